This is an optimization exercise on Yosys and OpenROAD, whose aim is small area and a short achievable clock period, not a production implementation.
The RTL was checked by simulation tests, not by an equivalence proof against the original design.
The runs stand in the order in which they began. Some may have run side by side, so a run need not build on the results above it, and the first need not be the original design.
Some runs may be left out. An edit can pass the tests and still lose a function that they never use.
Power and IR drop assume default switching activity.

==> design/flow/design.v <==
module mux2_1 (out, i0, i1, s0); 
    input i0, i1; 
    input s0;
    output out;
    reg out;
    always @( s0 or i0 or i1 )
        case ({ s0}) 
        1'b0 : out = i0;
        1'b1 : out = i1;
    endcase
endmodule
module mux4_1 (result, i0, i1, i2, i3, s); 
    input i0, i1, i2, i3; 
    input [1:0] s;
    output result;
    reg result;
    always @( s[0] or s[1] or i0 or i1 or i2 or i3 )
        case ({s[1],s[0]}) 
            2'b00 : result = i0;
            2'b01 : result = i1;
            2'b10 : result = i2;
            2'b11 : result = i3;
    endcase
endmodule
module FAS(sum,carry_out,a,b,carry_in);
    input  a,b,carry_in;
    output sum, carry_out;
    assign sum = (~a & ~b & carry_in) | (~a & b & ~carry_in) | (a & ~b & ~carry_in) | (a & b & carry_in); 
    assign carry_out = (a & b) | (b & carry_in) | (carry_in & a); 
endmodule
module AND(and_out,input1,input2);
    input input1;
    input input2;
    output and_out;
    assign and_out = input1 & input2;
endmodule
module OR(or_out,input1,input2);
    input input1;
    input input2;
    output or_out;
    assign or_out = input1 | input2;
endmodule
module xor_behavioural(y,a,b);
    input a,b;
    output y;
	assign y = (~a & b) | (a & ~b);
endmodule
module ALU (alu_out,alu_carry_out,A,B,alu_carry_in,Operation);
    input A;
    input B;
    input alu_carry_in;
    input [3:0] Operation;
    output reg  alu_out;
    output wire  alu_carry_out;
    wire i0_1,i1_1;
    wire out1;
    assign i0_1 = A;
    assign i1_1 = ~A;
    mux2_1 m1(out1,i0_1,i1_1,Operation[3]);
    wire i0_2,i1_2;
    wire out2;
    assign i0_2 = B;
    assign i1_2 = ~B;
    mux2_1 m2(out2,i0_2,i1_2,Operation[2]);
    wire and1,carry_outt,summ,sum_,carry_out_;
    AND and_1(and1,out1,out2);
    wire or1;
    OR or_1(or1,out1,out2);
    wire sum, carry_out;
    FAS addsub1(sum,carry_out,out1,out2,alu_carry_in);
    assign alu_carry_out = carry_out;
    always @(*)
    begin
        case ({Operation[3], Operation[2],Operation[1],Operation[0]}) 
            4'b0000: alu_out = and1;  
            4'b0001: alu_out = or1;   
            4'b0010: alu_out = sum;   
            4'b0110: alu_out = sum;   
            4'b1101: alu_out = or1;   
            4'b1100: alu_out = and1;  
            4'b0111: alu_out = sum;   
            default: alu_out = 1'b0;
        endcase
    end
endmodule  
module ALU_params(Alu_out,Alu_carry_out,A,B,Alu_carry_in,Operation);
    parameter N = 64;
    input [N-1:0] A,B;
    input Alu_carry_in;
    input [3:0] Operation;
    output [N-1:0] Alu_out;
    output Alu_carry_out;
    genvar i;
    wire [N:0] w;
    assign w[0] = Alu_carry_in;
    assign Alu_carry_out = w[N];
    generate for( i = 0; i< N; i=i+1)
    begin: alu
        ALU alu(.alu_out(Alu_out[i]),.alu_carry_out(w[i+1]),.A(A[i]),.B(B[i]),.alu_carry_in(w[i]),.Operation(Operation));
    end
	 endgenerate
endmodule
module Zero_check(out,in);
    parameter N = 64; 
    input [N-1:0] in;
    output out; 
    assign out = in ? 0:1;
endmodule  
module SLT(out0,in0,coutt,overfg);
    input in0;
    input overfg;
    input coutt;
    wire w_1;
    output wire out0; 
    xor_behavioural xor_gate(w_1,in0,overfg);
    xor_behavioural xor_gate2(out0,w_1,coutt);
endmodule  
module Overflow(flag,a,b,bin,cin,cout,sumout);
    input a,b,bin,cout,cin,sumout;
    output flag;
    assign flag = (cin!=cout)?1:0;
endmodule  
module ALU_CU(operation,fun6,AluOp);
    input [5:0] fun6;
    input [1:0] AluOp;
    output [3:0] operation;
    wire w1,w2;
    OR or2(w1,fun6[3],fun6[0]);
    AND and2(operation[0],w1,AluOp[1]);
    OR or4(operation[1],~fun6[2],~AluOp[1]);
    AND and4(w2,fun6[1],AluOp[1]);
    OR or3(operation[2],w2,AluOp[0]);
    AND and5(operation[3],AluOp[0],~AluOp[0]);
endmodule  
module Control_Unit (instruction6_0,Branch,MemRead,ALUOp,MemToReg,MemWrite,ALUSrc,RegWrite);
    input [6:0] instruction6_0;
    output Branch;  
    output MemRead;
    output MemToReg;
    output [1:0] ALUOp;
    output MemWrite;
    output ALUSrc;
    output RegWrite;
    assign ALUSrc   = ~instruction6_0[6] & ~instruction6_0[5] | ~instruction6_0[6] & ~instruction6_0[4];
    assign RegWrite = ~instruction6_0[6] & ~instruction6_0[5] | ~instruction6_0[6] &  instruction6_0[4];
    assign MemWrite = ~instruction6_0[6] &  instruction6_0[5] | ~instruction6_0[6] &  instruction6_0[4];
    assign MemRead  = ~instruction6_0[6] & ~instruction6_0[5] & ~instruction6_0[4];
    assign Branch   =  instruction6_0[6] &  instruction6_0[5] & ~instruction6_0[4];
    assign ALUOp[1] = ~instruction6_0[6] &  instruction6_0[4];
    assign ALUOp[0] =  instruction6_0[6] &  instruction6_0[5] & ~instruction6_0[4];
    assign MemToReg = (~instruction6_0[6] & instruction6_0[4] | instruction6_0[6] & instruction6_0[5] & ~instruction6_0[4]);     
endmodule  
module mux_2to1_64bit(out, inA, inB, sel);
    output  [63:0] out;
    input   [63:0] inA;
    input   [63:0] inB;
    input          sel;
	reg [63:0]out;
	always@(inA,inB,sel) begin
        if (sel == 0) begin
        out <= inA;
        end
        else begin
        out <= inB;
        end
	end
endmodule  
module FA(sum,carry_out,a,b,carry_in);
    input  a,b,carry_in;
    output sum, carry_out;
    assign sum = (~a & ~b & carry_in) | (~a & b & ~carry_in) | (a & ~b & ~carry_in) | (a & b & carry_in); 
    assign carry_out = (a & b) | (b & carry_in) | (carry_in & a); 
endmodule  
module RCA_param(Sum, carry_out, A, B, carry_in);
    parameter N = 64;
    input  [N-1:0] A,B;
    input  carry_in;
    output  [N-1:0] Sum;
    output  carry_out;
    genvar i;
    wire [N:0] w;
    assign w[0] = carry_in;
    assign carry_out = w[N];
    generate for( i = 0; i< N; i=i+1)
    begin: fa0
        FA fa0(.sum(Sum[i]),.carry_out(w[i+1]),.a(A[i]),.b(B[i]),.carry_in(w[i]));
    end
	 endgenerate
endmodule  
module left_shift_1(out_shifted,inp);
    input [63:0] inp;
    output [63:0] out_shifted;
    assign out_shifted[63:1] = inp[62:0];
    assign out_shifted[0] = 0;
endmodule
module sign_extension(out, in,ExtendSign);
    input   [31:0] in;
	input ExtendSign;
	wire [51:0] ext;
    wire [6:0] Opc;
	assign Opc = in[6:0];
    output  [63:0] out;
	reg [63:0] out;
    always@(in or Opc or ExtendSign)
	 begin
		out = 64'h0000000000000000;
	 	if(Opc == 7'b0010011 || Opc == 7'b0000011 ) begin
			if (ExtendSign == 1) begin
				out = {52'hfffffffffffff , in[31:20]};
			end 
			else begin
				out = {52'h0000000000000 , in[31:20]};
			end
		end
	 	if(Opc == 7'b1100011) begin
			if (ExtendSign == 1) begin
				out = {52'hfffffffffffff , in[31],in[7],in[30:25],in[11:8]};
			end 
			else begin
				out = {52'h0000000000000 , in[31],in[7],in[30:25],in[11:8]};
			end
		end
	 	if(Opc == 7'b0100011) begin
			if (ExtendSign == 1) begin
				out = {52'hfffffffffffff , in[31:25],in[11:7]};
			end 
			else begin
				out = {52'h0000000000000 , in[31:25],in[11:7]};
			end
		end
	end
endmodule   
module getreg(inp,rs1,rs2,rd);
	input [31:0] inp;
	output reg [4:0] rs1,rs2,rd;
	wire [6:0] Opc;
	assign Opc = inp[6:0];
	always@(inp or Opc)
	begin
		rs1 = {inp[19:15]};
		rs2 = {inp[24:20]};
		rd  = {inp[11:7]};
	 	if(Opc == 7'b0110011 ) begin
			rs1 = {inp[19:15]};
			rs2 = {inp[24:20]};  
			rd  = {inp[11:7]}; 
		end
	 	if(Opc == 7'b0010011 || Opc == 7'b0000011 ) begin
			rs1 = {inp[19:15]};
			rs2 = {inp[24:20]};  
			rd  = {inp[11:7]}; 
		end
	 	if(Opc == 7'b1100011) begin
			rs1 = {inp[19:15]};
			rs2 = {inp[24:20]};
			rd  = {inp[19:15]};  
		end
	 	if(Opc == 7'b0100011) begin
			rs1 = {inp[19:15]};
			rs2 = {inp[24:20]};  
			rd  = {inp[11:7] }; 
		end
	end
endmodule  
module PCAdderr(PCResultT, PCAddResultT);
    input [63:0]  PCResultT;
    output reg [63:0]  PCAddResultT;
    always @(PCResultT)
    begin
    	PCAddResultT <= PCResultT + 64'h0000000000000004;
    end
endmodule  
module ProgramCounterr(PCNextt, PCResultt, Resett, Clkk,PCWritee);
	input [63:0] PCNextt;
	input Resett, Clkk,PCWritee;
	output reg [63:0]  PCResultt;
    always @(posedge Clkk)
    begin
    	if (Resett == 1)
    	begin
    		PCResultt <= 64'h0000000000000000;
    	end
    	else
    	begin
			if (PCWritee == 1) begin
				PCResultt <= PCNextt;
			end
    	end
    end
endmodule  
module RegisterFile(ReadRegister1, ReadRegister2, WriteRegister, WriteData, RegWrite, Clk, ReadData1, ReadData2);
	input [4:0] ReadRegister1,ReadRegister2,WriteRegister;
	input [63:0] WriteData;
	input RegWrite,Clk;
	output reg [63:0] ReadData1,ReadData2;
	reg [63:0] Registers [0:31];
	always @(posedge Clk)
	begin
		if (RegWrite == 1) 
		begin
			Registers[WriteRegister] <= WriteData;
		end
	end
	always @(negedge Clk)
	begin
		ReadData1 <= Registers[ReadRegister1];
		ReadData2 <= Registers[ReadRegister2];
	end
endmodule
module Fun6_OP(inst31,inst14_12,fun6);
	input inst31;
	input [2:0] inst14_12;
	output [5:0] fun6;
	reg [5:0] fun6;
	always @(inst31,inst14_12) 
	begin
		fun6 <= {2'b00,inst14_12[2:1],inst31,inst14_12[0]};
	end
endmodule  
module Datapath(Clk,Instruction,zero,PCNow,PCNext4,Reset,NewPC,Jump,PCWrite,writedataa,readdata1,readdata2,
	DMemAddress,DMemWrite,DMemRead,DMemReadData);
    input Clk;
	input Reset,Jump,PCWrite;
	input [63:0] NewPC;
    output [63:0] writedataa,readdata1,readdata2;
	output [63:0] PCNext4,PCNow;
	input wire [31:0] Instruction;
	output zero;
	output [63:0] DMemAddress;
	output DMemWrite,DMemRead;
	input [31:0] DMemReadData;
    wire [63:0] PCAdderOut,PCNext,PCOut;
    wire [63:0] new_pc_out;
    wire [1:0] ALU_Op;
    wire RegWrite, ALUSrc, MemWrite, MemRead, MemToReg;
    PCAdderr pcadder(PCOut,PCAdderOut);
	ProgramCounterr PCounterr(PCNext,PCOut,Reset,Clk,PCWrite);
	mux_2to1_64bit JumpOrPCNext4Mux(PCNext,new_pc_out,NewPC,Jump); 
	assign PCNow = PCOut;
	assign PCNext4 = PCAdderOut;
	wire branch;
	Control_Unit Main_CU(Instruction[6:0],branch,MemRead,ALU_Op,MemToReg,MemWrite,ALUSrc,RegWrite);
	wire [4:0] rss1, rss2, rdd;
	getreg GR(Instruction[31:0],rss1,rss2,rdd);
    RegisterFile RF(rss1,rss2,rdd,writedataa,RegWrite,Clk,readdata1,readdata2);
    wire [63:0] sign_extended;
    sign_extension SE(sign_extended, Instruction[31:0], Instruction[31]);
	wire [5:0] fun6_ALU_CU;
	Fun6_OP F6(Instruction[30],Instruction[14:12],fun6_ALU_CU);
    wire [3:0] Operation;
	ALU_CU alucu(Operation,fun6_ALU_CU,ALU_Op);
    wire [63:0] mux_out;
    mux_2to1_64bit mx21_64(mux_out,readdata2,sign_extended,ALUSrc);
	wire Alu_carry_out;
    wire [63:0] ALU_result;
    wire cin;
    assign cin = Operation[2];
    ALU_params AP(ALU_result,Alu_carry_out,readdata1,mux_out,cin,Operation);
	Zero_check ZC(zero,ALU_result);
    wire [63:0] readdata3;
    wire [1:0] bhw;
    assign bhw = 2;
    assign DMemAddress = ALU_result;
    assign DMemWrite = MemWrite;
    assign DMemRead = MemRead;
    assign readdata3 = MemRead ? {32'h00000000, DMemReadData} : 64'h0000000000000000;
    wire [63:0] mux_out_mr;
    mux_2to1_64bit MtoREg(mux_out_mr,readdata3,ALU_result,MemToReg);
    assign writedataa = mux_out_mr;
    wire [63:0] shifted_by_1;
    left_shift_1 LS1(shifted_by_1,sign_extended);
    wire [63:0] rca_out;
    wire carryin,carryout;
    assign carryin = 0;
    RCA_param ADDER_NPC(rca_out,carryout,PCOut,shifted_by_1,carryin);
	wire PCSrc;
	AND and_near_pcsrc(PCSrc,zero,branch);
    mux_2to1_64bit near_npc(new_pc_out,PCAdderOut,rca_out,PCSrc);
endmodule  
==> design/flow/run.sh <==
#!/bin/bash
# synth_recipe.tcl (not shown) runs the flow's synth.tcl, then flattens the netlist and writes it again
# the make line also repeats each setting of config.mk as NAME=value (left out here)
make -C /OpenROAD-flow-scripts/flow DESIGN_CONFIG=/design/flow/config.mk WORK_HOME=/design/flow/orfs CLKGATE_MAP_FILE= SYNTH_SCRIPT=/design/flow/synth_recipe.tcl finish
==> design/flow/config.mk <==
export PLATFORM = sky130hd
export DESIGN_NAME = Datapath
export DESIGN_NICKNAME = Datapath
export VERILOG_FILES = /design/flow/design.v
export SDC_FILE = /design/flow/constraint.sdc
export NUM_CORES = 4
export LEC_CHECK = 0
export CAP_MARGIN = 20
export CORE_MARGIN = 2
export CORE_UTILIZATION = 45
export SLEW_MARGIN = 20
==> design/flow/constraint.sdc <==
create_clock -name core_clock -period 90.0 [get_ports {Clk}]
set_input_delay 18.0000 -clock core_clock [delete_from_list [all_inputs] [get_ports {Clk}]]
set_output_delay 18.0000 -clock core_clock [all_outputs]
set_load 0.01 [all_outputs]
==> results of run 1 <==
==> registers in the layout (all words and copies together), names as in the netlist <==
signal / cells
RF.Registers: 2048
RF.ReadData1: 64
PCounterr.PCResultt: 64
RF.ReadData2: 64
==> worst register-to-register path: cells and delay by family (launching register included) <==
kind | cells | cell delay, ns
AND/OR/NAND/NOR | 6 | 0.94
flip-flops | 1 | 0.33
adder cells (fa/ha/maj) | 61 | 22.84
XOR/XNOR | 1 | 0.13
multiplexers | 2 | 0.82
buffers and inverters | 8 | 2.03
AO/OA/AOI/OAI | 3 | 0.54
==> layer usage <==
metal  vias to the layer above  track usage, %  share of wire [%]
li1                      24100               -                  -
met1                     34000            39.1                 36
met2                      3507            49.9                 49
met3                       747            5.58                8.5
met4                         0            17.0                6.8
met5                         -               0                  0
==> through the flow <==
stage	instance area [um^2]	instances	setup WS, ns
floorplan	108000	5461	0.0483
global placement	117000	8800	-1.83
detailed placement	117000	8806	-1.99
CTS	125000	9375	0.00300
global route	125000	9381	0.0156
finish	126000	9383	0.635
==> layout make-up <==
| class | count | area, um^2 |
|---|---|---|
| Fill cell | 18900 | 114000 |
| Sequential cell | 2240 | 65300 |
| Multi-Input combinational cell | 2571 | 40300 |
| Timing Repair Buffer | 775 | 7350 |
| Clock buffer | 291 | 6430 |
| Tap cell | 3185 | 3990 |
| Clock inverter | 278 | 1920 |
| Inverter | 40 | 151 |
| Antenna cell | 3 | 7.51 |
==> cell usage in the layout, fill, tap and decap left out, types with 19 or more instances in the layout <==
cell type,synthesis,final
clkbuf_16,0,245
clkinv_2,0,43
xor2_1,23,23
clkdlybuf4s50_1,0,501
xnor2_1,107,107
nand2_1,158,157
and2_1,29,24
nor2_4,0,37
maj3_1,25,25
nor2_1,112,66
dfxtp_1,192,191
fa_2,0,59
clkbuf_1,283,33
o21ai_0,48,38
a22oi_1,30,28
and3_1,19,19
mux2_2,133,132
inv_1,40,172
nand3_1,45,42
mux4_2,1280,1280
a22o_1,34,23
mux2i_1,56,56
a21oi_1,36,32
o22ai_1,47,47
buf_4,198,239
a211oi_1,44,44
fa_1,121,62
clkinv_1,0,42
edfxtp_1,2048,2048
a32o_1,28,28
==> synth_stat cells, types with 23 or more instances <==
cell / instances / area, um^2
a211oi_1: 44 / 330
a21oi_1: 36 / 180
a22o_1: 34 / 298
a22oi_1: 30 / 225
a32o_1: 28 / 280
and2_1: 29 / 181
buf_1: 109 / 409
buf_4: 198 / 1490
clkbuf_1: 283 / 1060
dfxtp_1: 192 / 3840
edfxtp_1: 2048 / 61500
fa_1: 121 / 2420
inv_1: 40 / 150
maj3_1: 25 / 250
mux2_2: 133 / 1500
mux2i_1: 56 / 561
mux4_2: 1280 / 28800
nand2_1: 158 / 593
nand3_1: 45 / 225
nor2_1: 112 / 420
o21ai_0: 48 / 240
o22ai_1: 47 / 294
xnor2_1: 107 / 937
xor2_1: 23 / 201
==> kinds of logic after synthesis <==
family / count (synthesis) / share of synthesized area (%)
compound gates: 359 / 2.42
fa+ha+maj: 153 / 2.55
simple gates: 459 / 2.03
flops: 2240 / 60.4
mux: 1469 / 28.5
xor+xnor: 131 / 1.07
buf+inv: 650 / 2.99
==> power groups by stage <==
| stage | clock network (uW) | logic [uW] | registers (uW) |
|---|---|---|---|
| finish | 1010 | 495 | 1230 |
| global route | 1070 | 511 | 1230 |
| CTS | 1020 | 489 | 1230 |
| detailed placement | 8.67 | 483 | 1250 |
| global placement | 8.67 | 477 | 1250 |
| floorplan | 8.67 | 256 | 1240 |
==> path summary, 6_finish.rpt <==
path / startpoint / endpoint / slack [ns] / depth (start not counted)
max: RF.ReadData2[0] / zero / 0.64 / 76
min reg2reg: PCounterr.PCResultt[0] / PCounterr.PCResultt[0] / 0.49 / 2
max reg2reg: RF.ReadData2[0] / PCounterr.PCResultt[31] / 17.35 / 81
min: PCounterr.PCResultt[0] / PCounterr.PCResultt[0] / 0.49 / 2
==> what timing repair did <==
| action | CTS | global route |
|---|---|---|
| setup buffers | 1 | 3 |
| hold endpoints to repair | 0 | 0 |
| resized for setup | 50 | 9 |
| pin swaps | 10 | 41 |
| setup endpoints to repair | 19 | 7 |
==> results.toml, run 1 <==
[worst_setup_path]
slowest_stage = "fa_2"
crit_type = "reg -> out"
end_kind = "output pin"
crit_path_start_kind = "register"
cp_num_buf_inv = 5
worstPathArrival_ns = 71.36
cp_max_fo = 3
cpMostUsedCell = "fa_2"
cp_top_family = "adder cells"
slowest_delay_ns = 0.44
required_ns = 72.00

[global_routing]
grt_pass1_vias = 63300
grt_max_degree = 140
grt.overflow.total = 0
antenna_found_initial = 8
grt_pass1_wl_mm = 517
gr-usage-all-layers_pct = 30.7

[power_and_ir_drop]
ir_worst_vdd_mv = 0.0174
power.switching_uw = 762
switching_share_pct = 27.8
p_int_uw = 1970
total_power_uw = 2740
p_per_area_nw_per_um2 = 21.8
p_clk_share_pct = 37.1
p_seq_share_pct = 44.8
pwr-share-comb_pct = 18.1
p_leak_uw = 0.0406

[final_layout]
syn_to_final_growth_pct = 16.0
final_util_pct = 52.3
fin_nets = 6243
drive_gt1_share_pct = 35.8

[cts]
cts-root-buf = "clkbuf_16"
cts_tree = "built"
ctsLongestPathBuffers = 3
htree_levels = 4
numCtsBuffers = 232
cts.clk_slew.worst_paths_ns = 0.06
cts_num_sinks = 2240
clk_latency_ns = 0.91
postCtsHoldBufs = 0

[placed_design]
port_buffers = 518
gp_congestion = 0.906
dp_hpwl_mm = 226

[floorplanning]
io_pins = 519
start_util_pct = 45.1
die-width_um = 494
row_count = 180
die_h_um = 494
die-area_um2 = 244000
core_um2 = 240000

[routing]
drtPass1Iterations = 5
viasPerCell = 6.65
routed_wl_mm = 375
vias = 62400
drt_iter0_markers = 7877
ant_nets = 0
drc = 0
wl_per_cell_um = 40.0

[synthesis]
synth_cells = 5461
synthesis.area_um2 = 108000
yosysSeqAreaShare_pct = 60.4
synth_edf_count = 2048
synth_area_per_cell_um2 = 19.8
ys.flop_type = "edfxtp_1"
ys_warn_count = 9
async_flop_share_pct = 0
synth_seq_cells = 2240
synth_cell_type_count = 78

[timing]
rsz0062_at_grt = "false"
drv_slew = 0
tightest_slew_ns = 1.30
whs_ns = 0.486
finalSetupViolations = 0
slew_headroom_pct = 13.7
hold_viol = 0
finClkSkew_ns = 0.0929
setup_tns_ns = 0

[worst_hold_path]
hold_path_class = "reg -> reg"

[run]
maxCapViolations = 0

[run_status]
outcome = "timing/DRC/antenna clean"
==> run 2, diff against run 1 <==
==> design/flow/design.v (replaced) <==
module c_aoi21(output y, input a1, a2, b1);
    assign y = ~((a1 & a2) | b1);
endmodule
module c_oai21(output y, input a1, a2, b1);
    assign y = ~((a1 | a2) & b1);
endmodule
module c_nand2(output y, input a, b);
    assign y = ~(a & b);
endmodule
module c_nor2(output y, input a, b);
    assign y = ~(a | b);
endmodule
module c_inv(output y, input a);
    assign y = ~a;
endmodule
module c_xor2(output y, input a, b);
    assign y = a ^ b;
endmodule
module c_xnor2(output y, input a, b);
    assign y = ~(a ^ b);
endmodule
module alu_front(output gn, pn, pp, k, input a, r, im, src, sub, ss, sa, so);
    wire bsel = src ? im : r;
    wire b    = bsel ^ sub;
    assign gn = ~(a & b & ss);
    assign pn = ~(a ^ b);
    wire lg   = (sa & a & bsel) | (so & (a | bsel));
    assign pp = ss ? (a ^ b) : lg;
    assign k  = ss & (a | b);
endmodule
module alu_front0(output gn, pp, k, input a, r, im, src, sub, ss, sa, so);
    wire bsel = src ? im : r;
    wire b    = bsel ^ sub;
    assign gn = ~(ss & ((a & b) | ((a ^ b) & sub)));
    wire lg   = (sa & a & bsel) | (so & (a | bsel));
    assign pp = ss ? (a ^ b) : lg;
    assign k  = ss & (a | b);
endmodule
module alu_and64(output y, input [63:0] z);
    assign y = &z;
endmodule
module ALU(result, zero, A, R, IMM, src, sub, ss, sa, so);
    input  [63:0] A, R, IMM;
    input         src, sub, ss, sa, so;
    output [63:0] result;
    output        zero;
    wire [63:0] pp, k, z;
    wire g0_0;
    wire g0_1;
    wire p0_1;
    wire g0_2;
    wire p0_2;
    wire g0_3;
    wire p0_3;
    wire g0_4;
    wire p0_4;
    wire g0_5;
    wire p0_5;
    wire g0_6;
    wire p0_6;
    wire g0_7;
    wire p0_7;
    wire g0_8;
    wire p0_8;
    wire g0_9;
    wire p0_9;
    wire g0_10;
    wire p0_10;
    wire g0_11;
    wire p0_11;
    wire g0_12;
    wire p0_12;
    wire g0_13;
    wire p0_13;
    wire g0_14;
    wire p0_14;
    wire g0_15;
    wire p0_15;
    wire g0_16;
    wire p0_16;
    wire g0_17;
    wire p0_17;
    wire g0_18;
    wire p0_18;
    wire g0_19;
    wire p0_19;
    wire g0_20;
    wire p0_20;
    wire g0_21;
    wire p0_21;
    wire g0_22;
    wire p0_22;
    wire g0_23;
    wire p0_23;
    wire g0_24;
    wire p0_24;
    wire g0_25;
    wire p0_25;
    wire g0_26;
    wire p0_26;
    wire g0_27;
    wire p0_27;
    wire g0_28;
    wire p0_28;
    wire g0_29;
    wire p0_29;
    wire g0_30;
    wire p0_30;
    wire g0_31;
    wire p0_31;
    wire g0_32;
    wire p0_32;
    wire g0_33;
    wire p0_33;
    wire g0_34;
    wire p0_34;
    wire g0_35;
    wire p0_35;
    wire g0_36;
    wire p0_36;
    wire g0_37;
    wire p0_37;
    wire g0_38;
    wire p0_38;
    wire g0_39;
    wire p0_39;
    wire g0_40;
    wire p0_40;
    wire g0_41;
    wire p0_41;
    wire g0_42;
    wire p0_42;
    wire g0_43;
    wire p0_43;
    wire g0_44;
    wire p0_44;
    wire g0_45;
    wire p0_45;
    wire g0_46;
    wire p0_46;
    wire g0_47;
    wire p0_47;
    wire g0_48;
    wire p0_48;
    wire g0_49;
    wire p0_49;
    wire g0_50;
    wire p0_50;
    wire g0_51;
    wire p0_51;
    wire g0_52;
    wire p0_52;
    wire g0_53;
    wire p0_53;
    wire g0_54;
    wire p0_54;
    wire g0_55;
    wire p0_55;
    wire g0_56;
    wire p0_56;
    wire g0_57;
    wire p0_57;
    wire g0_58;
    wire p0_58;
    wire g0_59;
    wire p0_59;
    wire g0_60;
    wire p0_60;
    wire g0_61;
    wire p0_61;
    wire g0_62;
    wire p0_62;
    wire g0_63;
    wire p0_63;
    wire g1_1;
    wire gdn_1;
    wire g1_2;
    wire p1_2;
    wire g1_3;
    wire p1_3;
    wire g1_4;
    wire p1_4;
    wire g1_5;
    wire p1_5;
    wire g1_6;
    wire p1_6;
    wire g1_7;
    wire p1_7;
    wire g1_8;
    wire p1_8;
    wire g1_9;
    wire p1_9;
    wire g1_10;
    wire p1_10;
    wire g1_11;
    wire p1_11;
    wire g1_12;
    wire p1_12;
    wire g1_13;
    wire p1_13;
    wire g1_14;
    wire p1_14;
    wire g1_15;
    wire p1_15;
    wire g1_16;
    wire p1_16;
    wire g1_17;
    wire p1_17;
    wire g1_18;
    wire p1_18;
    wire g1_19;
    wire p1_19;
    wire g1_20;
    wire p1_20;
    wire g1_21;
    wire p1_21;
    wire g1_22;
    wire p1_22;
    wire g1_23;
    wire p1_23;
    wire g1_24;
    wire p1_24;
    wire g1_25;
    wire p1_25;
    wire g1_26;
    wire p1_26;
    wire g1_27;
    wire p1_27;
    wire g1_28;
    wire p1_28;
    wire g1_29;
    wire p1_29;
    wire g1_30;
    wire p1_30;
    wire g1_31;
    wire p1_31;
    wire g1_32;
    wire p1_32;
    wire g1_33;
    wire p1_33;
    wire g1_34;
    wire p1_34;
    wire g1_35;
    wire p1_35;
    wire g1_36;
    wire p1_36;
    wire g1_37;
    wire p1_37;
    wire g1_38;
    wire p1_38;
    wire g1_39;
    wire p1_39;
    wire g1_40;
    wire p1_40;
    wire g1_41;
    wire p1_41;
    wire g1_42;
    wire p1_42;
    wire g1_43;
    wire p1_43;
    wire g1_44;
    wire p1_44;
    wire g1_45;
    wire p1_45;
    wire g1_46;
    wire p1_46;
    wire g1_47;
    wire p1_47;
    wire g1_48;
    wire p1_48;
    wire g1_49;
    wire p1_49;
    wire g1_50;
    wire p1_50;
    wire g1_51;
    wire p1_51;
    wire g1_52;
    wire p1_52;
    wire g1_53;
    wire p1_53;
    wire g1_54;
    wire p1_54;
    wire g1_55;
    wire p1_55;
    wire g1_56;
    wire p1_56;
    wire g1_57;
    wire p1_57;
    wire g1_58;
    wire p1_58;
    wire g1_59;
    wire p1_59;
    wire g1_60;
    wire p1_60;
    wire g1_61;
    wire p1_61;
    wire g1_62;
    wire p1_62;
    wire g1_63;
    wire p1_63;
    wire gdp_0;
    wire g2_2;
    wire g2_3;
    wire gdp_2;
    wire g2_4;
    wire p2_4;
    wire gdp_3;
    wire g2_5;
    wire p2_5;
    wire g2_6;
    wire p2_6;
    wire g2_7;
    wire p2_7;
    wire g2_8;
    wire p2_8;
    wire g2_9;
    wire p2_9;
    wire g2_10;
    wire p2_10;
    wire g2_11;
    wire p2_11;
    wire g2_12;
    wire p2_12;
    wire g2_13;
    wire p2_13;
    wire g2_14;
    wire p2_14;
    wire g2_15;
    wire p2_15;
    wire g2_16;
    wire p2_16;
    wire g2_17;
    wire p2_17;
    wire g2_18;
    wire p2_18;
    wire g2_19;
    wire p2_19;
    wire g2_20;
    wire p2_20;
    wire g2_21;
    wire p2_21;
    wire g2_22;
    wire p2_22;
    wire g2_23;
    wire p2_23;
    wire g2_24;
    wire p2_24;
    wire g2_25;
    wire p2_25;
    wire g2_26;
    wire p2_26;
    wire g2_27;
    wire p2_27;
    wire g2_28;
    wire p2_28;
    wire g2_29;
    wire p2_29;
    wire g2_30;
    wire p2_30;
    wire g2_31;
    wire p2_31;
    wire g2_32;
    wire p2_32;
    wire g2_33;
    wire p2_33;
    wire g2_34;
    wire p2_34;
    wire g2_35;
    wire p2_35;
    wire g2_36;
    wire p2_36;
    wire g2_37;
    wire p2_37;
    wire g2_38;
    wire p2_38;
    wire g2_39;
    wire p2_39;
    wire g2_40;
    wire p2_40;
    wire g2_41;
    wire p2_41;
    wire g2_42;
    wire p2_42;
    wire g2_43;
    wire p2_43;
    wire g2_44;
    wire p2_44;
    wire g2_45;
    wire p2_45;
    wire g2_46;
    wire p2_46;
    wire g2_47;
    wire p2_47;
    wire g2_48;
    wire p2_48;
    wire g2_49;
    wire p2_49;
    wire g2_50;
    wire p2_50;
    wire g2_51;
    wire p2_51;
    wire g2_52;
    wire p2_52;
    wire g2_53;
    wire p2_53;
    wire g2_54;
    wire p2_54;
    wire g2_55;
    wire p2_55;
    wire g2_56;
    wire p2_56;
    wire g2_57;
    wire p2_57;
    wire g2_58;
    wire p2_58;
    wire g2_59;
    wire p2_59;
    wire g2_60;
    wire p2_60;
    wire g2_61;
    wire p2_61;
    wire g2_62;
    wire p2_62;
    wire g2_63;
    wire p2_63;
    wire g3_4;
    wire g3_5;
    wire g3_6;
    wire g3_7;
    wire gdn_4;
    wire g3_8;
    wire p3_8;
    wire gdn_5;
    wire g3_9;
    wire p3_9;
    wire gdn_6;
    wire g3_10;
    wire p3_10;
    wire gdn_7;
    wire g3_11;
    wire p3_11;
    wire g3_12;
    wire p3_12;
    wire g3_13;
    wire p3_13;
    wire g3_14;
    wire p3_14;
    wire g3_15;
    wire p3_15;
    wire g3_16;
    wire p3_16;
    wire g3_17;
    wire p3_17;
    wire g3_18;
    wire p3_18;
    wire g3_19;
    wire p3_19;
    wire g3_20;
    wire p3_20;
    wire g3_21;
    wire p3_21;
    wire g3_22;
    wire p3_22;
    wire g3_23;
    wire p3_23;
    wire g3_24;
    wire p3_24;
    wire g3_25;
    wire p3_25;
    wire g3_26;
    wire p3_26;
    wire g3_27;
    wire p3_27;
    wire g3_28;
    wire p3_28;
    wire g3_29;
    wire p3_29;
    wire g3_30;
    wire p3_30;
    wire g3_31;
    wire p3_31;
    wire g3_32;
    wire p3_32;
    wire g3_33;
    wire p3_33;
    wire g3_34;
    wire p3_34;
    wire g3_35;
    wire p3_35;
    wire g3_36;
    wire p3_36;
    wire g3_37;
    wire p3_37;
    wire g3_38;
    wire p3_38;
    wire g3_39;
    wire p3_39;
    wire g3_40;
    wire p3_40;
    wire g3_41;
    wire p3_41;
    wire g3_42;
    wire p3_42;
    wire g3_43;
    wire p3_43;
    wire g3_44;
    wire p3_44;
    wire g3_45;
    wire p3_45;
    wire g3_46;
    wire p3_46;
    wire g3_47;
    wire p3_47;
    wire g3_48;
    wire p3_48;
    wire g3_49;
    wire p3_49;
    wire g3_50;
    wire p3_50;
    wire g3_51;
    wire p3_51;
    wire g3_52;
    wire p3_52;
    wire g3_53;
    wire p3_53;
    wire g3_54;
    wire p3_54;
    wire g3_55;
    wire p3_55;
    wire g3_56;
    wire p3_56;
    wire g3_57;
    wire p3_57;
    wire g3_58;
    wire p3_58;
    wire g3_59;
    wire p3_59;
    wire g3_60;
    wire p3_60;
    wire g3_61;
    wire p3_61;
    wire g3_62;
    wire p3_62;
    wire g3_63;
    wire p3_63;
    wire g4_8;
    wire g4_9;
    wire g4_10;
    wire g4_11;
    wire g4_12;
    wire g4_13;
    wire g4_14;
    wire g4_15;
    wire gdp_8;
    wire g4_16;
    wire p4_16;
    wire gdp_9;
    wire g4_17;
    wire p4_17;
    wire gdp_10;
    wire g4_18;
    wire p4_18;
    wire gdp_11;
    wire g4_19;
    wire p4_19;
    wire gdp_12;
    wire g4_20;
    wire p4_20;
    wire gdp_13;
    wire g4_21;
    wire p4_21;
    wire gdp_14;
    wire g4_22;
    wire p4_22;
    wire gdp_15;
    wire g4_23;
    wire p4_23;
    wire g4_24;
    wire p4_24;
    wire g4_25;
    wire p4_25;
    wire g4_26;
    wire p4_26;
    wire g4_27;
    wire p4_27;
    wire g4_28;
    wire p4_28;
    wire g4_29;
    wire p4_29;
    wire g4_30;
    wire p4_30;
    wire g4_31;
    wire p4_31;
    wire g4_32;
    wire p4_32;
    wire g4_33;
    wire p4_33;
    wire g4_34;
    wire p4_34;
    wire g4_35;
    wire p4_35;
    wire g4_36;
    wire p4_36;
    wire g4_37;
    wire p4_37;
    wire g4_38;
    wire p4_38;
    wire g4_39;
    wire p4_39;
    wire g4_40;
    wire p4_40;
    wire g4_41;
    wire p4_41;
    wire g4_42;
    wire p4_42;
    wire g4_43;
    wire p4_43;
    wire g4_44;
    wire p4_44;
    wire g4_45;
    wire p4_45;
    wire g4_46;
    wire p4_46;
    wire g4_47;
    wire p4_47;
    wire g4_48;
    wire p4_48;
    wire g4_49;
    wire p4_49;
    wire g4_50;
    wire p4_50;
    wire g4_51;
    wire p4_51;
    wire g4_52;
    wire p4_52;
    wire g4_53;
    wire p4_53;
    wire g4_54;
    wire p4_54;
    wire g4_55;
    wire p4_55;
    wire g4_56;
    wire p4_56;
    wire g4_57;
    wire p4_57;
    wire g4_58;
    wire p4_58;
    wire g4_59;
    wire p4_59;
    wire g4_60;
    wire p4_60;
    wire g4_61;
    wire p4_61;
    wire g4_62;
    wire p4_62;
    wire g4_63;
    wire p4_63;
    wire g5_16;
    wire g5_17;
    wire g5_18;
    wire g5_19;
    wire g5_20;
    wire g5_21;
    wire g5_22;
    wire g5_23;
    wire g5_24;
    wire g5_25;
    wire g5_26;
    wire g5_27;
    wire g5_28;
    wire g5_29;
    wire g5_30;
    wire g5_31;
    wire gdn_16;
    wire g5_32;
    wire p5_32;
    wire gdn_17;
    wire g5_33;
    wire p5_33;
    wire gdn_18;
    wire g5_34;
    wire p5_34;
    wire gdn_19;
    wire g5_35;
    wire p5_35;
    wire gdn_20;
    wire g5_36;
    wire p5_36;
    wire gdn_21;
    wire g5_37;
    wire p5_37;
    wire gdn_22;
    wire g5_38;
    wire p5_38;
    wire gdn_23;
    wire g5_39;
    wire p5_39;
    wire gdn_24;
    wire g5_40;
    wire p5_40;
    wire gdn_25;
    wire g5_41;
    wire p5_41;
    wire gdn_26;
    wire g5_42;
    wire p5_42;
    wire gdn_27;
    wire g5_43;
    wire p5_43;
    wire gdn_28;
    wire g5_44;
    wire p5_44;
    wire gdn_29;
    wire g5_45;
    wire p5_45;
    wire gdn_30;
    wire g5_46;
    wire p5_46;
    wire gdn_31;
    wire g5_47;
    wire p5_47;
    wire g5_48;
    wire p5_48;
    wire g5_49;
    wire p5_49;
    wire g5_50;
    wire p5_50;
    wire g5_51;
    wire p5_51;
    wire g5_52;
    wire p5_52;
    wire g5_53;
    wire p5_53;
    wire g5_54;
    wire p5_54;
    wire g5_55;
    wire p5_55;
    wire g5_56;
    wire p5_56;
    wire g5_57;
    wire p5_57;
    wire g5_58;
    wire p5_58;
    wire g5_59;
    wire p5_59;
    wire g5_60;
    wire p5_60;
    wire g5_61;
    wire p5_61;
    wire g5_62;
    wire p5_62;
    wire g5_63;
    wire p5_63;
    wire g6_32;
    wire g6_33;
    wire g6_34;
    wire g6_35;
    wire g6_36;
    wire g6_37;
    wire g6_38;
    wire g6_39;
    wire g6_40;
    wire g6_41;
    wire g6_42;
    wire g6_43;
    wire g6_44;
    wire g6_45;
    wire g6_46;
    wire g6_47;
    wire g6_48;
    wire g6_49;
    wire g6_50;
    wire g6_51;
    wire g6_52;
    wire g6_53;
    wire g6_54;
    wire g6_55;
    wire g6_56;
    wire g6_57;
    wire g6_58;
    wire g6_59;
    wire g6_60;
    wire g6_61;
    wire g6_62;
    wire g6_63;
    alu_front0 f0(.gn(g0_0), .pp(pp[0]), .k(k[0]), .a(A[0]), .r(R[0]), .im(IMM[0]), .src(src), .sub(sub), .ss(ss), .sa(sa), .so(so));
    alu_front f1(.gn(g0_1), .pn(p0_1), .pp(pp[1]), .k(k[1]), .a(A[1]), .r(R[1]), .im(IMM[1]), .src(src), .sub(sub), .ss(ss), .sa(sa), .so(so));
    alu_front f2(.gn(g0_2), .pn(p0_2), .pp(pp[2]), .k(k[2]), .a(A[2]), .r(R[2]), .im(IMM[2]), .src(src), .sub(sub), .ss(ss), .sa(sa), .so(so));
    alu_front f3(.gn(g0_3), .pn(p0_3), .pp(pp[3]), .k(k[3]), .a(A[3]), .r(R[3]), .im(IMM[3]), .src(src), .sub(sub), .ss(ss), .sa(sa), .so(so));
    alu_front f4(.gn(g0_4), .pn(p0_4), .pp(pp[4]), .k(k[4]), .a(A[4]), .r(R[4]), .im(IMM[4]), .src(src), .sub(sub), .ss(ss), .sa(sa), .so(so));
    alu_front f5(.gn(g0_5), .pn(p0_5), .pp(pp[5]), .k(k[5]), .a(A[5]), .r(R[5]), .im(IMM[5]), .src(src), .sub(sub), .ss(ss), .sa(sa), .so(so));
    alu_front f6(.gn(g0_6), .pn(p0_6), .pp(pp[6]), .k(k[6]), .a(A[6]), .r(R[6]), .im(IMM[6]), .src(src), .sub(sub), .ss(ss), .sa(sa), .so(so));
    alu_front f7(.gn(g0_7), .pn(p0_7), .pp(pp[7]), .k(k[7]), .a(A[7]), .r(R[7]), .im(IMM[7]), .src(src), .sub(sub), .ss(ss), .sa(sa), .so(so));
    alu_front f8(.gn(g0_8), .pn(p0_8), .pp(pp[8]), .k(k[8]), .a(A[8]), .r(R[8]), .im(IMM[8]), .src(src), .sub(sub), .ss(ss), .sa(sa), .so(so));
    alu_front f9(.gn(g0_9), .pn(p0_9), .pp(pp[9]), .k(k[9]), .a(A[9]), .r(R[9]), .im(IMM[9]), .src(src), .sub(sub), .ss(ss), .sa(sa), .so(so));
    alu_front f10(.gn(g0_10), .pn(p0_10), .pp(pp[10]), .k(k[10]), .a(A[10]), .r(R[10]), .im(IMM[10]), .src(src), .sub(sub), .ss(ss), .sa(sa), .so(so));
    alu_front f11(.gn(g0_11), .pn(p0_11), .pp(pp[11]), .k(k[11]), .a(A[11]), .r(R[11]), .im(IMM[11]), .src(src), .sub(sub), .ss(ss), .sa(sa), .so(so));
    alu_front f12(.gn(g0_12), .pn(p0_12), .pp(pp[12]), .k(k[12]), .a(A[12]), .r(R[12]), .im(IMM[12]), .src(src), .sub(sub), .ss(ss), .sa(sa), .so(so));
    alu_front f13(.gn(g0_13), .pn(p0_13), .pp(pp[13]), .k(k[13]), .a(A[13]), .r(R[13]), .im(IMM[13]), .src(src), .sub(sub), .ss(ss), .sa(sa), .so(so));
    alu_front f14(.gn(g0_14), .pn(p0_14), .pp(pp[14]), .k(k[14]), .a(A[14]), .r(R[14]), .im(IMM[14]), .src(src), .sub(sub), .ss(ss), .sa(sa), .so(so));
    alu_front f15(.gn(g0_15), .pn(p0_15), .pp(pp[15]), .k(k[15]), .a(A[15]), .r(R[15]), .im(IMM[15]), .src(src), .sub(sub), .ss(ss), .sa(sa), .so(so));
    alu_front f16(.gn(g0_16), .pn(p0_16), .pp(pp[16]), .k(k[16]), .a(A[16]), .r(R[16]), .im(IMM[16]), .src(src), .sub(sub), .ss(ss), .sa(sa), .so(so));
    alu_front f17(.gn(g0_17), .pn(p0_17), .pp(pp[17]), .k(k[17]), .a(A[17]), .r(R[17]), .im(IMM[17]), .src(src), .sub(sub), .ss(ss), .sa(sa), .so(so));
    alu_front f18(.gn(g0_18), .pn(p0_18), .pp(pp[18]), .k(k[18]), .a(A[18]), .r(R[18]), .im(IMM[18]), .src(src), .sub(sub), .ss(ss), .sa(sa), .so(so));
    alu_front f19(.gn(g0_19), .pn(p0_19), .pp(pp[19]), .k(k[19]), .a(A[19]), .r(R[19]), .im(IMM[19]), .src(src), .sub(sub), .ss(ss), .sa(sa), .so(so));
    alu_front f20(.gn(g0_20), .pn(p0_20), .pp(pp[20]), .k(k[20]), .a(A[20]), .r(R[20]), .im(IMM[20]), .src(src), .sub(sub), .ss(ss), .sa(sa), .so(so));
    alu_front f21(.gn(g0_21), .pn(p0_21), .pp(pp[21]), .k(k[21]), .a(A[21]), .r(R[21]), .im(IMM[21]), .src(src), .sub(sub), .ss(ss), .sa(sa), .so(so));
    alu_front f22(.gn(g0_22), .pn(p0_22), .pp(pp[22]), .k(k[22]), .a(A[22]), .r(R[22]), .im(IMM[22]), .src(src), .sub(sub), .ss(ss), .sa(sa), .so(so));
    alu_front f23(.gn(g0_23), .pn(p0_23), .pp(pp[23]), .k(k[23]), .a(A[23]), .r(R[23]), .im(IMM[23]), .src(src), .sub(sub), .ss(ss), .sa(sa), .so(so));
    alu_front f24(.gn(g0_24), .pn(p0_24), .pp(pp[24]), .k(k[24]), .a(A[24]), .r(R[24]), .im(IMM[24]), .src(src), .sub(sub), .ss(ss), .sa(sa), .so(so));
    alu_front f25(.gn(g0_25), .pn(p0_25), .pp(pp[25]), .k(k[25]), .a(A[25]), .r(R[25]), .im(IMM[25]), .src(src), .sub(sub), .ss(ss), .sa(sa), .so(so));
    alu_front f26(.gn(g0_26), .pn(p0_26), .pp(pp[26]), .k(k[26]), .a(A[26]), .r(R[26]), .im(IMM[26]), .src(src), .sub(sub), .ss(ss), .sa(sa), .so(so));
    alu_front f27(.gn(g0_27), .pn(p0_27), .pp(pp[27]), .k(k[27]), .a(A[27]), .r(R[27]), .im(IMM[27]), .src(src), .sub(sub), .ss(ss), .sa(sa), .so(so));
    alu_front f28(.gn(g0_28), .pn(p0_28), .pp(pp[28]), .k(k[28]), .a(A[28]), .r(R[28]), .im(IMM[28]), .src(src), .sub(sub), .ss(ss), .sa(sa), .so(so));
    alu_front f29(.gn(g0_29), .pn(p0_29), .pp(pp[29]), .k(k[29]), .a(A[29]), .r(R[29]), .im(IMM[29]), .src(src), .sub(sub), .ss(ss), .sa(sa), .so(so));
    alu_front f30(.gn(g0_30), .pn(p0_30), .pp(pp[30]), .k(k[30]), .a(A[30]), .r(R[30]), .im(IMM[30]), .src(src), .sub(sub), .ss(ss), .sa(sa), .so(so));
    alu_front f31(.gn(g0_31), .pn(p0_31), .pp(pp[31]), .k(k[31]), .a(A[31]), .r(R[31]), .im(IMM[31]), .src(src), .sub(sub), .ss(ss), .sa(sa), .so(so));
    alu_front f32(.gn(g0_32), .pn(p0_32), .pp(pp[32]), .k(k[32]), .a(A[32]), .r(R[32]), .im(IMM[32]), .src(src), .sub(sub), .ss(ss), .sa(sa), .so(so));
    alu_front f33(.gn(g0_33), .pn(p0_33), .pp(pp[33]), .k(k[33]), .a(A[33]), .r(R[33]), .im(IMM[33]), .src(src), .sub(sub), .ss(ss), .sa(sa), .so(so));
    alu_front f34(.gn(g0_34), .pn(p0_34), .pp(pp[34]), .k(k[34]), .a(A[34]), .r(R[34]), .im(IMM[34]), .src(src), .sub(sub), .ss(ss), .sa(sa), .so(so));
    alu_front f35(.gn(g0_35), .pn(p0_35), .pp(pp[35]), .k(k[35]), .a(A[35]), .r(R[35]), .im(IMM[35]), .src(src), .sub(sub), .ss(ss), .sa(sa), .so(so));
    alu_front f36(.gn(g0_36), .pn(p0_36), .pp(pp[36]), .k(k[36]), .a(A[36]), .r(R[36]), .im(IMM[36]), .src(src), .sub(sub), .ss(ss), .sa(sa), .so(so));
    alu_front f37(.gn(g0_37), .pn(p0_37), .pp(pp[37]), .k(k[37]), .a(A[37]), .r(R[37]), .im(IMM[37]), .src(src), .sub(sub), .ss(ss), .sa(sa), .so(so));
    alu_front f38(.gn(g0_38), .pn(p0_38), .pp(pp[38]), .k(k[38]), .a(A[38]), .r(R[38]), .im(IMM[38]), .src(src), .sub(sub), .ss(ss), .sa(sa), .so(so));
    alu_front f39(.gn(g0_39), .pn(p0_39), .pp(pp[39]), .k(k[39]), .a(A[39]), .r(R[39]), .im(IMM[39]), .src(src), .sub(sub), .ss(ss), .sa(sa), .so(so));
    alu_front f40(.gn(g0_40), .pn(p0_40), .pp(pp[40]), .k(k[40]), .a(A[40]), .r(R[40]), .im(IMM[40]), .src(src), .sub(sub), .ss(ss), .sa(sa), .so(so));
    alu_front f41(.gn(g0_41), .pn(p0_41), .pp(pp[41]), .k(k[41]), .a(A[41]), .r(R[41]), .im(IMM[41]), .src(src), .sub(sub), .ss(ss), .sa(sa), .so(so));
    alu_front f42(.gn(g0_42), .pn(p0_42), .pp(pp[42]), .k(k[42]), .a(A[42]), .r(R[42]), .im(IMM[42]), .src(src), .sub(sub), .ss(ss), .sa(sa), .so(so));
    alu_front f43(.gn(g0_43), .pn(p0_43), .pp(pp[43]), .k(k[43]), .a(A[43]), .r(R[43]), .im(IMM[43]), .src(src), .sub(sub), .ss(ss), .sa(sa), .so(so));
    alu_front f44(.gn(g0_44), .pn(p0_44), .pp(pp[44]), .k(k[44]), .a(A[44]), .r(R[44]), .im(IMM[44]), .src(src), .sub(sub), .ss(ss), .sa(sa), .so(so));
    alu_front f45(.gn(g0_45), .pn(p0_45), .pp(pp[45]), .k(k[45]), .a(A[45]), .r(R[45]), .im(IMM[45]), .src(src), .sub(sub), .ss(ss), .sa(sa), .so(so));
    alu_front f46(.gn(g0_46), .pn(p0_46), .pp(pp[46]), .k(k[46]), .a(A[46]), .r(R[46]), .im(IMM[46]), .src(src), .sub(sub), .ss(ss), .sa(sa), .so(so));
    alu_front f47(.gn(g0_47), .pn(p0_47), .pp(pp[47]), .k(k[47]), .a(A[47]), .r(R[47]), .im(IMM[47]), .src(src), .sub(sub), .ss(ss), .sa(sa), .so(so));
    alu_front f48(.gn(g0_48), .pn(p0_48), .pp(pp[48]), .k(k[48]), .a(A[48]), .r(R[48]), .im(IMM[48]), .src(src), .sub(sub), .ss(ss), .sa(sa), .so(so));
    alu_front f49(.gn(g0_49), .pn(p0_49), .pp(pp[49]), .k(k[49]), .a(A[49]), .r(R[49]), .im(IMM[49]), .src(src), .sub(sub), .ss(ss), .sa(sa), .so(so));
    alu_front f50(.gn(g0_50), .pn(p0_50), .pp(pp[50]), .k(k[50]), .a(A[50]), .r(R[50]), .im(IMM[50]), .src(src), .sub(sub), .ss(ss), .sa(sa), .so(so));
    alu_front f51(.gn(g0_51), .pn(p0_51), .pp(pp[51]), .k(k[51]), .a(A[51]), .r(R[51]), .im(IMM[51]), .src(src), .sub(sub), .ss(ss), .sa(sa), .so(so));
    alu_front f52(.gn(g0_52), .pn(p0_52), .pp(pp[52]), .k(k[52]), .a(A[52]), .r(R[52]), .im(IMM[52]), .src(src), .sub(sub), .ss(ss), .sa(sa), .so(so));
    alu_front f53(.gn(g0_53), .pn(p0_53), .pp(pp[53]), .k(k[53]), .a(A[53]), .r(R[53]), .im(IMM[53]), .src(src), .sub(sub), .ss(ss), .sa(sa), .so(so));
    alu_front f54(.gn(g0_54), .pn(p0_54), .pp(pp[54]), .k(k[54]), .a(A[54]), .r(R[54]), .im(IMM[54]), .src(src), .sub(sub), .ss(ss), .sa(sa), .so(so));
    alu_front f55(.gn(g0_55), .pn(p0_55), .pp(pp[55]), .k(k[55]), .a(A[55]), .r(R[55]), .im(IMM[55]), .src(src), .sub(sub), .ss(ss), .sa(sa), .so(so));
    alu_front f56(.gn(g0_56), .pn(p0_56), .pp(pp[56]), .k(k[56]), .a(A[56]), .r(R[56]), .im(IMM[56]), .src(src), .sub(sub), .ss(ss), .sa(sa), .so(so));
    alu_front f57(.gn(g0_57), .pn(p0_57), .pp(pp[57]), .k(k[57]), .a(A[57]), .r(R[57]), .im(IMM[57]), .src(src), .sub(sub), .ss(ss), .sa(sa), .so(so));
    alu_front f58(.gn(g0_58), .pn(p0_58), .pp(pp[58]), .k(k[58]), .a(A[58]), .r(R[58]), .im(IMM[58]), .src(src), .sub(sub), .ss(ss), .sa(sa), .so(so));
    alu_front f59(.gn(g0_59), .pn(p0_59), .pp(pp[59]), .k(k[59]), .a(A[59]), .r(R[59]), .im(IMM[59]), .src(src), .sub(sub), .ss(ss), .sa(sa), .so(so));
    alu_front f60(.gn(g0_60), .pn(p0_60), .pp(pp[60]), .k(k[60]), .a(A[60]), .r(R[60]), .im(IMM[60]), .src(src), .sub(sub), .ss(ss), .sa(sa), .so(so));
    alu_front f61(.gn(g0_61), .pn(p0_61), .pp(pp[61]), .k(k[61]), .a(A[61]), .r(R[61]), .im(IMM[61]), .src(src), .sub(sub), .ss(ss), .sa(sa), .so(so));
    alu_front f62(.gn(g0_62), .pn(p0_62), .pp(pp[62]), .k(k[62]), .a(A[62]), .r(R[62]), .im(IMM[62]), .src(src), .sub(sub), .ss(ss), .sa(sa), .so(so));
    alu_front f63(.gn(g0_63), .pn(p0_63), .pp(pp[63]), .k(k[63]), .a(A[63]), .r(R[63]), .im(IMM[63]), .src(src), .sub(sub), .ss(ss), .sa(sa), .so(so));
    c_oai21 u1(g1_1, p0_1, g0_0, g0_1);
    c_inv u2(gdn_1, g1_1);
    c_oai21 u3(g1_2, p0_2, gdn_1, g0_2);
    c_nor2 u4(p1_2, p0_2, p0_1);
    c_oai21 u5(g1_3, p0_3, g0_2, g0_3);
    c_nor2 u6(p1_3, p0_3, p0_2);
    c_oai21 u7(g1_4, p0_4, g0_3, g0_4);
    c_nor2 u8(p1_4, p0_4, p0_3);
    c_oai21 u9(g1_5, p0_5, g0_4, g0_5);
    c_nor2 u10(p1_5, p0_5, p0_4);
    c_oai21 u11(g1_6, p0_6, g0_5, g0_6);
    c_nor2 u12(p1_6, p0_6, p0_5);
    c_oai21 u13(g1_7, p0_7, g0_6, g0_7);
    c_nor2 u14(p1_7, p0_7, p0_6);
    c_oai21 u15(g1_8, p0_8, g0_7, g0_8);
    c_nor2 u16(p1_8, p0_8, p0_7);
    c_oai21 u17(g1_9, p0_9, g0_8, g0_9);
    c_nor2 u18(p1_9, p0_9, p0_8);
    c_oai21 u19(g1_10, p0_10, g0_9, g0_10);
    c_nor2 u20(p1_10, p0_10, p0_9);
    c_oai21 u21(g1_11, p0_11, g0_10, g0_11);
    c_nor2 u22(p1_11, p0_11, p0_10);
    c_oai21 u23(g1_12, p0_12, g0_11, g0_12);
    c_nor2 u24(p1_12, p0_12, p0_11);
    c_oai21 u25(g1_13, p0_13, g0_12, g0_13);
    c_nor2 u26(p1_13, p0_13, p0_12);
    c_oai21 u27(g1_14, p0_14, g0_13, g0_14);
    c_nor2 u28(p1_14, p0_14, p0_13);
    c_oai21 u29(g1_15, p0_15, g0_14, g0_15);
    c_nor2 u30(p1_15, p0_15, p0_14);
    c_oai21 u31(g1_16, p0_16, g0_15, g0_16);
    c_nor2 u32(p1_16, p0_16, p0_15);
    c_oai21 u33(g1_17, p0_17, g0_16, g0_17);
    c_nor2 u34(p1_17, p0_17, p0_16);
    c_oai21 u35(g1_18, p0_18, g0_17, g0_18);
    c_nor2 u36(p1_18, p0_18, p0_17);
    c_oai21 u37(g1_19, p0_19, g0_18, g0_19);
    c_nor2 u38(p1_19, p0_19, p0_18);
    c_oai21 u39(g1_20, p0_20, g0_19, g0_20);
    c_nor2 u40(p1_20, p0_20, p0_19);
    c_oai21 u41(g1_21, p0_21, g0_20, g0_21);
    c_nor2 u42(p1_21, p0_21, p0_20);
    c_oai21 u43(g1_22, p0_22, g0_21, g0_22);
    c_nor2 u44(p1_22, p0_22, p0_21);
    c_oai21 u45(g1_23, p0_23, g0_22, g0_23);
    c_nor2 u46(p1_23, p0_23, p0_22);
    c_oai21 u47(g1_24, p0_24, g0_23, g0_24);
    c_nor2 u48(p1_24, p0_24, p0_23);
    c_oai21 u49(g1_25, p0_25, g0_24, g0_25);
    c_nor2 u50(p1_25, p0_25, p0_24);
    c_oai21 u51(g1_26, p0_26, g0_25, g0_26);
    c_nor2 u52(p1_26, p0_26, p0_25);
    c_oai21 u53(g1_27, p0_27, g0_26, g0_27);
    c_nor2 u54(p1_27, p0_27, p0_26);
    c_oai21 u55(g1_28, p0_28, g0_27, g0_28);
    c_nor2 u56(p1_28, p0_28, p0_27);
    c_oai21 u57(g1_29, p0_29, g0_28, g0_29);
    c_nor2 u58(p1_29, p0_29, p0_28);
    c_oai21 u59(g1_30, p0_30, g0_29, g0_30);
    c_nor2 u60(p1_30, p0_30, p0_29);
    c_oai21 u61(g1_31, p0_31, g0_30, g0_31);
    c_nor2 u62(p1_31, p0_31, p0_30);
    c_oai21 u63(g1_32, p0_32, g0_31, g0_32);
    c_nor2 u64(p1_32, p0_32, p0_31);
    c_oai21 u65(g1_33, p0_33, g0_32, g0_33);
    c_nor2 u66(p1_33, p0_33, p0_32);
    c_oai21 u67(g1_34, p0_34, g0_33, g0_34);
    c_nor2 u68(p1_34, p0_34, p0_33);
    c_oai21 u69(g1_35, p0_35, g0_34, g0_35);
    c_nor2 u70(p1_35, p0_35, p0_34);
    c_oai21 u71(g1_36, p0_36, g0_35, g0_36);
    c_nor2 u72(p1_36, p0_36, p0_35);
    c_oai21 u73(g1_37, p0_37, g0_36, g0_37);
    c_nor2 u74(p1_37, p0_37, p0_36);
    c_oai21 u75(g1_38, p0_38, g0_37, g0_38);
    c_nor2 u76(p1_38, p0_38, p0_37);
    c_oai21 u77(g1_39, p0_39, g0_38, g0_39);
    c_nor2 u78(p1_39, p0_39, p0_38);
    c_oai21 u79(g1_40, p0_40, g0_39, g0_40);
    c_nor2 u80(p1_40, p0_40, p0_39);
    c_oai21 u81(g1_41, p0_41, g0_40, g0_41);
    c_nor2 u82(p1_41, p0_41, p0_40);
    c_oai21 u83(g1_42, p0_42, g0_41, g0_42);
    c_nor2 u84(p1_42, p0_42, p0_41);
    c_oai21 u85(g1_43, p0_43, g0_42, g0_43);
    c_nor2 u86(p1_43, p0_43, p0_42);
    c_oai21 u87(g1_44, p0_44, g0_43, g0_44);
    c_nor2 u88(p1_44, p0_44, p0_43);
    c_oai21 u89(g1_45, p0_45, g0_44, g0_45);
    c_nor2 u90(p1_45, p0_45, p0_44);
    c_oai21 u91(g1_46, p0_46, g0_45, g0_46);
    c_nor2 u92(p1_46, p0_46, p0_45);
    c_oai21 u93(g1_47, p0_47, g0_46, g0_47);
    c_nor2 u94(p1_47, p0_47, p0_46);
    c_oai21 u95(g1_48, p0_48, g0_47, g0_48);
    c_nor2 u96(p1_48, p0_48, p0_47);
    c_oai21 u97(g1_49, p0_49, g0_48, g0_49);
    c_nor2 u98(p1_49, p0_49, p0_48);
    c_oai21 u99(g1_50, p0_50, g0_49, g0_50);
    c_nor2 u100(p1_50, p0_50, p0_49);
    c_oai21 u101(g1_51, p0_51, g0_50, g0_51);
    c_nor2 u102(p1_51, p0_51, p0_50);
    c_oai21 u103(g1_52, p0_52, g0_51, g0_52);
    c_nor2 u104(p1_52, p0_52, p0_51);
    c_oai21 u105(g1_53, p0_53, g0_52, g0_53);
    c_nor2 u106(p1_53, p0_53, p0_52);
    c_oai21 u107(g1_54, p0_54, g0_53, g0_54);
    c_nor2 u108(p1_54, p0_54, p0_53);
    c_oai21 u109(g1_55, p0_55, g0_54, g0_55);
    c_nor2 u110(p1_55, p0_55, p0_54);
    c_oai21 u111(g1_56, p0_56, g0_55, g0_56);
    c_nor2 u112(p1_56, p0_56, p0_55);
    c_oai21 u113(g1_57, p0_57, g0_56, g0_57);
    c_nor2 u114(p1_57, p0_57, p0_56);
    c_oai21 u115(g1_58, p0_58, g0_57, g0_58);
    c_nor2 u116(p1_58, p0_58, p0_57);
    c_oai21 u117(g1_59, p0_59, g0_58, g0_59);
    c_nor2 u118(p1_59, p0_59, p0_58);
    c_oai21 u119(g1_60, p0_60, g0_59, g0_60);
    c_nor2 u120(p1_60, p0_60, p0_59);
    c_oai21 u121(g1_61, p0_61, g0_60, g0_61);
    c_nor2 u122(p1_61, p0_61, p0_60);
    c_oai21 u123(g1_62, p0_62, g0_61, g0_62);
    c_nor2 u124(p1_62, p0_62, p0_61);
    c_oai21 u125(g1_63, p0_63, g0_62, g0_63);
    c_nor2 u126(p1_63, p0_63, p0_62);
    c_inv u127(gdp_0, g0_0);
    c_aoi21 u128(g2_2, p1_2, gdp_0, g1_2);
    c_aoi21 u129(g2_3, p1_3, g1_1, g1_3);
    c_inv u130(gdp_2, g2_2);
    c_aoi21 u131(g2_4, p1_4, gdp_2, g1_4);
    c_nand2 u132(p2_4, p1_4, p1_2);
    c_inv u133(gdp_3, g2_3);
    c_aoi21 u134(g2_5, p1_5, gdp_3, g1_5);
    c_nand2 u135(p2_5, p1_5, p1_3);
    c_aoi21 u136(g2_6, p1_6, g1_4, g1_6);
    c_nand2 u137(p2_6, p1_6, p1_4);
    c_aoi21 u138(g2_7, p1_7, g1_5, g1_7);
    c_nand2 u139(p2_7, p1_7, p1_5);
    c_aoi21 u140(g2_8, p1_8, g1_6, g1_8);
    c_nand2 u141(p2_8, p1_8, p1_6);
    c_aoi21 u142(g2_9, p1_9, g1_7, g1_9);
    c_nand2 u143(p2_9, p1_9, p1_7);
    c_aoi21 u144(g2_10, p1_10, g1_8, g1_10);
    c_nand2 u145(p2_10, p1_10, p1_8);
    c_aoi21 u146(g2_11, p1_11, g1_9, g1_11);
    c_nand2 u147(p2_11, p1_11, p1_9);
    c_aoi21 u148(g2_12, p1_12, g1_10, g1_12);
    c_nand2 u149(p2_12, p1_12, p1_10);
    c_aoi21 u150(g2_13, p1_13, g1_11, g1_13);
    c_nand2 u151(p2_13, p1_13, p1_11);
    c_aoi21 u152(g2_14, p1_14, g1_12, g1_14);
    c_nand2 u153(p2_14, p1_14, p1_12);
    c_aoi21 u154(g2_15, p1_15, g1_13, g1_15);
    c_nand2 u155(p2_15, p1_15, p1_13);
    c_aoi21 u156(g2_16, p1_16, g1_14, g1_16);
    c_nand2 u157(p2_16, p1_16, p1_14);
    c_aoi21 u158(g2_17, p1_17, g1_15, g1_17);
    c_nand2 u159(p2_17, p1_17, p1_15);
    c_aoi21 u160(g2_18, p1_18, g1_16, g1_18);
    c_nand2 u161(p2_18, p1_18, p1_16);
    c_aoi21 u162(g2_19, p1_19, g1_17, g1_19);
    c_nand2 u163(p2_19, p1_19, p1_17);
    c_aoi21 u164(g2_20, p1_20, g1_18, g1_20);
    c_nand2 u165(p2_20, p1_20, p1_18);
    c_aoi21 u166(g2_21, p1_21, g1_19, g1_21);
    c_nand2 u167(p2_21, p1_21, p1_19);
    c_aoi21 u168(g2_22, p1_22, g1_20, g1_22);
    c_nand2 u169(p2_22, p1_22, p1_20);
    c_aoi21 u170(g2_23, p1_23, g1_21, g1_23);
    c_nand2 u171(p2_23, p1_23, p1_21);
    c_aoi21 u172(g2_24, p1_24, g1_22, g1_24);
    c_nand2 u173(p2_24, p1_24, p1_22);
    c_aoi21 u174(g2_25, p1_25, g1_23, g1_25);
    c_nand2 u175(p2_25, p1_25, p1_23);
    c_aoi21 u176(g2_26, p1_26, g1_24, g1_26);
    c_nand2 u177(p2_26, p1_26, p1_24);
    c_aoi21 u178(g2_27, p1_27, g1_25, g1_27);
    c_nand2 u179(p2_27, p1_27, p1_25);
    c_aoi21 u180(g2_28, p1_28, g1_26, g1_28);
    c_nand2 u181(p2_28, p1_28, p1_26);
    c_aoi21 u182(g2_29, p1_29, g1_27, g1_29);
    c_nand2 u183(p2_29, p1_29, p1_27);
    c_aoi21 u184(g2_30, p1_30, g1_28, g1_30);
    c_nand2 u185(p2_30, p1_30, p1_28);
    c_aoi21 u186(g2_31, p1_31, g1_29, g1_31);
    c_nand2 u187(p2_31, p1_31, p1_29);
    c_aoi21 u188(g2_32, p1_32, g1_30, g1_32);
    c_nand2 u189(p2_32, p1_32, p1_30);
    c_aoi21 u190(g2_33, p1_33, g1_31, g1_33);
    c_nand2 u191(p2_33, p1_33, p1_31);
    c_aoi21 u192(g2_34, p1_34, g1_32, g1_34);
    c_nand2 u193(p2_34, p1_34, p1_32);
    c_aoi21 u194(g2_35, p1_35, g1_33, g1_35);
    c_nand2 u195(p2_35, p1_35, p1_33);
    c_aoi21 u196(g2_36, p1_36, g1_34, g1_36);
    c_nand2 u197(p2_36, p1_36, p1_34);
    c_aoi21 u198(g2_37, p1_37, g1_35, g1_37);
    c_nand2 u199(p2_37, p1_37, p1_35);
    c_aoi21 u200(g2_38, p1_38, g1_36, g1_38);
    c_nand2 u201(p2_38, p1_38, p1_36);
    c_aoi21 u202(g2_39, p1_39, g1_37, g1_39);
    c_nand2 u203(p2_39, p1_39, p1_37);
    c_aoi21 u204(g2_40, p1_40, g1_38, g1_40);
    c_nand2 u205(p2_40, p1_40, p1_38);
    c_aoi21 u206(g2_41, p1_41, g1_39, g1_41);
    c_nand2 u207(p2_41, p1_41, p1_39);
    c_aoi21 u208(g2_42, p1_42, g1_40, g1_42);
    c_nand2 u209(p2_42, p1_42, p1_40);
    c_aoi21 u210(g2_43, p1_43, g1_41, g1_43);
    c_nand2 u211(p2_43, p1_43, p1_41);
    c_aoi21 u212(g2_44, p1_44, g1_42, g1_44);
    c_nand2 u213(p2_44, p1_44, p1_42);
    c_aoi21 u214(g2_45, p1_45, g1_43, g1_45);
    c_nand2 u215(p2_45, p1_45, p1_43);
    c_aoi21 u216(g2_46, p1_46, g1_44, g1_46);
    c_nand2 u217(p2_46, p1_46, p1_44);
    c_aoi21 u218(g2_47, p1_47, g1_45, g1_47);
    c_nand2 u219(p2_47, p1_47, p1_45);
    c_aoi21 u220(g2_48, p1_48, g1_46, g1_48);
    c_nand2 u221(p2_48, p1_48, p1_46);
    c_aoi21 u222(g2_49, p1_49, g1_47, g1_49);
    c_nand2 u223(p2_49, p1_49, p1_47);
    c_aoi21 u224(g2_50, p1_50, g1_48, g1_50);
    c_nand2 u225(p2_50, p1_50, p1_48);
    c_aoi21 u226(g2_51, p1_51, g1_49, g1_51);
    c_nand2 u227(p2_51, p1_51, p1_49);
    c_aoi21 u228(g2_52, p1_52, g1_50, g1_52);
    c_nand2 u229(p2_52, p1_52, p1_50);
    c_aoi21 u230(g2_53, p1_53, g1_51, g1_53);
    c_nand2 u231(p2_53, p1_53, p1_51);
    c_aoi21 u232(g2_54, p1_54, g1_52, g1_54);
    c_nand2 u233(p2_54, p1_54, p1_52);
    c_aoi21 u234(g2_55, p1_55, g1_53, g1_55);
    c_nand2 u235(p2_55, p1_55, p1_53);
    c_aoi21 u236(g2_56, p1_56, g1_54, g1_56);
    c_nand2 u237(p2_56, p1_56, p1_54);
    c_aoi21 u238(g2_57, p1_57, g1_55, g1_57);
    c_nand2 u239(p2_57, p1_57, p1_55);
    c_aoi21 u240(g2_58, p1_58, g1_56, g1_58);
    c_nand2 u241(p2_58, p1_58, p1_56);
    c_aoi21 u242(g2_59, p1_59, g1_57, g1_59);
    c_nand2 u243(p2_59, p1_59, p1_57);
    c_aoi21 u244(g2_60, p1_60, g1_58, g1_60);
    c_nand2 u245(p2_60, p1_60, p1_58);
    c_aoi21 u246(g2_61, p1_61, g1_59, g1_61);
    c_nand2 u247(p2_61, p1_61, p1_59);
    c_aoi21 u248(g2_62, p1_62, g1_60, g1_62);
    c_nand2 u249(p2_62, p1_62, p1_60);
    c_aoi21 u250(g2_63, p1_63, g1_61, g1_63);
    c_nand2 u251(p2_63, p1_63, p1_61);
    c_oai21 u252(g3_4, p2_4, g0_0, g2_4);
    c_oai21 u253(g3_5, p2_5, gdn_1, g2_5);
    c_oai21 u254(g3_6, p2_6, g2_2, g2_6);
    c_oai21 u255(g3_7, p2_7, g2_3, g2_7);
    c_inv u256(gdn_4, g3_4);
    c_oai21 u257(g3_8, p2_8, gdn_4, g2_8);
    c_nor2 u258(p3_8, p2_8, p2_4);
    c_inv u259(gdn_5, g3_5);
    c_oai21 u260(g3_9, p2_9, gdn_5, g2_9);
    c_nor2 u261(p3_9, p2_9, p2_5);
    c_inv u262(gdn_6, g3_6);
    c_oai21 u263(g3_10, p2_10, gdn_6, g2_10);
    c_nor2 u264(p3_10, p2_10, p2_6);
    c_inv u265(gdn_7, g3_7);
    c_oai21 u266(g3_11, p2_11, gdn_7, g2_11);
    c_nor2 u267(p3_11, p2_11, p2_7);
    c_oai21 u268(g3_12, p2_12, g2_8, g2_12);
    c_nor2 u269(p3_12, p2_12, p2_8);
    c_oai21 u270(g3_13, p2_13, g2_9, g2_13);
    c_nor2 u271(p3_13, p2_13, p2_9);
    c_oai21 u272(g3_14, p2_14, g2_10, g2_14);
    c_nor2 u273(p3_14, p2_14, p2_10);
    c_oai21 u274(g3_15, p2_15, g2_11, g2_15);
    c_nor2 u275(p3_15, p2_15, p2_11);
    c_oai21 u276(g3_16, p2_16, g2_12, g2_16);
    c_nor2 u277(p3_16, p2_16, p2_12);
    c_oai21 u278(g3_17, p2_17, g2_13, g2_17);
    c_nor2 u279(p3_17, p2_17, p2_13);
    c_oai21 u280(g3_18, p2_18, g2_14, g2_18);
    c_nor2 u281(p3_18, p2_18, p2_14);
    c_oai21 u282(g3_19, p2_19, g2_15, g2_19);
    c_nor2 u283(p3_19, p2_19, p2_15);
    c_oai21 u284(g3_20, p2_20, g2_16, g2_20);
    c_nor2 u285(p3_20, p2_20, p2_16);
    c_oai21 u286(g3_21, p2_21, g2_17, g2_21);
    c_nor2 u287(p3_21, p2_21, p2_17);
    c_oai21 u288(g3_22, p2_22, g2_18, g2_22);
    c_nor2 u289(p3_22, p2_22, p2_18);
    c_oai21 u290(g3_23, p2_23, g2_19, g2_23);
    c_nor2 u291(p3_23, p2_23, p2_19);
    c_oai21 u292(g3_24, p2_24, g2_20, g2_24);
    c_nor2 u293(p3_24, p2_24, p2_20);
    c_oai21 u294(g3_25, p2_25, g2_21, g2_25);
    c_nor2 u295(p3_25, p2_25, p2_21);
    c_oai21 u296(g3_26, p2_26, g2_22, g2_26);
    c_nor2 u297(p3_26, p2_26, p2_22);
    c_oai21 u298(g3_27, p2_27, g2_23, g2_27);
    c_nor2 u299(p3_27, p2_27, p2_23);
    c_oai21 u300(g3_28, p2_28, g2_24, g2_28);
    c_nor2 u301(p3_28, p2_28, p2_24);
    c_oai21 u302(g3_29, p2_29, g2_25, g2_29);
    c_nor2 u303(p3_29, p2_29, p2_25);
    c_oai21 u304(g3_30, p2_30, g2_26, g2_30);
    c_nor2 u305(p3_30, p2_30, p2_26);
    c_oai21 u306(g3_31, p2_31, g2_27, g2_31);
    c_nor2 u307(p3_31, p2_31, p2_27);
    c_oai21 u308(g3_32, p2_32, g2_28, g2_32);
    c_nor2 u309(p3_32, p2_32, p2_28);
    c_oai21 u310(g3_33, p2_33, g2_29, g2_33);
    c_nor2 u311(p3_33, p2_33, p2_29);
    c_oai21 u312(g3_34, p2_34, g2_30, g2_34);
    c_nor2 u313(p3_34, p2_34, p2_30);
    c_oai21 u314(g3_35, p2_35, g2_31, g2_35);
    c_nor2 u315(p3_35, p2_35, p2_31);
    c_oai21 u316(g3_36, p2_36, g2_32, g2_36);
    c_nor2 u317(p3_36, p2_36, p2_32);
    c_oai21 u318(g3_37, p2_37, g2_33, g2_37);
    c_nor2 u319(p3_37, p2_37, p2_33);
    c_oai21 u320(g3_38, p2_38, g2_34, g2_38);
    c_nor2 u321(p3_38, p2_38, p2_34);
    c_oai21 u322(g3_39, p2_39, g2_35, g2_39);
    c_nor2 u323(p3_39, p2_39, p2_35);
    c_oai21 u324(g3_40, p2_40, g2_36, g2_40);
    c_nor2 u325(p3_40, p2_40, p2_36);
    c_oai21 u326(g3_41, p2_41, g2_37, g2_41);
    c_nor2 u327(p3_41, p2_41, p2_37);
    c_oai21 u328(g3_42, p2_42, g2_38, g2_42);
    c_nor2 u329(p3_42, p2_42, p2_38);
    c_oai21 u330(g3_43, p2_43, g2_39, g2_43);
    c_nor2 u331(p3_43, p2_43, p2_39);
    c_oai21 u332(g3_44, p2_44, g2_40, g2_44);
    c_nor2 u333(p3_44, p2_44, p2_40);
    c_oai21 u334(g3_45, p2_45, g2_41, g2_45);
    c_nor2 u335(p3_45, p2_45, p2_41);
    c_oai21 u336(g3_46, p2_46, g2_42, g2_46);
    c_nor2 u337(p3_46, p2_46, p2_42);
    c_oai21 u338(g3_47, p2_47, g2_43, g2_47);
    c_nor2 u339(p3_47, p2_47, p2_43);
    c_oai21 u340(g3_48, p2_48, g2_44, g2_48);
    c_nor2 u341(p3_48, p2_48, p2_44);
    c_oai21 u342(g3_49, p2_49, g2_45, g2_49);
    c_nor2 u343(p3_49, p2_49, p2_45);
    c_oai21 u344(g3_50, p2_50, g2_46, g2_50);
    c_nor2 u345(p3_50, p2_50, p2_46);
    c_oai21 u346(g3_51, p2_51, g2_47, g2_51);
    c_nor2 u347(p3_51, p2_51, p2_47);
    c_oai21 u348(g3_52, p2_52, g2_48, g2_52);
    c_nor2 u349(p3_52, p2_52, p2_48);
    c_oai21 u350(g3_53, p2_53, g2_49, g2_53);
    c_nor2 u351(p3_53, p2_53, p2_49);
    c_oai21 u352(g3_54, p2_54, g2_50, g2_54);
    c_nor2 u353(p3_54, p2_54, p2_50);
    c_oai21 u354(g3_55, p2_55, g2_51, g2_55);
    c_nor2 u355(p3_55, p2_55, p2_51);
    c_oai21 u356(g3_56, p2_56, g2_52, g2_56);
    c_nor2 u357(p3_56, p2_56, p2_52);
    c_oai21 u358(g3_57, p2_57, g2_53, g2_57);
    c_nor2 u359(p3_57, p2_57, p2_53);
    c_oai21 u360(g3_58, p2_58, g2_54, g2_58);
    c_nor2 u361(p3_58, p2_58, p2_54);
    c_oai21 u362(g3_59, p2_59, g2_55, g2_59);
    c_nor2 u363(p3_59, p2_59, p2_55);
    c_oai21 u364(g3_60, p2_60, g2_56, g2_60);
    c_nor2 u365(p3_60, p2_60, p2_56);
    c_oai21 u366(g3_61, p2_61, g2_57, g2_61);
    c_nor2 u367(p3_61, p2_61, p2_57);
    c_oai21 u368(g3_62, p2_62, g2_58, g2_62);
    c_nor2 u369(p3_62, p2_62, p2_58);
    c_oai21 u370(g3_63, p2_63, g2_59, g2_63);
    c_nor2 u371(p3_63, p2_63, p2_59);
    c_aoi21 u372(g4_8, p3_8, gdp_0, g3_8);
    c_aoi21 u373(g4_9, p3_9, g1_1, g3_9);
    c_aoi21 u374(g4_10, p3_10, gdp_2, g3_10);
    c_aoi21 u375(g4_11, p3_11, gdp_3, g3_11);
    c_aoi21 u376(g4_12, p3_12, g3_4, g3_12);
    c_aoi21 u377(g4_13, p3_13, g3_5, g3_13);
    c_aoi21 u378(g4_14, p3_14, g3_6, g3_14);
    c_aoi21 u379(g4_15, p3_15, g3_7, g3_15);
    c_inv u380(gdp_8, g4_8);
    c_aoi21 u381(g4_16, p3_16, gdp_8, g3_16);
    c_nand2 u382(p4_16, p3_16, p3_8);
    c_inv u383(gdp_9, g4_9);
    c_aoi21 u384(g4_17, p3_17, gdp_9, g3_17);
    c_nand2 u385(p4_17, p3_17, p3_9);
    c_inv u386(gdp_10, g4_10);
    c_aoi21 u387(g4_18, p3_18, gdp_10, g3_18);
    c_nand2 u388(p4_18, p3_18, p3_10);
    c_inv u389(gdp_11, g4_11);
    c_aoi21 u390(g4_19, p3_19, gdp_11, g3_19);
    c_nand2 u391(p4_19, p3_19, p3_11);
    c_inv u392(gdp_12, g4_12);
    c_aoi21 u393(g4_20, p3_20, gdp_12, g3_20);
    c_nand2 u394(p4_20, p3_20, p3_12);
    c_inv u395(gdp_13, g4_13);
    c_aoi21 u396(g4_21, p3_21, gdp_13, g3_21);
    c_nand2 u397(p4_21, p3_21, p3_13);
    c_inv u398(gdp_14, g4_14);
    c_aoi21 u399(g4_22, p3_22, gdp_14, g3_22);
    c_nand2 u400(p4_22, p3_22, p3_14);
    c_inv u401(gdp_15, g4_15);
    c_aoi21 u402(g4_23, p3_23, gdp_15, g3_23);
    c_nand2 u403(p4_23, p3_23, p3_15);
    c_aoi21 u404(g4_24, p3_24, g3_16, g3_24);
    c_nand2 u405(p4_24, p3_24, p3_16);
    c_aoi21 u406(g4_25, p3_25, g3_17, g3_25);
    c_nand2 u407(p4_25, p3_25, p3_17);
    c_aoi21 u408(g4_26, p3_26, g3_18, g3_26);
    c_nand2 u409(p4_26, p3_26, p3_18);
    c_aoi21 u410(g4_27, p3_27, g3_19, g3_27);
    c_nand2 u411(p4_27, p3_27, p3_19);
    c_aoi21 u412(g4_28, p3_28, g3_20, g3_28);
    c_nand2 u413(p4_28, p3_28, p3_20);
    c_aoi21 u414(g4_29, p3_29, g3_21, g3_29);
    c_nand2 u415(p4_29, p3_29, p3_21);
    c_aoi21 u416(g4_30, p3_30, g3_22, g3_30);
    c_nand2 u417(p4_30, p3_30, p3_22);
    c_aoi21 u418(g4_31, p3_31, g3_23, g3_31);
    c_nand2 u419(p4_31, p3_31, p3_23);
    c_aoi21 u420(g4_32, p3_32, g3_24, g3_32);
    c_nand2 u421(p4_32, p3_32, p3_24);
    c_aoi21 u422(g4_33, p3_33, g3_25, g3_33);
    c_nand2 u423(p4_33, p3_33, p3_25);
    c_aoi21 u424(g4_34, p3_34, g3_26, g3_34);
    c_nand2 u425(p4_34, p3_34, p3_26);
    c_aoi21 u426(g4_35, p3_35, g3_27, g3_35);
    c_nand2 u427(p4_35, p3_35, p3_27);
    c_aoi21 u428(g4_36, p3_36, g3_28, g3_36);
    c_nand2 u429(p4_36, p3_36, p3_28);
    c_aoi21 u430(g4_37, p3_37, g3_29, g3_37);
    c_nand2 u431(p4_37, p3_37, p3_29);
    c_aoi21 u432(g4_38, p3_38, g3_30, g3_38);
    c_nand2 u433(p4_38, p3_38, p3_30);
    c_aoi21 u434(g4_39, p3_39, g3_31, g3_39);
    c_nand2 u435(p4_39, p3_39, p3_31);
    c_aoi21 u436(g4_40, p3_40, g3_32, g3_40);
    c_nand2 u437(p4_40, p3_40, p3_32);
    c_aoi21 u438(g4_41, p3_41, g3_33, g3_41);
    c_nand2 u439(p4_41, p3_41, p3_33);
    c_aoi21 u440(g4_42, p3_42, g3_34, g3_42);
    c_nand2 u441(p4_42, p3_42, p3_34);
    c_aoi21 u442(g4_43, p3_43, g3_35, g3_43);
    c_nand2 u443(p4_43, p3_43, p3_35);
    c_aoi21 u444(g4_44, p3_44, g3_36, g3_44);
    c_nand2 u445(p4_44, p3_44, p3_36);
    c_aoi21 u446(g4_45, p3_45, g3_37, g3_45);
    c_nand2 u447(p4_45, p3_45, p3_37);
    c_aoi21 u448(g4_46, p3_46, g3_38, g3_46);
    c_nand2 u449(p4_46, p3_46, p3_38);
    c_aoi21 u450(g4_47, p3_47, g3_39, g3_47);
    c_nand2 u451(p4_47, p3_47, p3_39);
    c_aoi21 u452(g4_48, p3_48, g3_40, g3_48);
    c_nand2 u453(p4_48, p3_48, p3_40);
    c_aoi21 u454(g4_49, p3_49, g3_41, g3_49);
    c_nand2 u455(p4_49, p3_49, p3_41);
    c_aoi21 u456(g4_50, p3_50, g3_42, g3_50);
    c_nand2 u457(p4_50, p3_50, p3_42);
    c_aoi21 u458(g4_51, p3_51, g3_43, g3_51);
    c_nand2 u459(p4_51, p3_51, p3_43);
    c_aoi21 u460(g4_52, p3_52, g3_44, g3_52);
    c_nand2 u461(p4_52, p3_52, p3_44);
    c_aoi21 u462(g4_53, p3_53, g3_45, g3_53);
    c_nand2 u463(p4_53, p3_53, p3_45);
    c_aoi21 u464(g4_54, p3_54, g3_46, g3_54);
    c_nand2 u465(p4_54, p3_54, p3_46);
    c_aoi21 u466(g4_55, p3_55, g3_47, g3_55);
    c_nand2 u467(p4_55, p3_55, p3_47);
    c_aoi21 u468(g4_56, p3_56, g3_48, g3_56);
    c_nand2 u469(p4_56, p3_56, p3_48);
    c_aoi21 u470(g4_57, p3_57, g3_49, g3_57);
    c_nand2 u471(p4_57, p3_57, p3_49);
    c_aoi21 u472(g4_58, p3_58, g3_50, g3_58);
    c_nand2 u473(p4_58, p3_58, p3_50);
    c_aoi21 u474(g4_59, p3_59, g3_51, g3_59);
    c_nand2 u475(p4_59, p3_59, p3_51);
    c_aoi21 u476(g4_60, p3_60, g3_52, g3_60);
    c_nand2 u477(p4_60, p3_60, p3_52);
    c_aoi21 u478(g4_61, p3_61, g3_53, g3_61);
    c_nand2 u479(p4_61, p3_61, p3_53);
    c_aoi21 u480(g4_62, p3_62, g3_54, g3_62);
    c_nand2 u481(p4_62, p3_62, p3_54);
    c_aoi21 u482(g4_63, p3_63, g3_55, g3_63);
    c_nand2 u483(p4_63, p3_63, p3_55);
    c_oai21 u484(g5_16, p4_16, g0_0, g4_16);
    c_oai21 u485(g5_17, p4_17, gdn_1, g4_17);
    c_oai21 u486(g5_18, p4_18, g2_2, g4_18);
    c_oai21 u487(g5_19, p4_19, g2_3, g4_19);
    c_oai21 u488(g5_20, p4_20, gdn_4, g4_20);
    c_oai21 u489(g5_21, p4_21, gdn_5, g4_21);
    c_oai21 u490(g5_22, p4_22, gdn_6, g4_22);
    c_oai21 u491(g5_23, p4_23, gdn_7, g4_23);
    c_oai21 u492(g5_24, p4_24, g4_8, g4_24);
    c_oai21 u493(g5_25, p4_25, g4_9, g4_25);
    c_oai21 u494(g5_26, p4_26, g4_10, g4_26);
    c_oai21 u495(g5_27, p4_27, g4_11, g4_27);
    c_oai21 u496(g5_28, p4_28, g4_12, g4_28);
    c_oai21 u497(g5_29, p4_29, g4_13, g4_29);
    c_oai21 u498(g5_30, p4_30, g4_14, g4_30);
    c_oai21 u499(g5_31, p4_31, g4_15, g4_31);
    c_inv u500(gdn_16, g5_16);
    c_oai21 u501(g5_32, p4_32, gdn_16, g4_32);
    c_nor2 u502(p5_32, p4_32, p4_16);
    c_inv u503(gdn_17, g5_17);
    c_oai21 u504(g5_33, p4_33, gdn_17, g4_33);
    c_nor2 u505(p5_33, p4_33, p4_17);
    c_inv u506(gdn_18, g5_18);
    c_oai21 u507(g5_34, p4_34, gdn_18, g4_34);
    c_nor2 u508(p5_34, p4_34, p4_18);
    c_inv u509(gdn_19, g5_19);
    c_oai21 u510(g5_35, p4_35, gdn_19, g4_35);
    c_nor2 u511(p5_35, p4_35, p4_19);
    c_inv u512(gdn_20, g5_20);
    c_oai21 u513(g5_36, p4_36, gdn_20, g4_36);
    c_nor2 u514(p5_36, p4_36, p4_20);
    c_inv u515(gdn_21, g5_21);
    c_oai21 u516(g5_37, p4_37, gdn_21, g4_37);
    c_nor2 u517(p5_37, p4_37, p4_21);
    c_inv u518(gdn_22, g5_22);
    c_oai21 u519(g5_38, p4_38, gdn_22, g4_38);
    c_nor2 u520(p5_38, p4_38, p4_22);
    c_inv u521(gdn_23, g5_23);
    c_oai21 u522(g5_39, p4_39, gdn_23, g4_39);
    c_nor2 u523(p5_39, p4_39, p4_23);
    c_inv u524(gdn_24, g5_24);
    c_oai21 u525(g5_40, p4_40, gdn_24, g4_40);
    c_nor2 u526(p5_40, p4_40, p4_24);
    c_inv u527(gdn_25, g5_25);
    c_oai21 u528(g5_41, p4_41, gdn_25, g4_41);
    c_nor2 u529(p5_41, p4_41, p4_25);
    c_inv u530(gdn_26, g5_26);
    c_oai21 u531(g5_42, p4_42, gdn_26, g4_42);
    c_nor2 u532(p5_42, p4_42, p4_26);
    c_inv u533(gdn_27, g5_27);
    c_oai21 u534(g5_43, p4_43, gdn_27, g4_43);
    c_nor2 u535(p5_43, p4_43, p4_27);
    c_inv u536(gdn_28, g5_28);
    c_oai21 u537(g5_44, p4_44, gdn_28, g4_44);
    c_nor2 u538(p5_44, p4_44, p4_28);
    c_inv u539(gdn_29, g5_29);
    c_oai21 u540(g5_45, p4_45, gdn_29, g4_45);
    c_nor2 u541(p5_45, p4_45, p4_29);
    c_inv u542(gdn_30, g5_30);
    c_oai21 u543(g5_46, p4_46, gdn_30, g4_46);
    c_nor2 u544(p5_46, p4_46, p4_30);
    c_inv u545(gdn_31, g5_31);
    c_oai21 u546(g5_47, p4_47, gdn_31, g4_47);
    c_nor2 u547(p5_47, p4_47, p4_31);
    c_oai21 u548(g5_48, p4_48, g4_32, g4_48);
    c_nor2 u549(p5_48, p4_48, p4_32);
    c_oai21 u550(g5_49, p4_49, g4_33, g4_49);
    c_nor2 u551(p5_49, p4_49, p4_33);
    c_oai21 u552(g5_50, p4_50, g4_34, g4_50);
    c_nor2 u553(p5_50, p4_50, p4_34);
    c_oai21 u554(g5_51, p4_51, g4_35, g4_51);
    c_nor2 u555(p5_51, p4_51, p4_35);
    c_oai21 u556(g5_52, p4_52, g4_36, g4_52);
    c_nor2 u557(p5_52, p4_52, p4_36);
    c_oai21 u558(g5_53, p4_53, g4_37, g4_53);
    c_nor2 u559(p5_53, p4_53, p4_37);
    c_oai21 u560(g5_54, p4_54, g4_38, g4_54);
    c_nor2 u561(p5_54, p4_54, p4_38);
    c_oai21 u562(g5_55, p4_55, g4_39, g4_55);
    c_nor2 u563(p5_55, p4_55, p4_39);
    c_oai21 u564(g5_56, p4_56, g4_40, g4_56);
    c_nor2 u565(p5_56, p4_56, p4_40);
    c_oai21 u566(g5_57, p4_57, g4_41, g4_57);
    c_nor2 u567(p5_57, p4_57, p4_41);
    c_oai21 u568(g5_58, p4_58, g4_42, g4_58);
    c_nor2 u569(p5_58, p4_58, p4_42);
    c_oai21 u570(g5_59, p4_59, g4_43, g4_59);
    c_nor2 u571(p5_59, p4_59, p4_43);
    c_oai21 u572(g5_60, p4_60, g4_44, g4_60);
    c_nor2 u573(p5_60, p4_60, p4_44);
    c_oai21 u574(g5_61, p4_61, g4_45, g4_61);
    c_nor2 u575(p5_61, p4_61, p4_45);
    c_oai21 u576(g5_62, p4_62, g4_46, g4_62);
    c_nor2 u577(p5_62, p4_62, p4_46);
    c_oai21 u578(g5_63, p4_63, g4_47, g4_63);
    c_nor2 u579(p5_63, p4_63, p4_47);
    c_aoi21 u580(g6_32, p5_32, gdp_0, g5_32);
    c_aoi21 u581(g6_33, p5_33, g1_1, g5_33);
    c_aoi21 u582(g6_34, p5_34, gdp_2, g5_34);
    c_aoi21 u583(g6_35, p5_35, gdp_3, g5_35);
    c_aoi21 u584(g6_36, p5_36, g3_4, g5_36);
    c_aoi21 u585(g6_37, p5_37, g3_5, g5_37);
    c_aoi21 u586(g6_38, p5_38, g3_6, g5_38);
    c_aoi21 u587(g6_39, p5_39, g3_7, g5_39);
    c_aoi21 u588(g6_40, p5_40, gdp_8, g5_40);
    c_aoi21 u589(g6_41, p5_41, gdp_9, g5_41);
    c_aoi21 u590(g6_42, p5_42, gdp_10, g5_42);
    c_aoi21 u591(g6_43, p5_43, gdp_11, g5_43);
    c_aoi21 u592(g6_44, p5_44, gdp_12, g5_44);
    c_aoi21 u593(g6_45, p5_45, gdp_13, g5_45);
    c_aoi21 u594(g6_46, p5_46, gdp_14, g5_46);
    c_aoi21 u595(g6_47, p5_47, gdp_15, g5_47);
    c_aoi21 u596(g6_48, p5_48, g5_16, g5_48);
    c_aoi21 u597(g6_49, p5_49, g5_17, g5_49);
    c_aoi21 u598(g6_50, p5_50, g5_18, g5_50);
    c_aoi21 u599(g6_51, p5_51, g5_19, g5_51);
    c_aoi21 u600(g6_52, p5_52, g5_20, g5_52);
    c_aoi21 u601(g6_53, p5_53, g5_21, g5_53);
    c_aoi21 u602(g6_54, p5_54, g5_22, g5_54);
    c_aoi21 u603(g6_55, p5_55, g5_23, g5_55);
    c_aoi21 u604(g6_56, p5_56, g5_24, g5_56);
    c_aoi21 u605(g6_57, p5_57, g5_25, g5_57);
    c_aoi21 u606(g6_58, p5_58, g5_26, g5_58);
    c_aoi21 u607(g6_59, p5_59, g5_27, g5_59);
    c_aoi21 u608(g6_60, p5_60, g5_28, g5_60);
    c_aoi21 u609(g6_61, p5_61, g5_29, g5_61);
    c_aoi21 u610(g6_62, p5_62, g5_30, g5_62);
    c_aoi21 u611(g6_63, p5_63, g5_31, g5_63);
    wire cin = sub & ss;
    assign result[0] = pp[0] ^ cin;
    c_xor2 u612(result[1], pp[1], gdp_0);
    c_xor2 u613(result[2], pp[2], g1_1);
    c_xor2 u614(result[3], pp[3], gdp_2);
    c_xor2 u615(result[4], pp[4], gdp_3);
    c_xor2 u616(result[5], pp[5], g3_4);
    c_xor2 u617(result[6], pp[6], g3_5);
    c_xor2 u618(result[7], pp[7], g3_6);
    c_xor2 u619(result[8], pp[8], g3_7);
    c_xor2 u620(result[9], pp[9], gdp_8);
    c_xor2 u621(result[10], pp[10], gdp_9);
    c_xor2 u622(result[11], pp[11], gdp_10);
    c_xor2 u623(result[12], pp[12], gdp_11);
    c_xor2 u624(result[13], pp[13], gdp_12);
    c_xor2 u625(result[14], pp[14], gdp_13);
    c_xor2 u626(result[15], pp[15], gdp_14);
    c_xor2 u627(result[16], pp[16], gdp_15);
    c_xor2 u628(result[17], pp[17], g5_16);
    c_xor2 u629(result[18], pp[18], g5_17);
    c_xor2 u630(result[19], pp[19], g5_18);
    c_xor2 u631(result[20], pp[20], g5_19);
    c_xor2 u632(result[21], pp[21], g5_20);
    c_xor2 u633(result[22], pp[22], g5_21);
    c_xor2 u634(result[23], pp[23], g5_22);
    c_xor2 u635(result[24], pp[24], g5_23);
    c_xor2 u636(result[25], pp[25], g5_24);
    c_xor2 u637(result[26], pp[26], g5_25);
    c_xor2 u638(result[27], pp[27], g5_26);
    c_xor2 u639(result[28], pp[28], g5_27);
    c_xor2 u640(result[29], pp[29], g5_28);
    c_xor2 u641(result[30], pp[30], g5_29);
    c_xor2 u642(result[31], pp[31], g5_30);
    c_xor2 u643(result[32], pp[32], g5_31);
    c_xnor2 u644(result[33], pp[33], g6_32);
    c_xnor2 u645(result[34], pp[34], g6_33);
    c_xnor2 u646(result[35], pp[35], g6_34);
    c_xnor2 u647(result[36], pp[36], g6_35);
    c_xnor2 u648(result[37], pp[37], g6_36);
    c_xnor2 u649(result[38], pp[38], g6_37);
    c_xnor2 u650(result[39], pp[39], g6_38);
    c_xnor2 u651(result[40], pp[40], g6_39);
    c_xnor2 u652(result[41], pp[41], g6_40);
    c_xnor2 u653(result[42], pp[42], g6_41);
    c_xnor2 u654(result[43], pp[43], g6_42);
    c_xnor2 u655(result[44], pp[44], g6_43);
    c_xnor2 u656(result[45], pp[45], g6_44);
    c_xnor2 u657(result[46], pp[46], g6_45);
    c_xnor2 u658(result[47], pp[47], g6_46);
    c_xnor2 u659(result[48], pp[48], g6_47);
    c_xnor2 u660(result[49], pp[49], g6_48);
    c_xnor2 u661(result[50], pp[50], g6_49);
    c_xnor2 u662(result[51], pp[51], g6_50);
    c_xnor2 u663(result[52], pp[52], g6_51);
    c_xnor2 u664(result[53], pp[53], g6_52);
    c_xnor2 u665(result[54], pp[54], g6_53);
    c_xnor2 u666(result[55], pp[55], g6_54);
    c_xnor2 u667(result[56], pp[56], g6_55);
    c_xnor2 u668(result[57], pp[57], g6_56);
    c_xnor2 u669(result[58], pp[58], g6_57);
    c_xnor2 u670(result[59], pp[59], g6_58);
    c_xnor2 u671(result[60], pp[60], g6_59);
    c_xnor2 u672(result[61], pp[61], g6_60);
    c_xnor2 u673(result[62], pp[62], g6_61);
    c_xnor2 u674(result[63], pp[63], g6_62);
    assign z[0] = ~(pp[0] ^ cin);
    c_xnor2 u675(z[1], pp[1], k[0]);
    c_xnor2 u676(z[2], pp[2], k[1]);
    c_xnor2 u677(z[3], pp[3], k[2]);
    c_xnor2 u678(z[4], pp[4], k[3]);
    c_xnor2 u679(z[5], pp[5], k[4]);
    c_xnor2 u680(z[6], pp[6], k[5]);
    c_xnor2 u681(z[7], pp[7], k[6]);
    c_xnor2 u682(z[8], pp[8], k[7]);
    c_xnor2 u683(z[9], pp[9], k[8]);
    c_xnor2 u684(z[10], pp[10], k[9]);
    c_xnor2 u685(z[11], pp[11], k[10]);
    c_xnor2 u686(z[12], pp[12], k[11]);
    c_xnor2 u687(z[13], pp[13], k[12]);
    c_xnor2 u688(z[14], pp[14], k[13]);
    c_xnor2 u689(z[15], pp[15], k[14]);
    c_xnor2 u690(z[16], pp[16], k[15]);
    c_xnor2 u691(z[17], pp[17], k[16]);
    c_xnor2 u692(z[18], pp[18], k[17]);
    c_xnor2 u693(z[19], pp[19], k[18]);
    c_xnor2 u694(z[20], pp[20], k[19]);
    c_xnor2 u695(z[21], pp[21], k[20]);
    c_xnor2 u696(z[22], pp[22], k[21]);
    c_xnor2 u697(z[23], pp[23], k[22]);
    c_xnor2 u698(z[24], pp[24], k[23]);
    c_xnor2 u699(z[25], pp[25], k[24]);
    c_xnor2 u700(z[26], pp[26], k[25]);
    c_xnor2 u701(z[27], pp[27], k[26]);
    c_xnor2 u702(z[28], pp[28], k[27]);
    c_xnor2 u703(z[29], pp[29], k[28]);
    c_xnor2 u704(z[30], pp[30], k[29]);
    c_xnor2 u705(z[31], pp[31], k[30]);
    c_xnor2 u706(z[32], pp[32], k[31]);
    c_xnor2 u707(z[33], pp[33], k[32]);
    c_xnor2 u708(z[34], pp[34], k[33]);
    c_xnor2 u709(z[35], pp[35], k[34]);
    c_xnor2 u710(z[36], pp[36], k[35]);
    c_xnor2 u711(z[37], pp[37], k[36]);
    c_xnor2 u712(z[38], pp[38], k[37]);
    c_xnor2 u713(z[39], pp[39], k[38]);
    c_xnor2 u714(z[40], pp[40], k[39]);
    c_xnor2 u715(z[41], pp[41], k[40]);
    c_xnor2 u716(z[42], pp[42], k[41]);
    c_xnor2 u717(z[43], pp[43], k[42]);
    c_xnor2 u718(z[44], pp[44], k[43]);
    c_xnor2 u719(z[45], pp[45], k[44]);
    c_xnor2 u720(z[46], pp[46], k[45]);
    c_xnor2 u721(z[47], pp[47], k[46]);
    c_xnor2 u722(z[48], pp[48], k[47]);
    c_xnor2 u723(z[49], pp[49], k[48]);
    c_xnor2 u724(z[50], pp[50], k[49]);
    c_xnor2 u725(z[51], pp[51], k[50]);
    c_xnor2 u726(z[52], pp[52], k[51]);
    c_xnor2 u727(z[53], pp[53], k[52]);
    c_xnor2 u728(z[54], pp[54], k[53]);
    c_xnor2 u729(z[55], pp[55], k[54]);
    c_xnor2 u730(z[56], pp[56], k[55]);
    c_xnor2 u731(z[57], pp[57], k[56]);
    c_xnor2 u732(z[58], pp[58], k[57]);
    c_xnor2 u733(z[59], pp[59], k[58]);
    c_xnor2 u734(z[60], pp[60], k[59]);
    c_xnor2 u735(z[61], pp[61], k[60]);
    c_xnor2 u736(z[62], pp[62], k[61]);
    c_xnor2 u737(z[63], pp[63], k[62]);
    alu_and64 zt(zero, z);
endmodule
module ALU_CU(operation, f3, b30, AluOp);
    input  [2:0] f3;
    input        b30;
    input  [1:0] AluOp;
    output [2:0] operation;
    assign operation[0] = (f3[2] | f3[0]) & AluOp[1];
    assign operation[1] = ~f3[1] | ~AluOp[1];
    assign operation[2] = (b30 & AluOp[1]) | AluOp[0];
endmodule
module Control_Unit (instruction6_0,Branch,MemRead,ALUOp,MemToReg,MemWrite,ALUSrc,RegWrite);
    input  [6:0] instruction6_0;
    output Branch, MemRead, MemToReg, MemWrite, ALUSrc, RegWrite;
    output [1:0] ALUOp;
    wire i6 = instruction6_0[6], i5 = instruction6_0[5], i4 = instruction6_0[4];
    assign ALUSrc   = ~i6 & ~i5 | ~i6 & ~i4;
    assign RegWrite = ~i6 & ~i5 | ~i6 &  i4;
    assign MemWrite = ~i6 &  i5 | ~i6 &  i4;
    assign MemRead  = ~i6 & ~i5 & ~i4;
    assign Branch   =  i6 &  i5 & ~i4;
    assign ALUOp[1] = ~i6 &  i4;
    assign ALUOp[0] =  i6 &  i5 & ~i4;
    assign MemToReg = ~i6 & i4 | i6 & i5 & ~i4;
endmodule
module c_aoi222(output y, input a1, a2, b1, b2, c1, c2);
    assign y = ~((a1 & a2) | (b1 & b2) | (c1 & c2));
endmodule
module c_aoi22(output y, input a1, a2, b1, b2);
    assign y = ~((a1 & a2) | (b1 & b2));
endmodule
module c_nand4(output y, input a, b, c, d);
    assign y = ~(a & b & c & d);
endmodule
module c_nand3(output y, input a, b, c);
    assign y = ~(a & b & c);
endmodule
module c_or3(output y, input a, b, c);
    assign y = a | b | c;
endmodule
module rdmux(output y, input [31:0] s, input [31:0] r);
    wire [10:0] g;
    genvar k;
    generate for (k = 0; k < 10; k = k + 1) begin : grp
        c_aoi222 u(g[k], s[3*k], r[3*k], s[3*k+1], r[3*k+1], s[3*k+2], r[3*k+2]);
    end endgenerate
    c_aoi22 u10(g[10], s[30], r[30], s[31], r[31]);
    wire h0, h1, h2;
    c_nand4 n0(h0, g[0], g[1], g[2], g[3]);
    c_nand4 n1(h1, g[4], g[5], g[6], g[7]);
    c_nand3 n2(h2, g[8], g[9], g[10]);
    c_or3 o(y, h0, h1, h2);
endmodule
module wdbit(output y, input res, m2r, mr, d);
    assign y = m2r ? res : (mr & d);
endmodule
module pc_add(output [63:0] pc4, output [63:0] pcbr, input [63:0] pc, input [11:0] imm12, input immsign);
    wire [64:2] ci;
    assign ci[2] = 1'b1;
    genvar i;
    generate for (i = 2; i < 64; i = i + 1) begin : inc
        assign pc4[i]  = pc[i] ^ ci[i];
        assign ci[i+1] = pc[i] & ci[i];
    end endgenerate
    assign pc4[1:0] = pc[1:0];
    wire [63:0] off = {{51{immsign}}, imm12, 1'b0};
    wire [64:1] cb;
    assign cb[1] = 1'b0;
    assign pcbr[0] = pc[0];
    generate for (i = 1; i < 64; i = i + 1) begin : badd
        assign pcbr[i]  = pc[i] ^ off[i] ^ cb[i];
        assign cb[i+1]  = (pc[i] & off[i]) | (cb[i] & (pc[i] ^ off[i]));
    end endgenerate
endmodule
module Datapath(Clk,Instruction,zero,PCNow,PCNext4,Reset,NewPC,Jump,PCWrite,writedataa,readdata1,readdata2,
	DMemAddress,DMemWrite,DMemRead,DMemReadData);
    input         Clk;
    input         Reset, Jump, PCWrite;
    input  [63:0] NewPC;
    output [63:0] writedataa, readdata1, readdata2;
    output [63:0] PCNext4, PCNow;
    input  [31:0] Instruction;
    output        zero;
    output [63:0] DMemAddress;
    output        DMemWrite, DMemRead;
    input  [31:0] DMemReadData;
    wire [6:0] opc = Instruction[6:0];
    wire [4:0] rs1 = Instruction[19:15];
    wire [4:0] rs2 = Instruction[24:20];
    wire [4:0] rd  = Instruction[11:7];
    wire Branch, MemRead, MemToReg, MemWrite, ALUSrc, RegWrite;
    wire [1:0] ALUOp;
    Control_Unit cu(opc, Branch, MemRead, ALUOp, MemToReg, MemWrite, ALUSrc, RegWrite);
    wire [2:0] Operation;
    ALU_CU alucu(Operation, Instruction[14:12], Instruction[30], ALUOp);
    wire sub     = Operation[2];
    wire sel_sum = Operation[1] & (Operation[2] | ~Operation[0]);
    wire sel_and = ~Operation[2] & ~Operation[1] & ~Operation[0];
    wire sel_or  = ~Operation[2] & ~Operation[1] &  Operation[0];
    wire isI = (opc == 7'b0010011) | (opc == 7'b0000011);
    wire isB = (opc == 7'b1100011);
    wire isS = (opc == 7'b0100011);
    wire [11:0] imm12 = isB ? {Instruction[31], Instruction[7], Instruction[30:25], Instruction[11:8]} :
                        isS ? {Instruction[31:25], Instruction[11:7]} :
                        isI ? Instruction[31:20] : 12'd0;
    wire immsign = (isI | isB | isS) & Instruction[31];
    wire [63:0] imm = {{52{immsign}}, imm12};
    wire [63:0] wd_rf;
    reg [63:0] rf [0:31];
    always @(posedge Clk)
        if (RegWrite) rf[rd] <= wd_rf;
    wire [31:0] s1, s2;
    genvar k, b;
    generate for (k = 0; k < 32; k = k + 1) begin : dec
        assign s1[k] = rs1 == k;
        assign s2[k] = rs2 == k;
    end endgenerate
    generate for (b = 0; b < 64; b = b + 1) begin : rbit
        wire [31:0] col;
        for (k = 0; k < 32; k = k + 1) begin : c
            assign col[k] = rf[k][b];
        end
        rdmux m1(readdata1[b], s1, col);
        rdmux m2(readdata2[b], s2, col);
    end endgenerate
    wire [63:0] alu_res;
    ALU alu(alu_res, zero, readdata1, readdata2, imm, ALUSrc, sub, sel_sum, sel_and, sel_or);
    assign DMemAddress = alu_res;
    assign DMemWrite   = MemWrite;
    assign DMemRead    = MemRead;
    wire [63:0] dm = {32'd0, DMemReadData};
    generate for (b = 0; b < 64; b = b + 1) begin : wdb
        wdbit wp(writedataa[b], alu_res[b], MemToReg, MemRead, dm[b]);
        wdbit wr(wd_rf[b],      alu_res[b], MemToReg, MemRead, dm[b]);
    end endgenerate
    reg  [63:0] pc;
    wire [63:0] pcbr;
    assign PCNow = pc;
    pc_add pca(PCNext4, pcbr, pc, imm[11:0], immsign);
    wire [63:0] pcn = Jump ? NewPC : ((zero & Branch) ? pcbr : PCNext4);
    always @(posedge Clk)
        if (Reset) pc <= 64'd0;
        else if (PCWrite) pc <= pcn;
endmodule
--- a/design/flow/config.mk
+++ b/design/flow/config.mk
@@ -9,3 +9,4 @@
 export CORE_MARGIN = 2
 export CORE_UTILIZATION = 45
 export SLEW_MARGIN = 20
+export SYNTH_HIERARCHICAL = 1
==> run 2 against run 1 <==
Critical path depth down 49. Worst hold slack better by 0.075 ns. Largest cell class unchanged. Power down 3.9%. Sequential power down 7%. Non-clock buffer count up 46. Critical endpoint is now DMemAddress[49]. Global-route usage up 9.2 points. Clock power down 11%. Register-to-register slack better by 47 ns. Die area down 8.9%. Utilization up 1.7 points. Still clean.
==> results.toml, run 2 <==
[cts]
cts-root-buf = "clkbuf_16"
htree_levels = 4
cts_tree = "built"
clk_latency_ns = 0.92
cts_num_sinks = 2112
ctsResizeCount = 0
cts.clk_slew.worst_paths_ns = 0.06
postCtsHoldBufs = 0
numCtsBuffers = 216
ctsLongestPathBuffers = 3
post_cts_buffers = 0

[routing]
drtPass1Iterations = 14
wl_per_cell_um = 42.6
ant_nets = 0
viasPerCell = 7.59
drc = 0
routed_wl_mm = 460
drt_iter0_markers = 22100
vias = 81900

[worst_setup_path]
crit_type = "in -> out"
slowest_stage = "clkdlybuf4s50_1"
cp_top_family = "buffers and inverters"
cp_max_fo = 35
rr_startpoint = "pc[1]"
cp_num_buf_inv = 8
slowest_delay_ns = 0.93
worstSetupEndpoint = "DMemAddress[49]"
path_depth = 27
end_kind = "output pin"
required_ns = 72.00
reg2reg_setup_slack_ns = 63.97
crit_path_start_kind = "input pin"
setup.worst_path.start = "Instruction[21]"
r2r-end = "pc[63]"
worstPathArrival_ns = 27.40
ff2ff_path_depth = 66

[floorplanning]
io_pins = 519
core_um2 = 217000
start_util_pct = 45.3
die-width_um = 472
die_h_um = 472
die-area_um2 = 223000
row_count = 171

[synthesis]
synth_area_per_cell_um2 = 14.7
synth_cells = 6714
synthesis.area_um2 = 98500
ys_warn_count = 7

[timing]
fin_crit_ns = 45.40
rsz0062_at_grt = "false"
hold_viol = 0
slew_headroom_pct = 11.2
drv_slew = 0
finalSetupViolations = 0
max_freq_ghz = 0.0220
setup_tns_ns = 0
min_period_over_period_pct = 50.4
finClkSkew_ns = 0.0632
tightest_slew_ns = 1.33

[placed_design]
dp_hpwl_mm = 296
gp_congestion = 1.04
port_buffers = 518

[final_layout]
mostFrequentLayoutCells = "edfxtp_1 (2,048), a222oi_1 (1,280), clkdlybuf4s50_1 (515), nand2_1 (443), buf_4 (297)"
fin_nets = 8120
largest_reg_flops = 2048
drive_gt1_share_pct = 15.3
regMostFlops = "rf"
syn_to_final_growth_pct = 19.2
biggestRegsByFlops = "rf: 2048 flops, pc: 64 flops"
mostFrequentLayoutCell = "edfxtp_1"

[power_and_ir_drop]
total_power_uw = 2630
p_leak_uw = 0.0383
p_per_area_nw_per_um2 = 22.4
ir_worst_vdd_mv = 0.0167

[run_status]
outcome = "timing/DRC/antenna clean"

[run]
maxCapViolations = 0

[worst_hold_path]
hold_path_class = "reg -> reg"

[global_routing]
grt_pass1_vias = 77400
antenna_found_initial = 39
gr-usage-all-layers_pct = 39.8
grt_pass1_wl_mm = 619
grt.overflow.total = 0
grt_max_degree = 159
-- run 2: worst min path at each step --
stage	from	end	slack [ns]	cells after the start
floorplan	pc[0]	pc[0]	0.53	2
global placement	pc[61]	pc[61]	0.55	2
detailed placement	pc[63]	pc[63]	0.55	2
CTS	pc[63]	pc[63]	0.55	2
global route	pc[63]	pc[63]	0.59	2
finish	pc[63]	pc[63]	0.56	2
-- run 2: area by class of cell --
type                    instances  area, um^2
diodes                         16        40.0
inverters                     225         845
flip-flops and latches       2112       62800
repair buffers                821        7540
clock buffers                 267        5640
clock inverters               138        1340
multi-input cells            4364       35700
fillers                     18000       99900
well taps                    2854        3570
-- run 2: report_power, final --
group	leakage (uW)	internal [uW]	switching (uW)	total, uW
Sequential	0.0193	1150	7.05	1150
Clock	0.00339	499	401	900
Combinational	0.0156	173	400	573
-- run 2: tightest hold or removal path, stage by stage, from the launching register on --
cell and delay (ns):
dfxtp_1 0.35, nand2b_1 0.08, o32ai_1 0.08
-- run 2: per-stage QoR --
stage          hold WS (ns)  instances  setup WS [ns]  cell area, um^2  utilization (%)
3_3_place_gp          0.547      10400          44.76           110000             50.8
4_1_cts               0.550      10800          44.97           117000             54.0
5_1_grt               0.586      10800          44.57           117000             54.0
2_1_floorplan         0.532       6777          31.77            98800                -
6_report              0.561      10800          44.60           117000             54.0
3_5_place_dp          0.547      10400          44.79           110000             50.8
-- run 2: routing by layer --
layer  up-vias  global-route usage [%]  wire length, um  part of all wire (%)
met3      1636                    13.3            71200                    15
met1     40500                    50.6           159000                    35
met4        26                    26.8            36100                   7.8
met2      7912                    57.9           194000                    42
li1      31800                       -                -                     -
met5         -                   0.151              191                 0.042
==> run 3, diff against run 2 <==
==> design/flow/design.v (replaced) <==
module c_aoi21(output y, input a1, a2, b1);
    assign y = ~((a1 & a2) | b1);
endmodule
module c_oai21(output y, input a1, a2, b1);
    assign y = ~((a1 | a2) & b1);
endmodule
module c_nand2(output y, input a, b);
    assign y = ~(a & b);
endmodule
module c_nor2(output y, input a, b);
    assign y = ~(a | b);
endmodule
module c_inv(output y, input a);
    assign y = ~a;
endmodule
module c_xor2(output y, input a, b);
    assign y = a ^ b;
endmodule
module c_xnor2(output y, input a, b);
    assign y = ~(a ^ b);
endmodule
module c_mux2i(output y, input a0, a1, s);
    assign y = ~(s ? a1 : a0);
endmodule
module c_nand3b(output y, input an, b, c);
    assign y = ~(~an & b & c);
endmodule
module c_nand2b(output y, input an, b);
    assign y = ~(~an & b);
endmodule
module c_o22ai(output y, input a1, a2, b1, b2);
    assign y = ~((a1 | a2) & (b1 | b2));
endmodule
module c_kbit(output y, input a, bn, ss);
    assign y = ss & (a | ~bn);
endmodule
module alu_front0(output gn, pp, k, input a, r, im, src, sub, ss, sa, so);
    wire bsel = src ? im : r;
    wire b    = bsel ^ sub;
    assign gn = ~(ss & ((a & b) | ((a ^ b) & sub)));
    wire lg   = (sa & a & bsel) | (so & (a | bsel));
    assign pp = ss ? (a ^ b) : lg;
    assign k  = ss & (a | b);
endmodule
module alu_and64(output y, input [63:0] z);
    assign y = &z;
endmodule
module ALU(result, zero, A, R, IMM12, isg, src, sub, ss, sa, so);
    input  [63:0] A, R;
    input  [11:0] IMM12;
    input         isg;
    wire   [63:0] IMM = {{52{isg}}, IMM12};
    input         src, sub, ss, sa, so;
    output [63:0] result;
    output        zero;
    wire [63:0] pp, k, z;
    wire c1n = ~(ss | so);
    wire c2n = ~(sa | so);
    wire [63:0] imx = IMM ^ {64{sub}};
    wire [63:0] b1 = src ? imx : {64{~sub}};
    wire [63:0] b0 = src ? imx : {64{sub}};
    wire g0_0;
    wire bn_1;
    wire p0_1;
    wire g0_1;
    wire un_1;
    wire bn_2;
    wire p0_2;
    wire g0_2;
    wire un_2;
    wire bn_3;
    wire p0_3;
    wire g0_3;
    wire un_3;
    wire bn_4;
    wire p0_4;
    wire g0_4;
    wire un_4;
    wire bn_5;
    wire p0_5;
    wire g0_5;
    wire un_5;
    wire bn_6;
    wire p0_6;
    wire g0_6;
    wire un_6;
    wire bn_7;
    wire p0_7;
    wire g0_7;
    wire un_7;
    wire bn_8;
    wire p0_8;
    wire g0_8;
    wire un_8;
    wire bn_9;
    wire p0_9;
    wire g0_9;
    wire un_9;
    wire bn_10;
    wire p0_10;
    wire g0_10;
    wire un_10;
    wire bn_11;
    wire p0_11;
    wire g0_11;
    wire un_11;
    wire bn_12;
    wire p0_12;
    wire g0_12;
    wire un_12;
    wire bn_13;
    wire p0_13;
    wire g0_13;
    wire un_13;
    wire bn_14;
    wire p0_14;
    wire g0_14;
    wire un_14;
    wire bn_15;
    wire p0_15;
    wire g0_15;
    wire un_15;
    wire bn_16;
    wire p0_16;
    wire g0_16;
    wire un_16;
    wire bn_17;
    wire p0_17;
    wire g0_17;
    wire un_17;
    wire bn_18;
    wire p0_18;
    wire g0_18;
    wire un_18;
    wire bn_19;
    wire p0_19;
    wire g0_19;
    wire un_19;
    wire bn_20;
    wire p0_20;
    wire g0_20;
    wire un_20;
    wire bn_21;
    wire p0_21;
    wire g0_21;
    wire un_21;
    wire bn_22;
    wire p0_22;
    wire g0_22;
    wire un_22;
    wire bn_23;
    wire p0_23;
    wire g0_23;
    wire un_23;
    wire bn_24;
    wire p0_24;
    wire g0_24;
    wire un_24;
    wire bn_25;
    wire p0_25;
    wire g0_25;
    wire un_25;
    wire bn_26;
    wire p0_26;
    wire g0_26;
    wire un_26;
    wire bn_27;
    wire p0_27;
    wire g0_27;
    wire un_27;
    wire bn_28;
    wire p0_28;
    wire g0_28;
    wire un_28;
    wire bn_29;
    wire p0_29;
    wire g0_29;
    wire un_29;
    wire bn_30;
    wire p0_30;
    wire g0_30;
    wire un_30;
    wire bn_31;
    wire p0_31;
    wire g0_31;
    wire un_31;
    wire bn_32;
    wire p0_32;
    wire g0_32;
    wire un_32;
    wire bn_33;
    wire p0_33;
    wire g0_33;
    wire un_33;
    wire bn_34;
    wire p0_34;
    wire g0_34;
    wire un_34;
    wire bn_35;
    wire p0_35;
    wire g0_35;
    wire un_35;
    wire bn_36;
    wire p0_36;
    wire g0_36;
    wire un_36;
    wire bn_37;
    wire p0_37;
    wire g0_37;
    wire un_37;
    wire bn_38;
    wire p0_38;
    wire g0_38;
    wire un_38;
    wire bn_39;
    wire p0_39;
    wire g0_39;
    wire un_39;
    wire bn_40;
    wire p0_40;
    wire g0_40;
    wire un_40;
    wire bn_41;
    wire p0_41;
    wire g0_41;
    wire un_41;
    wire bn_42;
    wire p0_42;
    wire g0_42;
    wire un_42;
    wire bn_43;
    wire p0_43;
    wire g0_43;
    wire un_43;
    wire bn_44;
    wire p0_44;
    wire g0_44;
    wire un_44;
    wire bn_45;
    wire p0_45;
    wire g0_45;
    wire un_45;
    wire bn_46;
    wire p0_46;
    wire g0_46;
    wire un_46;
    wire bn_47;
    wire p0_47;
    wire g0_47;
    wire un_47;
    wire bn_48;
    wire p0_48;
    wire g0_48;
    wire un_48;
    wire bn_49;
    wire p0_49;
    wire g0_49;
    wire un_49;
    wire bn_50;
    wire p0_50;
    wire g0_50;
    wire un_50;
    wire bn_51;
    wire p0_51;
    wire g0_51;
    wire un_51;
    wire bn_52;
    wire p0_52;
    wire g0_52;
    wire un_52;
    wire bn_53;
    wire p0_53;
    wire g0_53;
    wire un_53;
    wire bn_54;
    wire p0_54;
    wire g0_54;
    wire un_54;
    wire bn_55;
    wire p0_55;
    wire g0_55;
    wire un_55;
    wire bn_56;
    wire p0_56;
    wire g0_56;
    wire un_56;
    wire bn_57;
    wire p0_57;
    wire g0_57;
    wire un_57;
    wire bn_58;
    wire p0_58;
    wire g0_58;
    wire un_58;
    wire bn_59;
    wire p0_59;
    wire g0_59;
    wire un_59;
    wire bn_60;
    wire p0_60;
    wire g0_60;
    wire un_60;
    wire bn_61;
    wire p0_61;
    wire g0_61;
    wire un_61;
    wire bn_62;
    wire p0_62;
    wire g0_62;
    wire un_62;
    wire bn_63;
    wire p0_63;
    wire g0_63;
    wire un_63;
    wire g1_1;
    wire g1_3;
    wire p1_3;
    wire g1_5;
    wire p1_5;
    wire g1_7;
    wire p1_7;
    wire g1_9;
    wire p1_9;
    wire g1_11;
    wire p1_11;
    wire g1_13;
    wire p1_13;
    wire g1_15;
    wire p1_15;
    wire g1_17;
    wire p1_17;
    wire g1_19;
    wire p1_19;
    wire g1_21;
    wire p1_21;
    wire g1_23;
    wire p1_23;
    wire g1_25;
    wire p1_25;
    wire g1_27;
    wire p1_27;
    wire g1_29;
    wire p1_29;
    wire g1_31;
    wire p1_31;
    wire g1_33;
    wire p1_33;
    wire g1_35;
    wire p1_35;
    wire g1_37;
    wire p1_37;
    wire g1_39;
    wire p1_39;
    wire g1_41;
    wire p1_41;
    wire g1_43;
    wire p1_43;
    wire g1_45;
    wire p1_45;
    wire g1_47;
    wire p1_47;
    wire g1_49;
    wire p1_49;
    wire g1_51;
    wire p1_51;
    wire g1_53;
    wire p1_53;
    wire g1_55;
    wire p1_55;
    wire g1_57;
    wire p1_57;
    wire g1_59;
    wire p1_59;
    wire g1_61;
    wire p1_61;
    wire g1_63;
    wire p1_63;
    wire g2_3;
    wire g2_5;
    wire p2_5;
    wire g2_7;
    wire p2_7;
    wire g2_9;
    wire p2_9;
    wire g2_11;
    wire p2_11;
    wire g2_13;
    wire p2_13;
    wire g2_15;
    wire p2_15;
    wire g2_17;
    wire p2_17;
    wire g2_19;
    wire p2_19;
    wire g2_21;
    wire p2_21;
    wire g2_23;
    wire p2_23;
    wire g2_25;
    wire p2_25;
    wire g2_27;
    wire p2_27;
    wire g2_29;
    wire p2_29;
    wire g2_31;
    wire p2_31;
    wire g2_33;
    wire p2_33;
    wire g2_35;
    wire p2_35;
    wire g2_37;
    wire p2_37;
    wire g2_39;
    wire p2_39;
    wire g2_41;
    wire p2_41;
    wire g2_43;
    wire p2_43;
    wire g2_45;
    wire p2_45;
    wire g2_47;
    wire p2_47;
    wire g2_49;
    wire p2_49;
    wire g2_51;
    wire p2_51;
    wire g2_53;
    wire p2_53;
    wire g2_55;
    wire p2_55;
    wire g2_57;
    wire p2_57;
    wire g2_59;
    wire p2_59;
    wire g2_61;
    wire p2_61;
    wire g2_63;
    wire p2_63;
    wire gdn_1;
    wire g3_5;
    wire g3_7;
    wire g3_9;
    wire p3_9;
    wire g3_11;
    wire p3_11;
    wire g3_13;
    wire p3_13;
    wire g3_15;
    wire p3_15;
    wire g3_17;
    wire p3_17;
    wire g3_19;
    wire p3_19;
    wire g3_21;
    wire p3_21;
    wire g3_23;
    wire p3_23;
    wire g3_25;
    wire p3_25;
    wire g3_27;
    wire p3_27;
    wire g3_29;
    wire p3_29;
    wire g3_31;
    wire p3_31;
    wire g3_33;
    wire p3_33;
    wire g3_35;
    wire p3_35;
    wire g3_37;
    wire p3_37;
    wire g3_39;
    wire p3_39;
    wire g3_41;
    wire p3_41;
    wire g3_43;
    wire p3_43;
    wire g3_45;
    wire p3_45;
    wire g3_47;
    wire p3_47;
    wire g3_49;
    wire p3_49;
    wire g3_51;
    wire p3_51;
    wire g3_53;
    wire p3_53;
    wire g3_55;
    wire p3_55;
    wire g3_57;
    wire p3_57;
    wire g3_59;
    wire p3_59;
    wire g3_61;
    wire p3_61;
    wire g3_63;
    wire p3_63;
    wire g4_9;
    wire gdp_3;
    wire g4_11;
    wire g4_13;
    wire g4_15;
    wire g4_17;
    wire p4_17;
    wire g4_19;
    wire p4_19;
    wire g4_21;
    wire p4_21;
    wire g4_23;
    wire p4_23;
    wire g4_25;
    wire p4_25;
    wire g4_27;
    wire p4_27;
    wire g4_29;
    wire p4_29;
    wire g4_31;
    wire p4_31;
    wire g4_33;
    wire p4_33;
    wire g4_35;
    wire p4_35;
    wire g4_37;
    wire p4_37;
    wire g4_39;
    wire p4_39;
    wire g4_41;
    wire p4_41;
    wire g4_43;
    wire p4_43;
    wire g4_45;
    wire p4_45;
    wire g4_47;
    wire p4_47;
    wire g4_49;
    wire p4_49;
    wire g4_51;
    wire p4_51;
    wire g4_53;
    wire p4_53;
    wire g4_55;
    wire p4_55;
    wire g4_57;
    wire p4_57;
    wire g4_59;
    wire p4_59;
    wire g4_61;
    wire p4_61;
    wire g4_63;
    wire p4_63;
    wire g5_17;
    wire g5_19;
    wire gdn_5;
    wire g5_21;
    wire gdn_7;
    wire g5_23;
    wire g5_25;
    wire g5_27;
    wire g5_29;
    wire g5_31;
    wire g5_33;
    wire p5_33;
    wire g5_35;
    wire p5_35;
    wire g5_37;
    wire p5_37;
    wire g5_39;
    wire p5_39;
    wire g5_41;
    wire p5_41;
    wire g5_43;
    wire p5_43;
    wire g5_45;
    wire p5_45;
    wire g5_47;
    wire p5_47;
    wire g5_49;
    wire p5_49;
    wire g5_51;
    wire p5_51;
    wire g5_53;
    wire p5_53;
    wire g5_55;
    wire p5_55;
    wire g5_57;
    wire p5_57;
    wire g5_59;
    wire p5_59;
    wire g5_61;
    wire p5_61;
    wire g5_63;
    wire p5_63;
    wire g6_33;
    wire g6_35;
    wire g6_37;
    wire g6_39;
    wire gdp_9;
    wire g6_41;
    wire gdp_11;
    wire g6_43;
    wire gdp_13;
    wire g6_45;
    wire gdp_15;
    wire g6_47;
    wire g6_49;
    wire g6_51;
    wire g6_53;
    wire g6_55;
    wire g6_57;
    wire g6_59;
    wire g6_61;
    wire g6_63;
    wire g7_2;
    wire g7_4;
    wire g7_6;
    wire g7_8;
    wire g7_10;
    wire g7_12;
    wire g7_14;
    wire g7_16;
    wire gdn_17;
    wire g7_18;
    wire gdn_19;
    wire g7_20;
    wire gdn_21;
    wire g7_22;
    wire gdn_23;
    wire g7_24;
    wire gdn_25;
    wire g7_26;
    wire gdn_27;
    wire g7_28;
    wire gdn_29;
    wire g7_30;
    wire gdn_31;
    wire g7_32;
    wire g7_34;
    wire g7_36;
    wire g7_38;
    wire g7_40;
    wire g7_42;
    wire g7_44;
    wire g7_46;
    wire g7_48;
    wire g7_50;
    wire g7_52;
    wire g7_54;
    wire g7_56;
    wire g7_58;
    wire g7_60;
    wire g7_62;
    alu_front0 f0(.gn(g0_0), .pp(pp[0]), .k(k[0]), .a(A[0]), .r(R[0]), .im(IMM[0]), .src(src), .sub(sub), .ss(ss), .sa(sa), .so(so));
    c_mux2i u1(bn_1, b0[1], b1[1], R[1]);
    c_xor2 u2(p0_1, A[1], bn_1);
    c_nand3b u3(g0_1, bn_1, A[1], ss);
    c_nand2b u4(un_1, bn_1, A[1]);
    c_o22ai u5(pp[1], p0_1, c1n, un_1, c2n);
    c_kbit u6(k[1], A[1], bn_1, ss);
    c_mux2i u7(bn_2, b0[2], b1[2], R[2]);
    c_xor2 u8(p0_2, A[2], bn_2);
    c_nand3b u9(g0_2, bn_2, A[2], ss);
    c_nand2b u10(un_2, bn_2, A[2]);
    c_o22ai u11(pp[2], p0_2, c1n, un_2, c2n);
    c_kbit u12(k[2], A[2], bn_2, ss);
    c_mux2i u13(bn_3, b0[3], b1[3], R[3]);
    c_xor2 u14(p0_3, A[3], bn_3);
    c_nand3b u15(g0_3, bn_3, A[3], ss);
    c_nand2b u16(un_3, bn_3, A[3]);
    c_o22ai u17(pp[3], p0_3, c1n, un_3, c2n);
    c_kbit u18(k[3], A[3], bn_3, ss);
    c_mux2i u19(bn_4, b0[4], b1[4], R[4]);
    c_xor2 u20(p0_4, A[4], bn_4);
    c_nand3b u21(g0_4, bn_4, A[4], ss);
    c_nand2b u22(un_4, bn_4, A[4]);
    c_o22ai u23(pp[4], p0_4, c1n, un_4, c2n);
    c_kbit u24(k[4], A[4], bn_4, ss);
    c_mux2i u25(bn_5, b0[5], b1[5], R[5]);
    c_xor2 u26(p0_5, A[5], bn_5);
    c_nand3b u27(g0_5, bn_5, A[5], ss);
    c_nand2b u28(un_5, bn_5, A[5]);
    c_o22ai u29(pp[5], p0_5, c1n, un_5, c2n);
    c_kbit u30(k[5], A[5], bn_5, ss);
    c_mux2i u31(bn_6, b0[6], b1[6], R[6]);
    c_xor2 u32(p0_6, A[6], bn_6);
    c_nand3b u33(g0_6, bn_6, A[6], ss);
    c_nand2b u34(un_6, bn_6, A[6]);
    c_o22ai u35(pp[6], p0_6, c1n, un_6, c2n);
    c_kbit u36(k[6], A[6], bn_6, ss);
    c_mux2i u37(bn_7, b0[7], b1[7], R[7]);
    c_xor2 u38(p0_7, A[7], bn_7);
    c_nand3b u39(g0_7, bn_7, A[7], ss);
    c_nand2b u40(un_7, bn_7, A[7]);
    c_o22ai u41(pp[7], p0_7, c1n, un_7, c2n);
    c_kbit u42(k[7], A[7], bn_7, ss);
    c_mux2i u43(bn_8, b0[8], b1[8], R[8]);
    c_xor2 u44(p0_8, A[8], bn_8);
    c_nand3b u45(g0_8, bn_8, A[8], ss);
    c_nand2b u46(un_8, bn_8, A[8]);
    c_o22ai u47(pp[8], p0_8, c1n, un_8, c2n);
    c_kbit u48(k[8], A[8], bn_8, ss);
    c_mux2i u49(bn_9, b0[9], b1[9], R[9]);
    c_xor2 u50(p0_9, A[9], bn_9);
    c_nand3b u51(g0_9, bn_9, A[9], ss);
    c_nand2b u52(un_9, bn_9, A[9]);
    c_o22ai u53(pp[9], p0_9, c1n, un_9, c2n);
    c_kbit u54(k[9], A[9], bn_9, ss);
    c_mux2i u55(bn_10, b0[10], b1[10], R[10]);
    c_xor2 u56(p0_10, A[10], bn_10);
    c_nand3b u57(g0_10, bn_10, A[10], ss);
    c_nand2b u58(un_10, bn_10, A[10]);
    c_o22ai u59(pp[10], p0_10, c1n, un_10, c2n);
    c_kbit u60(k[10], A[10], bn_10, ss);
    c_mux2i u61(bn_11, b0[11], b1[11], R[11]);
    c_xor2 u62(p0_11, A[11], bn_11);
    c_nand3b u63(g0_11, bn_11, A[11], ss);
    c_nand2b u64(un_11, bn_11, A[11]);
    c_o22ai u65(pp[11], p0_11, c1n, un_11, c2n);
    c_kbit u66(k[11], A[11], bn_11, ss);
    c_mux2i u67(bn_12, b0[12], b1[12], R[12]);
    c_xor2 u68(p0_12, A[12], bn_12);
    c_nand3b u69(g0_12, bn_12, A[12], ss);
    c_nand2b u70(un_12, bn_12, A[12]);
    c_o22ai u71(pp[12], p0_12, c1n, un_12, c2n);
    c_kbit u72(k[12], A[12], bn_12, ss);
    c_mux2i u73(bn_13, b0[13], b1[13], R[13]);
    c_xor2 u74(p0_13, A[13], bn_13);
    c_nand3b u75(g0_13, bn_13, A[13], ss);
    c_nand2b u76(un_13, bn_13, A[13]);
    c_o22ai u77(pp[13], p0_13, c1n, un_13, c2n);
    c_kbit u78(k[13], A[13], bn_13, ss);
    c_mux2i u79(bn_14, b0[14], b1[14], R[14]);
    c_xor2 u80(p0_14, A[14], bn_14);
    c_nand3b u81(g0_14, bn_14, A[14], ss);
    c_nand2b u82(un_14, bn_14, A[14]);
    c_o22ai u83(pp[14], p0_14, c1n, un_14, c2n);
    c_kbit u84(k[14], A[14], bn_14, ss);
    c_mux2i u85(bn_15, b0[15], b1[15], R[15]);
    c_xor2 u86(p0_15, A[15], bn_15);
    c_nand3b u87(g0_15, bn_15, A[15], ss);
    c_nand2b u88(un_15, bn_15, A[15]);
    c_o22ai u89(pp[15], p0_15, c1n, un_15, c2n);
    c_kbit u90(k[15], A[15], bn_15, ss);
    c_mux2i u91(bn_16, b0[16], b1[16], R[16]);
    c_xor2 u92(p0_16, A[16], bn_16);
    c_nand3b u93(g0_16, bn_16, A[16], ss);
    c_nand2b u94(un_16, bn_16, A[16]);
    c_o22ai u95(pp[16], p0_16, c1n, un_16, c2n);
    c_kbit u96(k[16], A[16], bn_16, ss);
    c_mux2i u97(bn_17, b0[17], b1[17], R[17]);
    c_xor2 u98(p0_17, A[17], bn_17);
    c_nand3b u99(g0_17, bn_17, A[17], ss);
    c_nand2b u100(un_17, bn_17, A[17]);
    c_o22ai u101(pp[17], p0_17, c1n, un_17, c2n);
    c_kbit u102(k[17], A[17], bn_17, ss);
    c_mux2i u103(bn_18, b0[18], b1[18], R[18]);
    c_xor2 u104(p0_18, A[18], bn_18);
    c_nand3b u105(g0_18, bn_18, A[18], ss);
    c_nand2b u106(un_18, bn_18, A[18]);
    c_o22ai u107(pp[18], p0_18, c1n, un_18, c2n);
    c_kbit u108(k[18], A[18], bn_18, ss);
    c_mux2i u109(bn_19, b0[19], b1[19], R[19]);
    c_xor2 u110(p0_19, A[19], bn_19);
    c_nand3b u111(g0_19, bn_19, A[19], ss);
    c_nand2b u112(un_19, bn_19, A[19]);
    c_o22ai u113(pp[19], p0_19, c1n, un_19, c2n);
    c_kbit u114(k[19], A[19], bn_19, ss);
    c_mux2i u115(bn_20, b0[20], b1[20], R[20]);
    c_xor2 u116(p0_20, A[20], bn_20);
    c_nand3b u117(g0_20, bn_20, A[20], ss);
    c_nand2b u118(un_20, bn_20, A[20]);
    c_o22ai u119(pp[20], p0_20, c1n, un_20, c2n);
    c_kbit u120(k[20], A[20], bn_20, ss);
    c_mux2i u121(bn_21, b0[21], b1[21], R[21]);
    c_xor2 u122(p0_21, A[21], bn_21);
    c_nand3b u123(g0_21, bn_21, A[21], ss);
    c_nand2b u124(un_21, bn_21, A[21]);
    c_o22ai u125(pp[21], p0_21, c1n, un_21, c2n);
    c_kbit u126(k[21], A[21], bn_21, ss);
    c_mux2i u127(bn_22, b0[22], b1[22], R[22]);
    c_xor2 u128(p0_22, A[22], bn_22);
    c_nand3b u129(g0_22, bn_22, A[22], ss);
    c_nand2b u130(un_22, bn_22, A[22]);
    c_o22ai u131(pp[22], p0_22, c1n, un_22, c2n);
    c_kbit u132(k[22], A[22], bn_22, ss);
    c_mux2i u133(bn_23, b0[23], b1[23], R[23]);
    c_xor2 u134(p0_23, A[23], bn_23);
    c_nand3b u135(g0_23, bn_23, A[23], ss);
    c_nand2b u136(un_23, bn_23, A[23]);
    c_o22ai u137(pp[23], p0_23, c1n, un_23, c2n);
    c_kbit u138(k[23], A[23], bn_23, ss);
    c_mux2i u139(bn_24, b0[24], b1[24], R[24]);
    c_xor2 u140(p0_24, A[24], bn_24);
    c_nand3b u141(g0_24, bn_24, A[24], ss);
    c_nand2b u142(un_24, bn_24, A[24]);
    c_o22ai u143(pp[24], p0_24, c1n, un_24, c2n);
    c_kbit u144(k[24], A[24], bn_24, ss);
    c_mux2i u145(bn_25, b0[25], b1[25], R[25]);
    c_xor2 u146(p0_25, A[25], bn_25);
    c_nand3b u147(g0_25, bn_25, A[25], ss);
    c_nand2b u148(un_25, bn_25, A[25]);
    c_o22ai u149(pp[25], p0_25, c1n, un_25, c2n);
    c_kbit u150(k[25], A[25], bn_25, ss);
    c_mux2i u151(bn_26, b0[26], b1[26], R[26]);
    c_xor2 u152(p0_26, A[26], bn_26);
    c_nand3b u153(g0_26, bn_26, A[26], ss);
    c_nand2b u154(un_26, bn_26, A[26]);
    c_o22ai u155(pp[26], p0_26, c1n, un_26, c2n);
    c_kbit u156(k[26], A[26], bn_26, ss);
    c_mux2i u157(bn_27, b0[27], b1[27], R[27]);
    c_xor2 u158(p0_27, A[27], bn_27);
    c_nand3b u159(g0_27, bn_27, A[27], ss);
    c_nand2b u160(un_27, bn_27, A[27]);
    c_o22ai u161(pp[27], p0_27, c1n, un_27, c2n);
    c_kbit u162(k[27], A[27], bn_27, ss);
    c_mux2i u163(bn_28, b0[28], b1[28], R[28]);
    c_xor2 u164(p0_28, A[28], bn_28);
    c_nand3b u165(g0_28, bn_28, A[28], ss);
    c_nand2b u166(un_28, bn_28, A[28]);
    c_o22ai u167(pp[28], p0_28, c1n, un_28, c2n);
    c_kbit u168(k[28], A[28], bn_28, ss);
    c_mux2i u169(bn_29, b0[29], b1[29], R[29]);
    c_xor2 u170(p0_29, A[29], bn_29);
    c_nand3b u171(g0_29, bn_29, A[29], ss);
    c_nand2b u172(un_29, bn_29, A[29]);
    c_o22ai u173(pp[29], p0_29, c1n, un_29, c2n);
    c_kbit u174(k[29], A[29], bn_29, ss);
    c_mux2i u175(bn_30, b0[30], b1[30], R[30]);
    c_xor2 u176(p0_30, A[30], bn_30);
    c_nand3b u177(g0_30, bn_30, A[30], ss);
    c_nand2b u178(un_30, bn_30, A[30]);
    c_o22ai u179(pp[30], p0_30, c1n, un_30, c2n);
    c_kbit u180(k[30], A[30], bn_30, ss);
    c_mux2i u181(bn_31, b0[31], b1[31], R[31]);
    c_xor2 u182(p0_31, A[31], bn_31);
    c_nand3b u183(g0_31, bn_31, A[31], ss);
    c_nand2b u184(un_31, bn_31, A[31]);
    c_o22ai u185(pp[31], p0_31, c1n, un_31, c2n);
    c_kbit u186(k[31], A[31], bn_31, ss);
    c_mux2i u187(bn_32, b0[32], b1[32], R[32]);
    c_xor2 u188(p0_32, A[32], bn_32);
    c_nand3b u189(g0_32, bn_32, A[32], ss);
    c_nand2b u190(un_32, bn_32, A[32]);
    c_o22ai u191(pp[32], p0_32, c1n, un_32, c2n);
    c_kbit u192(k[32], A[32], bn_32, ss);
    c_mux2i u193(bn_33, b0[33], b1[33], R[33]);
    c_xor2 u194(p0_33, A[33], bn_33);
    c_nand3b u195(g0_33, bn_33, A[33], ss);
    c_nand2b u196(un_33, bn_33, A[33]);
    c_o22ai u197(pp[33], p0_33, c1n, un_33, c2n);
    c_kbit u198(k[33], A[33], bn_33, ss);
    c_mux2i u199(bn_34, b0[34], b1[34], R[34]);
    c_xor2 u200(p0_34, A[34], bn_34);
    c_nand3b u201(g0_34, bn_34, A[34], ss);
    c_nand2b u202(un_34, bn_34, A[34]);
    c_o22ai u203(pp[34], p0_34, c1n, un_34, c2n);
    c_kbit u204(k[34], A[34], bn_34, ss);
    c_mux2i u205(bn_35, b0[35], b1[35], R[35]);
    c_xor2 u206(p0_35, A[35], bn_35);
    c_nand3b u207(g0_35, bn_35, A[35], ss);
    c_nand2b u208(un_35, bn_35, A[35]);
    c_o22ai u209(pp[35], p0_35, c1n, un_35, c2n);
    c_kbit u210(k[35], A[35], bn_35, ss);
    c_mux2i u211(bn_36, b0[36], b1[36], R[36]);
    c_xor2 u212(p0_36, A[36], bn_36);
    c_nand3b u213(g0_36, bn_36, A[36], ss);
    c_nand2b u214(un_36, bn_36, A[36]);
    c_o22ai u215(pp[36], p0_36, c1n, un_36, c2n);
    c_kbit u216(k[36], A[36], bn_36, ss);
    c_mux2i u217(bn_37, b0[37], b1[37], R[37]);
    c_xor2 u218(p0_37, A[37], bn_37);
    c_nand3b u219(g0_37, bn_37, A[37], ss);
    c_nand2b u220(un_37, bn_37, A[37]);
    c_o22ai u221(pp[37], p0_37, c1n, un_37, c2n);
    c_kbit u222(k[37], A[37], bn_37, ss);
    c_mux2i u223(bn_38, b0[38], b1[38], R[38]);
    c_xor2 u224(p0_38, A[38], bn_38);
    c_nand3b u225(g0_38, bn_38, A[38], ss);
    c_nand2b u226(un_38, bn_38, A[38]);
    c_o22ai u227(pp[38], p0_38, c1n, un_38, c2n);
    c_kbit u228(k[38], A[38], bn_38, ss);
    c_mux2i u229(bn_39, b0[39], b1[39], R[39]);
    c_xor2 u230(p0_39, A[39], bn_39);
    c_nand3b u231(g0_39, bn_39, A[39], ss);
    c_nand2b u232(un_39, bn_39, A[39]);
    c_o22ai u233(pp[39], p0_39, c1n, un_39, c2n);
    c_kbit u234(k[39], A[39], bn_39, ss);
    c_mux2i u235(bn_40, b0[40], b1[40], R[40]);
    c_xor2 u236(p0_40, A[40], bn_40);
    c_nand3b u237(g0_40, bn_40, A[40], ss);
    c_nand2b u238(un_40, bn_40, A[40]);
    c_o22ai u239(pp[40], p0_40, c1n, un_40, c2n);
    c_kbit u240(k[40], A[40], bn_40, ss);
    c_mux2i u241(bn_41, b0[41], b1[41], R[41]);
    c_xor2 u242(p0_41, A[41], bn_41);
    c_nand3b u243(g0_41, bn_41, A[41], ss);
    c_nand2b u244(un_41, bn_41, A[41]);
    c_o22ai u245(pp[41], p0_41, c1n, un_41, c2n);
    c_kbit u246(k[41], A[41], bn_41, ss);
    c_mux2i u247(bn_42, b0[42], b1[42], R[42]);
    c_xor2 u248(p0_42, A[42], bn_42);
    c_nand3b u249(g0_42, bn_42, A[42], ss);
    c_nand2b u250(un_42, bn_42, A[42]);
    c_o22ai u251(pp[42], p0_42, c1n, un_42, c2n);
    c_kbit u252(k[42], A[42], bn_42, ss);
    c_mux2i u253(bn_43, b0[43], b1[43], R[43]);
    c_xor2 u254(p0_43, A[43], bn_43);
    c_nand3b u255(g0_43, bn_43, A[43], ss);
    c_nand2b u256(un_43, bn_43, A[43]);
    c_o22ai u257(pp[43], p0_43, c1n, un_43, c2n);
    c_kbit u258(k[43], A[43], bn_43, ss);
    c_mux2i u259(bn_44, b0[44], b1[44], R[44]);
    c_xor2 u260(p0_44, A[44], bn_44);
    c_nand3b u261(g0_44, bn_44, A[44], ss);
    c_nand2b u262(un_44, bn_44, A[44]);
    c_o22ai u263(pp[44], p0_44, c1n, un_44, c2n);
    c_kbit u264(k[44], A[44], bn_44, ss);
    c_mux2i u265(bn_45, b0[45], b1[45], R[45]);
    c_xor2 u266(p0_45, A[45], bn_45);
    c_nand3b u267(g0_45, bn_45, A[45], ss);
    c_nand2b u268(un_45, bn_45, A[45]);
    c_o22ai u269(pp[45], p0_45, c1n, un_45, c2n);
    c_kbit u270(k[45], A[45], bn_45, ss);
    c_mux2i u271(bn_46, b0[46], b1[46], R[46]);
    c_xor2 u272(p0_46, A[46], bn_46);
    c_nand3b u273(g0_46, bn_46, A[46], ss);
    c_nand2b u274(un_46, bn_46, A[46]);
    c_o22ai u275(pp[46], p0_46, c1n, un_46, c2n);
    c_kbit u276(k[46], A[46], bn_46, ss);
    c_mux2i u277(bn_47, b0[47], b1[47], R[47]);
    c_xor2 u278(p0_47, A[47], bn_47);
    c_nand3b u279(g0_47, bn_47, A[47], ss);
    c_nand2b u280(un_47, bn_47, A[47]);
    c_o22ai u281(pp[47], p0_47, c1n, un_47, c2n);
    c_kbit u282(k[47], A[47], bn_47, ss);
    c_mux2i u283(bn_48, b0[48], b1[48], R[48]);
    c_xor2 u284(p0_48, A[48], bn_48);
    c_nand3b u285(g0_48, bn_48, A[48], ss);
    c_nand2b u286(un_48, bn_48, A[48]);
    c_o22ai u287(pp[48], p0_48, c1n, un_48, c2n);
    c_kbit u288(k[48], A[48], bn_48, ss);
    c_mux2i u289(bn_49, b0[49], b1[49], R[49]);
    c_xor2 u290(p0_49, A[49], bn_49);
    c_nand3b u291(g0_49, bn_49, A[49], ss);
    c_nand2b u292(un_49, bn_49, A[49]);
    c_o22ai u293(pp[49], p0_49, c1n, un_49, c2n);
    c_kbit u294(k[49], A[49], bn_49, ss);
    c_mux2i u295(bn_50, b0[50], b1[50], R[50]);
    c_xor2 u296(p0_50, A[50], bn_50);
    c_nand3b u297(g0_50, bn_50, A[50], ss);
    c_nand2b u298(un_50, bn_50, A[50]);
    c_o22ai u299(pp[50], p0_50, c1n, un_50, c2n);
    c_kbit u300(k[50], A[50], bn_50, ss);
    c_mux2i u301(bn_51, b0[51], b1[51], R[51]);
    c_xor2 u302(p0_51, A[51], bn_51);
    c_nand3b u303(g0_51, bn_51, A[51], ss);
    c_nand2b u304(un_51, bn_51, A[51]);
    c_o22ai u305(pp[51], p0_51, c1n, un_51, c2n);
    c_kbit u306(k[51], A[51], bn_51, ss);
    c_mux2i u307(bn_52, b0[52], b1[52], R[52]);
    c_xor2 u308(p0_52, A[52], bn_52);
    c_nand3b u309(g0_52, bn_52, A[52], ss);
    c_nand2b u310(un_52, bn_52, A[52]);
    c_o22ai u311(pp[52], p0_52, c1n, un_52, c2n);
    c_kbit u312(k[52], A[52], bn_52, ss);
    c_mux2i u313(bn_53, b0[53], b1[53], R[53]);
    c_xor2 u314(p0_53, A[53], bn_53);
    c_nand3b u315(g0_53, bn_53, A[53], ss);
    c_nand2b u316(un_53, bn_53, A[53]);
    c_o22ai u317(pp[53], p0_53, c1n, un_53, c2n);
    c_kbit u318(k[53], A[53], bn_53, ss);
    c_mux2i u319(bn_54, b0[54], b1[54], R[54]);
    c_xor2 u320(p0_54, A[54], bn_54);
    c_nand3b u321(g0_54, bn_54, A[54], ss);
    c_nand2b u322(un_54, bn_54, A[54]);
    c_o22ai u323(pp[54], p0_54, c1n, un_54, c2n);
    c_kbit u324(k[54], A[54], bn_54, ss);
    c_mux2i u325(bn_55, b0[55], b1[55], R[55]);
    c_xor2 u326(p0_55, A[55], bn_55);
    c_nand3b u327(g0_55, bn_55, A[55], ss);
    c_nand2b u328(un_55, bn_55, A[55]);
    c_o22ai u329(pp[55], p0_55, c1n, un_55, c2n);
    c_kbit u330(k[55], A[55], bn_55, ss);
    c_mux2i u331(bn_56, b0[56], b1[56], R[56]);
    c_xor2 u332(p0_56, A[56], bn_56);
    c_nand3b u333(g0_56, bn_56, A[56], ss);
    c_nand2b u334(un_56, bn_56, A[56]);
    c_o22ai u335(pp[56], p0_56, c1n, un_56, c2n);
    c_kbit u336(k[56], A[56], bn_56, ss);
    c_mux2i u337(bn_57, b0[57], b1[57], R[57]);
    c_xor2 u338(p0_57, A[57], bn_57);
    c_nand3b u339(g0_57, bn_57, A[57], ss);
    c_nand2b u340(un_57, bn_57, A[57]);
    c_o22ai u341(pp[57], p0_57, c1n, un_57, c2n);
    c_kbit u342(k[57], A[57], bn_57, ss);
    c_mux2i u343(bn_58, b0[58], b1[58], R[58]);
    c_xor2 u344(p0_58, A[58], bn_58);
    c_nand3b u345(g0_58, bn_58, A[58], ss);
    c_nand2b u346(un_58, bn_58, A[58]);
    c_o22ai u347(pp[58], p0_58, c1n, un_58, c2n);
    c_kbit u348(k[58], A[58], bn_58, ss);
    c_mux2i u349(bn_59, b0[59], b1[59], R[59]);
    c_xor2 u350(p0_59, A[59], bn_59);
    c_nand3b u351(g0_59, bn_59, A[59], ss);
    c_nand2b u352(un_59, bn_59, A[59]);
    c_o22ai u353(pp[59], p0_59, c1n, un_59, c2n);
    c_kbit u354(k[59], A[59], bn_59, ss);
    c_mux2i u355(bn_60, b0[60], b1[60], R[60]);
    c_xor2 u356(p0_60, A[60], bn_60);
    c_nand3b u357(g0_60, bn_60, A[60], ss);
    c_nand2b u358(un_60, bn_60, A[60]);
    c_o22ai u359(pp[60], p0_60, c1n, un_60, c2n);
    c_kbit u360(k[60], A[60], bn_60, ss);
    c_mux2i u361(bn_61, b0[61], b1[61], R[61]);
    c_xor2 u362(p0_61, A[61], bn_61);
    c_nand3b u363(g0_61, bn_61, A[61], ss);
    c_nand2b u364(un_61, bn_61, A[61]);
    c_o22ai u365(pp[61], p0_61, c1n, un_61, c2n);
    c_kbit u366(k[61], A[61], bn_61, ss);
    c_mux2i u367(bn_62, b0[62], b1[62], R[62]);
    c_xor2 u368(p0_62, A[62], bn_62);
    c_nand3b u369(g0_62, bn_62, A[62], ss);
    c_nand2b u370(un_62, bn_62, A[62]);
    c_o22ai u371(pp[62], p0_62, c1n, un_62, c2n);
    c_kbit u372(k[62], A[62], bn_62, ss);
    c_mux2i u373(bn_63, b0[63], b1[63], R[63]);
    c_xor2 u374(p0_63, A[63], bn_63);
    c_nand3b u375(g0_63, bn_63, A[63], ss);
    c_nand2b u376(un_63, bn_63, A[63]);
    c_o22ai u377(pp[63], p0_63, c1n, un_63, c2n);
    c_kbit u378(k[63], A[63], bn_63, ss);
    c_oai21 u379(g1_1, p0_1, g0_0, g0_1);
    c_oai21 u380(g1_3, p0_3, g0_2, g0_3);
    c_nor2 u381(p1_3, p0_3, p0_2);
    c_oai21 u382(g1_5, p0_5, g0_4, g0_5);
    c_nor2 u383(p1_5, p0_5, p0_4);
    c_oai21 u384(g1_7, p0_7, g0_6, g0_7);
    c_nor2 u385(p1_7, p0_7, p0_6);
    c_oai21 u386(g1_9, p0_9, g0_8, g0_9);
    c_nor2 u387(p1_9, p0_9, p0_8);
    c_oai21 u388(g1_11, p0_11, g0_10, g0_11);
    c_nor2 u389(p1_11, p0_11, p0_10);
    c_oai21 u390(g1_13, p0_13, g0_12, g0_13);
    c_nor2 u391(p1_13, p0_13, p0_12);
    c_oai21 u392(g1_15, p0_15, g0_14, g0_15);
    c_nor2 u393(p1_15, p0_15, p0_14);
    c_oai21 u394(g1_17, p0_17, g0_16, g0_17);
    c_nor2 u395(p1_17, p0_17, p0_16);
    c_oai21 u396(g1_19, p0_19, g0_18, g0_19);
    c_nor2 u397(p1_19, p0_19, p0_18);
    c_oai21 u398(g1_21, p0_21, g0_20, g0_21);
    c_nor2 u399(p1_21, p0_21, p0_20);
    c_oai21 u400(g1_23, p0_23, g0_22, g0_23);
    c_nor2 u401(p1_23, p0_23, p0_22);
    c_oai21 u402(g1_25, p0_25, g0_24, g0_25);
    c_nor2 u403(p1_25, p0_25, p0_24);
    c_oai21 u404(g1_27, p0_27, g0_26, g0_27);
    c_nor2 u405(p1_27, p0_27, p0_26);
    c_oai21 u406(g1_29, p0_29, g0_28, g0_29);
    c_nor2 u407(p1_29, p0_29, p0_28);
    c_oai21 u408(g1_31, p0_31, g0_30, g0_31);
    c_nor2 u409(p1_31, p0_31, p0_30);
    c_oai21 u410(g1_33, p0_33, g0_32, g0_33);
    c_nor2 u411(p1_33, p0_33, p0_32);
    c_oai21 u412(g1_35, p0_35, g0_34, g0_35);
    c_nor2 u413(p1_35, p0_35, p0_34);
    c_oai21 u414(g1_37, p0_37, g0_36, g0_37);
    c_nor2 u415(p1_37, p0_37, p0_36);
    c_oai21 u416(g1_39, p0_39, g0_38, g0_39);
    c_nor2 u417(p1_39, p0_39, p0_38);
    c_oai21 u418(g1_41, p0_41, g0_40, g0_41);
    c_nor2 u419(p1_41, p0_41, p0_40);
    c_oai21 u420(g1_43, p0_43, g0_42, g0_43);
    c_nor2 u421(p1_43, p0_43, p0_42);
    c_oai21 u422(g1_45, p0_45, g0_44, g0_45);
    c_nor2 u423(p1_45, p0_45, p0_44);
    c_oai21 u424(g1_47, p0_47, g0_46, g0_47);
    c_nor2 u425(p1_47, p0_47, p0_46);
    c_oai21 u426(g1_49, p0_49, g0_48, g0_49);
    c_nor2 u427(p1_49, p0_49, p0_48);
    c_oai21 u428(g1_51, p0_51, g0_50, g0_51);
    c_nor2 u429(p1_51, p0_51, p0_50);
    c_oai21 u430(g1_53, p0_53, g0_52, g0_53);
    c_nor2 u431(p1_53, p0_53, p0_52);
    c_oai21 u432(g1_55, p0_55, g0_54, g0_55);
    c_nor2 u433(p1_55, p0_55, p0_54);
    c_oai21 u434(g1_57, p0_57, g0_56, g0_57);
    c_nor2 u435(p1_57, p0_57, p0_56);
    c_oai21 u436(g1_59, p0_59, g0_58, g0_59);
    c_nor2 u437(p1_59, p0_59, p0_58);
    c_oai21 u438(g1_61, p0_61, g0_60, g0_61);
    c_nor2 u439(p1_61, p0_61, p0_60);
    c_oai21 u440(g1_63, p0_63, g0_62, g0_63);
    c_nor2 u441(p1_63, p0_63, p0_62);
    c_aoi21 u442(g2_3, p1_3, g1_1, g1_3);
    c_aoi21 u443(g2_5, p1_5, g1_3, g1_5);
    c_nand2 u444(p2_5, p1_5, p1_3);
    c_aoi21 u445(g2_7, p1_7, g1_5, g1_7);
    c_nand2 u446(p2_7, p1_7, p1_5);
    c_aoi21 u447(g2_9, p1_9, g1_7, g1_9);
    c_nand2 u448(p2_9, p1_9, p1_7);
    c_aoi21 u449(g2_11, p1_11, g1_9, g1_11);
    c_nand2 u450(p2_11, p1_11, p1_9);
    c_aoi21 u451(g2_13, p1_13, g1_11, g1_13);
    c_nand2 u452(p2_13, p1_13, p1_11);
    c_aoi21 u453(g2_15, p1_15, g1_13, g1_15);
    c_nand2 u454(p2_15, p1_15, p1_13);
    c_aoi21 u455(g2_17, p1_17, g1_15, g1_17);
    c_nand2 u456(p2_17, p1_17, p1_15);
    c_aoi21 u457(g2_19, p1_19, g1_17, g1_19);
    c_nand2 u458(p2_19, p1_19, p1_17);
    c_aoi21 u459(g2_21, p1_21, g1_19, g1_21);
    c_nand2 u460(p2_21, p1_21, p1_19);
    c_aoi21 u461(g2_23, p1_23, g1_21, g1_23);
    c_nand2 u462(p2_23, p1_23, p1_21);
    c_aoi21 u463(g2_25, p1_25, g1_23, g1_25);
    c_nand2 u464(p2_25, p1_25, p1_23);
    c_aoi21 u465(g2_27, p1_27, g1_25, g1_27);
    c_nand2 u466(p2_27, p1_27, p1_25);
    c_aoi21 u467(g2_29, p1_29, g1_27, g1_29);
    c_nand2 u468(p2_29, p1_29, p1_27);
    c_aoi21 u469(g2_31, p1_31, g1_29, g1_31);
    c_nand2 u470(p2_31, p1_31, p1_29);
    c_aoi21 u471(g2_33, p1_33, g1_31, g1_33);
    c_nand2 u472(p2_33, p1_33, p1_31);
    c_aoi21 u473(g2_35, p1_35, g1_33, g1_35);
    c_nand2 u474(p2_35, p1_35, p1_33);
    c_aoi21 u475(g2_37, p1_37, g1_35, g1_37);
    c_nand2 u476(p2_37, p1_37, p1_35);
    c_aoi21 u477(g2_39, p1_39, g1_37, g1_39);
    c_nand2 u478(p2_39, p1_39, p1_37);
    c_aoi21 u479(g2_41, p1_41, g1_39, g1_41);
    c_nand2 u480(p2_41, p1_41, p1_39);
    c_aoi21 u481(g2_43, p1_43, g1_41, g1_43);
    c_nand2 u482(p2_43, p1_43, p1_41);
    c_aoi21 u483(g2_45, p1_45, g1_43, g1_45);
    c_nand2 u484(p2_45, p1_45, p1_43);
    c_aoi21 u485(g2_47, p1_47, g1_45, g1_47);
    c_nand2 u486(p2_47, p1_47, p1_45);
    c_aoi21 u487(g2_49, p1_49, g1_47, g1_49);
    c_nand2 u488(p2_49, p1_49, p1_47);
    c_aoi21 u489(g2_51, p1_51, g1_49, g1_51);
    c_nand2 u490(p2_51, p1_51, p1_49);
    c_aoi21 u491(g2_53, p1_53, g1_51, g1_53);
    c_nand2 u492(p2_53, p1_53, p1_51);
    c_aoi21 u493(g2_55, p1_55, g1_53, g1_55);
    c_nand2 u494(p2_55, p1_55, p1_53);
    c_aoi21 u495(g2_57, p1_57, g1_55, g1_57);
    c_nand2 u496(p2_57, p1_57, p1_55);
    c_aoi21 u497(g2_59, p1_59, g1_57, g1_59);
    c_nand2 u498(p2_59, p1_59, p1_57);
    c_aoi21 u499(g2_61, p1_61, g1_59, g1_61);
    c_nand2 u500(p2_61, p1_61, p1_59);
    c_aoi21 u501(g2_63, p1_63, g1_61, g1_63);
    c_nand2 u502(p2_63, p1_63, p1_61);
    c_inv u503(gdn_1, g1_1);
    c_oai21 u504(g3_5, p2_5, gdn_1, g2_5);
    c_oai21 u505(g3_7, p2_7, g2_3, g2_7);
    c_oai21 u506(g3_9, p2_9, g2_5, g2_9);
    c_nor2 u507(p3_9, p2_9, p2_5);
    c_oai21 u508(g3_11, p2_11, g2_7, g2_11);
    c_nor2 u509(p3_11, p2_11, p2_7);
    c_oai21 u510(g3_13, p2_13, g2_9, g2_13);
    c_nor2 u511(p3_13, p2_13, p2_9);
    c_oai21 u512(g3_15, p2_15, g2_11, g2_15);
    c_nor2 u513(p3_15, p2_15, p2_11);
    c_oai21 u514(g3_17, p2_17, g2_13, g2_17);
    c_nor2 u515(p3_17, p2_17, p2_13);
    c_oai21 u516(g3_19, p2_19, g2_15, g2_19);
    c_nor2 u517(p3_19, p2_19, p2_15);
    c_oai21 u518(g3_21, p2_21, g2_17, g2_21);
    c_nor2 u519(p3_21, p2_21, p2_17);
    c_oai21 u520(g3_23, p2_23, g2_19, g2_23);
    c_nor2 u521(p3_23, p2_23, p2_19);
    c_oai21 u522(g3_25, p2_25, g2_21, g2_25);
    c_nor2 u523(p3_25, p2_25, p2_21);
    c_oai21 u524(g3_27, p2_27, g2_23, g2_27);
    c_nor2 u525(p3_27, p2_27, p2_23);
    c_oai21 u526(g3_29, p2_29, g2_25, g2_29);
    c_nor2 u527(p3_29, p2_29, p2_25);
    c_oai21 u528(g3_31, p2_31, g2_27, g2_31);
    c_nor2 u529(p3_31, p2_31, p2_27);
    c_oai21 u530(g3_33, p2_33, g2_29, g2_33);
    c_nor2 u531(p3_33, p2_33, p2_29);
    c_oai21 u532(g3_35, p2_35, g2_31, g2_35);
    c_nor2 u533(p3_35, p2_35, p2_31);
    c_oai21 u534(g3_37, p2_37, g2_33, g2_37);
    c_nor2 u535(p3_37, p2_37, p2_33);
    c_oai21 u536(g3_39, p2_39, g2_35, g2_39);
    c_nor2 u537(p3_39, p2_39, p2_35);
    c_oai21 u538(g3_41, p2_41, g2_37, g2_41);
    c_nor2 u539(p3_41, p2_41, p2_37);
    c_oai21 u540(g3_43, p2_43, g2_39, g2_43);
    c_nor2 u541(p3_43, p2_43, p2_39);
    c_oai21 u542(g3_45, p2_45, g2_41, g2_45);
    c_nor2 u543(p3_45, p2_45, p2_41);
    c_oai21 u544(g3_47, p2_47, g2_43, g2_47);
    c_nor2 u545(p3_47, p2_47, p2_43);
    c_oai21 u546(g3_49, p2_49, g2_45, g2_49);
    c_nor2 u547(p3_49, p2_49, p2_45);
    c_oai21 u548(g3_51, p2_51, g2_47, g2_51);
    c_nor2 u549(p3_51, p2_51, p2_47);
    c_oai21 u550(g3_53, p2_53, g2_49, g2_53);
    c_nor2 u551(p3_53, p2_53, p2_49);
    c_oai21 u552(g3_55, p2_55, g2_51, g2_55);
    c_nor2 u553(p3_55, p2_55, p2_51);
    c_oai21 u554(g3_57, p2_57, g2_53, g2_57);
    c_nor2 u555(p3_57, p2_57, p2_53);
    c_oai21 u556(g3_59, p2_59, g2_55, g2_59);
    c_nor2 u557(p3_59, p2_59, p2_55);
    c_oai21 u558(g3_61, p2_61, g2_57, g2_61);
    c_nor2 u559(p3_61, p2_61, p2_57);
    c_oai21 u560(g3_63, p2_63, g2_59, g2_63);
    c_nor2 u561(p3_63, p2_63, p2_59);
    c_aoi21 u562(g4_9, p3_9, g1_1, g3_9);
    c_inv u563(gdp_3, g2_3);
    c_aoi21 u564(g4_11, p3_11, gdp_3, g3_11);
    c_aoi21 u565(g4_13, p3_13, g3_5, g3_13);
    c_aoi21 u566(g4_15, p3_15, g3_7, g3_15);
    c_aoi21 u567(g4_17, p3_17, g3_9, g3_17);
    c_nand2 u568(p4_17, p3_17, p3_9);
    c_aoi21 u569(g4_19, p3_19, g3_11, g3_19);
    c_nand2 u570(p4_19, p3_19, p3_11);
    c_aoi21 u571(g4_21, p3_21, g3_13, g3_21);
    c_nand2 u572(p4_21, p3_21, p3_13);
    c_aoi21 u573(g4_23, p3_23, g3_15, g3_23);
    c_nand2 u574(p4_23, p3_23, p3_15);
    c_aoi21 u575(g4_25, p3_25, g3_17, g3_25);
    c_nand2 u576(p4_25, p3_25, p3_17);
    c_aoi21 u577(g4_27, p3_27, g3_19, g3_27);
    c_nand2 u578(p4_27, p3_27, p3_19);
    c_aoi21 u579(g4_29, p3_29, g3_21, g3_29);
    c_nand2 u580(p4_29, p3_29, p3_21);
    c_aoi21 u581(g4_31, p3_31, g3_23, g3_31);
    c_nand2 u582(p4_31, p3_31, p3_23);
    c_aoi21 u583(g4_33, p3_33, g3_25, g3_33);
    c_nand2 u584(p4_33, p3_33, p3_25);
    c_aoi21 u585(g4_35, p3_35, g3_27, g3_35);
    c_nand2 u586(p4_35, p3_35, p3_27);
    c_aoi21 u587(g4_37, p3_37, g3_29, g3_37);
    c_nand2 u588(p4_37, p3_37, p3_29);
    c_aoi21 u589(g4_39, p3_39, g3_31, g3_39);
    c_nand2 u590(p4_39, p3_39, p3_31);
    c_aoi21 u591(g4_41, p3_41, g3_33, g3_41);
    c_nand2 u592(p4_41, p3_41, p3_33);
    c_aoi21 u593(g4_43, p3_43, g3_35, g3_43);
    c_nand2 u594(p4_43, p3_43, p3_35);
    c_aoi21 u595(g4_45, p3_45, g3_37, g3_45);
    c_nand2 u596(p4_45, p3_45, p3_37);
    c_aoi21 u597(g4_47, p3_47, g3_39, g3_47);
    c_nand2 u598(p4_47, p3_47, p3_39);
    c_aoi21 u599(g4_49, p3_49, g3_41, g3_49);
    c_nand2 u600(p4_49, p3_49, p3_41);
    c_aoi21 u601(g4_51, p3_51, g3_43, g3_51);
    c_nand2 u602(p4_51, p3_51, p3_43);
    c_aoi21 u603(g4_53, p3_53, g3_45, g3_53);
    c_nand2 u604(p4_53, p3_53, p3_45);
    c_aoi21 u605(g4_55, p3_55, g3_47, g3_55);
    c_nand2 u606(p4_55, p3_55, p3_47);
    c_aoi21 u607(g4_57, p3_57, g3_49, g3_57);
    c_nand2 u608(p4_57, p3_57, p3_49);
    c_aoi21 u609(g4_59, p3_59, g3_51, g3_59);
    c_nand2 u610(p4_59, p3_59, p3_51);
    c_aoi21 u611(g4_61, p3_61, g3_53, g3_61);
    c_nand2 u612(p4_61, p3_61, p3_53);
    c_aoi21 u613(g4_63, p3_63, g3_55, g3_63);
    c_nand2 u614(p4_63, p3_63, p3_55);
    c_oai21 u615(g5_17, p4_17, gdn_1, g4_17);
    c_oai21 u616(g5_19, p4_19, g2_3, g4_19);
    c_inv u617(gdn_5, g3_5);
    c_oai21 u618(g5_21, p4_21, gdn_5, g4_21);
    c_inv u619(gdn_7, g3_7);
    c_oai21 u620(g5_23, p4_23, gdn_7, g4_23);
    c_oai21 u621(g5_25, p4_25, g4_9, g4_25);
    c_oai21 u622(g5_27, p4_27, g4_11, g4_27);
    c_oai21 u623(g5_29, p4_29, g4_13, g4_29);
    c_oai21 u624(g5_31, p4_31, g4_15, g4_31);
    c_oai21 u625(g5_33, p4_33, g4_17, g4_33);
    c_nor2 u626(p5_33, p4_33, p4_17);
    c_oai21 u627(g5_35, p4_35, g4_19, g4_35);
    c_nor2 u628(p5_35, p4_35, p4_19);
    c_oai21 u629(g5_37, p4_37, g4_21, g4_37);
    c_nor2 u630(p5_37, p4_37, p4_21);
    c_oai21 u631(g5_39, p4_39, g4_23, g4_39);
    c_nor2 u632(p5_39, p4_39, p4_23);
    c_oai21 u633(g5_41, p4_41, g4_25, g4_41);
    c_nor2 u634(p5_41, p4_41, p4_25);
    c_oai21 u635(g5_43, p4_43, g4_27, g4_43);
    c_nor2 u636(p5_43, p4_43, p4_27);
    c_oai21 u637(g5_45, p4_45, g4_29, g4_45);
    c_nor2 u638(p5_45, p4_45, p4_29);
    c_oai21 u639(g5_47, p4_47, g4_31, g4_47);
    c_nor2 u640(p5_47, p4_47, p4_31);
    c_oai21 u641(g5_49, p4_49, g4_33, g4_49);
    c_nor2 u642(p5_49, p4_49, p4_33);
    c_oai21 u643(g5_51, p4_51, g4_35, g4_51);
    c_nor2 u644(p5_51, p4_51, p4_35);
    c_oai21 u645(g5_53, p4_53, g4_37, g4_53);
    c_nor2 u646(p5_53, p4_53, p4_37);
    c_oai21 u647(g5_55, p4_55, g4_39, g4_55);
    c_nor2 u648(p5_55, p4_55, p4_39);
    c_oai21 u649(g5_57, p4_57, g4_41, g4_57);
    c_nor2 u650(p5_57, p4_57, p4_41);
    c_oai21 u651(g5_59, p4_59, g4_43, g4_59);
    c_nor2 u652(p5_59, p4_59, p4_43);
    c_oai21 u653(g5_61, p4_61, g4_45, g4_61);
    c_nor2 u654(p5_61, p4_61, p4_45);
    c_oai21 u655(g5_63, p4_63, g4_47, g4_63);
    c_nor2 u656(p5_63, p4_63, p4_47);
    c_aoi21 u657(g6_33, p5_33, g1_1, g5_33);
    c_aoi21 u658(g6_35, p5_35, gdp_3, g5_35);
    c_aoi21 u659(g6_37, p5_37, g3_5, g5_37);
    c_aoi21 u660(g6_39, p5_39, g3_7, g5_39);
    c_inv u661(gdp_9, g4_9);
    c_aoi21 u662(g6_41, p5_41, gdp_9, g5_41);
    c_inv u663(gdp_11, g4_11);
    c_aoi21 u664(g6_43, p5_43, gdp_11, g5_43);
    c_inv u665(gdp_13, g4_13);
    c_aoi21 u666(g6_45, p5_45, gdp_13, g5_45);
    c_inv u667(gdp_15, g4_15);
    c_aoi21 u668(g6_47, p5_47, gdp_15, g5_47);
    c_aoi21 u669(g6_49, p5_49, g5_17, g5_49);
    c_aoi21 u670(g6_51, p5_51, g5_19, g5_51);
    c_aoi21 u671(g6_53, p5_53, g5_21, g5_53);
    c_aoi21 u672(g6_55, p5_55, g5_23, g5_55);
    c_aoi21 u673(g6_57, p5_57, g5_25, g5_57);
    c_aoi21 u674(g6_59, p5_59, g5_27, g5_59);
    c_aoi21 u675(g6_61, p5_61, g5_29, g5_61);
    c_aoi21 u676(g6_63, p5_63, g5_31, g5_63);
    c_oai21 u677(g7_2, p0_2, gdn_1, g0_2);
    c_oai21 u678(g7_4, p0_4, g2_3, g0_4);
    c_oai21 u679(g7_6, p0_6, gdn_5, g0_6);
    c_oai21 u680(g7_8, p0_8, gdn_7, g0_8);
    c_oai21 u681(g7_10, p0_10, g4_9, g0_10);
    c_oai21 u682(g7_12, p0_12, g4_11, g0_12);
    c_oai21 u683(g7_14, p0_14, g4_13, g0_14);
    c_oai21 u684(g7_16, p0_16, g4_15, g0_16);
    c_inv u685(gdn_17, g5_17);
    c_oai21 u686(g7_18, p0_18, gdn_17, g0_18);
    c_inv u687(gdn_19, g5_19);
    c_oai21 u688(g7_20, p0_20, gdn_19, g0_20);
    c_inv u689(gdn_21, g5_21);
    c_oai21 u690(g7_22, p0_22, gdn_21, g0_22);
    c_inv u691(gdn_23, g5_23);
    c_oai21 u692(g7_24, p0_24, gdn_23, g0_24);
    c_inv u693(gdn_25, g5_25);
    c_oai21 u694(g7_26, p0_26, gdn_25, g0_26);
    c_inv u695(gdn_27, g5_27);
    c_oai21 u696(g7_28, p0_28, gdn_27, g0_28);
    c_inv u697(gdn_29, g5_29);
    c_oai21 u698(g7_30, p0_30, gdn_29, g0_30);
    c_inv u699(gdn_31, g5_31);
    c_oai21 u700(g7_32, p0_32, gdn_31, g0_32);
    c_oai21 u701(g7_34, p0_34, g6_33, g0_34);
    c_oai21 u702(g7_36, p0_36, g6_35, g0_36);
    c_oai21 u703(g7_38, p0_38, g6_37, g0_38);
    c_oai21 u704(g7_40, p0_40, g6_39, g0_40);
    c_oai21 u705(g7_42, p0_42, g6_41, g0_42);
    c_oai21 u706(g7_44, p0_44, g6_43, g0_44);
    c_oai21 u707(g7_46, p0_46, g6_45, g0_46);
    c_oai21 u708(g7_48, p0_48, g6_47, g0_48);
    c_oai21 u709(g7_50, p0_50, g6_49, g0_50);
    c_oai21 u710(g7_52, p0_52, g6_51, g0_52);
    c_oai21 u711(g7_54, p0_54, g6_53, g0_54);
    c_oai21 u712(g7_56, p0_56, g6_55, g0_56);
    c_oai21 u713(g7_58, p0_58, g6_57, g0_58);
    c_oai21 u714(g7_60, p0_60, g6_59, g0_60);
    c_oai21 u715(g7_62, p0_62, g6_61, g0_62);
    wire cin = sub & ss;
    assign result[0] = pp[0] ^ cin;
    c_xnor2 u716(result[1], pp[1], g0_0);
    c_xor2 u717(result[2], pp[2], g1_1);
    c_xor2 u718(result[3], pp[3], g7_2);
    c_xor2 u719(result[4], pp[4], gdp_3);
    c_xor2 u720(result[5], pp[5], g7_4);
    c_xor2 u721(result[6], pp[6], g3_5);
    c_xor2 u722(result[7], pp[7], g7_6);
    c_xor2 u723(result[8], pp[8], g3_7);
    c_xor2 u724(result[9], pp[9], g7_8);
    c_xor2 u725(result[10], pp[10], gdp_9);
    c_xor2 u726(result[11], pp[11], g7_10);
    c_xor2 u727(result[12], pp[12], gdp_11);
    c_xor2 u728(result[13], pp[13], g7_12);
    c_xor2 u729(result[14], pp[14], gdp_13);
    c_xor2 u730(result[15], pp[15], g7_14);
    c_xor2 u731(result[16], pp[16], gdp_15);
    c_xor2 u732(result[17], pp[17], g7_16);
    c_xor2 u733(result[18], pp[18], g5_17);
    c_xor2 u734(result[19], pp[19], g7_18);
    c_xor2 u735(result[20], pp[20], g5_19);
    c_xor2 u736(result[21], pp[21], g7_20);
    c_xor2 u737(result[22], pp[22], g5_21);
    c_xor2 u738(result[23], pp[23], g7_22);
    c_xor2 u739(result[24], pp[24], g5_23);
    c_xor2 u740(result[25], pp[25], g7_24);
    c_xor2 u741(result[26], pp[26], g5_25);
    c_xor2 u742(result[27], pp[27], g7_26);
    c_xor2 u743(result[28], pp[28], g5_27);
    c_xor2 u744(result[29], pp[29], g7_28);
    c_xor2 u745(result[30], pp[30], g5_29);
    c_xor2 u746(result[31], pp[31], g7_30);
    c_xor2 u747(result[32], pp[32], g5_31);
    c_xor2 u748(result[33], pp[33], g7_32);
    c_xnor2 u749(result[34], pp[34], g6_33);
    c_xor2 u750(result[35], pp[35], g7_34);
    c_xnor2 u751(result[36], pp[36], g6_35);
    c_xor2 u752(result[37], pp[37], g7_36);
    c_xnor2 u753(result[38], pp[38], g6_37);
    c_xor2 u754(result[39], pp[39], g7_38);
    c_xnor2 u755(result[40], pp[40], g6_39);
    c_xor2 u756(result[41], pp[41], g7_40);
    c_xnor2 u757(result[42], pp[42], g6_41);
    c_xor2 u758(result[43], pp[43], g7_42);
    c_xnor2 u759(result[44], pp[44], g6_43);
    c_xor2 u760(result[45], pp[45], g7_44);
    c_xnor2 u761(result[46], pp[46], g6_45);
    c_xor2 u762(result[47], pp[47], g7_46);
    c_xnor2 u763(result[48], pp[48], g6_47);
    c_xor2 u764(result[49], pp[49], g7_48);
    c_xnor2 u765(result[50], pp[50], g6_49);
    c_xor2 u766(result[51], pp[51], g7_50);
    c_xnor2 u767(result[52], pp[52], g6_51);
    c_xor2 u768(result[53], pp[53], g7_52);
    c_xnor2 u769(result[54], pp[54], g6_53);
    c_xor2 u770(result[55], pp[55], g7_54);
    c_xnor2 u771(result[56], pp[56], g6_55);
    c_xor2 u772(result[57], pp[57], g7_56);
    c_xnor2 u773(result[58], pp[58], g6_57);
    c_xor2 u774(result[59], pp[59], g7_58);
    c_xnor2 u775(result[60], pp[60], g6_59);
    c_xor2 u776(result[61], pp[61], g7_60);
    c_xnor2 u777(result[62], pp[62], g6_61);
    c_xor2 u778(result[63], pp[63], g7_62);
    assign z[0] = ~(pp[0] ^ cin);
    c_xnor2 u779(z[1], pp[1], k[0]);
    c_xnor2 u780(z[2], pp[2], k[1]);
    c_xnor2 u781(z[3], pp[3], k[2]);
    c_xnor2 u782(z[4], pp[4], k[3]);
    c_xnor2 u783(z[5], pp[5], k[4]);
    c_xnor2 u784(z[6], pp[6], k[5]);
    c_xnor2 u785(z[7], pp[7], k[6]);
    c_xnor2 u786(z[8], pp[8], k[7]);
    c_xnor2 u787(z[9], pp[9], k[8]);
    c_xnor2 u788(z[10], pp[10], k[9]);
    c_xnor2 u789(z[11], pp[11], k[10]);
    c_xnor2 u790(z[12], pp[12], k[11]);
    c_xnor2 u791(z[13], pp[13], k[12]);
    c_xnor2 u792(z[14], pp[14], k[13]);
    c_xnor2 u793(z[15], pp[15], k[14]);
    c_xnor2 u794(z[16], pp[16], k[15]);
    c_xnor2 u795(z[17], pp[17], k[16]);
    c_xnor2 u796(z[18], pp[18], k[17]);
    c_xnor2 u797(z[19], pp[19], k[18]);
    c_xnor2 u798(z[20], pp[20], k[19]);
    c_xnor2 u799(z[21], pp[21], k[20]);
    c_xnor2 u800(z[22], pp[22], k[21]);
    c_xnor2 u801(z[23], pp[23], k[22]);
    c_xnor2 u802(z[24], pp[24], k[23]);
    c_xnor2 u803(z[25], pp[25], k[24]);
    c_xnor2 u804(z[26], pp[26], k[25]);
    c_xnor2 u805(z[27], pp[27], k[26]);
    c_xnor2 u806(z[28], pp[28], k[27]);
    c_xnor2 u807(z[29], pp[29], k[28]);
    c_xnor2 u808(z[30], pp[30], k[29]);
    c_xnor2 u809(z[31], pp[31], k[30]);
    c_xnor2 u810(z[32], pp[32], k[31]);
    c_xnor2 u811(z[33], pp[33], k[32]);
    c_xnor2 u812(z[34], pp[34], k[33]);
    c_xnor2 u813(z[35], pp[35], k[34]);
    c_xnor2 u814(z[36], pp[36], k[35]);
    c_xnor2 u815(z[37], pp[37], k[36]);
    c_xnor2 u816(z[38], pp[38], k[37]);
    c_xnor2 u817(z[39], pp[39], k[38]);
    c_xnor2 u818(z[40], pp[40], k[39]);
    c_xnor2 u819(z[41], pp[41], k[40]);
    c_xnor2 u820(z[42], pp[42], k[41]);
    c_xnor2 u821(z[43], pp[43], k[42]);
    c_xnor2 u822(z[44], pp[44], k[43]);
    c_xnor2 u823(z[45], pp[45], k[44]);
    c_xnor2 u824(z[46], pp[46], k[45]);
    c_xnor2 u825(z[47], pp[47], k[46]);
    c_xnor2 u826(z[48], pp[48], k[47]);
    c_xnor2 u827(z[49], pp[49], k[48]);
    c_xnor2 u828(z[50], pp[50], k[49]);
    c_xnor2 u829(z[51], pp[51], k[50]);
    c_xnor2 u830(z[52], pp[52], k[51]);
    c_xnor2 u831(z[53], pp[53], k[52]);
    c_xnor2 u832(z[54], pp[54], k[53]);
    c_xnor2 u833(z[55], pp[55], k[54]);
    c_xnor2 u834(z[56], pp[56], k[55]);
    c_xnor2 u835(z[57], pp[57], k[56]);
    c_xnor2 u836(z[58], pp[58], k[57]);
    c_xnor2 u837(z[59], pp[59], k[58]);
    c_xnor2 u838(z[60], pp[60], k[59]);
    c_xnor2 u839(z[61], pp[61], k[60]);
    c_xnor2 u840(z[62], pp[62], k[61]);
    c_xnor2 u841(z[63], pp[63], k[62]);
    alu_and64 zt(zero, z);
endmodule
module ALU_CU(operation, f3, b30, AluOp);
    input  [2:0] f3;
    input        b30;
    input  [1:0] AluOp;
    output [2:0] operation;
    assign operation[0] = (f3[2] | f3[0]) & AluOp[1];
    assign operation[1] = ~f3[1] | ~AluOp[1];
    assign operation[2] = (b30 & AluOp[1]) | AluOp[0];
endmodule
module Control_Unit (instruction6_0,Branch,MemRead,ALUOp,MemToReg,MemWrite,ALUSrc,RegWrite);
    input  [6:0] instruction6_0;
    output Branch, MemRead, MemToReg, MemWrite, ALUSrc, RegWrite;
    output [1:0] ALUOp;
    wire i6 = instruction6_0[6], i5 = instruction6_0[5], i4 = instruction6_0[4];
    assign ALUSrc   = ~i6 & ~i5 | ~i6 & ~i4;
    assign RegWrite = ~i6 & ~i5 | ~i6 &  i4;
    assign MemWrite = ~i6 &  i5 | ~i6 &  i4;
    assign MemRead  = ~i6 & ~i5 & ~i4;
    assign Branch   =  i6 &  i5 & ~i4;
    assign ALUOp[1] = ~i6 &  i4;
    assign ALUOp[0] =  i6 &  i5 & ~i4;
    assign MemToReg = ~i6 & i4 | i6 & i5 & ~i4;
endmodule
module c_aoi222(output y, input a1, a2, b1, b2, c1, c2);
    assign y = ~((a1 & a2) | (b1 & b2) | (c1 & c2));
endmodule
module c_aoi22(output y, input a1, a2, b1, b2);
    assign y = ~((a1 & a2) | (b1 & b2));
endmodule
module c_nand4(output y, input a, b, c, d);
    assign y = ~(a & b & c & d);
endmodule
module c_nand3(output y, input a, b, c);
    assign y = ~(a & b & c);
endmodule
module rd_tail(output y, input h0, h1, g8, g9, s30, r30, s31, r31);
    wire g10 = ~((s30 & r30) | (s31 & r31));
    assign y = h0 | h1 | ~(g8 & g9 & g10);
endmodule
module rdmux(output y, input [31:0] s, input [31:0] r);
    wire [10:0] g;
    genvar k;
    generate for (k = 0; k < 10; k = k + 1) begin : grp
        c_aoi222 u(g[k], s[3*k], r[3*k], s[3*k+1], r[3*k+1], s[3*k+2], r[3*k+2]);
    end endgenerate
    wire h0, h1;
    c_nand4 n0(h0, g[0], g[1], g[2], g[3]);
    c_nand4 n1(h1, g[4], g[5], g[6], g[7]);
    rd_tail t(y, h0, h1, g[8], g[9], s[30], r[30], s[31], r[31]);
endmodule
module wdbit(output y, input res, m2r, mr, d);
    assign y = m2r ? res : (mr & d);
endmodule
module wdbit_hi(output y, input res, m2r);
    assign y = m2r & res;
endmodule
module pcn_bit(output y, input q, pc4, pcbr, npc, take, jump, rst, we);
    assign y = rst ? 1'b0 : (we ? (jump ? npc : (take ? pcbr : pc4)) : q);
endmodule
module pc_add(output [63:0] pc4, output [63:0] pcbr, input [63:0] pc, input [11:0] imm12, input immsign);
    wire [64:2] ci;
    assign ci[2] = 1'b1;
    genvar i;
    generate for (i = 2; i < 64; i = i + 1) begin : inc
        assign pc4[i]  = pc[i] ^ ci[i];
        assign ci[i+1] = pc[i] & ci[i];
    end endgenerate
    assign pc4[1:0] = pc[1:0];
    wire [63:0] off = {{51{immsign}}, imm12, 1'b0};
    wire [64:1] cb;
    assign cb[1] = 1'b0;
    assign pcbr[0] = pc[0];
    generate for (i = 1; i < 64; i = i + 1) begin : badd
        assign pcbr[i]  = pc[i] ^ off[i] ^ cb[i];
        assign cb[i+1]  = (pc[i] & off[i]) | (cb[i] & (pc[i] ^ off[i]));
    end endgenerate
endmodule
module Datapath(Clk,Instruction,zero,PCNow,PCNext4,Reset,NewPC,Jump,PCWrite,writedataa,readdata1,readdata2,
	DMemAddress,DMemWrite,DMemRead,DMemReadData);
    input         Clk;
    input         Reset, Jump, PCWrite;
    input  [63:0] NewPC;
    output [63:0] writedataa, readdata1, readdata2;
    output [63:0] PCNext4, PCNow;
    input  [31:0] Instruction;
    output        zero;
    output [63:0] DMemAddress;
    output        DMemWrite, DMemRead;
    input  [31:0] DMemReadData;
    wire [6:0] opc = Instruction[6:0];
    wire [4:0] rs1 = Instruction[19:15];
    wire [4:0] rs2 = Instruction[24:20];
    wire [4:0] rd  = Instruction[11:7];
    wire Branch, MemRead, MemToReg, MemWrite, ALUSrc, RegWrite;
    wire [1:0] ALUOp;
    Control_Unit cu(opc, Branch, MemRead, ALUOp, MemToReg, MemWrite, ALUSrc, RegWrite);
    wire [2:0] Operation;
    ALU_CU alucu(Operation, Instruction[14:12], Instruction[30], ALUOp);
    wire sub     = Operation[2];
    wire sel_sum = Operation[1] & (Operation[2] | ~Operation[0]);
    wire sel_and = ~Operation[2] & ~Operation[1] & ~Operation[0];
    wire sel_or  = ~Operation[2] & ~Operation[1] &  Operation[0];
    wire isI = (opc == 7'b0010011) | (opc == 7'b0000011);
    wire isB = (opc == 7'b1100011);
    wire isS = (opc == 7'b0100011);
    wire [11:0] imm12 = isB ? {Instruction[31], Instruction[7], Instruction[30:25], Instruction[11:8]} :
                        isS ? {Instruction[31:25], Instruction[11:7]} :
                        isI ? Instruction[31:20] : 12'd0;
    wire immsign = (isI | isB | isS) & Instruction[31];
    wire [63:0] imm = {{52{immsign}}, imm12};
    wire [63:0] wd_rf;
    reg [63:0] rf [0:31];
    always @(posedge Clk)
        if (RegWrite) rf[rd] <= wd_rf;
    wire [31:0] s1, s2;
    genvar k, b;
    generate for (k = 0; k < 32; k = k + 1) begin : dec
        assign s1[k] = rs1 == k;
        assign s2[k] = rs2 == k;
    end endgenerate
    generate for (b = 0; b < 64; b = b + 1) begin : rbit
        wire [31:0] col;
        for (k = 0; k < 32; k = k + 1) begin : c
            assign col[k] = rf[k][b];
        end
        rdmux m1(readdata1[b], s1, col);
        rdmux m2(readdata2[b], s2, col);
    end endgenerate
    wire [63:0] alu_res;
    ALU alu(alu_res, zero, readdata1, readdata2, imm12, immsign, ALUSrc, sub, sel_sum, sel_and, sel_or);
    assign DMemAddress = alu_res;
    assign DMemWrite   = MemWrite;
    assign DMemRead    = MemRead;
    generate for (b = 0; b < 32; b = b + 1) begin : wdb
        wdbit wp(writedataa[b], alu_res[b], MemToReg, MemRead, DMemReadData[b]);
        wdbit wr(wd_rf[b],      alu_res[b], MemToReg, MemRead, DMemReadData[b]);
    end endgenerate
    generate for (b = 32; b < 64; b = b + 1) begin : wdbh
        wdbit_hi wp(writedataa[b], alu_res[b], MemToReg);
        wdbit_hi wr(wd_rf[b],      alu_res[b], MemToReg);
    end endgenerate
    reg  [63:0] pc;
    wire [63:0] pcbr;
    assign PCNow = pc;
    pc_add pca(PCNext4, pcbr, pc, imm[11:0], immsign);
    wire [63:0] pcn;
    wire take = zero & Branch;
    generate for (b = 0; b < 64; b = b + 1) begin : pcb
        pcn_bit u(pcn[b], pc[b], PCNext4[b], pcbr[b], NewPC[b], take, Jump, Reset, PCWrite);
    end endgenerate
    always @(posedge Clk)
        pc <= pcn;
endmodule
==> design/flow/flow/run.sh (new file) <==
#!/bin/bash
# The standard layout with two changes to how it is made (the clock,
# SDC and design are unchanged):
#  - ports are buffered with buf_1 instead of the delay buffer buffer_ports
#    picks by default (the resizer upsizes the ones that need it);
#  - repair_timing is asked for 48 ns of setup slack, so the input-to-output
#    paths get sized and buffered for speed instead of being left at 0 margin.
set -euo pipefail
bash standard.sh \
  "BUFFER_PORTS_ARGS=-buffer_cell sky130_fd_sc_hd__buf_1" \
  SETUP_SLACK_MARGIN=48 \
  finish > standard.log 2>&1
==> design/flow/standard.sh (new file) <==
#!/bin/bash
# synth_recipe.tcl (not shown) runs the flow's synth.tcl, then flattens the netlist and writes it again
# the make line also repeats each setting of config.mk as NAME=value (left out here)
make -C /OpenROAD-flow-scripts/flow DESIGN_CONFIG=/design/flow/config.mk WORK_HOME=/design/flow/orfs CLKGATE_MAP_FILE= SYNTH_SCRIPT=/design/flow/synth_recipe.tcl "${@:-finish}"
--- a/design/flow/config.mk
+++ b/design/flow/config.mk
@@ -8,5 +8,8 @@
 export CAP_MARGIN = 20
 export CORE_MARGIN = 2
 export CORE_UTILIZATION = 45
+export CTS_BUF_LIST = sky130_fd_sc_hd__clkbuf_16
+export CTS_CLUSTER_DIAMETER = 100
+export CTS_CLUSTER_SIZE = 25
 export SLEW_MARGIN = 20
 export SYNTH_HIERARCHICAL = 1
removed: design/flow/run.sh
==> run 3 against run 2 <==
Fmax increased by 7.8%. First-iteration DRC count decreased by 2.3%. Die area decreased by 5.5%. Largest cell class unchanged. Critical path type unchanged.
==> results.toml, run 3 <==
[run_status]
outcome = "timing/DRC/antenna clean"

[worst_setup_path]
reg2reg_setup_slack_ns = 65.98
slowest_stage = "xor2_2"
worstPathArrival_ns = 24.11
crit_path_start_kind = "input pin"
r2r-end = "pc[63]"
setup.worst_path.start = "Instruction[23]"
ff2ff_path_depth = 65
crit_type = "in -> out"
rr_startpoint = "pc[1]"
worstPathCellList = "buf_1 > buf_4 > or3b_4 > nor2_4 > buf_6 > buf_6 > a222oi_1 > nand4_1 > nor2_4 > nand4_1 > mux2i_1 > xor2_1 > nor2_2 > a21oi_2 > o21ai_1 > a21oi_2 > o21ai_1 > a21oi_2 > o21ai_1 > xor2_2 > and2_1 > buf_1"
required_ns = 72.00
slowest_delay_ns = 0.60
cp_max_fo = 35
worstSetupEndpoint = "writedataa[41]"
end_kind = "output pin"

[routing]
vias = 76100
drtPass1Iterations = 14
drt_iter0_markers = 21500
ant_nets = 0
routed_wl_mm = 425
drc = 0
wl_per_cell_um = 44.3
viasPerCell = 7.93

[synthesis]
synth_cells = 5934
yosys.area.top_type = "edfxtp_1"
synth_area_leaders = "edfxtp_1 (66%), a222oi_1 (14%), nand4_1 (2.7%)"
synth_cell_type_count = 51
synthesis.area_um2 = 93100
ys_warn_count = 7
synth_top_cells_by_count = "edfxtp_1 (2,048), a222oi_1 (1,280), nand4_1 (400), nor2_1 (311), nand2_1 (201)"
synth_edf_count = 2048
ys.flop_type = "edfxtp_1"
async_flop_share_pct = 0
synth_seq_cells = 2112
synth_top_area_share_pct = 66.1
yosysSeqAreaShare_pct = 67.4
synth_area_per_cell_um2 = 15.7
yosysMostFrequentCell = "edfxtp_1"

[timing]
slew_headroom_pct = 10.3
max_freq_ghz = 0.0237
rsz0062_at_grt = "true"
min_period_over_period_pct = 46.8
tightest_slew_ns = 1.34
fin_crit_ns = 42.11
setup_tns_ns = 0
whs_ns = 0.593
finClkSkew_ns = 0.0677
hold_viol = 0
finalSetupViolations = 0
drv_slew = 0

[floorplanning]
core_um2 = 205000
die_h_um = 459
start_util_pct = 45.4
io_pins = 519
die-area_um2 = 210000
row_count = 166
die-width_um = 459

[cts]
clk_latency_ns = 0.87
htree_levels = 3
numCtsBuffers = 100
cts-root-buf = "clkbuf_16"
cts_num_sinks = 2112
ctsLongestPathBuffers = 3
cts.clk_slew.worst_paths_ns = 0.09
cts_tree = "built"

[global_routing]
grt.overflow.total = 0
gr-usage-all-layers_pct = 38.6
grt_max_degree = 101
grt_pass1_vias = 70200
grt_pass1_wl_mm = 568
antenna_found_initial = 24

[final_layout]
instances_no_fill = 9599
largest_reg_flops = 2048
fin_nets = 7126
fillCellCount = 17200
regMostFlops = "rf"
drive_gt1_share_pct = 11.9
biggestRegsByFlops = "rf: 2048 flops, pc: 64 flops"
mostFrequentLayoutCell = "edfxtp_1"
syn_to_final_growth_pct = 13.4
mostFrequentLayoutCells = "edfxtp_1 (2,048), a222oi_1 (1,280), buf_1 (508), nand4_1 (400), buf_4 (290)"

[power_and_ir_drop]
p_leak_uw = 0.0320
ir_worst_vdd_mv = 0.0210
p_per_area_nw_per_um2 = 20.3

[placed_design]
placed_cells = 9352
port_buffers = 518
gp_congestion = 0.970
dp_hpwl_mm = 261

[worst_hold_path]
hp-start = "pc[40]"
hold_path_class = "reg -> reg"

[run]
maxCapViolations = 0
-- run 3: cell types whose count changed in the layout (fill, tap and decap cells not counted), moves of 130 or more --
cell,change
o21ai_1,-146
or3_1,-130
nand2_1,-244
buf_1,+508
inv_1,-140
clkdlybuf4s50_1,-515
-- run 3: cell families (layout without fill, tap and decap cells) --
logic type | count (synthesis) | after routing | share of synthesized area [%]
DFF | 2112 | 2112 | 67.4
muxes | 131 | 131 | 1.42
buffers and inverters | 109 | 1057 | 0.504
xor gates and xnor gates | 218 | 218 | 2.07
adders and majority gates | 123 | 123 | 2.15
other | 0 | 16 | 0
AOI/OAI and AO/OA | 1872 | 1872 | 18.1
and+or+nand+nor | 1369 | 1382 | 8.30
-- run 3: critical path: cells and delay by family --
kind	cells	cell delay [ns]
AOI/OAI and AO/OA	7	1.65
xor gates and xnor gates	2	1.10
buffers and inverters	5	1.03
muxes	1	0.40
and+or+nand+nor	7	1.87
-- run 3: what timing repair did --
action | in CTS | in global routing
gates resized for setup | 103 | 82
setup buffers | 29 | 60
hold buffers | 0 | 0
cloned | 9 | 4
pin swaps | 20 | 19
endpoints found under the setup margin | 128 | 107
-- run 3: area by class of cell --
class	instances	area (um^2)	share of cell area, %
Antenna cell	16	40.0	0.0379
Clock buffer	100	2500	2.37
Clock inverter	26	348	0.330
Inverter	82	308	0.292
Multi-Input combinational cell	3726	31500	29.8
Sequential cell	2112	62800	59.5
Tap cell	2688	3360	3.19
Timing Repair Buffer	849	4680	4.44
-- run 3: how the worst min path moves through the flow --
stage             end  cells past startpoint
2_1_floorplan   pc[0]                      2
3_3_place_gp    pc[0]                      2
3_5_place_dp    pc[0]                      2
4_1_cts        pc[40]                      2
5_1_grt        pc[32]                      2
6_report       pc[40]                      2
-- run 3: modules after synthesis, one instance, submodules excluded, excerpt --
| module | flops+latches | area [um^2] |
|---|---|---|
| Datapath | 2112 | 63800 |
| ALU | 0 | 418 |
| rd_tail | 0 | 17.5 |
| alu_and64 | 0 | 134 |
| c_nand2b | 0 | 6.26 |
| c_nor2 | 0 | 3.75 |
| c_aoi222 | 0 | 10.0 |
| c_oai21 | 0 | 5.00 |
| ALU_CU | 0 | 18.8 |
| c_kbit | 0 | 11.3 |
| c_nand2 | 0 | 3.75 |
| alu_front0 | 0 | 85.1 |
-- run 3: metrics by stage --
stage | setup WS, ns | cell area (um^2) | utilization (%) | total power, uW
finish | 47.89 | 106000 | 51.4 | 2150
global route | 47.94 | 105000 | 51.4 | 2190
CTS | 47.89 | 105000 | 51.0 | 2120
detailed placement | 46.09 | 101000 | 49.2 | 1600
global placement | 46.19 | 101000 | 49.2 | 1590
floorplan | 47.73 | 93100 | - | 1380
-- run 3: power by group --
| part | switching (uW) | internal [uW] | total (uW) |
|---|---|---|---|
| Combinational | 353 | 113 | 466 |
| Clock | 323 | 209 | 532 |
| Sequential | 5.78 | 1140 | 1150 |
-- run 3: metal layers --
layer | routed length, um | vias up | global-route usage, %
met1 | 143000 | 38100 | 48.5
met5 | 273 | - | 0.666
met3 | 71200 | 1445 | 15.2
met4 | 33400 | 18 | 24.4
li1 | - | 29200 | -
met2 | 178000 | 7398 | 55.7
==> run 4, diff against run 3 <==
--- a/design/flow/config.mk
+++ b/design/flow/config.mk
@@ -6,6 +6,8 @@
 export NUM_CORES = 4
 export LEC_CHECK = 0
 export CAP_MARGIN = 20
+export CELL_PAD_IN_SITES_DETAIL_PLACEMENT = 1
+export CELL_PAD_IN_SITES_GLOBAL_PLACEMENT = 1
 export CORE_MARGIN = 2
 export CORE_UTILIZATION = 45
 export CTS_BUF_LIST = sky130_fd_sc_hd__clkbuf_16
==> run 4 against run 3 <==
Still clean on timing, DRC and antenna. Register-to-register slack got worse by 0.02 ns. Power decreased by 0.22%. Synthesized cell count unchanged. Clock power increased by 2%. Worst hold slack got worse by 0.0050 ns. Clock skew decreased by 0.015 ns. Flip-flop and latch count unchanged. Non-clock buffer count decreased by 11. Critical endpoint is now writedataa[37]. Largest cell class unchanged. Highest routed layer unchanged.
==> results.toml, run 4 <==
[run_status]
outcome = "timing/DRC/antenna clean"

[global_routing]
grt_max_degree = 140
grt_pass1_wl_mm = 634
grt.overflow.total = 0
antenna_found_initial = 29
gr-usage-all-layers_pct = 43.9
grt_pass1_vias = 75500

[worst_setup_path]
cp_max_fo = 28
ff2ff_path_depth = 65
reg2reg_setup_slack_ns = 65.96
crit_type = "in -> out"
crit_path_start_kind = "input pin"
end_kind = "output pin"
required_ns = 72.00
worstPathArrival_ns = 24.22

[routing]
routed_wl_mm = 479
viasPerCell = 8.17
drt_iter0_markers = 20400
drtPass1Iterations = 15
wl_per_cell_um = 50.0
ant_nets = 0
drc = 0
vias = 78300

[power_and_ir_drop]
p_per_area_nw_per_um2 = 20.3
ir_worst_vdd_mv = 0.0215
p_leak_uw = 0.0320

[timing]
slew_headroom_pct = 11.9
rsz0062_at_grt = "true"
tightest_slew_ns = 1.32
max_freq_ghz = 0.0237
min_period_over_period_pct = 46.9
finClkSkew_ns = 0.0531
hold_viol = 0
setup_tns_ns = 0
drv_slew = 0
finalSetupViolations = 0
fin_crit_ns = 42.22

[synthesis]
synth_cells = 5934
synth_seq_cells = 2112
ys.flop_type = "edfxtp_1"
synth_top_area_share_pct = 66.1
async_flop_share_pct = 0
synth_edf_count = 2048
synth_cell_type_count = 51
synth_area_per_cell_um2 = 15.7
yosysMostFrequentCell = "edfxtp_1"
yosys.area.top_type = "edfxtp_1"
synth_area_leaders = "edfxtp_1 (66%), a222oi_1 (14%), nand4_1 (2.7%)"
yosysSeqAreaShare_pct = 67.4
ys_warn_count = 7
synthesis.area_um2 = 93100
synth_top_cells_by_count = "edfxtp_1 (2,048), a222oi_1 (1,280), nand4_1 (400), nor2_1 (311), nand2_1 (201)"

[final_layout]
syn_to_final_growth_pct = 13.4
fin_area_um2 = 106000
drive_gt1_share_pct = 11.6
mostFrequentLayoutCell = "edfxtp_1"
regMostFlops = "rf"
biggestRegsByFlops = "rf: 2048 flops, pc: 64 flops"
fin_nets = 7108
mostFrequentLayoutCells = "edfxtp_1 (2,048), a222oi_1 (1,280), buf_1 (507), nand4_1 (400), buf_4 (254)"
largest_reg_flops = 2048

[run]
maxCapViolations = 0

[placed_design]
gp_congestion = 0.942
port_buffers = 518
place_area_um2 = 101000
dp_hpwl_mm = 279

[cts]
cts_tree = "built"
numCtsBuffers = 99
cts-root-buf = "clkbuf_16"
clk_latency_ns = 0.85
cts.clk_slew.worst_paths_ns = 0.11
postCtsHoldBufs = 0
ctsLongestPathBuffers = 3
htree_levels = 3
cts_num_sinks = 2112

[floorplanning]
io_pins = 519
row_count = 166
start_util_pct = 45.4
core_um2 = 205000
die_h_um = 459
die-area_um2 = 210000
die-width_um = 459

[worst_hold_path]
min_path_cells = 2
hold_path_class = "reg -> reg"
-- run 4: kinds of logic after synthesis --
| group | after synthesis | share of synthesized area [%] |
|---|---|---|
| buffers and inverters | 109 | 0.504 |
| DFF | 2112 | 67.4 |
| xor gates and xnor gates | 218 | 2.07 |
| muxes | 131 | 1.42 |
| AOI/OAI and AO/OA | 1872 | 18.1 |
| adders and majority gates | 123 | 2.15 |
| and+or+nand+nor | 1369 | 8.30 |
-- run 4: worst max-delay path, stage by stage --
cell and delay [ns]:
buf_1 0.36, or3b_4 0.62, nor2_4 0.20, buf_4 0.61
buf_6 0.53, a222oi_1 0.19, nand4_1 0.19, nor2_1 0.08
nand4_1 0.24, xor2_1 0.31, o21ai_1 0.35, a21oi_2 0.27
o21ai_1 0.19, a21oi_2 0.29, o21ai_1 0.13, a21oi_2 0.44
o21ai_1 0.21, xor2_2 0.52, and2_1 0.20, buf_1 0.15
-- run 4: timing repair --
item,in CTS,in global routing
gates resized for setup,126,68
gates cloned,7,0
buffers inserted,48,31
setup endpoints to repair,121,70
pin swaps,27,11
-- run 4: worst paths after layout --
check,start,end
hold reg to reg,pc[0],pc[0]
hold / removal,pc[0],pc[0]
setup reg to reg,pc[1],pc[63]
setup / recovery,Instruction[19],writedataa[37]
-- run 4: cell type report --
type	instances	area, um^2
fill	19800	99600
sequential	2112	62800
multi-input combinational	3720	31400
timing repair buffer	838	4820
tap	2688	3360
clock buffer	102	2550
inverter	82	308
clock inverter	32	292
antenna	12	30.0
-- run 4: modules after synthesis (local to each module, per instance), a selection --
module,times used,flip-flops and latches,cell area [um^2]
c_kbit,62,0,11.3
c_nor2,72,0,3.75
c_nand3b,62,0,7.51
alu_front0,1,0,85.1
c_nand2b,63,0,6.26
c_nand4,256,0,6.26
c_nand2,52,0,3.75
c_xor2,110,0,8.76
-- run 4: per-stage QoR --
step / hold slack, ns / power, uW / utilization, % / setup slack, ns / cells
final: 0.588 / 2140 / 51.4 / 47.78 / 9586
after global routing: 0.627 / 2180 / 51.4 / 47.95 / 9578
after CTS: 0.598 / 2110 / 51.1 / 47.87 / 9542
after detailed placement: 0.583 / 1590 / 49.3 / 45.66 / 9353
after global placement: 0.561 / 1580 / 49.2 / 45.65 / 9350
after floorplan: 0.571 / 1380 / - / 47.73 / 5934
-- run 4: layer usage --
layer	track usage, %	up-vias	wire length [um]
met3	14.4	1762	71700
met4	30.6	14	40300
li1	-	29200	-
met5	0	-	126
met1	54.5	40000	162000
met2	64.8	7420	205000
-- run 4: power breakdown --
part	switching, uW	internal, uW
Combinational	343	109
Sequential	5.90	1140
Clock	329	211
Total	678	1460
==> run 5, diff against run 4 <==
==> design/flow/design.v (replaced) <==
module c_aoi21(output y, input a1, a2, b1);
    assign y = ~((a1 & a2) | b1);
endmodule
module c_oai21(output y, input a1, a2, b1);
    assign y = ~((a1 | a2) & b1);
endmodule
module c_nand2(output y, input a, b);
    assign y = ~(a & b);
endmodule
module c_nor2(output y, input a, b);
    assign y = ~(a | b);
endmodule
module c_inv(output y, input a);
    assign y = ~a;
endmodule
module c_xor2(output y, input a, b);
    assign y = a ^ b;
endmodule
module c_xnor2(output y, input a, b);
    assign y = ~(a ^ b);
endmodule
module c_mux2i(output y, input a0, a1, s);
    assign y = ~(s ? a1 : a0);
endmodule
module c_nand3b(output y, input an, b, c);
    assign y = ~(~an & b & c);
endmodule
module c_nand2b(output y, input an, b);
    assign y = ~(~an & b);
endmodule
module c_o22ai(output y, input a1, a2, b1, b2);
    assign y = ~((a1 | a2) & (b1 | b2));
endmodule
module c_mux2(output y, input a0, a1, s);
    assign y = s ? a1 : a0;
endmodule
module c_nand3(output y, input a, b, c);
    assign y = ~(a & b & c);
endmodule
module alu_front0(output gn, pp, k, input a, r, im, src, sub, ss, sa, so);
    wire bsel = src ? im : r;
    wire b    = bsel ^ sub;
    assign gn = ~(ss & ((a & b) | ((a ^ b) & sub)));
    wire lg   = (sa & a & bsel) | (so & (a | bsel));
    assign pp = ss ? (a ^ b) : lg;
    assign k  = ss & (a | b);
endmodule
module alu_and64(output y, input [63:0] z);
    assign y = &z;
endmodule
module ALU(result, zero, A, R, IMM12, isg, src, sub, ss, sa, so);
    input  [63:0] A, R;
    input  [11:0] IMM12;
    input         isg;
    wire   [63:0] IMM = {{52{isg}}, IMM12};
    input         src, sub, ss, sa, so;
    output [63:0] result;
    output        zero;
    wire [63:0] pp, k, z;
    wire c1n = ~(ss | so);
    wire c2n = ~(sa | so);
    wire ssn = ~ss;
    wire [63:0] imx = IMM ^ {64{sub}};
    wire [63:0] b1 = src ? imx : {64{~sub}};
    wire [63:0] b0 = src ? imx : {64{sub}};
    wire g0_0;
    wire b_1;
    wire p0_1;
    wire g0_1;
    wire un_1;
    wire xn_1;
    wire b_2;
    wire p0_2;
    wire g0_2;
    wire un_2;
    wire xn_2;
    wire b_3;
    wire p0_3;
    wire g0_3;
    wire un_3;
    wire xn_3;
    wire b_4;
    wire p0_4;
    wire g0_4;
    wire un_4;
    wire xn_4;
    wire b_5;
    wire p0_5;
    wire g0_5;
    wire un_5;
    wire xn_5;
    wire b_6;
    wire p0_6;
    wire g0_6;
    wire un_6;
    wire xn_6;
    wire b_7;
    wire p0_7;
    wire g0_7;
    wire un_7;
    wire xn_7;
    wire b_8;
    wire p0_8;
    wire g0_8;
    wire un_8;
    wire xn_8;
    wire b_9;
    wire p0_9;
    wire g0_9;
    wire un_9;
    wire xn_9;
    wire b_10;
    wire p0_10;
    wire g0_10;
    wire un_10;
    wire xn_10;
    wire b_11;
    wire p0_11;
    wire g0_11;
    wire un_11;
    wire xn_11;
    wire b_12;
    wire p0_12;
    wire g0_12;
    wire un_12;
    wire xn_12;
    wire b_13;
    wire p0_13;
    wire g0_13;
    wire un_13;
    wire xn_13;
    wire b_14;
    wire p0_14;
    wire g0_14;
    wire un_14;
    wire xn_14;
    wire b_15;
    wire p0_15;
    wire g0_15;
    wire un_15;
    wire xn_15;
    wire b_16;
    wire p0_16;
    wire g0_16;
    wire un_16;
    wire xn_16;
    wire b_17;
    wire p0_17;
    wire g0_17;
    wire un_17;
    wire xn_17;
    wire b_18;
    wire p0_18;
    wire g0_18;
    wire un_18;
    wire xn_18;
    wire b_19;
    wire p0_19;
    wire g0_19;
    wire un_19;
    wire xn_19;
    wire b_20;
    wire p0_20;
    wire g0_20;
    wire un_20;
    wire xn_20;
    wire b_21;
    wire p0_21;
    wire g0_21;
    wire un_21;
    wire xn_21;
    wire b_22;
    wire p0_22;
    wire g0_22;
    wire un_22;
    wire xn_22;
    wire b_23;
    wire p0_23;
    wire g0_23;
    wire un_23;
    wire xn_23;
    wire b_24;
    wire p0_24;
    wire g0_24;
    wire un_24;
    wire xn_24;
    wire b_25;
    wire p0_25;
    wire g0_25;
    wire un_25;
    wire xn_25;
    wire b_26;
    wire p0_26;
    wire g0_26;
    wire un_26;
    wire xn_26;
    wire b_27;
    wire p0_27;
    wire g0_27;
    wire un_27;
    wire xn_27;
    wire b_28;
    wire p0_28;
    wire g0_28;
    wire un_28;
    wire xn_28;
    wire b_29;
    wire p0_29;
    wire g0_29;
    wire un_29;
    wire xn_29;
    wire b_30;
    wire p0_30;
    wire g0_30;
    wire un_30;
    wire xn_30;
    wire b_31;
    wire p0_31;
    wire g0_31;
    wire un_31;
    wire xn_31;
    wire b_32;
    wire p0_32;
    wire g0_32;
    wire un_32;
    wire xn_32;
    wire b_33;
    wire p0_33;
    wire g0_33;
    wire un_33;
    wire xn_33;
    wire b_34;
    wire p0_34;
    wire g0_34;
    wire un_34;
    wire xn_34;
    wire b_35;
    wire p0_35;
    wire g0_35;
    wire un_35;
    wire xn_35;
    wire b_36;
    wire p0_36;
    wire g0_36;
    wire un_36;
    wire xn_36;
    wire b_37;
    wire p0_37;
    wire g0_37;
    wire un_37;
    wire xn_37;
    wire b_38;
    wire p0_38;
    wire g0_38;
    wire un_38;
    wire xn_38;
    wire b_39;
    wire p0_39;
    wire g0_39;
    wire un_39;
    wire xn_39;
    wire b_40;
    wire p0_40;
    wire g0_40;
    wire un_40;
    wire xn_40;
    wire b_41;
    wire p0_41;
    wire g0_41;
    wire un_41;
    wire xn_41;
    wire b_42;
    wire p0_42;
    wire g0_42;
    wire un_42;
    wire xn_42;
    wire b_43;
    wire p0_43;
    wire g0_43;
    wire un_43;
    wire xn_43;
    wire b_44;
    wire p0_44;
    wire g0_44;
    wire un_44;
    wire xn_44;
    wire b_45;
    wire p0_45;
    wire g0_45;
    wire un_45;
    wire xn_45;
    wire b_46;
    wire p0_46;
    wire g0_46;
    wire un_46;
    wire xn_46;
    wire b_47;
    wire p0_47;
    wire g0_47;
    wire un_47;
    wire xn_47;
    wire b_48;
    wire p0_48;
    wire g0_48;
    wire un_48;
    wire xn_48;
    wire b_49;
    wire p0_49;
    wire g0_49;
    wire un_49;
    wire xn_49;
    wire b_50;
    wire p0_50;
    wire g0_50;
    wire un_50;
    wire xn_50;
    wire b_51;
    wire p0_51;
    wire g0_51;
    wire un_51;
    wire xn_51;
    wire b_52;
    wire p0_52;
    wire g0_52;
    wire un_52;
    wire xn_52;
    wire b_53;
    wire p0_53;
    wire g0_53;
    wire un_53;
    wire xn_53;
    wire b_54;
    wire p0_54;
    wire g0_54;
    wire un_54;
    wire xn_54;
    wire b_55;
    wire p0_55;
    wire g0_55;
    wire un_55;
    wire xn_55;
    wire b_56;
    wire p0_56;
    wire g0_56;
    wire un_56;
    wire xn_56;
    wire b_57;
    wire p0_57;
    wire g0_57;
    wire un_57;
    wire xn_57;
    wire b_58;
    wire p0_58;
    wire g0_58;
    wire un_58;
    wire xn_58;
    wire b_59;
    wire p0_59;
    wire g0_59;
    wire un_59;
    wire xn_59;
    wire b_60;
    wire p0_60;
    wire g0_60;
    wire un_60;
    wire xn_60;
    wire b_61;
    wire p0_61;
    wire g0_61;
    wire un_61;
    wire xn_61;
    wire b_62;
    wire p0_62;
    wire g0_62;
    wire un_62;
    wire xn_62;
    wire b_63;
    wire p0_63;
    wire g0_63;
    wire un_63;
    wire xn_63;
    wire g1_1;
    wire g1_3;
    wire p1_3;
    wire g1_5;
    wire p1_5;
    wire g1_7;
    wire p1_7;
    wire g1_9;
    wire p1_9;
    wire g1_11;
    wire p1_11;
    wire g1_13;
    wire p1_13;
    wire g1_15;
    wire p1_15;
    wire g1_17;
    wire p1_17;
    wire g1_19;
    wire p1_19;
    wire g1_21;
    wire p1_21;
    wire g1_23;
    wire p1_23;
    wire g1_25;
    wire p1_25;
    wire g1_27;
    wire p1_27;
    wire g1_29;
    wire p1_29;
    wire g1_31;
    wire p1_31;
    wire g1_33;
    wire p1_33;
    wire g1_35;
    wire p1_35;
    wire g1_37;
    wire p1_37;
    wire g1_39;
    wire p1_39;
    wire g1_41;
    wire p1_41;
    wire g1_43;
    wire p1_43;
    wire g1_45;
    wire p1_45;
    wire g1_47;
    wire p1_47;
    wire g1_49;
    wire p1_49;
    wire g1_51;
    wire p1_51;
    wire g1_53;
    wire p1_53;
    wire g1_55;
    wire p1_55;
    wire g1_57;
    wire p1_57;
    wire g1_59;
    wire p1_59;
    wire g1_61;
    wire p1_61;
    wire g1_63;
    wire p1_63;
    wire g2_3;
    wire g2_5;
    wire p2_5;
    wire g2_7;
    wire p2_7;
    wire g2_9;
    wire p2_9;
    wire g2_11;
    wire p2_11;
    wire g2_13;
    wire p2_13;
    wire g2_15;
    wire p2_15;
    wire g2_17;
    wire p2_17;
    wire g2_19;
    wire p2_19;
    wire g2_21;
    wire p2_21;
    wire g2_23;
    wire p2_23;
    wire g2_25;
    wire p2_25;
    wire g2_27;
    wire p2_27;
    wire g2_29;
    wire p2_29;
    wire g2_31;
    wire p2_31;
    wire g2_33;
    wire p2_33;
    wire g2_35;
    wire p2_35;
    wire g2_37;
    wire p2_37;
    wire g2_39;
    wire p2_39;
    wire g2_41;
    wire p2_41;
    wire g2_43;
    wire p2_43;
    wire g2_45;
    wire p2_45;
    wire g2_47;
    wire p2_47;
    wire g2_49;
    wire p2_49;
    wire g2_51;
    wire p2_51;
    wire g2_53;
    wire p2_53;
    wire g2_55;
    wire p2_55;
    wire g2_57;
    wire p2_57;
    wire g2_59;
    wire p2_59;
    wire g2_61;
    wire p2_61;
    wire g2_63;
    wire p2_63;
    wire gdn_1;
    wire g3_5;
    wire g3_7;
    wire g3_9;
    wire p3_9;
    wire g3_11;
    wire p3_11;
    wire g3_13;
    wire p3_13;
    wire g3_15;
    wire p3_15;
    wire g3_17;
    wire p3_17;
    wire g3_19;
    wire p3_19;
    wire g3_21;
    wire p3_21;
    wire g3_23;
    wire p3_23;
    wire g3_25;
    wire p3_25;
    wire g3_27;
    wire p3_27;
    wire g3_29;
    wire p3_29;
    wire g3_31;
    wire p3_31;
    wire g3_33;
    wire p3_33;
    wire g3_35;
    wire p3_35;
    wire g3_37;
    wire p3_37;
    wire g3_39;
    wire p3_39;
    wire g3_41;
    wire p3_41;
    wire g3_43;
    wire p3_43;
    wire g3_45;
    wire p3_45;
    wire g3_47;
    wire p3_47;
    wire g3_49;
    wire p3_49;
    wire g3_51;
    wire p3_51;
    wire g3_53;
    wire p3_53;
    wire g3_55;
    wire p3_55;
    wire g3_57;
    wire p3_57;
    wire g3_59;
    wire p3_59;
    wire g3_61;
    wire p3_61;
    wire g3_63;
    wire p3_63;
    wire g4_9;
    wire gdp_3;
    wire g4_11;
    wire g4_13;
    wire g4_15;
    wire g4_17;
    wire p4_17;
    wire g4_19;
    wire p4_19;
    wire g4_21;
    wire p4_21;
    wire g4_23;
    wire p4_23;
    wire g4_25;
    wire p4_25;
    wire g4_27;
    wire p4_27;
    wire g4_29;
    wire p4_29;
    wire g4_31;
    wire p4_31;
    wire g4_33;
    wire p4_33;
    wire g4_35;
    wire p4_35;
    wire g4_37;
    wire p4_37;
    wire g4_39;
    wire p4_39;
    wire g4_41;
    wire p4_41;
    wire g4_43;
    wire p4_43;
    wire g4_45;
    wire p4_45;
    wire g4_47;
    wire p4_47;
    wire g4_49;
    wire p4_49;
    wire g4_51;
    wire p4_51;
    wire g4_53;
    wire p4_53;
    wire g4_55;
    wire p4_55;
    wire g4_57;
    wire p4_57;
    wire g4_59;
    wire p4_59;
    wire g4_61;
    wire p4_61;
    wire g4_63;
    wire p4_63;
    wire g5_17;
    wire g5_19;
    wire gdn_5;
    wire g5_21;
    wire gdn_7;
    wire g5_23;
    wire g5_25;
    wire g5_27;
    wire g5_29;
    wire g5_31;
    wire g5_33;
    wire p5_33;
    wire g5_35;
    wire p5_35;
    wire g5_37;
    wire p5_37;
    wire g5_39;
    wire p5_39;
    wire g5_41;
    wire p5_41;
    wire g5_43;
    wire p5_43;
    wire g5_45;
    wire p5_45;
    wire g5_47;
    wire p5_47;
    wire g5_49;
    wire p5_49;
    wire g5_51;
    wire p5_51;
    wire g5_53;
    wire p5_53;
    wire g5_55;
    wire p5_55;
    wire g5_57;
    wire p5_57;
    wire g5_59;
    wire p5_59;
    wire g5_61;
    wire p5_61;
    wire g5_63;
    wire p5_63;
    wire g6_33;
    wire g6_35;
    wire g6_37;
    wire g6_39;
    wire gdp_9;
    wire g6_41;
    wire gdp_11;
    wire g6_43;
    wire gdp_13;
    wire g6_45;
    wire gdp_15;
    wire g6_47;
    wire g6_49;
    wire g6_51;
    wire g6_53;
    wire g6_55;
    wire g6_57;
    wire g6_59;
    wire g6_61;
    wire g6_63;
    wire g7_2;
    wire g7_4;
    wire g7_6;
    wire g7_8;
    wire g7_10;
    wire g7_12;
    wire g7_14;
    wire g7_16;
    wire gdn_17;
    wire g7_18;
    wire gdn_19;
    wire g7_20;
    wire gdn_21;
    wire g7_22;
    wire gdn_23;
    wire g7_24;
    wire gdn_25;
    wire g7_26;
    wire gdn_27;
    wire g7_28;
    wire gdn_29;
    wire g7_30;
    wire gdn_31;
    wire g7_32;
    wire g7_34;
    wire g7_36;
    wire g7_38;
    wire g7_40;
    wire g7_42;
    wire g7_44;
    wire g7_46;
    wire g7_48;
    wire g7_50;
    wire g7_52;
    wire g7_54;
    wire g7_56;
    wire g7_58;
    wire g7_60;
    wire g7_62;
    alu_front0 f0(.gn(g0_0), .pp(pp[0]), .k(k[0]), .a(A[0]), .r(R[0]), .im(IMM[0]), .src(src), .sub(sub), .ss(ss), .sa(sa), .so(so));
    c_mux2 u1(b_1, b0[1], b1[1], R[1]);
    c_nor2 u2(p0_1, A[1], b_1);
    c_nand3 u3(g0_1, A[1], b_1, ss);
    c_xnor2 u4(xn_1, A[1], b_1);
    c_nand2 u5(un_1, A[1], b_1);
    c_o22ai u6(pp[1], xn_1, c1n, un_1, c2n);
    c_nor2 u7(k[1], p0_1, ssn);
    c_mux2 u8(b_2, b0[2], b1[2], R[2]);
    c_nor2 u9(p0_2, A[2], b_2);
    c_nand3 u10(g0_2, A[2], b_2, ss);
    c_xnor2 u11(xn_2, A[2], b_2);
    c_nand2 u12(un_2, A[2], b_2);
    c_o22ai u13(pp[2], xn_2, c1n, un_2, c2n);
    c_nor2 u14(k[2], p0_2, ssn);
    c_mux2 u15(b_3, b0[3], b1[3], R[3]);
    c_nor2 u16(p0_3, A[3], b_3);
    c_nand3 u17(g0_3, A[3], b_3, ss);
    c_xnor2 u18(xn_3, A[3], b_3);
    c_nand2 u19(un_3, A[3], b_3);
    c_o22ai u20(pp[3], xn_3, c1n, un_3, c2n);
    c_nor2 u21(k[3], p0_3, ssn);
    c_mux2 u22(b_4, b0[4], b1[4], R[4]);
    c_nor2 u23(p0_4, A[4], b_4);
    c_nand3 u24(g0_4, A[4], b_4, ss);
    c_xnor2 u25(xn_4, A[4], b_4);
    c_nand2 u26(un_4, A[4], b_4);
    c_o22ai u27(pp[4], xn_4, c1n, un_4, c2n);
    c_nor2 u28(k[4], p0_4, ssn);
    c_mux2 u29(b_5, b0[5], b1[5], R[5]);
    c_nor2 u30(p0_5, A[5], b_5);
    c_nand3 u31(g0_5, A[5], b_5, ss);
    c_xnor2 u32(xn_5, A[5], b_5);
    c_nand2 u33(un_5, A[5], b_5);
    c_o22ai u34(pp[5], xn_5, c1n, un_5, c2n);
    c_nor2 u35(k[5], p0_5, ssn);
    c_mux2 u36(b_6, b0[6], b1[6], R[6]);
    c_nor2 u37(p0_6, A[6], b_6);
    c_nand3 u38(g0_6, A[6], b_6, ss);
    c_xnor2 u39(xn_6, A[6], b_6);
    c_nand2 u40(un_6, A[6], b_6);
    c_o22ai u41(pp[6], xn_6, c1n, un_6, c2n);
    c_nor2 u42(k[6], p0_6, ssn);
    c_mux2 u43(b_7, b0[7], b1[7], R[7]);
    c_nor2 u44(p0_7, A[7], b_7);
    c_nand3 u45(g0_7, A[7], b_7, ss);
    c_xnor2 u46(xn_7, A[7], b_7);
    c_nand2 u47(un_7, A[7], b_7);
    c_o22ai u48(pp[7], xn_7, c1n, un_7, c2n);
    c_nor2 u49(k[7], p0_7, ssn);
    c_mux2 u50(b_8, b0[8], b1[8], R[8]);
    c_nor2 u51(p0_8, A[8], b_8);
    c_nand3 u52(g0_8, A[8], b_8, ss);
    c_xnor2 u53(xn_8, A[8], b_8);
    c_nand2 u54(un_8, A[8], b_8);
    c_o22ai u55(pp[8], xn_8, c1n, un_8, c2n);
    c_nor2 u56(k[8], p0_8, ssn);
    c_mux2 u57(b_9, b0[9], b1[9], R[9]);
    c_nor2 u58(p0_9, A[9], b_9);
    c_nand3 u59(g0_9, A[9], b_9, ss);
    c_xnor2 u60(xn_9, A[9], b_9);
    c_nand2 u61(un_9, A[9], b_9);
    c_o22ai u62(pp[9], xn_9, c1n, un_9, c2n);
    c_nor2 u63(k[9], p0_9, ssn);
    c_mux2 u64(b_10, b0[10], b1[10], R[10]);
    c_nor2 u65(p0_10, A[10], b_10);
    c_nand3 u66(g0_10, A[10], b_10, ss);
    c_xnor2 u67(xn_10, A[10], b_10);
    c_nand2 u68(un_10, A[10], b_10);
    c_o22ai u69(pp[10], xn_10, c1n, un_10, c2n);
    c_nor2 u70(k[10], p0_10, ssn);
    c_mux2 u71(b_11, b0[11], b1[11], R[11]);
    c_nor2 u72(p0_11, A[11], b_11);
    c_nand3 u73(g0_11, A[11], b_11, ss);
    c_xnor2 u74(xn_11, A[11], b_11);
    c_nand2 u75(un_11, A[11], b_11);
    c_o22ai u76(pp[11], xn_11, c1n, un_11, c2n);
    c_nor2 u77(k[11], p0_11, ssn);
    c_mux2 u78(b_12, b0[12], b1[12], R[12]);
    c_nor2 u79(p0_12, A[12], b_12);
    c_nand3 u80(g0_12, A[12], b_12, ss);
    c_xnor2 u81(xn_12, A[12], b_12);
    c_nand2 u82(un_12, A[12], b_12);
    c_o22ai u83(pp[12], xn_12, c1n, un_12, c2n);
    c_nor2 u84(k[12], p0_12, ssn);
    c_mux2 u85(b_13, b0[13], b1[13], R[13]);
    c_nor2 u86(p0_13, A[13], b_13);
    c_nand3 u87(g0_13, A[13], b_13, ss);
    c_xnor2 u88(xn_13, A[13], b_13);
    c_nand2 u89(un_13, A[13], b_13);
    c_o22ai u90(pp[13], xn_13, c1n, un_13, c2n);
    c_nor2 u91(k[13], p0_13, ssn);
    c_mux2 u92(b_14, b0[14], b1[14], R[14]);
    c_nor2 u93(p0_14, A[14], b_14);
    c_nand3 u94(g0_14, A[14], b_14, ss);
    c_xnor2 u95(xn_14, A[14], b_14);
    c_nand2 u96(un_14, A[14], b_14);
    c_o22ai u97(pp[14], xn_14, c1n, un_14, c2n);
    c_nor2 u98(k[14], p0_14, ssn);
    c_mux2 u99(b_15, b0[15], b1[15], R[15]);
    c_nor2 u100(p0_15, A[15], b_15);
    c_nand3 u101(g0_15, A[15], b_15, ss);
    c_xnor2 u102(xn_15, A[15], b_15);
    c_nand2 u103(un_15, A[15], b_15);
    c_o22ai u104(pp[15], xn_15, c1n, un_15, c2n);
    c_nor2 u105(k[15], p0_15, ssn);
    c_mux2 u106(b_16, b0[16], b1[16], R[16]);
    c_nor2 u107(p0_16, A[16], b_16);
    c_nand3 u108(g0_16, A[16], b_16, ss);
    c_xnor2 u109(xn_16, A[16], b_16);
    c_nand2 u110(un_16, A[16], b_16);
    c_o22ai u111(pp[16], xn_16, c1n, un_16, c2n);
    c_nor2 u112(k[16], p0_16, ssn);
    c_mux2 u113(b_17, b0[17], b1[17], R[17]);
    c_nor2 u114(p0_17, A[17], b_17);
    c_nand3 u115(g0_17, A[17], b_17, ss);
    c_xnor2 u116(xn_17, A[17], b_17);
    c_nand2 u117(un_17, A[17], b_17);
    c_o22ai u118(pp[17], xn_17, c1n, un_17, c2n);
    c_nor2 u119(k[17], p0_17, ssn);
    c_mux2 u120(b_18, b0[18], b1[18], R[18]);
    c_nor2 u121(p0_18, A[18], b_18);
    c_nand3 u122(g0_18, A[18], b_18, ss);
    c_xnor2 u123(xn_18, A[18], b_18);
    c_nand2 u124(un_18, A[18], b_18);
    c_o22ai u125(pp[18], xn_18, c1n, un_18, c2n);
    c_nor2 u126(k[18], p0_18, ssn);
    c_mux2 u127(b_19, b0[19], b1[19], R[19]);
    c_nor2 u128(p0_19, A[19], b_19);
    c_nand3 u129(g0_19, A[19], b_19, ss);
    c_xnor2 u130(xn_19, A[19], b_19);
    c_nand2 u131(un_19, A[19], b_19);
    c_o22ai u132(pp[19], xn_19, c1n, un_19, c2n);
    c_nor2 u133(k[19], p0_19, ssn);
    c_mux2 u134(b_20, b0[20], b1[20], R[20]);
    c_nor2 u135(p0_20, A[20], b_20);
    c_nand3 u136(g0_20, A[20], b_20, ss);
    c_xnor2 u137(xn_20, A[20], b_20);
    c_nand2 u138(un_20, A[20], b_20);
    c_o22ai u139(pp[20], xn_20, c1n, un_20, c2n);
    c_nor2 u140(k[20], p0_20, ssn);
    c_mux2 u141(b_21, b0[21], b1[21], R[21]);
    c_nor2 u142(p0_21, A[21], b_21);
    c_nand3 u143(g0_21, A[21], b_21, ss);
    c_xnor2 u144(xn_21, A[21], b_21);
    c_nand2 u145(un_21, A[21], b_21);
    c_o22ai u146(pp[21], xn_21, c1n, un_21, c2n);
    c_nor2 u147(k[21], p0_21, ssn);
    c_mux2 u148(b_22, b0[22], b1[22], R[22]);
    c_nor2 u149(p0_22, A[22], b_22);
    c_nand3 u150(g0_22, A[22], b_22, ss);
    c_xnor2 u151(xn_22, A[22], b_22);
    c_nand2 u152(un_22, A[22], b_22);
    c_o22ai u153(pp[22], xn_22, c1n, un_22, c2n);
    c_nor2 u154(k[22], p0_22, ssn);
    c_mux2 u155(b_23, b0[23], b1[23], R[23]);
    c_nor2 u156(p0_23, A[23], b_23);
    c_nand3 u157(g0_23, A[23], b_23, ss);
    c_xnor2 u158(xn_23, A[23], b_23);
    c_nand2 u159(un_23, A[23], b_23);
    c_o22ai u160(pp[23], xn_23, c1n, un_23, c2n);
    c_nor2 u161(k[23], p0_23, ssn);
    c_mux2 u162(b_24, b0[24], b1[24], R[24]);
    c_nor2 u163(p0_24, A[24], b_24);
    c_nand3 u164(g0_24, A[24], b_24, ss);
    c_xnor2 u165(xn_24, A[24], b_24);
    c_nand2 u166(un_24, A[24], b_24);
    c_o22ai u167(pp[24], xn_24, c1n, un_24, c2n);
    c_nor2 u168(k[24], p0_24, ssn);
    c_mux2 u169(b_25, b0[25], b1[25], R[25]);
    c_nor2 u170(p0_25, A[25], b_25);
    c_nand3 u171(g0_25, A[25], b_25, ss);
    c_xnor2 u172(xn_25, A[25], b_25);
    c_nand2 u173(un_25, A[25], b_25);
    c_o22ai u174(pp[25], xn_25, c1n, un_25, c2n);
    c_nor2 u175(k[25], p0_25, ssn);
    c_mux2 u176(b_26, b0[26], b1[26], R[26]);
    c_nor2 u177(p0_26, A[26], b_26);
    c_nand3 u178(g0_26, A[26], b_26, ss);
    c_xnor2 u179(xn_26, A[26], b_26);
    c_nand2 u180(un_26, A[26], b_26);
    c_o22ai u181(pp[26], xn_26, c1n, un_26, c2n);
    c_nor2 u182(k[26], p0_26, ssn);
    c_mux2 u183(b_27, b0[27], b1[27], R[27]);
    c_nor2 u184(p0_27, A[27], b_27);
    c_nand3 u185(g0_27, A[27], b_27, ss);
    c_xnor2 u186(xn_27, A[27], b_27);
    c_nand2 u187(un_27, A[27], b_27);
    c_o22ai u188(pp[27], xn_27, c1n, un_27, c2n);
    c_nor2 u189(k[27], p0_27, ssn);
    c_mux2 u190(b_28, b0[28], b1[28], R[28]);
    c_nor2 u191(p0_28, A[28], b_28);
    c_nand3 u192(g0_28, A[28], b_28, ss);
    c_xnor2 u193(xn_28, A[28], b_28);
    c_nand2 u194(un_28, A[28], b_28);
    c_o22ai u195(pp[28], xn_28, c1n, un_28, c2n);
    c_nor2 u196(k[28], p0_28, ssn);
    c_mux2 u197(b_29, b0[29], b1[29], R[29]);
    c_nor2 u198(p0_29, A[29], b_29);
    c_nand3 u199(g0_29, A[29], b_29, ss);
    c_xnor2 u200(xn_29, A[29], b_29);
    c_nand2 u201(un_29, A[29], b_29);
    c_o22ai u202(pp[29], xn_29, c1n, un_29, c2n);
    c_nor2 u203(k[29], p0_29, ssn);
    c_mux2 u204(b_30, b0[30], b1[30], R[30]);
    c_nor2 u205(p0_30, A[30], b_30);
    c_nand3 u206(g0_30, A[30], b_30, ss);
    c_xnor2 u207(xn_30, A[30], b_30);
    c_nand2 u208(un_30, A[30], b_30);
    c_o22ai u209(pp[30], xn_30, c1n, un_30, c2n);
    c_nor2 u210(k[30], p0_30, ssn);
    c_mux2 u211(b_31, b0[31], b1[31], R[31]);
    c_nor2 u212(p0_31, A[31], b_31);
    c_nand3 u213(g0_31, A[31], b_31, ss);
    c_xnor2 u214(xn_31, A[31], b_31);
    c_nand2 u215(un_31, A[31], b_31);
    c_o22ai u216(pp[31], xn_31, c1n, un_31, c2n);
    c_nor2 u217(k[31], p0_31, ssn);
    c_mux2 u218(b_32, b0[32], b1[32], R[32]);
    c_nor2 u219(p0_32, A[32], b_32);
    c_nand3 u220(g0_32, A[32], b_32, ss);
    c_xnor2 u221(xn_32, A[32], b_32);
    c_nand2 u222(un_32, A[32], b_32);
    c_o22ai u223(pp[32], xn_32, c1n, un_32, c2n);
    c_nor2 u224(k[32], p0_32, ssn);
    c_mux2 u225(b_33, b0[33], b1[33], R[33]);
    c_nor2 u226(p0_33, A[33], b_33);
    c_nand3 u227(g0_33, A[33], b_33, ss);
    c_xnor2 u228(xn_33, A[33], b_33);
    c_nand2 u229(un_33, A[33], b_33);
    c_o22ai u230(pp[33], xn_33, c1n, un_33, c2n);
    c_nor2 u231(k[33], p0_33, ssn);
    c_mux2 u232(b_34, b0[34], b1[34], R[34]);
    c_nor2 u233(p0_34, A[34], b_34);
    c_nand3 u234(g0_34, A[34], b_34, ss);
    c_xnor2 u235(xn_34, A[34], b_34);
    c_nand2 u236(un_34, A[34], b_34);
    c_o22ai u237(pp[34], xn_34, c1n, un_34, c2n);
    c_nor2 u238(k[34], p0_34, ssn);
    c_mux2 u239(b_35, b0[35], b1[35], R[35]);
    c_nor2 u240(p0_35, A[35], b_35);
    c_nand3 u241(g0_35, A[35], b_35, ss);
    c_xnor2 u242(xn_35, A[35], b_35);
    c_nand2 u243(un_35, A[35], b_35);
    c_o22ai u244(pp[35], xn_35, c1n, un_35, c2n);
    c_nor2 u245(k[35], p0_35, ssn);
    c_mux2 u246(b_36, b0[36], b1[36], R[36]);
    c_nor2 u247(p0_36, A[36], b_36);
    c_nand3 u248(g0_36, A[36], b_36, ss);
    c_xnor2 u249(xn_36, A[36], b_36);
    c_nand2 u250(un_36, A[36], b_36);
    c_o22ai u251(pp[36], xn_36, c1n, un_36, c2n);
    c_nor2 u252(k[36], p0_36, ssn);
    c_mux2 u253(b_37, b0[37], b1[37], R[37]);
    c_nor2 u254(p0_37, A[37], b_37);
    c_nand3 u255(g0_37, A[37], b_37, ss);
    c_xnor2 u256(xn_37, A[37], b_37);
    c_nand2 u257(un_37, A[37], b_37);
    c_o22ai u258(pp[37], xn_37, c1n, un_37, c2n);
    c_nor2 u259(k[37], p0_37, ssn);
    c_mux2 u260(b_38, b0[38], b1[38], R[38]);
    c_nor2 u261(p0_38, A[38], b_38);
    c_nand3 u262(g0_38, A[38], b_38, ss);
    c_xnor2 u263(xn_38, A[38], b_38);
    c_nand2 u264(un_38, A[38], b_38);
    c_o22ai u265(pp[38], xn_38, c1n, un_38, c2n);
    c_nor2 u266(k[38], p0_38, ssn);
    c_mux2 u267(b_39, b0[39], b1[39], R[39]);
    c_nor2 u268(p0_39, A[39], b_39);
    c_nand3 u269(g0_39, A[39], b_39, ss);
    c_xnor2 u270(xn_39, A[39], b_39);
    c_nand2 u271(un_39, A[39], b_39);
    c_o22ai u272(pp[39], xn_39, c1n, un_39, c2n);
    c_nor2 u273(k[39], p0_39, ssn);
    c_mux2 u274(b_40, b0[40], b1[40], R[40]);
    c_nor2 u275(p0_40, A[40], b_40);
    c_nand3 u276(g0_40, A[40], b_40, ss);
    c_xnor2 u277(xn_40, A[40], b_40);
    c_nand2 u278(un_40, A[40], b_40);
    c_o22ai u279(pp[40], xn_40, c1n, un_40, c2n);
    c_nor2 u280(k[40], p0_40, ssn);
    c_mux2 u281(b_41, b0[41], b1[41], R[41]);
    c_nor2 u282(p0_41, A[41], b_41);
    c_nand3 u283(g0_41, A[41], b_41, ss);
    c_xnor2 u284(xn_41, A[41], b_41);
    c_nand2 u285(un_41, A[41], b_41);
    c_o22ai u286(pp[41], xn_41, c1n, un_41, c2n);
    c_nor2 u287(k[41], p0_41, ssn);
    c_mux2 u288(b_42, b0[42], b1[42], R[42]);
    c_nor2 u289(p0_42, A[42], b_42);
    c_nand3 u290(g0_42, A[42], b_42, ss);
    c_xnor2 u291(xn_42, A[42], b_42);
    c_nand2 u292(un_42, A[42], b_42);
    c_o22ai u293(pp[42], xn_42, c1n, un_42, c2n);
    c_nor2 u294(k[42], p0_42, ssn);
    c_mux2 u295(b_43, b0[43], b1[43], R[43]);
    c_nor2 u296(p0_43, A[43], b_43);
    c_nand3 u297(g0_43, A[43], b_43, ss);
    c_xnor2 u298(xn_43, A[43], b_43);
    c_nand2 u299(un_43, A[43], b_43);
    c_o22ai u300(pp[43], xn_43, c1n, un_43, c2n);
    c_nor2 u301(k[43], p0_43, ssn);
    c_mux2 u302(b_44, b0[44], b1[44], R[44]);
    c_nor2 u303(p0_44, A[44], b_44);
    c_nand3 u304(g0_44, A[44], b_44, ss);
    c_xnor2 u305(xn_44, A[44], b_44);
    c_nand2 u306(un_44, A[44], b_44);
    c_o22ai u307(pp[44], xn_44, c1n, un_44, c2n);
    c_nor2 u308(k[44], p0_44, ssn);
    c_mux2 u309(b_45, b0[45], b1[45], R[45]);
    c_nor2 u310(p0_45, A[45], b_45);
    c_nand3 u311(g0_45, A[45], b_45, ss);
    c_xnor2 u312(xn_45, A[45], b_45);
    c_nand2 u313(un_45, A[45], b_45);
    c_o22ai u314(pp[45], xn_45, c1n, un_45, c2n);
    c_nor2 u315(k[45], p0_45, ssn);
    c_mux2 u316(b_46, b0[46], b1[46], R[46]);
    c_nor2 u317(p0_46, A[46], b_46);
    c_nand3 u318(g0_46, A[46], b_46, ss);
    c_xnor2 u319(xn_46, A[46], b_46);
    c_nand2 u320(un_46, A[46], b_46);
    c_o22ai u321(pp[46], xn_46, c1n, un_46, c2n);
    c_nor2 u322(k[46], p0_46, ssn);
    c_mux2 u323(b_47, b0[47], b1[47], R[47]);
    c_nor2 u324(p0_47, A[47], b_47);
    c_nand3 u325(g0_47, A[47], b_47, ss);
    c_xnor2 u326(xn_47, A[47], b_47);
    c_nand2 u327(un_47, A[47], b_47);
    c_o22ai u328(pp[47], xn_47, c1n, un_47, c2n);
    c_nor2 u329(k[47], p0_47, ssn);
    c_mux2 u330(b_48, b0[48], b1[48], R[48]);
    c_nor2 u331(p0_48, A[48], b_48);
    c_nand3 u332(g0_48, A[48], b_48, ss);
    c_xnor2 u333(xn_48, A[48], b_48);
    c_nand2 u334(un_48, A[48], b_48);
    c_o22ai u335(pp[48], xn_48, c1n, un_48, c2n);
    c_nor2 u336(k[48], p0_48, ssn);
    c_mux2 u337(b_49, b0[49], b1[49], R[49]);
    c_nor2 u338(p0_49, A[49], b_49);
    c_nand3 u339(g0_49, A[49], b_49, ss);
    c_xnor2 u340(xn_49, A[49], b_49);
    c_nand2 u341(un_49, A[49], b_49);
    c_o22ai u342(pp[49], xn_49, c1n, un_49, c2n);
    c_nor2 u343(k[49], p0_49, ssn);
    c_mux2 u344(b_50, b0[50], b1[50], R[50]);
    c_nor2 u345(p0_50, A[50], b_50);
    c_nand3 u346(g0_50, A[50], b_50, ss);
    c_xnor2 u347(xn_50, A[50], b_50);
    c_nand2 u348(un_50, A[50], b_50);
    c_o22ai u349(pp[50], xn_50, c1n, un_50, c2n);
    c_nor2 u350(k[50], p0_50, ssn);
    c_mux2 u351(b_51, b0[51], b1[51], R[51]);
    c_nor2 u352(p0_51, A[51], b_51);
    c_nand3 u353(g0_51, A[51], b_51, ss);
    c_xnor2 u354(xn_51, A[51], b_51);
    c_nand2 u355(un_51, A[51], b_51);
    c_o22ai u356(pp[51], xn_51, c1n, un_51, c2n);
    c_nor2 u357(k[51], p0_51, ssn);
    c_mux2 u358(b_52, b0[52], b1[52], R[52]);
    c_nor2 u359(p0_52, A[52], b_52);
    c_nand3 u360(g0_52, A[52], b_52, ss);
    c_xnor2 u361(xn_52, A[52], b_52);
    c_nand2 u362(un_52, A[52], b_52);
    c_o22ai u363(pp[52], xn_52, c1n, un_52, c2n);
    c_nor2 u364(k[52], p0_52, ssn);
    c_mux2 u365(b_53, b0[53], b1[53], R[53]);
    c_nor2 u366(p0_53, A[53], b_53);
    c_nand3 u367(g0_53, A[53], b_53, ss);
    c_xnor2 u368(xn_53, A[53], b_53);
    c_nand2 u369(un_53, A[53], b_53);
    c_o22ai u370(pp[53], xn_53, c1n, un_53, c2n);
    c_nor2 u371(k[53], p0_53, ssn);
    c_mux2 u372(b_54, b0[54], b1[54], R[54]);
    c_nor2 u373(p0_54, A[54], b_54);
    c_nand3 u374(g0_54, A[54], b_54, ss);
    c_xnor2 u375(xn_54, A[54], b_54);
    c_nand2 u376(un_54, A[54], b_54);
    c_o22ai u377(pp[54], xn_54, c1n, un_54, c2n);
    c_nor2 u378(k[54], p0_54, ssn);
    c_mux2 u379(b_55, b0[55], b1[55], R[55]);
    c_nor2 u380(p0_55, A[55], b_55);
    c_nand3 u381(g0_55, A[55], b_55, ss);
    c_xnor2 u382(xn_55, A[55], b_55);
    c_nand2 u383(un_55, A[55], b_55);
    c_o22ai u384(pp[55], xn_55, c1n, un_55, c2n);
    c_nor2 u385(k[55], p0_55, ssn);
    c_mux2 u386(b_56, b0[56], b1[56], R[56]);
    c_nor2 u387(p0_56, A[56], b_56);
    c_nand3 u388(g0_56, A[56], b_56, ss);
    c_xnor2 u389(xn_56, A[56], b_56);
    c_nand2 u390(un_56, A[56], b_56);
    c_o22ai u391(pp[56], xn_56, c1n, un_56, c2n);
    c_nor2 u392(k[56], p0_56, ssn);
    c_mux2 u393(b_57, b0[57], b1[57], R[57]);
    c_nor2 u394(p0_57, A[57], b_57);
    c_nand3 u395(g0_57, A[57], b_57, ss);
    c_xnor2 u396(xn_57, A[57], b_57);
    c_nand2 u397(un_57, A[57], b_57);
    c_o22ai u398(pp[57], xn_57, c1n, un_57, c2n);
    c_nor2 u399(k[57], p0_57, ssn);
    c_mux2 u400(b_58, b0[58], b1[58], R[58]);
    c_nor2 u401(p0_58, A[58], b_58);
    c_nand3 u402(g0_58, A[58], b_58, ss);
    c_xnor2 u403(xn_58, A[58], b_58);
    c_nand2 u404(un_58, A[58], b_58);
    c_o22ai u405(pp[58], xn_58, c1n, un_58, c2n);
    c_nor2 u406(k[58], p0_58, ssn);
    c_mux2 u407(b_59, b0[59], b1[59], R[59]);
    c_nor2 u408(p0_59, A[59], b_59);
    c_nand3 u409(g0_59, A[59], b_59, ss);
    c_xnor2 u410(xn_59, A[59], b_59);
    c_nand2 u411(un_59, A[59], b_59);
    c_o22ai u412(pp[59], xn_59, c1n, un_59, c2n);
    c_nor2 u413(k[59], p0_59, ssn);
    c_mux2 u414(b_60, b0[60], b1[60], R[60]);
    c_nor2 u415(p0_60, A[60], b_60);
    c_nand3 u416(g0_60, A[60], b_60, ss);
    c_xnor2 u417(xn_60, A[60], b_60);
    c_nand2 u418(un_60, A[60], b_60);
    c_o22ai u419(pp[60], xn_60, c1n, un_60, c2n);
    c_nor2 u420(k[60], p0_60, ssn);
    c_mux2 u421(b_61, b0[61], b1[61], R[61]);
    c_nor2 u422(p0_61, A[61], b_61);
    c_nand3 u423(g0_61, A[61], b_61, ss);
    c_xnor2 u424(xn_61, A[61], b_61);
    c_nand2 u425(un_61, A[61], b_61);
    c_o22ai u426(pp[61], xn_61, c1n, un_61, c2n);
    c_nor2 u427(k[61], p0_61, ssn);
    c_mux2 u428(b_62, b0[62], b1[62], R[62]);
    c_nor2 u429(p0_62, A[62], b_62);
    c_nand3 u430(g0_62, A[62], b_62, ss);
    c_xnor2 u431(xn_62, A[62], b_62);
    c_nand2 u432(un_62, A[62], b_62);
    c_o22ai u433(pp[62], xn_62, c1n, un_62, c2n);
    c_nor2 u434(k[62], p0_62, ssn);
    c_mux2 u435(b_63, b0[63], b1[63], R[63]);
    c_nor2 u436(p0_63, A[63], b_63);
    c_nand3 u437(g0_63, A[63], b_63, ss);
    c_xnor2 u438(xn_63, A[63], b_63);
    c_nand2 u439(un_63, A[63], b_63);
    c_o22ai u440(pp[63], xn_63, c1n, un_63, c2n);
    c_nor2 u441(k[63], p0_63, ssn);
    c_oai21 u442(g1_1, p0_1, g0_0, g0_1);
    c_oai21 u443(g1_3, p0_3, g0_2, g0_3);
    c_nor2 u444(p1_3, p0_3, p0_2);
    c_oai21 u445(g1_5, p0_5, g0_4, g0_5);
    c_nor2 u446(p1_5, p0_5, p0_4);
    c_oai21 u447(g1_7, p0_7, g0_6, g0_7);
    c_nor2 u448(p1_7, p0_7, p0_6);
    c_oai21 u449(g1_9, p0_9, g0_8, g0_9);
    c_nor2 u450(p1_9, p0_9, p0_8);
    c_oai21 u451(g1_11, p0_11, g0_10, g0_11);
    c_nor2 u452(p1_11, p0_11, p0_10);
    c_oai21 u453(g1_13, p0_13, g0_12, g0_13);
    c_nor2 u454(p1_13, p0_13, p0_12);
    c_oai21 u455(g1_15, p0_15, g0_14, g0_15);
    c_nor2 u456(p1_15, p0_15, p0_14);
    c_oai21 u457(g1_17, p0_17, g0_16, g0_17);
    c_nor2 u458(p1_17, p0_17, p0_16);
    c_oai21 u459(g1_19, p0_19, g0_18, g0_19);
    c_nor2 u460(p1_19, p0_19, p0_18);
    c_oai21 u461(g1_21, p0_21, g0_20, g0_21);
    c_nor2 u462(p1_21, p0_21, p0_20);
    c_oai21 u463(g1_23, p0_23, g0_22, g0_23);
    c_nor2 u464(p1_23, p0_23, p0_22);
    c_oai21 u465(g1_25, p0_25, g0_24, g0_25);
    c_nor2 u466(p1_25, p0_25, p0_24);
    c_oai21 u467(g1_27, p0_27, g0_26, g0_27);
    c_nor2 u468(p1_27, p0_27, p0_26);
    c_oai21 u469(g1_29, p0_29, g0_28, g0_29);
    c_nor2 u470(p1_29, p0_29, p0_28);
    c_oai21 u471(g1_31, p0_31, g0_30, g0_31);
    c_nor2 u472(p1_31, p0_31, p0_30);
    c_oai21 u473(g1_33, p0_33, g0_32, g0_33);
    c_nor2 u474(p1_33, p0_33, p0_32);
    c_oai21 u475(g1_35, p0_35, g0_34, g0_35);
    c_nor2 u476(p1_35, p0_35, p0_34);
    c_oai21 u477(g1_37, p0_37, g0_36, g0_37);
    c_nor2 u478(p1_37, p0_37, p0_36);
    c_oai21 u479(g1_39, p0_39, g0_38, g0_39);
    c_nor2 u480(p1_39, p0_39, p0_38);
    c_oai21 u481(g1_41, p0_41, g0_40, g0_41);
    c_nor2 u482(p1_41, p0_41, p0_40);
    c_oai21 u483(g1_43, p0_43, g0_42, g0_43);
    c_nor2 u484(p1_43, p0_43, p0_42);
    c_oai21 u485(g1_45, p0_45, g0_44, g0_45);
    c_nor2 u486(p1_45, p0_45, p0_44);
    c_oai21 u487(g1_47, p0_47, g0_46, g0_47);
    c_nor2 u488(p1_47, p0_47, p0_46);
    c_oai21 u489(g1_49, p0_49, g0_48, g0_49);
    c_nor2 u490(p1_49, p0_49, p0_48);
    c_oai21 u491(g1_51, p0_51, g0_50, g0_51);
    c_nor2 u492(p1_51, p0_51, p0_50);
    c_oai21 u493(g1_53, p0_53, g0_52, g0_53);
    c_nor2 u494(p1_53, p0_53, p0_52);
    c_oai21 u495(g1_55, p0_55, g0_54, g0_55);
    c_nor2 u496(p1_55, p0_55, p0_54);
    c_oai21 u497(g1_57, p0_57, g0_56, g0_57);
    c_nor2 u498(p1_57, p0_57, p0_56);
    c_oai21 u499(g1_59, p0_59, g0_58, g0_59);
    c_nor2 u500(p1_59, p0_59, p0_58);
    c_oai21 u501(g1_61, p0_61, g0_60, g0_61);
    c_nor2 u502(p1_61, p0_61, p0_60);
    c_oai21 u503(g1_63, p0_63, g0_62, g0_63);
    c_nor2 u504(p1_63, p0_63, p0_62);
    c_aoi21 u505(g2_3, p1_3, g1_1, g1_3);
    c_aoi21 u506(g2_5, p1_5, g1_3, g1_5);
    c_nand2 u507(p2_5, p1_5, p1_3);
    c_aoi21 u508(g2_7, p1_7, g1_5, g1_7);
    c_nand2 u509(p2_7, p1_7, p1_5);
    c_aoi21 u510(g2_9, p1_9, g1_7, g1_9);
    c_nand2 u511(p2_9, p1_9, p1_7);
    c_aoi21 u512(g2_11, p1_11, g1_9, g1_11);
    c_nand2 u513(p2_11, p1_11, p1_9);
    c_aoi21 u514(g2_13, p1_13, g1_11, g1_13);
    c_nand2 u515(p2_13, p1_13, p1_11);
    c_aoi21 u516(g2_15, p1_15, g1_13, g1_15);
    c_nand2 u517(p2_15, p1_15, p1_13);
    c_aoi21 u518(g2_17, p1_17, g1_15, g1_17);
    c_nand2 u519(p2_17, p1_17, p1_15);
    c_aoi21 u520(g2_19, p1_19, g1_17, g1_19);
    c_nand2 u521(p2_19, p1_19, p1_17);
    c_aoi21 u522(g2_21, p1_21, g1_19, g1_21);
    c_nand2 u523(p2_21, p1_21, p1_19);
    c_aoi21 u524(g2_23, p1_23, g1_21, g1_23);
    c_nand2 u525(p2_23, p1_23, p1_21);
    c_aoi21 u526(g2_25, p1_25, g1_23, g1_25);
    c_nand2 u527(p2_25, p1_25, p1_23);
    c_aoi21 u528(g2_27, p1_27, g1_25, g1_27);
    c_nand2 u529(p2_27, p1_27, p1_25);
    c_aoi21 u530(g2_29, p1_29, g1_27, g1_29);
    c_nand2 u531(p2_29, p1_29, p1_27);
    c_aoi21 u532(g2_31, p1_31, g1_29, g1_31);
    c_nand2 u533(p2_31, p1_31, p1_29);
    c_aoi21 u534(g2_33, p1_33, g1_31, g1_33);
    c_nand2 u535(p2_33, p1_33, p1_31);
    c_aoi21 u536(g2_35, p1_35, g1_33, g1_35);
    c_nand2 u537(p2_35, p1_35, p1_33);
    c_aoi21 u538(g2_37, p1_37, g1_35, g1_37);
    c_nand2 u539(p2_37, p1_37, p1_35);
    c_aoi21 u540(g2_39, p1_39, g1_37, g1_39);
    c_nand2 u541(p2_39, p1_39, p1_37);
    c_aoi21 u542(g2_41, p1_41, g1_39, g1_41);
    c_nand2 u543(p2_41, p1_41, p1_39);
    c_aoi21 u544(g2_43, p1_43, g1_41, g1_43);
    c_nand2 u545(p2_43, p1_43, p1_41);
    c_aoi21 u546(g2_45, p1_45, g1_43, g1_45);
    c_nand2 u547(p2_45, p1_45, p1_43);
    c_aoi21 u548(g2_47, p1_47, g1_45, g1_47);
    c_nand2 u549(p2_47, p1_47, p1_45);
    c_aoi21 u550(g2_49, p1_49, g1_47, g1_49);
    c_nand2 u551(p2_49, p1_49, p1_47);
    c_aoi21 u552(g2_51, p1_51, g1_49, g1_51);
    c_nand2 u553(p2_51, p1_51, p1_49);
    c_aoi21 u554(g2_53, p1_53, g1_51, g1_53);
    c_nand2 u555(p2_53, p1_53, p1_51);
    c_aoi21 u556(g2_55, p1_55, g1_53, g1_55);
    c_nand2 u557(p2_55, p1_55, p1_53);
    c_aoi21 u558(g2_57, p1_57, g1_55, g1_57);
    c_nand2 u559(p2_57, p1_57, p1_55);
    c_aoi21 u560(g2_59, p1_59, g1_57, g1_59);
    c_nand2 u561(p2_59, p1_59, p1_57);
    c_aoi21 u562(g2_61, p1_61, g1_59, g1_61);
    c_nand2 u563(p2_61, p1_61, p1_59);
    c_aoi21 u564(g2_63, p1_63, g1_61, g1_63);
    c_nand2 u565(p2_63, p1_63, p1_61);
    c_inv u566(gdn_1, g1_1);
    c_oai21 u567(g3_5, p2_5, gdn_1, g2_5);
    c_oai21 u568(g3_7, p2_7, g2_3, g2_7);
    c_oai21 u569(g3_9, p2_9, g2_5, g2_9);
    c_nor2 u570(p3_9, p2_9, p2_5);
    c_oai21 u571(g3_11, p2_11, g2_7, g2_11);
    c_nor2 u572(p3_11, p2_11, p2_7);
    c_oai21 u573(g3_13, p2_13, g2_9, g2_13);
    c_nor2 u574(p3_13, p2_13, p2_9);
    c_oai21 u575(g3_15, p2_15, g2_11, g2_15);
    c_nor2 u576(p3_15, p2_15, p2_11);
    c_oai21 u577(g3_17, p2_17, g2_13, g2_17);
    c_nor2 u578(p3_17, p2_17, p2_13);
    c_oai21 u579(g3_19, p2_19, g2_15, g2_19);
    c_nor2 u580(p3_19, p2_19, p2_15);
    c_oai21 u581(g3_21, p2_21, g2_17, g2_21);
    c_nor2 u582(p3_21, p2_21, p2_17);
    c_oai21 u583(g3_23, p2_23, g2_19, g2_23);
    c_nor2 u584(p3_23, p2_23, p2_19);
    c_oai21 u585(g3_25, p2_25, g2_21, g2_25);
    c_nor2 u586(p3_25, p2_25, p2_21);
    c_oai21 u587(g3_27, p2_27, g2_23, g2_27);
    c_nor2 u588(p3_27, p2_27, p2_23);
    c_oai21 u589(g3_29, p2_29, g2_25, g2_29);
    c_nor2 u590(p3_29, p2_29, p2_25);
    c_oai21 u591(g3_31, p2_31, g2_27, g2_31);
    c_nor2 u592(p3_31, p2_31, p2_27);
    c_oai21 u593(g3_33, p2_33, g2_29, g2_33);
    c_nor2 u594(p3_33, p2_33, p2_29);
    c_oai21 u595(g3_35, p2_35, g2_31, g2_35);
    c_nor2 u596(p3_35, p2_35, p2_31);
    c_oai21 u597(g3_37, p2_37, g2_33, g2_37);
    c_nor2 u598(p3_37, p2_37, p2_33);
    c_oai21 u599(g3_39, p2_39, g2_35, g2_39);
    c_nor2 u600(p3_39, p2_39, p2_35);
    c_oai21 u601(g3_41, p2_41, g2_37, g2_41);
    c_nor2 u602(p3_41, p2_41, p2_37);
    c_oai21 u603(g3_43, p2_43, g2_39, g2_43);
    c_nor2 u604(p3_43, p2_43, p2_39);
    c_oai21 u605(g3_45, p2_45, g2_41, g2_45);
    c_nor2 u606(p3_45, p2_45, p2_41);
    c_oai21 u607(g3_47, p2_47, g2_43, g2_47);
    c_nor2 u608(p3_47, p2_47, p2_43);
    c_oai21 u609(g3_49, p2_49, g2_45, g2_49);
    c_nor2 u610(p3_49, p2_49, p2_45);
    c_oai21 u611(g3_51, p2_51, g2_47, g2_51);
    c_nor2 u612(p3_51, p2_51, p2_47);
    c_oai21 u613(g3_53, p2_53, g2_49, g2_53);
    c_nor2 u614(p3_53, p2_53, p2_49);
    c_oai21 u615(g3_55, p2_55, g2_51, g2_55);
    c_nor2 u616(p3_55, p2_55, p2_51);
    c_oai21 u617(g3_57, p2_57, g2_53, g2_57);
    c_nor2 u618(p3_57, p2_57, p2_53);
    c_oai21 u619(g3_59, p2_59, g2_55, g2_59);
    c_nor2 u620(p3_59, p2_59, p2_55);
    c_oai21 u621(g3_61, p2_61, g2_57, g2_61);
    c_nor2 u622(p3_61, p2_61, p2_57);
    c_oai21 u623(g3_63, p2_63, g2_59, g2_63);
    c_nor2 u624(p3_63, p2_63, p2_59);
    c_aoi21 u625(g4_9, p3_9, g1_1, g3_9);
    c_inv u626(gdp_3, g2_3);
    c_aoi21 u627(g4_11, p3_11, gdp_3, g3_11);
    c_aoi21 u628(g4_13, p3_13, g3_5, g3_13);
    c_aoi21 u629(g4_15, p3_15, g3_7, g3_15);
    c_aoi21 u630(g4_17, p3_17, g3_9, g3_17);
    c_nand2 u631(p4_17, p3_17, p3_9);
    c_aoi21 u632(g4_19, p3_19, g3_11, g3_19);
    c_nand2 u633(p4_19, p3_19, p3_11);
    c_aoi21 u634(g4_21, p3_21, g3_13, g3_21);
    c_nand2 u635(p4_21, p3_21, p3_13);
    c_aoi21 u636(g4_23, p3_23, g3_15, g3_23);
    c_nand2 u637(p4_23, p3_23, p3_15);
    c_aoi21 u638(g4_25, p3_25, g3_17, g3_25);
    c_nand2 u639(p4_25, p3_25, p3_17);
    c_aoi21 u640(g4_27, p3_27, g3_19, g3_27);
    c_nand2 u641(p4_27, p3_27, p3_19);
    c_aoi21 u642(g4_29, p3_29, g3_21, g3_29);
    c_nand2 u643(p4_29, p3_29, p3_21);
    c_aoi21 u644(g4_31, p3_31, g3_23, g3_31);
    c_nand2 u645(p4_31, p3_31, p3_23);
    c_aoi21 u646(g4_33, p3_33, g3_25, g3_33);
    c_nand2 u647(p4_33, p3_33, p3_25);
    c_aoi21 u648(g4_35, p3_35, g3_27, g3_35);
    c_nand2 u649(p4_35, p3_35, p3_27);
    c_aoi21 u650(g4_37, p3_37, g3_29, g3_37);
    c_nand2 u651(p4_37, p3_37, p3_29);
    c_aoi21 u652(g4_39, p3_39, g3_31, g3_39);
    c_nand2 u653(p4_39, p3_39, p3_31);
    c_aoi21 u654(g4_41, p3_41, g3_33, g3_41);
    c_nand2 u655(p4_41, p3_41, p3_33);
    c_aoi21 u656(g4_43, p3_43, g3_35, g3_43);
    c_nand2 u657(p4_43, p3_43, p3_35);
    c_aoi21 u658(g4_45, p3_45, g3_37, g3_45);
    c_nand2 u659(p4_45, p3_45, p3_37);
    c_aoi21 u660(g4_47, p3_47, g3_39, g3_47);
    c_nand2 u661(p4_47, p3_47, p3_39);
    c_aoi21 u662(g4_49, p3_49, g3_41, g3_49);
    c_nand2 u663(p4_49, p3_49, p3_41);
    c_aoi21 u664(g4_51, p3_51, g3_43, g3_51);
    c_nand2 u665(p4_51, p3_51, p3_43);
    c_aoi21 u666(g4_53, p3_53, g3_45, g3_53);
    c_nand2 u667(p4_53, p3_53, p3_45);
    c_aoi21 u668(g4_55, p3_55, g3_47, g3_55);
    c_nand2 u669(p4_55, p3_55, p3_47);
    c_aoi21 u670(g4_57, p3_57, g3_49, g3_57);
    c_nand2 u671(p4_57, p3_57, p3_49);
    c_aoi21 u672(g4_59, p3_59, g3_51, g3_59);
    c_nand2 u673(p4_59, p3_59, p3_51);
    c_aoi21 u674(g4_61, p3_61, g3_53, g3_61);
    c_nand2 u675(p4_61, p3_61, p3_53);
    c_aoi21 u676(g4_63, p3_63, g3_55, g3_63);
    c_nand2 u677(p4_63, p3_63, p3_55);
    c_oai21 u678(g5_17, p4_17, gdn_1, g4_17);
    c_oai21 u679(g5_19, p4_19, g2_3, g4_19);
    c_inv u680(gdn_5, g3_5);
    c_oai21 u681(g5_21, p4_21, gdn_5, g4_21);
    c_inv u682(gdn_7, g3_7);
    c_oai21 u683(g5_23, p4_23, gdn_7, g4_23);
    c_oai21 u684(g5_25, p4_25, g4_9, g4_25);
    c_oai21 u685(g5_27, p4_27, g4_11, g4_27);
    c_oai21 u686(g5_29, p4_29, g4_13, g4_29);
    c_oai21 u687(g5_31, p4_31, g4_15, g4_31);
    c_oai21 u688(g5_33, p4_33, g4_17, g4_33);
    c_nor2 u689(p5_33, p4_33, p4_17);
    c_oai21 u690(g5_35, p4_35, g4_19, g4_35);
    c_nor2 u691(p5_35, p4_35, p4_19);
    c_oai21 u692(g5_37, p4_37, g4_21, g4_37);
    c_nor2 u693(p5_37, p4_37, p4_21);
    c_oai21 u694(g5_39, p4_39, g4_23, g4_39);
    c_nor2 u695(p5_39, p4_39, p4_23);
    c_oai21 u696(g5_41, p4_41, g4_25, g4_41);
    c_nor2 u697(p5_41, p4_41, p4_25);
    c_oai21 u698(g5_43, p4_43, g4_27, g4_43);
    c_nor2 u699(p5_43, p4_43, p4_27);
    c_oai21 u700(g5_45, p4_45, g4_29, g4_45);
    c_nor2 u701(p5_45, p4_45, p4_29);
    c_oai21 u702(g5_47, p4_47, g4_31, g4_47);
    c_nor2 u703(p5_47, p4_47, p4_31);
    c_oai21 u704(g5_49, p4_49, g4_33, g4_49);
    c_nor2 u705(p5_49, p4_49, p4_33);
    c_oai21 u706(g5_51, p4_51, g4_35, g4_51);
    c_nor2 u707(p5_51, p4_51, p4_35);
    c_oai21 u708(g5_53, p4_53, g4_37, g4_53);
    c_nor2 u709(p5_53, p4_53, p4_37);
    c_oai21 u710(g5_55, p4_55, g4_39, g4_55);
    c_nor2 u711(p5_55, p4_55, p4_39);
    c_oai21 u712(g5_57, p4_57, g4_41, g4_57);
    c_nor2 u713(p5_57, p4_57, p4_41);
    c_oai21 u714(g5_59, p4_59, g4_43, g4_59);
    c_nor2 u715(p5_59, p4_59, p4_43);
    c_oai21 u716(g5_61, p4_61, g4_45, g4_61);
    c_nor2 u717(p5_61, p4_61, p4_45);
    c_oai21 u718(g5_63, p4_63, g4_47, g4_63);
    c_nor2 u719(p5_63, p4_63, p4_47);
    c_aoi21 u720(g6_33, p5_33, g1_1, g5_33);
    c_aoi21 u721(g6_35, p5_35, gdp_3, g5_35);
    c_aoi21 u722(g6_37, p5_37, g3_5, g5_37);
    c_aoi21 u723(g6_39, p5_39, g3_7, g5_39);
    c_inv u724(gdp_9, g4_9);
    c_aoi21 u725(g6_41, p5_41, gdp_9, g5_41);
    c_inv u726(gdp_11, g4_11);
    c_aoi21 u727(g6_43, p5_43, gdp_11, g5_43);
    c_inv u728(gdp_13, g4_13);
    c_aoi21 u729(g6_45, p5_45, gdp_13, g5_45);
    c_inv u730(gdp_15, g4_15);
    c_aoi21 u731(g6_47, p5_47, gdp_15, g5_47);
    c_aoi21 u732(g6_49, p5_49, g5_17, g5_49);
    c_aoi21 u733(g6_51, p5_51, g5_19, g5_51);
    c_aoi21 u734(g6_53, p5_53, g5_21, g5_53);
    c_aoi21 u735(g6_55, p5_55, g5_23, g5_55);
    c_aoi21 u736(g6_57, p5_57, g5_25, g5_57);
    c_aoi21 u737(g6_59, p5_59, g5_27, g5_59);
    c_aoi21 u738(g6_61, p5_61, g5_29, g5_61);
    c_aoi21 u739(g6_63, p5_63, g5_31, g5_63);
    c_oai21 u740(g7_2, p0_2, gdn_1, g0_2);
    c_oai21 u741(g7_4, p0_4, g2_3, g0_4);
    c_oai21 u742(g7_6, p0_6, gdn_5, g0_6);
    c_oai21 u743(g7_8, p0_8, gdn_7, g0_8);
    c_oai21 u744(g7_10, p0_10, g4_9, g0_10);
    c_oai21 u745(g7_12, p0_12, g4_11, g0_12);
    c_oai21 u746(g7_14, p0_14, g4_13, g0_14);
    c_oai21 u747(g7_16, p0_16, g4_15, g0_16);
    c_inv u748(gdn_17, g5_17);
    c_oai21 u749(g7_18, p0_18, gdn_17, g0_18);
    c_inv u750(gdn_19, g5_19);
    c_oai21 u751(g7_20, p0_20, gdn_19, g0_20);
    c_inv u752(gdn_21, g5_21);
    c_oai21 u753(g7_22, p0_22, gdn_21, g0_22);
    c_inv u754(gdn_23, g5_23);
    c_oai21 u755(g7_24, p0_24, gdn_23, g0_24);
    c_inv u756(gdn_25, g5_25);
    c_oai21 u757(g7_26, p0_26, gdn_25, g0_26);
    c_inv u758(gdn_27, g5_27);
    c_oai21 u759(g7_28, p0_28, gdn_27, g0_28);
    c_inv u760(gdn_29, g5_29);
    c_oai21 u761(g7_30, p0_30, gdn_29, g0_30);
    c_inv u762(gdn_31, g5_31);
    c_oai21 u763(g7_32, p0_32, gdn_31, g0_32);
    c_oai21 u764(g7_34, p0_34, g6_33, g0_34);
    c_oai21 u765(g7_36, p0_36, g6_35, g0_36);
    c_oai21 u766(g7_38, p0_38, g6_37, g0_38);
    c_oai21 u767(g7_40, p0_40, g6_39, g0_40);
    c_oai21 u768(g7_42, p0_42, g6_41, g0_42);
    c_oai21 u769(g7_44, p0_44, g6_43, g0_44);
    c_oai21 u770(g7_46, p0_46, g6_45, g0_46);
    c_oai21 u771(g7_48, p0_48, g6_47, g0_48);
    c_oai21 u772(g7_50, p0_50, g6_49, g0_50);
    c_oai21 u773(g7_52, p0_52, g6_51, g0_52);
    c_oai21 u774(g7_54, p0_54, g6_53, g0_54);
    c_oai21 u775(g7_56, p0_56, g6_55, g0_56);
    c_oai21 u776(g7_58, p0_58, g6_57, g0_58);
    c_oai21 u777(g7_60, p0_60, g6_59, g0_60);
    c_oai21 u778(g7_62, p0_62, g6_61, g0_62);
    wire cin = sub & ss;
    assign result[0] = pp[0] ^ cin;
    c_xnor2 u779(result[1], pp[1], g0_0);
    c_xor2 u780(result[2], pp[2], g1_1);
    c_xor2 u781(result[3], pp[3], g7_2);
    c_xor2 u782(result[4], pp[4], gdp_3);
    c_xor2 u783(result[5], pp[5], g7_4);
    c_xor2 u784(result[6], pp[6], g3_5);
    c_xor2 u785(result[7], pp[7], g7_6);
    c_xor2 u786(result[8], pp[8], g3_7);
    c_xor2 u787(result[9], pp[9], g7_8);
    c_xor2 u788(result[10], pp[10], gdp_9);
    c_xor2 u789(result[11], pp[11], g7_10);
    c_xor2 u790(result[12], pp[12], gdp_11);
    c_xor2 u791(result[13], pp[13], g7_12);
    c_xor2 u792(result[14], pp[14], gdp_13);
    c_xor2 u793(result[15], pp[15], g7_14);
    c_xor2 u794(result[16], pp[16], gdp_15);
    c_xor2 u795(result[17], pp[17], g7_16);
    c_xor2 u796(result[18], pp[18], g5_17);
    c_xor2 u797(result[19], pp[19], g7_18);
    c_xor2 u798(result[20], pp[20], g5_19);
    c_xor2 u799(result[21], pp[21], g7_20);
    c_xor2 u800(result[22], pp[22], g5_21);
    c_xor2 u801(result[23], pp[23], g7_22);
    c_xor2 u802(result[24], pp[24], g5_23);
    c_xor2 u803(result[25], pp[25], g7_24);
    c_xor2 u804(result[26], pp[26], g5_25);
    c_xor2 u805(result[27], pp[27], g7_26);
    c_xor2 u806(result[28], pp[28], g5_27);
    c_xor2 u807(result[29], pp[29], g7_28);
    c_xor2 u808(result[30], pp[30], g5_29);
    c_xor2 u809(result[31], pp[31], g7_30);
    c_xor2 u810(result[32], pp[32], g5_31);
    c_xor2 u811(result[33], pp[33], g7_32);
    c_xnor2 u812(result[34], pp[34], g6_33);
    c_xor2 u813(result[35], pp[35], g7_34);
    c_xnor2 u814(result[36], pp[36], g6_35);
    c_xor2 u815(result[37], pp[37], g7_36);
    c_xnor2 u816(result[38], pp[38], g6_37);
    c_xor2 u817(result[39], pp[39], g7_38);
    c_xnor2 u818(result[40], pp[40], g6_39);
    c_xor2 u819(result[41], pp[41], g7_40);
    c_xnor2 u820(result[42], pp[42], g6_41);
    c_xor2 u821(result[43], pp[43], g7_42);
    c_xnor2 u822(result[44], pp[44], g6_43);
    c_xor2 u823(result[45], pp[45], g7_44);
    c_xnor2 u824(result[46], pp[46], g6_45);
    c_xor2 u825(result[47], pp[47], g7_46);
    c_xnor2 u826(result[48], pp[48], g6_47);
    c_xor2 u827(result[49], pp[49], g7_48);
    c_xnor2 u828(result[50], pp[50], g6_49);
    c_xor2 u829(result[51], pp[51], g7_50);
    c_xnor2 u830(result[52], pp[52], g6_51);
    c_xor2 u831(result[53], pp[53], g7_52);
    c_xnor2 u832(result[54], pp[54], g6_53);
    c_xor2 u833(result[55], pp[55], g7_54);
    c_xnor2 u834(result[56], pp[56], g6_55);
    c_xor2 u835(result[57], pp[57], g7_56);
    c_xnor2 u836(result[58], pp[58], g6_57);
    c_xor2 u837(result[59], pp[59], g7_58);
    c_xnor2 u838(result[60], pp[60], g6_59);
    c_xor2 u839(result[61], pp[61], g7_60);
    c_xnor2 u840(result[62], pp[62], g6_61);
    c_xor2 u841(result[63], pp[63], g7_62);
    assign z[0] = ~(pp[0] ^ cin);
    c_xnor2 u842(z[1], pp[1], k[0]);
    c_xnor2 u843(z[2], pp[2], k[1]);
    c_xnor2 u844(z[3], pp[3], k[2]);
    c_xnor2 u845(z[4], pp[4], k[3]);
    c_xnor2 u846(z[5], pp[5], k[4]);
    c_xnor2 u847(z[6], pp[6], k[5]);
    c_xnor2 u848(z[7], pp[7], k[6]);
    c_xnor2 u849(z[8], pp[8], k[7]);
    c_xnor2 u850(z[9], pp[9], k[8]);
    c_xnor2 u851(z[10], pp[10], k[9]);
    c_xnor2 u852(z[11], pp[11], k[10]);
    c_xnor2 u853(z[12], pp[12], k[11]);
    c_xnor2 u854(z[13], pp[13], k[12]);
    c_xnor2 u855(z[14], pp[14], k[13]);
    c_xnor2 u856(z[15], pp[15], k[14]);
    c_xnor2 u857(z[16], pp[16], k[15]);
    c_xnor2 u858(z[17], pp[17], k[16]);
    c_xnor2 u859(z[18], pp[18], k[17]);
    c_xnor2 u860(z[19], pp[19], k[18]);
    c_xnor2 u861(z[20], pp[20], k[19]);
    c_xnor2 u862(z[21], pp[21], k[20]);
    c_xnor2 u863(z[22], pp[22], k[21]);
    c_xnor2 u864(z[23], pp[23], k[22]);
    c_xnor2 u865(z[24], pp[24], k[23]);
    c_xnor2 u866(z[25], pp[25], k[24]);
    c_xnor2 u867(z[26], pp[26], k[25]);
    c_xnor2 u868(z[27], pp[27], k[26]);
    c_xnor2 u869(z[28], pp[28], k[27]);
    c_xnor2 u870(z[29], pp[29], k[28]);
    c_xnor2 u871(z[30], pp[30], k[29]);
    c_xnor2 u872(z[31], pp[31], k[30]);
    c_xnor2 u873(z[32], pp[32], k[31]);
    c_xnor2 u874(z[33], pp[33], k[32]);
    c_xnor2 u875(z[34], pp[34], k[33]);
    c_xnor2 u876(z[35], pp[35], k[34]);
    c_xnor2 u877(z[36], pp[36], k[35]);
    c_xnor2 u878(z[37], pp[37], k[36]);
    c_xnor2 u879(z[38], pp[38], k[37]);
    c_xnor2 u880(z[39], pp[39], k[38]);
    c_xnor2 u881(z[40], pp[40], k[39]);
    c_xnor2 u882(z[41], pp[41], k[40]);
    c_xnor2 u883(z[42], pp[42], k[41]);
    c_xnor2 u884(z[43], pp[43], k[42]);
    c_xnor2 u885(z[44], pp[44], k[43]);
    c_xnor2 u886(z[45], pp[45], k[44]);
    c_xnor2 u887(z[46], pp[46], k[45]);
    c_xnor2 u888(z[47], pp[47], k[46]);
    c_xnor2 u889(z[48], pp[48], k[47]);
    c_xnor2 u890(z[49], pp[49], k[48]);
    c_xnor2 u891(z[50], pp[50], k[49]);
    c_xnor2 u892(z[51], pp[51], k[50]);
    c_xnor2 u893(z[52], pp[52], k[51]);
    c_xnor2 u894(z[53], pp[53], k[52]);
    c_xnor2 u895(z[54], pp[54], k[53]);
    c_xnor2 u896(z[55], pp[55], k[54]);
    c_xnor2 u897(z[56], pp[56], k[55]);
    c_xnor2 u898(z[57], pp[57], k[56]);
    c_xnor2 u899(z[58], pp[58], k[57]);
    c_xnor2 u900(z[59], pp[59], k[58]);
    c_xnor2 u901(z[60], pp[60], k[59]);
    c_xnor2 u902(z[61], pp[61], k[60]);
    c_xnor2 u903(z[62], pp[62], k[61]);
    c_xnor2 u904(z[63], pp[63], k[62]);
    alu_and64 zt(zero, z);
endmodule
module ALU_CU(operation, f3, b30, AluOp);
    input  [2:0] f3;
    input        b30;
    input  [1:0] AluOp;
    output [2:0] operation;
    assign operation[0] = (f3[2] | f3[0]) & AluOp[1];
    assign operation[1] = ~f3[1] | ~AluOp[1];
    assign operation[2] = (b30 & AluOp[1]) | AluOp[0];
endmodule
module Control_Unit (instruction6_0,Branch,MemRead,ALUOp,MemToReg,MemWrite,ALUSrc,RegWrite);
    input  [6:0] instruction6_0;
    output Branch, MemRead, MemToReg, MemWrite, ALUSrc, RegWrite;
    output [1:0] ALUOp;
    wire i6 = instruction6_0[6], i5 = instruction6_0[5], i4 = instruction6_0[4];
    assign ALUSrc   = ~i6 & ~i5 | ~i6 & ~i4;
    assign RegWrite = ~i6 & ~i5 | ~i6 &  i4;
    assign MemWrite = ~i6 &  i5 | ~i6 &  i4;
    assign MemRead  = ~i6 & ~i5 & ~i4;
    assign Branch   =  i6 &  i5 & ~i4;
    assign ALUOp[1] = ~i6 &  i4;
    assign ALUOp[0] =  i6 &  i5 & ~i4;
    assign MemToReg = ~i6 & i4 | i6 & i5 & ~i4;
endmodule
module c_aoi222(output y, input a1, a2, b1, b2, c1, c2);
    assign y = ~((a1 & a2) | (b1 & b2) | (c1 & c2));
endmodule
module c_nand4(output y, input a, b, c, d);
    assign y = ~(a & b & c & d);
endmodule
module rd_h2(output y, input g8, g9, s30, r30, s31, r31);
    assign y = ~(g8 & g9 & ~((s30 & r30) | (s31 & r31)));
endmodule
module c_or3(output y, input a, b, c);
    assign y = a | b | c;
endmodule
module rdmux(output y, input [31:0] s, input [31:0] r);
    wire [9:0] g;
    genvar k;
    generate for (k = 0; k < 10; k = k + 1) begin : grp
        c_aoi222 u(g[k], s[3*k], r[3*k], s[3*k+1], r[3*k+1], s[3*k+2], r[3*k+2]);
    end endgenerate
    wire h0, h1;
    c_nand4 n0(h0, g[0], g[1], g[2], g[3]);
    c_nand4 n1(h1, g[4], g[5], g[6], g[7]);
    wire h2;
    rd_h2 n2(h2, g[8], g[9], s[30], r[30], s[31], r[31]);
    c_or3 o(y, h0, h1, h2);
endmodule
module wdbit(output y, input res, m2r, mr, d);
    assign y = m2r ? res : (mr & d);
endmodule
module wdbit_hi(output y, input res, m2r);
    assign y = m2r & res;
endmodule
module pcn_bit(output y, input q, pc4, pcbr, npc, take, jump, rst, we);
    assign y = rst ? 1'b0 : (we ? (jump ? npc : (take ? pcbr : pc4)) : q);
endmodule
module pc_add(output [63:0] pc4, output [63:0] pcbr, input [63:0] pc, input [11:0] imm12, input immsign);
    wire [64:2] ci;
    assign ci[2] = 1'b1;
    genvar i;
    generate for (i = 2; i < 64; i = i + 1) begin : inc
        assign pc4[i]  = pc[i] ^ ci[i];
        assign ci[i+1] = pc[i] & ci[i];
    end endgenerate
    assign pc4[1:0] = pc[1:0];
    wire [63:0] off = {{51{immsign}}, imm12, 1'b0};
    wire [64:1] cb;
    assign cb[1] = 1'b0;
    assign pcbr[0] = pc[0];
    generate for (i = 1; i < 64; i = i + 1) begin : badd
        assign pcbr[i]  = pc[i] ^ off[i] ^ cb[i];
        assign cb[i+1]  = (pc[i] & off[i]) | (cb[i] & (pc[i] ^ off[i]));
    end endgenerate
endmodule
module Datapath(Clk,Instruction,zero,PCNow,PCNext4,Reset,NewPC,Jump,PCWrite,writedataa,readdata1,readdata2,
	DMemAddress,DMemWrite,DMemRead,DMemReadData);
    input         Clk;
    input         Reset, Jump, PCWrite;
    input  [63:0] NewPC;
    output [63:0] writedataa, readdata1, readdata2;
    output [63:0] PCNext4, PCNow;
    input  [31:0] Instruction;
    output        zero;
    output [63:0] DMemAddress;
    output        DMemWrite, DMemRead;
    input  [31:0] DMemReadData;
    wire [6:0] opc = Instruction[6:0];
    wire [4:0] rs1 = Instruction[19:15];
    wire [4:0] rs2 = Instruction[24:20];
    wire [4:0] rd  = Instruction[11:7];
    wire Branch, MemRead, MemToReg, MemWrite, ALUSrc, RegWrite;
    wire [1:0] ALUOp;
    Control_Unit cu(opc, Branch, MemRead, ALUOp, MemToReg, MemWrite, ALUSrc, RegWrite);
    wire [2:0] Operation;
    ALU_CU alucu(Operation, Instruction[14:12], Instruction[30], ALUOp);
    wire sub     = Operation[2];
    wire sel_sum = Operation[1] & (Operation[2] | ~Operation[0]);
    wire sel_and = ~Operation[2] & ~Operation[1] & ~Operation[0];
    wire sel_or  = ~Operation[2] & ~Operation[1] &  Operation[0];
    wire isI = (opc == 7'b0010011) | (opc == 7'b0000011);
    wire isB = (opc == 7'b1100011);
    wire isS = (opc == 7'b0100011);
    wire [11:0] imm12 = isB ? {Instruction[31], Instruction[7], Instruction[30:25], Instruction[11:8]} :
                        isS ? {Instruction[31:25], Instruction[11:7]} :
                        isI ? Instruction[31:20] : 12'd0;
    wire immsign = (isI | isB | isS) & Instruction[31];
    wire [63:0] imm = {{52{immsign}}, imm12};
    wire [63:0] wd_rf;
    reg [63:0] rf [0:31];
    always @(posedge Clk)
        if (RegWrite) rf[rd] <= wd_rf;
    wire [31:0] s1, s2;
    genvar k, b;
    generate for (k = 0; k < 32; k = k + 1) begin : dec
        assign s1[k] = rs1 == k;
        assign s2[k] = rs2 == k;
    end endgenerate
    generate for (b = 0; b < 64; b = b + 1) begin : rbit
        wire [31:0] col;
        for (k = 0; k < 32; k = k + 1) begin : c
            assign col[k] = rf[k][b];
        end
        rdmux m1(readdata1[b], s1, col);
        rdmux m2(readdata2[b], s2, col);
    end endgenerate
    wire [63:0] alu_res;
    ALU alu(alu_res, zero, readdata1, readdata2, imm12, immsign, ALUSrc, sub, sel_sum, sel_and, sel_or);
    assign DMemAddress = alu_res;
    assign DMemWrite   = MemWrite;
    assign DMemRead    = MemRead;
    generate for (b = 0; b < 32; b = b + 1) begin : wdb
        wdbit wp(writedataa[b], alu_res[b], MemToReg, MemRead, DMemReadData[b]);
        wdbit wr(wd_rf[b],      alu_res[b], MemToReg, MemRead, DMemReadData[b]);
    end endgenerate
    generate for (b = 32; b < 64; b = b + 1) begin : wdbh
        wdbit_hi wp(writedataa[b], alu_res[b], MemToReg);
        wdbit_hi wr(wd_rf[b],      alu_res[b], MemToReg);
    end endgenerate
    reg  [63:0] pc;
    wire [63:0] pcbr;
    assign PCNow = pc;
    pc_add pca(PCNext4, pcbr, pc, imm[11:0], immsign);
    wire [63:0] pcn;
    wire take = zero & Branch;
    generate for (b = 0; b < 64; b = b + 1) begin : pcb
        pcn_bit u(pcn[b], pc[b], PCNext4[b], pcbr[b], NewPC[b], take, Jump, Reset, PCWrite);
    end endgenerate
    always @(posedge Clk)
        pc <= pcn;
endmodule
--- a/design/flow/config.mk
+++ b/design/flow/config.mk
@@ -6,8 +6,6 @@
 export NUM_CORES = 4
 export LEC_CHECK = 0
 export CAP_MARGIN = 20
-export CELL_PAD_IN_SITES_DETAIL_PLACEMENT = 1
-export CELL_PAD_IN_SITES_GLOBAL_PLACEMENT = 1
 export CORE_MARGIN = 2
 export CORE_UTILIZATION = 45
 export CTS_BUF_LIST = sky130_fd_sc_hd__clkbuf_16
==> run 5 against run 4 <==
Cell area decreased by 0.68%. Wire length decreased by 11%. Non-clock buffer count decreased by 32. Synthesized cell count about the same. Power increased by 0.37%. Sequential power about the same. Global-route usage decreased by 4.9 points. Sequential share of layout area increased by 0.40 points. Clock skew decreased by 0.0036 ns. Critical path type unchanged. Largest cell class unchanged.
==> results.toml, run 5 <==
[synthesis]
ys_warn_count = 7
async_flop_share_pct = 0
synth_seq_cells = 2112
yosysSeqAreaShare_pct = 67.5
synth_area_leaders = "edfxtp_1 (66%), a222oi_1 (14%), nand4_1 (1.8%)"
yosys.area.top_type = "edfxtp_1"
synth_edf_count = 2048
ys.flop_type = "edfxtp_1"
synth_area_per_cell_um2 = 15.7
synth-simple-area-share_pct = 8.64
synthMuxAreaShare_pct = 1.76
synth_top_area_share_pct = 66.1
synthesis.area_um2 = 93000
synth_cell_type_count = 51
yosysMostFrequentCell = "edfxtp_1"
synth_cells = 5935
synth_top_family_by_area = "compound AO/OA/AOI/OAI gates"
yosys.area_share.adder_pct = 2.15
synth_top_cells_by_count = "edfxtp_1 (2,048), a222oi_1 (1,280), nor2_1 (307), nand4_1 (272), nand2_1 (264)"
synth-xor-area-share_pct = 2.07
synth_compound_area_share_pct = 17.6

[power_and_ir_drop]
p_per_area_nw_per_um2 = 20.5
total_power_uw = 2150
p_leak_uw = 0.0322
ir_worst_vdd_mv = 0.0206

[worst_setup_path]
required_ns = 72.00
crit_path_start_kind = "input pin"
r2r-end = "pc[63]"
cp_max_fo = 33
worstPathArrival_ns = 24.12
end_kind = "output pin"
reg2reg_setup_slack_ns = 65.76
crit_type = "in -> out"
rr_startpoint = "pc[1]"
slowest_stage = "xor2_1"
slowest_delay_ns = 0.87
worstPathCellList = "buf_2 > or3b_4 > nor2_4 > clkbuf_8 > buf_8 > a222oi_1 > nand4_1 > or3_1 > mux2_4 > nor2_1 > nor2_1 > a21oi_4 > o21ai_1 > a21oi_2 > o21ai_1 > xor2_1 > and2_1 > buf_1"
ff2ff_path_depth = 65

[floorplanning]
die-width_um = 459
start_util_pct = 45.4
core_um2 = 205000
row_count = 166
die_h_um = 459
die-area_um2 = 210000
io_pins = 519

[timing]
finClkSkew_ns = 0.0494
finalSetupViolations = 0
setup_tns_ns = 0
max_freq_ghz = 0.0237
slew_headroom_pct = 16.4
min_period_over_period_pct = 46.8
tightest_slew_ns = 1.25
hold_viol = 0
fin_crit_ns = 42.12
rsz0062_at_grt = "true"
drv_slew = 0

[placed_design]
gp_congestion = 1.01
port_buffers = 518
placed_cells = 9364
dp_hpwl_mm = 260

[final_layout]
largest_reg_flops = 2048
syn_to_final_growth_pct = 12.7
instances_no_fill = 9551
mostFrequentLayoutCell = "edfxtp_1"
mostFrequentLayoutCells = "edfxtp_1 (2,048), a222oi_1 (1,280), buf_1 (506), nand4_1 (272), nand2_1 (263)"
biggestRegsByFlops = "rf: 2048 flops, pc: 64 flops"
regMostFlops = "rf"
fin_nets = 7072
drive_gt1_share_pct = 11.1

[global_routing]
gr-usage-all-layers_pct = 39.0
grt_pass1_wl_mm = 569
grt_pass1_vias = 71200
grt.overflow.total = 0
grt_max_degree = 127
antenna_found_initial = 32

[routing]
drc = 0
routed_wl_mm = 428
vias = 76300
ant_nets = 0
wl_per_cell_um = 44.8
viasPerCell = 7.99
drt_iter0_markers = 21000
drtPass1Iterations = 13

[cts]
cts_num_sinks = 2112
cts.clk_slew.worst_paths_ns = 0.09
postCtsHoldBufs = 0
ctsLongestPathBuffers = 3
cts_tree = "built"
htree_levels = 3
clk_latency_ns = 0.83
numCtsBuffers = 100
cts-root-buf = "clkbuf_16"

[worst_hold_path]
hold_path_class = "reg -> reg"
min_path_cells = 2
hp-start = "pc[55]"
min_to = "pc[55]"

[run_status]
outcome = "timing/DRC/antenna clean"

[run]
maxCapViolations = 0
[run 5: worst max path at each step]
stage / from / to / slack, ns / cells after the start
after floorplan: Instruction[6] / pc[63] / 47.74 / 69
after global placement: Instruction[6] / pc[63] / 45.92 / 69
after detailed placement: Instruction[6] / pc[63] / 45.87 / 69
after CTS: Instruction[6] / pc[63] / 47.87 / 69
after global routing: Instruction[6] / pc[63] / 47.86 / 69
final: Instruction[23] / writedataa[32] / 47.88 / 18
[run 5: kinds of logic after synthesis]
logic type	after synthesis
flip-flops	2112
AO/OA/AOI/OAI	1810
AND/OR/NAND/NOR	1493
XOR/XNOR	218
multiplexers	131
adder cells (fa/ha/maj)	123
buffers and inverters	48
[run 5: timing repair]
item                                    in CTS  in global routing
pin swaps                                   11                  3
cloned                                       1                  0
buffers inserted                            27                  6
endpoints found under the setup margin     109                 47
resized for setup                           83                 49
[run 5: area by class of cell]
| cell class | count | area [um^2] |
|---|---|---|
| tap | 2688 | 3360 |
| antenna | 22 | 55.1 |
| timing repair buffer | 806 | 4570 |
| clock buffer | 101 | 2530 |
| inverter | 21 | 80.1 |
| sequential | 2112 | 62800 |
| clock inverter | 25 | 290 |
| multi-input combinational | 3776 | 31200 |
| fill | 17200 | 100000 |
[run 5: critical path, delay by kind of cell]
family | cells | cell delay [ns]
XOR/XNOR | 1 | 0.87
buffers and inverters | 4 | 1.13
multiplexers | 1 | 0.42
AND/OR/NAND/NOR | 7 | 1.85
AO/OA/AOI/OAI | 5 | 1.78
[run 5: metrics by stage]
stage	hold slack [ns]	worst slack, ns	utilization, %	cell area (um^2)
after CTS	0.601	47.87	50.9	104000
after floorplan	0.571	47.74	-	93100
final	0.605	47.88	51.1	105000
after global placement	0.551	45.92	49.3	101000
after global routing	0.616	47.86	51.1	105000
after detailed placement	0.584	45.87	49.3	101000
[run 5: where the power goes]
part | total, uW | internal [uW] | switching, uW
clock | 531 | 210 | 321
combinational | 464 | 112 | 353
sequential | 1150 | 1150 | 6.00
[run 5: routing by layer]
layer | vias to the layer above | track usage [%] | share of wire (%)
li1 | 29100 | - | -
met1 | 37800 | 48.8 | 33
met2 | 7756 | 56.5 | 42
met3 | 1643 | 14.2 | 17
met4 | 18 | 26.0 | 8.1
met5 | - | 0 | 0.029
[run 5: Yosys stat by module (local to each module, per instance), excerpt]
module | cells | cell area [um^2] | flops+latches | times used
pcn_bit | 5 | 42.5 | 0 | 64
ALU_CU | 3 | 18.8 | 0 | 1
c_mux2 | 1 | 15.0 | 0 | 63
wdbit | 3 | 12.5 | 0 | 64
c_aoi222 | 1 | 10.0 | 0 | 1280
c_xor2 | 1 | 8.76 | 0 | 47
c_xnor2 | 1 | 8.76 | 0 | 142
c_nand4 | 1 | 6.26 | 0 | 256
c_oai21 | 1 | 5.00 | 0 | 114
c_nor2 | 1 | 3.75 | 0 | 196
==> run 6, diff against run 5 <==
--- a/design/flow/design.v
+++ b/design/flow/design.v
@@ -1661,6 +1661,25 @@
 module c_or3(output y, input a, b, c);
     assign y = a | b | c;
 endmodule
+module rdec(output [31:0] sl, output [31:0] sh, input [4:0] a);
+    wire [4:0] an;
+    wire [3:0] lon;
+    wire [7:0] hin;
+    genvar j;
+    generate for (j = 0; j < 5; j = j + 1) begin : iv
+        c_inv u(an[j], a[j]);
+    end
+    for (j = 0; j < 4; j = j + 1) begin : lo
+        c_nand2 u(lon[j], j[0] ? a[0] : an[0], j[1] ? a[1] : an[1]);
+    end
+    for (j = 0; j < 8; j = j + 1) begin : hi
+        c_nand3 u(hin[j], j[0] ? a[2] : an[2], j[1] ? a[3] : an[3], j[2] ? a[4] : an[4]);
+    end
+    for (j = 0; j < 32; j = j + 1) begin : fin
+        c_nor2 ul(sl[j], lon[j % 4], hin[j / 4]);
+        c_nor2 uh(sh[j], lon[j % 4], hin[j / 4]);
+    end endgenerate
+endmodule
 module rdmux(output y, input [31:0] s, input [31:0] r);
     wire [9:0] g;
     genvar k;
@@ -1738,19 +1757,22 @@
     reg [63:0] rf [0:31];
     always @(posedge Clk)
         if (RegWrite) rf[rd] <= wd_rf;
-    wire [31:0] s1, s2;
+    wire [31:0] s1l, s1h, s2l, s2h;
+    rdec d1(s1l, s1h, rs1);
+    rdec d2(s2l, s2h, rs2);
     genvar k, b;
-    generate for (k = 0; k < 32; k = k + 1) begin : dec
-        assign s1[k] = rs1 == k;
-        assign s2[k] = rs2 == k;
-    end endgenerate
     generate for (b = 0; b < 64; b = b + 1) begin : rbit
         wire [31:0] col;
         for (k = 0; k < 32; k = k + 1) begin : c
             assign col[k] = rf[k][b];
         end
-        rdmux m1(readdata1[b], s1, col);
-        rdmux m2(readdata2[b], s2, col);
+        if (b < 32) begin : lo
+            rdmux m1(readdata1[b], s1l, col);
+            rdmux m2(readdata2[b], s2l, col);
+        end else begin : hi
+            rdmux m1(readdata1[b], s1h, col);
+            rdmux m2(readdata2[b], s2h, col);
+        end
     end endgenerate
     wire [63:0] alu_res;
     ALU alu(alu_res, zero, readdata1, readdata2, imm12, immsign, ALUSrc, sub, sel_sum, sel_and, sel_or);
==> design/flow/flow/run.sh (replaced) <==
#!/bin/bash
# The standard layout with two changes to how it is made (the clock,
# SDC and design are unchanged):
#  - ports are buffered with buf_1 instead of the delay buffer buffer_ports
#    picks by default (the resizer upsizes the ones that need it);
#  - repair_timing is asked for 49 ns of setup slack, so the input-to-output
#    paths get sized and buffered for speed instead of being left at 0 margin.
set -euo pipefail
bash standard.sh \
  "BUFFER_PORTS_ARGS=-buffer_cell sky130_fd_sc_hd__buf_1" \
  SETUP_SLACK_MARGIN=49 \
  finish > standard.log 2>&1
==> run 6 against run 5 <==
Sequential share of layout area fell by 2.0 points. Synthesized cell count grew 1.0%. Critical path type unchanged. Clock skew increased by 0.019 ns. Largest power group unchanged. Still clean on timing, DRC and antenna. Synthesized area is 0.20% higher. Largest cell class unchanged. First-iteration DRC count shrank 1.7%. Global-route usage shrank 1.0 points. Cell count increased by 2.0%. Setup slack improved by 0.87 ns. Count of clock-buffer cells in the layout is the same. Worst hold slack lost 0.014 ns. Via count down 0.22%. Die area is 0.20% higher.
==> results.toml, run 6 <==
[power_and_ir_drop]
ir_worst_vdd_mv = 0.0189
switching_share_pct = 31.7
pwr-share-comb_pct = 23.1
power.switching_uw = 694
p_int_uw = 1500
total_power_uw = 2190
p_per_area_nw_per_um2 = 20.2
p_seq_share_pct = 52.7
p_leak_uw = 0.0332
p_clk_share_pct = 24.2

[synthesis]
synthesis.area_um2 = 93200
synth_area_per_cell_um2 = 15.5
ys.flop_type = "edfxtp_1"
synth_cell_type_count = 52
synth_top_area_share_pct = 66.0
yosys.area.top_type = "edfxtp_1"
yosysSeqAreaShare_pct = 67.4
synth_cells = 5995
synth_seq_cells = 2112
synth_area_leaders = "edfxtp_1 (66%), a222oi_1 (14%), nand4_1 (1.8%)"
yosysMostFrequentCell = "edfxtp_1"
async_flop_share_pct = 0
synth_top_cells_by_count = "edfxtp_1 (2,048), a222oi_1 (1,280), nor2_1 (368), nand4_1 (272), nand2_1 (269)"
synth_edf_count = 2048
ys_warn_count = 7

[timing]
finClkSkew_ns = 0.0682
finalSetupViolations = 0
rsz0062_at_grt = "true"
setup_tns_ns = 0
max_freq_ghz = 0.0242
min_period_over_period_pct = 45.8
fin_crit_ns = 41.25
tightest_slew_ns = 1.28
slew_headroom_pct = 14.6
whs_ns = 0.590
hold_viol = 0
drv_slew = 0

[final_layout]
fillCellCount = 17100
syn_to_final_growth_pct = 16.3
largest_reg_flops = 2048
regMostFlops = "rf"
drive_gt1_share_pct = 17.0
fin_nets = 7246
biggestRegsByFlops = "rf: 2048 flops, pc: 64 flops"
mostFrequentLayoutCells = "edfxtp_1 (2,048), a222oi_1 (1,280), buf_1 (497), buf_4 (316), nand4_1 (272)"
final_util_pct = 52.5
mostFrequentLayoutCell = "edfxtp_1"
fin_area_um2 = 108000

[worst_setup_path]
cp_num_buf_inv = 5
slowest_stage = "nand4_1"
end_kind = "output pin"
cp_max_fo = 16
crit_type = "in -> out"
slowest_delay_ns = 0.69
crit_path_start_kind = "input pin"
worstPathCellList = "buf_8 > clkinvlp_4 > nand3_4 > buf_4 > nor2_4 > buf_12 > a222oi_1 > nand4_1 > or3_4 > mux2_4 > xnor2_2 > o22ai_2 > xnor2_1 > nand4_1 > nor4_4 > and4_4 > buf_6"
required_ns = 72.00
worstPathArrival_ns = 23.25
cpMostUsedCell = "nand4_1"
rr_startpoint = "pc[1]"
reg2reg_setup_slack_ns = 66.71
setup.worst_path.start = "Instruction[24]"
cp_top_family = "simple AND/OR/NAND/NOR gates"

[cts]
cts_num_sinks = 2112
ctsLongestPathBuffers = 3
cts_tree = "built"
htree_levels = 3
postCtsHoldBufs = 0
cts-root-buf = "clkbuf_16"
numCtsBuffers = 99
cts.clk_slew.worst_paths_ns = 0.10
clk_latency_ns = 0.85

[global_routing]
grt.overflow.total = 0
grt_pass1_vias = 70700
gr-usage-all-layers_pct = 37.9
grt_max_degree = 105
antenna_found_initial = 29
grt_pass1_wl_mm = 560

[routing]
drc = 0
routed_wl_mm = 418
drt_iter0_markers = 20600
viasPerCell = 7.82
drtPass1Iterations = 17
ant_nets = 0
vias = 76100
wl_per_cell_um = 43.0

[floorplanning]
die-width_um = 459
core_um2 = 206000
die-area_um2 = 211000
io_pins = 519
row_count = 167
start_util_pct = 45.1
die_h_um = 459

[placed_design]
place_area_um2 = 102000
port_buffers = 518
gp_congestion = 1.02
dp_hpwl_mm = 256

[run]
maxCapViolations = 0

[worst_hold_path]
hp-start = "pc[19]"
hold_path_class = "reg -> reg"

[run_status]
outcome = "timing/DRC/antenna clean"
[run 6: cell count changes after synthesis, sizes merged, moves of 3 or more]
| cell | previous run | this run |
|---|---|---|
| nand2 | 264 | 269 |
| and3 | 0 | 3 |
| nand3 | 195 | 209 |
| inv | 21 | 31 |
| o311a | 0 | 3 |
| clkbuf | 9 | 1 |
| or3b | 72 | 67 |
| o2bb2ai | 0 | 3 |
| nor2 | 308 | 369 |
| nand3b | 17 | 11 |
| nand2b | 69 | 65 |
| nor3 | 10 | 4 |
[run 6: area by class of cell]
type                    count  area, um^2  area share (%)
flip-flops and latches   2112       62800            57.9
multi-input cells        3838       33500            30.9
clock inverters            29         337           0.311
well taps                2704        3380            3.12
repair buffers            909        5650            5.21
inverters                  31         146           0.135
diodes                     15        37.5          0.0346
clock buffers             101        2530            2.33
[run 6: modules after synthesis (local to each module, per instance), excerpt]
module     cells  cell area (um^2)
ALU           59               422
alu_and64     21               134
c_aoi21        1              8.76
c_aoi222       1              10.0
c_inv          1              3.75
c_mux2         1              15.0
c_nand2        1              3.75
c_o22ai        1              6.26
c_oai21        1              5.00
c_or3          1              6.26
c_xnor2        1              8.76
c_xor2         1              8.76
pc_add       128              2040
rd_h2          2              12.5
[run 6: power groups by stage]
stage	Combinational, uW	Clock [uW]	Sequential (uW)
2_1_floorplan	220	0	1180
3_3_place_gp	428	0	1180
3_5_place_dp	432	0	1180
4_1_cts	458	530	1160
5_1_grt	518	560	1160
6_report	506	529	1160
[run 6: through the flow]
step	cells	setup slack (ns)
finish	9739	48.75
global route	9731	48.85
CTS	9640	48.98
detailed placement	9445	47.11
global placement	9444	47.15
floorplan	5995	49.03
[run 6: worst register-to-register path: cells and delay by family (launching register included)]
family | cells | cell delay (ns)
DFF | 1 | 0.39
muxes | 1 | 0.15
xor gates and xnor gates | 1 | 0.35
adders and majority gates | 62 | 22.11
AOI/OAI and AO/OA | 1 | 0.13
[run 6: final timing paths]
| path | end | cells past startpoint |
|---|---|---|
| hold reg to reg | pc[19] | 2 |
| setup / recovery | zero | 17 |
| hold / removal | pc[19] | 2 |
| setup reg to reg | pc[63] | 65 |
[run 6: timing repair]
action,CTS,global route
endpoints found under the setup margin,127,108
cloned,3,4
pin swaps,61,133
resized for setup,230,232
hold endpoints to repair,0,0
setup buffers,62,78
[run 6: cells by family after synthesis]
group | Yosys count | share of synthesized area [%]
AOI/OAI and AO/OA | 1813 | 17.6
xor gates and xnor gates | 218 | 2.06
adders and majority gates | 123 | 2.14
buffers and inverters | 48 | 0.254
DFF | 2112 | 67.4
muxes | 131 | 1.75
and+or+nand+nor | 1550 | 8.80
[run 6: layer usage]
metal / share of wire [%] / global-route usage (%) / up-vias
li1: - / - / 29500
met1: 33 / 47.6 / 37700
met2: 43 / 56.1 / 7438
met3: 16 / 13.6 / 1498
met4: 7.7 / 23.3 / 18
met5: 0.032 / 0 / -
==> run 7, diff against run 6 <==
--- a/design/flow/design.v
+++ b/design/flow/design.v
@@ -1661,25 +1661,6 @@
 module c_or3(output y, input a, b, c);
     assign y = a | b | c;
 endmodule
-module rdec(output [31:0] sl, output [31:0] sh, input [4:0] a);
-    wire [4:0] an;
-    wire [3:0] lon;
-    wire [7:0] hin;
-    genvar j;
-    generate for (j = 0; j < 5; j = j + 1) begin : iv
-        c_inv u(an[j], a[j]);
-    end
-    for (j = 0; j < 4; j = j + 1) begin : lo
-        c_nand2 u(lon[j], j[0] ? a[0] : an[0], j[1] ? a[1] : an[1]);
-    end
-    for (j = 0; j < 8; j = j + 1) begin : hi
-        c_nand3 u(hin[j], j[0] ? a[2] : an[2], j[1] ? a[3] : an[3], j[2] ? a[4] : an[4]);
-    end
-    for (j = 0; j < 32; j = j + 1) begin : fin
-        c_nor2 ul(sl[j], lon[j % 4], hin[j / 4]);
-        c_nor2 uh(sh[j], lon[j % 4], hin[j / 4]);
-    end endgenerate
-endmodule
 module rdmux(output y, input [31:0] s, input [31:0] r);
     wire [9:0] g;
     genvar k;
@@ -1757,22 +1738,19 @@
     reg [63:0] rf [0:31];
     always @(posedge Clk)
         if (RegWrite) rf[rd] <= wd_rf;
-    wire [31:0] s1l, s1h, s2l, s2h;
-    rdec d1(s1l, s1h, rs1);
-    rdec d2(s2l, s2h, rs2);
+    wire [31:0] s1, s2;
     genvar k, b;
+    generate for (k = 0; k < 32; k = k + 1) begin : dec
+        assign s1[k] = rs1 == k;
+        assign s2[k] = rs2 == k;
+    end endgenerate
     generate for (b = 0; b < 64; b = b + 1) begin : rbit
         wire [31:0] col;
         for (k = 0; k < 32; k = k + 1) begin : c
             assign col[k] = rf[k][b];
         end
-        if (b < 32) begin : lo
-            rdmux m1(readdata1[b], s1l, col);
-            rdmux m2(readdata2[b], s2l, col);
-        end else begin : hi
-            rdmux m1(readdata1[b], s1h, col);
-            rdmux m2(readdata2[b], s2h, col);
-        end
+        rdmux m1(readdata1[b], s1, col);
+        rdmux m2(readdata2[b], s2, col);
     end endgenerate
     wire [63:0] alu_res;
     ALU alu(alu_res, zero, readdata1, readdata2, imm12, immsign, ALUSrc, sub, sel_sum, sel_and, sel_or);
==> run 7 against run 6 <==
Clock skew decreased by 0.0088 ns. Cell count shrank 0.78%. Register-to-register slack is essentially flat. Power is 1.1% higher. Die area fell by 0.20%. Setup slack improved by 0.029 ns. Via count up 1.9%. Still clean.
==> results.toml, run 7 <==
[routing]
viasPerCell = 8.03
routed_wl_mm = 441
wl_per_cell_um = 45.6
ant_nets = 0
drtPass1Iterations = 14
drt_iter0_markers = 22400
drc = 0
vias = 77600

[synthesis]
ys.flop_type = "edfxtp_1"
synthesis.area_um2 = 93000
async_flop_share_pct = 0
yosysSeqAreaShare_pct = 67.5
synth_cells = 5935
synth_area_per_cell_um2 = 15.7
synth_area_leaders = "edfxtp_1 (66%), a222oi_1 (14%), nand4_1 (1.8%)"
synth_top_area_share_pct = 66.1
synth_top_cells_by_count = "edfxtp_1 (2,048), a222oi_1 (1,280), nor2_1 (307), nand4_1 (272), nand2_1 (264)"
synth_edf_count = 2048
synth_cell_type_count = 51
yosys.area.top_type = "edfxtp_1"
synth_seq_cells = 2112
yosysMostFrequentCell = "edfxtp_1"
ys_warn_count = 7

[placed_design]
post-place-ws_ns = 45.93
dp_hpwl_mm = 259
port_buffers = 518
place_area_um2 = 101000
gp_congestion = 1.00

[final_layout]
fin_nets = 7164
biggestRegsByFlops = "rf: 2048 flops, pc: 64 flops"
largest_reg_flops = 2048
fin_area_um2 = 108000
mostFrequentLayoutCells = "edfxtp_1 (2,048), a222oi_1 (1,280), buf_1 (498), nand4_1 (272), buf_4 (253)"
syn_to_final_growth_pct = 16.1
fillCellCount = 16900
drive_gt1_share_pct = 16.5
regMostFlops = "rf"
mostFrequentLayoutCell = "edfxtp_1"

[worst_setup_path]
crit_path_start_kind = "input pin"
end_kind = "output pin"
worstPathArrival_ns = 23.22
required_ns = 72.00
crit_type = "in -> out"
cp_max_fo = 10

[cts]
cts.clk_slew.worst_paths_ns = 0.09
htree_levels = 3
cts_num_sinks = 2112
cts_tree = "built"
postCtsHoldBufs = 0
clk_latency_ns = 0.84
cts-root-buf = "clkbuf_16"
ctsLongestPathBuffers = 3
numCtsBuffers = 101

[timing]
hold_viol = 0
setup_tns_ns = 0
finClkSkew_ns = 0.0595
max_freq_ghz = 0.0243
tightest_slew_ns = 1.24
min_period_over_period_pct = 45.8
drv_slew = 0
fin_crit_ns = 41.22
rsz0062_at_grt = "true"
slew_headroom_pct = 17.3
finalSetupViolations = 0
final.setup.worst_slack_ns = 48.78

[global_routing]
antenna_found_initial = 49
grt.overflow.total = 0
grt_pass1_wl_mm = 580
grt_max_degree = 121
grt_pass1_vias = 71400
gr-usage-all-layers_pct = 39.7

[floorplanning]
io_pins = 519
core_um2 = 205000
die_h_um = 459
die-width_um = 459
start_util_pct = 45.4
row_count = 166
die-area_um2 = 210000

[run_status]
outcome = "timing/DRC/antenna clean"

[run]
maxCapViolations = 0

[power_and_ir_drop]
p_per_area_nw_per_um2 = 20.5
total_power_uw = 2220
ir_worst_vdd_mv = 0.0169
p_leak_uw = 0.0331

[worst_hold_path]
hold_path_class = "reg -> reg"
## run 7: final timing paths
| check | start | endpoint | slack (ns) | depth (start not counted) |
|---|---|---|---|---|
| setup / recovery | Instruction[22] | zero | 48.78 | 16 |
| hold / removal | pc[57] | pc[57] | 0.60 | 2 |
| hold reg to reg | pc[57] | pc[57] | 0.60 | 2 |
| setup reg to reg | pc[1] | pc[63] | 66.71 | 65 |
## run 7: metrics by stage
step	hold slack [ns]	instances	util, %
2_1_floorplan	0.571	5935	-
3_5_place_dp	0.581	9342	49.4
6_report	0.601	9663	52.7
5_1_grt	0.637	9635	52.6
3_3_place_gp	0.563	9341	49.3
4_1_cts	0.595	9562	51.9
## run 7: area by class of cell
| class | instances | area, um^2 | area share (%) |
|---|---|---|---|
| antenna | 41 | 103 | 0.0950 |
| clock buffer | 103 | 2580 | 2.39 |
| clock inverter | 25 | 290 | 0.269 |
| inverter | 21 | 83.8 | 0.0776 |
| multi-input combinational | 3786 | 32900 | 30.4 |
| sequential | 2112 | 62800 | 58.1 |
| tap | 2688 | 3360 | 3.11 |
| timing repair buffer | 887 | 5930 | 5.49 |
## run 7: kinds of logic after synthesis
group           after synthesis  share of synthesized area [%]
mux                         131                           1.76
flops                      2112                           67.5
xor+xnor                    218                           2.07
buf+inv                      48                          0.258
simple gates               1493                           8.64
compound gates             1810                           17.6
fa+ha+maj                   123                           2.15
## run 7: layer usage
layer / track usage [%] / up-vias / part of all wire, % / routed length [um]
met4: 25.1 / 20 / 7.7 / 34200
met3: 16.4 / 1525 / 18 / 77700
li1: - / 29300 / - / -
met2: 56.7 / 8034 / 42 / 184000
met5: 0.184 / - / 0.12 / 538
met1: 49.9 / 38700 / 33 / 144000
## run 7: critical path: stages
cell and delay [ns]:
clkbuf_4 0.23, nand3b_1 0.19, buf_4 0.21, buf_4 0.19
nor2_2 0.85, a222oi_1 0.23, nand4_1 0.22, or3_1 0.37
mux2_4 0.36, xnor2_1 0.13, o22ai_1 0.66, xnor2_1 0.20
nand4_1 0.14, nor4_2 0.55, and4_4 0.44, buf_1 0.18
## run 7: timing repair
action	in CTS	in global routing
setup buffers	79	46
pin swaps	78	92
gates cloned	13	12
gates resized for setup	347	182
setup endpoints to repair	134	106
## run 7: per-module statistics from Yosys (local to each module, per instance), excerpt
| module | copies in the design | flops+latches | cell area [um^2] | cells inside |
|---|---|---|---|---|
| c_inv | 16 | 0 | 3.75 | 1 |
| ALU | 1 | 0 | 422 | 59 |
| c_mux2 | 63 | 0 | 15.0 | 1 |
| c_o22ai | 63 | 0 | 6.26 | 1 |
| c_nor2 | 196 | 0 | 3.75 | 1 |
| pc_add | 1 | 0 | 2040 | 128 |
| c_xnor2 | 142 | 0 | 8.76 | 1 |
## run 7: report_power, final
group	leakage, uW	internal [uW]	switching [uW]
clock network	0.00141	211	325
registers	0.0193	1150	6.12
logic	0.0124	145	379
total	0.0331	1510	710
==> run 8, diff against run 7 <==
==> design/flow/flow/run.sh (replaced) <==
#!/bin/bash
# The standard layout with two changes to how it is made (the clock,
# SDC and design are unchanged):
#  - ports are buffered with buf_1 instead of the delay buffer buffer_ports
#    picks by default (the resizer upsizes the ones that need it);
#  - repair_timing is asked for 48 ns of setup slack, so the input-to-output
#    paths get sized and buffered for speed instead of being left at 0 margin.
set -euo pipefail
bash standard.sh \
  "BUFFER_PORTS_ARGS=-buffer_cell sky130_fd_sc_hd__buf_1" \
  SETUP_SLACK_MARGIN=48 \
  finish > standard.log 2>&1
--- a/design/flow/config.mk
+++ b/design/flow/config.mk
@@ -7,7 +7,7 @@
 export LEC_CHECK = 0
 export CAP_MARGIN = 20
 export CORE_MARGIN = 2
-export CORE_UTILIZATION = 45
+export CORE_UTILIZATION = 55
 export CTS_BUF_LIST = sky130_fd_sc_hd__clkbuf_16
 export CTS_CLUSTER_DIAMETER = 100
 export CTS_CLUSTER_SIZE = 25
==> run 8 against run 7 <==
Setup slack got worse by 0.94 ns. Synthesized cell count did not move. Power fell by 4.4%. Wire length fell by 3.7%. Combinational power fell by 14%. Critical endpoint is now writedataa[61]. Highest routed layer unchanged.
==> results.toml, run 8 <==
[run]
maxCapViolations = 0

[synthesis]
synth_area_leaders = "edfxtp_1 (66%), a222oi_1 (14%), nand4_1 (1.8%)"
synth_top_area_share_pct = 66.1
synth_cells = 5935
synth_seq_cells = 2112
synth_cell_type_count = 51
ys_warn_count = 7
synth_area_per_cell_um2 = 15.7
synth_top_cells_by_count = "edfxtp_1 (2,048), a222oi_1 (1,280), nor2_1 (307), nand4_1 (272), nand2_1 (264)"
yosysSeqAreaShare_pct = 67.5
synth_edf_count = 2048
yosys.area.top_type = "edfxtp_1"
synthesis.area_um2 = 93000
async_flop_share_pct = 0
ys.flop_type = "edfxtp_1"
yosysMostFrequentCell = "edfxtp_1"

[global_routing]
grt_max_degree = 101
gr-usage-all-layers_pct = 47.3
grt_pass1_wl_mm = 566
grt.overflow.total = 0
grt_pass1_vias = 71400
antenna_found_initial = 25

[routing]
drt_iter0_markers = 23400
ant_nets = 0
vias = 77500
drtPass1Iterations = 17
routed_wl_mm = 424
viasPerCell = 8.59
drc = 0
wl_per_cell_um = 47.1

[worst_setup_path]
crit_path_start_kind = "input pin"
worstPathCellList = "buf_1 > nand2b_2 > nor2_4 > buf_4 > buf_4 > a222oi_1 > nand4_1 > or3_1 > mux2_4 > nor2_1 > o21ai_1 > a21oi_2 > o21ai_1 > a21oi_2 > o21ai_2 > a21oi_2 > o21ai_1 > xor2_4 > and2_1 > buf_1"
cp_top_family = "compound AO/OA/AOI/OAI gates"
cp_max_fo = 40
slowest_stage = "a222oi_1"
reg2reg_setup_slack_ns = 66.01
cp_num_buf_inv = 4
slowest_delay_ns = 0.53
crit_type = "in -> out"
required_ns = 72.00
end_kind = "output pin"
worstPathArrival_ns = 24.16

[cts]
ctsLongestPathBuffers = 3
clk_latency_ns = 0.81
cts_num_sinks = 2112
cts-root-buf = "clkbuf_16"
cts_tree = "built"
htree_levels = 3
postCtsHoldBufs = 0
cts.clk_slew.worst_paths_ns = 0.11
numCtsBuffers = 96

[final_layout]
mostFrequentLayoutCell = "edfxtp_1"
fin_nets = 7023
instances_no_fill = 9021
biggestRegsByFlops = "rf: 2048 flops, pc: 64 flops"
drive_gt1_share_pct = 10.3
syn_to_final_growth_pct = 11.6
regMostFlops = "rf"
largest_reg_flops = 2048
mostFrequentLayoutCells = "edfxtp_1 (2,048), a222oi_1 (1,280), buf_1 (509), nand4_1 (272), nand2_1 (263)"
fillCellCount = 12700

[timing]
setup_tns_ns = 0
finalSetupViolations = 0
rsz0062_at_grt = "true"
min_period_over_period_pct = 46.8
final.setup.worst_slack_ns = 47.84
slew_headroom_pct = 9.57
hold_viol = 0
finClkSkew_ns = 0.0472
fin_crit_ns = 42.16
max_freq_ghz = 0.0237
drv_slew = 0
tightest_slew_ns = 1.36

[placed_design]
placed_cells = 8864
dp_hpwl_mm = 245
port_buffers = 518
gp_congestion = 1.02
post-place-ws_ns = 46.32

[floorplanning]
die-width_um = 415
start_util_pct = 55.5
io_pins = 519
core_um2 = 168000
die_h_um = 415
die-area_um2 = 172000
row_count = 150

[power_and_ir_drop]
p_int_uw = 1460
power.switching_uw = 657
p_leak_uw = 0.0320
ir_worst_vdd_mv = 0.0211
pwr-share-comb_pct = 21.2
p_clk_share_pct = 24.2
switching_share_pct = 31.0
p_per_area_nw_per_um2 = 20.4
p_seq_share_pct = 54.6
total_power_uw = 2120

[worst_hold_path]
hold_path_class = "reg -> reg"

[run_status]
outcome = "timing/DRC/antenna clean"
==> run 8: cell types whose count changed in the layout (fill, tap and decap cells not counted), moves of 22 or more <==
cell     delta
o21ai_1    +50
or3_1      +61
o21ai_2    -39
or3_4      -61
buf_6      -31
nor2_1     +65
nor2_4     -35
fa_1       +22
fa_2       -22
buf_4      -51
nor2_2     -40
==> run 8: cell families after synthesis <==
| logic type | count (synthesis) | synth area share, % |
|---|---|---|
| adder cells (fa/ha/maj) | 123 | 2.15 |
| multiplexers | 131 | 1.76 |
| flip-flops | 2112 | 67.5 |
| buffers and inverters | 48 | 0.258 |
| AND/OR/NAND/NOR | 1493 | 8.64 |
| XOR/XNOR | 218 | 2.07 |
| AO/OA/AOI/OAI | 1810 | 17.6 |
==> run 8: stage by stage <==
| stage | hold WS [ns] | cell area (um^2) | util (%) |
|---|---|---|---|
| 6_report | 0.592 | 104000 | 61.9 |
| 5_1_grt | 0.623 | 104000 | 61.9 |
| 4_1_cts | 0.598 | 103000 | 61.7 |
| 3_5_place_dp | 0.580 | 101000 | 60.0 |
| 3_3_place_gp | 0.568 | 101000 | 60.0 |
| 2_1_floorplan | 0.571 | 93100 | - |
==> run 8: Yosys stat by module, one instance, submodules excluded, a selection <==
module | area (um^2) | times used
c_nor2 | 3.75 | 196
alu_and64 | 134 | 1
wdbit | 12.5 | 64
c_xor2 | 8.76 | 47
ALU | 422 | 1
alu_front0 | 85.1 | 1
c_mux2 | 15.0 | 63
wdbit_hi | 6.26 | 64
pcn_bit | 42.5 | 64
c_nand3 | 5.00 | 62
c_aoi21 | 8.76 | 72
c_nand2 | 3.75 | 115
==> run 8: worst register-to-register path, delay by kind of cell, from the launching register on <==
kind | cells | cell delay (ns)
fa+ha+maj | 62 | 22.85
flops | 1 | 0.39
xor+xnor | 1 | 0.37
mux | 1 | 0.15
compound gates | 1 | 0.12
==> run 8: repair_timing <==
item	CTS	global route
gates resized for setup	47	43
buffers inserted	7	1
gates cloned	1	0
pin swaps	7	2
endpoints found under the setup margin	113	74
==> run 8: cell type report <==
class / instances / area, um^2 / area share [%]
Tap cell: 2204 / 2760 / 2.66
Sequential cell: 2112 / 62800 / 60.5
Inverter: 21 / 81.3 / 0.0784
Multi-Input combinational cell: 3776 / 31300 / 30.1
Timing Repair Buffer: 761 / 4180 / 4.03
Clock buffer: 99 / 2480 / 2.39
Clock inverter: 24 / 200 / 0.193
Antenna cell: 24 / 60.1 / 0.0579
==> run 8: path summary, 6_finish.rpt <==
kind / from / end / cells past startpoint
worst max-delay path: Instruction[20] / writedataa[61] / 20
worst min-delay path: pc[28] / pc[28] / 2
worst max register to register: pc[1] / pc[63] / 65
worst min register to register: pc[28] / pc[28] / 2
==> run 8: routing by layer <==
layer | up-vias | part of all wire (%) | track usage (%)
met2 | 8713 | 42 | 67.5
met1 | 37900 | 32 | 59.7
met5 | - | 0.036 | 0.278
met4 | 24 | 8.5 | 32.2
li1 | 29000 | - | -
met3 | 1940 | 18 | 18.3
==> run 8: power groups by stage <==
stage          clock network (uW)  registers, uW  logic, uW
2_1_floorplan                   0           1180        220
3_3_place_gp                    0           1180        413
3_5_place_dp                    0           1180        417
4_1_cts                       509           1150        422
5_1_grt                       540           1160        458
6_report                      513           1150        449

-- re-timing with driven ports --
Ports are ideal in the flow. The routed layouts listed here were re-timed in OpenROAD.
Step 1: set_driving_cell puts a clkbuf_16 on Clk and a buf_2 on each other input, an assumption about the parent block.
Step 2 also shifts input and output timing later by t, the mid clock arrival at the registers, as if the neighbouring blocks saw the same clock.
a / b / c = no drivers / after step 1 / after step 2; a / b = the first two.
| run | shift t [ns] | setup WS [ns] | worst hold slack (ns) | slew at the worst register clock pin (ns) | worst data-port slew with drivers (ns) |
|---|---|---|---|---|---|
| run 2 | 0.984 | 44.596 / 44.505 / 44.429 | 0.561 / 0.561 / 0.561 | 0.07 / 0.07 | 0.24 |
| run 3 | 0.930 | 47.892 / 47.696 / 47.465 | 0.593 / 0.593 / 0.593 | 0.11 / 0.11 | 0.26 |
| run 4 | 0.927 | 47.781 / 47.591 / 47.588 | 0.588 / 0.588 / 0.588 | 0.11 / 0.11 | 0.21 |
| run 5 | 0.897 | 47.876 / 47.737 / 47.517 | 0.605 / 0.605 / 0.605 | 0.12 / 0.12 | 0.15 |
| run 6 | 0.897 | 48.749 / 48.697 / 48.338 | 0.590 / 0.590 / 0.590 | 0.11 / 0.11 | 0.39 |
| run 7 | 0.904 | 48.778 / 48.600 / 48.385 | 0.601 / 0.601 / 0.601 | 0.11 / 0.11 | 0.34 |
| run 8 | 0.873 | 47.843 / 47.794 / 47.583 | 0.592 / 0.592 / 0.592 | 0.11 / 0.11 | 0.11 |
After both steps every run listed still meets setup and hold. The setup slack of run 3, which loses most, moves by -0.196 ns with the drivers and by -0.427 ns with both steps.
